This is an optimization exercise on Yosys and OpenROAD, whose aim is small area, a short achievable clock period and few clock cycles, not a production implementation. RTL that was checked went through simulation tests only; none was proved equivalent to the original. Order is by start time. A run may have started before the one above it ended, and the first run may already hold edits. The series may have gaps, and a smaller design here may also do less where the tests do not look. Only the layout flow was run in runs 8 to 12, 19 and 33; the RTL was not checked for function there.

==> design/flow/run.sh <==
#!/bin/bash
# synth_recipe.tcl (not shown) runs the flow's synth.tcl, then flattens the netlist and writes it again
# the make line also repeats each setting of config.mk as NAME=value (left out here)
make -C /OpenROAD-flow-scripts/flow DESIGN_CONFIG=/design/flow/config.mk WORK_HOME=/design/flow/orfs CLKGATE_MAP_FILE= SYNTH_SCRIPT=/design/flow/synth_recipe.tcl finish
==> design/flow/config.mk <==
export PLATFORM = sky130hd
export DESIGN_NAME = ahb_lite_fir_filter
export DESIGN_NICKNAME = ahb_lite_fir_filter
export VERILOG_FILES = /design/flow/design.v
export SDC_FILE = /design/flow/constraint.sdc
export NUM_CORES = 4
export LEC_CHECK = 0
export CAP_MARGIN = 20
export CORE_MARGIN = 2
export CORE_UTILIZATION = 40
export SLEW_MARGIN = 20
==> design/flow/constraint.sdc <==
create_clock -name core_clock -period 11.0 [get_ports {clk}]
set_input_delay 2.2000 -clock core_clock [delete_from_list [all_inputs] [get_ports {clk}]]
set_output_delay 2.2000 -clock core_clock [all_outputs]
set_load 0.01 [all_outputs]
==> design/flow/design.v <==
module flex_counter
#(
	parameter NUM_CNT_BITS = 4
)
(
	input wire clk,
	input wire n_rst,
	input wire clear,
	input wire count_enable,
	input wire [NUM_CNT_BITS-1:0]rollover_val,
	output reg [NUM_CNT_BITS-1:0]count_out,
	output reg rollover_flag
);
	reg [NUM_CNT_BITS-1:0] next_count;
	reg flag;
 	always_comb
	begin
		next_count = count_out;
		flag = rollover_flag;
		if (clear)
		begin
			next_count = 0;
			flag = 0;
		end		
		else if (count_enable)
		begin
			if (rollover_flag == 1'b1)
			begin
				next_count = 1;
			end
			else begin
				next_count = count_out + 1'b1;
			end
			if ((count_out + 1 == rollover_val) || (count_out == 1 && rollover_val == 1))
			begin
				flag = 1'b1;
			end
			else
			begin
				flag = 1'b0;
			end
		end
	end
	always_ff @(negedge n_rst, posedge clk)
	begin
		if(n_rst == 0)
		begin
			count_out <= 0;
			rollover_flag <= 1'b0;
		end
		else
		begin
			count_out <= next_count;
			rollover_flag <= flag;
		end
	end
endmodule
module counter
(
    input wire clk,
    input wire n_rst,
    input wire cnt_up,
    input wire clear,
    output reg one_k_samples
);
    wire [9:0] o;
    flex_counter #(
    	.NUM_CNT_BITS(10)
    )
    CORE (
	.clk(clk),
	.n_rst(n_rst),
	.clear(clear),
	.count_enable(cnt_up),
	.rollover_val(10'd1000),
	.count_out(o),
	.rollover_flag(one_k_samples)
    );
endmodule
module magnitude
(
   input wire [16:0] in,
   output reg [15:0] out
);
   always_comb
   begin: SIGNED
   	if (in [16] == 1'b1)
	    out = (~in[15:0] + 1'b1);
   	else
	    out = in[15:0];
   end
endmodule
module datapath_decode
(
  input  wire [2:0] op,
  output wire       w_en,
  output wire [1:0] w_data_sel,
  output wire [1:0] alu_op
);
  assign w_en          = (op != 3'b000);
  assign w_data_sel[1] = ~(op[1] & ~op[2]);
  assign w_data_sel[0] = ~w_data_sel[1] & op[0];
  assign alu_op[0]     = op[2] & ~op[0];
  assign alu_op[1]     = op[1] ? (op[2] & ~op[0]) : (op[2] & op[0]);
endmodule
module alu
(
  input  wire [16:0] src1_data,
  input  wire [16:0] src2_data,
  input  wire [1:0]  alu_op,
  output reg  [16:0] result,
  output reg         overflow
);
  wire [17:0] large_sum;
  wire [17:0] large_dif;
  wire [31:0] full_mult;
  assign large_sum = {src1_data[16], src1_data} + {src2_data[16], src2_data};
  assign large_dif = {src1_data[16], src1_data} - {src2_data[16], src2_data};
  assign full_mult = src1_data[15:0] * src2_data[15:0];
  always_comb
  begin
    case (alu_op)
      2'b00: begin
        result   = src1_data;
        overflow = 1'b0;
      end
      2'b01: begin
        result   = large_sum[16:0];
        overflow = large_sum[17] ^ large_sum[16];
      end
      2'b10: begin
        result   = large_dif[16:0];
        overflow = large_dif[17] ^ large_dif[16];
      end
      default: begin
        result   = {1'b0, full_mult[30:15]};
        overflow = full_mult[31];
      end
    endcase
  end
endmodule
module flex_sreg
#(
  parameter NUM_BITS = 17
)
(
  input  wire                clk,
  input  wire                n_reset,
  input  wire                write_enable,
  input  wire [NUM_BITS-1:0] new_value,
  output reg  [NUM_BITS-1:0] current_value
);
  always_ff @ (posedge clk, negedge n_reset)
  begin
    if (!n_reset)
      current_value <= '0;
    else if (write_enable)
      current_value <= new_value;
  end
endmodule
module register_file
(
  input  wire        clk,
  input  wire        n_reset,
  input  wire        w_en,
  input  wire [3:0]  r1_sel,
  input  wire [3:0]  r2_sel,
  input  wire [3:0]  w_sel,
  input  wire [16:0] w_data,
  output wire [16:0] r1_data,
  output wire [16:0] r2_data,
  output wire [16:0] outreg_data
);
  wire [16:0] regs_matrix [15:0];
  genvar i;
  generate
    for (i = 0; i < 16; i = i + 1) begin : genblk1
      flex_sreg #(.NUM_BITS(17)) REGX
      (
        .clk(clk),
        .n_reset(n_reset),
        .write_enable(w_en && (w_sel == i)),
        .new_value(w_data),
        .current_value(regs_matrix[i])
      );
    end
  endgenerate
  assign r1_data     = regs_matrix[r1_sel];
  assign r2_data     = regs_matrix[r2_sel];
  assign outreg_data = regs_matrix[0];
endmodule
module datapath
(
  input  wire        clk,
  input  wire        n_reset,
  input  wire [2:0]  op,
  input  wire [3:0]  src1,
  input  wire [3:0]  src2,
  input  wire [3:0]  dest,
  input  wire [15:0] ext_data1,
  input  wire [15:0] ext_data2,
  output wire [16:0] outreg_data,
  output wire        overflow
);
  wire        w_en;
  wire [1:0]  w_data_sel;
  wire [1:0]  alu_op;
  wire [16:0] src1_data;
  wire [16:0] src2_data;
  wire [16:0] alu_result;
  reg  [16:0] dest_data;
  datapath_decode DEC
  (
    .op(op),
    .w_en(w_en),
    .w_data_sel(w_data_sel),
    .alu_op(alu_op)
  );
  alu CORE
  (
    .src1_data(src1_data),
    .src2_data(src2_data),
    .alu_op(alu_op),
    .result(alu_result),
    .overflow(overflow)
  );
  register_file RF
  (
    .clk(clk),
    .n_reset(n_reset),
    .w_en(w_en),
    .r1_sel(src1),
    .r2_sel(src2),
    .w_sel(dest),
    .w_data(dest_data),
    .r1_data(src1_data),
    .r2_data(src2_data),
    .outreg_data(outreg_data)
  );
  always_comb
  begin
    if (w_data_sel[1])
      dest_data = alu_result;
    else if (w_data_sel[0])
      dest_data = {1'b0, ext_data2};
    else
      dest_data = {1'b0, ext_data1};
  end
endmodule
module controller
(
    input wire clk,
    input wire n_rst,
    input wire dr,
    input wire lc,
    input wire overflow,
    output reg cnt_up,
    output reg clear,
    output reg modwait,
    output reg [2:0] op,
    output reg [3:0] src1,
    output reg [3:0] src2,
    output reg [3:0] dest,
    output reg err
);
    typedef enum bit[4:0] {IDLE,  LOAD1, WAIT1, LOAD2, WAIT2, LOAD3,
               WAIT3, LOAD4, STORE, ZERO, SORT1, SORT2,
               SORT3, SORT4, MUL1, ADD1, MUL2, SUB1,
               MUL3, ADD2, MUL4, SUB2, EIDLE} stateType;
    stateType state;
    stateType next_state;
    always_ff @ (posedge clk, negedge n_rst)
    begin: STATE
    	if (!n_rst)
	    state <= IDLE;
	else
	    state <= next_state;
    end
    always_comb
    begin: PROCESS
      next_state = state;
      case(state)
	IDLE:begin
	      begin
		if (dr)	next_state = STORE;
	      end 
	      begin
		if (lc)	next_state = LOAD1;
	      end
	     end
	LOAD1:	next_state = WAIT1;
	WAIT1:	if (lc)	next_state = LOAD2;
		else next_state = WAIT1;
	LOAD2:	next_state = WAIT2;
	WAIT2:	if (lc)	next_state = LOAD3;
		else next_state = WAIT2;
	LOAD3:	next_state = WAIT3;
	WAIT3:	if (lc)	next_state = LOAD4;
		else next_state = WAIT3;
	LOAD4:	next_state = IDLE;
	STORE:	if (!dr) next_state = EIDLE;
		else next_state = ZERO;
	ZERO:	next_state = SORT1;
	SORT1:	next_state = SORT2;
	SORT2:	next_state = SORT3;
	SORT3:	next_state = SORT4;
	SORT4:	next_state = MUL1;
	MUL1:	next_state = ADD1;
	ADD1:  if (overflow) next_state = EIDLE;
	       else next_state = MUL2;
	MUL2: next_state = SUB1;
	SUB1: if (overflow) next_state = EIDLE;
	      else next_state = MUL3;
	MUL3: next_state = ADD2;
	ADD2:   if (overflow) next_state = EIDLE;
	        else next_state = MUL4;
	MUL4:	next_state = SUB2;
	SUB2:	if (overflow) next_state = EIDLE;
		else	next_state = IDLE;
	EIDLE: begin
		  if (lc)	next_state = LOAD1;
		  else if (dr)	next_state = STORE;
		  else next_state = EIDLE;
	     end
      endcase
    end
    always_comb
    begin: OUTPUT
      cnt_up = 1'b0;
      clear = 1'b0;
      modwait = 1'b1;
      op = 3'b000;
      src1 = 4'b0000;
      src2 = 4'b0000;
      dest = 4'b0000;
      err = 1'b0;
      case(state)
	IDLE: begin
		cnt_up = 1'b0;
		clear = 1'b0;
		modwait = 1'b0;
		op = 3'b000;
		src1 = 4'b0000;
		src2 = 4'b0000;
		dest = 4'b0000;
		err = 1'b0;
	      end
	LOAD1: begin
		cnt_up = 1'b0;
		clear = 1'b1;
		modwait = 1'b1;
		op = 3'b011;
		src1 = 4'd0;
		src2 = 4'd0;
		dest = 4'd9;
		err = 1'b0;
	      end
	WAIT1: begin
		cnt_up = 1'b0;
		clear = 1'b1;
		modwait = 1'b0;
		op = 3'b000;
		src1 = 4'd0;
		src2 = 4'd0;
		dest = 4'd0;
		err = 1'b0;
	      end
	LOAD2: begin
		cnt_up = 1'b0;
		clear = 1'b1;
		modwait = 1'b1;
		op = 3'b011;
		src1 = 4'd0;
		src2 = 4'd0;
		dest = 4'd8;
		err = 1'b0;
	      end
	WAIT2: begin
		cnt_up = 1'b0;
		clear = 1'b1;
		modwait = 1'b0;
		op = 3'b000;
		src1 = 4'b0000;
		src2 = 4'b0000;
		dest = 4'b0000;
		err = 1'b0;
	       end
	LOAD3: begin
		cnt_up = 1'b0;
		clear = 1'b1;
		modwait = 1'b1;
		op = 3'b011;
		src1 = 4'b0000;
		src2 = 4'b0000;
		dest = 4'd7;
		err = 1'b0;
	       end
	WAIT3: begin
		cnt_up = 1'b0;
		clear = 1'b1;
		modwait = 1'b0;
		op = 3'b000;
		src1 = 4'b0000;
		src2 = 4'b0000;
		dest = 4'b0000;
		err = 1'b0;
	       end
	LOAD4: begin
		cnt_up = 1'b0;
		clear = 1'b1;
		modwait = 1'b1;
		op = 3'b011;
		src1 = 4'b0000;
		src2 = 4'b0000;
		dest = 4'd6;
		err = 1'b0;
	       end
	STORE: begin
		cnt_up = 1'b0;
		clear = 1'b0;
		modwait = 1'b1;
		op = 3'b010;
		src1 = 4'b0000;
		src2 = 4'b0000;
		dest = 4'd5;
		err = 1'b0;
	      end
	ZERO: begin
		cnt_up = 1'b1;
		clear = 1'b0;
		modwait = 1'b1;
		op = 3'b101;
		src1 = 4'd5;
		src2 = 4'd5;
		dest = 4'b0000;
		err = 1'b0;
	      end
	SORT1: begin
		cnt_up = 1'b0;
		clear = 1'b0;
		modwait = 1'b1;
		op = 3'b001;
		src1 = 4'd2;
		src2 = 4'b0000;
		dest = 4'd1;
		err = 1'b0;
	      end
	SORT2: begin
		cnt_up = 1'b0;
		clear = 1'b0;
		modwait = 1'b1;
		op = 3'b001;
		src1 = 4'd3;
		src2 = 4'b0000;
		dest = 4'd2;
		err = 1'b0;
	      end
	SORT3: begin
		cnt_up = 1'b0;
		clear = 1'b0;
		modwait = 1'b1;
		op = 3'b001;
		src1 = 4'd4;
		src2 = 4'b0000;
		dest = 4'd3;
		err = 1'b0;
	      end
	SORT4: begin
		cnt_up = 1'b0;
		clear = 1'b0;
		modwait = 1'b1;
		op = 3'b001;
		src1 = 4'd5;
		src2 = 4'b0000;
		dest = 4'd4;
		err = 1'b0;
	      end
	MUL1: begin
		cnt_up = 1'b0;
		clear = 1'b0;
		modwait = 1'b1;
		op = 3'b110;
		src1 = 4'd1;
		src2 = 4'd6;
		dest = 4'd10;
		err = 1'b0;
	      end
	ADD1: begin
		cnt_up = 1'b0;
		clear = 1'b0;
		modwait = 1'b1;
		op = 3'b100;
		src1 = 4'd0;
		src2 = 4'd10;
		dest = 4'd0;
		err = 1'b0;
	      end
	MUL2: begin
		cnt_up = 1'b0;
		clear = 1'b0;
		modwait = 1'b1;
		op = 3'b110;
		src1 = 4'd2;
		src2 = 4'd7;
		dest = 4'd10;
		err = 1'b0;
	      end
	SUB1: begin
		cnt_up = 1'b0;
		clear = 1'b0;
		modwait = 1'b1;
		op = 3'b101;
		src1 = 4'd0;
		src2 = 4'd10;
		dest = 4'd0;
		err = 1'b0;
	      end
	MUL3: begin
		cnt_up = 1'b0;
		clear = 1'b0;
		modwait = 1'b1;
		op = 3'b110;
		src1 = 4'd3;
		src2 = 4'd8;
		dest = 4'd10;
		err = 1'b0;
	      end
	ADD2: begin
		cnt_up = 1'b0;
		clear = 1'b0;
		modwait = 1'b1;
		op = 3'b100;
		src1 = 4'd0;
		src2 = 4'd10;
		dest = 4'd0;
		err = 1'b0;
	      end
	MUL4: begin
		cnt_up = 1'b0;
		clear = 1'b0;
		modwait = 1'b1;
		op = 3'b110;
		src1 = 4'd4;
		src2 = 4'd9;
		dest = 4'd10;
		err = 1'b0;
	      end
	SUB2: begin
		cnt_up = 1'b0;
		clear = 1'b0;
		modwait = 1'b1;
		op = 3'b101;
		src1 = 4'd0;
		src2 = 4'd10;
		dest = 4'd0;
		err = 1'b0;
	      end
	EIDLE: begin
		cnt_up = 1'b0;
		clear = 1'b0;
		modwait = 1'b0;
		op = 3'b000;
		src1 = 4'b0000;
		src2 = 4'b0000;
		dest = 4'b0000;
		err = 1'b1;
	      end
      endcase
    end
endmodule
module fir_filter
(
  input wire clk,
  input wire n_reset,
  input wire [15:0] sample_data,
  input wire [15:0] fir_coefficient,
  input wire load_coeff,
  input wire data_ready,
  output reg one_k_samples,
  output reg modwait,
  output reg [15:0] fir_out,
  output reg err
);
  wire clear, cnt_up, overflow;
  wire [2:0] op;
  wire [3:0] src1;
  wire [3:0] src2;
  wire [3:0] dest;
  wire [16:0] outreg_data;
  controller CTRL
    (
	.clk(clk),
	.n_rst(n_reset),
	.dr(data_ready),
	.lc(load_coeff),
	.overflow(overflow),
	.cnt_up(cnt_up),
	.clear(clear),
	.modwait(modwait),
	.op(op),
	.src1(src1),
	.src2(src2),
	.dest(dest),
	.err(err)
    );
  counter COUNTER
    (
	.clk(clk),
	.n_rst(n_reset),
	.cnt_up(cnt_up),
	.clear(clear),
	.one_k_samples(one_k_samples)
    );
  magnitude MGNTD
    (
	.in(outreg_data),
	.out(fir_out)
    );
  datapath DTPATH
    (
	.clk(clk),
	.n_reset(n_reset),
	.op(op),
	.src1(src1),
	.src2(src2),
	.dest(dest),
	.ext_data1(sample_data),
	.ext_data2(fir_coefficient),
	.outreg_data(outreg_data),
	.overflow(overflow)
    );
endmodule
module coefficient_loader
(
  input wire clk,
  input wire n_reset,
  input wire new_coefficient_set,
  input wire modwait,
  output reg load_coeff,
  output reg [1:0] coefficient_num,
  output reg load_done
);
  typedef enum bit[3:0] {IDLE, LOAD1, WAIT1, LOAD2, WAIT2, LOAD3, WAIT3, LOAD4, WAIT4} stateType;
  stateType state;
  stateType next_state;
  always_ff @ (posedge clk, negedge n_reset)
  begin: STATE
    if (!n_reset)
      state <= IDLE;
    else
      state <= next_state;
  end
  always_comb
  begin: PROCESS
    next_state = state;
    case(state)
      IDLE: 	if (!modwait && new_coefficient_set)  next_state = LOAD1;
	    	else	next_state = IDLE;
      LOAD1: 	next_state = WAIT1;
      WAIT1:	if (!modwait)	next_state = LOAD2;
		else	next_state = WAIT1;
      LOAD2:	next_state = WAIT2;
      WAIT2:	if (!modwait)	next_state = LOAD3;
		else	next_state = WAIT2;
      LOAD3:	next_state = WAIT3;
      WAIT3:	if (!modwait)	next_state = LOAD4;
		else	next_state = WAIT3;
      LOAD4:	next_state = WAIT4;
      WAIT4:    next_state = IDLE;
    endcase
  end
  always_comb
  begin: OUTPUT
    load_coeff = 1'b0;
    coefficient_num = 2'd0;
    load_done = 1'b0;
    case(state)
      LOAD1: begin
		load_coeff = 1'b1;
		coefficient_num = 2'd0;
      end
      WAIT1: begin
               coefficient_num = 2'd0;
	 end
      LOAD2: begin
		load_coeff = 1'b1;
		coefficient_num = 2'd1;
      end
      WAIT2: begin
               coefficient_num = 2'd1;
	    end
      LOAD3: begin
		load_coeff = 1'b1;
		coefficient_num = 2'd2;
      end
      WAIT3: begin
               coefficient_num = 2'd2;
	 end
      LOAD4: begin
		load_coeff = 1'b1;
		coefficient_num = 2'd3;
      end
      WAIT4: begin;
	        load_done = 1'b1;
                coefficient_num = 2'd3;
             end
    endcase
  end
endmodule
module ahb_lite_slave
(
  input wire 	    clk,
  input wire 	    n_rst,
  output reg [15:0] sample_data,
  output reg 	    data_ready,
  output reg [15:0] fir_coefficient,
  output reg 	    new_coefficient_set,
  input wire [1:0]  coefficient_num,
  input wire 	    modwait, 
  input wire [15:0] fir_out,
  input wire 	    err,
  input wire        load_done,
  input wire 	    hsel,
  input wire [3:0]  haddr,
  input wire 	    hsize,
  input wire [1:0]  htrans,
  input wire 	    hwrite,
  input wire [15:0] hwdata,
  output reg [15:0] hrdata,
  output reg 	    hresp
);
  typedef enum bit[1:0] {IDLE, WRITE, READ, ERROR} stateType;
  stateType state;
  stateType next_state;
  reg [14:0][7:0] rf;
  reg [14:0][7:0] next_rf;
  reg [3:0] prev_haddr;
  reg prev_hsize;
  reg [2:0] next_data_ready;
  always_ff @ (posedge clk, negedge n_rst)
  begin: STATE
    if (!n_rst) begin
      state <= IDLE;
      rf[0] <= '0;
      rf[1] <= '0; 
      rf[2] <= '0;
      rf[3] <= '0; 
      rf[4] <= '0;
      rf[5] <= '0; 
      rf[6] <= '0;
      rf[7] <= '0; 
      rf[8] <= '0;
      rf[9] <= '0; 
      rf[10] <= '0;
      rf[11] <= '0; 
      rf[12] <= '0;
      rf[13] <= '0; 
      rf[14] <= '0;
      sample_data <= '0;
      fir_coefficient <= '0;
      new_coefficient_set <= 0;
      prev_haddr <= '0;
      prev_hsize <= '0;
      next_data_ready <= '0;
    end
    else begin
      state <= next_state;
      rf <= next_rf;
      sample_data <= {next_rf[5],next_rf[4]};
      if (coefficient_num == 2'd0) fir_coefficient <= {next_rf[7],next_rf[6]};
      else if (coefficient_num == 2'd1) fir_coefficient <= {next_rf[9],next_rf[8]};
      else if (coefficient_num == 2'd2) fir_coefficient <= {next_rf[11],next_rf[10]};
      else if (coefficient_num == 2'd3) fir_coefficient <= {next_rf[13],next_rf[12]};
      if (load_done) begin
        new_coefficient_set <= 1'b0; 
	rf[14] <= 8'd0;
      end
      else new_coefficient_set <= next_rf[14][0]; 
      prev_haddr <= haddr;
      prev_hsize <= hsize;
      if (htrans == 2'd2 && hsel && hwrite && (haddr == 4'd4 || haddr == 4'd5)) 
	 next_data_ready <= 3'b011;
      else
	next_data_ready <= {next_data_ready[1:0],1'b0};     
    end
  end
  always_comb
  begin: LOGIC
    next_state = state;
   hresp = 1'b0;
    case(state)
      IDLE: begin 
	     if (htrans == 2'd2 && hsel && hwrite) begin
		if (haddr == 4'd4 || haddr == 4'd5 || haddr == 4'd6 || 
                    haddr == 4'd7 || haddr == 4'd8 || haddr == 4'd9 || 
                    haddr == 4'd10 || haddr == 4'd11 || haddr == 4'd12 || 
                    haddr == 4'd13 || haddr == 4'd14)
		  next_state = WRITE;
		else begin
		  hresp = 1'b1;
                  next_state = ERROR;
		end
	     end
	     else if (htrans == 2'd2 && hsel && !hwrite) begin
	        if (haddr == 4'd15) begin
		  hresp = 1'b1;
		  next_state = ERROR;
		end
		else  
		  next_state = READ;
	     end
	     else
		next_state = IDLE;
	    end
      WRITE: begin 
	     if (htrans == 2'd0)
		next_state = IDLE;
	     else if (htrans == 2'd2 && hsel && !hwrite) begin
	        if (haddr == 4'd15) begin
		  hresp = 1'b1;
                  next_state = ERROR;
		end
		else  
		  next_state = READ;
	     end
	     else if (htrans == 2'd2 && hsel && hwrite) begin
		if (haddr == 4'd4 || haddr == 4'd5 || haddr == 4'd6 || 
                    haddr == 4'd7 || haddr == 4'd8 || haddr == 4'd9 || 
                    haddr == 4'd10 || haddr == 4'd11 || haddr == 4'd12 || 
                    haddr == 4'd13 || haddr == 4'd14)
		  next_state = WRITE;
		else begin
		  hresp = 1'b1;
		  next_state = ERROR; 
		end
	     end
	     else
		next_state = IDLE;
	    end
      READ:  begin 
	     if (htrans == 2'd0)
		next_state = IDLE;
	     else if (htrans == 2'd2 && hsel && hwrite) begin
		if (haddr == 4'd4 || haddr == 4'd5 || haddr == 4'd6 || 
                    haddr == 4'd7 || haddr == 4'd8 || haddr == 4'd9 || 
                    haddr == 4'd10 || haddr == 4'd11 || haddr == 4'd12 || 
                    haddr == 4'd13 || haddr == 4'd14)
		  next_state = WRITE;
		else begin
		  hresp = 1'b1;
		  next_state = ERROR; 
		end
	     end
	     else if (htrans == 2'd2 && hsel && !hwrite) begin
	        if (haddr == 4'd15) begin
		  hresp = 1'b1;
                  next_state = ERROR;
		end
		else  
		  next_state = READ;
	     end
	     else
		next_state = IDLE;
      end  
      ERROR:  begin 
	     if (htrans == 2'd0)
		next_state = IDLE;
	     else if (htrans == 2'd2 && hsel && hwrite) begin
		if (haddr == 4'd4 || haddr == 4'd5 || haddr == 4'd6 || 
                    haddr == 4'd7 || haddr == 4'd8 || haddr == 4'd9 || 
                    haddr == 4'd10 || haddr == 4'd11 || haddr == 4'd12 || 
                    haddr == 4'd13 || haddr == 4'd14)
		  next_state = WRITE;
		else begin
		  hresp = 1'b1;
		  next_state = ERROR; 
		end
	     end
	     else if (htrans == 2'd2 && hsel && !hwrite) begin
	        if (haddr == 4'd15) begin
		  hresp = 1'b1;
                  next_state = ERROR;
		end
		else  
		  next_state = READ;
	     end
	     else
		next_state = IDLE;
	   end
    endcase 
  end
  always_comb
    begin: OUTPUT
    next_rf = rf;   
    hrdata ='0;
    data_ready = next_data_ready[2];
    if (new_coefficient_set)  next_rf[0] = 8'd1;
    else if (modwait)  next_rf[0] = 8'd1;
    else next_rf[0] = 8'd0; 
    next_rf[1] = {7'd0,err};
    next_rf[2] = fir_out[7:0];
    next_rf[3] = fir_out[15:8]; 
    next_rf[4] = sample_data[7:0];
    next_rf[5] = sample_data[15:8];
    next_rf[6] = rf[6];
    next_rf[7] = rf[7]; 
    next_rf[8] = rf[8];
    next_rf[9] = rf[9]; 
    next_rf[10] = rf[10];
    next_rf[11] = rf[11]; 
    next_rf[12] = rf[12];
    next_rf[13] = rf[13]; 
    next_rf[14] = {7'd0, new_coefficient_set};
    case(state)
      WRITE: begin
	      if (prev_hsize == 1'b0)
		if (prev_haddr % 2 == 0) 
		  next_rf [prev_haddr] = hwdata[7:0];
	        else  
		  next_rf [prev_haddr] = hwdata[15:8];
	      else begin
		 if (prev_haddr == 4'he) begin
		    next_rf [prev_haddr] = hwdata[7:0];
		 end
		 else if (prev_haddr % 2 == 0) begin  
	           next_rf [prev_haddr] = hwdata[7:0];
		   next_rf [prev_haddr+1'b1] = hwdata[15:8];
		 end
		 else begin  
		   next_rf [prev_haddr-1'b1] = hwdata[7:0];
		   next_rf [prev_haddr] = hwdata[15:8];
		 end
	      end
	     end
      READ: begin
	      if (prev_hsize == 1'b0)
		if (prev_haddr % 2 == 0) 
		  hrdata = {8'd0,next_rf[prev_haddr]};
	        else  
		  hrdata = {next_rf[prev_haddr],8'd0};
	      else begin
		 if (prev_haddr == 4'he)
		   hrdata = {8'd0, next_rf[prev_haddr]};
		 else if (prev_haddr % 2 == 0)  
	            hrdata = {next_rf[prev_haddr+1'b1],next_rf[prev_haddr]};
		 else  
		    hrdata = {next_rf[prev_haddr],next_rf[prev_haddr-1'b1]};
	      end
	     end
    endcase 
  end 
endmodule
module ahb_lite_fir_filter
(
  input wire clk,
  input wire n_rst,
  input wire hsel,
  input wire [3:0] haddr,
  input wire hsize,
  input wire [1:0] htrans,
  input wire hwrite,
  input wire [15:0] hwdata,
  output reg [15:0] hrdata,
  output reg hresp
);
  wire data_ready, new_coefficient_set, modwait, err, load_coeff, load_done;
  wire [15:0] fir_coefficient;
  wire [15:0] fir_out;
  wire [15:0] sample_data; 
  wire [1:0] coefficient_num;
  ahb_lite_slave CTRL
  (
    .clk(clk),
    .n_rst(n_rst),
    .sample_data(sample_data),
    .data_ready(data_ready),
    .fir_coefficient(fir_coefficient),
    .new_coefficient_set(new_coefficient_set),
    .coefficient_num(coefficient_num),
    .modwait(modwait), 
    .fir_out(fir_out),
    .err(err),
    .load_done(load_done),
    .hsel(hsel),
    .haddr(haddr),
    .hsize(hsize),
    .htrans(htrans),
    .hwrite(hwrite),
    .hwdata(hwdata),
    .hrdata(hrdata),
    .hresp(hresp)
  );
  coefficient_loader LOADER
  (
    .clk(clk),
    .n_reset(n_rst),
    .new_coefficient_set(new_coefficient_set),
    .modwait(modwait),
    .load_coeff(load_coeff),
    .coefficient_num(coefficient_num),
    .load_done(load_done)
  );
  fir_filter FILTER
  (
    .clk(clk),
    .n_reset(n_rst),
    .sample_data(sample_data),
    .fir_coefficient(fir_coefficient),
    .load_coeff(load_coeff),
    .data_ready(data_ready),
    .one_k_samples(),
    .modwait(modwait),
    .fir_out(fir_out),
    .err(err)
  );
endmodule
==> results.sh, run 1 <==
export IMPL_cp_end_kind="flop"
export IMPL_ys_warn_count=9
export IMPL_drc=0
export IMPL_die_width_um=301.8
export IMPL_report_final_setup_viol=0
export IMPL_synth_seq_area_share_pct=27.36
export IMPL_cap_viol_max_count=0
export IMPL_grt_ovfl_total=0
export IMPL_cp_arrival_ps=11020
export IMPL_cp_slowest_stage_delay_ps=930
export IMPL_first_pass_iters=7
export IMPL_yosysUniqueCellTypes=103
export IMPL_die_h_um=301.8
export IMPL_grt_total_usage_pct=32.54
export IMPL_wl_per_cell_um=27.33
export IMPL_hpwl_mm=109.9
export IMPL_synth_area_top_cells="dfrtp_1 (27%), fa_1 (11%), nand2_1 (7.5%)"
export IMPL_synth_cells=4320
export IMPL_clockBufferDepth=3
export IMPL_wl_mm=149.2
export IMPL_min_path_type="flop to flop"
export IMPL_synth_top_area_share_pct=27.36
export IMPL_finClkSkew_ps=26.04
export IMPL_period_share_pct=95.62
export IMPL_grtUsageMet2_pct=47.86
export IMPL_slowest_stage="a2111oi_4"
export IMPL_htree_levels=2
export IMPL_n_fill_cell=8826
export IMPL_syn_avg_cell_area_um2=8.214
export IMPL_use_met1_pct=44.99
export IMPL_fmax_mhz=95.07
export IMPL_crit_fanout=16
export IMPL_vias=34895
export IMPL_seq_area_um2=9717
export IMPL_hold_violations=0
export IMPL_gp_congestion=0.9964
export IMPL_multi_input_area_um2=23420
export IMPL_path_class="flop to flop"
export IMPL_drt_initial_drc_count=4632
export IMPL_start_util_pct=40.27
export IMPL_yosysTopAreaCell="dfrtp_1"
export IMPL_io_buffer_count=43
export IMPL_holdBufCountCts=0
export IMPL_area_growth_pct=9.778
export IMPL_rsz0062_at_grt="no"
export IMPL_drive_above_1_share_pct=9.502
export IMPL_synth_edf_count=0
export IMPL_grt_antenna_before_repair=0
export IMPL_core_area_um2=88100
export IMPL_numClockSinks=388
export IMPL_crit_family="adder cells"
export IMPL_syn_num_nets=4704
export IMPL_tightest_slew_ps=1227
export IMPL_required_ps=11500
export IMPL_cp_common_cell="fa_1"
export IMPL_grt_busiest_layer="met2"
export IMPL_yosysMostFrequentCell="nand2_1"
export IMPL_use_met3_pct=8.303
export IMPL_grt_max_degree=119
export IMPL_status="no timing/DRC/antenna violations"
export IMPL_start_kind="flop"
export IMPL_slew_headroom_pct=18.20
export IMPL_rows=109
export IMPL_fin_tns_setup_ps=0
export IMPL_synth_commonest_cells="nand2_1 (712), dfrtp_1 (388), nor2_1 (326), o21ai_0 (321), inv_1 (306)"
export IMPL_synth_area_um2=35480
export IMPL_ant_nets=0
export IMPL_worstSkewPairLatency_ps=610
export IMPL_yosys_register_bits=388
export IMPL_cts_made_buffers=45
export IMPL_dieArea_um2=91100
export IMPL_synthArstFlopShare_pct=100.0
export IMPL_tritoncts="done"
export IMPL_cp_num_buf_inv=8
export IMPL_nNetsFinal=4643
export IMPL_finalMaxSlewViolations=0
export IMPL_clk_pin_slew_worst_paths_ps=60
export IMPL_via_per_inst=6.390
export IMPL_grt_pass1_vias=33624
export IMPL_synth_main_ff_cell="dfrtp_1"
export IMPL_grt_pass1_wl_mm=223.4
export IMPL_cts_root_buf="clkbuf_16"
export IMPL_min_period_ps=10520
export IMPL_ios=44
state kept, by name, summed over array words and instances (netlist names):
name,count
CTRL.next_data_ready,3
CTRL.new_coefficient_set,1
LOADER.state,4
CTRL.state,2
CTRL.rf,65
FILTER.DTPATH.RF.genblk1.REGX.current_value,272
CTRL.fir_coefficient,16
FILTER.CTRL.state,5
CTRL.sample_data,15
CTRL.prev_haddr,4
CTRL.prev_hsize,1
path summary, 6_finish.rpt:
check                                                     to                         startpoint  cells after the start  slack (ps)
max in group asynchronous          CTRL.prev_hsize$_DFF_PN0_                              n_rst                      2        7740
hold / removal             CTRL.next_data_ready[1]$_DFF_PN0_  CTRL.next_data_ready[0]$_DFF_PN0_                      1         440
setup reg to reg                                        flop   FILTER.CTRL.state[1]$_DFFE_PN0P_                     34         480
hold reg to reg            CTRL.next_data_ready[1]$_DFF_PN0_  CTRL.next_data_ready[0]$_DFF_PN0_                      1         440
min in group asynchronous                          async pin                              n_rst                      1        1690
setup / recovery                                        flop   FILTER.CTRL.state[1]$_DFFE_PN0P_                     34         480
worst register-to-register path: cells and delay by family (launching register included):
family | cells | cell delay [ps]
flip-flops | 1 | 510
AO/OA/AOI/OAI | 9 | 3090
AND/OR/NAND/NOR | 9 | 1650
adder cells (fa/ha/maj) | 8 | 3740
buffers and inverters | 8 | 1400
layout by cell type (no fill, tap or decap), drive strengths merged, types with 31 or more instances in the layout:
cell           netlist  final
nand2              713    713
fa                 195    195
mux4                37     37
o22ai               50     50
nor3                70     70
buf                 67    168
ha                 162    162
nand3               98     98
a221oi              55     55
dfrtp              388    388
nand4               39     39
a211oi              31     31
a22o                31     31
o21ai              376    376
o31ai               40     40
a21oi              281    281
a22oi              141    141
a31oi               34     34
and2                59     59
mux2                32     32
inv                308    312
clkdlybuf4s50        0     42
nor2               327    327
clkbuf             251     55
mux2i               67     67
repair_timing:
item                                   CTS  global route
endpoints found under the hold margin    0             0
setup endpoints to repair                0            67
buffers inserted                         0             0
gates resized for setup                  0             3
through the flow:
step / worst slack [ps] / util, % / hold WS [ps] / std cells / area (um^2)
after floorplan: 1965 / - / 408.4 / 4320 / 35480
after global placement: 683.2 / 42.52 / 421.0 / 5377 / 37460
after detailed placement: 410.4 / 42.52 / 425.6 / 5377 / 37460
after CTS: 357.3 / 44.18 / 440.0 / 5459 / 38920
after global routing: 2.630 / 44.21 / 465.8 / 5459 / 38950
final: 481.7 / 44.21 / 438.3 / 5461 / 38950
layout make-up:
type	count	share of cell area, %
clock buffer	55	3.167
inverter	313	3.016
timing repair buffer	210	4.401
tap	1165	3.742
clock inverter	27	0.5910
sequential	388	24.95
antenna	2	0.01285
multi-input combinational	3301	60.12
cells by family after synthesis:
family / Yosys count / synth area share, %
flip-flops: 388 / 27.36
adder cells (fa/ha/maj): 357 / 16.71
buffers and inverters: 631 / 6.943
XOR/XNOR: 41 / 1.051
AO/OA/AOI/OAI: 1316 / 24.55
AND/OR/NAND/NOR: 1451 / 18.12
multiplexers: 136 / 5.254
routing by layer:
layer  part of all wire [%]  wire (um)
met1                     41      61550
met2                     42      63040
met3                     11      16970
met4                    5.1       7668
met5                      0          0
Testbench counts, summed over its fixed seeds: cycles 15,160.
Power of run 1 is not shown: default switching activity piles up to over one toggle a cycle in this logic, so the estimate is an artifact.
==> inputs of run 2 (changes only) <==
==> design/flow/design.v (replaced) <==
module ahb_lite_fir_filter
(
  input  wire        clk,
  input  wire        n_rst,
  input  wire        hsel,
  input  wire [3:0]  haddr,
  input  wire        hsize,
  input  wire [1:0]  htrans,
  input  wire        hwrite,
  input  wire [15:0] hwdata,
  output reg  [15:0] hrdata,
  output reg         hresp
);
  wire xfer   = hsel & (htrans == 2'd2);
  wire wr_ok  = (haddr >= 4'd4) & (haddr <= 4'd14);
  always_comb hresp = xfer & (hwrite ? ~wr_ok : (haddr == 4'd15));
  reg        wp;           
  reg [3:0]  pa;           
  reg        ps;           
  always_ff @(posedge clk, negedge n_rst)
    if (!n_rst) wp <= 1'b0;
    else        wp <= xfer & hwrite & wr_ok;
  always_ff @(posedge clk) begin
    pa <= haddr;
    ps <= hsize;
  end
  wire wlo = wp & (ps | ~pa[0]);
  wire whi = wp & (ps |  pa[0]);
  reg [15:0] smp;                  
  reg [15:0] f0, f1, f2, f3;       
  reg [15:0] c0, c1, c2, c3;       
  reg [15:0] x1, x2;               
  reg [17:0] acc;                  
  reg [15:0] res;                  
  reg        rneg;                 
  reg        err;
  reg        go;                   
  reg [1:0]  pc;                   
  wire sel_smp = pa[3:1] == 3'd2;
  wire start   = wp & sel_smp;
  wire load    = wp & (pa == 4'd14) & hwdata[0];
  wire [15:0] smp_n = {whi & sel_smp ? hwdata[15:8] : smp[15:8],
                       wlo & sel_smp ? hwdata[7:0]  : smp[7:0]};
  reg  [15:0] ma, mb;
  always_comb begin
    if (go)              begin ma = smp; mb = c0; end
    else if (pc == 2'd1) begin ma = smp; mb = c1; end
    else if (pc == 2'd2) begin ma = x1;  mb = c2; end
    else                 begin ma = x2;  mb = c3; end
  end
  wire [31:0] prod = ma * mb;
  wire [15:0] m    = prod[30:15];
  wire        sub  = go | (pc == 2'd2);
  wire [17:0] opa  = (pc == 2'd1 && !go) ? 18'd0 : acc;
  wire [17:0] sum  = sub ? opa - {2'b0, m} : opa + {2'b0, m};
  wire ovf3 = ~acc[17] & acc[16];           
  wire ovf4 = sum[17] & ~sum[16];           
  always_ff @(posedge clk, negedge n_rst) begin
    if (!n_rst) begin
      smp <= '0;
      f0 <= '0; f1 <= '0; f2 <= '0; f3 <= '0;
      c0 <= '0; c1 <= '0; c2 <= '0; c3 <= '0;
      x1 <= '0; x2 <= '0;
      acc <= '0;
      res <= '0;
      rneg <= 1'b0;
      err <= 1'b0;
      go <= 1'b0;
      pc <= 2'd0;
    end else begin
      smp <= smp_n;
      if (wlo && pa[3:1] == 3'd3) f0[7:0]  <= hwdata[7:0];
      if (whi && pa[3:1] == 3'd3) f0[15:8] <= hwdata[15:8];
      if (wlo && pa[3:1] == 3'd4) f1[7:0]  <= hwdata[7:0];
      if (whi && pa[3:1] == 3'd4) f1[15:8] <= hwdata[15:8];
      if (wlo && pa[3:1] == 3'd5) f2[7:0]  <= hwdata[7:0];
      if (whi && pa[3:1] == 3'd5) f2[15:8] <= hwdata[15:8];
      if (wlo && pa[3:1] == 3'd6) f3[7:0]  <= hwdata[7:0];
      if (whi && pa[3:1] == 3'd6) f3[15:8] <= hwdata[15:8];
      if (start) begin
        x1 <= smp;
        x2 <= x1;
      end
      go <= start;
      if (load) begin
        c0 <= f0; c1 <= f1; c2 <= f2; c3 <= f3;
        err <= 1'b0;
        pc <= 2'd1;
      end else if (go) begin
        pc <= 2'd1;
      end else if (pc != 2'd0) begin
        pc <= pc + 2'd1;
      end
      if (go) begin
        err  <= ovf3 | ovf4;
        res  <= sum[15:0];
        rneg <= sum[17];
      end else begin
        if (pc != 2'd0)
          acc <= sum;
        if (rneg) begin
          res  <= -res;
          rneg <= 1'b0;
        end
      end
    end
  end
  reg [7:0] blo, bhi;
  always_comb begin
    case (pa[3:1])
      3'd0:    begin blo = {7'b0, go}; bhi = {7'b0, err}; end
      3'd1:    begin blo = res[7:0];   bhi = res[15:8];   end
      3'd2:    begin blo = smp[7:0];   bhi = smp[15:8];   end
      3'd3:    begin blo = f0[7:0];    bhi = f0[15:8];    end
      3'd4:    begin blo = f1[7:0];    bhi = f1[15:8];    end
      3'd5:    begin blo = f2[7:0];    bhi = f2[15:8];    end
      3'd6:    begin blo = f3[7:0];    bhi = f3[15:8];    end
      default: begin blo = 8'd0;       bhi = 8'd0;        end
    endcase
    hrdata = {(ps | pa[0]) ? bhi : 8'd0, (ps | ~pa[0]) ? blo : 8'd0};
  end
endmodule
==> results.sh, run 2 <==
export IMPL_final_cell_mix="inv_1 (247), nand2_1 (230), dfrtp_1 (215)"
export IMPL_cp_end_kind="flop"
export IMPL_rsz0062_at_grt="no"
export IMPL_die_h_um=225.3
export IMPL_finalMaxSlewViolations=0
export IMPL_slowest_stage="fa_1"
export IMPL_hold_violations=0
export IMPL_synth_main_ff_cell="dfrtp_1"
export IMPL_grt_total_usage_pct=22.34
export IMPL_clk_pin_slew_worst_paths_ps=60
export IMPL_cts_root_buf="clkbuf_16"
export IMPL_ctsResizeCount=0
export IMPL_area_growth_pct=10.72
export IMPL_grt_pass1_vias=15488
export IMPL_worstSkewPairLatency_ps=550
export IMPL_ios=44
export IMPL_hold_depth=2
export IMPL_yosysUniqueCellTypes=70
export IMPL_grt_ovfl_total=0
export IMPL_cp_common_cell="fa_1"
export IMPL_fmax_mhz=97.11
export IMPL_min_to="acc[13]$_DFFE_PN0P_"
export IMPL_drive_above_1_share_pct=14.81
export IMPL_nNetsFinal=2375
export IMPL_cap_viol_max_count=0
export IMPL_min_path_type="flop to flop"
export IMPL_report_final_setup_viol=0
export IMPL_rr_worst_depth=38
export IMPL_finClkSkew_ps=30.32
export IMPL_syn_num_nets=2338
export IMPL_place_area_um2=20910
export IMPL_synth_commonest_cells="inv_1 (247), nand2_1 (230), dfrtp_1 (216), fa_1 (193), nor2_1 (190)"
export IMPL_min_period_ps=10300
export IMPL_fin_tns_setup_ps=0
export IMPL_multi_input_area_um2=12950
export IMPL_first_pass_iters=5
export IMPL_grt_pass1_wl_mm=87.41
export IMPL_drt_initial_drc_count=1104
export IMPL_dieArea_um2=50760
export IMPL_grt_antenna_before_repair=0
export IMPL_r2r_end="acc[16]$_DFFE_PN0P_"
export IMPL_synth_top_area_share_pct=27.59
export IMPL_die_width_um=225.3
export IMPL_path_class="flop to flop"
export IMPL_cts_made_buffers=23
export IMPL_finish_instance_area_um2=21690
export IMPL_diodes=0
export IMPL_largest_reg_flops=18
export IMPL_n_fill_cell=4711
export IMPL_tritoncts="done"
export IMPL_start_util_pct=40.27
export IMPL_regMostFlops="acc"
export IMPL_ant_nets=0
export IMPL_cp_arrival_ps=10690
export IMPL_start_kind="flop"
export IMPL_cp_slowest_stage_delay_ps=570
export IMPL_vias=14743
export IMPL_slew_headroom_pct=31.19
export IMPL_status="no timing/DRC/antenna violations"
export IMPL_gp_congestion=0.9447
export IMPL_synth_seq_area_share_pct=28.10
export IMPL_ys_warn_count=1
export IMPL_yosysTopAreaCell="dfrtp_1"
export IMPL_htree_levels=1
export IMPL_min_from="acc[13]$_DFFE_PN0P_"
export IMPL_hpwl_mm=41.24
export IMPL_holdBufCountCts=0
export IMPL_r2r_slack_ps=700
export IMPL_yosys_register_bits=221
export IMPL_synth_area_um2=19590
export IMPL_rows=81
export IMPL_wl_mm=54.47
export IMPL_required_ps=11390
export IMPL_grt_max_degree=84
export IMPL_synth_edf_count=0
export IMPL_period_share_pct=93.62
export IMPL_numClockSinks=221
export IMPL_wl_per_cell_um=20.36
export IMPL_synth_cells=1999
export IMPL_synth_area_top_cells="dfrtp_1 (28%), fa_1 (20%), mux2_2 (11%)"
export IMPL_crit_fanout=17
export IMPL_post_cts_setup_buffer_count=0
export IMPL_drc=0
export IMPL_io_buffer_count=43
export IMPL_clockBufferDepth=3
export IMPL_yosysMostFrequentCell="inv_1"
export IMPL_core_area_um2=48650
export IMPL_final_common_cell="inv_1"
export IMPL_syn_avg_cell_area_um2=9.799
export IMPL_via_per_inst=5.511
export IMPL_r2r_start="pc[0]$_DFFE_PN0P_"
export IMPL_seq_area_um2=5508
export IMPL_synthArstFlopShare_pct=97.74
export IMPL_tightest_slew_ps=1028
[run 2: cell type report]
type                            count  area share (%)
Tap cell                          622           3.588
Timing Repair Buffer               90           3.652
Sequential cell                   221           25.39
Inverter                          247           4.275
Multi-Input combinational cell   1453           59.73
Clock inverter                      7          0.2711
Clock buffer                       35           3.092
[run 2: through the flow]
step	worst slack [ps]	hold slack [ps]	utilization [%]	cells
6_report	702.2	471.1	44.59	2675
3_5_place_dp	564.6	460.4	42.99	2633
5_1_grt	4.783	495.4	44.59	2675
2_1_floorplan	824.7	437.5	-	1999
4_1_cts	494.2	475.8	44.49	2675
3_3_place_gp	706.0	451.7	42.99	2633
[run 2: cells by family after synthesis]
group | Yosys count | synth area share, %
simple gates | 556 | 12.37
fa+ha+maj | 312 | 27.33
buf+inv | 325 | 6.272
xor+xnor | 64 | 2.862
mux | 226 | 12.85
flops | 221 | 28.10
compound gates | 295 | 10.22
[run 2: worst max-delay path, delay by kind of cell, from the launching register on]
kind / cells / cell delay [ps]
fa+ha+maj: 10 / 4280
simple gates: 8 / 1530
compound gates: 10 / 2050
xor+xnor: 3 / 880
buf+inv: 6 / 710
mux: 1 / 300
flops: 1 / 410
[run 2: metal layers]
layer / routed length, um / GRT usage, % / share of wire (%) / vias to the layer above
met5: 0 / 0 / 0 / -
met4: 2428 / 9.378 / 4.5 / 0
met3: 3365 / 3.325 / 6.2 / 105
met2: 25280 / 36.77 / 46 / 454
met1: 23390 / 29.46 / 43 / 7476
li1: - / - / - / 6708
[run 2: how the worst max path moves through the flow]
stage / startpoint / to / slack, ps / cells past startpoint
after floorplan: pc[0]$_DFFE_PN0P_ / err$_DFFE_PN0P_ / 820 / 41
after global placement: pc[0]$_DFFE_PN0P_ / err$_DFFE_PN0P_ / 710 / 39
after detailed placement: pc[0]$_DFFE_PN0P_ / err$_DFFE_PN0P_ / 560 / 39
after CTS: pc[0]$_DFFE_PN0P_ / err$_DFFE_PN0P_ / 490 / 39
after global routing: pc[0]$_DFFE_PN0P_ / err$_DFFE_PN0P_ / 5 / 42
final: pc[0]$_DFFE_PN0P_ / acc[16]$_DFFE_PN0P_ / 700 / 38
Testbench counts for the RTL of run 2, summed over its fixed seeds: cycles 4,104.
Power of run 2 is not shown: the default activity estimate is doubtful for this run.
==> inputs of run 3 (changes only) <==
==> design/flow/design.v (replaced) <==
module ahb_lite_fir_filter
(
  input  wire        clk,
  input  wire        n_rst,
  input  wire        hsel,
  input  wire [3:0]  haddr,
  input  wire        hsize,
  input  wire [1:0]  htrans,
  input  wire        hwrite,
  input  wire [15:0] hwdata,
  output reg  [15:0] hrdata,
  output reg         hresp
);
  wire xfer   = hsel & (htrans == 2'd2);
  wire wr_ok  = (haddr >= 4'd4) & (haddr <= 4'd14);
  always_comb hresp = xfer & (hwrite ? ~wr_ok : (haddr == 4'd15));
  reg        wp;           
  reg [3:0]  pa;           
  reg        ps;           
  always_ff @(posedge clk, negedge n_rst)
    if (!n_rst) wp <= 1'b0;
    else        wp <= xfer & hwrite & wr_ok;
  always_ff @(posedge clk) begin
    pa <= haddr;
    ps <= hsize;
  end
  wire wlo = wp & (ps | ~pa[0]);
  wire whi = wp & (ps |  pa[0]);
  reg [15:0] smp;                  
  reg [15:0] f0, f1, f2, f3;       
  reg [15:0] c0, c1, c2, c3;       
  reg [15:0] x1, x2;               
  reg [17:0] acc;                  
  reg [15:0] res;                  
  reg        err;
  reg [15:0] mr;                   
  reg [15:0] ma, mb;               
  reg s_0;                         
  reg u;                           
  reg s_c1;                        
  reg s_c2;                        
  reg s_c3;                        
  reg s_a3;                        
  reg g2;                          
  wire sel_smp = pa[3:1] == 3'd2;
  wire start   = wp & sel_smp;
  wire load    = wp & (pa == 4'd14) & hwdata[0];
  wire [15:0] smp_n = {whi & sel_smp ? hwdata[15:8] : smp[15:8],
                       wlo & sel_smp ? hwdata[7:0]  : smp[7:0]};
  always_ff @(posedge clk) begin
    if (start)     begin ma <= smp_n; mb <= c0; end
    else if (s_0)  begin ma <= smp;   mb <= c1; end
    else if (s_c1) begin ma <= x1;    mb <= c2; end
    else           begin ma <= x2;    mb <= c3; end
  end
  wire [31:0] prod = ma * mb;
  wire        sub  = g2 | s_c3;
  wire [17:0] opa  = s_c2 ? 18'd0 : acc;
  wire [17:0] sum  = sub ? opa - {2'b0, mr} : opa + {2'b0, mr};
  wire err_now = (~acc[17] & acc[16]) | (acc[17] & (mr > acc[15:0]));
  always_ff @(posedge clk)
    mr <= prod[30:15];
  always_ff @(posedge clk, negedge n_rst) begin
    if (!n_rst) begin
      smp <= '0;
      f0 <= '0; f1 <= '0; f2 <= '0; f3 <= '0;
      c0 <= '0; c1 <= '0; c2 <= '0; c3 <= '0;
      x1 <= '0; x2 <= '0;
      acc <= '0;
      res <= '0;
      err <= 1'b0;
      s_0 <= 1'b0; u <= 1'b0; s_c1 <= 1'b0; s_c2 <= 1'b0; s_c3 <= 1'b0;
      s_a3 <= 1'b0; g2 <= 1'b0;
    end else begin
      smp <= smp_n;
      if (wlo && pa[3:1] == 3'd3) f0[7:0]  <= hwdata[7:0];
      if (whi && pa[3:1] == 3'd3) f0[15:8] <= hwdata[15:8];
      if (wlo && pa[3:1] == 3'd4) f1[7:0]  <= hwdata[7:0];
      if (whi && pa[3:1] == 3'd4) f1[15:8] <= hwdata[15:8];
      if (wlo && pa[3:1] == 3'd5) f2[7:0]  <= hwdata[7:0];
      if (whi && pa[3:1] == 3'd5) f2[15:8] <= hwdata[15:8];
      if (wlo && pa[3:1] == 3'd6) f3[7:0]  <= hwdata[7:0];
      if (whi && pa[3:1] == 3'd6) f3[15:8] <= hwdata[15:8];
      if (start) begin
        x1 <= smp;
        x2 <= x1;
      end
      s_0  <= start | load;
      u    <= start;
      s_c1 <= s_0;
      g2   <= s_0 & u;
      s_c2 <= s_c1;
      s_c3 <= s_c2;
      s_a3 <= s_c3;
      if (load) begin
        c0 <= f0; c1 <= f1; c2 <= f2; c3 <= f3;
      end
      if (load)
        err <= 1'b0;
      else if (g2)
        err <= err_now;
      if (g2)
        res <= sum[17] ? 16'd0 - sum[15:0] : sum[15:0];
      if (s_c2 | s_c3 | s_a3)
        acc <= sum;
    end
  end
  reg [7:0] blo, bhi;
  always_comb begin
    case (pa[3:1])
      3'd0:    begin blo = {7'b0, s_0}; bhi = {7'b0, g2 ? err_now : err}; end
      3'd1:    begin blo = res[7:0];     bhi = res[15:8];   end
      3'd2:    begin blo = smp[7:0];     bhi = smp[15:8];   end
      3'd3:    begin blo = f0[7:0];      bhi = f0[15:8];    end
      3'd4:    begin blo = f1[7:0];      bhi = f1[15:8];    end
      3'd5:    begin blo = f2[7:0];      bhi = f2[15:8];    end
      3'd6:    begin blo = f3[7:0];      bhi = f3[15:8];    end
      default: begin blo = 8'd0;         bhi = 8'd0;        end
    endcase
    hrdata = {(ps | pa[0]) ? bhi : 8'd0, (ps | ~pa[0]) ? blo : 8'd0};
  end
endmodule
==> results.sh, run 3 <==
export IMPL_fmax_mhz=149.9
export IMPL_gp_congestion=0.8614
export IMPL_numClockSinks=272
export IMPL_r2r_slack_ps=4330
export IMPL_crit_family="adder cells"
export IMPL_cts_made_buffers=29
export IMPL_synthArstFlopShare_pct=80.51
export IMPL_post_cts_setup_buffer_count=0
export IMPL_n_fill_cell=4874
export IMPL_htree_levels=1
export IMPL_r2r_end="mr[15]$_DFF_P_"
export IMPL_drive_above_1_share_pct=11.03
export IMPL_yosysTopAreaCell="dfrtp_1"
export IMPL_synth_area_um2=20580
export IMPL_final_cell_mix="nand2_1 (315), inv_1 (256), dfrtp_1 (217)"
export IMPL_largest_reg_flops=18
export IMPL_cp_end_kind="flop"
export IMPL_finalMaxSlewViolations=0
export IMPL_cp_slowest_stage_delay_ps=730
export IMPL_dieArea_um2=53280
export IMPL_report_final_setup_viol=0
export IMPL_grt_max_degree=84
export IMPL_first_pass_iters=5
export IMPL_cap_viol_max_count=0
export IMPL_synth_main_ff_cell="dfrtp_1"
export IMPL_synth_area_top_cells="dfrtp_1 (27%), fa_1 (19%), mux2_2 (8.4%)"
export IMPL_die_width_um=230.8
export IMPL_holdBufCountCts=0
export IMPL_grt_antenna_before_repair=1
export IMPL_cp_arrival_ps=7130
export IMPL_min_from="s_c3$_DFF_PN0_"
export IMPL_startpoint="ma[10]$_DFF_P_"
export IMPL_required_ps=11460
export IMPL_drc=0
export IMPL_tritoncts="done"
export IMPL_nNetsFinal=2441
export IMPL_grt_ovfl_total=0
export IMPL_worstSkewPairLatency_ps=570
export IMPL_grt_pass1_wl_mm=83.03
export IMPL_synth_commonest_cells="nand2_1 (315), inv_1 (256), dfrtp_1 (219), fa_1 (193), mux2_2 (154)"
export IMPL_tightest_slew_ps=979.2
export IMPL_critical_path_cell_chain="nand2_1 > fa_1 > fa_1 > fa_1 > inv_1 > fa_1 > fa_1 > inv_1 > fa_1 > inv_1 > ha_1 > nand2_1 > a211o_1 > a21o_1 > o21ai_0 > o31a_1 > a21oi_1 > o211ai_1 > a31o_2 > a21oi_1 > xnor2_1"
export IMPL_ios=44
export IMPL_start_util_pct=40.28
export IMPL_hold_depth=0
export IMPL_core_area_um2=51090
export IMPL_synth_seq_area_share_pct=31.78
export IMPL_fin_tns_setup_ps=0
export IMPL_min_period_ps=6670
export IMPL_die_h_um=230.8
export IMPL_syn_avg_cell_area_um2=9.847
export IMPL_ctsResizeCount=0
export IMPL_ant_nets=0
export IMPL_regMostFlops="acc"
export IMPL_yosysUniqueCellTypes=67
export IMPL_drt_initial_drc_count=1005
export IMPL_start_kind="flop"
export IMPL_rows=83
export IMPL_area_growth_pct=9.593
export IMPL_synth_cells=2090
export IMPL_crit_fanout=16
export IMPL_diodes=0
export IMPL_multi_input_area_um2=12760
export IMPL_r2r_start="ma[10]$_DFF_P_"
export IMPL_rr_worst_depth=21
export IMPL_hold_violations=0
export IMPL_clockBufferDepth=3
export IMPL_wl_mm=50.49
export IMPL_hpwl_mm=37.72
export IMPL_status="no timing/DRC/antenna violations"
export IMPL_clk_pin_slew_worst_paths_ps=70
export IMPL_cp_num_buf_inv=3
export IMPL_period_share_pct=60.64
export IMPL_vias=14478
export IMPL_cts_root_buf="clkbuf_16"
export IMPL_grt_total_usage_pct=19.57
export IMPL_finClkSkew_ps=14.26
export IMPL_io_buffer_count=43
export IMPL_seq_area_um2=6544
export IMPL_via_per_inst=5.186
export IMPL_final_common_cell="nand2_1"
export IMPL_ys_warn_count=1
export IMPL_slowest_stage="dfxtp_1"
export IMPL_synth_top_area_share_pct=26.63
export IMPL_wl_per_cell_um=18.08
export IMPL_grt_pass1_vias=14967
export IMPL_yosysMostFrequentCell="nand2_1"
export IMPL_min_to="s_a3$_DFF_PN0_"
export IMPL_min_path_type="flop to flop"
export IMPL_cp_common_cell="fa_1"
export IMPL_yosys_register_bits=272
export IMPL_syn_num_nets=2442
export IMPL_path_class="flop to flop"
export IMPL_rsz0062_at_grt="no"
export IMPL_synth_edf_count=0
export IMPL_slew_headroom_pct=34.63
## run 3: cell types whose count changed after synthesis, sizes merged, moves of 22 or more
cell	change
a22oi	+23
o21ai	+26
a211oi	-22
dfxtp	+48
mux2	-34
nand2	+86
nor2	-91
and2	+96
## run 3: how the worst max path moves through the flow
| stage | end | cells past startpoint |
|---|---|---|
| after floorplan | mr[15]$_DFF_P_ | 22 |
| after global placement | mr[15]$_DFF_P_ | 21 |
| after detailed placement | mr[15]$_DFF_P_ | 21 |
| after CTS | mr[15]$_DFF_P_ | 21 |
| after global routing | mr[15]$_DFF_P_ | 21 |
| final | mr[15]$_DFF_P_ | 21 |
## run 3: area by class of cell
| class | count | area share (%) |
|---|---|---|
| multi-input cells | 1472 | 56.57 |
| repair buffers | 57 | 2.413 |
| well taps | 680 | 3.772 |
| clock buffers | 47 | 3.694 |
| inverters | 257 | 4.277 |
| flip-flops and latches | 272 | 29.01 |
| clock inverters | 7 | 0.2607 |
## run 3: per-layer routing
metal / track usage, % / wire length, um
met1: 28.17 / 23670
met2: 31.44 / 23450
met3: 1.902 / 2152
met4: 5.423 / 1202
met5: 0 / 13
## run 3: metrics by stage
stage                     cells  worst slack, ps  area (um^2)  utilization (%)  hold slack, ps
final                      2792             4330        22560            44.14           441.7
after global routing       2792             3911        22560            44.14           443.7
after CTS                  2792             4262        22550            44.14           439.7
after detailed placement   2738             4284        21660            42.39           423.0
after global placement     2738             4377        21660            42.39           418.4
after floorplan            2090             5096        20580                -           351.9
## run 3: logic make-up after synthesis
kind of cell    synth area share, %
compound gates                8.171
xor+xnor                      2.590
fa+ha+maj                     26.80
buf+inv                       6.371
flops                         31.78
mux                           10.38
simple gates                  13.90
## run 3: worst register-to-register path: cells and delay by family (launching register included)
family	cells	cell delay, ps
AOI/OAI and AO/OA	8	1970
adders and majority gates	7	3320
DFF	1	730
and+or+nand+nor	2	290
xor gates and xnor gates	1	120
buffers and inverters	3	160
Testbench counts for the RTL of run 3, summed over its fixed seeds: cycles 4,104.
Power of run 3 is not shown: the default activity estimate is doubtful for this run.
==> inputs of run 4 (changes only) <==
--- a/design/flow/design.v
+++ b/design/flow/design.v
@@ -1,2 +1,862 @@
+module fir_mul
+(
+  input  wire [15:0] a,
+  input  wire [8:0]  one,
+  input  wire [7:0]  two,
+  input  wire [7:0]  neg,
+  output wire [15:0] m
+);
+  wire pp1;
+  wire pp2;
+  wire pp3;
+  wire pp4;
+  wire pp5;
+  wire pp6;
+  wire pp7;
+  wire pp8;
+  wire pp9;
+  wire pp10;
+  wire pp11;
+  wire pp12;
+  wire pp13;
+  wire pp14;
+  wire pp15;
+  wire pp16;
+  wire pp17;
+  wire pp18;
+  wire pp19;
+  wire pp20;
+  wire pp21;
+  wire pp22;
+  wire pp23;
+  wire pp24;
+  wire pp25;
+  wire pp26;
+  wire pp27;
+  wire pp28;
+  wire pp29;
+  wire pp30;
+  wire pp31;
+  wire pp32;
+  wire pp33;
+  wire pp34;
+  wire pp35;
+  wire pp36;
+  wire pp37;
+  wire pp38;
+  wire pp39;
+  wire pp40;
+  wire pp41;
+  wire pp42;
+  wire pp43;
+  wire pp44;
+  wire pp45;
+  wire pp46;
+  wire pp47;
+  wire pp48;
+  wire pp49;
+  wire pp50;
+  wire pp51;
+  wire pp52;
+  wire pp53;
+  wire pp54;
+  wire pp55;
+  wire pp56;
+  wire pp57;
+  wire pp58;
+  wire pp59;
+  wire pp60;
+  wire pp61;
+  wire pp62;
+  wire pp63;
+  wire pp64;
+  wire pp65;
+  wire pp66;
+  wire pp67;
+  wire pp68;
+  wire pp69;
+  wire pp70;
+  wire pp71;
+  wire pp72;
+  wire pp73;
+  wire pp74;
+  wire pp75;
+  wire pp76;
+  wire pp77;
+  wire pp78;
+  wire pp79;
+  wire pp80;
+  wire pp81;
+  wire pp82;
+  wire pp83;
+  wire pp84;
+  wire pp85;
+  wire pp86;
+  wire pp87;
+  wire pp88;
+  wire pp89;
+  wire pp90;
+  wire pp91;
+  wire pp92;
+  wire pp93;
+  wire pp94;
+  wire pp95;
+  wire pp96;
+  wire pp97;
+  wire pp98;
+  wire pp99;
+  wire pp100;
+  wire pp101;
+  wire pp102;
+  wire pp103;
+  wire pp104;
+  wire pp105;
+  wire pp106;
+  wire pp107;
+  wire pp108;
+  wire pp109;
+  wire pp110;
+  wire pp111;
+  wire pp112;
+  wire pp113;
+  wire pp114;
+  wire pp115;
+  wire pp116;
+  wire pp117;
+  wire pp118;
+  wire pp119;
+  wire pp120;
+  wire pp121;
+  wire pp122;
+  wire pp123;
+  wire pp124;
+  wire pp125;
+  wire pp126;
+  wire pp127;
+  wire pp128;
+  wire pp129;
+  wire pp130;
+  wire pp131;
+  wire pp132;
+  wire pp133;
+  wire pp134;
+  wire pp135;
+  wire pp136;
+  wire pp137;
+  wire pp138;
+  wire pp139;
+  wire pp140;
+  wire pp141;
+  wire pp142;
+  wire pp143;
+  wire pp144;
+  wire pp145;
+  wire pp146;
+  wire pp147;
+  wire pp148;
+  wire pp149;
+  wire pp150;
+  wire pp151;
+  wire pp152;
+  wire s153;
+  wire c154;
+  wire s155;
+  wire c156;
+  wire s157;
+  wire c158;
+  wire s159;
+  wire c160;
+  wire s161;
+  wire c162;
+  wire s163;
+  wire c164;
+  wire s165;
+  wire c166;
+  wire s167;
+  wire c168;
+  wire s169;
+  wire c170;
+  wire s171;
+  wire c172;
+  wire s173;
+  wire c174;
+  wire s175;
+  wire c176;
+  wire s177;
+  wire c178;
+  wire s179;
+  wire c180;
+  wire s181;
+  wire c182;
+  wire s183;
+  wire c184;
+  wire s185;
+  wire c186;
+  wire s187;
+  wire c188;
+  wire s189;
+  wire c190;
+  wire s191;
+  wire c192;
+  wire s193;
+  wire c194;
+  wire s195;
+  wire c196;
+  wire s197;
+  wire c198;
+  wire s199;
+  wire c200;
+  wire s201;
+  wire c202;
+  wire s203;
+  wire c204;
+  wire s205;
+  wire c206;
+  wire s207;
+  wire c208;
+  wire s209;
+  wire c210;
+  wire s211;
+  wire c212;
+  wire s213;
+  wire c214;
+  wire s215;
+  wire c216;
+  wire s217;
+  wire c218;
+  wire s219;
+  wire c220;
+  wire s221;
+  wire c222;
+  wire s223;
+  wire c224;
+  wire s225;
+  wire c226;
+  wire s227;
+  wire c228;
+  wire s229;
+  wire c230;
+  wire s231;
+  wire c232;
+  wire s233;
+  wire c234;
+  wire s235;
+  wire c236;
+  wire s237;
+  wire c238;
+  wire s239;
+  wire c240;
+  wire s241;
+  wire c242;
+  wire s243;
+  wire c244;
+  wire s245;
+  wire c246;
+  wire s247;
+  wire c248;
+  wire s249;
+  wire c250;
+  wire s251;
+  wire c252;
+  wire s253;
+  wire c254;
+  wire s255;
+  wire c256;
+  wire s257;
+  wire c258;
+  wire s259;
+  wire c260;
+  wire s261;
+  wire c262;
+  wire s263;
+  wire c264;
+  wire s265;
+  wire c266;
+  wire s267;
+  wire c268;
+  wire s269;
+  wire c270;
+  wire s271;
+  wire c272;
+  wire s273;
+  wire c274;
+  wire s275;
+  wire c276;
+  wire s277;
+  wire c278;
+  wire s279;
+  wire c280;
+  wire s281;
+  wire c282;
+  wire s283;
+  wire c284;
+  wire s285;
+  wire c286;
+  wire s287;
+  wire c288;
+  wire s289;
+  wire c290;
+  wire s291;
+  wire c292;
+  wire s293;
+  wire c294;
+  wire s295;
+  wire c296;
+  wire s297;
+  wire c298;
+  wire s299;
+  wire c300;
+  wire s301;
+  wire c302;
+  wire s303;
+  wire c304;
+  wire s305;
+  wire c306;
+  wire s307;
+  wire c308;
+  wire s309;
+  wire c310;
+  wire s311;
+  wire c312;
+  wire s313;
+  wire c314;
+  wire s315;
+  wire c316;
+  wire s317;
+  wire c318;
+  wire s319;
+  wire c320;
+  wire s321;
+  wire c322;
+  wire s323;
+  wire c324;
+  wire s325;
+  wire c326;
+  wire s327;
+  wire c328;
+  wire s329;
+  wire c330;
+  wire s331;
+  wire c332;
+  wire s333;
+  wire c334;
+  wire s335;
+  wire c336;
+  wire s337;
+  wire c338;
+  wire s339;
+  wire c340;
+  wire s341;
+  wire c342;
+  wire s343;
+  wire c344;
+  wire s345;
+  wire c346;
+  wire s347;
+  wire c348;
+  wire s349;
+  wire c350;
+  wire s351;
+  wire c352;
+  wire s353;
+  wire c354;
+  wire s355;
+  wire c356;
+  wire s357;
+  wire c358;
+  wire s359;
+  wire c360;
+  wire s361;
+  wire c362;
+  wire s363;
+  wire c364;
+  wire s365;
+  wire c366;
+  wire s367;
+  wire c368;
+  wire s369;
+  wire c370;
+  wire s371;
+  wire c372;
+  wire s373;
+  wire c374;
+  wire s375;
+  wire c376;
+  wire s377;
+  wire c378;
+  wire s379;
+  wire c380;
+  wire s381;
+  wire c382;
+  wire s383;
+  wire c384;
+  wire s385;
+  wire c386;
+  wire s387;
+  wire c388;
+  wire s389;
+  wire c390;
+  wire s391;
+  wire c392;
+  wire s393;
+  wire c394;
+  wire s395;
+  wire c396;
+  wire s397;
+  wire c398;
+  wire s399;
+  wire c400;
+  wire s401;
+  wire c402;
+  wire s403;
+  wire c404;
+  wire s405;
+  wire c406;
+  wire s407;
+  wire c408;
+  wire s409;
+  wire c410;
+  wire s411;
+  wire c412;
+  wire s413;
+  wire c414;
+  assign pp1 = ((one[0] & a[0])) ^ neg[0];
+  assign pp2 = ((one[0] & a[1]) | (two[0] & a[0])) ^ neg[0];
+  assign pp3 = ((one[0] & a[2]) | (two[0] & a[1])) ^ neg[0];
+  assign pp4 = ((one[0] & a[3]) | (two[0] & a[2])) ^ neg[0];
+  assign pp5 = ((one[0] & a[4]) | (two[0] & a[3])) ^ neg[0];
+  assign pp6 = ((one[0] & a[5]) | (two[0] & a[4])) ^ neg[0];
+  assign pp7 = ((one[0] & a[6]) | (two[0] & a[5])) ^ neg[0];
+  assign pp8 = ((one[0] & a[7]) | (two[0] & a[6])) ^ neg[0];
+  assign pp9 = ((one[0] & a[8]) | (two[0] & a[7])) ^ neg[0];
+  assign pp10 = ((one[0] & a[9]) | (two[0] & a[8])) ^ neg[0];
+  assign pp11 = ((one[0] & a[10]) | (two[0] & a[9])) ^ neg[0];
+  assign pp12 = ((one[0] & a[11]) | (two[0] & a[10])) ^ neg[0];
+  assign pp13 = ((one[0] & a[12]) | (two[0] & a[11])) ^ neg[0];
+  assign pp14 = ((one[0] & a[13]) | (two[0] & a[12])) ^ neg[0];
+  assign pp15 = ((one[0] & a[14]) | (two[0] & a[13])) ^ neg[0];
+  assign pp16 = ((one[0] & a[15]) | (two[0] & a[14])) ^ neg[0];
+  assign pp17 = ((two[0] & a[15])) ^ neg[0];
+  assign pp18 = ((one[1] & a[0])) ^ neg[1];
+  assign pp19 = ((one[1] & a[1]) | (two[1] & a[0])) ^ neg[1];
+  assign pp20 = ((one[1] & a[2]) | (two[1] & a[1])) ^ neg[1];
+  assign pp21 = ((one[1] & a[3]) | (two[1] & a[2])) ^ neg[1];
+  assign pp22 = ((one[1] & a[4]) | (two[1] & a[3])) ^ neg[1];
+  assign pp23 = ((one[1] & a[5]) | (two[1] & a[4])) ^ neg[1];
+  assign pp24 = ((one[1] & a[6]) | (two[1] & a[5])) ^ neg[1];
+  assign pp25 = ((one[1] & a[7]) | (two[1] & a[6])) ^ neg[1];
+  assign pp26 = ((one[1] & a[8]) | (two[1] & a[7])) ^ neg[1];
+  assign pp27 = ((one[1] & a[9]) | (two[1] & a[8])) ^ neg[1];
+  assign pp28 = ((one[1] & a[10]) | (two[1] & a[9])) ^ neg[1];
+  assign pp29 = ((one[1] & a[11]) | (two[1] & a[10])) ^ neg[1];
+  assign pp30 = ((one[1] & a[12]) | (two[1] & a[11])) ^ neg[1];
+  assign pp31 = ((one[1] & a[13]) | (two[1] & a[12])) ^ neg[1];
+  assign pp32 = ((one[1] & a[14]) | (two[1] & a[13])) ^ neg[1];
+  assign pp33 = ((one[1] & a[15]) | (two[1] & a[14])) ^ neg[1];
+  assign pp34 = ((two[1] & a[15])) ^ neg[1];
+  assign pp35 = ((one[2] & a[0])) ^ neg[2];
+  assign pp36 = ((one[2] & a[1]) | (two[2] & a[0])) ^ neg[2];
+  assign pp37 = ((one[2] & a[2]) | (two[2] & a[1])) ^ neg[2];
+  assign pp38 = ((one[2] & a[3]) | (two[2] & a[2])) ^ neg[2];
+  assign pp39 = ((one[2] & a[4]) | (two[2] & a[3])) ^ neg[2];
+  assign pp40 = ((one[2] & a[5]) | (two[2] & a[4])) ^ neg[2];
+  assign pp41 = ((one[2] & a[6]) | (two[2] & a[5])) ^ neg[2];
+  assign pp42 = ((one[2] & a[7]) | (two[2] & a[6])) ^ neg[2];
+  assign pp43 = ((one[2] & a[8]) | (two[2] & a[7])) ^ neg[2];
+  assign pp44 = ((one[2] & a[9]) | (two[2] & a[8])) ^ neg[2];
+  assign pp45 = ((one[2] & a[10]) | (two[2] & a[9])) ^ neg[2];
+  assign pp46 = ((one[2] & a[11]) | (two[2] & a[10])) ^ neg[2];
+  assign pp47 = ((one[2] & a[12]) | (two[2] & a[11])) ^ neg[2];
+  assign pp48 = ((one[2] & a[13]) | (two[2] & a[12])) ^ neg[2];
+  assign pp49 = ((one[2] & a[14]) | (two[2] & a[13])) ^ neg[2];
+  assign pp50 = ((one[2] & a[15]) | (two[2] & a[14])) ^ neg[2];
+  assign pp51 = ((two[2] & a[15])) ^ neg[2];
+  assign pp52 = ((one[3] & a[0])) ^ neg[3];
+  assign pp53 = ((one[3] & a[1]) | (two[3] & a[0])) ^ neg[3];
+  assign pp54 = ((one[3] & a[2]) | (two[3] & a[1])) ^ neg[3];
+  assign pp55 = ((one[3] & a[3]) | (two[3] & a[2])) ^ neg[3];
+  assign pp56 = ((one[3] & a[4]) | (two[3] & a[3])) ^ neg[3];
+  assign pp57 = ((one[3] & a[5]) | (two[3] & a[4])) ^ neg[3];
+  assign pp58 = ((one[3] & a[6]) | (two[3] & a[5])) ^ neg[3];
+  assign pp59 = ((one[3] & a[7]) | (two[3] & a[6])) ^ neg[3];
+  assign pp60 = ((one[3] & a[8]) | (two[3] & a[7])) ^ neg[3];
+  assign pp61 = ((one[3] & a[9]) | (two[3] & a[8])) ^ neg[3];
+  assign pp62 = ((one[3] & a[10]) | (two[3] & a[9])) ^ neg[3];
+  assign pp63 = ((one[3] & a[11]) | (two[3] & a[10])) ^ neg[3];
+  assign pp64 = ((one[3] & a[12]) | (two[3] & a[11])) ^ neg[3];
+  assign pp65 = ((one[3] & a[13]) | (two[3] & a[12])) ^ neg[3];
+  assign pp66 = ((one[3] & a[14]) | (two[3] & a[13])) ^ neg[3];
+  assign pp67 = ((one[3] & a[15]) | (two[3] & a[14])) ^ neg[3];
+  assign pp68 = ((two[3] & a[15])) ^ neg[3];
+  assign pp69 = ((one[4] & a[0])) ^ neg[4];
+  assign pp70 = ((one[4] & a[1]) | (two[4] & a[0])) ^ neg[4];
+  assign pp71 = ((one[4] & a[2]) | (two[4] & a[1])) ^ neg[4];
+  assign pp72 = ((one[4] & a[3]) | (two[4] & a[2])) ^ neg[4];
+  assign pp73 = ((one[4] & a[4]) | (two[4] & a[3])) ^ neg[4];
+  assign pp74 = ((one[4] & a[5]) | (two[4] & a[4])) ^ neg[4];
+  assign pp75 = ((one[4] & a[6]) | (two[4] & a[5])) ^ neg[4];
+  assign pp76 = ((one[4] & a[7]) | (two[4] & a[6])) ^ neg[4];
+  assign pp77 = ((one[4] & a[8]) | (two[4] & a[7])) ^ neg[4];
+  assign pp78 = ((one[4] & a[9]) | (two[4] & a[8])) ^ neg[4];
+  assign pp79 = ((one[4] & a[10]) | (two[4] & a[9])) ^ neg[4];
+  assign pp80 = ((one[4] & a[11]) | (two[4] & a[10])) ^ neg[4];
+  assign pp81 = ((one[4] & a[12]) | (two[4] & a[11])) ^ neg[4];
+  assign pp82 = ((one[4] & a[13]) | (two[4] & a[12])) ^ neg[4];
+  assign pp83 = ((one[4] & a[14]) | (two[4] & a[13])) ^ neg[4];
+  assign pp84 = ((one[4] & a[15]) | (two[4] & a[14])) ^ neg[4];
+  assign pp85 = ((two[4] & a[15])) ^ neg[4];
+  assign pp86 = ((one[5] & a[0])) ^ neg[5];
+  assign pp87 = ((one[5] & a[1]) | (two[5] & a[0])) ^ neg[5];
+  assign pp88 = ((one[5] & a[2]) | (two[5] & a[1])) ^ neg[5];
+  assign pp89 = ((one[5] & a[3]) | (two[5] & a[2])) ^ neg[5];
+  assign pp90 = ((one[5] & a[4]) | (two[5] & a[3])) ^ neg[5];
+  assign pp91 = ((one[5] & a[5]) | (two[5] & a[4])) ^ neg[5];
+  assign pp92 = ((one[5] & a[6]) | (two[5] & a[5])) ^ neg[5];
+  assign pp93 = ((one[5] & a[7]) | (two[5] & a[6])) ^ neg[5];
+  assign pp94 = ((one[5] & a[8]) | (two[5] & a[7])) ^ neg[5];
+  assign pp95 = ((one[5] & a[9]) | (two[5] & a[8])) ^ neg[5];
+  assign pp96 = ((one[5] & a[10]) | (two[5] & a[9])) ^ neg[5];
+  assign pp97 = ((one[5] & a[11]) | (two[5] & a[10])) ^ neg[5];
+  assign pp98 = ((one[5] & a[12]) | (two[5] & a[11])) ^ neg[5];
+  assign pp99 = ((one[5] & a[13]) | (two[5] & a[12])) ^ neg[5];
+  assign pp100 = ((one[5] & a[14]) | (two[5] & a[13])) ^ neg[5];
+  assign pp101 = ((one[5] & a[15]) | (two[5] & a[14])) ^ neg[5];
+  assign pp102 = ((two[5] & a[15])) ^ neg[5];
+  assign pp103 = ((one[6] & a[0])) ^ neg[6];
+  assign pp104 = ((one[6] & a[1]) | (two[6] & a[0])) ^ neg[6];
+  assign pp105 = ((one[6] & a[2]) | (two[6] & a[1])) ^ neg[6];
+  assign pp106 = ((one[6] & a[3]) | (two[6] & a[2])) ^ neg[6];
+  assign pp107 = ((one[6] & a[4]) | (two[6] & a[3])) ^ neg[6];
+  assign pp108 = ((one[6] & a[5]) | (two[6] & a[4])) ^ neg[6];
+  assign pp109 = ((one[6] & a[6]) | (two[6] & a[5])) ^ neg[6];
+  assign pp110 = ((one[6] & a[7]) | (two[6] & a[6])) ^ neg[6];
+  assign pp111 = ((one[6] & a[8]) | (two[6] & a[7])) ^ neg[6];
+  assign pp112 = ((one[6] & a[9]) | (two[6] & a[8])) ^ neg[6];
+  assign pp113 = ((one[6] & a[10]) | (two[6] & a[9])) ^ neg[6];
+  assign pp114 = ((one[6] & a[11]) | (two[6] & a[10])) ^ neg[6];
+  assign pp115 = ((one[6] & a[12]) | (two[6] & a[11])) ^ neg[6];
+  assign pp116 = ((one[6] & a[13]) | (two[6] & a[12])) ^ neg[6];
+  assign pp117 = ((one[6] & a[14]) | (two[6] & a[13])) ^ neg[6];
+  assign pp118 = ((one[6] & a[15]) | (two[6] & a[14])) ^ neg[6];
+  assign pp119 = ((two[6] & a[15])) ^ neg[6];
+  assign pp120 = ((one[7] & a[0])) ^ neg[7];
+  assign pp121 = ((one[7] & a[1]) | (two[7] & a[0])) ^ neg[7];
+  assign pp122 = ((one[7] & a[2]) | (two[7] & a[1])) ^ neg[7];
+  assign pp123 = ((one[7] & a[3]) | (two[7] & a[2])) ^ neg[7];
+  assign pp124 = ((one[7] & a[4]) | (two[7] & a[3])) ^ neg[7];
+  assign pp125 = ((one[7] & a[5]) | (two[7] & a[4])) ^ neg[7];
+  assign pp126 = ((one[7] & a[6]) | (two[7] & a[5])) ^ neg[7];
+  assign pp127 = ((one[7] & a[7]) | (two[7] & a[6])) ^ neg[7];
+  assign pp128 = ((one[7] & a[8]) | (two[7] & a[7])) ^ neg[7];
+  assign pp129 = ((one[7] & a[9]) | (two[7] & a[8])) ^ neg[7];
+  assign pp130 = ((one[7] & a[10]) | (two[7] & a[9])) ^ neg[7];
+  assign pp131 = ((one[7] & a[11]) | (two[7] & a[10])) ^ neg[7];
+  assign pp132 = ((one[7] & a[12]) | (two[7] & a[11])) ^ neg[7];
+  assign pp133 = ((one[7] & a[13]) | (two[7] & a[12])) ^ neg[7];
+  assign pp134 = ((one[7] & a[14]) | (two[7] & a[13])) ^ neg[7];
+  assign pp135 = ((one[7] & a[15]) | (two[7] & a[14])) ^ neg[7];
+  assign pp136 = ((two[7] & a[15])) ^ neg[7];
+  assign pp137 = one[8] & a[0];
+  assign pp138 = one[8] & a[1];
+  assign pp139 = one[8] & a[2];
+  assign pp140 = one[8] & a[3];
+  assign pp141 = one[8] & a[4];
+  assign pp142 = one[8] & a[5];
+  assign pp143 = one[8] & a[6];
+  assign pp144 = one[8] & a[7];
+  assign pp145 = one[8] & a[8];
+  assign pp146 = one[8] & a[9];
+  assign pp147 = one[8] & a[10];
+  assign pp148 = one[8] & a[11];
+  assign pp149 = one[8] & a[12];
+  assign pp150 = one[8] & a[13];
+  assign pp151 = one[8] & a[14];
+  assign pp152 = one[8] & a[15];
+  assign s153 = pp11 ^ pp26;
+  assign c154 = pp11 & pp26;
+  assign s155 = pp12 ^ pp27;
+  assign c156 = pp12 & pp27;
+  assign s157 = pp13 ^ pp28 ^ pp43;
+  assign c158 = (pp13 & pp28) | (pp13 & pp43) | (pp28 & pp43);
+  assign s159 = pp58 ^ pp73;
+  assign c160 = pp58 & pp73;
+  assign s161 = pp14 ^ pp29 ^ pp44;
+  assign c162 = (pp14 & pp29) | (pp14 & pp44) | (pp29 & pp44);
+  assign s163 = pp59 ^ pp74;
+  assign c164 = pp59 & pp74;
+  assign s165 = pp15 ^ pp30 ^ pp45;
+  assign c166 = (pp15 & pp30) | (pp15 & pp45) | (pp30 & pp45);
+  assign s167 = pp60 ^ pp75 ^ pp90;
+  assign c168 = (pp60 & pp75) | (pp60 & pp90) | (pp75 & pp90);
+  assign s169 = pp105 ^ pp120;
+  assign c170 = pp105 & pp120;
+  assign s171 = pp16 ^ pp31 ^ pp46;
+  assign c172 = (pp16 & pp31) | (pp16 & pp46) | (pp31 & pp46);
+  assign s173 = pp61 ^ pp76 ^ pp91;
+  assign c174 = (pp61 & pp76) | (pp61 & pp91) | (pp76 & pp91);
+  assign s175 = pp106 ^ pp121;
+  assign c176 = pp106 & pp121;
+  assign s177 = pp17 ^ pp32 ^ pp47;
+  assign c178 = (pp17 & pp32) | (pp17 & pp47) | (pp32 & pp47);
+  assign s179 = pp62 ^ pp77 ^ pp92;
+  assign c180 = (pp62 & pp77) | (pp62 & pp92) | (pp77 & pp92);
+  assign s181 = pp107 ^ pp122 ^ pp137;
+  assign c182 = (pp107 & pp122) | (pp107 & pp137) | (pp122 & pp137);
+  assign s183 = pp33 ^ pp48 ^ pp63;
+  assign c184 = (pp33 & pp48) | (pp33 & pp63) | (pp48 & pp63);
+  assign s185 = pp78 ^ pp93 ^ pp108;
+  assign c186 = (pp78 & pp93) | (pp78 & pp108) | (pp93 & pp108);
+  assign s187 = pp123 ^ pp138 ^ neg[0];
+  assign c188 = (pp123 & pp138) | (pp123 & neg[0]) | (pp138 & neg[0]);
+  assign s189 = pp34 ^ pp49 ^ pp64;
+  assign c190 = (pp34 & pp49) | (pp34 & pp64) | (pp49 & pp64);
+  assign s191 = pp79 ^ pp94 ^ pp109;
+  assign c192 = (pp79 & pp94) | (pp79 & pp109) | (pp94 & pp109);
+  assign s193 = pp124 ^ pp139 ^ neg[0];
+  assign c194 = (pp124 & pp139) | (pp124 & neg[0]) | (pp139 & neg[0]);
+  assign s195 = pp50 ^ pp65 ^ pp80;
+  assign c196 = (pp50 & pp65) | (pp50 & pp80) | (pp65 & pp80);
+  assign s197 = pp95 ^ pp110 ^ pp125;
+  assign c198 = (pp95 & pp110) | (pp95 & pp125) | (pp110 & pp125);
+  assign s199 = pp140 ^ ~neg[0] ^ ~neg[1];
+  assign c200 = (pp140 & ~neg[0]) | (pp140 & ~neg[1]) | (~neg[0] & ~neg[1]);
+  assign s201 = pp51 ^ pp66 ^ pp81;
+  assign c202 = (pp51 & pp66) | (pp51 & pp81) | (pp66 & pp81);
+  assign s203 = pp96 ^ pp111 ^ pp126;
+  assign c204 = (pp96 & pp111) | (pp96 & pp126) | (pp111 & pp126);
+  assign s205 = pp141 ^ 1'b1;
+  assign c206 = pp141 & 1'b1;
+  assign s207 = pp67 ^ pp82 ^ pp97;
+  assign c208 = (pp67 & pp82) | (pp67 & pp97) | (pp82 & pp97);
+  assign s209 = pp112 ^ pp127 ^ pp142;
+  assign c210 = (pp112 & pp127) | (pp112 & pp142) | (pp127 & pp142);
+  assign s211 = pp68 ^ pp83 ^ pp98;
+  assign c212 = (pp68 & pp83) | (pp68 & pp98) | (pp83 & pp98);
+  assign s213 = pp113 ^ pp128;
+  assign c214 = pp113 & pp128;
+  assign s215 = pp84 ^ pp99 ^ pp114;
+  assign c216 = (pp84 & pp99) | (pp84 & pp114) | (pp99 & pp114);
+  assign s217 = pp85 ^ pp100;
+  assign c218 = pp85 & pp100;
+  assign s219 = pp7 ^ pp22;
+  assign c220 = pp7 & pp22;
+  assign s221 = pp8 ^ pp23;
+  assign c222 = pp8 & pp23;
+  assign s223 = pp9 ^ pp24 ^ pp39;
+  assign c224 = (pp9 & pp24) | (pp9 & pp39) | (pp24 & pp39);
+  assign s225 = pp54 ^ pp69;
+  assign c226 = pp54 & pp69;
+  assign s227 = pp10 ^ pp25 ^ pp40;
+  assign c228 = (pp10 & pp25) | (pp10 & pp40) | (pp25 & pp40);
+  assign s229 = pp55 ^ pp70;
+  assign c230 = pp55 & pp70;
+  assign s231 = s153 ^ pp41 ^ pp56;
+  assign c232 = (s153 & pp41) | (s153 & pp56) | (pp41 & pp56);
+  assign s233 = pp71 ^ pp86 ^ neg[5];
+  assign c234 = (pp71 & pp86) | (pp71 & neg[5]) | (pp86 & neg[5]);
+  assign s235 = c154 ^ s155 ^ pp42;
+  assign c236 = (c154 & s155) | (c154 & pp42) | (s155 & pp42);
+  assign s237 = pp57 ^ pp72 ^ pp87;
+  assign c238 = (pp57 & pp72) | (pp57 & pp87) | (pp72 & pp87);
+  assign s239 = c156 ^ s157 ^ s159;
+  assign c240 = (c156 & s157) | (c156 & s159) | (s157 & s159);
+  assign s241 = pp88 ^ pp103 ^ neg[6];
+  assign c242 = (pp88 & pp103) | (pp88 & neg[6]) | (pp103 & neg[6]);
+  assign s243 = c158 ^ c160 ^ s161;
+  assign c244 = (c158 & c160) | (c158 & s161) | (c160 & s161);
+  assign s245 = s163 ^ pp89 ^ pp104;
+  assign c246 = (s163 & pp89) | (s163 & pp104) | (pp89 & pp104);
+  assign s247 = c162 ^ c164 ^ s165;
+  assign c248 = (c162 & c164) | (c162 & s165) | (c164 & s165);
+  assign s249 = s167 ^ s169 ^ neg[7];
+  assign c250 = (s167 & s169) | (s167 & neg[7]) | (s169 & neg[7]);
+  assign s251 = c166 ^ c168 ^ c170;
+  assign c252 = (c166 & c168) | (c166 & c170) | (c168 & c170);
+  assign s253 = s171 ^ s173 ^ s175;
+  assign c254 = (s171 & s173) | (s171 & s175) | (s173 & s175);
+  assign s255 = c172 ^ c174 ^ c176;
+  assign c256 = (c172 & c174) | (c172 & c176) | (c174 & c176);
+  assign s257 = s177 ^ s179 ^ s181;
+  assign c258 = (s177 & s179) | (s177 & s181) | (s179 & s181);
+  assign s259 = c178 ^ c180 ^ c182;
+  assign c260 = (c178 & c180) | (c178 & c182) | (c180 & c182);
+  assign s261 = s183 ^ s185 ^ s187;
+  assign c262 = (s183 & s185) | (s183 & s187) | (s185 & s187);
+  assign s263 = c184 ^ c186 ^ c188;
+  assign c264 = (c184 & c186) | (c184 & c188) | (c186 & c188);
+  assign s265 = s189 ^ s191 ^ s193;
+  assign c266 = (s189 & s191) | (s189 & s193) | (s191 & s193);
+  assign s267 = c190 ^ c192 ^ c194;
+  assign c268 = (c190 & c192) | (c190 & c194) | (c192 & c194);
+  assign s269 = s195 ^ s197 ^ s199;
+  assign c270 = (s195 & s197) | (s195 & s199) | (s197 & s199);
+  assign s271 = c196 ^ c198 ^ c200;
+  assign c272 = (c196 & c198) | (c196 & c200) | (c198 & c200);
+  assign s273 = s201 ^ s203 ^ s205;
+  assign c274 = (s201 & s203) | (s201 & s205) | (s203 & s205);
+  assign s275 = c202 ^ c204 ^ c206;
+  assign c276 = (c202 & c204) | (c202 & c206) | (c204 & c206);
+  assign s277 = s207 ^ s209 ^ ~neg[2];
+  assign c278 = (s207 & s209) | (s207 & ~neg[2]) | (s209 & ~neg[2]);
+  assign s279 = c208 ^ c210 ^ s211;
+  assign c280 = (c208 & c210) | (c208 & s211) | (c210 & s211);
+  assign s281 = s213 ^ pp143 ^ 1'b1;
+  assign c282 = (s213 & pp143) | (s213 & 1'b1) | (pp143 & 1'b1);
+  assign s283 = c212 ^ c214 ^ s215;
+  assign c284 = (c212 & c214) | (c212 & s215) | (c214 & s215);
+  assign s285 = pp129 ^ pp144 ^ ~neg[3];
+  assign c286 = (pp129 & pp144) | (pp129 & ~neg[3]) | (pp144 & ~neg[3]);
+  assign s287 = c216 ^ s217 ^ pp115;
+  assign c288 = (c216 & s217) | (c216 & pp115) | (s217 & pp115);
+  assign s289 = pp130 ^ pp145 ^ 1'b1;
+  assign c290 = (pp130 & pp145) | (pp130 & 1'b1) | (pp145 & 1'b1);
+  assign s291 = c218 ^ pp101 ^ pp116;
+  assign c292 = (c218 & pp101) | (c218 & pp116) | (pp101 & pp116);
+  assign s293 = pp131 ^ pp146 ^ ~neg[4];
+  assign c294 = (pp131 & pp146) | (pp131 & ~neg[4]) | (pp146 & ~neg[4]);
+  assign s295 = pp102 ^ pp117 ^ pp132;
+  assign c296 = (pp102 & pp117) | (pp102 & pp132) | (pp117 & pp132);
+  assign s297 = pp147 ^ 1'b1;
+  assign c298 = pp147 & 1'b1;
+  assign s299 = pp118 ^ pp133 ^ pp148;
+  assign c300 = (pp118 & pp133) | (pp118 & pp148) | (pp133 & pp148);
+  assign s301 = pp119 ^ pp134;
+  assign c302 = pp119 & pp134;
+  assign s303 = pp5 ^ pp20;
+  assign c304 = pp5 & pp20;
+  assign s305 = pp6 ^ pp21;
+  assign c306 = pp6 & pp21;
+  assign s307 = s219 ^ pp37 ^ pp52;
+  assign c308 = (s219 & pp37) | (s219 & pp52) | (pp37 & pp52);
+  assign s309 = c220 ^ s221 ^ pp38;
+  assign c310 = (c220 & s221) | (c220 & pp38) | (s221 & pp38);
+  assign s311 = c222 ^ s223 ^ s225;
+  assign c312 = (c222 & s223) | (c222 & s225) | (s223 & s225);
+  assign s313 = c224 ^ c226 ^ s227;
+  assign c314 = (c224 & c226) | (c224 & s227) | (c226 & s227);
+  assign s315 = c228 ^ c230 ^ s231;
+  assign c316 = (c228 & c230) | (c228 & s231) | (c230 & s231);
+  assign s317 = c232 ^ c234 ^ s235;
+  assign c318 = (c232 & c234) | (c232 & s235) | (c234 & s235);
+  assign s319 = c236 ^ c238 ^ s239;
+  assign c320 = (c236 & c238) | (c236 & s239) | (c238 & s239);
+  assign s321 = c240 ^ c242 ^ s243;
+  assign c322 = (c240 & c242) | (c240 & s243) | (c242 & s243);
+  assign s323 = c244 ^ c246 ^ s247;
+  assign c324 = (c244 & c246) | (c244 & s247) | (c246 & s247);
+  assign s325 = c248 ^ c250 ^ s251;
+  assign c326 = (c248 & c250) | (c248 & s251) | (c250 & s251);
+  assign s327 = c252 ^ c254 ^ s255;
+  assign c328 = (c252 & c254) | (c252 & s255) | (c254 & s255);
+  assign s329 = c256 ^ c258 ^ s259;
+  assign c330 = (c256 & c258) | (c256 & s259) | (c258 & s259);
+  assign s331 = c260 ^ c262 ^ s263;
+  assign c332 = (c260 & c262) | (c260 & s263) | (c262 & s263);
+  assign s333 = c264 ^ c266 ^ s267;
+  assign c334 = (c264 & c266) | (c264 & s267) | (c266 & s267);
+  assign s335 = c268 ^ c270 ^ s271;
+  assign c336 = (c268 & c270) | (c268 & s271) | (c270 & s271);
+  assign s337 = c272 ^ c274 ^ s275;
+  assign c338 = (c272 & c274) | (c272 & s275) | (c274 & s275);
+  assign s339 = c276 ^ c278 ^ s279;
+  assign c340 = (c276 & c278) | (c276 & s279) | (c278 & s279);
+  assign s341 = c280 ^ c282 ^ s283;
+  assign c342 = (c280 & c282) | (c280 & s283) | (c282 & s283);
+  assign s343 = c284 ^ c286 ^ s287;
+  assign c344 = (c284 & c286) | (c284 & s287) | (c286 & s287);
+  assign s345 = c288 ^ c290 ^ s291;
+  assign c346 = (c288 & c290) | (c288 & s291) | (c290 & s291);
+  assign s347 = c292 ^ c294 ^ s295;
+  assign c348 = (c292 & c294) | (c292 & s295) | (c294 & s295);
+  assign s349 = c296 ^ c298 ^ s299;
+  assign c350 = (c296 & c298) | (c296 & s299) | (c298 & s299);
+  assign s351 = c300 ^ s301 ^ pp149;
+  assign c352 = (c300 & s301) | (c300 & pp149) | (s301 & pp149);
+  assign s353 = c302 ^ pp135 ^ pp150;
+  assign c354 = (c302 & pp135) | (c302 & pp150) | (pp135 & pp150);
+  assign s355 = pp136 ^ pp151;
+  assign c356 = pp136 & pp151;
+  assign s357 = pp3 ^ pp18;
+  assign c358 = pp3 & pp18;
+  assign s359 = pp4 ^ pp19;
+  assign c360 = pp4 & pp19;
+  assign s361 = s303 ^ pp35 ^ neg[2];
+  assign c362 = (s303 & pp35) | (s303 & neg[2]) | (pp35 & neg[2]);
+  assign s363 = c304 ^ s305 ^ pp36;
+  assign c364 = (c304 & s305) | (c304 & pp36) | (s305 & pp36);
+  assign s365 = c306 ^ s307 ^ neg[3];
+  assign c366 = (c306 & s307) | (c306 & neg[3]) | (s307 & neg[3]);
+  assign s367 = c308 ^ s309 ^ pp53;
+  assign c368 = (c308 & s309) | (c308 & pp53) | (s309 & pp53);
+  assign s369 = c310 ^ s311 ^ neg[4];
+  assign c370 = (c310 & s311) | (c310 & neg[4]) | (s311 & neg[4]);
+  assign s371 = c312 ^ s313 ^ s229;
+  assign c372 = (c312 & s313) | (c312 & s229) | (s313 & s229);
+  assign s373 = c314 ^ s315 ^ s233;
+  assign c374 = (c314 & s315) | (c314 & s233) | (s315 & s233);
+  assign s375 = c316 ^ s317 ^ s237;
+  assign c376 = (c316 & s317) | (c316 & s237) | (s317 & s237);
+  assign s377 = c318 ^ s319 ^ s241;
+  assign c378 = (c318 & s319) | (c318 & s241) | (s319 & s241);
+  assign s379 = c320 ^ s321 ^ s245;
+  assign c380 = (c320 & s321) | (c320 & s245) | (s321 & s245);
+  assign s381 = c322 ^ s323 ^ s249;
+  assign c382 = (c322 & s323) | (c322 & s249) | (s323 & s249);
+  assign s383 = c324 ^ s325 ^ s253;
+  assign c384 = (c324 & s325) | (c324 & s253) | (s325 & s253);
+  assign s385 = c326 ^ s327 ^ s257;
+  assign c386 = (c326 & s327) | (c326 & s257) | (s327 & s257);
+  assign s387 = c328 ^ s329 ^ s261;
+  assign c388 = (c328 & s329) | (c328 & s261) | (s329 & s261);
+  assign s389 = c330 ^ s331 ^ s265;
+  assign c390 = (c330 & s331) | (c330 & s265) | (s331 & s265);
+  assign s391 = c332 ^ s333 ^ s269;
+  assign c392 = (c332 & s333) | (c332 & s269) | (s333 & s269);
+  assign s393 = c334 ^ s335 ^ s273;
+  assign c394 = (c334 & s335) | (c334 & s273) | (s335 & s273);
+  assign s395 = c336 ^ s337 ^ s277;
+  assign c396 = (c336 & s337) | (c336 & s277) | (s337 & s277);
+  assign s397 = c338 ^ s339 ^ s281;
+  assign c398 = (c338 & s339) | (c338 & s281) | (s339 & s281);
+  assign s399 = c340 ^ s341 ^ s285;
+  assign c400 = (c340 & s341) | (c340 & s285) | (s341 & s285);
+  assign s401 = c342 ^ s343 ^ s289;
+  assign c402 = (c342 & s343) | (c342 & s289) | (s343 & s289);
+  assign s403 = c344 ^ s345 ^ s293;
+  assign c404 = (c344 & s345) | (c344 & s293) | (s345 & s293);
+  assign s405 = c346 ^ s347 ^ s297;
+  assign c406 = (c346 & s347) | (c346 & s297) | (s347 & s297);
+  assign s407 = c348 ^ s349 ^ ~neg[5];
+  assign c408 = (c348 & s349) | (c348 & ~neg[5]) | (s349 & ~neg[5]);
+  assign s409 = c350 ^ s351 ^ 1'b1;
+  assign c410 = (c350 & s351) | (c350 & 1'b1) | (s351 & 1'b1);
+  assign s411 = c352 ^ s353 ^ ~neg[6];
+  assign c412 = (c352 & s353) | (c352 & ~neg[6]) | (s353 & ~neg[6]);
+  assign s413 = c354 ^ s355 ^ 1'b1;
+  assign c414 = (c354 & s355) | (c354 & 1'b1) | (s355 & 1'b1);
+  wire [30:0] r0 = {c412, c410, c408, c406, c404, c402, c400, c398, c396, c394, c392, c390, c388, c386, c384, c382, c380, c378, c376, c374, c372, c370, c368, c366, c364, c362, c360, c358, s357, pp2, pp1};
+  wire [30:0] r1 = {s413, s411, s409, s407, s405, s403, s401, s399, s397, s395, s393, s391, s389, s387, s385, s383, s381, s379, s377, s375, s373, s371, s369, s367, s365, s363, s361, s359, neg[1], 1'b0, neg[0]};
+  wire [30:0] p = r0 + r1;
+  assign m = p[30:15];
+endmodule
+module fir_booth
+(
+  input  wire [15:0] b,
+  output wire [8:0]  one,
+  output wire [7:0]  two,
+  output wire [7:0]  neg
+);
+  wire [16:0] bx = {b, 1'b0};
+  genvar i;
+  generate
+    for (i = 0; i < 8; i = i + 1) begin : dig
+      wire h = bx[2*i+2], m = bx[2*i+1], l = bx[2*i];
+      assign one[i] = m ^ l;
+      assign two[i] = (h & ~m & ~l) | (~h & m & l);
+      assign neg[i] = h & ~(m & l);
+    end
+  endgenerate
+  assign one[8] = b[15];
+endmodule
 module ahb_lite_fir_filter
 (
@@ -35,5 +895,7 @@
   reg        err;
   reg [15:0] mr;                   
-  reg [15:0] ma, mb;               
+  reg [15:0] ma;                   
+  reg [8:0]  bone;                 
+  reg [7:0]  btwo, bneg;
   reg s_0;                         
   reg u;                           
@@ -48,11 +910,25 @@
   wire [15:0] smp_n = {whi & sel_smp ? hwdata[15:8] : smp[15:8],
                        wlo & sel_smp ? hwdata[7:0]  : smp[7:0]};
+  reg  [15:0] bn;
+  wire [8:0]  bn_one;
+  wire [7:0]  bn_two, bn_neg;
+  wire [15:0] m;
+  always_comb begin
+    if (start)     bn = c0;
+    else if (s_0)  bn = c1;
+    else if (s_c1) bn = c2;
+    else           bn = c3;
+  end
+  fir_booth ENC (.b(bn), .one(bn_one), .two(bn_two), .neg(bn_neg));
   always_ff @(posedge clk) begin
-    if (start)     begin ma <= smp_n; mb <= c0; end
-    else if (s_0)  begin ma <= smp;   mb <= c1; end
-    else if (s_c1) begin ma <= x1;    mb <= c2; end
-    else           begin ma <= x2;    mb <= c3; end
+    if (start)     ma <= smp_n;
+    else if (s_0)  ma <= smp;
+    else if (s_c1) ma <= x1;
+    else           ma <= x2;
+    bone <= bn_one;
+    btwo <= bn_two;
+    bneg <= bn_neg;
   end
-  wire [31:0] prod = ma * mb;
+  fir_mul MUL (.a(ma), .one(bone), .two(btwo), .neg(bneg), .m(m));
   wire        sub  = g2 | s_c3;
   wire [17:0] opa  = s_c2 ? 18'd0 : acc;
@@ -60,5 +936,5 @@
   wire err_now = (~acc[17] & acc[16]) | (acc[17] & (mr > acc[15:0]));
   always_ff @(posedge clk)
-    mr <= prod[30:15];
+    mr <= m;
   always_ff @(posedge clk, negedge n_rst) begin
     if (!n_rst) begin
==> design/flow/flow/run.sh (new file) <==
#!/bin/bash
set -uo pipefail
export SETUP_SLACK_MARGIN=6.0
export BUFFER_PORTS_ARGS="-buffer_cell sky130_fd_sc_hd__buf_2"
bash standard.sh > standard.log 2>&1
==> design/flow/standard.sh (new file) <==
#!/bin/bash
# synth_recipe.tcl (not shown) runs the flow's synth.tcl, then flattens the netlist and writes it again
# the make line also repeats each setting of config.mk as NAME=value (left out here)
make -C /OpenROAD-flow-scripts/flow DESIGN_CONFIG=/design/flow/config.mk WORK_HOME=/design/flow/orfs CLKGATE_MAP_FILE= SYNTH_SCRIPT=/design/flow/synth_recipe.tcl "${@:-finish}"
removed: design/flow/run.sh
==> results.sh, run 4 <==
export IMPL_grt_pass1_wl_mm=85.88
export IMPL_syn_avg_cell_area_um2=9.522
export IMPL_seq_area_um2=6842
export IMPL_area_growth_pct=12.83
export IMPL_synth_top_area_share_pct=27.33
export IMPL_clk_pin_slew_worst_paths_ps=60
export IMPL_min_path_type="flop to flop"
export IMPL_fin_tns_setup_ps=0
export IMPL_status="no timing/DRC/antenna violations"
export IMPL_required_ps=8800
export IMPL_start_kind="flop"
export IMPL_drive_above_1_share_pct=19.93
export IMPL_dieArea_um2=51940
export IMPL_slew_headroom_pct=29.73
export IMPL_start_util_pct=40.22
export IMPL_cts_made_buffers=34
export IMPL_hpwl_mm=39.07
export IMPL_final_cell_mix="dfrtp_1 (217), nand2_1 (210), inv_1 (201)"
export IMPL_synth_area_um2=20050
export IMPL_grt_max_degree=98
export IMPL_htree_levels=2
export IMPL_tritoncts="done"
export IMPL_ios=44
export IMPL_hold_violations=0
export IMPL_min_period_ps=4944
export IMPL_fmax_mhz=202.3
export IMPL_via_per_inst=5.452
export IMPL_synth_commonest_cells="dfrtp_1 (219), nand2_1 (210), inv_1 (202), mux2_2 (156), xnor2_1 (134)"
export IMPL_report_final_setup_viol=0
export IMPL_nNetsFinal=2341
export IMPL_finalMaxSlewViolations=0
export IMPL_cp_end_kind="primary output"
export IMPL_first_pass_iters=5
export IMPL_worstSkewPairLatency_ps=550
export IMPL_drc=0
export IMPL_r2r_start="ma[0]$_DFF_P_"
export IMPL_yosysUniqueCellTypes=76
export IMPL_yosysMostFrequentCell="dfrtp_1"
export IMPL_grt_ovfl_total=0
export IMPL_wl_per_cell_um=19.38
export IMPL_period_share_pct=44.94
export IMPL_ant_nets=0
export IMPL_tightest_slew_ps=1027
export IMPL_post_route_util_pct=45.38
export IMPL_n_fill_cell=4795
export IMPL_diodes=0
export IMPL_vias=15341
export IMPL_crit_fanout=3
export IMPL_grt_pass1_vias=14988
export IMPL_syn_num_nets=2328
export IMPL_cp_arrival_ps=2740
export IMPL_multi_input_area_um2=12240
export IMPL_grt_total_usage_pct=20.58
export IMPL_core_area_um2=49860
export IMPL_finClkSkew_ps=27.70
export IMPL_largest_reg_flops=18
export IMPL_cap_viol_max_count=0
export IMPL_final_common_cell="dfrtp_1"
export IMPL_clockBufferDepth=3
export IMPL_gp_congestion=0.8771
export IMPL_ys_warn_count=1
export IMPL_synth_cells=2106
export IMPL_wl_mm=54.54
export IMPL_grt_antenna_before_repair=0
export IMPL_startpoint="acc[14]$_DFFE_PN0P_"
export IMPL_synth_seq_area_share_pct=33.52
export IMPL_rows=82
export IMPL_path_class="flop to primary output"
export IMPL_synth_main_ff_cell="dfrtp_1"
export IMPL_hold_ws_ps=451.9
export IMPL_numClockSinks=281
export IMPL_yosysTopAreaCell="dfrtp_1"
export IMPL_finish_instance_area_um2=22630
export IMPL_cts_root_buf="clkbuf_16"
export IMPL_drt_initial_drc_count=1056
export IMPL_synth_area_top_cells="dfrtp_1 (27%), fa_1 (10%), mux2_2 (8.8%)"
export IMPL_yosys_register_bits=281
export IMPL_synth_edf_count=0
export IMPL_synthArstFlopShare_pct=77.94
export IMPL_regMostFlops="acc"
export IMPL_io_buffer_count=43
export IMPL_place_area_um2=20730
export IMPL_die_width_um=227.9
export IMPL_min_from="s_c3$_DFF_PN0_"
export IMPL_rsz0062_at_grt="yes"
export IMPL_die_h_um=227.9
==> run 4: repair_timing <==
item                                    in CTS  in global routing
gates resized for setup                     67                 48
pin swaps                                    5                 15
hold buffers                                 0                  0
buffers inserted                             1                 55
endpoints found under the setup margin      27                 17
==> run 4: critical path: stages (launching register included) <==
cell and delay [ps]:
dfrtp_1 360, inv_1 70, ha_1 300, nand4_1 230, nor2_1 190, o31ai_2 120
a2111oi_4 440, o21ai_1 110, a21oi_1 200, buf_2 170
==> run 4: path summary, 6_finish.rpt <==
path / slack [ps] / to / cells past startpoint
max: 6060 / hrdata[8] / 9
min: 450 / s_a3$_DFF_PN0_ / 0
max reg2reg: 6140 / mr[10]$_DFF_P_ / 16
min reg2reg: 450 / s_a3$_DFF_PN0_ / 0
max in group asynchronous: 8090 / acc[5]$_DFFE_PN0P_ / 2
min in group asynchronous: 1690 / c2[3]$_DFFE_PN0P_ / 1
==> run 4: logic make-up after synthesis <==
kind of cell,after synthesis,share of synthesized area [%]
AO/OA/AOI/OAI,431,14.47
XOR/XNOR,176,7.687
adder cells (fa/ha/maj),195,16.10
buffers and inverters,347,6.638
flip-flops,281,33.52
multiplexers,200,11.02
AND/OR/NAND/NOR,476,10.58
==> run 4: cell type report <==
class                      instances  share of cell area, %
multi-input combinational       1478                  54.09
sequential                       281                  30.23
clock buffer                      48                  4.302
timing repair buffer             118                  3.771
tap                              672                  3.716
inverter                         206                  3.417
clock inverter                    11                 0.4645
==> run 4: metrics by stage <==
stage | cells | setup WS, ps
detailed placement | 2699 | 5441
global route | 2814 | 5921
global placement | 2699 | 5476
finish | 2814 | 6056
CTS | 2759 | 5957
floorplan | 2106 | 5978
==> run 4: layer usage <==
| metal | up-vias | share of wire (%) | global-route usage (%) |
|---|---|---|---|
| met5 | - | 0 | 0 |
| met1 | 7595 | 46 | 29.82 |
| met4 | 0 | 2.3 | 5.372 |
| met2 | 457 | 45 | 31.99 |
| li1 | 7199 | - | - |
| met3 | 90 | 6.0 | 3.300 |
Testbench counts for the RTL of run 4, summed over its fixed seeds: cycles 4,104.
Power of run 4 is not shown: the default activity estimate is doubtful for this run.
==> inputs of run 5 (changes only) <==
==> design/flow/run.sh (new file) <==
#!/bin/bash
# synth_recipe.tcl (not shown) runs the flow's synth.tcl, then flattens the netlist and writes it again
# the make line also repeats each setting of config.mk as NAME=value (left out here)
make -C /OpenROAD-flow-scripts/flow DESIGN_CONFIG=/design/flow/config.mk WORK_HOME=/design/flow/orfs CLKGATE_MAP_FILE= SYNTH_SCRIPT=/design/flow/synth_recipe.tcl finish
--- a/design/flow/config.mk
+++ b/design/flow/config.mk
@@ -9,3 +9,4 @@
 export CORE_MARGIN = 2
 export CORE_UTILIZATION = 40
+export SETUP_SLACK_MARGIN = 5
 export SLEW_MARGIN = 20
removed: design/flow/flow/run.sh
removed: design/flow/standard.sh
==> results.sh, run 5 <==
export IMPL_cp_end_kind="primary output"
export IMPL_ant_nets=0
export IMPL_synth_top_area_share_pct=27.33
export IMPL_dieArea_um2=51940
export IMPL_gp_congestion=0.8100
export IMPL_grt_pass1_wl_mm=84.48
export IMPL_synth_area_top_cells="dfrtp_1 (27%), fa_1 (10%), mux2_2 (8.8%)"
export IMPL_fmax_mhz=173.4
export IMPL_synth_commonest_cells="dfrtp_1 (219), nand2_1 (210), inv_1 (202), mux2_2 (156), xnor2_1 (134)"
export IMPL_ios=44
export IMPL_hpwl_mm=38.05
export IMPL_nNetsFinal=2285
export IMPL_core_area_um2=49860
export IMPL_tritoncts="done"
export IMPL_syn_num_nets=2328
export IMPL_syn_avg_cell_area_um2=9.522
export IMPL_cts_root_buf="clkbuf_16"
export IMPL_yosysUniqueCellTypes=76
export IMPL_yosysMostFrequentCell="dfrtp_1"
export IMPL_drt_initial_drc_count=1176
export IMPL_first_pass_iters=5
export IMPL_finalMaxSlewViolations=0
export IMPL_r2r_start="bneg[4]$_DFF_P_"
export IMPL_crit_fanout=3
export IMPL_synth_main_ff_cell="dfrtp_1"
export IMPL_synth_area_um2=20050
export IMPL_post_cts_setup_buffer_count=0
export IMPL_largest_reg_flops=18
export IMPL_vias=14978
export IMPL_regMostFlops="acc"
export IMPL_grt_max_degree=85
export IMPL_required_ps=8800
export IMPL_grt_total_usage_pct=20.11
export IMPL_cap_viol_max_count=0
export IMPL_clockBufferDepth=3
export IMPL_synth_cells=2106
export IMPL_tightest_slew_ps=1122
export IMPL_grt_antenna_before_repair=0
export IMPL_path_class="input port to primary output"
export IMPL_io_buffer_count=43
export IMPL_htree_levels=1
export IMPL_fin_tns_setup_ps=0
export IMPL_min_period_ps=5766
export IMPL_grt_ovfl_total=0
export IMPL_synth_edf_count=0
export IMPL_die_width_um=227.9
export IMPL_final_common_cell="dfrtp_1"
export IMPL_diodes=0
export IMPL_rsz0062_at_grt="no"
export IMPL_drc=0
export IMPL_grt_pass1_vias=14993
export IMPL_hold_violations=0
export IMPL_numClockSinks=281
export IMPL_yosysTopAreaCell="dfrtp_1"
export IMPL_worstSkewPairLatency_ps=600
export IMPL_status="no timing/DRC/antenna violations"
export IMPL_drive_above_1_share_pct=12.55
export IMPL_cp_arrival_ps=3570
export IMPL_clk_pin_slew_worst_paths_ps=60
export IMPL_final_cell_mix="dfrtp_1 (217), nand2_1 (210), inv_1 (202)"
export IMPL_synth_seq_area_share_pct=33.52
export IMPL_synthArstFlopShare_pct=77.94
export IMPL_ys_warn_count=1
export IMPL_period_share_pct=52.42
export IMPL_rows=82
export IMPL_die_h_um=227.9
export IMPL_cts_made_buffers=31
export IMPL_startpoint="haddr[2]"
export IMPL_post_route_util_pct=44.13
export IMPL_start_util_pct=40.22
export IMPL_wl_per_cell_um=19.02
export IMPL_via_per_inst=5.427
export IMPL_start_kind="input port"
export IMPL_min_path_type="flop to flop"
export IMPL_finClkSkew_ps=37.00
export IMPL_wl_mm=52.51
export IMPL_yosys_register_bits=281
export IMPL_area_growth_pct=9.720
export IMPL_slew_headroom_pct=25.11
export IMPL_min_from="u$_DFF_PN0_"
export IMPL_report_final_setup_viol=0
run 5: cell count changes in the layout (fill, tap and decap cells not counted), moves of 11 or more:
cell	before	now
dfxtp_1	28	62
clkdlybuf4s50_1	0	42
dfxtp_4	30	0
buf_4	63	21
a22oi_2	11	0
buf_2	44	0
a22oi_1	119	130
run 5: final cells by class:
type | instances | area [um^2]
clock buffers | 49 | 923.4
clock inverters | 9 | 90.09
fillers | 4898 | 27860
inverters | 206 | 773.2
multi-input cells | 1478 | 12030
flip-flops and latches | 281 | 6724
well taps | 672 | 840.8
repair buffers | 65 | 620.6
run 5: metal layers:
layer | vias to the layer above | GRT usage, % | share of wire, %
li1 | 7088 | - | -
met1 | 7377 | 28.64 | 46
met2 | 448 | 33.01 | 46
met3 | 65 | 2.513 | 5.7
met4 | 0 | 3.942 | 1.6
met5 | - | 0 | 0
run 5: cell families (layout without fill, tap and decap cells):
family                   Yosys count  in the layout  share of synthesized area [%]
AND/OR/NAND/NOR                  476            476                          10.58
AO/OA/AOI/OAI                    431            431                          14.47
buffers and inverters            347            329                          6.638
flip-flops                       281            281                          33.52
multiplexers                     200            200                          11.02
adder cells (fa/ha/maj)          195            195                          16.10
XOR/XNOR                         176            176                          7.687
run 5: worst paths after layout:
kind                                endpoint  slack (ps)  cells after the start
setup / recovery                       hresp        5230                      5
hold / removal                  g2$_DFF_PN0_         450                      1
setup reg to reg              mr[15]$_DFF_P_        5320                     17
hold reg to reg                 g2$_DFF_PN0_         450                      1
max in group asynchronous  smp[15]$_DFF_PN0_        7960                      2
min in group asynchronous  x1[2]$_DFFE_PN0P_        1600                      1
run 5: worst max-delay path: stages:
cell and delay [ps]:
clkdlybuf4s50_1 440, nor2_1 150, nand2_1 70, a21oi_1 150, clkdlybuf4s50_1 560
run 5: repair_timing:
| item | 4_1_cts | 5_1_grt |
|---|---|---|
| setup endpoints to repair | 1 | 1 |
| resized for setup | 1 | 1 |
| pin swaps | 0 | 0 |
| hold buffers | 0 | 0 |
run 5: stage by stage:
| stage | std cells | worst slack, ps | area (um^2) | hold slack, ps |
|---|---|---|---|---|
| 2_1_floorplan | 2106 | 5757 | 20050 | 351.9 |
| 3_3_place_gp | 2700 | 5217 | 20950 | 433.3 |
| 3_5_place_dp | 2700 | 5232 | 20950 | 441.4 |
| 4_1_cts | 2758 | 5118 | 21960 | 454.2 |
| 5_1_grt | 2760 | 5039 | 22000 | 466.2 |
| 6_report | 2760 | 5234 | 22000 | 454.1 |
Power of run 5 is not shown: the default activity estimate is doubtful for this run.
==> inputs of run 6 (changes only) <==
==> design/flow/flow/run.sh (new file) <==
#!/bin/bash
set -uo pipefail
export SETUP_SLACK_MARGIN=6.0
export BUFFER_PORTS_ARGS="-buffer_cell sky130_fd_sc_hd__buf_2"
bash standard.sh > standard.log 2>&1
==> design/flow/standard.sh (new file) <==
#!/bin/bash
# synth_recipe.tcl (not shown) runs the flow's synth.tcl, then flattens the netlist and writes it again
# the make line also repeats each setting of config.mk as NAME=value (left out here)
make -C /OpenROAD-flow-scripts/flow DESIGN_CONFIG=/design/flow/config.mk WORK_HOME=/design/flow/orfs CLKGATE_MAP_FILE= SYNTH_SCRIPT=/design/flow/synth_recipe.tcl "${@:-finish}"
--- a/design/flow/config.mk
+++ b/design/flow/config.mk
@@ -9,4 +9,4 @@
 export CORE_MARGIN = 2
 export CORE_UTILIZATION = 40
-export SETUP_SLACK_MARGIN = 5
+export CTS_BUF_LIST = sky130_fd_sc_hd__clkbuf_8
 export SLEW_MARGIN = 20
removed: design/flow/run.sh
==> results.sh, run 6 <==
export IMPL_synthArstFlopShare_pct=77.94
export IMPL_synth_area_um2=20050
export IMPL_ios=44
export IMPL_syn_num_nets=2328
export IMPL_synth_area_top_cells="dfrtp_1 (27%), fa_1 (10%), mux2_2 (8.8%)"
export IMPL_grt_pass1_wl_mm=86.26
export IMPL_min_period_ps=4977
export IMPL_wl_met1_mm=25.26
export IMPL_syn_avg_cell_area_um2=9.522
export IMPL_start_util_pct=40.22
export IMPL_status="no timing/DRC/antenna violations"
export IMPL_io_buffer_count=43
export IMPL_area_growth_pct=11.97
export IMPL_core_area_um2=49860
export IMPL_fmax_mhz=200.9
export IMPL_clockBufferDepth=3
export IMPL_finClkSkew_ps=37.12
export IMPL_grt_antenna_before_repair=0
export IMPL_fin_tns_setup_ps=0
export IMPL_wl_met3_mm=3.037
export IMPL_synth_edf_count=0
export IMPL_largest_reg_flops=18
export IMPL_finalMaxSlewViolations=0
export IMPL_slew_headroom_pct=33.05
export IMPL_gp_congestion=0.8771
export IMPL_grt_pass1_vias=15119
export IMPL_cp_arrival_ps=2780
export IMPL_drc=0
export IMPL_final_common_cell="inv_1"
export IMPL_wl_mm=54.30
export IMPL_grt_total_usage_pct=20.66
export IMPL_required_ps=8800
export IMPL_drive_above_1_share_pct=20.30
export IMPL_synth_main_ff_cell="dfrtp_1"
export IMPL_period_share_pct=45.25
export IMPL_regMostFlops="acc"
export IMPL_yosysMostFrequentCell="dfrtp_1"
export IMPL_synth_commonest_cells="dfrtp_1 (219), nand2_1 (210), inv_1 (202), mux2_2 (156), xnor2_1 (134)"
export IMPL_finish_instance_area_um2=22460
export IMPL_yosys_register_bits=281
export IMPL_report_final_setup_viol=0
export IMPL_rsz0062_at_grt="yes"
export IMPL_tritoncts="done"
export IMPL_top_layer="met4"
export IMPL_hpwl_mm=39.07
export IMPL_cts_root_buf="clkbuf_8"
export IMPL_cp_end_kind="primary output"
export IMPL_ys_warn_count=1
export IMPL_holdBufCountCts=0
export IMPL_final_cell_mix="inv_1 (222), dfrtp_1 (217), nand2_1 (210)"
export IMPL_hold_violations=0
export IMPL_pre_cts_ws_ps=5441
export IMPL_synth_top_area_share_pct=27.33
export IMPL_path_class="flop to primary output"
export IMPL_synth_cells=2106
export IMPL_setup_slack_ps=6023
export IMPL_yosysTopAreaCell="dfrtp_1"
export IMPL_min_path_type="flop to flop"
export IMPL_rows=82
export IMPL_die_h_um=227.9
export IMPL_start_kind="flop"
export IMPL_nNetsFinal=2346
export IMPL_tightest_slew_ps=998.2
export IMPL_numClockSinks=281
export IMPL_ant_nets=0
export IMPL_vias=15322
export IMPL_place_area_um2=20730
export IMPL_yosysUniqueCellTypes=76
export IMPL_cts_made_buffers=47
export IMPL_via_per_inst=5.405
export IMPL_clk_pin_slew_worst_paths_ps=60
export IMPL_htree_levels=2
export IMPL_synth_seq_area_share_pct=33.52
export IMPL_dieArea_um2=51940
export IMPL_dr_wl_met2_mm=24.88
export IMPL_grt_ovfl_total=0
export IMPL_diodes=0
export IMPL_drt_initial_drc_count=1055
export IMPL_die_width_um=227.9
export IMPL_wl_per_cell_um=19.15
export IMPL_worstSkewPairLatency_ps=620
export IMPL_grt_max_degree=98
export IMPL_first_pass_iters=6
export IMPL_cap_viol_max_count=0
export IMPL_crit_fanout=3
## run 6: cell counts after synthesis
No cell type changed its count.
## run 6: worst max-delay path: stages (launching register included)
cell and delay, ps:
dfrtp_1 370, inv_2 70, ha_4 260, nand4_1 240
nor2_2 210, o31ai_4 110, a2111oi_4 420, o21ai_1 100
a21oi_1 200, buf_2 170
## run 6: worst paths after layout
path	end	from	slack, ps	cells after the start
worst min-delay path	g2$_DFF_PN0_	u$_DFF_PN0_	460	1
worst max-delay path	hrdata[8]	acc[14]$_DFFE_PN0P_	6020	9
worst min register to register	g2$_DFF_PN0_	u$_DFF_PN0_	460	1
max in group asynchronous	c3[10]$_DFFE_PN0P_	n_rst	8160	2
worst max register to register	mr[10]$_DFF_P_	ma[14]$_DFF_P_	6150	17
min in group asynchronous	c2[3]$_DFFE_PN0P_	n_rst	1600	1
## run 6: timing repair
item | in CTS | in global routing
buffers inserted | 6 | 42
resized for setup | 59 | 61
hold endpoints to repair | 0 | 0
pin swaps | 6 | 12
endpoints found under the setup margin | 28 | 14
## run 6: layout make-up
type,instances,area (um^2)
clock buffer,57,784.5
clock inverter,31,168.9
fill,4827,27410
inverter,206,773.2
multi-input combinational,1478,12270
sequential,281,6844
tap,672,840.8
timing repair buffer,110,770.7
## run 6: routing by layer
layer / vias up / global-route usage (%)
li1: 7222 / -
met1: 7567 / 29.84
met2: 450 / 32.27
met3: 83 / 3.388
met4: 0 / 5.229
met5: - / 0
## run 6: metrics by stage
stage / util [%] / hold slack (ps) / std cells
after global placement: 41.57 / 422.2 / 2699
after CTS: 43.87 / 454.8 / 2793
final: 45.03 / 455.4 / 2835
after global routing: 45.03 / 476.0 / 2835
after detailed placement: 41.58 / 432.5 / 2699
after floorplan: - / 351.9 / 2106
## run 6: cell families (layout without fill, tap and decap cells)
group | after synthesis | in the layout | share of synthesized area (%)
AO/OA/AOI/OAI | 431 | 431 | 14.47
XOR/XNOR | 176 | 176 | 7.687
flip-flops | 281 | 281 | 33.52
adder cells (fa/ha/maj) | 195 | 195 | 16.10
AND/OR/NAND/NOR | 476 | 476 | 10.58
buffers and inverters | 347 | 404 | 6.638
multiplexers | 200 | 200 | 11.02
Power of run 6 is not shown: the default activity estimate is doubtful for this run.
==> inputs of run 7 (changes only) <==
--- a/design/flow/config.mk
+++ b/design/flow/config.mk
@@ -9,4 +9,5 @@
 export CORE_MARGIN = 2
 export CORE_UTILIZATION = 40
-export CTS_BUF_LIST = sky130_fd_sc_hd__clkbuf_8
+export CTS_BUF_LIST = sky130_fd_sc_hd__clkbuf_4
+export CTS_CLUSTER_SIZE = 30
 export SLEW_MARGIN = 20
==> results.sh, run 7 <==
export IMPL_startpoint="acc[14]$_DFFE_PN0P_"
export IMPL_final_common_cell="dfrtp_1"
export IMPL_r2r_start="ma[11]$_DFF_P_"
export IMPL_syn_num_nets=2328
export IMPL_largest_reg_flops=18
export IMPL_start_kind="flop"
export IMPL_clockBufferDepth=3
export IMPL_drive_above_1_share_pct=23.50
export IMPL_pre_cts_ws_ps=5441
export IMPL_die_width_um=227.9
export IMPL_drt_initial_drc_count=1037
export IMPL_cap_viol_max_count=0
export IMPL_rr_worst_depth=18
export IMPL_cp_arrival_ps=3020
export IMPL_hold_violations=0
export IMPL_period_share_pct=47.42
export IMPL_r2r_slack_ps=6170
export IMPL_cp_end_kind="primary output"
export IMPL_fmax_mhz=191.7
export IMPL_die_h_um=227.9
export IMPL_status="no timing/DRC/antenna violations"
export IMPL_dr_wl_met2_mm=25.37
export IMPL_start_util_pct=40.22
export IMPL_report_final_setup_viol=0
export IMPL_critPathCapture="hrdata[8]"
export IMPL_slew_headroom_pct=35.18
export IMPL_yosysTopAreaCell="dfrtp_1"
export IMPL_top_layer="met4"
export IMPL_grt_max_degree=98
export IMPL_wl_per_cell_um=18.92
export IMPL_muxShareOfSynthArea_pct=11.02
export IMPL_grt_pass1_wl_mm=86.58
export IMPL_synthAdderAreaFrac_pct=16.10
export IMPL_synth_top_family_by_area="adder cells"
export IMPL_tightest_slew_ps=947.8
export IMPL_hold_ws_ps=447.3
export IMPL_clk_pin_slew_worst_paths_ps=60
export IMPL_hpwl_mm=39.07
export IMPL_synth_area_top_cells="dfrtp_1 (27%), fa_1 (10%), mux2_2 (8.8%)"
export IMPL_via_per_inst=5.402
export IMPL_gp_congestion=0.8771
export IMPL_fin_tns_setup_ps=0
export IMPL_synth_commonest_cells="dfrtp_1 (219), nand2_1 (210), inv_1 (202), mux2_2 (156), xnor2_1 (134)"
export IMPL_vias=15714
export IMPL_grt_ovfl_total=0
export IMPL_min_period_ps=5216
export IMPL_tritoncts="done"
export IMPL_io_buffer_count=43
export IMPL_numClockSinks=281
export IMPL_final_cell_mix="dfrtp_1 (217), nand2_1 (210), inv_1 (200)"
export IMPL_wl_mm=55.03
export IMPL_htree_levels=3
export IMPL_ys_warn_count=1
export IMPL_ios=44
export IMPL_min_path_type="flop to flop"
export IMPL_r2r_end="mr[10]$_DFF_P_"
export IMPL_crit_fanout=3
export IMPL_drc=0
export IMPL_nNetsFinal=2399
export IMPL_finalMaxSlewViolations=0
export IMPL_synth_edf_count=0
export IMPL_yosysMostFrequentCell="dfrtp_1"
export IMPL_dieArea_um2=51940
export IMPL_path_class="flop to primary output"
export IMPL_setup_slack_ps=5784
export IMPL_cts_root_buf="clkbuf_4"
export IMPL_cts_made_buffers=76
export IMPL_required_ps=8800
export IMPL_core_area_um2=49860
export IMPL_rows=82
export IMPL_worstSkewPairLatency_ps=820
export IMPL_grt_antenna_before_repair=2
export IMPL_rsz0062_at_grt="yes"
export IMPL_synth_main_ff_cell="dfrtp_1"
export IMPL_syn_avg_cell_area_um2=9.522
export IMPL_synthSimpleGateAreaFrac_pct=10.58
export IMPL_synthArstFlopShare_pct=77.94
export IMPL_synthXorXnorAreaFrac_pct=7.687
export IMPL_finClkSkew_ps=89.21
export IMPL_area_growth_pct=13.26
export IMPL_yosysUniqueCellTypes=76
export IMPL_first_pass_iters=7
export IMPL_synth_top_area_share_pct=27.33
export IMPL_regMostFlops="acc"
export IMPL_dp_cells=2699
export IMPL_synth_compound_area_share_pct=14.47
export IMPL_wl_met3_mm=2.990
export IMPL_stdcell_count=2909
export IMPL_synth_seq_area_share_pct=33.52
export IMPL_grt_pass1_vias=15380
export IMPL_wl_met1_mm=25.60
export IMPL_grt_total_usage_pct=20.83
export IMPL_synth_cells=2106
export IMPL_synth_area_um2=20050
export IMPL_ant_nets=0
export IMPL_yosys_register_bits=281
==> run 7: changes by cell type in the layout (fill, tap and decap cells not counted), sizes merged, moves of 2 or more <==
cell      before  now
clkbuf        59  122
inv          230  206
clkinvlp       0    2
diode          0    3
buf          108  132
clkinv         6   11
==> run 7: layer usage <==
metal | GRT usage [%] | vias to the layer above
met5 | 0 | -
li1 | - | 7381
met2 | 32.37 | 472
met3 | 4.113 | 86
met1 | 29.69 | 7775
met4 | 5.474 | 0
==> run 7: repair_timing <==
item	CTS	global route
hold buffers	0	0
buffers inserted	8	64
resized for setup	56	63
endpoints found under the setup margin	29	22
pin swaps	6	19
==> run 7: worst min path at each step <==
stage                   start              to  slack (ps)  cells past startpoint
2_1_floorplan  s_c1$_DFF_PN0_  s_c2$_DFF_PN0_         350                      0
3_3_place_gp   s_c3$_DFF_PN0_  s_a3$_DFF_PN0_         420                      0
5_1_grt        s_c3$_DFF_PN0_  s_a3$_DFF_PN0_         470                      0
6_report          u$_DFF_PN0_    g2$_DFF_PN0_         450                      1
4_1_cts        s_c3$_DFF_PN0_  s_a3$_DFF_PN0_         450                      0
3_5_place_dp   s_c3$_DFF_PN0_  s_a3$_DFF_PN0_         430                      0
==> run 7: cell families (layout without fill, tap and decap cells) <==
| kind of cell | count (synthesis) | after routing |
|---|---|---|
| buf+inv | 347 | 475 |
| flops | 281 | 281 |
| simple gates | 476 | 476 |
| other cells | 0 | 3 |
| fa+ha+maj | 195 | 195 |
| xor+xnor | 176 | 176 |
| compound gates | 431 | 431 |
| mux | 200 | 200 |
==> run 7: through the flow <==
| step | util (%) | cell area, um^2 |
|---|---|---|
| final | 45.55 | 22710 |
| after detailed placement | 41.58 | 20730 |
| after floorplan | - | 20060 |
| after CTS | 44.10 | 21990 |
| after global routing | 45.55 | 22710 |
| after global placement | 41.57 | 20730 |
==> run 7: layout make-up <==
cell class / instances / area, um^2
inverter: 206 / 775.7
antenna: 3 / 7.507
sequential: 281 / 6840
tap: 672 / 840.8
clock buffer: 120 / 900.9
timing repair buffer: 134 / 973.4
clock inverter: 15 / 123.9
fill: 4838 / 27150
multi-input combinational: 1478 / 12250
==> run 7: critical path, cell delays in order (launching register included) <==
cell and delay [ps]:
dfrtp_1 360, inv_1 70, ha_1 300, nand4_1 210, nor2_1 200, o31ai_2 120
a2111oi_4 450, o21ai_1 110, a21oi_1 200, buf_2 170
Power of run 7 is not shown: the default activity estimate is doubtful for this run.
==> inputs of run 8 (changes only) <==
--- a/design/flow/design.v
+++ b/design/flow/design.v
@@ -891,4 +891,5 @@
   reg [15:0] c0, c1, c2, c3;       
   reg [15:0] x1, x2;               
+  reg        vc, vx1, vx2;         
   reg [17:0] acc;                  
   reg [15:0] res;                  
@@ -907,5 +908,6 @@
   wire sel_smp = pa[3:1] == 3'd2;
   wire start   = wp & sel_smp;
-  wire load    = wp & (pa == 4'd14) & hwdata[0];
+  wire wr14    = wp & (pa == 4'd14);
+  wire load    = wr14 & hwdata[0];
   wire [15:0] smp_n = {whi & sel_smp ? hwdata[15:8] : smp[15:8],
                        wlo & sel_smp ? hwdata[7:0]  : smp[7:0]};
@@ -914,16 +916,11 @@
   wire [7:0]  bn_two, bn_neg;
   wire [15:0] m;
-  always_comb begin
-    if (start)     bn = c0;
-    else if (s_0)  bn = c1;
-    else if (s_c1) bn = c2;
-    else           bn = c3;
-  end
+  always_comb
+    bn = ({16{start & vc}} & c0) | ({16{s_0 & vc}} & c1) |
+         ({16{s_c1 & vc}} & c2) | ({16{s_c2 & vc}} & c3);
   fir_booth ENC (.b(bn), .one(bn_one), .two(bn_two), .neg(bn_neg));
   always_ff @(posedge clk) begin
-    if (start)     ma <= smp_n;
-    else if (s_0)  ma <= smp;
-    else if (s_c1) ma <= x1;
-    else           ma <= x2;
+    ma <= ({16{start | wr14 | s_0}} & smp_n) | ({16{s_c1 & vx1}} & x1) |
+          ({16{s_c2 & vx2}} & x2);
     bone <= bn_one;
     btwo <= bn_two;
@@ -941,6 +938,5 @@
       smp <= '0;
       f0 <= '0; f1 <= '0; f2 <= '0; f3 <= '0;
-      c0 <= '0; c1 <= '0; c2 <= '0; c3 <= '0;
-      x1 <= '0; x2 <= '0;
+      vc <= 1'b0; vx1 <= 1'b0; vx2 <= 1'b0;
       acc <= '0;
       res <= '0;
@@ -959,7 +955,9 @@
       if (whi && pa[3:1] == 3'd6) f3[15:8] <= hwdata[15:8];
       if (start) begin
-        x1 <= smp;
-        x2 <= x1;
+        vx1 <= 1'b1;
+        vx2 <= vx1;
       end
+      if (load)
+        vc <= 1'b1;
       s_0  <= start | load;
       u    <= start;
@@ -969,7 +967,4 @@
       s_c3 <= s_c2;
       s_a3 <= s_c3;
-      if (load) begin
-        c0 <= f0; c1 <= f1; c2 <= f2; c3 <= f3;
-      end
       if (load)
         err <= 1'b0;
@@ -982,4 +977,13 @@
     end
   end
+  always_ff @(posedge clk) begin
+    if (start) begin
+      x1 <= smp;
+      x2 <= x1;
+    end
+    if (load) begin
+      c0 <= f0; c1 <= f1; c2 <= f2; c3 <= f3;
+    end
+  end
   reg [7:0] blo, bhi;
   always_comb begin
--- a/design/flow/config.mk
+++ b/design/flow/config.mk
@@ -9,5 +9,6 @@
 export CORE_MARGIN = 2
 export CORE_UTILIZATION = 40
-export CTS_BUF_LIST = sky130_fd_sc_hd__clkbuf_4
-export CTS_CLUSTER_SIZE = 30
+export CTS_BUF_LIST = sky130_fd_sc_hd__clkbuf_16
+export CTS_CLUSTER_DIAMETER = 80
+export CTS_CLUSTER_SIZE = 25
 export SLEW_MARGIN = 20
==> results.sh, run 8 <==
export IMPL_r2r_start="btwo[3]$_DFF_P_"
export IMPL_htree_levels=1
export IMPL_yosysMostFrequentCell="inv_1"
export IMPL_wl_mm=51.38
export IMPL_report_final_setup_viol=0
export IMPL_synth_edf_count=96
export IMPL_grt_antenna_before_repair=1
export IMPL_grtUsageMet2_pct=34.40
export IMPL_clk_pin_slew_worst_paths_ps=100
export IMPL_grt_total_usage_pct=20.98
export IMPL_vias=13957
export IMPL_fmax_mhz=194.5
export IMPL_drt_initial_drc_count=1211
export IMPL_tightest_slew_ps=1041
export IMPL_holdBufCountCts=0
export IMPL_hold_depth=0
export IMPL_grt_pass1_vias=14195
export IMPL_syn_num_nets=2068
export IMPL_synthArstFlopShare_pct=44.37
export IMPL_synth_seq_area_share_pct=38.15
export IMPL_use_met3_pct=2.327
export IMPL_drc=0
export IMPL_use_met1_pct=29.17
export IMPL_final_common_cell="inv_1"
export IMPL_synth_cells=1846
export IMPL_synth_main_ff_cell="dfrtp_1"
export IMPL_rows=80
export IMPL_synth_commonest_cells="inv_1 (209), a22oi_1 (143), xnor2_1 (134), dfrtp_1 (126), fa_1 (105)"
export IMPL_finalMaxSlewViolations=0
export IMPL_ios=44
export IMPL_die_width_um=222.4
export IMPL_clockBufferDepth=3
export IMPL_grt_pass1_wl_mm=82.03
export IMPL_synth_top_area_share_pct=16.53
export IMPL_min_path_type="flop to flop"
export IMPL_worstSkewPairLatency_ps=520
export IMPL_first_pass_iters=5
export IMPL_cp_arrival_ps=5550
export IMPL_period_share_pct=46.73
export IMPL_start_kind="flop"
export IMPL_hold_violations=0
export IMPL_io_buffer_count=43
export IMPL_area_growth_pct=13.08
export IMPL_crit_fanout=6
export IMPL_cts_made_buffers=17
export IMPL_setup_slack_ps=5859
export IMPL_rsz0062_at_grt="yes"
export IMPL_yosysTopAreaCell="dfrtp_1"
export IMPL_dieArea_um2=49460
export IMPL_startpoint="btwo[3]$_DFF_P_"
export IMPL_via_per_inst=5.552
export IMPL_rr_worst_depth=20
export IMPL_yosysUniqueCellTypes=71
export IMPL_path_class="flop to flop"
export IMPL_finClkSkew_ps=16.43
export IMPL_gp_congestion=0.8706
export IMPL_slew_headroom_pct=30.49
export IMPL_required_ps=11410
export IMPL_fin_tns_setup_ps=0
export IMPL_grt_ovfl_total=0
export IMPL_regMostFlops="acc"
export IMPL_min_period_ps=5141
export IMPL_diodes=0
export IMPL_pre_cts_ws_ps=5100
export IMPL_drive_above_1_share_pct=21.48
export IMPL_wl_per_cell_um=20.44
export IMPL_start_util_pct=40.21
export IMPL_numClockSinks=284
export IMPL_hpwl_mm=35.27
export IMPL_yosys_register_bits=284
export IMPL_ys_warn_count=1
export IMPL_cap_viol_max_count=0
export IMPL_min_from="s_c1$_DFF_PN0_"
export IMPL_cts_root_buf="clkbuf_16"
export IMPL_die_h_um=222.4
export IMPL_final_cell_mix="inv_1 (204), xnor2_1 (126), dfrtp_1 (126)"
export IMPL_largest_reg_flops=18
export IMPL_tritoncts="done"
export IMPL_synth_area_um2=19080
export IMPL_ant_nets=0
export IMPL_grt_max_degree=79
export IMPL_syn_avg_cell_area_um2=10.33
export IMPL_status="no timing/DRC/antenna violations"
export IMPL_synth_area_top_cells="dfrtp_1 (17%), edfxtp_1 (15%), fa_1 (11%)"
export IMPL_grt_busiest_layer="met2"
export IMPL_nNetsFinal=2110
export IMPL_core_area_um2=47450
export IMPL_cp_end_kind="flop"
run 8: metrics by stage:
stage | instances | utilization, % | hold WS [ps] | area (um^2)
2_1_floorplan | 1846 | - | 359.2 | 19490
3_3_place_gp | 2395 | 41.74 | 378.1 | 19800
3_5_place_dp | 2395 | 41.74 | 387.2 | 19800
4_1_cts | 2500 | 44.83 | 410.9 | 21270
5_1_grt | 2514 | 45.47 | 418.0 | 21570
6_report | 2514 | 45.47 | 408.7 | 21570
run 8: final timing paths:
kind | end | slack (ps)
worst max-delay path | mr[15]$_DFF_P_ | 5860
worst min-delay path | s_c2$_DFF_PN0_ | 410
worst max register to register | mr[15]$_DFF_P_ | 5860
worst min register to register | s_c2$_DFF_PN0_ | 410
max in group asynchronous | f0[1]$_DFFE_PN0P_ | 8120
min in group asynchronous | res[14]$_DFFE_PN0P_ | 1710
run 8: area by class of cell:
type,instances,area [um^2]
clock buffers,17,425.4
clock inverters,13,111.4
fillers,4492,25870
inverters,211,794.5
multi-input cells,1226,10990
flip-flops and latches,284,7417
well taps,615,769.5
repair buffers,148,1069
run 8: logic make-up after synthesis:
group           synth area share (%)
xor+xnor                       8.631
compound gates                 14.43
fa+ha+maj                      16.92
mux                            6.795
flops                          38.15
buf+inv                        6.690
simple gates                   8.389
run 8: layer usage:
| metal | vias up | share of wire (%) |
|---|---|---|
| li1 | 6440 | - |
| met1 | 6923 | 44 |
| met2 | 497 | 47 |
| met3 | 97 | 5.8 |
| met4 | 0 | 3.0 |
| met5 | - | 0 |
run 8: worst max-delay path: stages (launching register included):
cell	delay [ps]
dfxtp_4	390
a22oi_2	210
xnor2_1	120
fa_2	380
fa_1	500
inv_2	40
fa_1	520
inv_1	50
fa_1	510
inv_2	50
ha_4	210
a211oi_2	240
nor2_2	70
or4b_4	520
and3_4	170
a211o_4	300
a211oi_4	260
buf_6	150
a31oi_4	90
a21oi_2	160
xnor2_1	70
run 8: timing repair:
item                       4_1_cts  5_1_grt
setup buffers                   75       14
setup endpoints to repair       26       25
gates resized for setup        126       41
pin swaps                       24       31
Power of run 8 is not shown: the default activity estimate is doubtful for this run.
==> inputs of run 9 (changes only) <==
--- a/design/flow/config.mk
+++ b/design/flow/config.mk
@@ -10,5 +10,5 @@
 export CORE_UTILIZATION = 40
 export CTS_BUF_LIST = sky130_fd_sc_hd__clkbuf_16
-export CTS_CLUSTER_DIAMETER = 80
-export CTS_CLUSTER_SIZE = 25
+export CTS_CLUSTER_DIAMETER = 60
+export CTS_CLUSTER_SIZE = 35
 export SLEW_MARGIN = 20
==> results.sh, run 9 <==
export IMPL_min_period_ps=5146
export IMPL_r2r_start="btwo[0]$_DFF_P_"
export IMPL_grt_antenna_before_repair=1
export IMPL_slowest_stage="fa_1"
export IMPL_setup_slack_ps=5854
export IMPL_clockBufferDepth=3
export IMPL_grt_total_usage_pct=21.05
export IMPL_start_util_pct=40.21
export IMPL_drc=0
export IMPL_yosys_register_bits=284
export IMPL_start_kind="flop"
export IMPL_synth_seq_area_share_pct=38.15
export IMPL_core_area_um2=47450
export IMPL_r2r_end="mr[15]$_DFF_P_"
export IMPL_worstSkewPairLatency_ps=560
export IMPL_fmax_mhz=194.3
export IMPL_tightest_slew_ps=1024
export IMPL_crit_fanout=6
export IMPL_n_fill_cell=4466
export IMPL_htree_levels=1
export IMPL_synth_area_um2=19080
export IMPL_hpwl_mm=35.27
export IMPL_period_share_pct=46.78
export IMPL_cp_slowest_stage_delay_ps=540
export IMPL_yosysMostFrequentCell="inv_1"
export IMPL_ant_nets=0
export IMPL_cp_num_buf_inv=5
export IMPL_grt_ovfl_total=0
export IMPL_rows=80
export IMPL_use_met1_pct=29.18
export IMPL_synth_area_top_cells="dfrtp_1 (17%), edfxtp_1 (15%), fa_1 (11%)"
export IMPL_synth_main_ff_cell="dfrtp_1"
export IMPL_cts_root_buf="clkbuf_16"
export IMPL_final_cell_mix="inv_1 (200), xnor2_1 (126), dfrtp_1 (126)"
export IMPL_largest_reg_flops=18
export IMPL_slew_headroom_pct=31.75
export IMPL_rsz0062_at_grt="yes"
export IMPL_tritoncts="done"
export IMPL_path_class="flop to flop"
export IMPL_hold_violations=0
export IMPL_wl_per_cell_um=20.51
export IMPL_grt_busiest_layer="met2"
export IMPL_first_pass_iters=6
export IMPL_cts_made_buffers=24
export IMPL_syn_avg_cell_area_um2=10.33
export IMPL_die_h_um=222.4
export IMPL_regMostFlops="acc"
export IMPL_fin_tns_setup_ps=0
export IMPL_wl_mm=51.65
export IMPL_use_met3_pct=2.433
export IMPL_synth_commonest_cells="inv_1 (209), a22oi_1 (143), xnor2_1 (134), dfrtp_1 (126), fa_1 (105)"
export IMPL_syn_num_nets=2068
export IMPL_yosysUniqueCellTypes=71
export IMPL_drive_above_1_share_pct=21.91
export IMPL_grt_pass1_vias=14234
export IMPL_numClockSinks=284
export IMPL_final_common_cell="inv_1"
export IMPL_min_path_type="flop to flop"
export IMPL_yosysTopAreaCell="dfrtp_1"
export IMPL_required_ps=11480
export IMPL_cp_end_kind="flop"
export IMPL_finClkSkew_ps=30.43
export IMPL_crit_family="adder cells"
export IMPL_via_per_inst=5.571
export IMPL_hold_ws_ps=400.5
export IMPL_nNetsFinal=2107
export IMPL_startpoint="btwo[0]$_DFF_P_"
export IMPL_synthArstFlopShare_pct=44.37
export IMPL_area_growth_pct=14.59
export IMPL_status="no timing/DRC/antenna violations"
export IMPL_gp_congestion=0.8706
export IMPL_die_width_um=222.4
export IMPL_vias=14029
export IMPL_critical_path_cell_chain="a22oi_2 > xnor2_1 > fa_1 > inv_1 > fa_1 > inv_2 > fa_1 > inv_1 > fa_1 > inv_1 > ha_4 > o21ai_2 > nor2_2 > or4b_4 > and3_4 > a211o_4 > a211oi_4 > buf_6 > a31oi_4 > a21oi_2 > xnor2_1"
export IMPL_ys_warn_count=1
export IMPL_grt_pass1_wl_mm=82.17
export IMPL_clk_pin_slew_worst_paths_ps=100
export IMPL_io_buffer_count=43
export IMPL_synth_top_area_share_pct=16.53
export IMPL_path_depth=21
export IMPL_r2r_slack_ps=5850
export IMPL_grt_max_degree=79
export IMPL_diodes=0
export IMPL_holdBufCountCts=0
export IMPL_rr_worst_depth=21
export IMPL_synth_cells=1846
export IMPL_ios=44
export IMPL_cap_viol_max_count=0
export IMPL_dieArea_um2=49460
export IMPL_drt_initial_drc_count=1194
export IMPL_cp_arrival_ps=5630
export IMPL_grtUsageMet2_pct=34.40
export IMPL_cp_common_cell="fa_1"
export IMPL_finalMaxSlewViolations=0
export IMPL_synth_edf_count=96
export IMPL_critPathCapture="mr[15]$_DFF_P_"
export IMPL_report_final_setup_viol=0
export IMPL_pre_cts_ws_ps=5100
==> run 9: cell types whose count changed in the layout (fill, tap and decap cells not counted), moves of 3 or more <==
cell / previous run / this run
inv_2: 13 / 10
clkinv_8: 0 / 3
buf_4: 93 / 86
clkbuf_16: 17 / 25
a22oi_1: 121 / 118
a22oi_2: 22 / 25
inv_1: 204 / 200
inv_12: 1 / 5
==> run 9: metal layers <==
| layer | vias up | part of all wire [%] |
|---|---|---|
| met3 | 96 | 6.5 |
| met1 | 6943 | 44 |
| li1 | 6443 | - |
| met2 | 547 | 47 |
| met4 | 0 | 3.2 |
| met5 | - | 0 |
==> run 9: final cells by class <==
cell class,count,area (um^2),share of cell area (%)
inverters,211,794.5,3.634
clock inverters,19,302.8,1.385
well taps,615,769.5,3.520
flip-flops and latches,284,7417,33.93
multi-input cells,1226,10960,50.14
clock buffers,25,625.6,2.862
repair buffers,138,989.7,4.527
==> run 9: through the flow <==
step,instances,instance area (um^2),util (%)
5_1_grt,2518,21860,46.08
3_3_place_gp,2395,19800,41.74
4_1_cts,2510,21620,45.56
3_5_place_dp,2395,19800,41.74
2_1_floorplan,1846,19490,-
6_report,2518,21860,46.08
==> run 9: worst min-delay path by stage <==
stage / from / endpoint / slack [ps] / cells after the start
floorplan: s_c1$_DFF_PN0_ / s_c2$_DFF_PN0_ / 360 / 0
global placement: s_c1$_DFF_PN0_ / s_c2$_DFF_PN0_ / 380 / 0
detailed placement: s_c1$_DFF_PN0_ / s_c2$_DFF_PN0_ / 390 / 0
CTS: s_c1$_DFF_PN0_ / s_c2$_DFF_PN0_ / 410 / 0
global route: s_c1$_DFF_PN0_ / s_c2$_DFF_PN0_ / 410 / 0
finish: s_c1$_DFF_PN0_ / s_c2$_DFF_PN0_ / 400 / 0
==> run 9: logic make-up (layout without fill, tap and decap cells) <==
logic type	count (synthesis)	after routing	share of synthesized area [%]
adders and majority gates	195	195	16.92
xor gates and xnor gates	188	188	8.631
and+or+nand+nor	330	330	8.389
DFF	284	284	38.15
AOI/OAI and AO/OA	395	395	14.43
buffers and inverters	336	393	6.690
muxes	118	118	6.795
==> run 9: repair_timing <==
item	4_1_cts	5_1_grt
setup buffers	71	8
endpoints found under the setup margin	26	34
resized for setup	121	42
hold endpoints to repair	0	0
pin swaps	33	25
Power of run 9 is not shown: the default activity estimate is doubtful for this run.
==> inputs of run 10 (changes only) <==
--- a/design/flow/design.v
+++ b/design/flow/design.v
@@ -837,6 +837,126 @@
   wire [30:0] r0 = {c412, c410, c408, c406, c404, c402, c400, c398, c396, c394, c392, c390, c388, c386, c384, c382, c380, c378, c376, c374, c372, c370, c368, c366, c364, c362, c360, c358, s357, pp2, pp1};
   wire [30:0] r1 = {s413, s411, s409, s407, s405, s403, s401, s399, s397, s395, s393, s391, s389, s387, s385, s383, s381, s379, s377, s375, s373, s371, s369, s367, s365, s363, s361, s359, neg[1], 1'b0, neg[0]};
-  wire [30:0] p = r0 + r1;
-  assign m = p[30:15];
+  wire [30:0] g0 = r0 & r1;
+  wire [30:0] p0 = r0 ^ r1;
+  wire G1 = g0[1] | (p0[1] & g0[0]);
+  wire P1 = p0[1] & p0[0];
+  wire G2 = g0[3] | (p0[3] & g0[2]);
+  wire P2 = p0[3] & p0[2];
+  wire G3 = g0[5] | (p0[5] & g0[4]);
+  wire P3 = p0[5] & p0[4];
+  wire G4 = g0[7] | (p0[7] & g0[6]);
+  wire P4 = p0[7] & p0[6];
+  wire G5 = g0[9] | (p0[9] & g0[8]);
+  wire P5 = p0[9] & p0[8];
+  wire G6 = g0[11] | (p0[11] & g0[10]);
+  wire P6 = p0[11] & p0[10];
+  wire G7 = g0[13] | (p0[13] & g0[12]);
+  wire P7 = p0[13] & p0[12];
+  wire G8 = g0[15] | (p0[15] & g0[14]);
+  wire P8 = p0[15] & p0[14];
+  wire G9 = g0[17] | (p0[17] & g0[16]);
+  wire P9 = p0[17] & p0[16];
+  wire G10 = g0[19] | (p0[19] & g0[18]);
+  wire P10 = p0[19] & p0[18];
+  wire G11 = g0[21] | (p0[21] & g0[20]);
+  wire P11 = p0[21] & p0[20];
+  wire G12 = g0[23] | (p0[23] & g0[22]);
+  wire P12 = p0[23] & p0[22];
+  wire G13 = g0[25] | (p0[25] & g0[24]);
+  wire P13 = p0[25] & p0[24];
+  wire G14 = g0[27] | (p0[27] & g0[26]);
+  wire P14 = p0[27] & p0[26];
+  wire G15 = g0[29] | (p0[29] & g0[28]);
+  wire P15 = p0[29] & p0[28];
+  wire G16 = G2 | (P2 & G1);
+  wire P16 = P2 & P1;
+  wire G17 = G4 | (P4 & G3);
+  wire P17 = P4 & P3;
+  wire G18 = G6 | (P6 & G5);
+  wire P18 = P6 & P5;
+  wire G19 = G8 | (P8 & G7);
+  wire P19 = P8 & P7;
+  wire G20 = G10 | (P10 & G9);
+  wire P20 = P10 & P9;
+  wire G21 = G12 | (P12 & G11);
+  wire P21 = P12 & P11;
+  wire G22 = G14 | (P14 & G13);
+  wire P22 = P14 & P13;
+  wire G23 = G17 | (P17 & G16);
+  wire P23 = P17 & P16;
+  wire G24 = G19 | (P19 & G18);
+  wire P24 = P19 & P18;
+  wire G25 = G21 | (P21 & G20);
+  wire P25 = P21 & P20;
+  wire G26 = G24 | (P24 & G23);
+  wire P26 = P24 & P23;
+  wire G27 = G25 | (P25 & G26);
+  wire P27 = P25 & P26;
+  wire G28 = G18 | (P18 & G23);
+  wire P28 = P18 & P23;
+  wire G29 = G20 | (P20 & G26);
+  wire P29 = P20 & P26;
+  wire G30 = G22 | (P22 & G27);
+  wire P30 = P22 & P27;
+  wire G31 = G3 | (P3 & G16);
+  wire P31 = P3 & P16;
+  wire G32 = G5 | (P5 & G23);
+  wire P32 = P5 & P23;
+  wire G33 = G7 | (P7 & G28);
+  wire P33 = P7 & P28;
+  wire G34 = G9 | (P9 & G26);
+  wire P34 = P9 & P26;
+  wire G35 = G11 | (P11 & G29);
+  wire P35 = P11 & P29;
+  wire G36 = G13 | (P13 & G27);
+  wire P36 = P13 & P27;
+  wire G37 = G15 | (P15 & G30);
+  wire P37 = P15 & P30;
+  wire G38 = g0[2] | (p0[2] & G1);
+  wire P38 = p0[2] & P1;
+  wire G39 = g0[4] | (p0[4] & G16);
+  wire P39 = p0[4] & P16;
+  wire G40 = g0[6] | (p0[6] & G31);
+  wire P40 = p0[6] & P31;
+  wire G41 = g0[8] | (p0[8] & G23);
+  wire P41 = p0[8] & P23;
+  wire G42 = g0[10] | (p0[10] & G32);
+  wire P42 = p0[10] & P32;
+  wire G43 = g0[12] | (p0[12] & G28);
+  wire P43 = p0[12] & P28;
+  wire G44 = g0[14] | (p0[14] & G33);
+  wire P44 = p0[14] & P33;
+  wire G45 = g0[16] | (p0[16] & G26);
+  wire P45 = p0[16] & P26;
+  wire G46 = g0[18] | (p0[18] & G34);
+  wire P46 = p0[18] & P34;
+  wire G47 = g0[20] | (p0[20] & G29);
+  wire P47 = p0[20] & P29;
+  wire G48 = g0[22] | (p0[22] & G35);
+  wire P48 = p0[22] & P35;
+  wire G49 = g0[24] | (p0[24] & G27);
+  wire P49 = p0[24] & P27;
+  wire G50 = g0[26] | (p0[26] & G36);
+  wire P50 = p0[26] & P36;
+  wire G51 = g0[28] | (p0[28] & G30);
+  wire P51 = p0[28] & P30;
+  wire G52 = g0[30] | (p0[30] & G37);
+  wire P52 = p0[30] & P37;
+  assign m[0] = p0[15] ^ G44;
+  assign m[1] = p0[16] ^ G26;
+  assign m[2] = p0[17] ^ G45;
+  assign m[3] = p0[18] ^ G34;
+  assign m[4] = p0[19] ^ G46;
+  assign m[5] = p0[20] ^ G29;
+  assign m[6] = p0[21] ^ G47;
+  assign m[7] = p0[22] ^ G35;
+  assign m[8] = p0[23] ^ G48;
+  assign m[9] = p0[24] ^ G27;
+  assign m[10] = p0[25] ^ G49;
+  assign m[11] = p0[26] ^ G36;
+  assign m[12] = p0[27] ^ G50;
+  assign m[13] = p0[28] ^ G30;
+  assign m[14] = p0[29] ^ G51;
+  assign m[15] = p0[30] ^ G37;
 endmodule
 module fir_booth
--- a/design/flow/config.mk
+++ b/design/flow/config.mk
@@ -10,5 +10,5 @@
 export CORE_UTILIZATION = 40
 export CTS_BUF_LIST = sky130_fd_sc_hd__clkbuf_16
-export CTS_CLUSTER_DIAMETER = 60
-export CTS_CLUSTER_SIZE = 35
+export CTS_CLUSTER_DIAMETER = 80
+export CTS_CLUSTER_SIZE = 25
 export SLEW_MARGIN = 20
==> results.sh, run 10 <==
export IMPL_status="no timing/DRC/antenna violations"
export IMPL_slowest_stage="dfrtp_1"
export IMPL_r2r_end="mr[13]$_DFF_P_"
export IMPL_start_util_pct=40.29
export IMPL_worstSkewPairLatency_ps=530
export IMPL_post_route_util_pct=46.09
export IMPL_yosysTopAreaCell="dfrtp_1"
export IMPL_cts_root_buf="clkbuf_16"
export IMPL_ant_nets=0
export IMPL_synth_commonest_cells="a22oi_1 (183), inv_1 (181), xnor2_1 (148), dfrtp_1 (126), fa_1 (112)"
export IMPL_drt_initial_drc_count=1146
export IMPL_cp_slowest_stage_delay_ps=390
export IMPL_grt_ovfl_total=0
export IMPL_dieArea_um2=48440
export IMPL_grt_pass1_vias=13505
export IMPL_largest_reg_flops=18
export IMPL_cp_common_cell="o21a_1"
export IMPL_min_period_ps=5032
export IMPL_synth_area_top_cells="dfrtp_1 (17%), edfxtp_1 (15%), fa_1 (12%)"
export IMPL_rsz0062_at_grt="yes"
export IMPL_multi_input_area_um2=10800
export IMPL_r2r_start="ma[8]$_DFF_P_"
export IMPL_syn_num_nets=1990
export IMPL_rr_worst_depth=19
export IMPL_numClockSinks=284
export IMPL_ys_warn_count=1
export IMPL_grt_max_degree=81
export IMPL_gp_congestion=0.9012
export IMPL_clockBufferDepth=3
export IMPL_grt_pass1_wl_mm=77.51
export IMPL_fin_tns_setup_ps=0
export IMPL_synth_edf_count=96
export IMPL_synthXorXnorAreaFrac_pct=8.668
export IMPL_path_class="flop to primary output"
export IMPL_muxShareOfSynthArea_pct=5.835
export IMPL_synth_area_um2=18680
export IMPL_hpwl_mm=34.88
export IMPL_vias=13673
export IMPL_synth_cells=1761
export IMPL_htree_levels=1
export IMPL_hold_depth=0
export IMPL_r2r_slack_ps=6020
export IMPL_first_pass_iters=5
export IMPL_slew_headroom_pct=34.05
export IMPL_yosys_register_bits=284
export IMPL_via_per_inst=5.618
export IMPL_synthAdderAreaFrac_pct=18.03
export IMPL_synth_compound_area_share_pct=14.36
export IMPL_area_growth_pct=14.38
export IMPL_start_kind="flop"
export IMPL_regMostFlops="acc"
export IMPL_die_h_um=220.1
export IMPL_finalMaxSlewViolations=0
export IMPL_min_from="s_c1$_DFF_PN0_"
export IMPL_drc=0
export IMPL_finClkSkew_ps=29.78
export IMPL_yosysMostFrequentCell="a22oi_1"
export IMPL_wl_mm=50.68
export IMPL_hold_violations=0
export IMPL_report_final_setup_viol=0
export IMPL_wl_per_cell_um=20.82
export IMPL_die_width_um=220.1
export IMPL_pre_cts_ws_ps=5181
export IMPL_tritoncts="done"
export IMPL_required_ps=8800
export IMPL_fmax_mhz=198.7
export IMPL_seq_area_um2=7426
export IMPL_tightest_slew_ps=983.9
export IMPL_cp_end_kind="primary output"
export IMPL_synthArstFlopShare_pct=44.37
export IMPL_synth_seq_area_share_pct=38.96
export IMPL_cp_arrival_ps=2830
export IMPL_synthSimpleGateAreaFrac_pct=8.052
export IMPL_diodes=0
export IMPL_crit_fanout=2
export IMPL_synth_main_ff_cell="dfrtp_1"
export IMPL_critical_path_cell_chain="inv_2 > ha_4 > nor2b_1 > o21a_1 > o21a_1 > o21a_1 > o21a_1 > o211ai_1 > a21oi_1 > nor3b_2 > buf_4 > o31ai_4 > buf_2"
export IMPL_synth_top_area_share_pct=16.88
export IMPL_period_share_pct=45.74
export IMPL_min_path_type="flop to flop"
export IMPL_rows=79
export IMPL_nNetsFinal=2045
export IMPL_drive_above_1_share_pct=22.00
export IMPL_holdBufCountCts=0
export IMPL_yosysUniqueCellTypes=63
export IMPL_min_to="s_c2$_DFF_PN0_"
export IMPL_grt_total_usage_pct=20.69
export IMPL_ios=44
export IMPL_setup_slack_ps=5968
export IMPL_cap_viol_max_count=0
export IMPL_syn_avg_cell_area_um2=10.61
export IMPL_final_cell_mix="inv_1 (185), a22oi_1 (162), xnor2_1 (144)"
export IMPL_clk_pin_slew_worst_paths_ps=100
export IMPL_cts_made_buffers=18
export IMPL_n_fill_cell=4259
export IMPL_grt_antenna_before_repair=1
export IMPL_core_area_um2=46360
export IMPL_synth_top_family_by_area="adder cells"
export IMPL_final_common_cell="inv_1"
export IMPL_io_buffer_count=43
==> run 10: cell count changes after synthesis, moves of 15 or more <==
cell	previous run	this run
inv_1	209	181
a21oi_1	63	43
nor2_1	92	73
xor2_1	54	35
a22oi_1	143	183
o21ai_0	64	49
a31oi_1	8	24
==> run 10: area by class of cell <==
| type | count | area share (%) |
|---|---|---|
| Clock buffer | 19 | 2.225 |
| Clock inverter | 12 | 0.5739 |
| Inverter | 186 | 3.297 |
| Multi-Input combinational cell | 1176 | 50.54 |
| Sequential cell | 284 | 34.76 |
| Tap cell | 607 | 3.555 |
| Timing Repair Buffer | 150 | 5.054 |
==> run 10: worst max-delay path by stage <==
stage | from | to | slack [ps] | cells after the start
after global placement | bneg[0]$_DFF_P_ | mr[13]$_DFF_P_ | 5300 | 17
final | acc[1]$_DFFE_PN0P_ | hrdata[8] | 5970 | 13
after floorplan | btwo[0]$_DFF_P_ | mr[13]$_DFF_P_ | 6000 | 19
after global routing | ma[7]$_DFF_P_ | mr[13]$_DFF_P_ | 5840 | 21
after CTS | btwo[0]$_DFF_P_ | mr[13]$_DFF_P_ | 5900 | 18
after detailed placement | bneg[0]$_DFF_P_ | mr[13]$_DFF_P_ | 5180 | 17
==> run 10: metrics by stage <==
stage / std cells / hold WS, ps / instance area, um^2
floorplan: 1761 / 359.2 / 18840
global placement: 2307 / 376.5 / 19390
detailed placement: 2307 / 377.9 / 19390
CTS: 2385 / 406.3 / 20610
global route: 2434 / 432.9 / 21360
finish: 2434 / 403.3 / 21360
==> run 10: cell families (layout without fill, tap and decap cells) <==
group           count (synthesis)  after routing
mux                            98             98
xor+xnor                      184            184
simple gates                  310            310
compound gates                382            382
buf+inv                       301            367
flops                         284            284
fa+ha+maj                     202            202
==> run 10: worst max-delay path: cells and delay by family, from the launching register on <==
| kind | cells | cell delay [ps] |
|---|---|---|
| AOI/OAI and AO/OA | 7 | 1010 |
| buffers and inverters | 3 | 400 |
| DFF | 1 | 390 |
| and+or+nand+nor | 2 | 300 |
| adders and majority gates | 1 | 200 |
==> run 10: timing repair <==
action | 4_1_cts | 5_1_grt
setup buffers | 47 | 49
resized for setup | 97 | 75
setup endpoints to repair | 29 | 38
pin swaps | 9 | 36
==> run 10: per-layer routing <==
layer | track usage (%) | up-vias | wire length (um)
li1 | - | 6219 | -
met1 | 29.14 | 6872 | 22080
met2 | 33.66 | 502 | 24080
met3 | 2.319 | 80 | 3208
met4 | 5.906 | 0 | 1321
met5 | 0 | - | 0
Power of run 10 is not shown: the default activity estimate is doubtful for this run.
==> inputs of run 11 (changes only) <==
--- a/design/flow/design.v
+++ b/design/flow/design.v
@@ -869,94 +869,140 @@
   wire G15 = g0[29] | (p0[29] & g0[28]);
   wire P15 = p0[29] & p0[28];
-  wire G16 = G2 | (P2 & G1);
-  wire P16 = P2 & P1;
-  wire G17 = G4 | (P4 & G3);
-  wire P17 = P4 & P3;
-  wire G18 = G6 | (P6 & G5);
-  wire P18 = P6 & P5;
-  wire G19 = G8 | (P8 & G7);
-  wire P19 = P8 & P7;
-  wire G20 = G10 | (P10 & G9);
-  wire P20 = P10 & P9;
-  wire G21 = G12 | (P12 & G11);
-  wire P21 = P12 & P11;
-  wire G22 = G14 | (P14 & G13);
-  wire P22 = P14 & P13;
-  wire G23 = G17 | (P17 & G16);
-  wire P23 = P17 & P16;
-  wire G24 = G19 | (P19 & G18);
-  wire P24 = P19 & P18;
-  wire G25 = G21 | (P21 & G20);
-  wire P25 = P21 & P20;
-  wire G26 = G24 | (P24 & G23);
-  wire P26 = P24 & P23;
-  wire G27 = G25 | (P25 & G26);
-  wire P27 = P25 & P26;
-  wire G28 = G18 | (P18 & G23);
-  wire P28 = P18 & P23;
-  wire G29 = G20 | (P20 & G26);
-  wire P29 = P20 & P26;
-  wire G30 = G22 | (P22 & G27);
-  wire P30 = P22 & P27;
-  wire G31 = G3 | (P3 & G16);
-  wire P31 = P3 & P16;
-  wire G32 = G5 | (P5 & G23);
-  wire P32 = P5 & P23;
-  wire G33 = G7 | (P7 & G28);
-  wire P33 = P7 & P28;
-  wire G34 = G9 | (P9 & G26);
-  wire P34 = P9 & P26;
-  wire G35 = G11 | (P11 & G29);
-  wire P35 = P11 & P29;
-  wire G36 = G13 | (P13 & G27);
-  wire P36 = P13 & P27;
-  wire G37 = G15 | (P15 & G30);
-  wire P37 = P15 & P30;
-  wire G38 = g0[2] | (p0[2] & G1);
-  wire P38 = p0[2] & P1;
-  wire G39 = g0[4] | (p0[4] & G16);
-  wire P39 = p0[4] & P16;
-  wire G40 = g0[6] | (p0[6] & G31);
-  wire P40 = p0[6] & P31;
-  wire G41 = g0[8] | (p0[8] & G23);
-  wire P41 = p0[8] & P23;
-  wire G42 = g0[10] | (p0[10] & G32);
-  wire P42 = p0[10] & P32;
-  wire G43 = g0[12] | (p0[12] & G28);
-  wire P43 = p0[12] & P28;
-  wire G44 = g0[14] | (p0[14] & G33);
-  wire P44 = p0[14] & P33;
-  wire G45 = g0[16] | (p0[16] & G26);
-  wire P45 = p0[16] & P26;
-  wire G46 = g0[18] | (p0[18] & G34);
-  wire P46 = p0[18] & P34;
-  wire G47 = g0[20] | (p0[20] & G29);
-  wire P47 = p0[20] & P29;
-  wire G48 = g0[22] | (p0[22] & G35);
-  wire P48 = p0[22] & P35;
-  wire G49 = g0[24] | (p0[24] & G27);
-  wire P49 = p0[24] & P27;
-  wire G50 = g0[26] | (p0[26] & G36);
-  wire P50 = p0[26] & P36;
-  wire G51 = g0[28] | (p0[28] & G30);
-  wire P51 = p0[28] & P30;
-  wire G52 = g0[30] | (p0[30] & G37);
-  wire P52 = p0[30] & P37;
-  assign m[0] = p0[15] ^ G44;
-  assign m[1] = p0[16] ^ G26;
-  assign m[2] = p0[17] ^ G45;
-  assign m[3] = p0[18] ^ G34;
-  assign m[4] = p0[19] ^ G46;
-  assign m[5] = p0[20] ^ G29;
-  assign m[6] = p0[21] ^ G47;
-  assign m[7] = p0[22] ^ G35;
-  assign m[8] = p0[23] ^ G48;
-  assign m[9] = p0[24] ^ G27;
-  assign m[10] = p0[25] ^ G49;
-  assign m[11] = p0[26] ^ G36;
-  assign m[12] = p0[27] ^ G50;
-  assign m[13] = p0[28] ^ G30;
-  assign m[14] = p0[29] ^ G51;
-  assign m[15] = p0[30] ^ G37;
+  wire G16 = g0[2] | (p0[2] & G1);
+  wire P16 = p0[2] & P1;
+  wire G17 = G2 | (P2 & G1);
+  wire P17 = P2 & P1;
+  wire G18 = g0[6] | (p0[6] & G3);
+  wire P18 = p0[6] & P3;
+  wire G19 = G4 | (P4 & G3);
+  wire P19 = P4 & P3;
+  wire G20 = g0[10] | (p0[10] & G5);
+  wire P20 = p0[10] & P5;
+  wire G21 = G6 | (P6 & G5);
+  wire P21 = P6 & P5;
+  wire G22 = g0[14] | (p0[14] & G7);
+  wire P22 = p0[14] & P7;
+  wire G23 = G8 | (P8 & G7);
+  wire P23 = P8 & P7;
+  wire G24 = g0[18] | (p0[18] & G9);
+  wire P24 = p0[18] & P9;
+  wire G25 = G10 | (P10 & G9);
+  wire P25 = P10 & P9;
+  wire G26 = g0[22] | (p0[22] & G11);
+  wire P26 = p0[22] & P11;
+  wire G27 = G12 | (P12 & G11);
+  wire P27 = P12 & P11;
+  wire G28 = g0[26] | (p0[26] & G13);
+  wire P28 = p0[26] & P13;
+  wire G29 = G14 | (P14 & G13);
+  wire P29 = P14 & P13;
+  wire G30 = g0[30] | (p0[30] & G15);
+  wire P30 = p0[30] & P15;
+  wire G31 = g0[4] | (p0[4] & G17);
+  wire P31 = p0[4] & P17;
+  wire G32 = G3 | (P3 & G17);
+  wire P32 = P3 & P17;
+  wire G33 = G18 | (P18 & G17);
+  wire P33 = P18 & P17;
+  wire G34 = G19 | (P19 & G17);
+  wire P34 = P19 & P17;
+  wire G35 = g0[12] | (p0[12] & G21);
+  wire P35 = p0[12] & P21;
+  wire G36 = G7 | (P7 & G21);
+  wire P36 = P7 & P21;
+  wire G37 = G22 | (P22 & G21);
+  wire P37 = P22 & P21;
+  wire G38 = G23 | (P23 & G21);
+  wire P38 = P23 & P21;
+  wire G39 = g0[20] | (p0[20] & G25);
+  wire P39 = p0[20] & P25;
+  wire G40 = G11 | (P11 & G25);
+  wire P40 = P11 & P25;
+  wire G41 = G26 | (P26 & G25);
+  wire P41 = P26 & P25;
+  wire G42 = G27 | (P27 & G25);
+  wire P42 = P27 & P25;
+  wire G43 = g0[28] | (p0[28] & G29);
+  wire P43 = p0[28] & P29;
+  wire G44 = G15 | (P15 & G29);
+  wire P44 = P15 & P29;
+  wire G45 = G30 | (P30 & G29);
+  wire P45 = P30 & P29;
+  wire G46 = g0[8] | (p0[8] & G34);
+  wire P46 = p0[8] & P34;
+  wire G47 = G5 | (P5 & G34);
+  wire P47 = P5 & P34;
+  wire G48 = G20 | (P20 & G34);
+  wire P48 = P20 & P34;
+  wire G49 = G21 | (P21 & G34);
+  wire P49 = P21 & P34;
+  wire G50 = G35 | (P35 & G34);
+  wire P50 = P35 & P34;
+  wire G51 = G36 | (P36 & G34);
+  wire P51 = P36 & P34;
+  wire G52 = G37 | (P37 & G34);
+  wire P52 = P37 & P34;
+  wire G53 = G38 | (P38 & G34);
+  wire P53 = P38 & P34;
+  wire G54 = g0[24] | (p0[24] & G42);
+  wire P54 = p0[24] & P42;
+  wire G55 = G13 | (P13 & G42);
+  wire P55 = P13 & P42;
+  wire G56 = G28 | (P28 & G42);
+  wire P56 = P28 & P42;
+  wire G57 = G29 | (P29 & G42);
+  wire P57 = P29 & P42;
+  wire G58 = G43 | (P43 & G42);
+  wire P58 = P43 & P42;
+  wire G59 = G44 | (P44 & G42);
+  wire P59 = P44 & P42;
+  wire G60 = G45 | (P45 & G42);
+  wire P60 = P45 & P42;
+  wire G61 = g0[16] | (p0[16] & G53);
+  wire P61 = p0[16] & P53;
+  wire G62 = G9 | (P9 & G53);
+  wire P62 = P9 & P53;
+  wire G63 = G24 | (P24 & G53);
+  wire P63 = P24 & P53;
+  wire G64 = G25 | (P25 & G53);
+  wire P64 = P25 & P53;
+  wire G65 = G39 | (P39 & G53);
+  wire P65 = P39 & P53;
+  wire G66 = G40 | (P40 & G53);
+  wire P66 = P40 & P53;
+  wire G67 = G41 | (P41 & G53);
+  wire P67 = P41 & P53;
+  wire G68 = G42 | (P42 & G53);
+  wire P68 = P42 & P53;
+  wire G69 = G54 | (P54 & G53);
+  wire P69 = P54 & P53;
+  wire G70 = G55 | (P55 & G53);
+  wire P70 = P55 & P53;
+  wire G71 = G56 | (P56 & G53);
+  wire P71 = P56 & P53;
+  wire G72 = G57 | (P57 & G53);
+  wire P72 = P57 & P53;
+  wire G73 = G58 | (P58 & G53);
+  wire P73 = P58 & P53;
+  wire G74 = G59 | (P59 & G53);
+  wire P74 = P59 & P53;
+  wire G75 = G60 | (P60 & G53);
+  wire P75 = P60 & P53;
+  assign m[0] = p0[15] ^ G52;
+  assign m[1] = p0[16] ^ G53;
+  assign m[2] = p0[17] ^ G61;
+  assign m[3] = p0[18] ^ G62;
+  assign m[4] = p0[19] ^ G63;
+  assign m[5] = p0[20] ^ G64;
+  assign m[6] = p0[21] ^ G65;
+  assign m[7] = p0[22] ^ G66;
+  assign m[8] = p0[23] ^ G67;
+  assign m[9] = p0[24] ^ G68;
+  assign m[10] = p0[25] ^ G69;
+  assign m[11] = p0[26] ^ G70;
+  assign m[12] = p0[27] ^ G71;
+  assign m[13] = p0[28] ^ G72;
+  assign m[14] = p0[29] ^ G73;
+  assign m[15] = p0[30] ^ G74;
 endmodule
 module fir_booth
==> results.sh, run 11 <==
export IMPL_worstSkewPairLatency_ps=510
export IMPL_dieArea_um2=48960
export IMPL_nNetsFinal=2045
export IMPL_area_growth_pct=11.39
export IMPL_regMostFlops="acc"
export IMPL_drc=0
export IMPL_tritoncts="done"
export IMPL_slew_headroom_pct=28.04
export IMPL_synth_main_ff_cell="dfrtp_1"
export IMPL_final_common_cell="inv_1"
export IMPL_required_ps=8800
export IMPL_diodes=0
export IMPL_syn_num_nets=2034
export IMPL_die_h_um=221.3
export IMPL_grt_pass1_vias=13963
export IMPL_ant_nets=0
export IMPL_fin_tns_setup_ps=0
export IMPL_rsz0062_at_grt="yes"
export IMPL_cap_viol_max_count=0
export IMPL_via_per_inst=5.636
export IMPL_start_kind="flop"
export IMPL_hpwl_mm=35.21
export IMPL_cts_made_buffers=17
export IMPL_die_width_um=221.3
export IMPL_hold_ws_ps=413.8
export IMPL_setup_slack_ps=5769
export IMPL_largest_reg_flops=18
export IMPL_grt_ovfl_total=0
export IMPL_htree_levels=1
export IMPL_yosysMostFrequentCell="inv_1"
export IMPL_syn_avg_cell_area_um2=10.43
export IMPL_cp_end_kind="primary output"
export IMPL_finalMaxSlewViolations=0
export IMPL_synth_top_area_share_pct=16.70
export IMPL_wl_mm=50.36
export IMPL_vias=13752
export IMPL_path_class="flop to primary output"
export IMPL_critical_path_cell_chain="inv_2 > ha_4 > a21o_1 > a21o_1 > a21o_1 > a21oi_2 > nor2_2 > a2111oi_4 > o221ai_4 > o21ai_4 > a31oi_1 > buf_2"
export IMPL_report_final_setup_viol=0
export IMPL_grt_antenna_before_repair=0
export IMPL_tightest_slew_ps=1077
export IMPL_synth_edf_count=96
export IMPL_ys_warn_count=1
export IMPL_r2r_slack_ps=5900
export IMPL_synthArstFlopShare_pct=44.37
export IMPL_grt_max_degree=71
export IMPL_synth_area_top_cells="dfrtp_1 (17%), edfxtp_1 (15%), fa_1 (11%)"
export IMPL_status="no timing/DRC/antenna violations"
export IMPL_yosysUniqueCellTypes=70
export IMPL_period_share_pct=47.56
export IMPL_holdBufCountCts=0
export IMPL_io_buffer_count=43
export IMPL_synth_area_um2=18880
export IMPL_fmax_mhz=191.2
export IMPL_synth_commonest_cells="inv_1 (176), a22oi_1 (146), xnor2_1 (145), dfrtp_1 (126), clkbuf_1 (118)"
export IMPL_wl_per_cell_um=20.64
export IMPL_drive_above_1_share_pct=18.71
export IMPL_yosys_register_bits=284
export IMPL_cp_common_cell="a21o_1"
export IMPL_finClkSkew_ps=30.33
export IMPL_cts_root_buf="clkbuf_16"
export IMPL_min_period_ps=5231
export IMPL_numClockSinks=284
export IMPL_final_cell_mix="inv_1 (176), xnor2_1 (141), a22oi_1 (134)"
export IMPL_yosysTopAreaCell="dfrtp_1"
export IMPL_slowest_stage="dfrtp_1"
export IMPL_cp_arrival_ps=3030
export IMPL_pre_cts_ws_ps=4898
export IMPL_ios=44
export IMPL_synth_seq_area_share_pct=38.54
export IMPL_synth_cells=1811
export IMPL_gp_congestion=0.8534
export IMPL_hold_violations=0
export IMPL_place_area_um2=19530
export IMPL_clockBufferDepth=3
export IMPL_cp_slowest_stage_delay_ps=410
export IMPL_clk_pin_slew_worst_paths_ps=100
export IMPL_n_fill_cell=4283
export IMPL_min_path_type="flop to flop"
export IMPL_grt_pass1_wl_mm=79.98
export IMPL_crit_fanout=2
export IMPL_rows=79
export IMPL_first_pass_iters=6
export IMPL_grt_total_usage_pct=20.43
export IMPL_drt_initial_drc_count=1275
export IMPL_start_util_pct=40.55
export IMPL_finish_instance_area_um2=21030
export IMPL_core_area_um2=46560
==> run 11: timing repair <==
item / in CTS / in global routing
pin swaps: 40 / 32
cloned: 0 / 1
gates resized for setup: 101 / 45
endpoints found under the setup margin: 18 / 38
buffers inserted: 52 / 7
==> run 11: worst paths after layout <==
check                           cells past startpoint          startpoint             endpoint
worst max-delay path                               12  acc[9]$_DFFE_PN0P_            hrdata[8]
worst min-delay path                                0      s_c1$_DFF_PN0_       s_c2$_DFF_PN0_
worst max register to register                     19       ma[9]$_DFF_P_       mr[15]$_DFF_P_
worst min register to register                      0      s_c1$_DFF_PN0_       s_c2$_DFF_PN0_
max in group asynchronous                           2               n_rst    f1[4]$_DFFE_PN0P_
min in group asynchronous                           1               n_rst  res[15]$_DFFE_PN0P_
==> run 11: cell families after synthesis <==
kind of cell               synth area share (%)
AOI/OAI and AO/OA                         14.47
and+or+nand+nor                           9.271
buffers and inverters                     6.189
DFF                                       38.54
adders and majority gates                 17.20
xor gates and xnor gates                  8.118
muxes                                     6.209
==> run 11: routing by layer <==
layer  GRT usage, %  share of wire, %  wire length [um]
met1          28.08                44             22360
met2          33.87                47             23830
met3          1.846               5.1              2589
met4          7.015               3.2              1589
met5              0                 0                 0
==> run 11: through the flow <==
step | instances | util (%)
floorplan | 1811 | -
global placement | 2350 | 41.94
detailed placement | 2350 | 41.94
CTS | 2432 | 44.57
global route | 2440 | 45.17
finish | 2440 | 45.17
==> run 11: critical path: cells and delay by family, from the launching register on <==
family / cells / cell delay (ps)
flops: 1 / 410
buf+inv: 2 / 290
simple gates: 1 / 60
compound gates: 8 / 1560
fa+ha+maj: 1 / 210
==> run 11: layout make-up <==
| type | instances | area, um^2 | area share, % |
|---|---|---|---|
| clock buffers | 17 | 425.4 | 2.023 |
| clock inverters | 13 | 107.6 | 0.5116 |
| inverters | 180 | 681.9 | 3.242 |
| multi-input cells | 1220 | 10850 | 51.60 |
| flip-flops and latches | 284 | 7387 | 35.12 |
| well taps | 607 | 759.5 | 3.611 |
| repair buffers | 119 | 818.3 | 3.891 |
Power of run 11 is not shown: the default activity estimate is doubtful for this run.
==> inputs of run 12 (changes only) <==
--- a/design/flow/design.v
+++ b/design/flow/design.v
@@ -869,140 +869,94 @@
   wire G15 = g0[29] | (p0[29] & g0[28]);
   wire P15 = p0[29] & p0[28];
-  wire G16 = g0[2] | (p0[2] & G1);
-  wire P16 = p0[2] & P1;
-  wire G17 = G2 | (P2 & G1);
-  wire P17 = P2 & P1;
-  wire G18 = g0[6] | (p0[6] & G3);
-  wire P18 = p0[6] & P3;
-  wire G19 = G4 | (P4 & G3);
-  wire P19 = P4 & P3;
-  wire G20 = g0[10] | (p0[10] & G5);
-  wire P20 = p0[10] & P5;
-  wire G21 = G6 | (P6 & G5);
-  wire P21 = P6 & P5;
-  wire G22 = g0[14] | (p0[14] & G7);
-  wire P22 = p0[14] & P7;
-  wire G23 = G8 | (P8 & G7);
-  wire P23 = P8 & P7;
-  wire G24 = g0[18] | (p0[18] & G9);
-  wire P24 = p0[18] & P9;
-  wire G25 = G10 | (P10 & G9);
-  wire P25 = P10 & P9;
-  wire G26 = g0[22] | (p0[22] & G11);
-  wire P26 = p0[22] & P11;
-  wire G27 = G12 | (P12 & G11);
-  wire P27 = P12 & P11;
-  wire G28 = g0[26] | (p0[26] & G13);
-  wire P28 = p0[26] & P13;
-  wire G29 = G14 | (P14 & G13);
-  wire P29 = P14 & P13;
-  wire G30 = g0[30] | (p0[30] & G15);
-  wire P30 = p0[30] & P15;
-  wire G31 = g0[4] | (p0[4] & G17);
-  wire P31 = p0[4] & P17;
-  wire G32 = G3 | (P3 & G17);
-  wire P32 = P3 & P17;
-  wire G33 = G18 | (P18 & G17);
-  wire P33 = P18 & P17;
-  wire G34 = G19 | (P19 & G17);
-  wire P34 = P19 & P17;
-  wire G35 = g0[12] | (p0[12] & G21);
-  wire P35 = p0[12] & P21;
-  wire G36 = G7 | (P7 & G21);
-  wire P36 = P7 & P21;
-  wire G37 = G22 | (P22 & G21);
-  wire P37 = P22 & P21;
-  wire G38 = G23 | (P23 & G21);
-  wire P38 = P23 & P21;
-  wire G39 = g0[20] | (p0[20] & G25);
-  wire P39 = p0[20] & P25;
-  wire G40 = G11 | (P11 & G25);
-  wire P40 = P11 & P25;
-  wire G41 = G26 | (P26 & G25);
-  wire P41 = P26 & P25;
-  wire G42 = G27 | (P27 & G25);
-  wire P42 = P27 & P25;
-  wire G43 = g0[28] | (p0[28] & G29);
-  wire P43 = p0[28] & P29;
-  wire G44 = G15 | (P15 & G29);
-  wire P44 = P15 & P29;
-  wire G45 = G30 | (P30 & G29);
-  wire P45 = P30 & P29;
-  wire G46 = g0[8] | (p0[8] & G34);
-  wire P46 = p0[8] & P34;
-  wire G47 = G5 | (P5 & G34);
-  wire P47 = P5 & P34;
-  wire G48 = G20 | (P20 & G34);
-  wire P48 = P20 & P34;
-  wire G49 = G21 | (P21 & G34);
-  wire P49 = P21 & P34;
-  wire G50 = G35 | (P35 & G34);
-  wire P50 = P35 & P34;
-  wire G51 = G36 | (P36 & G34);
-  wire P51 = P36 & P34;
-  wire G52 = G37 | (P37 & G34);
-  wire P52 = P37 & P34;
-  wire G53 = G38 | (P38 & G34);
-  wire P53 = P38 & P34;
-  wire G54 = g0[24] | (p0[24] & G42);
-  wire P54 = p0[24] & P42;
-  wire G55 = G13 | (P13 & G42);
-  wire P55 = P13 & P42;
-  wire G56 = G28 | (P28 & G42);
-  wire P56 = P28 & P42;
-  wire G57 = G29 | (P29 & G42);
-  wire P57 = P29 & P42;
-  wire G58 = G43 | (P43 & G42);
-  wire P58 = P43 & P42;
-  wire G59 = G44 | (P44 & G42);
-  wire P59 = P44 & P42;
-  wire G60 = G45 | (P45 & G42);
-  wire P60 = P45 & P42;
-  wire G61 = g0[16] | (p0[16] & G53);
-  wire P61 = p0[16] & P53;
-  wire G62 = G9 | (P9 & G53);
-  wire P62 = P9 & P53;
-  wire G63 = G24 | (P24 & G53);
-  wire P63 = P24 & P53;
-  wire G64 = G25 | (P25 & G53);
-  wire P64 = P25 & P53;
-  wire G65 = G39 | (P39 & G53);
-  wire P65 = P39 & P53;
-  wire G66 = G40 | (P40 & G53);
-  wire P66 = P40 & P53;
-  wire G67 = G41 | (P41 & G53);
-  wire P67 = P41 & P53;
-  wire G68 = G42 | (P42 & G53);
-  wire P68 = P42 & P53;
-  wire G69 = G54 | (P54 & G53);
-  wire P69 = P54 & P53;
-  wire G70 = G55 | (P55 & G53);
-  wire P70 = P55 & P53;
-  wire G71 = G56 | (P56 & G53);
-  wire P71 = P56 & P53;
-  wire G72 = G57 | (P57 & G53);
-  wire P72 = P57 & P53;
-  wire G73 = G58 | (P58 & G53);
-  wire P73 = P58 & P53;
-  wire G74 = G59 | (P59 & G53);
-  wire P74 = P59 & P53;
-  wire G75 = G60 | (P60 & G53);
-  wire P75 = P60 & P53;
-  assign m[0] = p0[15] ^ G52;
-  assign m[1] = p0[16] ^ G53;
-  assign m[2] = p0[17] ^ G61;
-  assign m[3] = p0[18] ^ G62;
-  assign m[4] = p0[19] ^ G63;
-  assign m[5] = p0[20] ^ G64;
-  assign m[6] = p0[21] ^ G65;
-  assign m[7] = p0[22] ^ G66;
-  assign m[8] = p0[23] ^ G67;
-  assign m[9] = p0[24] ^ G68;
-  assign m[10] = p0[25] ^ G69;
-  assign m[11] = p0[26] ^ G70;
-  assign m[12] = p0[27] ^ G71;
-  assign m[13] = p0[28] ^ G72;
-  assign m[14] = p0[29] ^ G73;
-  assign m[15] = p0[30] ^ G74;
+  wire G16 = G2 | (P2 & G1);
+  wire P16 = P2 & P1;
+  wire G17 = G4 | (P4 & G3);
+  wire P17 = P4 & P3;
+  wire G18 = G6 | (P6 & G5);
+  wire P18 = P6 & P5;
+  wire G19 = G8 | (P8 & G7);
+  wire P19 = P8 & P7;
+  wire G20 = G10 | (P10 & G9);
+  wire P20 = P10 & P9;
+  wire G21 = G12 | (P12 & G11);
+  wire P21 = P12 & P11;
+  wire G22 = G14 | (P14 & G13);
+  wire P22 = P14 & P13;
+  wire G23 = G17 | (P17 & G16);
+  wire P23 = P17 & P16;
+  wire G24 = G19 | (P19 & G18);
+  wire P24 = P19 & P18;
+  wire G25 = G21 | (P21 & G20);
+  wire P25 = P21 & P20;
+  wire G26 = G24 | (P24 & G23);
+  wire P26 = P24 & P23;
+  wire G27 = G25 | (P25 & G26);
+  wire P27 = P25 & P26;
+  wire G28 = G18 | (P18 & G23);
+  wire P28 = P18 & P23;
+  wire G29 = G20 | (P20 & G26);
+  wire P29 = P20 & P26;
+  wire G30 = G22 | (P22 & G27);
+  wire P30 = P22 & P27;
+  wire G31 = G3 | (P3 & G16);
+  wire P31 = P3 & P16;
+  wire G32 = G5 | (P5 & G23);
+  wire P32 = P5 & P23;
+  wire G33 = G7 | (P7 & G28);
+  wire P33 = P7 & P28;
+  wire G34 = G9 | (P9 & G26);
+  wire P34 = P9 & P26;
+  wire G35 = G11 | (P11 & G29);
+  wire P35 = P11 & P29;
+  wire G36 = G13 | (P13 & G27);
+  wire P36 = P13 & P27;
+  wire G37 = G15 | (P15 & G30);
+  wire P37 = P15 & P30;
+  wire G38 = g0[2] | (p0[2] & G1);
+  wire P38 = p0[2] & P1;
+  wire G39 = g0[4] | (p0[4] & G16);
+  wire P39 = p0[4] & P16;
+  wire G40 = g0[6] | (p0[6] & G31);
+  wire P40 = p0[6] & P31;
+  wire G41 = g0[8] | (p0[8] & G23);
+  wire P41 = p0[8] & P23;
+  wire G42 = g0[10] | (p0[10] & G32);
+  wire P42 = p0[10] & P32;
+  wire G43 = g0[12] | (p0[12] & G28);
+  wire P43 = p0[12] & P28;
+  wire G44 = g0[14] | (p0[14] & G33);
+  wire P44 = p0[14] & P33;
+  wire G45 = g0[16] | (p0[16] & G26);
+  wire P45 = p0[16] & P26;
+  wire G46 = g0[18] | (p0[18] & G34);
+  wire P46 = p0[18] & P34;
+  wire G47 = g0[20] | (p0[20] & G29);
+  wire P47 = p0[20] & P29;
+  wire G48 = g0[22] | (p0[22] & G35);
+  wire P48 = p0[22] & P35;
+  wire G49 = g0[24] | (p0[24] & G27);
+  wire P49 = p0[24] & P27;
+  wire G50 = g0[26] | (p0[26] & G36);
+  wire P50 = p0[26] & P36;
+  wire G51 = g0[28] | (p0[28] & G30);
+  wire P51 = p0[28] & P30;
+  wire G52 = g0[30] | (p0[30] & G37);
+  wire P52 = p0[30] & P37;
+  assign m[0] = p0[15] ^ G44;
+  assign m[1] = p0[16] ^ G26;
+  assign m[2] = p0[17] ^ G45;
+  assign m[3] = p0[18] ^ G34;
+  assign m[4] = p0[19] ^ G46;
+  assign m[5] = p0[20] ^ G29;
+  assign m[6] = p0[21] ^ G47;
+  assign m[7] = p0[22] ^ G35;
+  assign m[8] = p0[23] ^ G48;
+  assign m[9] = p0[24] ^ G27;
+  assign m[10] = p0[25] ^ G49;
+  assign m[11] = p0[26] ^ G36;
+  assign m[12] = p0[27] ^ G50;
+  assign m[13] = p0[28] ^ G30;
+  assign m[14] = p0[29] ^ G51;
+  assign m[15] = p0[30] ^ G37;
 endmodule
 module fir_booth
@@ -1078,4 +1032,16 @@
   wire [15:0] smp_n = {whi & sel_smp ? hwdata[15:8] : smp[15:8],
                        wlo & sel_smp ? hwdata[7:0]  : smp[7:0]};
+  function automatic gt16(input [15:0] a, input [15:0] b);
+    reg [15:0] g, l;
+    integer w, i;
+    g = a & ~b;
+    l = ~a & b;
+    for (w = 1; w < 16; w = w * 2)
+      for (i = 0; i < 16; i = i + 2 * w) begin
+        g[i] = g[i + w] | (~l[i + w] & g[i]);
+        l[i] = l[i + w] | (~g[i + w] & l[i]);
+      end
+    gt16 = g[0];
+  endfunction
   reg  [15:0] bn;
   wire [8:0]  bn_one;
@@ -1097,5 +1063,5 @@
   wire [17:0] opa  = s_c2 ? 18'd0 : acc;
   wire [17:0] sum  = sub ? opa - {2'b0, mr} : opa + {2'b0, mr};
-  wire err_now = (~acc[17] & acc[16]) | (acc[17] & (mr > acc[15:0]));
+  wire err_now = (~acc[17] & acc[16]) | (acc[17] & gt16(mr, acc[15:0]));
   always_ff @(posedge clk)
     mr <= m;
@@ -1152,17 +1118,25 @@
     end
   end
-  reg [7:0] blo, bhi;
+  reg [6:0] rlo, rhi;
+  wire      rd = xfer & ~hwrite;
+  always_ff @(posedge clk) begin
+    for (int k = 0; k < 7; k++) begin
+      rlo[k] <= rd & (haddr[3:1] == k) & (hsize | ~haddr[0]);
+      rhi[k] <= rd & (haddr[3:1] == k) & (hsize |  haddr[0]);
+    end
+  end
+  wire [15:0] g0 = {7'b0, g2 ? err_now : err, 7'b0, s_0};
+  wire [15:0] r_hl [0:6];
+  assign r_hl[0] = g0;
+  assign r_hl[1] = res;
+  assign r_hl[2] = smp;
+  assign r_hl[3] = f0;
+  assign r_hl[4] = f1;
+  assign r_hl[5] = f2;
+  assign r_hl[6] = f3;
   always_comb begin
-    case (pa[3:1])
-      3'd0:    begin blo = {7'b0, s_0}; bhi = {7'b0, g2 ? err_now : err}; end
-      3'd1:    begin blo = res[7:0];     bhi = res[15:8];   end
-      3'd2:    begin blo = smp[7:0];     bhi = smp[15:8];   end
-      3'd3:    begin blo = f0[7:0];      bhi = f0[15:8];    end
-      3'd4:    begin blo = f1[7:0];      bhi = f1[15:8];    end
-      3'd5:    begin blo = f2[7:0];      bhi = f2[15:8];    end
-      3'd6:    begin blo = f3[7:0];      bhi = f3[15:8];    end
-      default: begin blo = 8'd0;         bhi = 8'd0;        end
-    endcase
-    hrdata = {(ps | pa[0]) ? bhi : 8'd0, (ps | ~pa[0]) ? blo : 8'd0};
+    hrdata = 16'd0;
+    for (int k = 0; k < 7; k++)
+      hrdata = hrdata | ({{8{rhi[k]}}, {8{rlo[k]}}} & r_hl[k]);
   end
 endmodule
==> results.sh, run 12 <==
export IMPL_status="no timing/DRC/antenna violations"
export IMPL_clk_pin_slew_worst_paths_ps=100
export IMPL_synth_commonest_cells="inv_1 (185), a22oi_1 (181), xnor2_1 (151), dfrtp_1 (126), clkbuf_1 (115)"
export IMPL_required_ps=8800
export IMPL_grt_total_usage_pct=19.73
export IMPL_hpwl_mm=34.49
export IMPL_yosysTopAreaCell="dfrtp_1"
export IMPL_synth_area_top_cells="dfrtp_1 (17%), edfxtp_1 (15%), fa_1 (12%)"
export IMPL_synth_area_um2=19020
export IMPL_dieArea_um2=49310
export IMPL_cp_end_kind="primary output"
export IMPL_rows=79
export IMPL_area_growth_pct=11.93
export IMPL_path_class="flop to primary output"
export IMPL_finalMaxSlewViolations=0
export IMPL_synth_cells=1805
export IMPL_htree_levels=1
export IMPL_yosysUniqueCellTypes=78
export IMPL_drt_initial_drc_count=1104
export IMPL_yosys_register_bits=298
export IMPL_tritoncts="done"
export IMPL_grt_pass1_wl_mm=77.51
export IMPL_drive_above_1_share_pct=19.68
export IMPL_start_util_pct=40.68
export IMPL_clockBufferDepth=3
export IMPL_report_final_setup_viol=0
export IMPL_final_cell_mix="inv_1 (183), a22oi_1 (156), xnor2_1 (143)"
export IMPL_min_path_type="flop to flop"
export IMPL_fin_tns_setup_ps=0
export IMPL_ant_nets=0
export IMPL_nNetsFinal=2020
export IMPL_largest_reg_flops=18
export IMPL_min_period_ps=5219
export IMPL_grt_pass1_vias=13702
export IMPL_cts_root_buf="clkbuf_16"
export IMPL_die_width_um=222.1
export IMPL_slew_headroom_pct=28.45
export IMPL_cap_viol_max_count=0
export IMPL_finClkSkew_ps=21.67
export IMPL_crit_fanout=2
export IMPL_rsz0062_at_grt="yes"
export IMPL_synth_edf_count=96
export IMPL_wl_per_cell_um=20.25
export IMPL_syn_avg_cell_area_um2=10.54
export IMPL_grt_antenna_before_repair=0
export IMPL_grt_ovfl_total=0
export IMPL_die_h_um=222.1
export IMPL_synthArstFlopShare_pct=42.28
export IMPL_gp_congestion=0.8675
export IMPL_ys_warn_count=1
export IMPL_syn_num_nets=2018
export IMPL_diodes=0
export IMPL_core_area_um2=46750
export IMPL_tightest_slew_ps=1067
export IMPL_start_kind="flop"
export IMPL_holdBufCountCts=0
export IMPL_synth_seq_area_share_pct=39.74
export IMPL_grt_max_degree=70
export IMPL_period_share_pct=47.44
export IMPL_wl_mm=49.12
export IMPL_ios=44
export IMPL_regMostFlops="acc"
export IMPL_via_per_inst=5.592
export IMPL_hold_violations=0
export IMPL_first_pass_iters=5
export IMPL_final_common_cell="inv_1"
export IMPL_cp_arrival_ps=3020
export IMPL_synth_main_ff_cell="dfrtp_1"
export IMPL_vias=13566
export IMPL_worstSkewPairLatency_ps=530
export IMPL_fmax_mhz=191.6
export IMPL_numClockSinks=298
export IMPL_io_buffer_count=43
export IMPL_synth_top_area_share_pct=16.58
export IMPL_yosysMostFrequentCell="inv_1"
export IMPL_drc=0
export IMPL_cts_made_buffers=18
[run 12: layout make-up]
class                      count  area (um^2)
fill                        4321        25470
multi-input combinational   1191        10710
sequential                   298         7690
timing repair buffer         108        773.2
tap                          607        759.5
inverter                     190        718.2
clock buffer                  18        450.4
clock inverter                14        188.9
[run 12: per-layer routing]
| metal | vias to the layer above | GRT usage, % | part of all wire (%) |
|---|---|---|---|
| met2 | 458 | 33.05 | 48 |
| met4 | 0 | 5.776 | 2.7 |
| met1 | 6789 | 27.26 | 45 |
| li1 | 6237 | - | - |
| met5 | - | 0 | 0 |
| met3 | 82 | 1.776 | 5.2 |
[run 12: kinds of logic after synthesis]
| logic type | after synthesis | synth area share, % |
|---|---|---|
| AOI/OAI and AO/OA | 381 | 14.22 |
| xor gates and xnor gates | 183 | 8.507 |
| and+or+nand+nor | 346 | 8.961 |
| buffers and inverters | 316 | 6.474 |
| adders and majority gates | 195 | 17.13 |
| muxes | 86 | 4.974 |
| DFF | 298 | 39.74 |
[run 12: repair_timing]
item	CTS	global route
gates resized for setup	106	84
endpoints found under the hold margin	0	0
pin swaps	15	42
buffers inserted	12	41
setup endpoints to repair	19	12
[run 12: path summary, 6_finish.rpt]
kind	start	endpoint	slack, ps	cells past startpoint
max reg2reg	bone[3]$_DFF_P_	mr[14]$_DFF_P_	6030	20
min reg2reg	s_c1$_DFF_PN0_	s_c2$_DFF_PN0_	430	0
max in group asynchronous	n_rst	f2[1]$_DFFE_PN0P_	8050	2
min	s_c1$_DFF_PN0_	s_c2$_DFF_PN0_	430	0
min in group asynchronous	n_rst	res[15]$_DFFE_PN0P_	1680	1
max	mr[0]$_DFF_P_	hrdata[8]	5780	10
[run 12: stage by stage]
stage                     instance area, um^2  setup slack [ps]  instances  hold WS [ps]  util (%)
final                                   21290              5781       2426         428.2     45.53
after global routing                    21290              5739       2426         455.8     45.53
after CTS                               20620              5742       2385         426.0     44.11
after detailed placement                19600              5163       2341         395.4     41.93
after global placement                  19600              5253       2341         380.1     41.93
after floorplan                         19110              5994       1805         359.2         -
[run 12: worst max-delay path, stage by stage, from the launching register on]
cell and delay [ps]:
dfxtp_4 360, nor2b_4 120, maj3_2 300, maj3_2 310
maj3_2 330, a21oi_2 140, maj3_2 230, o221ai_4 120
a31oi_4 240, o211ai_1 170, buf_2 180
Power of run 12 is not shown: the default activity estimate is doubtful for this run.
==> inputs of run 13 (changes only) <==
--- a/design/flow/design.v
+++ b/design/flow/design.v
@@ -869,94 +869,140 @@
   wire G15 = g0[29] | (p0[29] & g0[28]);
   wire P15 = p0[29] & p0[28];
-  wire G16 = G2 | (P2 & G1);
-  wire P16 = P2 & P1;
-  wire G17 = G4 | (P4 & G3);
-  wire P17 = P4 & P3;
-  wire G18 = G6 | (P6 & G5);
-  wire P18 = P6 & P5;
-  wire G19 = G8 | (P8 & G7);
-  wire P19 = P8 & P7;
-  wire G20 = G10 | (P10 & G9);
-  wire P20 = P10 & P9;
-  wire G21 = G12 | (P12 & G11);
-  wire P21 = P12 & P11;
-  wire G22 = G14 | (P14 & G13);
-  wire P22 = P14 & P13;
-  wire G23 = G17 | (P17 & G16);
-  wire P23 = P17 & P16;
-  wire G24 = G19 | (P19 & G18);
-  wire P24 = P19 & P18;
-  wire G25 = G21 | (P21 & G20);
-  wire P25 = P21 & P20;
-  wire G26 = G24 | (P24 & G23);
-  wire P26 = P24 & P23;
-  wire G27 = G25 | (P25 & G26);
-  wire P27 = P25 & P26;
-  wire G28 = G18 | (P18 & G23);
-  wire P28 = P18 & P23;
-  wire G29 = G20 | (P20 & G26);
-  wire P29 = P20 & P26;
-  wire G30 = G22 | (P22 & G27);
-  wire P30 = P22 & P27;
-  wire G31 = G3 | (P3 & G16);
-  wire P31 = P3 & P16;
-  wire G32 = G5 | (P5 & G23);
-  wire P32 = P5 & P23;
-  wire G33 = G7 | (P7 & G28);
-  wire P33 = P7 & P28;
-  wire G34 = G9 | (P9 & G26);
-  wire P34 = P9 & P26;
-  wire G35 = G11 | (P11 & G29);
-  wire P35 = P11 & P29;
-  wire G36 = G13 | (P13 & G27);
-  wire P36 = P13 & P27;
-  wire G37 = G15 | (P15 & G30);
-  wire P37 = P15 & P30;
-  wire G38 = g0[2] | (p0[2] & G1);
-  wire P38 = p0[2] & P1;
-  wire G39 = g0[4] | (p0[4] & G16);
-  wire P39 = p0[4] & P16;
-  wire G40 = g0[6] | (p0[6] & G31);
-  wire P40 = p0[6] & P31;
-  wire G41 = g0[8] | (p0[8] & G23);
-  wire P41 = p0[8] & P23;
-  wire G42 = g0[10] | (p0[10] & G32);
-  wire P42 = p0[10] & P32;
-  wire G43 = g0[12] | (p0[12] & G28);
-  wire P43 = p0[12] & P28;
-  wire G44 = g0[14] | (p0[14] & G33);
-  wire P44 = p0[14] & P33;
-  wire G45 = g0[16] | (p0[16] & G26);
-  wire P45 = p0[16] & P26;
-  wire G46 = g0[18] | (p0[18] & G34);
-  wire P46 = p0[18] & P34;
-  wire G47 = g0[20] | (p0[20] & G29);
-  wire P47 = p0[20] & P29;
-  wire G48 = g0[22] | (p0[22] & G35);
-  wire P48 = p0[22] & P35;
-  wire G49 = g0[24] | (p0[24] & G27);
-  wire P49 = p0[24] & P27;
-  wire G50 = g0[26] | (p0[26] & G36);
-  wire P50 = p0[26] & P36;
-  wire G51 = g0[28] | (p0[28] & G30);
-  wire P51 = p0[28] & P30;
-  wire G52 = g0[30] | (p0[30] & G37);
-  wire P52 = p0[30] & P37;
-  assign m[0] = p0[15] ^ G44;
-  assign m[1] = p0[16] ^ G26;
-  assign m[2] = p0[17] ^ G45;
-  assign m[3] = p0[18] ^ G34;
-  assign m[4] = p0[19] ^ G46;
-  assign m[5] = p0[20] ^ G29;
-  assign m[6] = p0[21] ^ G47;
-  assign m[7] = p0[22] ^ G35;
-  assign m[8] = p0[23] ^ G48;
-  assign m[9] = p0[24] ^ G27;
-  assign m[10] = p0[25] ^ G49;
-  assign m[11] = p0[26] ^ G36;
-  assign m[12] = p0[27] ^ G50;
-  assign m[13] = p0[28] ^ G30;
-  assign m[14] = p0[29] ^ G51;
-  assign m[15] = p0[30] ^ G37;
+  wire G16 = g0[2] | (p0[2] & G1);
+  wire P16 = p0[2] & P1;
+  wire G17 = G2 | (P2 & G1);
+  wire P17 = P2 & P1;
+  wire G18 = g0[6] | (p0[6] & G3);
+  wire P18 = p0[6] & P3;
+  wire G19 = G4 | (P4 & G3);
+  wire P19 = P4 & P3;
+  wire G20 = g0[10] | (p0[10] & G5);
+  wire P20 = p0[10] & P5;
+  wire G21 = G6 | (P6 & G5);
+  wire P21 = P6 & P5;
+  wire G22 = g0[14] | (p0[14] & G7);
+  wire P22 = p0[14] & P7;
+  wire G23 = G8 | (P8 & G7);
+  wire P23 = P8 & P7;
+  wire G24 = g0[18] | (p0[18] & G9);
+  wire P24 = p0[18] & P9;
+  wire G25 = G10 | (P10 & G9);
+  wire P25 = P10 & P9;
+  wire G26 = g0[22] | (p0[22] & G11);
+  wire P26 = p0[22] & P11;
+  wire G27 = G12 | (P12 & G11);
+  wire P27 = P12 & P11;
+  wire G28 = g0[26] | (p0[26] & G13);
+  wire P28 = p0[26] & P13;
+  wire G29 = G14 | (P14 & G13);
+  wire P29 = P14 & P13;
+  wire G30 = g0[30] | (p0[30] & G15);
+  wire P30 = p0[30] & P15;
+  wire G31 = g0[4] | (p0[4] & G17);
+  wire P31 = p0[4] & P17;
+  wire G32 = G3 | (P3 & G17);
+  wire P32 = P3 & P17;
+  wire G33 = G18 | (P18 & G17);
+  wire P33 = P18 & P17;
+  wire G34 = G19 | (P19 & G17);
+  wire P34 = P19 & P17;
+  wire G35 = g0[12] | (p0[12] & G21);
+  wire P35 = p0[12] & P21;
+  wire G36 = G7 | (P7 & G21);
+  wire P36 = P7 & P21;
+  wire G37 = G22 | (P22 & G21);
+  wire P37 = P22 & P21;
+  wire G38 = G23 | (P23 & G21);
+  wire P38 = P23 & P21;
+  wire G39 = g0[20] | (p0[20] & G25);
+  wire P39 = p0[20] & P25;
+  wire G40 = G11 | (P11 & G25);
+  wire P40 = P11 & P25;
+  wire G41 = G26 | (P26 & G25);
+  wire P41 = P26 & P25;
+  wire G42 = G27 | (P27 & G25);
+  wire P42 = P27 & P25;
+  wire G43 = g0[28] | (p0[28] & G29);
+  wire P43 = p0[28] & P29;
+  wire G44 = G15 | (P15 & G29);
+  wire P44 = P15 & P29;
+  wire G45 = G30 | (P30 & G29);
+  wire P45 = P30 & P29;
+  wire G46 = g0[8] | (p0[8] & G34);
+  wire P46 = p0[8] & P34;
+  wire G47 = G5 | (P5 & G34);
+  wire P47 = P5 & P34;
+  wire G48 = G20 | (P20 & G34);
+  wire P48 = P20 & P34;
+  wire G49 = G21 | (P21 & G34);
+  wire P49 = P21 & P34;
+  wire G50 = G35 | (P35 & G34);
+  wire P50 = P35 & P34;
+  wire G51 = G36 | (P36 & G34);
+  wire P51 = P36 & P34;
+  wire G52 = G37 | (P37 & G34);
+  wire P52 = P37 & P34;
+  wire G53 = G38 | (P38 & G34);
+  wire P53 = P38 & P34;
+  wire G54 = g0[24] | (p0[24] & G42);
+  wire P54 = p0[24] & P42;
+  wire G55 = G13 | (P13 & G42);
+  wire P55 = P13 & P42;
+  wire G56 = G28 | (P28 & G42);
+  wire P56 = P28 & P42;
+  wire G57 = G29 | (P29 & G42);
+  wire P57 = P29 & P42;
+  wire G58 = G43 | (P43 & G42);
+  wire P58 = P43 & P42;
+  wire G59 = G44 | (P44 & G42);
+  wire P59 = P44 & P42;
+  wire G60 = G45 | (P45 & G42);
+  wire P60 = P45 & P42;
+  wire G61 = g0[16] | (p0[16] & G53);
+  wire P61 = p0[16] & P53;
+  wire G62 = G9 | (P9 & G53);
+  wire P62 = P9 & P53;
+  wire G63 = G24 | (P24 & G53);
+  wire P63 = P24 & P53;
+  wire G64 = G25 | (P25 & G53);
+  wire P64 = P25 & P53;
+  wire G65 = G39 | (P39 & G53);
+  wire P65 = P39 & P53;
+  wire G66 = G40 | (P40 & G53);
+  wire P66 = P40 & P53;
+  wire G67 = G41 | (P41 & G53);
+  wire P67 = P41 & P53;
+  wire G68 = G42 | (P42 & G53);
+  wire P68 = P42 & P53;
+  wire G69 = G54 | (P54 & G53);
+  wire P69 = P54 & P53;
+  wire G70 = G55 | (P55 & G53);
+  wire P70 = P55 & P53;
+  wire G71 = G56 | (P56 & G53);
+  wire P71 = P56 & P53;
+  wire G72 = G57 | (P57 & G53);
+  wire P72 = P57 & P53;
+  wire G73 = G58 | (P58 & G53);
+  wire P73 = P58 & P53;
+  wire G74 = G59 | (P59 & G53);
+  wire P74 = P59 & P53;
+  wire G75 = G60 | (P60 & G53);
+  wire P75 = P60 & P53;
+  assign m[0] = p0[15] ^ G52;
+  assign m[1] = p0[16] ^ G53;
+  assign m[2] = p0[17] ^ G61;
+  assign m[3] = p0[18] ^ G62;
+  assign m[4] = p0[19] ^ G63;
+  assign m[5] = p0[20] ^ G64;
+  assign m[6] = p0[21] ^ G65;
+  assign m[7] = p0[22] ^ G66;
+  assign m[8] = p0[23] ^ G67;
+  assign m[9] = p0[24] ^ G68;
+  assign m[10] = p0[25] ^ G69;
+  assign m[11] = p0[26] ^ G70;
+  assign m[12] = p0[27] ^ G71;
+  assign m[13] = p0[28] ^ G72;
+  assign m[14] = p0[29] ^ G73;
+  assign m[15] = p0[30] ^ G74;
 endmodule
 module fir_booth
==> results.sh, run 13 <==
export IMPL_status="no timing/DRC/antenna violations"
export IMPL_worstSkewPairLatency_ps=550
export IMPL_tightest_slew_ps=1035
export IMPL_largest_reg_flops=18
export IMPL_report_final_setup_viol=0
export IMPL_final_common_cell="inv_1"
export IMPL_htree_levels=1
export IMPL_grt_pass1_vias=13598
export IMPL_seq_area_um2=7692
export IMPL_fin_tns_setup_ps=0
export IMPL_finClkSkew_ps=26.30
export IMPL_area_growth_pct=12.74
export IMPL_drc=0
export IMPL_path_class="input port to primary output"
export IMPL_tritoncts="done"
export IMPL_synthArstFlopShare_pct=42.28
export IMPL_hold_violations=0
export IMPL_grt_antenna_before_repair=0
export IMPL_start_util_pct=40.64
export IMPL_synth_edf_count=96
export IMPL_synth_area_top_cells="dfrtp_1 (17%), edfxtp_1 (15%), fa_1 (11%)"
export IMPL_grt_ovfl_total=0
export IMPL_synth_cells=1834
export IMPL_clk_pin_slew_worst_paths_ps=90
export IMPL_r2r_end="mr[1]$_DFF_P_"
export IMPL_yosys_register_bits=298
export IMPL_cts_root_buf="clkbuf_16"
export IMPL_synth_top_area_share_pct=16.59
export IMPL_first_pass_iters=7
export IMPL_n_fill_cell=4339
export IMPL_vias=13822
export IMPL_slew_headroom_pct=30.75
export IMPL_clockBufferDepth=3
export IMPL_grt_max_degree=66
export IMPL_yosysTopAreaCell="dfrtp_1"
export IMPL_nNetsFinal=2056
export IMPL_regMostFlops="acc"
export IMPL_gp_congestion=0.8712
export IMPL_synth_area_um2=19000
export IMPL_yosysUniqueCellTypes=80
export IMPL_min_path_type="flop to flop"
export IMPL_drt_initial_drc_count=1313
export IMPL_syn_avg_cell_area_um2=10.36
export IMPL_drive_above_1_share_pct=19.12
export IMPL_die_h_um=222.0
export IMPL_final_cell_mix="inv_1 (188), a22oi_1 (157), xnor2_1 (138)"
export IMPL_crit_fanout=7
export IMPL_start_kind="input port"
export IMPL_syn_num_nets=2041
export IMPL_finalMaxSlewViolations=0
export IMPL_ys_warn_count=1
export IMPL_cp_arrival_ps=2800
export IMPL_grt_total_usage_pct=19.95
export IMPL_period_share_pct=45.42
export IMPL_via_per_inst=5.598
export IMPL_numClockSinks=298
export IMPL_wl_mm=49.81
export IMPL_die_width_um=222.0
export IMPL_ios=44
export IMPL_min_from="s_c1$_DFF_PN0_"
export IMPL_grt_pass1_wl_mm=78.24
export IMPL_rows=79
export IMPL_cts_made_buffers=19
export IMPL_hold_depth=0
export IMPL_fmax_mhz=200.1
export IMPL_r2r_slack_ps=6020
export IMPL_wl_per_cell_um=20.17
export IMPL_ant_nets=0
export IMPL_yosysMostFrequentCell="a22oi_1"
export IMPL_diodes=0
export IMPL_synth_main_ff_cell="dfrtp_1"
export IMPL_io_buffer_count=43
export IMPL_rsz0062_at_grt="yes"
export IMPL_rr_worst_depth=15
export IMPL_required_ps=8800
export IMPL_dieArea_um2=49260
export IMPL_cp_end_kind="primary output"
export IMPL_cap_viol_max_count=0
export IMPL_synth_commonest_cells="a22oi_1 (183), inv_1 (182), xnor2_1 (144), dfrtp_1 (126), nand2_1 (122)"
export IMPL_min_period_ps=4997
export IMPL_hold_ws_ps=400.5
export IMPL_min_to="s_c2$_DFF_PN0_"
export IMPL_core_area_um2=46750
export IMPL_multi_input_area_um2=10780
export IMPL_hpwl_mm=35.13
export IMPL_r2r_start="ma[11]$_DFF_P_"
export IMPL_synth_seq_area_share_pct=39.77
run 13: cell count changes in the layout (fill, tap and decap cells not counted), sizes merged, moves of 5 or more:
cell and delta:
nand3 +9, a21oi -6, fa -6, nor2 +5
o31ai +5, xnor2 -7, nand2 +8, o21bai -7
nor2b +6, a21o -5, nor3 +7, o21ai +8
maj3 -7, buf +12
run 13: worst max-delay path by stage:
stage,from,cells past startpoint,end,slack (ps)
3_5_place_dp,bneg[4]$_DFF_P_,18,mr[14]$_DFF_P_,5160
6_report,haddr[3],5,hresp,6000
5_1_grt,bone[3]$_DFF_P_,17,mr[1]$_DFF_P_,5870
2_1_floorplan,bneg[0]$_DFF_P_,18,mr[14]$_DFF_P_,6000
4_1_cts,ma[1]$_DFF_P_,17,mr[14]$_DFF_P_,5920
3_3_place_gp,bneg[4]$_DFF_P_,16,mr[14]$_DFF_P_,5270
run 13: cells by family (layout without fill, tap and decap cells):
kind of cell / count (synthesis) / after routing / share of synthesized area, %
AND/OR/NAND/NOR: 380 / 380 / 9.719
adder cells (fa/ha/maj): 182 / 182 / 16.15
AO/OA/AOI/OAI: 400 / 400 / 14.99
multiplexers: 85 / 85 / 4.912
flip-flops: 298 / 298 / 39.77
XOR/XNOR: 177 / 177 / 8.198
buffers and inverters: 312 / 340 / 6.262
run 13: final cells by class:
class	count	share of cell area, %
sequential	298	35.91
tap	607	3.545
multi-input combinational	1224	50.30
clock buffer	19	2.219
timing repair buffer	120	3.995
inverter	186	3.259
clock inverter	15	0.7768
run 13: timing repair:
item                       CTS  global route
gates cloned                 0             0
pin swaps                    3            42
buffers inserted            24            38
hold buffers                 0             0
gates resized for setup     83            98
setup endpoints to repair   18            30
run 13: worst max-delay path, stage by stage:
cell and delay [ps]:
clkbuf_4 150, nor2_2 110, nand2_1 80, a21oi_2 120, buf_2 140
run 13: per-stage QoR:
| step | instances | setup slack (ps) | cell area (um^2) | utilization, % |
|---|---|---|---|---|
| floorplan | 1834 | 6003 | 19100 | - |
| global placement | 2373 | 5268 | 19620 | 41.97 |
| detailed placement | 2373 | 5159 | 19620 | 41.97 |
| CTS | 2431 | 5916 | 20650 | 44.17 |
| global route | 2469 | 5872 | 21420 | 45.82 |
| finish | 2469 | 6003 | 21420 | 45.82 |
run 13: metal layers:
metal | global-route usage (%) | part of all wire (%)
met1 | 28.47 | 45
met2 | 31.96 | 47
met3 | 2.385 | 5.5
met4 | 5.776 | 2.6
met5 | 0 | 0
Testbench counts for the RTL of run 13, summed over its fixed seeds: cycles 4,104.
Power of run 13 is not shown: the default activity estimate is doubtful for this run.
==> inputs of run 14 (changes only) <==
==> design/flow/flow/run.sh (replaced) <==
#!/bin/bash
set -uo pipefail
export SETUP_SLACK_MARGIN=6.0
export BUFFER_PORTS_ARGS="-buffer_cell sky130_fd_sc_hd__buf_2"
export CTS_ARGS="-sink_clustering_enable -repair_clock_nets -sink_clustering_size 25 -sink_clustering_max_diameter 80 -buf_list sky130_fd_sc_hd__clkbuf_16 -dont_use_dummy_load"
bash standard.sh > standard.log 2>&1
--- a/design/flow/config.mk
+++ b/design/flow/config.mk
@@ -9,6 +9,3 @@
 export CORE_MARGIN = 2
 export CORE_UTILIZATION = 40
-export CTS_BUF_LIST = sky130_fd_sc_hd__clkbuf_16
-export CTS_CLUSTER_DIAMETER = 80
-export CTS_CLUSTER_SIZE = 25
 export SLEW_MARGIN = 20
==> results.sh, run 14 <==
export IMPL_drt_initial_drc_count=1183
export IMPL_slowest_stage="fa_2"
export IMPL_syn_avg_cell_area_um2=10.36
export IMPL_yosysMostFrequentCell="a22oi_1"
export IMPL_r2r_end="mr[1]$_DFF_P_"
export IMPL_grt_antenna_before_repair=0
export IMPL_diodes=0
export IMPL_hpwl_mm=35.13
export IMPL_status="no timing/DRC/antenna violations"
export IMPL_fin_tns_setup_ps=0
export IMPL_grt_max_degree=66
export IMPL_clockBufferDepth=3
export IMPL_synth_commonest_cells="a22oi_1 (183), inv_1 (182), xnor2_1 (144), dfrtp_1 (126), nand2_1 (122)"
export IMPL_hold_depth=0
export IMPL_cap_viol_max_count=0
export IMPL_r2r_slack_ps=5970
export IMPL_min_period_ps=5034
export IMPL_numClockSinks=298
export IMPL_finClkSkew_ps=68.06
export IMPL_io_buffer_count=43
export IMPL_drive_above_1_share_pct=20.33
export IMPL_grt_pass1_wl_mm=77.76
export IMPL_htree_levels=1
export IMPL_synth_seq_area_share_pct=39.77
export IMPL_synth_edf_count=96
export IMPL_cp_end_kind="flop"
export IMPL_period_share_pct=45.76
export IMPL_grt_ovfl_total=0
export IMPL_dieArea_um2=49260
export IMPL_cp_slowest_stage_delay_ps=550
export IMPL_worstSkewPairLatency_ps=530
export IMPL_report_final_setup_viol=0
export IMPL_die_width_um=222.0
export IMPL_slew_headroom_pct=29.86
export IMPL_start_kind="flop"
export IMPL_first_pass_iters=6
export IMPL_die_h_um=222.0
export IMPL_rr_worst_depth=15
export IMPL_yosys_register_bits=298
export IMPL_tritoncts="done"
export IMPL_cp_num_buf_inv=2
export IMPL_min_path_type="flop to flop"
export IMPL_nNetsFinal=2073
export IMPL_holdBufCountCts=0
export IMPL_ys_warn_count=1
export IMPL_wl_mm=50.08
export IMPL_gp_congestion=0.8712
export IMPL_cp_common_cell="fa_1"
export IMPL_n_fill_cell=4359
export IMPL_vias=13926
export IMPL_grt_pass1_vias=13526
export IMPL_ios=44
export IMPL_crit_family="adder cells"
export IMPL_via_per_inst=5.636
export IMPL_required_ps=11390
export IMPL_r2r_start="ma[11]$_DFF_P_"
export IMPL_fmax_mhz=198.6
export IMPL_synth_cells=1834
export IMPL_min_to="s_c2$_DFF_PN0_"
export IMPL_min_from="s_c1$_DFF_PN0_"
export IMPL_tightest_slew_ps=1046
export IMPL_start_util_pct=40.64
export IMPL_syn_num_nets=2041
export IMPL_largest_reg_flops=18
export IMPL_synth_top_area_share_pct=16.59
export IMPL_ant_nets=0
export IMPL_crit_fanout=8
export IMPL_synth_area_um2=19000
export IMPL_critical_path_cell_chain="a22oi_2 > xor2_2 > fa_1 > fa_2 > fa_1 > inv_1 > fa_1 > ha_1 > o2111ai_4 > or4_4 > a21oi_4 > o21ai_2 > and2_4 > fa_2 > inv_1"
export IMPL_drc=0
export IMPL_rsz0062_at_grt="yes"
export IMPL_rows=79
export IMPL_synth_main_ff_cell="dfrtp_1"
export IMPL_post_route_util_pct=45.89
export IMPL_final_common_cell="inv_1"
export IMPL_cts_root_buf="clkbuf_16"
export IMPL_wl_per_cell_um=20.27
export IMPL_hold_violations=0
export IMPL_yosysTopAreaCell="dfrtp_1"
export IMPL_path_class="flop to flop"
export IMPL_final_cell_mix="inv_1 (180), a22oi_1 (154), xnor2_1 (135)"
export IMPL_core_area_um2=46750
export IMPL_cp_arrival_ps=5420
export IMPL_synthArstFlopShare_pct=42.28
export IMPL_regMostFlops="acc"
export IMPL_synth_area_top_cells="dfrtp_1 (17%), edfxtp_1 (15%), fa_1 (11%)"
export IMPL_area_growth_pct=12.91
export IMPL_yosysUniqueCellTypes=80
export IMPL_finalMaxSlewViolations=0
export IMPL_cts_made_buffers=19
export IMPL_clk_pin_slew_worst_paths_ps=90
export IMPL_grt_total_usage_pct=19.81
[run 14: cell count changes in the layout (fill, tap and decap cells not counted), moves of 7 or more]
cell   change
fa_2       +7
inv_1      -8
fa_1       -7
buf_4     +13
[run 14: cell families after synthesis]
family                     count (synthesis)  synth area share [%]
and+or+nand+nor                          380                 9.719
xor gates and xnor gates                 177                 8.198
AOI/OAI and AO/OA                        400                 14.99
DFF                                      298                 39.77
buffers and inverters                    312                 6.262
adders and majority gates                182                 16.15
muxes                                     85                 4.912
[run 14: repair_timing]
| action | in CTS | in global routing |
|---|---|---|
| resized for setup | 83 | 111 |
| buffers inserted | 14 | 65 |
| endpoints found under the setup margin | 18 | 31 |
| pin swaps | 3 | 46 |
[run 14: metrics by stage]
| step | setup WS [ps] | hold WS [ps] | cells | instance area (um^2) |
|---|---|---|---|---|
| after floorplan | 6003 | 359.2 | 1834 | 19100 |
| after global placement | 5268 | 373.0 | 2373 | 19620 |
| after detailed placement | 5159 | 379.1 | 2373 | 19620 |
| after CTS | 5911 | 400.5 | 2406 | 20400 |
| after global routing | 5808 | 421.6 | 2471 | 21460 |
| final | 5966 | 400.1 | 2471 | 21460 |
[run 14: how the worst max path moves through the flow]
stage,slack [ps],end,startpoint,cells past startpoint
4_1_cts,5910,mr[14]$_DFF_P_,ma[1]$_DFF_P_,17
3_5_place_dp,5160,mr[14]$_DFF_P_,bneg[4]$_DFF_P_,18
2_1_floorplan,6000,mr[14]$_DFF_P_,bneg[0]$_DFF_P_,18
3_3_place_gp,5270,mr[14]$_DFF_P_,bneg[4]$_DFF_P_,16
5_1_grt,5810,mr[14]$_DFF_P_,ma[7]$_DFF_P_,18
6_report,5970,mr[1]$_DFF_P_,ma[11]$_DFF_P_,15
[run 14: metal layers]
metal / up-vias / track usage [%] / routed length, um
met4: 0 / 5.645 / 1263
li1: 6422 / - / -
met5: - / 0 / 0
met1: 6990 / 28.39 / 22780
met3: 65 / 2.332 / 2661
met2: 449 / 31.68 / 23370
[run 14: cell type report]
class | instances | area [um^2] | area share, %
clock buffer | 19 | 475.5 | 2.216
inverter | 186 | 700.7 | 3.266
multi-input combinational | 1224 | 10840 | 50.50
sequential | 298 | 7690 | 35.84
tap | 607 | 759.5 | 3.540
timing repair buffer | 137 | 994.7 | 4.636
Power of run 14 is not shown: the default activity estimate is doubtful for this run.
==> inputs of run 15 (changes only) <==
--- a/design/flow/design.v
+++ b/design/flow/design.v
@@ -1106,8 +1106,12 @@
   end
   fir_mul MUL (.a(ma), .one(bone), .two(btwo), .neg(bneg), .m(m));
+  wire        mgt  = gt16(mr, acc[15:0]);
+  wire        dneg = acc[17] | mgt;
   wire        sub  = g2 | s_c3;
   wire [17:0] opa  = s_c2 ? 18'd0 : acc;
-  wire [17:0] sum  = sub ? opa - {2'b0, mr} : opa + {2'b0, mr};
-  wire err_now = (~acc[17] & acc[16]) | (acc[17] & gt16(mr, acc[15:0]));
+  wire [17:0] opb  = sub ? ~{2'b0, mr} : {2'b0, mr};
+  wire        cin  = s_c3 | (g2 & ~dneg);
+  wire [17:0] sum  = opa + opb + {17'd0, cin};
+  wire err_now = (~acc[17] & acc[16]) | (acc[17] & mgt);
   always_ff @(posedge clk)
     mr <= m;
@@ -1150,5 +1154,5 @@
         err <= err_now;
       if (g2)
-        res <= sum[17] ? 16'd0 - sum[15:0] : sum[15:0];
+        res <= sum[15:0] ^ {16{dneg}};
       if (s_c2 | s_c3 | s_a3)
         acc <= sum;
==> design/flow/flow/run.sh (replaced) <==
#!/bin/bash
set -uo pipefail
export SETUP_SLACK_MARGIN=6.0
export BUFFER_PORTS_ARGS="-buffer_cell sky130_fd_sc_hd__buf_2"
bash standard.sh > standard.log 2>&1
--- a/design/flow/config.mk
+++ b/design/flow/config.mk
@@ -9,3 +9,6 @@
 export CORE_MARGIN = 2
 export CORE_UTILIZATION = 40
+export CTS_BUF_LIST = sky130_fd_sc_hd__clkbuf_16
+export CTS_CLUSTER_DIAMETER = 80
+export CTS_CLUSTER_SIZE = 25
 export SLEW_MARGIN = 20
==> results.sh, run 15 <==
export IMPL_min_period_ps=4975
export IMPL_die_width_um=219.0
export IMPL_slew_headroom_pct=27.41
export IMPL_ios=44
export IMPL_tritoncts="done"
export IMPL_hold_depth=0
export IMPL_start_util_pct=40.66
export IMPL_worstSkewPairLatency_ps=520
export IMPL_fmax_mhz=201.0
export IMPL_finalMaxSlewViolations=0
export IMPL_tightest_slew_ps=1085
export IMPL_period_share_pct=45.23
export IMPL_min_from="s_c1$_DFF_PN0_"
export IMPL_synth_area_top_cells="dfrtp_1 (17%), edfxtp_1 (16%), fa_1 (12%)"
export IMPL_first_pass_iters=6
export IMPL_clk_pin_slew_worst_paths_ps=100
export IMPL_multi_input_area_um2=10030
export IMPL_yosys_register_bits=298
export IMPL_cts_made_buffers=18
export IMPL_grt_pass1_wl_mm=72.88
export IMPL_cp_num_buf_inv=2
export IMPL_cap_viol_max_count=0
export IMPL_seq_area_um2=7654
export IMPL_hold_violations=0
export IMPL_r2r_start="btwo[1]$_DFF_P_"
export IMPL_grt_pass1_vias=12621
export IMPL_drive_above_1_share_pct=17.95
export IMPL_slowest_stage="a21oi_2"
export IMPL_synth_main_ff_cell="dfrtp_1"
export IMPL_drt_initial_drc_count=814
export IMPL_cp_arrival_ps=2770
export IMPL_yosysMostFrequentCell="a22oi_1"
export IMPL_required_ps=8800
export IMPL_syn_num_nets=1918
export IMPL_synth_edf_count=96
export IMPL_synth_cells=1713
export IMPL_die_h_um=219.0
export IMPL_min_path_type="flop to flop"
export IMPL_via_per_inst=5.477
export IMPL_hpwl_mm=34.05
export IMPL_grt_total_usage_pct=19.50
export IMPL_crit_family="buffers and inverters"
export IMPL_yosysUniqueCellTypes=75
export IMPL_final_common_cell="inv_1"
export IMPL_finClkSkew_ps=25.09
export IMPL_final_cell_mix="inv_1 (183), a22oi_1 (171), xnor2_1 (159)"
export IMPL_core_area_um2=45480
export IMPL_use_met1_pct=27.17
export IMPL_report_final_setup_viol=0
export IMPL_cp_end_kind="primary output"
export IMPL_cts_root_buf="clkbuf_16"
export IMPL_ant_nets=0
export IMPL_grtUsageMet2_pct=31.56
export IMPL_n_fill_cell=4296
export IMPL_rr_worst_depth=17
export IMPL_r2r_end="mr[15]$_DFF_P_"
export IMPL_wl_mm=47.48
export IMPL_cp_slowest_stage_delay_ps=150
export IMPL_start_kind="input port"
export IMPL_r2r_slack_ps=6140
export IMPL_grt_max_degree=75
export IMPL_synthArstFlopShare_pct=42.28
export IMPL_status="no timing/DRC/antenna violations"
export IMPL_synth_seq_area_share_pct=40.87
export IMPL_synth_top_area_share_pct=17.05
export IMPL_regMostFlops="acc"
export IMPL_vias=12746
export IMPL_min_to="s_c2$_DFF_PN0_"
export IMPL_use_met3_pct=2.758
export IMPL_ys_warn_count=1
export IMPL_fin_tns_setup_ps=0
export IMPL_nNetsFinal=1920
export IMPL_diodes=0
export IMPL_synth_area_um2=18490
export IMPL_rows=78
export IMPL_io_buffer_count=43
export IMPL_area_growth_pct=10.53
export IMPL_numClockSinks=298
export IMPL_clockBufferDepth=3
export IMPL_synth_commonest_cells="a22oi_1 (182), inv_1 (177), xnor2_1 (161), dfrtp_1 (126), clkbuf_1 (113)"
export IMPL_yosysTopAreaCell="dfrtp_1"
export IMPL_rsz0062_at_grt="yes"
export IMPL_grt_busiest_layer="met2"
export IMPL_wl_per_cell_um=20.40
export IMPL_path_class="input port to primary output"
export IMPL_largest_reg_flops=18
export IMPL_crit_fanout=9
export IMPL_grt_antenna_before_repair=0
export IMPL_dieArea_um2=47970
export IMPL_htree_levels=1
export IMPL_drc=0
export IMPL_gp_congestion=0.8569
export IMPL_grt_ovfl_total=0
export IMPL_syn_avg_cell_area_um2=10.80
export IMPL_critical_path_cell_chain="buf_4 > nand4_1 > a21oi_2 > buf_2"
## run 15: cell count changes in the layout (fill, tap and decap cells not counted), sizes merged, moves of 11 or more
| cell | change |
|---|---|
| nor3 | -11 |
| xnor2 | +16 |
| nor2 | -25 |
| mux2 | +12 |
| nand2 | -22 |
| o21ai | -29 |
| nand3 | -13 |
| buf | -31 |
## run 15: area by class of cell
cell class                 instances  area share (%)
multi-input combinational       1111           49.08
sequential                       298           37.44
tap                              600           3.673
timing repair buffer             105           3.557
inverter                         181           3.324
clock buffer                      19           2.326
clock inverter                    13          0.5999
## run 15: metal layers
layer	routed length [um]	vias to the layer above
met5	0	-
met4	1441	0
met3	2684	65
met2	22310	331
met1	21050	6465
li1	-	5885
## run 15: worst max path at each step
stage / slack, ps / cells past startpoint / end / startpoint
final: 6030 / 4 / hresp / haddr[1]
after global routing: 5930 / 17 / mr[15]$_DFF_P_ / ma[11]$_DFF_P_
after CTS: 6000 / 17 / mr[15]$_DFF_P_ / ma[9]$_DFF_P_
after detailed placement: 5180 / 17 / mr[15]$_DFF_P_ / bneg[0]$_DFF_P_
after global placement: 5330 / 17 / mr[15]$_DFF_P_ / bneg[0]$_DFF_P_
after floorplan: 6010 / 19 / mr[15]$_DFF_P_ / bneg[0]$_DFF_P_
## run 15: kinds of logic (layout without fill, tap and decap cells)
group | count (synthesis) | count (layout) | share of synthesized area, %
adders and majority gates | 180 | 180 | 16.50
DFF | 298 | 298 | 40.87
buffers and inverters | 304 | 318 | 6.279
xor gates and xnor gates | 192 | 192 | 9.093
and+or+nand+nor | 306 | 306 | 8.268
muxes | 96 | 96 | 5.724
AOI/OAI and AO/OA | 337 | 337 | 13.27
## run 15: repair_timing
item | in CTS | in global routing
buffers inserted | 2 | 47
pin swaps | 4 | 17
gates cloned | 0 | 0
hold buffers | 0 | 0
setup endpoints to repair | 19 | 17
gates resized for setup | 66 | 49
## run 15: metrics by stage
step	hold slack (ps)	setup WS, ps	std cells	cell area, um^2	utilization (%)
floorplan	359.2	6005	1713	18500	-
global placement	369.6	5330	2245	19110	42.02
detailed placement	372.4	5181	2245	19110	42.02
CTS	396.7	6000	2279	19880	43.71
global route	420.8	5925	2327	20440	44.94
finish	403.8	6025	2327	20440	44.94
Testbench counts for the RTL of run 15, summed over its fixed seeds: cycles 4,104.
Power of run 15 is not shown: the default activity estimate is doubtful for this run.
==> inputs of run 16 (changes only) <==
==> design/flow/flow/run.sh (replaced) <==
#!/bin/bash
set -uo pipefail
export SETUP_SLACK_MARGIN=6.25
export BUFFER_PORTS_ARGS="-buffer_cell sky130_fd_sc_hd__buf_2"
bash standard.sh > standard.log 2>&1
--- a/design/flow/config.mk
+++ b/design/flow/config.mk
@@ -8,5 +8,5 @@
 export CAP_MARGIN = 20
 export CORE_MARGIN = 2
-export CORE_UTILIZATION = 40
+export CORE_UTILIZATION = 60
 export CTS_BUF_LIST = sky130_fd_sc_hd__clkbuf_16
 export CTS_CLUSTER_DIAMETER = 80
==> results.sh, run 16 <==
export IMPL_vias=12893
export IMPL_dieArea_um2=32240
export IMPL_status="no timing/DRC/antenna violations"
export IMPL_start_kind="input port"
export IMPL_cp_arrival_ps=2720
export IMPL_start_util_pct=60.61
export IMPL_largest_reg_flops=18
export IMPL_yosys_register_bits=298
export IMPL_ant_nets=0
export IMPL_area_growth_pct=10.70
export IMPL_drive_above_1_share_pct=20.19
export IMPL_report_final_setup_viol=0
export IMPL_htree_levels=1
export IMPL_die_width_um=179.6
export IMPL_grt_max_degree=73
export IMPL_synth_main_ff_cell="dfrtp_1"
export IMPL_io_buffer_count=43
export IMPL_synth_area_um2=18490
export IMPL_rsz0062_at_grt="yes"
export IMPL_rows=64
export IMPL_grt_ovfl_total=0
export IMPL_crit_fanout=4
export IMPL_cts_root_buf="clkbuf_16"
export IMPL_cp_end_kind="primary output"
export IMPL_finClkSkew_ps=20.65
export IMPL_cts_made_buffers=16
export IMPL_syn_num_nets=1918
export IMPL_tightest_slew_ps=1014
export IMPL_path_class="input port to primary output"
export IMPL_hpwl_mm=32.22
export IMPL_synth_area_top_cells="dfrtp_1 (17%), edfxtp_1 (16%), fa_1 (12%)"
export IMPL_cap_viol_max_count=0
export IMPL_fin_tns_setup_ps=0
export IMPL_synthArstFlopShare_pct=42.28
export IMPL_yosysUniqueCellTypes=75
export IMPL_ys_warn_count=1
export IMPL_hold_violations=0
export IMPL_synth_commonest_cells="a22oi_1 (182), inv_1 (177), xnor2_1 (161), dfrtp_1 (126), clkbuf_1 (113)"
export IMPL_ios=44
export IMPL_worstSkewPairLatency_ps=510
export IMPL_grt_pass1_wl_mm=72.17
export IMPL_min_path_type="flop to flop"
export IMPL_period_share_pct=44.71
export IMPL_die_h_um=179.6
export IMPL_numClockSinks=298
export IMPL_synth_seq_area_share_pct=40.87
export IMPL_diodes=0
export IMPL_synth_edf_count=96
export IMPL_nNetsFinal=1943
export IMPL_grt_pass1_vias=12762
export IMPL_grt_antenna_before_repair=0
export IMPL_first_pass_iters=6
export IMPL_hold_depth=0
export IMPL_seq_area_um2=7667
export IMPL_slew_headroom_pct=32.22
export IMPL_syn_avg_cell_area_um2=10.80
export IMPL_wl_mm=47.08
export IMPL_final_cell_mix="inv_1 (184), a22oi_1 (169), xnor2_1 (154)"
export IMPL_regMostFlops="acc"
export IMPL_n_fill_cell=2383
export IMPL_drt_initial_drc_count=1077
export IMPL_tritoncts="done"
export IMPL_clockBufferDepth=3
export IMPL_synth_cells=1713
export IMPL_yosysTopAreaCell="dfrtp_1"
export IMPL_grt_total_usage_pct=28.53
export IMPL_rr_worst_depth=18
export IMPL_yosysMostFrequentCell="a22oi_1"
export IMPL_wl_per_cell_um=21.96
export IMPL_multi_input_area_um2=10200
export IMPL_finalMaxSlewViolations=0
export IMPL_core_area_um2=30510
export IMPL_fmax_mhz=203.3
export IMPL_via_per_inst=6.014
export IMPL_synth_top_area_share_pct=17.05
export IMPL_clk_pin_slew_worst_paths_ps=100
export IMPL_min_period_ps=4918
export IMPL_gp_congestion=0.8537
export IMPL_final_common_cell="inv_1"
export IMPL_required_ps=8800
export IMPL_drc=0
-- run 16: cell counts after synthesis --
Identical to the previous run, type by type.
-- run 16: area by class of cell --
class	count	area share [%]
Tap cell	396	2.420
Inverter	181	3.331
Sequential cell	298	37.45
Clock inverter	11	0.3301
Clock buffer	17	2.078
Multi-Input combinational cell	1111	49.85
Timing Repair Buffer	130	4.535
-- run 16: path summary, 6_finish.rpt --
check | endpoint | start | slack, ps
max | hresp | haddr[2] | 6080
min | s_c2$_DFF_PN0_ | s_c1$_DFF_PN0_ | 400
max reg2reg | mr[15]$_DFF_P_ | bone[2]$_DFF_P_ | 6160
min reg2reg | s_c2$_DFF_PN0_ | s_c1$_DFF_PN0_ | 400
max in group asynchronous | res[11]$_DFFE_PN0P_ | n_rst | 8020
min in group asynchronous | f2[2]$_DFFE_PN0P_ | n_rst | 1660
-- run 16: timing repair --
item                       in CTS  in global routing
pin swaps                      10                 31
hold buffers                    0                  0
setup endpoints to repair      19                 19
setup buffers                  14                 61
gates resized for setup        85                 62
-- run 16: worst max-delay path, cell delays in order --
cell and delay (ps):
buf_12 110, nor2_4 110, nand2_2 50, a21oi_2 120
buf_2 130
-- run 16: per-layer routing --
| layer | wire [um] | GRT usage [%] |
|---|---|---|
| met1 | 21330 | 40.84 |
| met2 | 22050 | 46.61 |
| met3 | 2134 | 2.755 |
| met4 | 1556 | 8.488 |
| met5 | 0 | 0 |
-- run 16: per-stage QoR --
| stage | worst slack, ps | instances | utilization, % | hold slack (ps) | area (um^2) |
|---|---|---|---|---|---|
| after floorplan | 6175 | 1713 | - | 359.2 | 18620 |
| after global placement | 5492 | 2041 | 61.92 | 385.2 | 18890 |
| after detailed placement | 5408 | 2041 | 61.92 | 392.2 | 18890 |
| after CTS | 6077 | 2083 | 64.55 | 403.2 | 19690 |
| after global routing | 5991 | 2144 | 67.10 | 421.2 | 20470 |
| final | 6082 | 2144 | 67.10 | 400.6 | 20470 |
-- run 16: cell families after synthesis --
logic type / count (synthesis) / synth area share [%]
DFF: 298 / 40.87
adders and majority gates: 180 / 16.50
buffers and inverters: 304 / 6.279
AOI/OAI and AO/OA: 337 / 13.27
and+or+nand+nor: 306 / 8.268
muxes: 96 / 5.724
xor gates and xnor gates: 192 / 9.093
Power of run 16 is not shown: the default activity estimate is doubtful for this run.
==> inputs of run 17 (changes only) <==
==> design/flow/flow/run.sh (replaced) <==
#!/bin/bash
set -uo pipefail
export SETUP_SLACK_MARGIN=6.0
export BUFFER_PORTS_ARGS="-buffer_cell sky130_fd_sc_hd__buf_2"
bash standard.sh > standard.log 2>&1
--- a/design/flow/config.mk
+++ b/design/flow/config.mk
@@ -8,5 +8,5 @@
 export CAP_MARGIN = 20
 export CORE_MARGIN = 2
-export CORE_UTILIZATION = 60
+export CORE_UTILIZATION = 70
 export CTS_BUF_LIST = sky130_fd_sc_hd__clkbuf_16
 export CTS_CLUSTER_DIAMETER = 80
==> results.sh, run 17 <==
export IMPL_grt_pass1_vias=13088
export IMPL_regMostFlops="acc"
export IMPL_gp_congestion=0.8981
export IMPL_final_common_cell="inv_1"
export IMPL_slowest_stage="nand3b_1"
export IMPL_ys_warn_count=1
export IMPL_path_class="input port to primary output"
export IMPL_tritoncts="done"
export IMPL_fin_tns_setup_ps=0
export IMPL_cp_slowest_stage_delay_ps=210
export IMPL_synth_edf_count=96
export IMPL_numClockSinks=298
export IMPL_die_width_um=166.5
export IMPL_start_util_pct=71.17
export IMPL_core_area_um2=25980
export IMPL_cap_viol_max_count=0
export IMPL_cp_end_kind="primary output"
export IMPL_min_period_ps=4961
export IMPL_diodes=0
export IMPL_cts_made_buffers=16
export IMPL_yosys_register_bits=298
export IMPL_drt_initial_drc_count=1308
export IMPL_tightest_slew_ps=1059
export IMPL_drc=0
export IMPL_grt_ovfl_total=0
export IMPL_drive_above_1_share_pct=16.45
export IMPL_syn_avg_cell_area_um2=10.80
export IMPL_wl_per_cell_um=22.57
export IMPL_fmax_mhz=201.6
export IMPL_worstSkewPairLatency_ps=510
export IMPL_post_route_util_pct=76.48
export IMPL_largest_reg_flops=18
export IMPL_hpwl_mm=31.90
export IMPL_holdBufCountCts=0
export IMPL_hold_depth=0
export IMPL_hold_violations=0
export IMPL_cts_root_buf="clkbuf_16"
export IMPL_via_per_inst=6.431
export IMPL_synthArstFlopShare_pct=42.28
export IMPL_finClkSkew_ps=27.58
export IMPL_synth_area_um2=18490
export IMPL_rows=59
export IMPL_period_share_pct=45.10
export IMPL_setup_slack_ps=6039
export IMPL_required_ps=8800
export IMPL_vias=13177
export IMPL_area_growth_pct=7.463
export IMPL_rr_worst_depth=17
export IMPL_die_h_um=166.5
export IMPL_synth_commonest_cells="a22oi_1 (182), inv_1 (177), xnor2_1 (161), dfrtp_1 (126), clkbuf_1 (113)"
export IMPL_crit_fanout=4
export IMPL_grt_antenna_before_repair=0
export IMPL_clk_pin_slew_worst_paths_ps=110
export IMPL_synth_top_area_share_pct=17.05
export IMPL_synth_main_ff_cell="dfrtp_1"
export IMPL_nNetsFinal=1909
export IMPL_syn_num_nets=1918
export IMPL_final_cell_mix="inv_1 (185), a22oi_1 (175), xnor2_1 (161)"
export IMPL_clockBufferDepth=3
export IMPL_io_buffer_count=43
export IMPL_grt_total_usage_pct=32.93
export IMPL_wl_mm=46.24
export IMPL_pre_cts_ws_ps=5442
export IMPL_report_final_setup_viol=0
export IMPL_grt_pass1_wl_mm=72.16
export IMPL_synth_cells=1713
export IMPL_min_path_type="flop to flop"
export IMPL_ant_nets=0
export IMPL_first_pass_iters=8
export IMPL_yosysMostFrequentCell="a22oi_1"
export IMPL_start_kind="input port"
export IMPL_synth_seq_area_share_pct=40.87
export IMPL_slew_headroom_pct=29.31
export IMPL_critical_path_cell_chain="buf_6 > nand3b_1 > a21oi_2 > buf_2"
export IMPL_htree_levels=1
export IMPL_yosysTopAreaCell="dfrtp_1"
export IMPL_grt_max_degree=79
export IMPL_yosysUniqueCellTypes=75
export IMPL_finalMaxSlewViolations=0
export IMPL_status="no timing/DRC/antenna violations"
export IMPL_rsz0062_at_grt="yes"
export IMPL_dieArea_um2=27730
export IMPL_ios=44
export IMPL_cp_arrival_ps=2760
export IMPL_synth_area_top_cells="dfrtp_1 (17%), edfxtp_1 (16%), fa_1 (12%)"
[run 17: final timing paths]
path	end	from	slack (ps)
min in group asynchronous	f0[2]$_DFFE_PN0P_	n_rst	1710
max in group asynchronous	acc[13]$_DFFE_PN0P_	n_rst	8150
worst min register to register	s_c2$_DFF_PN0_	s_c1$_DFF_PN0_	430
worst max-delay path	hresp	htrans[0]	6040
worst max register to register	mr[15]$_DFF_P_	bneg[0]$_DFF_P_	6070
worst min-delay path	s_c2$_DFF_PN0_	s_c1$_DFF_PN0_	430
[run 17: area by class of cell]
class / instances / area [um^2]
multi-input cells: 1111 / 9966
flip-flops and latches: 298 / 7661
fillers: 1800 / 6112
inverters: 181 / 679.4
repair buffers: 96 / 658.1
clock buffers: 17 / 425.4
well taps: 335 / 419.2
clock inverters: 11 / 63.81
[run 17: timing repair]
item	4_1_cts	5_1_grt
endpoints found under the setup margin	17	15
gates resized for setup	59	49
setup buffers	1	36
pin swaps	2	20
[run 17: layer usage]
metal / vias to the layer above / track usage [%] / routed length (um)
met5: - / 0 / 0
met4: 0 / 9.933 / 1596
met3: 128 / 2.852 / 3325
met2: 625 / 55.10 / 22440
met1: 6564 / 46.52 / 18880
li1: 5860 / - / -
[run 17: kinds of logic after synthesis]
| group | share of synthesized area, % |
|---|---|
| flops | 40.87 |
| mux | 5.724 |
| compound gates | 13.27 |
| xor+xnor | 9.093 |
| buf+inv | 6.279 |
| fa+ha+maj | 16.50 |
| simple gates | 8.268 |
[run 17: critical path, delay by kind of cell]
kind,cells,cell delay (ps)
buffers and inverters,2,230
and+or+nand+nor,1,210
AOI/OAI and AO/OA,1,130
[run 17: through the flow]
| step | instance area, um^2 | hold slack [ps] | instances |
|---|---|---|---|
| finish | 19870 | 428.2 | 2049 |
| CTS | 19420 | 428.6 | 2013 |
| global placement | 18800 | 401.7 | 1984 |
| detailed placement | 18800 | 402.8 | 1984 |
| global route | 19870 | 438.2 | 2049 |
| floorplan | 18500 | 359.2 | 1713 |
Power of run 17 is not shown: the default activity estimate is doubtful for this run.
==> inputs of run 18 (changes only) <==
--- a/design/flow/config.mk
+++ b/design/flow/config.mk
@@ -8,7 +8,8 @@
 export CAP_MARGIN = 20
 export CORE_MARGIN = 2
-export CORE_UTILIZATION = 70
+export CORE_UTILIZATION = 60
 export CTS_BUF_LIST = sky130_fd_sc_hd__clkbuf_16
 export CTS_CLUSTER_DIAMETER = 80
 export CTS_CLUSTER_SIZE = 25
+export PLACE_DENSITY = 0.75
 export SLEW_MARGIN = 20
==> results.sh, run 18 <==
export IMPL_status="no timing/DRC/antenna violations"
export IMPL_drive_above_1_share_pct=16.42
export IMPL_final_common_cell="inv_1"
export IMPL_drc=0
export IMPL_regMostFlops="acc"
export IMPL_via_per_inst=6.159
export IMPL_cp_arrival_ps=2810
export IMPL_area_growth_pct=7.781
export IMPL_synth_area_top_cells="dfrtp_1 (17%), edfxtp_1 (16%), fa_1 (12%)"
export IMPL_clk_pin_slew_worst_paths_ps=100
export IMPL_path_class="flop to primary output"
export IMPL_grt_total_usage_pct=27.51
export IMPL_cap_viol_max_count=0
export IMPL_dieArea_um2=32240
export IMPL_yosysUniqueCellTypes=75
export IMPL_grt_max_degree=54
export IMPL_gp_congestion=0.9089
export IMPL_ios=44
export IMPL_grt_pass1_vias=12540
export IMPL_min_period_ps=5012
export IMPL_crit_fanout=4
export IMPL_synth_area_um2=18490
export IMPL_yosysTopAreaCell="dfrtp_1"
export IMPL_start_kind="flop"
export IMPL_final_cell_mix="inv_1 (184), a22oi_1 (175), xnor2_1 (161)"
export IMPL_hpwl_mm=32.49
export IMPL_grt_ovfl_total=0
export IMPL_clockBufferDepth=3
export IMPL_grt_pass1_wl_mm=70.44
export IMPL_tightest_slew_ps=1021
export IMPL_worstSkewPairLatency_ps=520
export IMPL_finClkSkew_ps=38.38
export IMPL_wl_per_cell_um=21.55
export IMPL_yosys_register_bits=298
export IMPL_grt_antenna_before_repair=0
export IMPL_synth_main_ff_cell="dfrtp_1"
export IMPL_tritoncts="done"
export IMPL_die_width_um=179.6
export IMPL_synth_commonest_cells="a22oi_1 (182), inv_1 (177), xnor2_1 (161), dfrtp_1 (126), clkbuf_1 (113)"
export IMPL_synth_edf_count=96
export IMPL_synthArstFlopShare_pct=42.28
export IMPL_rsz0062_at_grt="yes"
export IMPL_required_ps=8800
export IMPL_cts_made_buffers=17
export IMPL_ant_nets=0
export IMPL_syn_avg_cell_area_um2=10.80
export IMPL_wl_mm=45.40
export IMPL_slew_headroom_pct=31.90
export IMPL_syn_num_nets=1918
export IMPL_min_path_type="flop to flop"
export IMPL_synth_top_area_share_pct=17.05
export IMPL_synth_cells=1713
export IMPL_finalMaxSlewViolations=0
export IMPL_numClockSinks=298
export IMPL_cts_root_buf="clkbuf_16"
export IMPL_fin_tns_setup_ps=0
export IMPL_yosysMostFrequentCell="a22oi_1"
export IMPL_die_h_um=179.6
export IMPL_vias=12978
export IMPL_diodes=0
export IMPL_cp_end_kind="primary output"
export IMPL_drt_initial_drc_count=1312
export IMPL_first_pass_iters=7
export IMPL_rows=64
export IMPL_start_util_pct=60.61
export IMPL_period_share_pct=45.56
export IMPL_htree_levels=1
export IMPL_nNetsFinal=1906
export IMPL_hold_violations=0
export IMPL_largest_reg_flops=18
export IMPL_ys_warn_count=1
export IMPL_core_area_um2=30510
export IMPL_synth_seq_area_share_pct=40.87
export IMPL_fmax_mhz=199.5
export IMPL_report_final_setup_viol=0
export IMPL_io_buffer_count=43
==> run 18: cell counts after synthesis <==
No cell type changed its count.
==> run 18: worst paths after layout <==
check	slack, ps	cells after the start	start	to
max	5990	10	acc[1]$_DFFE_PN0P_	hrdata[8]
min	400	0	s_c1$_DFF_PN0_	s_c2$_DFF_PN0_
max reg2reg	6200	18	btwo[1]$_DFF_P_	mr[15]$_DFF_P_
min reg2reg	400	0	s_c1$_DFF_PN0_	s_c2$_DFF_PN0_
max in group asynchronous	7740	3	n_rst	acc[4]$_DFFE_PN0P_
min in group asynchronous	1630	1	n_rst	f3[10]$_DFFE_PN0P_
==> run 18: cells by family (layout without fill, tap and decap cells) <==
| family | Yosys count | in the layout | synth area share [%] |
|---|---|---|---|
| AOI/OAI and AO/OA | 337 | 337 | 13.27 |
| xor gates and xnor gates | 192 | 192 | 9.093 |
| adders and majority gates | 180 | 180 | 16.50 |
| buffers and inverters | 304 | 302 | 6.279 |
| DFF | 298 | 298 | 40.87 |
| muxes | 96 | 96 | 5.724 |
| and+or+nand+nor | 306 | 306 | 8.268 |
==> run 18: per-layer routing <==
layer,part of all wire (%),vias up,track usage (%)
met3,7.1,97,4.032
met2,47,540,43.16
met5,0,-,0
met1,42,6480,38.78
met4,4.1,0,11.22
li1,-,5861,-
==> run 18: area by class of cell <==
cell class | instances | area [um^2]
Fill cell | 2342 | 10580
Multi-Input combinational cell | 1111 | 9941
Sequential cell | 298 | 7687
Inverter | 181 | 681.9
Timing Repair Buffer | 92 | 610.6
Tap cell | 396 | 495.5
Clock buffer | 17 | 425.4
Clock inverter | 12 | 90.09
==> run 18: timing repair <==
item | 4_1_cts | 5_1_grt
hold buffers | 0 | 0
gates resized for setup | 52 | 61
endpoints found under the hold margin | 0 | 0
pin swaps | 5 | 13
setup buffers | 0 | 36
endpoints found under the setup margin | 21 | 22
==> run 18: per-stage QoR <==
step           setup slack (ps)  area (um^2)  utilization [%]  hold WS (ps)  instances
6_report                   5988        19930            65.33         395.9       2107
5_1_grt                    5877        19930            65.33         411.3       2107
4_1_cts                    5947        19470            63.82         397.6       2071
3_5_place_dp               5305        18850            61.79         374.3       2042
3_3_place_gp               5470        18850            61.79         385.8       2042
2_1_floorplan              6005        18500                -         359.2       1713
==> run 18: critical path, stage by stage (launching register included) <==
cell and delay [ps]:
dfrtp_1 390, nor2b_2 150, o221ai_1 130, a22oi_1 160, o21ai_1 100, a21o_1 200, a221o_1 390, o211a_1 280
o22ai_4 230, o21ai_2 100, buf_2 150
Power of run 18 is not shown: the default activity estimate is doubtful for this run.
==> inputs of run 19 (changes only) <==
--- a/design/flow/design.v
+++ b/design/flow/design.v
@@ -869,140 +869,94 @@
   wire G15 = g0[29] | (p0[29] & g0[28]);
   wire P15 = p0[29] & p0[28];
-  wire G16 = g0[2] | (p0[2] & G1);
-  wire P16 = p0[2] & P1;
-  wire G17 = G2 | (P2 & G1);
-  wire P17 = P2 & P1;
-  wire G18 = g0[6] | (p0[6] & G3);
-  wire P18 = p0[6] & P3;
-  wire G19 = G4 | (P4 & G3);
-  wire P19 = P4 & P3;
-  wire G20 = g0[10] | (p0[10] & G5);
-  wire P20 = p0[10] & P5;
-  wire G21 = G6 | (P6 & G5);
-  wire P21 = P6 & P5;
-  wire G22 = g0[14] | (p0[14] & G7);
-  wire P22 = p0[14] & P7;
-  wire G23 = G8 | (P8 & G7);
-  wire P23 = P8 & P7;
-  wire G24 = g0[18] | (p0[18] & G9);
-  wire P24 = p0[18] & P9;
-  wire G25 = G10 | (P10 & G9);
-  wire P25 = P10 & P9;
-  wire G26 = g0[22] | (p0[22] & G11);
-  wire P26 = p0[22] & P11;
-  wire G27 = G12 | (P12 & G11);
-  wire P27 = P12 & P11;
-  wire G28 = g0[26] | (p0[26] & G13);
-  wire P28 = p0[26] & P13;
-  wire G29 = G14 | (P14 & G13);
-  wire P29 = P14 & P13;
-  wire G30 = g0[30] | (p0[30] & G15);
-  wire P30 = p0[30] & P15;
-  wire G31 = g0[4] | (p0[4] & G17);
-  wire P31 = p0[4] & P17;
-  wire G32 = G3 | (P3 & G17);
-  wire P32 = P3 & P17;
-  wire G33 = G18 | (P18 & G17);
-  wire P33 = P18 & P17;
-  wire G34 = G19 | (P19 & G17);
-  wire P34 = P19 & P17;
-  wire G35 = g0[12] | (p0[12] & G21);
-  wire P35 = p0[12] & P21;
-  wire G36 = G7 | (P7 & G21);
-  wire P36 = P7 & P21;
-  wire G37 = G22 | (P22 & G21);
-  wire P37 = P22 & P21;
-  wire G38 = G23 | (P23 & G21);
-  wire P38 = P23 & P21;
-  wire G39 = g0[20] | (p0[20] & G25);
-  wire P39 = p0[20] & P25;
-  wire G40 = G11 | (P11 & G25);
-  wire P40 = P11 & P25;
-  wire G41 = G26 | (P26 & G25);
-  wire P41 = P26 & P25;
-  wire G42 = G27 | (P27 & G25);
-  wire P42 = P27 & P25;
-  wire G43 = g0[28] | (p0[28] & G29);
-  wire P43 = p0[28] & P29;
-  wire G44 = G15 | (P15 & G29);
-  wire P44 = P15 & P29;
-  wire G45 = G30 | (P30 & G29);
-  wire P45 = P30 & P29;
-  wire G46 = g0[8] | (p0[8] & G34);
-  wire P46 = p0[8] & P34;
-  wire G47 = G5 | (P5 & G34);
-  wire P47 = P5 & P34;
-  wire G48 = G20 | (P20 & G34);
-  wire P48 = P20 & P34;
-  wire G49 = G21 | (P21 & G34);
-  wire P49 = P21 & P34;
-  wire G50 = G35 | (P35 & G34);
-  wire P50 = P35 & P34;
-  wire G51 = G36 | (P36 & G34);
-  wire P51 = P36 & P34;
-  wire G52 = G37 | (P37 & G34);
-  wire P52 = P37 & P34;
-  wire G53 = G38 | (P38 & G34);
-  wire P53 = P38 & P34;
-  wire G54 = g0[24] | (p0[24] & G42);
-  wire P54 = p0[24] & P42;
-  wire G55 = G13 | (P13 & G42);
-  wire P55 = P13 & P42;
-  wire G56 = G28 | (P28 & G42);
-  wire P56 = P28 & P42;
-  wire G57 = G29 | (P29 & G42);
-  wire P57 = P29 & P42;
-  wire G58 = G43 | (P43 & G42);
-  wire P58 = P43 & P42;
-  wire G59 = G44 | (P44 & G42);
-  wire P59 = P44 & P42;
-  wire G60 = G45 | (P45 & G42);
-  wire P60 = P45 & P42;
-  wire G61 = g0[16] | (p0[16] & G53);
-  wire P61 = p0[16] & P53;
-  wire G62 = G9 | (P9 & G53);
-  wire P62 = P9 & P53;
-  wire G63 = G24 | (P24 & G53);
-  wire P63 = P24 & P53;
-  wire G64 = G25 | (P25 & G53);
-  wire P64 = P25 & P53;
-  wire G65 = G39 | (P39 & G53);
-  wire P65 = P39 & P53;
-  wire G66 = G40 | (P40 & G53);
-  wire P66 = P40 & P53;
-  wire G67 = G41 | (P41 & G53);
-  wire P67 = P41 & P53;
-  wire G68 = G42 | (P42 & G53);
-  wire P68 = P42 & P53;
-  wire G69 = G54 | (P54 & G53);
-  wire P69 = P54 & P53;
-  wire G70 = G55 | (P55 & G53);
-  wire P70 = P55 & P53;
-  wire G71 = G56 | (P56 & G53);
-  wire P71 = P56 & P53;
-  wire G72 = G57 | (P57 & G53);
-  wire P72 = P57 & P53;
-  wire G73 = G58 | (P58 & G53);
-  wire P73 = P58 & P53;
-  wire G74 = G59 | (P59 & G53);
-  wire P74 = P59 & P53;
-  wire G75 = G60 | (P60 & G53);
-  wire P75 = P60 & P53;
-  assign m[0] = p0[15] ^ G52;
-  assign m[1] = p0[16] ^ G53;
-  assign m[2] = p0[17] ^ G61;
-  assign m[3] = p0[18] ^ G62;
-  assign m[4] = p0[19] ^ G63;
-  assign m[5] = p0[20] ^ G64;
-  assign m[6] = p0[21] ^ G65;
-  assign m[7] = p0[22] ^ G66;
-  assign m[8] = p0[23] ^ G67;
-  assign m[9] = p0[24] ^ G68;
-  assign m[10] = p0[25] ^ G69;
-  assign m[11] = p0[26] ^ G70;
-  assign m[12] = p0[27] ^ G71;
-  assign m[13] = p0[28] ^ G72;
-  assign m[14] = p0[29] ^ G73;
-  assign m[15] = p0[30] ^ G74;
+  wire G16 = G2 | (P2 & G1);
+  wire P16 = P2 & P1;
+  wire G17 = G4 | (P4 & G3);
+  wire P17 = P4 & P3;
+  wire G18 = G6 | (P6 & G5);
+  wire P18 = P6 & P5;
+  wire G19 = G8 | (P8 & G7);
+  wire P19 = P8 & P7;
+  wire G20 = G10 | (P10 & G9);
+  wire P20 = P10 & P9;
+  wire G21 = G12 | (P12 & G11);
+  wire P21 = P12 & P11;
+  wire G22 = G14 | (P14 & G13);
+  wire P22 = P14 & P13;
+  wire G23 = G17 | (P17 & G16);
+  wire P23 = P17 & P16;
+  wire G24 = G19 | (P19 & G18);
+  wire P24 = P19 & P18;
+  wire G25 = G21 | (P21 & G20);
+  wire P25 = P21 & P20;
+  wire G26 = G24 | (P24 & G23);
+  wire P26 = P24 & P23;
+  wire G27 = G25 | (P25 & G26);
+  wire P27 = P25 & P26;
+  wire G28 = G18 | (P18 & G23);
+  wire P28 = P18 & P23;
+  wire G29 = G20 | (P20 & G26);
+  wire P29 = P20 & P26;
+  wire G30 = G22 | (P22 & G27);
+  wire P30 = P22 & P27;
+  wire G31 = G3 | (P3 & G16);
+  wire P31 = P3 & P16;
+  wire G32 = G5 | (P5 & G23);
+  wire P32 = P5 & P23;
+  wire G33 = G7 | (P7 & G28);
+  wire P33 = P7 & P28;
+  wire G34 = G9 | (P9 & G26);
+  wire P34 = P9 & P26;
+  wire G35 = G11 | (P11 & G29);
+  wire P35 = P11 & P29;
+  wire G36 = G13 | (P13 & G27);
+  wire P36 = P13 & P27;
+  wire G37 = G15 | (P15 & G30);
+  wire P37 = P15 & P30;
+  wire G38 = g0[2] | (p0[2] & G1);
+  wire P38 = p0[2] & P1;
+  wire G39 = g0[4] | (p0[4] & G16);
+  wire P39 = p0[4] & P16;
+  wire G40 = g0[6] | (p0[6] & G31);
+  wire P40 = p0[6] & P31;
+  wire G41 = g0[8] | (p0[8] & G23);
+  wire P41 = p0[8] & P23;
+  wire G42 = g0[10] | (p0[10] & G32);
+  wire P42 = p0[10] & P32;
+  wire G43 = g0[12] | (p0[12] & G28);
+  wire P43 = p0[12] & P28;
+  wire G44 = g0[14] | (p0[14] & G33);
+  wire P44 = p0[14] & P33;
+  wire G45 = g0[16] | (p0[16] & G26);
+  wire P45 = p0[16] & P26;
+  wire G46 = g0[18] | (p0[18] & G34);
+  wire P46 = p0[18] & P34;
+  wire G47 = g0[20] | (p0[20] & G29);
+  wire P47 = p0[20] & P29;
+  wire G48 = g0[22] | (p0[22] & G35);
+  wire P48 = p0[22] & P35;
+  wire G49 = g0[24] | (p0[24] & G27);
+  wire P49 = p0[24] & P27;
+  wire G50 = g0[26] | (p0[26] & G36);
+  wire P50 = p0[26] & P36;
+  wire G51 = g0[28] | (p0[28] & G30);
+  wire P51 = p0[28] & P30;
+  wire G52 = g0[30] | (p0[30] & G37);
+  wire P52 = p0[30] & P37;
+  assign m[0] = p0[15] ^ G44;
+  assign m[1] = p0[16] ^ G26;
+  assign m[2] = p0[17] ^ G45;
+  assign m[3] = p0[18] ^ G34;
+  assign m[4] = p0[19] ^ G46;
+  assign m[5] = p0[20] ^ G29;
+  assign m[6] = p0[21] ^ G47;
+  assign m[7] = p0[22] ^ G35;
+  assign m[8] = p0[23] ^ G48;
+  assign m[9] = p0[24] ^ G27;
+  assign m[10] = p0[25] ^ G49;
+  assign m[11] = p0[26] ^ G36;
+  assign m[12] = p0[27] ^ G50;
+  assign m[13] = p0[28] ^ G30;
+  assign m[14] = p0[29] ^ G51;
+  assign m[15] = p0[30] ^ G37;
 endmodule
 module fir_booth
--- a/design/flow/config.mk
+++ b/design/flow/config.mk
@@ -12,4 +12,3 @@
 export CTS_CLUSTER_DIAMETER = 80
 export CTS_CLUSTER_SIZE = 25
-export PLACE_DENSITY = 0.75
 export SLEW_MARGIN = 20
==> results.sh, run 19 <==
export IMPL_final_cell_mix="inv_1 (181), a22oi_1 (165), xnor2_1 (148)"
export IMPL_grt_pass1_wl_mm=71.48
export IMPL_cts_root_buf="clkbuf_16"
export IMPL_yosys_register_bits=298
export IMPL_start_util_pct=60.55
export IMPL_synth_area_top_cells="dfrtp_1 (17%), edfxtp_1 (16%), fa_1 (12%)"
export IMPL_area_growth_pct=10.63
export IMPL_vias=12623
export IMPL_min_period_ps=5015
export IMPL_crit_fanout=9
export IMPL_gp_congestion=0.8714
export IMPL_grt_max_degree=76
export IMPL_grt_antenna_before_repair=1
export IMPL_die_h_um=179
export IMPL_final_common_cell="inv_1"
export IMPL_numClockSinks=298
export IMPL_wl_per_cell_um=22.05
export IMPL_startpoint="ma[13]$_DFF_P_"
export IMPL_synth_top_area_share_pct=17.16
export IMPL_via_per_inst=5.963
export IMPL_finalMaxSlewViolations=0
export IMPL_drt_initial_drc_count=1107
export IMPL_synth_commonest_cells="a22oi_1 (182), inv_1 (178), xnor2_1 (150), dfrtp_1 (126), fa_1 (113)"
export IMPL_rows=64
export IMPL_post_route_util_pct=66.98
export IMPL_cp_end_kind="flop"
export IMPL_synth_seq_area_share_pct=41.13
export IMPL_tritoncts="done"
export IMPL_slew_headroom_pct=35.36
export IMPL_path_class="flop to flop"
export IMPL_nNetsFinal=1921
export IMPL_r2r_start="ma[13]$_DFF_P_"
export IMPL_hpwl_mm=32.61
export IMPL_required_ps=11400
export IMPL_rr_worst_depth=19
export IMPL_grt_total_usage_pct=29.59
export IMPL_synthArstFlopShare_pct=42.28
export IMPL_min_path_type="flop to flop"
export IMPL_fmax_mhz=199.4
export IMPL_r2r_slack_ps=5980
export IMPL_finClkSkew_ps=17.65
export IMPL_syn_num_nets=1899
export IMPL_hold_ws_ps=426.7
export IMPL_critPathCapture="mr[12]$_DFF_P_"
export IMPL_tightest_slew_ps=966.5
export IMPL_synth_edf_count=96
export IMPL_grt_ovfl_total=0
export IMPL_cp_arrival_ps=5420
export IMPL_synth_cells=1688
export IMPL_r2r_end="mr[12]$_DFF_P_"
export IMPL_largest_reg_flops=18
export IMPL_finish_instance_area_um2=20330
export IMPL_htree_levels=1
export IMPL_fin_tns_setup_ps=0
export IMPL_yosysMostFrequentCell="a22oi_1"
export IMPL_die_width_um=179
export IMPL_dieArea_um2=32040
export IMPL_worstSkewPairLatency_ps=520
export IMPL_ios=44
export IMPL_period_share_pct=45.59
export IMPL_start_kind="flop"
export IMPL_regMostFlops="acc"
export IMPL_drive_above_1_share_pct=19.93
export IMPL_report_final_setup_viol=0
export IMPL_yosysUniqueCellTypes=62
export IMPL_drc=0
export IMPL_wl_mm=46.67
export IMPL_synth_area_um2=18380
export IMPL_diodes=0
export IMPL_core_area_um2=30350
export IMPL_rsz0062_at_grt="yes"
export IMPL_cap_viol_max_count=0
export IMPL_first_pass_iters=6
export IMPL_place_area_um2=18830
export IMPL_status="no timing/DRC/antenna violations"
export IMPL_ys_warn_count=1
export IMPL_synth_main_ff_cell="dfrtp_1"
export IMPL_grt_pass1_vias=12384
export IMPL_cts_made_buffers=17
export IMPL_clk_pin_slew_worst_paths_ps=100
export IMPL_min_from="s_c1$_DFF_PN0_"
export IMPL_n_fill_cell=2372
export IMPL_ant_nets=0
export IMPL_clockBufferDepth=3
export IMPL_hold_violations=0
export IMPL_yosysTopAreaCell="dfrtp_1"
export IMPL_syn_avg_cell_area_um2=10.89
export IMPL_io_buffer_count=43
==> run 19: routing by layer <==
| layer | share of wire (%) | track usage [%] | up-vias |
|---|---|---|---|
| li1 | - | - | 5815 |
| met1 | 45 | 43.54 | 6257 |
| met2 | 46 | 47.12 | 484 |
| met3 | 6.9 | 3.859 | 65 |
| met4 | 2.2 | 6.504 | 2 |
| met5 | 0.028 | 0 | - |
==> run 19: worst min-delay path by stage <==
stage,end,slack [ps],cells after the start
2_1_floorplan,s_c2$_DFF_PN0_,360,0
3_3_place_gp,s_c2$_DFF_PN0_,400,0
3_5_place_dp,s_c2$_DFF_PN0_,400,0
4_1_cts,s_c2$_DFF_PN0_,420,0
5_1_grt,s_c2$_DFF_PN0_,440,0
6_report,s_c2$_DFF_PN0_,430,0
==> run 19: timing repair <==
action	CTS	global route
setup buffers	62	3
resized for setup	109	35
hold buffers	0	0
pin swaps	31	20
setup endpoints to repair	22	14
==> run 19: cells by family (layout without fill, tap and decap cells) <==
group	count (synthesis)	count (layout)	share of synthesized area [%]
AND/OR/NAND/NOR	280	280	7.415
buffers and inverters	303	336	6.285
XOR/XNOR	193	193	9.199
flip-flops	298	298	41.13
multiplexers	98	98	5.897
adder cells (fa/ha/maj)	192	192	17.62
AO/OA/AOI/OAI	324	324	12.45
==> run 19: area by class of cell <==
cell class              instances  area [um^2]  share of cell area, %
multi-input cells            1087        10040                  49.38
inverters                     184        698.2                  3.434
flip-flops and latches        298         7687                  37.82
repair buffers                122        889.6                  4.376
well taps                     396        495.5                  2.437
clock inverters                13        95.09                 0.4678
clock buffers                  17        425.4                  2.093
==> run 19: critical path: stages (launching register included) <==
cell	delay, ps
dfxtp_4	390
buf_4	180
buf_4	180
a22oi_1	220
xnor2_1	120
fa_1	510
inv_1	50
fa_1	490
inv_1	50
fa_1	500
fa_1	440
ha_1	310
nor2b_1	130
o21ai_0	180
nand2b_1	110
o21bai_4	200
a21o_1	180
a21o_1	180
fa_2	330
xor2_1	150
==> run 19: stage by stage <==
step	cells	worst slack (ps)
2_1_floorplan	1688	5922
3_3_place_gp	2022	5287
3_5_place_dp	2022	5185
6_report	2117	5985
5_1_grt	2117	5796
4_1_cts	2114	5888
Power of run 19 is not shown: the default activity estimate is doubtful for this run.
==> inputs of run 20 (changes only) <==
==> design/flow/design.v: back to that of run 15 <==
--- a/design/flow/config.mk
+++ b/design/flow/config.mk
@@ -10,5 +10,5 @@
 export CORE_UTILIZATION = 60
 export CTS_BUF_LIST = sky130_fd_sc_hd__clkbuf_16
-export CTS_CLUSTER_DIAMETER = 80
-export CTS_CLUSTER_SIZE = 25
+export CTS_CLUSTER_DIAMETER = 70
+export CTS_CLUSTER_SIZE = 35
 export SLEW_MARGIN = 20
==> results.sh, run 20 <==
export IMPL_required_ps=8800
export IMPL_numClockSinks=298
export IMPL_core_area_um2=30510
export IMPL_cp_num_buf_inv=2
export IMPL_wl_per_cell_um=22.11
export IMPL_crit_family="buffers and inverters"
export IMPL_yosys_register_bits=298
export IMPL_tightest_slew_ps=1040
export IMPL_ios=44
export IMPL_ys_warn_count=1
export IMPL_via_per_inst=6.090
export IMPL_grt_total_usage_pct=29.05
export IMPL_cap_viol_max_count=0
export IMPL_top_layer="met4"
export IMPL_clk_pin_slew_worst_paths_ps=120
export IMPL_synth_commonest_cells="a22oi_1 (182), inv_1 (177), xnor2_1 (161), dfrtp_1 (126), clkbuf_1 (113)"
export IMPL_synth_cells=1713
export IMPL_vias=12874
export IMPL_htree_levels=1
export IMPL_drive_above_1_share_pct=17.64
export IMPL_final_cell_mix="inv_1 (177), a22oi_1 (175), xnor2_1 (157)"
export IMPL_die_h_um=179.6
export IMPL_grt_pass1_wl_mm=73.67
export IMPL_synth_area_um2=18490
export IMPL_slew_headroom_pct=30.42
export IMPL_nNetsFinal=1911
export IMPL_multi_input_area_um2=10030
export IMPL_clockBufferDepth=3
export IMPL_syn_avg_cell_area_um2=10.80
export IMPL_drc=0
export IMPL_min_period_ps=4971
export IMPL_hpwl_mm=32.34
export IMPL_hold_violations=0
export IMPL_cts_made_buffers=18
export IMPL_rows=64
export IMPL_synth_main_ff_cell="dfrtp_1"
export IMPL_synth_seq_area_share_pct=40.87
export IMPL_status="no timing/DRC/antenna violations"
export IMPL_synth_edf_count=96
export IMPL_cp_end_kind="primary output"
export IMPL_gp_congestion=0.8763
export IMPL_yosysTopAreaCell="dfrtp_1"
export IMPL_slowest_stage="clkbuf_4"
export IMPL_wl_met3_mm=2.534
export IMPL_worstSkewPairLatency_ps=530
export IMPL_min_path_type="flop to flop"
export IMPL_yosysUniqueCellTypes=75
export IMPL_cp_slowest_stage_delay_ps=150
export IMPL_finalMaxSlewViolations=0
export IMPL_drt_initial_drc_count=1166
export IMPL_seq_area_um2=7656
export IMPL_synthArstFlopShare_pct=42.28
export IMPL_grt_max_degree=68
export IMPL_cts_root_buf="clkbuf_16"
export IMPL_regMostFlops="acc"
export IMPL_tritoncts="done"
export IMPL_fin_tns_setup_ps=0
export IMPL_ant_nets=0
export IMPL_synth_area_top_cells="dfrtp_1 (17%), edfxtp_1 (16%), fa_1 (12%)"
export IMPL_dieArea_um2=32240
export IMPL_start_kind="input port"
export IMPL_wl_met1_mm=20.79
export IMPL_grt_ovfl_total=0
export IMPL_finClkSkew_ps=28.54
export IMPL_crit_fanout=7
export IMPL_die_width_um=179.6
export IMPL_critical_path_cell_chain="clkbuf_4 > nor2_4 > nand2_1 > a21oi_2 > buf_2"
export IMPL_report_final_setup_viol=0
export IMPL_syn_num_nets=1918
export IMPL_final_common_cell="inv_1"
export IMPL_diodes=0
export IMPL_path_class="input port to primary output"
export IMPL_grt_antenna_before_repair=0
export IMPL_rsz0062_at_grt="no"
export IMPL_largest_reg_flops=18
export IMPL_area_growth_pct=9.330
export IMPL_r2r_slack_ps=6190
export IMPL_start_util_pct=60.61
export IMPL_wl_mm=46.74
export IMPL_synth_top_area_share_pct=17.05
export IMPL_period_share_pct=45.19
export IMPL_fmax_mhz=201.2
export IMPL_yosysMostFrequentCell="a22oi_1"
export IMPL_first_pass_iters=9
export IMPL_io_buffer_count=43
export IMPL_cp_arrival_ps=2770
export IMPL_dr_wl_met2_mm=22.02
export IMPL_grt_pass1_vias=12762
export IMPL_n_fill_cell=2427
run 20: final cells by class:
class | instances | area share [%]
clock buffer | 19 | 2.352
clock inverter | 13 | 1.108
inverter | 181 | 3.373
multi-input combinational | 1111 | 49.61
sequential | 298 | 37.87
tap | 396 | 2.451
timing repair buffer | 96 | 3.243
run 20: path summary, 6_finish.rpt:
check                               start                  end  cells after the start
max                              haddr[3]                hresp                      5
min                        s_c1$_DFF_PN0_       s_c2$_DFF_PN0_                      0
max reg2reg                 ma[4]$_DFF_P_       mr[15]$_DFF_P_                     16
min reg2reg                s_c1$_DFF_PN0_       s_c2$_DFF_PN0_                      0
max in group asynchronous           n_rst  acc[14]$_DFFE_PN0P_                      2
min in group asynchronous           n_rst    f1[2]$_DFFE_PN0P_                      1
run 20: worst register-to-register path, delay by kind of cell, from the launching register on:
family | cells | cell delay, ps
flip-flops | 1 | 610
adder cells (fa/ha/maj) | 4 | 1710
buffers and inverters | 1 | 80
AO/OA/AOI/OAI | 7 | 1700
AND/OR/NAND/NOR | 3 | 410
XOR/XNOR | 1 | 220
run 20: per-layer routing:
layer  global-route usage, %  vias to the layer above
met3                   2.066                       99
met5                       0                        -
met2                   47.02                      430
met4                   8.715                        0
li1                        -                     5862
met1                   42.48                     6483
run 20: kinds of logic after synthesis:
| kind of cell | share of synthesized area (%) |
|---|---|
| AOI/OAI and AO/OA | 13.27 |
| and+or+nand+nor | 8.268 |
| buffers and inverters | 6.279 |
| DFF | 40.87 |
| xor gates and xnor gates | 9.093 |
| adders and majority gates | 16.50 |
| muxes | 5.724 |
run 20: what timing repair did:
action	CTS	global route
cloned	0	0
pin swaps	4	19
setup endpoints to repair	17	14
setup buffers	5	34
hold buffers	0	0
resized for setup	61	50
run 20: stage by stage:
stage	std cells	hold WS, ps	setup slack (ps)	util [%]	instance area, um^2
floorplan	1713	359.2	6005	-	18500
global placement	2043	393.8	5472	61.93	18890
detailed placement	2043	396.6	5355	61.93	18890
CTS	2080	409.6	6000	64.78	19770
global route	2114	417.0	5968	66.27	20220
finish	2114	404.6	6029	66.27	20220
Testbench counts for the RTL of run 20, summed over its fixed seeds: cycles 4,104.
Power of run 20 is not shown: the default activity estimate is doubtful for this run.
==> inputs of run 21 (changes only) <==
--- a/design/flow/config.mk
+++ b/design/flow/config.mk
@@ -10,5 +10,5 @@
 export CORE_UTILIZATION = 60
 export CTS_BUF_LIST = sky130_fd_sc_hd__clkbuf_16
-export CTS_CLUSTER_DIAMETER = 70
-export CTS_CLUSTER_SIZE = 35
+export CTS_CLUSTER_DIAMETER = 80
+export CTS_CLUSTER_SIZE = 25
 export SLEW_MARGIN = 20
==> results.sh, run 21 <==
export IMPL_status="no timing/DRC/antenna violations"
export IMPL_synth_seq_area_share_pct=40.87
export IMPL_grt_max_degree=68
export IMPL_pre_cts_ws_ps=5355
export IMPL_nNetsFinal=1912
export IMPL_hold_violations=0
export IMPL_min_period_ps=4968
export IMPL_synth_edf_count=96
export IMPL_yosysTopAreaCell="dfrtp_1"
export IMPL_ios=44
export IMPL_worstSkewPairLatency_ps=510
export IMPL_core_area_um2=30510
export IMPL_drive_above_1_share_pct=17.24
export IMPL_cap_viol_max_count=0
export IMPL_area_growth_pct=8.410
export IMPL_path_class="input port to primary output"
export IMPL_grt_total_usage_pct=28.95
export IMPL_post_route_util_pct=65.71
export IMPL_cp_end_kind="primary output"
export IMPL_final_cell_mix="inv_1 (185), a22oi_1 (171), xnor2_1 (158)"
export IMPL_r2r_start="btwo[1]$_DFF_P_"
export IMPL_rr_worst_depth=20
export IMPL_crit_fanout=7
export IMPL_drc=0
export IMPL_hpwl_mm=32.34
export IMPL_r2r_slack_ps=6160
export IMPL_tightest_slew_ps=1007
export IMPL_synth_commonest_cells="a22oi_1 (182), inv_1 (177), xnor2_1 (161), dfrtp_1 (126), clkbuf_1 (113)"
export IMPL_htree_levels=1
export IMPL_ant_nets=0
export IMPL_largest_reg_flops=18
export IMPL_holdBufCountCts=0
export IMPL_yosysMostFrequentCell="a22oi_1"
export IMPL_die_h_um=179.6
export IMPL_die_width_um=179.6
export IMPL_cts_root_buf="clkbuf_16"
export IMPL_cts_made_buffers=16
export IMPL_start_kind="input port"
export IMPL_regMostFlops="acc"
export IMPL_min_path_type="flop to flop"
export IMPL_grt_antenna_before_repair=0
export IMPL_fmax_mhz=201.3
export IMPL_clockBufferDepth=3
export IMPL_synth_top_area_share_pct=17.05
export IMPL_critPathCapture="hresp"
export IMPL_required_ps=8800
export IMPL_synth_cells=1713
export IMPL_cp_arrival_ps=2770
export IMPL_startpoint="haddr[3]"
export IMPL_synth_area_top_cells="dfrtp_1 (17%), edfxtp_1 (16%), fa_1 (12%)"
export IMPL_drt_initial_drc_count=1179
export IMPL_gp_congestion=0.8763
export IMPL_syn_num_nets=1918
export IMPL_synth_area_um2=18490
export IMPL_yosysUniqueCellTypes=75
export IMPL_syn_avg_cell_area_um2=10.80
export IMPL_n_fill_cell=2456
export IMPL_io_buffer_count=43
export IMPL_finClkSkew_ps=30.24
export IMPL_synth_main_ff_cell="dfrtp_1"
export IMPL_diodes=0
export IMPL_final_common_cell="inv_1"
export IMPL_rsz0062_at_grt="no"
export IMPL_grt_ovfl_total=0
export IMPL_yosys_register_bits=298
export IMPL_report_final_setup_viol=0
export IMPL_r2r_end="mr[12]$_DFF_P_"
export IMPL_period_share_pct=45.16
export IMPL_first_pass_iters=5
export IMPL_synthArstFlopShare_pct=42.28
export IMPL_dieArea_um2=32240
export IMPL_finalMaxSlewViolations=0
export IMPL_tritoncts="done"
export IMPL_wl_per_cell_um=22.22
export IMPL_grt_pass1_wl_mm=73.46
export IMPL_numClockSinks=298
export IMPL_grt_pass1_vias=12778
export IMPL_clk_pin_slew_worst_paths_ps=110
export IMPL_ys_warn_count=1
export IMPL_start_util_pct=60.61
export IMPL_vias=12870
export IMPL_fin_tns_setup_ps=0
export IMPL_via_per_inst=6.091
export IMPL_rows=64
export IMPL_slew_headroom_pct=32.66
export IMPL_wl_mm=46.95
export IMPL_setup_slack_ps=6032
==> run 21: cell counts after synthesis <==
No cell type changed its count.
==> run 21: what timing repair did <==
item                       CTS  global route
setup buffers                2            40
pin swaps                    3            18
setup endpoints to repair   19            14
gates cloned                 0             0
resized for setup           59            56
==> run 21: logic make-up (layout without fill, tap and decap cells) <==
| group | Yosys count | count (layout) | synth area share (%) |
|---|---|---|---|
| muxes | 96 | 96 | 5.724 |
| DFF | 298 | 298 | 40.87 |
| adders and majority gates | 180 | 180 | 16.50 |
| and+or+nand+nor | 306 | 306 | 8.268 |
| xor gates and xnor gates | 192 | 192 | 9.093 |
| AOI/OAI and AO/OA | 337 | 337 | 13.27 |
| buffers and inverters | 304 | 308 | 6.279 |
==> run 21: worst min path at each step <==
stage	startpoint	cells after the start	endpoint
after floorplan	s_c1$_DFF_PN0_	0	s_c2$_DFF_PN0_
after global placement	s_c1$_DFF_PN0_	0	s_c2$_DFF_PN0_
after detailed placement	s_c1$_DFF_PN0_	0	s_c2$_DFF_PN0_
after CTS	s_c1$_DFF_PN0_	0	s_c2$_DFF_PN0_
after global routing	s_c1$_DFF_PN0_	0	s_c2$_DFF_PN0_
final	s_c1$_DFF_PN0_	0	s_c2$_DFF_PN0_
==> run 21: stage by stage <==
step	hold slack, ps	instances	instance area [um^2]
after floorplan	359.2	1713	18500
after global placement	393.8	2043	18890
after detailed placement	396.6	2043	18890
after CTS	411.3	2073	19520
after global routing	423.9	2113	20050
final	402.6	2113	20050
==> run 21: cell type report <==
type	count	area, um^2	share of cell area, %
clock buffers	17	425.4	2.122
inverters	181	681.9	3.401
repair buffers	99	690.7	3.445
well taps	396	495.5	2.471
flip-flops and latches	298	7652	38.17
clock inverters	11	62.56	0.3121
multi-input cells	1111	10040	50.08
==> run 21: critical path: stages <==
cell	delay [ps]
clkbuf_4	150
nor2_4	90
nand2_1	70
a21oi_2	120
buf_2	130
==> run 21: layer usage <==
metal	routed length (um)	GRT usage, %	vias up
met5	0	0	-
li1	-	-	5866
met2	22320	47.00	452
met4	1293	8.846	0
met3	2361	2.147	76
met1	20980	42.07	6476
Power of run 21 is not shown: the default activity estimate is doubtful for this run.
==> inputs of run 22 (changes only) <==
--- a/design/flow/config.mk
+++ b/design/flow/config.mk
@@ -6,4 +6,5 @@
 export NUM_CORES = 4
 export LEC_CHECK = 0
+export ABC_AREA = 1
 export CAP_MARGIN = 20
 export CORE_MARGIN = 2
==> results.sh, run 22 <==
export IMPL_tritoncts="done"
export IMPL_seq_area_um2=7585
export IMPL_cap_viol_max_count=0
export IMPL_drt_initial_drc_count=1534
export IMPL_synth_area_um2=19090
export IMPL_die_h_um=182.4
export IMPL_via_per_inst=5.698
export IMPL_n_fill_cell=2650
export IMPL_period_share_pct=45.00
export IMPL_r2r_start="ma[12]$_DFF_P_"
export IMPL_wl_mm=52.74
export IMPL_grt_pass1_vias=14765
export IMPL_use_met1_pct=44.68
export IMPL_tightest_slew_ps=937.7
export IMPL_drive_above_1_share_pct=10.38
export IMPL_cp_end_kind="primary output"
export IMPL_synth_area_top_cells="dfrtp_1 (17%), edfxtp_1 (15%), nand2_1 (11%)"
export IMPL_multi_input_area_um2=9975
export IMPL_hold_depth=0
export IMPL_min_to="s_c2$_DFF_PN0_"
export IMPL_fmax_mhz=202.0
export IMPL_r2r_end="mr[15]$_DFF_P_"
export IMPL_path_class="input port to primary output"
export IMPL_r2r_slack_ps=6210
export IMPL_clk_pin_slew_worst_paths_ps=100
export IMPL_holdBufCountCts=0
export IMPL_worstSkewPairLatency_ps=550
export IMPL_crit_family="simple AND/OR/NAND/NOR gates"
export IMPL_regMostFlops="acc"
export IMPL_syn_avg_cell_area_um2=8.496
export IMPL_grt_max_degree=75
export IMPL_final_common_cell="nand2_1"
export IMPL_clockBufferDepth=3
export IMPL_synth_commonest_cells="nand2_1 (579), inv_1 (343), xor2_1 (152), dfrtp_1 (126), o22ai_1 (120)"
export IMPL_drc=0
export IMPL_wl_per_cell_um=19.36
export IMPL_min_period_ps=4950
export IMPL_nNetsFinal=2515
export IMPL_grtUsageMet2_pct=51.80
export IMPL_area_growth_pct=10.68
export IMPL_grt_antenna_before_repair=0
export IMPL_fin_tns_setup_ps=0
export IMPL_dp_cells=2612
export IMPL_synth_top_area_share_pct=16.52
export IMPL_crit_fanout=8
export IMPL_ant_nets=0
export IMPL_gp_congestion=0.9114
export IMPL_core_area_um2=31470
export IMPL_cp_slowest_stage_delay_ps=130
export IMPL_synth_edf_count=96
export IMPL_diodes=0
export IMPL_stdcell_count=2724
export IMPL_yosysMostFrequentCell="nand2_1"
export IMPL_grt_total_usage_pct=31.35
export IMPL_finalMaxSlewViolations=0
export IMPL_htree_levels=1
export IMPL_rsz0062_at_grt="no"
export IMPL_hold_violations=0
export IMPL_slowest_stage="buf_2"
export IMPL_synth_cells=2247
export IMPL_numClockSinks=298
export IMPL_cp_num_buf_inv=2
export IMPL_synthArstFlopShare_pct=42.28
export IMPL_synth_main_ff_cell="dfrtp_1"
export IMPL_yosys_register_bits=298
export IMPL_min_path_type="flop to flop"
export IMPL_rr_worst_depth=20
export IMPL_cts_made_buffers=18
export IMPL_cp_arrival_ps=2750
export IMPL_post_route_util_pct=67.13
export IMPL_final_cell_mix="nand2_1 (578), inv_1 (323), xor2_1 (149)"
export IMPL_yosysTopAreaCell="dfrtp_1"
export IMPL_grt_pass1_wl_mm=81.59
export IMPL_io_buffer_count=43
export IMPL_syn_num_nets=2452
export IMPL_synth_seq_area_share_pct=39.59
export IMPL_required_ps=8800
export IMPL_min_from="s_c1$_DFF_PN0_"
export IMPL_ios=44
export IMPL_rows=65
export IMPL_start_util_pct=60.65
export IMPL_cts_root_buf="clkbuf_16"
export IMPL_largest_reg_flops=18
export IMPL_yosysUniqueCellTypes=44
export IMPL_start_kind="input port"
export IMPL_first_pass_iters=8
export IMPL_slew_headroom_pct=37.28
export IMPL_report_final_setup_viol=0
export IMPL_ys_warn_count=1
export IMPL_use_met3_pct=3.552
export IMPL_status="no timing/DRC/antenna violations"
export IMPL_die_width_um=182.4
export IMPL_grt_busiest_layer="met2"
export IMPL_vias=15520
export IMPL_grt_ovfl_total=0
export IMPL_finClkSkew_ps=54.31
export IMPL_hpwl_mm=37.18
export IMPL_critical_path_cell_chain="buf_8 > nand3_4 > nor2_4 > a21oi_2 > nor2_1 > buf_2"
export IMPL_dieArea_um2=33260
-- run 22: per-stage QoR --
stage | setup slack [ps] | hold WS [ps] | area, um^2
floorplan | 6219 | 374.0 | 19090
global placement | 5635 | 413.2 | 19520
detailed placement | 5461 | 427.4 | 19520
CTS | 5971 | 448.4 | 20310
global route | 5980 | 451.4 | 21130
finish | 6050 | 456.5 | 21130
-- run 22: area by class of cell --
class | count | share of cell area, %
repair buffers | 127 | 4.696
flip-flops and latches | 298 | 35.90
well taps | 402 | 2.381
inverters | 354 | 6.781
clock buffers | 19 | 2.250
clock inverters | 13 | 0.6751
multi-input cells | 1507 | 47.21
repair inverters | 4 | 0.1066
-- run 22: worst max path at each step --
stage	from	endpoint	slack, ps	cells past startpoint
after floorplan	haddr[2]	hresp	6220	4
after global placement	bneg[0]$_DFF_P_	mr[1]$_DFF_P_	5640	16
after detailed placement	bneg[1]$_DFF_P_	mr[1]$_DFF_P_	5460	16
after CTS	ma[8]$_DFF_P_	mr[1]$_DFF_P_	5970	17
after global routing	ma[1]$_DFF_P_	mr[13]$_DFF_P_	5980	20
final	haddr[2]	hresp	6050	6
-- run 22: logic make-up (layout without fill, tap and decap cells) --
family / after synthesis / in the layout / share of synthesized area (%)
compound gates: 324 / 324 / 10.12
simple gates: 843 / 843 / 18.11
buf+inv: 442 / 517 / 8.875
xor+xnor: 162 / 162 / 7.433
flops: 298 / 298 / 39.59
fa+ha+maj: 178 / 178 / 15.87
-- run 22: per-layer routing --
metal	wire (um)	vias to the layer above
li1	-	7341
met1	22760	7363
met2	24430	692
met3	4042	124
met4	1502	0
met5	0	-
-- run 22: worst register-to-register path, cell delays in order, from the launching register on --
cell and delay [ps]:
dfxtp_2 380, clkinvlp_4 170, buf_6 210, o22ai_1 200
xor2_1 270, fa_1 480, fa_1 420, fa_1 540
inv_1 50, fa_1 500, inv_1 40, ha_1 360
nand2_1 110, nor2_1 180, inv_1 90, nor2_2 150
inv_1 90, nor3_1 200, nand2_1 90, nand3_1 80
nand2_1 50
-- run 22: repair_timing --
item,CTS,global route
pin swaps,2,5
gates resized for setup,32,56
setup buffers,10,66
setup endpoints to repair,17,17
cloned,0,4
Power of run 22 is not shown: the default activity estimate is doubtful for this run.
==> inputs of run 23 (changes only) <==
==> design/flow/flow/run.sh (replaced) <==
#!/bin/bash
set -uo pipefail
export SETUP_SLACK_MARGIN=6.0
export BUFFER_PORTS_ARGS="-buffer_cell sky130_fd_sc_hd__buf_2"
export SYNTH_ARGS="-noabc"
bash standard.sh > standard.log 2>&1
--- a/design/flow/config.mk
+++ b/design/flow/config.mk
@@ -6,5 +6,4 @@
 export NUM_CORES = 4
 export LEC_CHECK = 0
-export ABC_AREA = 1
 export CAP_MARGIN = 20
 export CORE_MARGIN = 2
==> results.sh, run 23 <==
export IMPL_status="no timing/DRC/antenna violations"
export IMPL_tritoncts="done"
export IMPL_synth_compound_area_share_pct=14.68
export IMPL_gp_congestion=0.8919
export IMPL_report_final_setup_viol=0
export IMPL_min_period_ps=5211
export IMPL_top_layer="met4"
export IMPL_worstSkewPairLatency_ps=550
export IMPL_cp_arrival_ps=3010
export IMPL_wl_mm=49.97
export IMPL_cp_end_kind="primary output"
export IMPL_hold_ws_ps=452.7
export IMPL_clk_pin_slew_worst_paths_ps=90
export IMPL_synth_edf_count=96
export IMPL_largest_reg_flops=18
export IMPL_hold_depth=0
export IMPL_critical_path_cell_chain="nand2b_4 > maj3_2 > maj3_2 > a211oi_2 > o211ai_1 > o2111a_2 > a2111oi_4 > buf_6 > o21ai_4 > o21ai_1 > buf_2"
export IMPL_start_util_pct=60.59
export IMPL_fmax_mhz=191.9
export IMPL_dr_wl_met2_mm=23.66
export IMPL_startpoint="acc[4]$_DFFE_PN0P_"
export IMPL_wl_met1_mm=21.33
export IMPL_slowest_stage="dfrtp_1"
export IMPL_grt_antenna_before_repair=1
export IMPL_period_share_pct=47.37
export IMPL_stdcell_count=2135
export IMPL_synth_top_area_share_pct=17.10
export IMPL_via_per_inst=6.342
export IMPL_core_area_um2=30430
export IMPL_synth_area_um2=18440
export IMPL_drive_above_1_share_pct=20.94
export IMPL_yosys_register_bits=298
export IMPL_grt_pass1_wl_mm=75.53
export IMPL_rr_worst_depth=22
export IMPL_cts_root_buf="clkbuf_16"
export IMPL_grt_max_degree=72
export IMPL_cp_common_cell="maj3_2"
export IMPL_muxShareOfSynthArea_pct=4.940
export IMPL_crit_fanout=3
export IMPL_synth_cells=1692
export IMPL_start_kind="flop"
export IMPL_first_pass_iters=8
export IMPL_rows=64
export IMPL_io_buffer_count=43
export IMPL_hold_violations=0
export IMPL_grt_total_usage_pct=31.08
export IMPL_min_path_type="flop to flop"
export IMPL_critPathCapture="hrdata[8]"
export IMPL_required_ps=8800
export IMPL_clockBufferDepth=3
export IMPL_dp_cells=2014
export IMPL_synthSimpleGateAreaFrac_pct=9.114
export IMPL_cp_slowest_stage_delay_ps=390
export IMPL_wl_per_cell_um=23.41
export IMPL_r2r_end="res[14]$_DFFE_PN0P_"
export IMPL_path_class="flop to primary output"
export IMPL_final_cell_mix="xnor2_1 (160), a22oi_1 (158), nand2_1 (132)"
export IMPL_slew_headroom_pct=31.54
export IMPL_synth_commonest_cells="a22oi_1 (183), xnor2_1 (165), nand2_1 (132), clkbuf_1 (127), dfrtp_1 (126)"
export IMPL_fin_tns_setup_ps=0
export IMPL_drc=0
export IMPL_hpwl_mm=34.48
export IMPL_numClockSinks=298
export IMPL_cap_viol_max_count=0
export IMPL_post_route_util_pct=68.05
export IMPL_r2r_start="acc[4]$_DFFE_PN0P_"
export IMPL_area_growth_pct=12.31
export IMPL_synthXorXnorAreaFrac_pct=8.408
export IMPL_synthAdderAreaFrac_pct=17.21
export IMPL_dieArea_um2=32150
export IMPL_r2r_slack_ps=5860
export IMPL_wl_met3_mm=3.130
export IMPL_syn_num_nets=1904
export IMPL_grt_ovfl_total=0
export IMPL_synth_main_ff_cell="dfrtp_1"
export IMPL_vias=13541
export IMPL_yosysTopAreaCell="dfrtp_1"
export IMPL_synth_seq_area_share_pct=40.99
export IMPL_synth_top_family_by_area="adder cells"
export IMPL_finalMaxSlewViolations=0
export IMPL_die_h_um=179.3
export IMPL_ant_nets=0
export IMPL_tightest_slew_ps=1023
export IMPL_htree_levels=1
export IMPL_nNetsFinal=1938
export IMPL_drt_initial_drc_count=1450
export IMPL_yosysMostFrequentCell="a22oi_1"
export IMPL_cts_made_buffers=18
export IMPL_syn_avg_cell_area_um2=10.90
export IMPL_synthArstFlopShare_pct=42.28
export IMPL_synth_area_top_cells="dfrtp_1 (17%), edfxtp_1 (16%), fa_1 (12%)"
export IMPL_die_width_um=179.3
export IMPL_yosysUniqueCellTypes=69
export IMPL_final_common_cell="xnor2_1"
export IMPL_finClkSkew_ps=54.21
export IMPL_grt_pass1_vias=13106
export IMPL_regMostFlops="acc"
export IMPL_ys_warn_count=1
export IMPL_rsz0062_at_grt="yes"
export IMPL_ios=44
-- run 23: layer usage --
layer	up-vias	global-route usage (%)
met5	-	0
met3	121	3.181
met2	560	50.56
met4	0	8.770
li1	6037	-
met1	6823	44.60
-- run 23: worst min path at each step --
stage	start	to	slack (ps)
floorplan	s_c3$_DFF_PN0_	s_a3$_DFF_PN0_	350
global placement	s_c1$_DFF_PN0_	s_c2$_DFF_PN0_	410
detailed placement	s_c1$_DFF_PN0_	s_c2$_DFF_PN0_	430
CTS	s_c1$_DFF_PN0_	s_c2$_DFF_PN0_	450
global route	s_c1$_DFF_PN0_	s_c2$_DFF_PN0_	460
finish	s_c1$_DFF_PN0_	s_c2$_DFF_PN0_	450
-- run 23: kinds of logic after synthesis --
| logic type | Yosys count |
|---|---|
| xor+xnor | 177 |
| flops | 298 |
| buf+inv | 226 |
| mux | 83 |
| compound gates | 373 |
| simple gates | 347 |
| fa+ha+maj | 188 |
-- run 23: what timing repair did --
| action | CTS | global route |
|---|---|---|
| setup buffers | 34 | 54 |
| resized for setup | 85 | 95 |
| endpoints found under the hold margin | 0 | 0 |
| setup endpoints to repair | 32 | 31 |
| pin swaps | 19 | 48 |
| hold buffers | 0 | 0 |
-- run 23: critical path, delay by kind of cell (launching register included) --
kind / cells / cell delay (ps)
compound gates: 6 / 1030
simple gates: 1 / 140
fa+ha+maj: 2 / 610
buf+inv: 2 / 320
flops: 1 / 390
-- run 23: layout make-up --
cell class,instances,area (um^2)
Fill cell,2286,9722
Tap cell,396,495.5
Antenna cell,1,2.502
Multi-Input combinational cell,1168,10480
Timing Repair Buffer,147,1109
Clock buffer,18,450.4
Sequential cell,298,7681
Inverter,93,349.1
Clock inverter,14,143.9
-- run 23: stage by stage --
stage               worst slack (ps)  area, um^2
floorplan                       5908       18450
global placement                5199       18790
detailed placement              5087       18790
CTS                             5702       19860
global route                    5681       20710
finish                          5789       20710
Power of run 23 is not shown: the default activity estimate is doubtful for this run.
==> inputs of run 24 (changes only) <==
==> design/flow/flow/run.sh (replaced) <==
#!/bin/bash
set -uo pipefail
export SETUP_SLACK_MARGIN=6.0
export BUFFER_PORTS_ARGS="-buffer_cell sky130_fd_sc_hd__buf_2"
R=orfs/results/sky130hd/ahb_lite_fir_filter/base
bash standard.sh synth > synth.log 2>&1 || exit 1
cp $R/1_2_yosys.v synth_netlist.v
python3 flow/polfa.py synth_netlist.v $R/1_2_yosys.v > polfa.log 2>&1 || exit 1
rm -f $R/1_synth.odb $R/1_synth.sdc
bash standard.sh > standard.log 2>&1
==> design/flow/flow/polfa.py (new file) <==
#!/usr/bin/env python3
"""Remove inverters around full adders in a Yosys gate netlist.

A full adder on complemented inputs gives complemented outputs:
FA(~a, ~b, ~c) = (~s, ~co). So each sky130 fa cell may be "flipped": it then
carries the complement of its original logical values, with no change to the
cell. This script picks flips that minimise the inverters needed between full
adders (and between full adders and other cells), removes the inverters next
to full adders and re-inserts only the ones still needed. An xor2/xnor2 whose
every consumer wants its complement is swapped to the other type instead.
The netlist's function is unchanged; no flip-flop is touched.

usage: polfa.py in.v out.v
"""
import re
import sys
import random
from collections import defaultdict

OUTS = {"X", "Y", "Q", "Q_N", "SUM", "COUT", "HI", "LO"}
P = "sky130_fd_sc_hd__"

src = open(sys.argv[1]).read()
inst_re = re.compile(r"^(\s*)(" + P + r"\w+)\s+(\S+)\s*\((.*?)\);\n", re.S | re.M)
pin_re = re.compile(r"\.(\w+)\(([^()]*)\)")

insts = {}      # name -> [type, {pin: raw net}]
order = []
spans = {}
for m in inst_re.finditer(src):
    typ, name, body = m.group(2), m.group(3), m.group(4)
    pins = {p: n for p, n in pin_re.findall(body)}
    insts[name] = [typ, pins]
    order.append(name)
    spans[name] = (m.start(), m.end())


def key(raw):
    return raw.strip()


drv = {}
loads = defaultdict(list)   # net -> [(inst, pin)]
for name, (typ, pins) in insts.items():
    for p, n in pins.items():
        k = key(n)
        if p in OUTS:
            drv[k] = (name, p)
        else:
            loads[k].append((name, p))

# nets that are module ports must not lose their driver: find port names
ports = set()
for m in re.finditer(r"^\s*(?:input|output)\s+(?:\[[^\]]*\]\s*)?(\S+);", src, re.M):
    ports.add(m.group(1))


def is_port(k):
    base = k.split("[")[0].lstrip("\\")
    return base in ports or k in ports


def ctype(name):
    return insts[name][0][len(P):]


fas = [n for n in order if ctype(n).startswith("fa_")]
faset = set(fas)


def is_inv(name):
    t = ctype(name)
    return t.startswith("inv_") or t.startswith("clkinv_")


# scope inverters: input driven by a full adder, or every load a full adder input
scope = set()
for name in order:
    if not is_inv(name):
        continue
    a = key(insts[name][1]["A"])
    y = key(insts[name][1]["Y"])
    if is_port(y) or is_port(a):
        continue
    d = drv.get(a)
    ls = loads[y]
    if (d and d[0] in faset) or (ls and all(l[0] in faset for l in ls)):
        scope.add(name)

# follow scope inverters back to a source: net -> (source net, parity)
def source(k):
    p = 0
    seen = 0
    while True:
        d = drv.get(k)
        if d and d[0] in scope:
            k = key(insts[d[0]][1]["A"])
            p ^= 1
            seen += 1
            if seen > 10:
                raise SystemExit("inverter loop")
        else:
            return k, p


# consumers: (consumer inst, pin, needed logical = source ^ parity)
# collect demands for every source net of interest
demands = defaultdict(list)   # src net -> [(inst, pin, parity)]
for name in order:
    if name in scope:
        continue
    for p, n in insts[name][1].items():
        if p in OUTS:
            continue
        k = key(n)
        s, par = source(k)
        d = drv.get(k)
        if (d and d[0] in scope) or (name in faset) or (drv.get(s) and drv[s][0] in faset):
            demands[s].append((name, p, par))
# port nets / loads outside instances: a scope inverter driving a port is excluded above

srcs = list(demands)


def src_flip(s, f):
    d = drv.get(s)
    if d and d[0] in faset:
        return f[d[0]]
    return 0


def swappable(s):
    d = drv.get(s)
    if d is None or ctype(d[0]).split("_")[0] not in ("xor2", "xnor2") or is_port(s):
        return False
    # every load of s must be a demand (or a removed inverter)
    dem = set((i, p) for i, p, _ in demands[s])
    return all(l in dem or l[0] in scope for l in loads[s])


def cost(f):
    c = 0
    for s in srcs:
        fs = src_flip(s, f)
        need = [par ^ fs ^ (f[i] if i in faset else 0) for i, _, par in demands[s]]
        if any(need):
            if all(need) and swappable(s):
                continue
            c += 1
    return c


f = {n: 0 for n in fas}
best = cost(f)
start_cost = best
touch = defaultdict(set)
for s in srcs:
    d = drv.get(s)
    if d and d[0] in faset:
        touch[d[0]].add(s)
    for i, _, _ in demands[s]:
        if i in faset:
            touch[i].add(s)


def local(s, f):
    fs = src_flip(s, f)
    need = [par ^ fs ^ (f[i] if i in faset else 0) for i, _, par in demands[s]]
    if any(need):
        if all(need) and swappable(s):
            return 0
        return 1
    return 0


rng = random.Random(1)
cur = dict(f)
curc = best
for rnd in range(40):
    improved = True
    while improved:
        improved = False
        for n in fas:
            before = sum(local(s, cur) for s in touch[n])
            cur[n] ^= 1
            after = sum(local(s, cur) for s in touch[n])
            if after < before:
                curc += after - before
                improved = True
            else:
                cur[n] ^= 1
    if curc < best:
        best, f = curc, dict(cur)
    # perturb
    cur = dict(f)
    curc = best
    for n in rng.sample(fas, max(1, len(fas) // 10)):
        before = sum(local(s, cur) for s in touch[n])
        cur[n] ^= 1
        curc += sum(local(s, cur) for s in touch[n]) - before

sys.stderr.write(f"polfa: {len(fas)} full adders, {len(scope)} inverters in scope, "
                 f"cost {start_cost} -> {best}, flipped {sum(f.values())}\n")

# ---- rebuild ----
newwires = []
newinst = []
rename = {}   # (inst, pin) -> raw net
swap = set()
cnt = 0
for s in srcs:
    fs = src_flip(s, f)
    need = [(i, p, par ^ fs ^ (f[i] if i in faset else 0)) for i, p, par in demands[s]]
    raw_s = s + (" " if s.startswith("\\") else "")
    if any(n for _, _, n in need) and all(n for _, _, n in need) and swappable(s):
        swap.add(drv[s][0])
        for i, p, _ in need:
            rename[(i, p)] = raw_s
        continue
    inv_net = None
    for i, p, n in need:
        if n:
            if inv_net is None:
                cnt += 1
                inv_net = f"_polinv{cnt}_"
                newwires.append(f"  wire {inv_net};\n")
                newinst.append(f"  {P}inv_1 _polinvc{cnt}_ (\n    .A({raw_s}),\n    .Y({inv_net})\n  );\n")
            rename[(i, p)] = inv_net
        else:
            rename[(i, p)] = raw_s

out = []
pos = 0
for name in order:
    a, b = spans[name]
    out.append(src[pos:a])
    pos = b
    if name in scope:
        continue
    typ, pins = insts[name]
    if name in swap:
        t = ctype(name)
        if t.startswith("xnor2"):
            typ = P + t.replace("xnor2", "xor2")
            pins = {("X" if p == "Y" else p): n for p, n in pins.items()}
        else:
            typ = P + t.replace("xor2", "xnor2")
            pins = {("Y" if p == "X" else p): n for p, n in pins.items()}
    body = ",\n".join(f"    .{p}({rename.get((name, p), n)})" for p, n in pins.items())
    out.append(f"  {typ} {name} (\n{body}\n  );\n")
rest = src[pos:]
text = "".join(out)
# declare new wires after the last existing wire declaration
idx = text.rfind("  wire ")
idx = text.index("\n", idx) + 1
text = text[:idx] + "".join(newwires) + text[idx:]
rest = "".join(newinst) + rest
open(sys.argv[2], "w").write(text + rest)
==> results.sh, run 24 <==
export IMPL_nNetsFinal=1796
export IMPL_min_from="s_c1$_DFF_PN0_"
export IMPL_synth_cells=1608
export IMPL_regMostFlops="acc"
export IMPL_rsz0062_at_grt="yes"
export IMPL_hpwl_mm=33.44
export IMPL_syn_avg_cell_area_um2=11.26
export IMPL_period_share_pct=45.06
export IMPL_wl_mm=46.04
export IMPL_wl_per_cell_um=23.12
export IMPL_first_pass_iters=6
export IMPL_grt_max_degree=65
export IMPL_hold_ws_ps=414.7
export IMPL_slew_headroom_pct=31.52
export IMPL_grt_total_usage_pct=29.65
export IMPL_die_width_um=177.7
export IMPL_numClockSinks=298
export IMPL_syn_num_nets=1813
export IMPL_cts_made_buffers=16
export IMPL_fmax_mhz=201.7
export IMPL_status="no timing/DRC/antenna violations"
export IMPL_r2r_start="btwo[0]$_DFF_P_"
export IMPL_clk_pin_slew_worst_paths_ps=100
export IMPL_rows=63
export IMPL_synth_area_um2=18100
export IMPL_required_ps=8800
export IMPL_tritoncts="done"
export IMPL_start_kind="flop"
export IMPL_cap_viol_max_count=0
export IMPL_min_period_ps=4957
export IMPL_cts_root_buf="clkbuf_16"
export IMPL_dieArea_um2=31570
export IMPL_path_class="flop to primary output"
export IMPL_die_h_um=177.7
export IMPL_tightest_slew_ps=1023
export IMPL_grt_ovfl_total=0
export IMPL_cp_arrival_ps=2760
export IMPL_ios=44
export IMPL_finClkSkew_ps=18.12
export IMPL_core_area_um2=29640
export IMPL_vias=12493
export IMPL_drc=0
export IMPL_startpoint="acc[4]$_DFFE_PN0P_"
export IMPL_min_path_type="flop to flop"
export IMPL_finalMaxSlewViolations=0
export IMPL_grt_antenna_before_repair=1
export IMPL_report_final_setup_viol=0
export IMPL_largest_reg_flops=18
export IMPL_gp_congestion=0.8545
export IMPL_drt_initial_drc_count=1445
export IMPL_final_cell_mix="a22oi_1 (178), xnor2_1 (138), dfrtp_1 (126)"
export IMPL_hold_violations=0
export IMPL_grt_pass1_wl_mm=70.88
export IMPL_ys_warn_count=1
export IMPL_cp_end_kind="primary output"
export IMPL_grt_pass1_vias=12137
export IMPL_htree_levels=1
export IMPL_worstSkewPairLatency_ps=500
export IMPL_diodes=0
export IMPL_start_util_pct=61.06
export IMPL_via_per_inst=6.275
export IMPL_fin_tns_setup_ps=0
export IMPL_holdBufCountCts=0
export IMPL_ant_nets=0
export IMPL_final_common_cell="a22oi_1"
export IMPL_area_growth_pct=7.639
export IMPL_drive_above_1_share_pct=16.74
export IMPL_crit_fanout=3
export IMPL_clockBufferDepth=3
export IMPL_io_buffer_count=43
-- run 24: what timing repair did --
item	CTS	global route
gates cloned	0	0
resized for setup	54	46
endpoints found under the setup margin	17	14
pin swaps	2	15
buffers inserted	0	30
-- run 24: worst paths after layout --
kind / to / slack (ps) / cells after the start
setup / recovery: hrdata[8] / 6040 / 10
hold / removal: s_c2$_DFF_PN0_ / 410 / 0
setup reg to reg: mr[15]$_DFF_P_ / 6090 / 16
hold reg to reg: s_c2$_DFF_PN0_ / 410 / 0
max in group asynchronous: f1[15]$_DFFE_PN0P_ / 8010 / 2
min in group asynchronous: acc[1]$_DFFE_PN0P_ / 1660 / 1
-- run 24: per-layer routing --
metal	GRT usage [%]	up-vias	wire length [um]
li1	-	5636	-
met1	42.34	6267	20050
met2	47.85	485	21720
met3	3.042	105	2633
met4	9.631	0	1635
met5	0	-	0
-- run 24: area by class of cell --
class | count | area, um^2
Clock inverter | 11 | 85.08
Multi-Input combinational cell | 1111 | 9937
Inverter | 76 | 287.8
Timing Repair Buffer | 88 | 585.6
Clock buffer | 17 | 425.4
Tap cell | 390 | 488.0
Fill cell | 2374 | 10160
Sequential cell | 298 | 7672
-- run 24: critical path, cell delays in order (launching register included) --
cell      delay, ps
dfrtp_1         430
nand2b_4         60
maj3_2          300
nor2_2          130
a211oi_2         40
a21o_1          210
a221o_1         400
o211a_1         280
o22ai_4         160
o21ai_2          90
buf_2           150
-- run 24: stage by stage --
| step | utilization [%] | worst slack, ps | instances | instance area [um^2] |
|---|---|---|---|---|
| final | 65.73 | 6043 | 1991 | 19480 |
| after global routing | 65.73 | 5945 | 1991 | 19480 |
| after CTS | 64.47 | 5962 | 1961 | 19110 |
| after detailed placement | 62.37 | 5473 | 1933 | 18490 |
| after global placement | 62.37 | 5491 | 1933 | 18490 |
| after floorplan | - | 6014 | 1608 | 18100 |
Power of run 24 is not shown: the default activity estimate is doubtful for this run.
==> inputs of run 25 (changes only) <==
--- a/design/flow/flow/run.sh
+++ b/design/flow/flow/run.sh
@@ -1,5 +1,5 @@
 #!/bin/bash
 set -uo pipefail
-export SETUP_SLACK_MARGIN=6.0
+export SETUP_SLACK_MARGIN=6.1
 export BUFFER_PORTS_ARGS="-buffer_cell sky130_fd_sc_hd__buf_2"
 R=orfs/results/sky130hd/ahb_lite_fir_filter/base
==> results.sh, run 25 <==
export IMPL_status="no timing/DRC/antenna violations"
export IMPL_core_area_um2=29640
export IMPL_vias=12476
export IMPL_drt_initial_drc_count=1234
export IMPL_tightest_slew_ps=973.6
export IMPL_ios=44
export IMPL_grt_pass1_vias=12369
export IMPL_rows=63
export IMPL_required_ps=8800
export IMPL_worstSkewPairLatency_ps=500
export IMPL_tritoncts="done"
export IMPL_clk_pin_slew_worst_paths_ps=100
export IMPL_regMostFlops="acc"
export IMPL_final_cell_mix="a22oi_1 (173), xnor2_1 (137), dfrtp_1 (126)"
export IMPL_hold_violations=0
export IMPL_path_class="input port to primary output"
export IMPL_grt_ovfl_total=0
export IMPL_cp_arrival_ps=2730
export IMPL_syn_avg_cell_area_um2=11.26
export IMPL_ys_warn_count=1
export IMPL_first_pass_iters=5
export IMPL_clockBufferDepth=3
export IMPL_cap_viol_max_count=0
export IMPL_cp_end_kind="primary output"
export IMPL_fmax_mhz=202.9
export IMPL_numClockSinks=298
export IMPL_area_growth_pct=8.876
export IMPL_report_final_setup_viol=0
export IMPL_critical_path_cell_chain="buf_2 > nand3b_1 > a21oi_2 > buf_2"
export IMPL_slew_headroom_pct=34.85
export IMPL_period_share_pct=44.81
export IMPL_syn_num_nets=1813
export IMPL_dieArea_um2=31570
export IMPL_largest_reg_flops=18
export IMPL_die_width_um=177.7
export IMPL_min_period_ps=4930
export IMPL_final_common_cell="a22oi_1"
export IMPL_grt_total_usage_pct=29.94
export IMPL_cp_slowest_stage_delay_ps=180
export IMPL_nNetsFinal=1812
export IMPL_drive_above_1_share_pct=18.49
export IMPL_cp_common_cell="buf_2"
export IMPL_htree_levels=1
export IMPL_crit_fanout=2
export IMPL_fin_tns_setup_ps=0
export IMPL_start_kind="input port"
export IMPL_start_util_pct=61.06
export IMPL_via_per_inst=6.213
export IMPL_drc=0
export IMPL_gp_congestion=0.9128
export IMPL_synth_cells=1608
export IMPL_slowest_stage="nand3b_1"
export IMPL_min_path_type="flop to flop"
export IMPL_cts_made_buffers=16
export IMPL_die_h_um=177.7
export IMPL_wl_mm=46.36
export IMPL_hpwl_mm=33.13
export IMPL_grt_antenna_before_repair=1
export IMPL_ant_nets=0
export IMPL_wl_per_cell_um=23.09
export IMPL_io_buffer_count=43
export IMPL_grt_max_degree=66
export IMPL_finClkSkew_ps=17.21
export IMPL_rsz0062_at_grt="yes"
export IMPL_synth_area_um2=18100
export IMPL_finalMaxSlewViolations=0
export IMPL_cts_root_buf="clkbuf_16"
export IMPL_grt_pass1_wl_mm=71.97
run 25: changes by cell type in the layout (fill, tap and decap cells not counted), sizes merged:
cell,change
diode,+1
buf,+13
clkbuf,+3
bufinv,-1
clkinv,+1
run 25: worst paths after layout:
path | from | endpoint | slack [ps] | depth (start not counted)
max | htrans[0] | hresp | 6070 | 4
min | s_c1$_DFF_PN0_ | s_c2$_DFF_PN0_ | 430 | 0
min in group asynchronous | n_rst | acc[1]$_DFFE_PN0P_ | 1670 | 1
max in group asynchronous | n_rst | f3[7]$_DFFE_PN0P_ | 8010 | 2
min reg2reg | s_c1$_DFF_PN0_ | s_c2$_DFF_PN0_ | 430 | 0
max reg2reg | ma[7]$_DFF_P_ | mr[15]$_DFF_P_ | 6160 | 17
run 25: layer usage:
| layer | global-route usage [%] | vias to the layer above | routed length [um] |
|---|---|---|---|
| li1 | - | 5672 | - |
| met3 | 3.213 | 98 | 2561 |
| met1 | 42.02 | 6272 | 20170 |
| met4 | 9.153 | 0 | 1547 |
| met5 | 0 | - | 0 |
| met2 | 49.29 | 434 | 22090 |
run 25: final cells by class:
| class | instances | area (um^2) |
|---|---|---|
| clock inverter | 11 | 62.56 |
| tap | 390 | 488.0 |
| inverter | 76 | 287.8 |
| sequential | 298 | 7665 |
| multi-input combinational | 1111 | 10030 |
| antenna | 1 | 2.502 |
| timing repair buffer | 104 | 747.0 |
| fill | 2363 | 9933 |
| clock buffer | 17 | 425.4 |
run 25: metrics by stage:
stage	std cells	setup WS [ps]	hold WS, ps	utilization [%]	instance area [um^2]
floorplan	1608	6110	359.2	-	18110
global placement	1934	5478	385.6	62.38	18490
detailed placement	1934	5308	391.8	62.38	18490
CTS	1966	6059	415.4	64.69	19170
global route	2007	6001	424.4	66.48	19700
finish	2008	6070	430.2	66.49	19710
run 25: critical path, delay by kind of cell:
kind,cells,cell delay (ps)
buffers and inverters,2,230
AND/OR/NAND/NOR,1,180
AO/OA/AOI/OAI,1,120
run 25: what timing repair did:
action | in CTS | in global routing
setup endpoints to repair | 19 | 17
resized for setup | 74 | 49
hold buffers | 0 | 0
buffers inserted | 4 | 41
pin swaps | 10 | 15
Power of run 25 is not shown: the default activity estimate is doubtful for this run.
==> inputs of run 26 (changes only) <==
--- a/design/flow/flow/run.sh
+++ b/design/flow/flow/run.sh
@@ -1,5 +1,5 @@
 #!/bin/bash
 set -uo pipefail
-export SETUP_SLACK_MARGIN=6.1
+export SETUP_SLACK_MARGIN=6.0
 export BUFFER_PORTS_ARGS="-buffer_cell sky130_fd_sc_hd__buf_2"
 R=orfs/results/sky130hd/ahb_lite_fir_filter/base
--- a/design/flow/config.mk
+++ b/design/flow/config.mk
@@ -8,5 +8,5 @@
 export CAP_MARGIN = 20
 export CORE_MARGIN = 2
-export CORE_UTILIZATION = 60
+export CORE_UTILIZATION = 70
 export CTS_BUF_LIST = sky130_fd_sc_hd__clkbuf_16
 export CTS_CLUSTER_DIAMETER = 80
==> results.sh, run 26 <==
export IMPL_ant_nets=0
export IMPL_min_period_ps=4981
export IMPL_grt_pass1_wl_mm=69.72
export IMPL_finClkSkew_ps=24.66
export IMPL_ys_warn_count=1
export IMPL_htree_levels=1
export IMPL_min_path_type="flop to flop"
export IMPL_final_cell_mix="a22oi_1 (177), xnor2_1 (138), dfrtp_1 (126)"
export IMPL_via_per_inst=6.571
export IMPL_holdBufCountCts=0
export IMPL_grt_ovfl_total=0
export IMPL_tightest_slew_ps=1052
export IMPL_grt_max_degree=72
export IMPL_grt_antenna_before_repair=1
export IMPL_final_common_cell="a22oi_1"
export IMPL_slew_headroom_pct=29.78
export IMPL_wl_per_cell_um=23.27
export IMPL_clk_pin_slew_worst_paths_ps=100
export IMPL_fin_tns_setup_ps=0
export IMPL_required_ps=8800
export IMPL_cp_arrival_ps=2780
export IMPL_synth_cells=1608
export IMPL_r2r_slack_ps=6140
export IMPL_io_buffer_count=43
export IMPL_grt_total_usage_pct=33.69
export IMPL_critical_path_cell_chain="buf_6 > nand3b_1 > a21oi_2 > buf_2"
export IMPL_cts_made_buffers=16
export IMPL_fmax_mhz=200.8
export IMPL_worstSkewPairLatency_ps=510
export IMPL_drt_initial_drc_count=1168
export IMPL_hold_violations=0
export IMPL_diodes=0
export IMPL_core_area_um2=25250
export IMPL_crit_fanout=4
export IMPL_rows=58
export IMPL_finalMaxSlewViolations=0
export IMPL_syn_num_nets=1813
export IMPL_gp_congestion=0.8938
export IMPL_numClockSinks=298
export IMPL_synth_area_um2=18100
export IMPL_drive_above_1_share_pct=16.45
export IMPL_die_width_um=164.8
export IMPL_cp_end_kind="primary output"
export IMPL_area_growth_pct=6.595
export IMPL_first_pass_iters=6
export IMPL_vias=12596
export IMPL_wl_mm=44.62
export IMPL_period_share_pct=45.28
export IMPL_status="no timing/DRC/antenna violations"
export IMPL_drc=0
export IMPL_start_kind="input port"
export IMPL_ios=44
export IMPL_start_util_pct=71.67
export IMPL_clockBufferDepth=3
export IMPL_dieArea_um2=27160
export IMPL_slowest_stage="nand3b_1"
export IMPL_largest_reg_flops=18
export IMPL_nNetsFinal=1782
export IMPL_n_fill_cell=1729
export IMPL_tritoncts="done"
export IMPL_grt_pass1_vias=12456
export IMPL_rsz0062_at_grt="yes"
export IMPL_hpwl_mm=32.02
export IMPL_die_h_um=164.8
export IMPL_syn_avg_cell_area_um2=11.26
export IMPL_cts_root_buf="clkbuf_16"
export IMPL_cap_viol_max_count=0
export IMPL_cp_slowest_stage_delay_ps=220
export IMPL_regMostFlops="acc"
export IMPL_path_class="input port to primary output"
export IMPL_report_final_setup_viol=0
run 26: area by class of cell:
class / instances / area [um^2] / share of cell area [%]
Clock inverter: 11 / 65.06 / 0.3372
Clock buffer: 17 / 425.4 / 2.205
Timing Repair Buffer: 74 / 484.2 / 2.510
Multi-Input combinational cell: 1111 / 9956 / 51.61
Sequential cell: 298 / 7661 / 39.71
Tap cell: 330 / 412.9 / 2.140
Inverter: 76 / 287.8 / 1.492
run 26: worst max-delay path: cells and delay by family:
kind,cells,cell delay [ps]
compound gates,1,140
simple gates,1,220
buf+inv,2,230
run 26: per-stage QoR:
stage / cells / instance area [um^2] / util [%] / hold WS (ps) / setup WS, ps
final: 1917 / 19290 / 76.39 / 411.3 / 6019
after global routing: 1917 / 19290 / 76.39 / 409.0 / 5944
after CTS: 1899 / 19000 / 75.22 / 410.2 / 5977
after detailed placement: 1871 / 18380 / 72.76 / 390.6 / 5398
after global placement: 1871 / 18380 / 72.76 / 390.4 / 5468
after floorplan: 1608 / 18100 / - / 359.2 / 6014
run 26: repair_timing:
item	4_1_cts	5_1_grt
setup buffers	0	18
resized for setup	63	40
pin swaps	2	16
setup endpoints to repair	18	11
run 26: final timing paths:
path	start	end	cells after the start
worst max-delay path	htrans[0]	hresp	4
worst min-delay path	s_c1$_DFF_PN0_	s_c2$_DFF_PN0_	0
min in group asynchronous	n_rst	f1[1]$_DFFE_PN0P_	1
max in group asynchronous	n_rst	smp[14]$_DFF_PN0_	2
worst max register to register	ma[0]$_DFF_P_	mr[15]$_DFF_P_	15
worst min register to register	s_c1$_DFF_PN0_	s_c2$_DFF_PN0_	0
run 26: routing by layer:
metal | wire, um | global-route usage [%] | part of all wire (%)
met1 | 18500 | 46.68 | 41
met3 | 3162 | 4.294 | 7.1
met2 | 21450 | 55.29 | 48
met4 | 1485 | 12.13 | 3.3
met5 | 13 | 0 | 0.029
Power of run 26 is not shown: the default activity estimate is doubtful for this run.
==> inputs of run 27 (changes only) <==
--- a/design/flow/flow/run.sh
+++ b/design/flow/flow/run.sh
@@ -3,4 +3,5 @@
 export SETUP_SLACK_MARGIN=6.0
 export BUFFER_PORTS_ARGS="-buffer_cell sky130_fd_sc_hd__buf_2"
+export CTS_ARGS="-sink_clustering_enable -repair_clock_nets -sink_clustering_size 25 -sink_clustering_max_diameter 80 -buf_list sky130_fd_sc_hd__clkbuf_16 -dont_use_dummy_load"
 R=orfs/results/sky130hd/ahb_lite_fir_filter/base
 bash standard.sh synth > synth.log 2>&1 || exit 1
--- a/design/flow/config.mk
+++ b/design/flow/config.mk
@@ -8,5 +8,5 @@
 export CAP_MARGIN = 20
 export CORE_MARGIN = 2
-export CORE_UTILIZATION = 70
+export CORE_UTILIZATION = 60
 export CTS_BUF_LIST = sky130_fd_sc_hd__clkbuf_16
 export CTS_CLUSTER_DIAMETER = 80
==> results.sh, run 27 <==
export IMPL_status="no timing/DRC/antenna violations"
export IMPL_cp_end_kind="primary output"
export IMPL_ant_nets=0
export IMPL_drc=0
export IMPL_cp_num_buf_inv=1
export IMPL_path_class="flop to primary output"
export IMPL_dp_cells=1933
export IMPL_synth_cells=1608
export IMPL_synth_area_um2=18100
export IMPL_cts_made_buffers=16
export IMPL_final_cell_mix="a22oi_1 (180), xnor2_1 (138), dfrtp_1 (126)"
export IMPL_vias=12424
export IMPL_required_ps=8800
export IMPL_via_per_inst=6.294
export IMPL_slowest_stage="dfrtp_1"
export IMPL_die_h_um=177.7
export IMPL_area_growth_pct=6.623
export IMPL_gp_congestion=0.8545
export IMPL_wl_per_cell_um=23.29
export IMPL_numClockSinks=298
export IMPL_syn_avg_cell_area_um2=11.26
export IMPL_critical_path_cell_chain="nand2b_4 > maj3_2 > nor2_2 > a211oi_2 > a21o_1 > a221o_1 > o211a_1 > o22ai_4 > o21ai_2 > buf_2"
export IMPL_ios=44
export IMPL_finClkSkew_ps=40.71
export IMPL_diodes=0
export IMPL_grt_antenna_before_repair=1
export IMPL_start_util_pct=61.06
export IMPL_crit_family="compound AO/OA/AOI/OAI gates"
export IMPL_clk_pin_slew_worst_paths_ps=110
export IMPL_cap_viol_max_count=0
export IMPL_holdBufCountCts=0
export IMPL_largest_reg_flops=18
export IMPL_grt_max_degree=65
export IMPL_clockBufferDepth=3
export IMPL_die_width_um=177.7
export IMPL_drt_initial_drc_count=1361
export IMPL_report_final_setup_viol=0
export IMPL_ys_warn_count=1
export IMPL_cts_root_buf="clkbuf_16"
export IMPL_fmax_mhz=202.3
export IMPL_crit_fanout=3
export IMPL_setup_slack_ps=6056
export IMPL_tritoncts="done"
export IMPL_finalMaxSlewViolations=0
export IMPL_slew_headroom_pct=34.22
export IMPL_syn_num_nets=1813
export IMPL_rows=63
export IMPL_wl_mm=45.97
export IMPL_drive_above_1_share_pct=16.22
export IMPL_grt_total_usage_pct=29.66
export IMPL_grt_pass1_vias=12124
export IMPL_tightest_slew_ps=983.0
export IMPL_period_share_pct=44.94
export IMPL_rsz0062_at_grt="yes"
export IMPL_hpwl_mm=33.44
export IMPL_stdcell_count=1974
export IMPL_hold_violations=0
export IMPL_min_period_ps=4944
export IMPL_core_area_um2=29640
export IMPL_cp_arrival_ps=2740
export IMPL_min_path_type="flop to flop"
export IMPL_dieArea_um2=31570
export IMPL_cp_slowest_stage_delay_ps=430
export IMPL_io_buffer_count=43
export IMPL_htree_levels=1
export IMPL_first_pass_iters=6
export IMPL_regMostFlops="acc"
export IMPL_pre_cts_ws_ps=5473
export IMPL_grt_ovfl_total=0
export IMPL_grt_pass1_wl_mm=70.88
export IMPL_final_common_cell="a22oi_1"
export IMPL_worstSkewPairLatency_ps=510
export IMPL_start_kind="flop"
export IMPL_nNetsFinal=1791
export IMPL_fin_tns_setup_ps=0
-- run 27: changes by cell type in the layout (fill, tap and decap cells not counted), sizes merged --
| cell | before | now |
|---|---|---|
| buf | 72 | 82 |
| clkbuf | 19 | 17 |
| inv | 87 | 76 |
-- run 27: cell type report --
cell class	instances	area, um^2
multi-input cells	1111	9927
clock buffers	16	400.4
repair buffers	83	544.3
well taps	390	488.0
fillers	2398	10340
flip-flops and latches	298	7650
inverters	76	287.8
-- run 27: routing by layer --
layer	part of all wire, %	global-route usage [%]	up-vias
met2	48	47.85	467
met3	6.2	3.278	107
li1	-	-	5608
met1	43	42.08	6242
met5	0	0	-
met4	3.4	9.904	0
-- run 27: final timing paths --
| kind | to | from | slack (ps) | cells past startpoint |
|---|---|---|---|---|
| hold / removal | s_c2$_DFF_PN0_ | s_c1$_DFF_PN0_ | 410 | 0 |
| setup / recovery | hrdata[8] | acc[4]$_DFFE_PN0P_ | 6060 | 10 |
| min in group asynchronous | acc[1]$_DFFE_PN0P_ | n_rst | 1660 | 1 |
| hold reg to reg | s_c2$_DFF_PN0_ | s_c1$_DFF_PN0_ | 410 | 0 |
| setup reg to reg | mr[15]$_DFF_P_ | ma[7]$_DFF_P_ | 6070 | 16 |
| max in group asynchronous | f3[9]$_DFFE_PN0P_ | n_rst | 8020 | 2 |
-- run 27: what timing repair did --
item | 4_1_cts | 5_1_grt
endpoints found under the setup margin | 17 | 15
endpoints found under the hold margin | 0 | 0
pin swaps | 3 | 14
setup buffers | 3 | 22
gates resized for setup | 54 | 35
-- run 27: worst register-to-register path, stage by stage, from the launching register on --
cell      delay [ps]
dfxtp_4          420
a22oi_2          230
xor2_1           210
fa_1             480
fa_1             440
fa_1             580
fa_1             430
ha_1             310
a21o_1           180
a211o_1          340
a21oi_2          200
or2_2            170
a211oi_2          70
o21ai_2          220
nand3_2          120
and3_1           200
a311oi_1         270
-- run 27: stage by stage --
step	hold slack (ps)	util [%]	instance area, um^2
after CTS	409.9	64.18	19020
after detailed placement	396.0	62.37	18490
after global routing	435.4	65.11	19300
after floorplan	359.2	-	18100
after global placement	393.2	62.37	18490
final	410.8	65.11	19300
Power of run 27 is not shown: the default activity estimate is doubtful for this run.
==> inputs of run 28 (changes only) <==
--- a/design/flow/config.mk
+++ b/design/flow/config.mk
@@ -8,5 +8,5 @@
 export CAP_MARGIN = 20
 export CORE_MARGIN = 2
-export CORE_UTILIZATION = 60
+export CORE_UTILIZATION = 70
 export CTS_BUF_LIST = sky130_fd_sc_hd__clkbuf_16
 export CTS_CLUSTER_DIAMETER = 80
==> results.sh, run 28 <==
export IMPL_grt_pass1_vias=12429
export IMPL_vias=12493
export IMPL_grt_pass1_wl_mm=69.43
export IMPL_grt_ovfl_total=0
export IMPL_ios=44
export IMPL_clockBufferDepth=3
export IMPL_start_util_pct=71.67
export IMPL_hpwl_mm=32.02
export IMPL_dieArea_um2=27160
export IMPL_cts_root_buf="clkbuf_16"
export IMPL_wl_mm=44.16
export IMPL_area_growth_pct=5.787
export IMPL_report_final_setup_viol=0
export IMPL_rr_worst_depth=15
export IMPL_final_cell_mix="a22oi_1 (177), xnor2_1 (138), dfrtp_1 (126)"
export IMPL_via_per_inst=6.572
export IMPL_gp_congestion=0.8938
export IMPL_holdBufCountCts=0
export IMPL_r2r_slack_ps=6130
export IMPL_start_kind="input port"
export IMPL_die_h_um=164.8
export IMPL_fin_tns_setup_ps=0
export IMPL_htree_levels=1
export IMPL_required_ps=8800
export IMPL_hold_depth=0
export IMPL_drive_above_1_share_pct=15.85
export IMPL_period_share_pct=45.23
export IMPL_grt_antenna_before_repair=1
export IMPL_worstSkewPairLatency_ps=500
export IMPL_min_period_ps=4975
export IMPL_finalMaxSlewViolations=0
export IMPL_syn_num_nets=1813
export IMPL_tritoncts="done"
export IMPL_fmax_mhz=201.0
export IMPL_first_pass_iters=6
export IMPL_ys_warn_count=1
export IMPL_clk_pin_slew_worst_paths_ps=90
export IMPL_min_path_type="flop to flop"
export IMPL_status="no timing/DRC/antenna violations"
export IMPL_slew_headroom_pct=30.59
export IMPL_nNetsFinal=1778
export IMPL_final_common_cell="a22oi_1"
export IMPL_path_class="input port to primary output"
export IMPL_n_fill_cell=1734
export IMPL_diodes=0
export IMPL_die_width_um=164.8
export IMPL_crit_fanout=4
export IMPL_r2r_start="ma[0]$_DFF_P_"
export IMPL_io_buffer_count=43
export IMPL_cp_arrival_ps=2780
export IMPL_ant_nets=0
export IMPL_drc=0
export IMPL_largest_reg_flops=18
export IMPL_rows=58
export IMPL_rsz0062_at_grt="yes"
export IMPL_core_area_um2=25250
export IMPL_finClkSkew_ps=44.18
export IMPL_syn_avg_cell_area_um2=11.26
export IMPL_wl_per_cell_um=23.23
export IMPL_r2r_end="mr[15]$_DFF_P_"
export IMPL_cts_made_buffers=16
export IMPL_cap_viol_max_count=0
export IMPL_synth_cells=1608
export IMPL_min_from="s_c1$_DFF_PN0_"
export IMPL_tightest_slew_ps=1040
export IMPL_drt_initial_drc_count=1041
export IMPL_cp_end_kind="primary output"
export IMPL_hold_violations=0
export IMPL_numClockSinks=298
export IMPL_grt_total_usage_pct=33.56
export IMPL_regMostFlops="acc"
export IMPL_grt_max_degree=72
export IMPL_min_to="s_c2$_DFF_PN0_"
export IMPL_synth_area_um2=18100
==> run 28: what timing repair did <==
item                       CTS  global route
setup endpoints to repair   18            13
setup buffers                0            14
gates resized for setup     60            37
pin swaps                    1            14
==> run 28: cell type report <==
type	count	area, um^2	area share [%]
Inverter	76	287.8	1.503
Tap cell	330	412.9	2.157
Sequential cell	298	7662	40.02
Clock buffer	16	400.4	2.091
Timing Repair Buffer	70	454.2	2.372
Multi-Input combinational cell	1111	9928	51.86
==> run 28: critical path, stage by stage <==
cell	delay, ps
buf_6	90
nand3b_1	220
a21oi_2	140
buf_2	140
==> run 28: worst max path at each step <==
stage | start | slack (ps) | to
4_1_cts | bneg[2]$_DFF_P_ | 5930 | mr[15]$_DFF_P_
3_5_place_dp | bneg[0]$_DFF_P_ | 5400 | mr[15]$_DFF_P_
5_1_grt | acc[1]$_DFFE_PN0P_ | 5970 | hrdata[8]
2_1_floorplan | haddr[2] | 6010 | hresp
6_report | htrans[0] | 6020 | hresp
3_3_place_gp | bneg[1]$_DFF_P_ | 5470 | mr[15]$_DFF_P_
==> run 28: through the flow <==
stage | utilization [%] | cell area (um^2) | setup WS (ps) | cells | hold slack [ps]
3_5_place_dp | 72.76 | 18380 | 5398 | 1871 | 390.6
6_report | 75.81 | 19150 | 6025 | 1901 | 405.4
2_1_floorplan | - | 18100 | 6014 | 1608 | 359.2
4_1_cts | 74.84 | 18900 | 5931 | 1887 | 409.4
3_3_place_gp | 72.76 | 18380 | 5468 | 1871 | 390.4
5_1_grt | 75.81 | 19150 | 5975 | 1901 | 406.7
==> run 28: metal layers <==
metal  track usage (%)  share of wire [%]
met1             46.54                 42
met2             55.10                 48
met3             4.294                7.0
met4             11.98                3.5
met5                 0              0.029
Power of run 28 is not shown: the default activity estimate is doubtful for this run.
==> inputs of run 29 (changes only) <==
--- a/design/flow/config.mk
+++ b/design/flow/config.mk
@@ -12,3 +12,4 @@
 export CTS_CLUSTER_DIAMETER = 80
 export CTS_CLUSTER_SIZE = 25
+export GPL_ROUTABILITY_DRIVEN = 0
 export SLEW_MARGIN = 20
==> results.sh, run 29 <==
export IMPL_status="no timing/DRC/antenna violations"
export IMPL_final_common_cell="a22oi_1"
export IMPL_clockBufferDepth=3
export IMPL_finalMaxSlewViolations=0
export IMPL_period_share_pct=45.47
export IMPL_grt_pass1_vias=12400
export IMPL_hpwl_mm=31.78
export IMPL_crit_fanout=4
export IMPL_grt_max_degree=70
export IMPL_cp_arrival_ps=2800
export IMPL_ios=44
export IMPL_n_fill_cell=1757
export IMPL_cp_end_kind="primary output"
export IMPL_start_kind="input port"
export IMPL_cap_viol_max_count=0
export IMPL_worstSkewPairLatency_ps=510
export IMPL_min_period_ps=5002
export IMPL_holdBufCountCts=0
export IMPL_min_path_type="flop to flop"
export IMPL_ys_warn_count=1
export IMPL_report_final_setup_viol=0
export IMPL_cts_made_buffers=16
export IMPL_syn_num_nets=1813
export IMPL_core_area_um2=25250
export IMPL_synth_cells=1608
export IMPL_tritoncts="done"
export IMPL_startpoint="htrans[0]"
export IMPL_multi_input_area_um2=9903
export IMPL_die_width_um=164.8
export IMPL_min_from="s_c1$_DFF_PN0_"
export IMPL_grt_total_usage_pct=33.24
export IMPL_seq_area_um2=7681
export IMPL_path_class="input port to primary output"
export IMPL_grt_pass1_wl_mm=69.01
export IMPL_r2r_start="ma[8]$_DFF_P_"
export IMPL_drc=0
export IMPL_stdcell_count=1896
export IMPL_vias=12435
export IMPL_tightest_slew_ps=955.8
export IMPL_fin_tns_setup_ps=0
export IMPL_start_util_pct=71.67
export IMPL_numClockSinks=298
export IMPL_pre_cts_ws_ps=5454
export IMPL_ant_nets=0
export IMPL_dp_cells=1873
export IMPL_dieArea_um2=27160
export IMPL_critPathCapture="hresp"
export IMPL_required_ps=8800
export IMPL_first_pass_iters=8
export IMPL_rsz0062_at_grt="yes"
export IMPL_rows=58
export IMPL_via_per_inst=6.559
export IMPL_wl_per_cell_um=23.23
export IMPL_die_h_um=164.8
export IMPL_io_buffer_count=43
export IMPL_grt_ovfl_total=0
export IMPL_drt_initial_drc_count=1373
export IMPL_final_cell_mix="a22oi_1 (181), xnor2_1 (138), dfrtp_1 (126)"
export IMPL_diodes=0
export IMPL_r2r_end="mr[15]$_DFF_P_"
export IMPL_nNetsFinal=1773
export IMPL_syn_avg_cell_area_um2=11.26
export IMPL_largest_reg_flops=18
export IMPL_grt_antenna_before_repair=0
export IMPL_slew_headroom_pct=36.28
export IMPL_hold_violations=0
export IMPL_drive_above_1_share_pct=15.33
export IMPL_setup_slack_ps=5999
export IMPL_htree_levels=1
export IMPL_fmax_mhz=199.9
export IMPL_r2r_slack_ps=6060
export IMPL_rr_worst_depth=16
export IMPL_regMostFlops="acc"
export IMPL_area_growth_pct=5.586
export IMPL_synth_area_um2=18100
export IMPL_finClkSkew_ps=40.78
export IMPL_wl_mm=44.05
export IMPL_clk_pin_slew_worst_paths_ps=90
export IMPL_cts_root_buf="clkbuf_16"
run 29: routing by layer:
| layer | routed length (um) | part of all wire [%] | global-route usage [%] | vias up |
|---|---|---|---|---|
| met5 | 0 | 0 | 0 | - |
| met4 | 1434 | 3.3 | 10.67 | 0 |
| met3 | 3178 | 7.2 | 5.349 | 112 |
| met2 | 21060 | 48 | 54.70 | 543 |
| met1 | 18380 | 42 | 45.72 | 6193 |
| li1 | - | - | - | 5587 |
run 29: worst min-delay path by stage:
stage	to	depth (start not counted)
3_5_place_dp	s_c2$_DFF_PN0_	0
4_1_cts	s_c2$_DFF_PN0_	0
3_3_place_gp	s_c2$_DFF_PN0_	0
2_1_floorplan	s_c2$_DFF_PN0_	0
5_1_grt	g2$_DFF_PN0_	1
6_report	s_c2$_DFF_PN0_	0
run 29: stage by stage:
step	util [%]	hold WS, ps	instance area (um^2)
finish	75.67	437.5	19110
global route	75.67	457.7	19110
CTS	74.81	441.1	18890
detailed placement	72.82	408.9	18390
global placement	72.82	404.0	18390
floorplan	-	359.2	18100
run 29: worst max-delay path, stage by stage:
cell and delay [ps]:
buf_6 90, nand3b_1 220, a21oi_2 150, buf_2 140
run 29: cell type report:
class                   count  area share (%)
repair buffers             65           2.220
flip-flops and latches    298           40.20
inverters                  76           1.506
multi-input cells        1111           51.82
clock buffers              16           2.095
well taps                 330           2.161
run 29: repair_timing:
| action | 4_1_cts | 5_1_grt |
|---|---|---|
| pin swaps | 1 | 8 |
| endpoints found under the hold margin | 0 | 0 |
| setup buffers | 0 | 7 |
| endpoints found under the setup margin | 17 | 15 |
| gates resized for setup | 49 | 56 |
Power of run 29 is not shown: the default activity estimate is doubtful for this run.
==> inputs of run 30 (changes only) <==
--- a/design/flow/config.mk
+++ b/design/flow/config.mk
@@ -12,4 +12,4 @@
 export CTS_CLUSTER_DIAMETER = 80
 export CTS_CLUSTER_SIZE = 25
-export GPL_ROUTABILITY_DRIVEN = 0
+export GPL_TIMING_DRIVEN = 0
 export SLEW_MARGIN = 20
==> results.sh, run 30 <==
export IMPL_status="no timing/DRC/antenna violations"
export IMPL_die_width_um=164.8
export IMPL_io_buffer_count=43
export IMPL_worstSkewPairLatency_ps=520
export IMPL_ys_warn_count=1
export IMPL_vias=13360
export IMPL_required_ps=11380
export IMPL_via_per_inst=6.588
export IMPL_critical_path_cell_chain="buf_8 > buf_6 > a22oi_2 > xor2_1 > fa_2 > fa_1 > fa_1 > fa_1 > ha_4 > a21o_1 > a211o_1 > a21oi_4 > or2_4 > a211oi_4 > o21ai_2 > nand3_4 > and3_4 > a311oi_2"
export IMPL_n_fill_cell=1565
export IMPL_synth_area_um2=18100
export IMPL_drc=0
export IMPL_cp_slowest_stage_delay_ps=540
export IMPL_cp_end_kind="flop"
export IMPL_cp_arrival_ps=5420
export IMPL_slowest_stage="fa_1"
export IMPL_cts_made_buffers=16
export IMPL_diodes=0
export IMPL_wl_mm=49.51
export IMPL_min_path_type="flop to flop"
export IMPL_slew_headroom_pct=37.22
export IMPL_path_class="flop to flop"
export IMPL_fin_tns_setup_ps=0
export IMPL_crit_family="adder cells"
export IMPL_hold_violations=0
export IMPL_final_cell_mix="a22oi_1 (171), xnor2_1 (137), dfrtp_1 (126)"
export IMPL_final_common_cell="a22oi_1"
export IMPL_grt_ovfl_total=0
export IMPL_syn_num_nets=1813
export IMPL_fmax_mhz=198.2
export IMPL_tightest_slew_ps=938.2
export IMPL_cp_num_buf_inv=2
export IMPL_cap_viol_max_count=0
export IMPL_ios=44
export IMPL_numClockSinks=298
export IMPL_synth_cells=1608
export IMPL_syn_avg_cell_area_um2=11.26
export IMPL_crit_fanout=4
export IMPL_grt_max_degree=71
export IMPL_finClkSkew_ps=59.21
export IMPL_drive_above_1_share_pct=19.79
export IMPL_wl_per_cell_um=24.42
export IMPL_seq_area_um2=7571
export IMPL_largest_reg_flops=18
export IMPL_dieArea_um2=27160
export IMPL_area_growth_pct=12.03
export IMPL_first_pass_iters=7
export IMPL_start_kind="flop"
export IMPL_multi_input_area_um2=10180
export IMPL_tritoncts="done"
export IMPL_cts_root_buf="clkbuf_16"
export IMPL_grt_pass1_vias=13369
export IMPL_clockBufferDepth=3
export IMPL_hpwl_mm=36.08
export IMPL_nNetsFinal=1905
export IMPL_drt_initial_drc_count=1348
export IMPL_finalMaxSlewViolations=0
export IMPL_cp_common_cell="fa_1"
export IMPL_regMostFlops="acc"
export IMPL_rsz0062_at_grt="yes"
export IMPL_grt_antenna_before_repair=0
export IMPL_grt_pass1_wl_mm=75.02
export IMPL_rows=58
export IMPL_clk_pin_slew_worst_paths_ps=100
export IMPL_core_area_um2=25250
export IMPL_htree_levels=1
export IMPL_ant_nets=0
export IMPL_period_share_pct=45.86
export IMPL_start_util_pct=71.67
export IMPL_report_final_setup_viol=0
export IMPL_grt_total_usage_pct=36.97
export IMPL_die_h_um=164.8
export IMPL_min_period_ps=5045
export IMPL_gp_congestion=0.9779
run 30: layout make-up:
cell class / instances / share of cell area (%)
Multi-Input combinational cell: 1111 / 50.21
Clock buffer: 16 / 1.975
Tap cell: 330 / 2.036
Buffer: 123 / 4.437
Timing Repair Buffer: 74 / 2.586
Inverter: 76 / 1.419
Sequential cell: 298 / 37.34
run 30: routing by layer:
layer	wire length, um	share of wire (%)	track usage [%]
met4	2711	5.5	18.38
met2	23390	47	59.74
met3	4126	8.3	6.153
met5	0	0	0
met1	19290	39	48.92
run 30: final timing paths:
path,endpoint,startpoint,slack [ps],cells after the start
max,mr[15]$_DFF_P_,ma[8]$_DFF_P_,5960,18
min,s_c2$_DFF_PN0_,s_c1$_DFF_PN0_,380,0
max reg2reg,mr[15]$_DFF_P_,ma[8]$_DFF_P_,5960,18
min reg2reg,s_c2$_DFF_PN0_,s_c1$_DFF_PN0_,380,0
max in group asynchronous,smp[15]$_DFF_PN0_,n_rst,8660,2
min in group asynchronous,f0[1]$_DFFE_PN0P_,n_rst,1610,1
run 30: repair_timing:
| action | in CTS | in global routing |
|---|---|---|
| pin swaps | 21 | 33 |
| hold buffers | 0 | 0 |
| buffers inserted | 12 | 10 |
| endpoints found under the hold margin | 0 | 0 |
| setup endpoints to repair | 19 | 21 |
| gates resized for setup | 154 | 133 |
run 30: stage by stage:
| stage | area [um^2] | setup slack (ps) | util, % | hold WS [ps] | cells |
|---|---|---|---|---|---|
| final | 20280 | 5955 | 80.29 | 384.5 | 2028 |
| after global routing | 20280 | 5815 | 80.29 | 402.5 | 2028 |
| after CTS | 19870 | 5963 | 78.67 | 386.0 | 2018 |
| after detailed placement | 18900 | 4797 | 74.84 | 377.7 | 1990 |
| after global placement | 18730 | 4659 | 74.17 | 367.1 | 1981 |
| after floorplan | 18100 | 6014 | - | 359.2 | 1608 |
Power of run 30 is not shown: the default activity estimate is doubtful for this run.
==> inputs of run 31 (changes only) <==
--- a/design/flow/config.mk
+++ b/design/flow/config.mk
@@ -12,4 +12,4 @@
 export CTS_CLUSTER_DIAMETER = 80
 export CTS_CLUSTER_SIZE = 25
-export GPL_TIMING_DRIVEN = 0
 export SLEW_MARGIN = 20
+export TNS_END_PERCENT = 20
==> results.sh, run 31 <==
export IMPL_status="no timing/DRC/antenna violations"
export IMPL_syn_avg_cell_area_um2=11.26
export IMPL_min_period_ps=5003
export IMPL_wl_met3_mm=3.009
export IMPL_vias=12440
export IMPL_cp_slowest_stage_delay_ps=170
export IMPL_synth_area_um2=18100
export IMPL_seq_area_um2=7676
export IMPL_final_cell_mix="a22oi_1 (178), xnor2_1 (138), dfrtp_1 (126)"
export IMPL_first_pass_iters=6
export IMPL_start_util_pct=71.67
export IMPL_holdBufCountCts=0
export IMPL_die_width_um=164.8
export IMPL_min_path_type="flop to flop"
export IMPL_finClkSkew_ps=46.88
export IMPL_htree_levels=1
export IMPL_cap_viol_max_count=0
export IMPL_path_class="input port to primary output"
export IMPL_cp_arrival_ps=2800
export IMPL_hpwl_mm=31.64
export IMPL_fmax_mhz=199.9
export IMPL_slew_headroom_pct=39.56
export IMPL_post_route_util_pct=75.91
export IMPL_gp_congestion=0.9086
export IMPL_cts_root_buf="clkbuf_16"
export IMPL_final_common_cell="a22oi_1"
export IMPL_drt_initial_drc_count=1204
export IMPL_period_share_pct=45.48
export IMPL_rsz0062_at_grt="yes"
export IMPL_regMostFlops="acc"
export IMPL_largest_reg_flops=18
export IMPL_core_area_um2=25250
export IMPL_cp_end_kind="primary output"
export IMPL_dr_wl_met2_mm=20.74
export IMPL_drive_above_1_share_pct=16.14
export IMPL_crit_fanout=10
export IMPL_startpoint="haddr[2]"
export IMPL_critical_path_cell_chain="clkbuf_4 > nor2_4 > nand2_1 > a21oi_2 > buf_2"
export IMPL_rr_worst_depth=16
export IMPL_r2r_slack_ps=6160
export IMPL_path_depth=5
export IMPL_finalMaxSlewViolations=0
export IMPL_grt_max_degree=51
export IMPL_grt_antenna_before_repair=0
export IMPL_syn_num_nets=1813
export IMPL_ant_nets=0
export IMPL_required_ps=8800
export IMPL_setup_slack_ps=5997
export IMPL_drc=0
export IMPL_grt_pass1_vias=12447
export IMPL_dieArea_um2=27160
export IMPL_report_final_setup_viol=0
export IMPL_numClockSinks=298
export IMPL_top_layer="met4"
export IMPL_slowest_stage="clkbuf_4"
export IMPL_clockBufferDepth=3
export IMPL_clk_pin_slew_worst_paths_ps=100
export IMPL_multi_input_area_um2=9942
export IMPL_hold_violations=0
export IMPL_wl_per_cell_um=22.79
export IMPL_cp_num_buf_inv=2
export IMPL_diodes=0
export IMPL_die_h_um=164.8
export IMPL_crit_family="buffers and inverters"
export IMPL_r2r_end="mr[15]$_DFF_P_"
export IMPL_tritoncts="done"
export IMPL_io_buffer_count=43
export IMPL_critPathCapture="hresp"
export IMPL_area_growth_pct=5.925
export IMPL_wl_met1_mm=18.31
export IMPL_grt_pass1_wl_mm=68.87
export IMPL_wl_mm=43.39
export IMPL_grt_ovfl_total=0
export IMPL_rows=58
export IMPL_tightest_slew_ps=903.3
export IMPL_synth_cells=1608
export IMPL_cts_made_buffers=16
export IMPL_pre_cts_ws_ps=5385
export IMPL_start_kind="input port"
export IMPL_ios=44
export IMPL_ys_warn_count=1
export IMPL_n_fill_cell=1778
export IMPL_hold_depth=0
export IMPL_fin_tns_setup_ps=0
export IMPL_nNetsFinal=1781
export IMPL_r2r_start="btwo[1]$_DFF_P_"
export IMPL_via_per_inst=6.534
export IMPL_grt_total_usage_pct=33.13
export IMPL_worstSkewPairLatency_ps=510
-- run 31: layout make-up --
cell class                      instances  share of cell area (%)
Sequential cell                       298                   40.04
Timing Repair Buffer                   73                   2.343
Clock buffer                           16                   2.088
Tap cell                              330                   2.154
Inverter                               76                   1.514
Multi-Input combinational cell       1111                   51.86
-- run 31: how the worst min path moves through the flow --
stage,start,endpoint,slack (ps)
CTS,s_c1$_DFF_PN0_,s_c2$_DFF_PN0_,390
detailed placement,s_c1$_DFF_PN0_,s_c2$_DFF_PN0_,400
floorplan,s_c1$_DFF_PN0_,s_c2$_DFF_PN0_,360
global route,s_c1$_DFF_PN0_,s_c2$_DFF_PN0_,420
global placement,s_c1$_DFF_PN0_,s_c2$_DFF_PN0_,400
finish,s_c1$_DFF_PN0_,s_c2$_DFF_PN0_,400
-- run 31: stage by stage --
stage / area (um^2) / hold slack [ps] / std cells
floorplan: 18100 / 359.2 / 1608
global route: 19170 / 418.6 / 1904
CTS: 18900 / 386.9 / 1889
finish: 19170 / 396.4 / 1904
global placement: 18390 / 399.7 / 1873
detailed placement: 18390 / 398.1 / 1873
-- run 31: repair_timing --
| action | CTS | global route |
|---|---|---|
| hold endpoints to repair | 0 | 0 |
| setup buffers | 0 | 15 |
| endpoints found under the setup margin | 17 | 16 |
| gates resized for setup | 56 | 47 |
| pin swaps | 1 | 17 |
-- run 31: layer usage --
layer / vias to the layer above / GRT usage (%)
met3: 110 / 4.169
met2: 538 / 54.09
met1: 6194 / 46.97
met4: 0 / 10.20
li1: 5598 / -
met5: - / 0
-- run 31: worst reg2reg max path, cell delays in order (launching register included) --
cell and delay, ps:
dfxtp_4 420, a22oi_1 260, xnor2_1 190, fa_1 470, fa_1 510, fa_1 430, fa_1 470, ha_1 330
a21o_1 190, a211o_1 330, a21oi_2 180, or2_2 150, a211oi_2 70, o21ai_2 210, nand3_2 120, and3_1 210
a311oi_1 200
Power of run 31 is not shown: the default activity estimate is doubtful for this run.
==> inputs of run 32 (changes only) <==
--- a/design/flow/config.mk
+++ b/design/flow/config.mk
@@ -6,5 +6,5 @@
 export NUM_CORES = 4
 export LEC_CHECK = 0
-export CAP_MARGIN = 20
+export CAP_MARGIN = 0
 export CORE_MARGIN = 2
 export CORE_UTILIZATION = 70
@@ -12,4 +12,3 @@
 export CTS_CLUSTER_DIAMETER = 80
 export CTS_CLUSTER_SIZE = 25
-export SLEW_MARGIN = 20
-export TNS_END_PERCENT = 20
+export SLEW_MARGIN = 0
==> results.sh, run 32 <==
export IMPL_status="no timing/DRC/antenna violations"
export IMPL_rsz0062_at_grt="yes"
export IMPL_hold_depth=0
export IMPL_grt_max_degree=72
export IMPL_gp_congestion=0.8938
export IMPL_crit_family="buffers and inverters"
export IMPL_htree_levels=1
export IMPL_period_share_pct=45.23
export IMPL_r2r_start="ma[0]$_DFF_P_"
export IMPL_syn_num_nets=1813
export IMPL_r2r_slack_ps=6130
export IMPL_grt_ovfl_total=0
export IMPL_drive_above_1_share_pct=15.85
export IMPL_first_pass_iters=6
export IMPL_grt_pass1_wl_mm=69.43
export IMPL_regMostFlops="acc"
export IMPL_report_final_setup_viol=0
export IMPL_grt_antenna_before_repair=1
export IMPL_wl_per_cell_um=23.23
export IMPL_die_h_um=164.8
export IMPL_largest_reg_flops=18
export IMPL_ys_warn_count=1
export IMPL_cp_end_kind="primary output"
export IMPL_finalMaxSlewViolations=0
export IMPL_post_route_util_pct=75.81
export IMPL_die_width_um=164.8
export IMPL_ant_nets=0
export IMPL_core_area_um2=25250
export IMPL_fmax_mhz=201.0
export IMPL_via_per_inst=6.572
export IMPL_final_cell_mix="a22oi_1 (177), xnor2_1 (138), dfrtp_1 (126)"
export IMPL_diodes=0
export IMPL_slowest_stage="nand3b_1"
export IMPL_crit_fanout=4
export IMPL_dieArea_um2=27160
export IMPL_drt_initial_drc_count=1041
export IMPL_r2r_end="mr[15]$_DFF_P_"
export IMPL_min_to="s_c2$_DFF_PN0_"
export IMPL_syn_avg_cell_area_um2=11.26
export IMPL_min_path_type="flop to flop"
export IMPL_final_common_cell="a22oi_1"
export IMPL_cap_viol_max_count=0
export IMPL_numClockSinks=298
export IMPL_min_from="s_c1$_DFF_PN0_"
export IMPL_clockBufferDepth=3
export IMPL_synth_cells=1608
export IMPL_wl_mm=44.16
export IMPL_min_period_ps=4975
export IMPL_drc=0
export IMPL_rows=58
export IMPL_io_buffer_count=43
export IMPL_slew_headroom_pct=30.59
export IMPL_cp_slowest_stage_delay_ps=220
export IMPL_cts_made_buffers=16
export IMPL_synth_area_um2=18100
export IMPL_cts_root_buf="clkbuf_16"
export IMPL_nNetsFinal=1778
export IMPL_vias=12493
export IMPL_grt_total_usage_pct=33.56
export IMPL_cp_num_buf_inv=2
export IMPL_worstSkewPairLatency_ps=500
export IMPL_hold_violations=0
export IMPL_rr_worst_depth=15
export IMPL_start_util_pct=71.67
export IMPL_finClkSkew_ps=44.18
export IMPL_tightest_slew_ps=1040
export IMPL_required_ps=8800
export IMPL_hpwl_mm=32.02
export IMPL_critical_path_cell_chain="buf_6 > nand3b_1 > a21oi_2 > buf_2"
export IMPL_ios=44
export IMPL_cp_arrival_ps=2780
export IMPL_grt_pass1_vias=12429
export IMPL_area_growth_pct=5.787
export IMPL_tritoncts="done"
export IMPL_fin_tns_setup_ps=0
export IMPL_clk_pin_slew_worst_paths_ps=90
export IMPL_start_kind="input port"
export IMPL_path_class="input port to primary output"
[run 32: worst max-delay path by stage]
stage	from	to	slack, ps	cells past startpoint
4_1_cts	bneg[2]$_DFF_P_	mr[15]$_DFF_P_	5930	16
3_5_place_dp	bneg[0]$_DFF_P_	mr[15]$_DFF_P_	5400	15
3_3_place_gp	bneg[1]$_DFF_P_	mr[15]$_DFF_P_	5470	15
5_1_grt	acc[1]$_DFFE_PN0P_	hrdata[8]	5970	10
6_report	htrans[0]	hresp	6020	4
2_1_floorplan	haddr[2]	hresp	6010	3
[run 32: per-layer routing]
metal / track usage (%) / vias to the layer above / part of all wire, %
met5: 0 / - / 0.029
met4: 11.98 / 2 / 3.5
met3: 4.294 / 114 / 7.0
met2: 55.10 / 555 / 48
met1: 46.54 / 6243 / 42
li1: - / 5579 / -
[run 32: final cells by class]
class	count	area, um^2
Clock buffer	16	400.4
Sequential cell	298	7662
Timing Repair Buffer	70	454.2
Fill cell	1734	6108
Inverter	76	287.8
Tap cell	330	412.9
Multi-Input combinational cell	1111	9928
[run 32: through the flow]
stage | setup slack [ps] | hold slack, ps | instances | cell area, um^2
2_1_floorplan | 6014 | 359.2 | 1608 | 18100
3_3_place_gp | 5468 | 390.4 | 1871 | 18380
3_5_place_dp | 5398 | 390.6 | 1871 | 18380
4_1_cts | 5931 | 409.4 | 1887 | 18900
5_1_grt | 5975 | 406.7 | 1901 | 19150
6_report | 6025 | 405.4 | 1901 | 19150
[run 32: worst reg2reg max path, cell delays in order (launching register included)]
cell and delay [ps]:
dfxtp_1 820, nand2_1 180, xnor2_1 300, ha_1 310, fa_1 510, fa_1 460, ha_1 330, a21o_1 160
a21oi_1 130, nor2b_1 80, a2111oi_4 530, a211oi_2 210, o21ai_2 200, nand3_2 120, and3_1 210, a311oi_2 240
[run 32: what timing repair did]
item,CTS,global route
setup buffers,0,14
resized for setup,60,37
setup endpoints to repair,18,13
pin swaps,1,14
hold buffers,0,0
Power of run 32 is not shown: the default activity estimate is doubtful for this run.
==> inputs of run 33 (changes only) <==
--- a/design/flow/design.v
+++ b/design/flow/design.v
@@ -839,20 +839,21 @@
   wire [30:0] g0 = r0 & r1;
   wire [30:0] p0 = r0 ^ r1;
-  wire G1 = g0[1] | (p0[1] & g0[0]);
-  wire P1 = p0[1] & p0[0];
-  wire G2 = g0[3] | (p0[3] & g0[2]);
-  wire P2 = p0[3] & p0[2];
-  wire G3 = g0[5] | (p0[5] & g0[4]);
-  wire P3 = p0[5] & p0[4];
-  wire G4 = g0[7] | (p0[7] & g0[6]);
-  wire P4 = p0[7] & p0[6];
-  wire G5 = g0[9] | (p0[9] & g0[8]);
-  wire P5 = p0[9] & p0[8];
-  wire G6 = g0[11] | (p0[11] & g0[10]);
-  wire P6 = p0[11] & p0[10];
-  wire G7 = g0[13] | (p0[13] & g0[12]);
-  wire P7 = p0[13] & p0[12];
+  wire [14:0] q0 = r0[14:0] | r1[14:0];
+  wire G1 = g0[1] | (q0[1] & g0[0]);
+  wire P1 = q0[1] & q0[0];
+  wire G2 = g0[3] | (q0[3] & g0[2]);
+  wire P2 = q0[3] & q0[2];
+  wire G3 = g0[5] | (q0[5] & g0[4]);
+  wire P3 = q0[5] & q0[4];
+  wire G4 = g0[7] | (q0[7] & g0[6]);
+  wire P4 = q0[7] & q0[6];
+  wire G5 = g0[9] | (q0[9] & g0[8]);
+  wire P5 = q0[9] & q0[8];
+  wire G6 = g0[11] | (q0[11] & g0[10]);
+  wire P6 = q0[11] & q0[10];
+  wire G7 = g0[13] | (q0[13] & g0[12]);
+  wire P7 = q0[13] & q0[12];
   wire G8 = g0[15] | (p0[15] & g0[14]);
-  wire P8 = p0[15] & p0[14];
+  wire P8 = p0[15] & q0[14];
   wire G9 = g0[17] | (p0[17] & g0[16]);
   wire P9 = p0[17] & p0[16];
@@ -869,18 +870,18 @@
   wire G15 = g0[29] | (p0[29] & g0[28]);
   wire P15 = p0[29] & p0[28];
-  wire G16 = g0[2] | (p0[2] & G1);
-  wire P16 = p0[2] & P1;
+  wire G16 = g0[2] | (q0[2] & G1);
+  wire P16 = q0[2] & P1;
   wire G17 = G2 | (P2 & G1);
   wire P17 = P2 & P1;
-  wire G18 = g0[6] | (p0[6] & G3);
-  wire P18 = p0[6] & P3;
+  wire G18 = g0[6] | (q0[6] & G3);
+  wire P18 = q0[6] & P3;
   wire G19 = G4 | (P4 & G3);
   wire P19 = P4 & P3;
-  wire G20 = g0[10] | (p0[10] & G5);
-  wire P20 = p0[10] & P5;
+  wire G20 = g0[10] | (q0[10] & G5);
+  wire P20 = q0[10] & P5;
   wire G21 = G6 | (P6 & G5);
   wire P21 = P6 & P5;
-  wire G22 = g0[14] | (p0[14] & G7);
-  wire P22 = p0[14] & P7;
+  wire G22 = g0[14] | (q0[14] & G7);
+  wire P22 = q0[14] & P7;
   wire G23 = G8 | (P8 & G7);
   wire P23 = P8 & P7;
@@ -899,6 +900,6 @@
   wire G30 = g0[30] | (p0[30] & G15);
   wire P30 = p0[30] & P15;
-  wire G31 = g0[4] | (p0[4] & G17);
-  wire P31 = p0[4] & P17;
+  wire G31 = g0[4] | (q0[4] & G17);
+  wire P31 = q0[4] & P17;
   wire G32 = G3 | (P3 & G17);
   wire P32 = P3 & P17;
@@ -907,6 +908,6 @@
   wire G34 = G19 | (P19 & G17);
   wire P34 = P19 & P17;
-  wire G35 = g0[12] | (p0[12] & G21);
-  wire P35 = p0[12] & P21;
+  wire G35 = g0[12] | (q0[12] & G21);
+  wire P35 = q0[12] & P21;
   wire G36 = G7 | (P7 & G21);
   wire P36 = P7 & P21;
@@ -929,6 +930,6 @@
   wire G45 = G30 | (P30 & G29);
   wire P45 = P30 & P29;
-  wire G46 = g0[8] | (p0[8] & G34);
-  wire P46 = p0[8] & P34;
+  wire G46 = g0[8] | (q0[8] & G34);
+  wire P46 = q0[8] & P34;
   wire G47 = G5 | (P5 & G34);
   wire P47 = P5 & P34;
@@ -1060,4 +1061,5 @@
   reg [17:0] acc;                  
   reg [15:0] res;                  
+  reg        rv;                   
   reg        err;
   reg [15:0] mr;                   
@@ -1122,5 +1124,5 @@
       vc <= 1'b0; vx1 <= 1'b0; vx2 <= 1'b0;
       acc <= '0;
-      res <= '0;
+      rv <= 1'b0;
       err <= 1'b0;
       s_0 <= 1'b0; u <= 1'b0; s_c1 <= 1'b0; s_c2 <= 1'b0; s_c3 <= 1'b0;
@@ -1154,5 +1156,5 @@
         err <= err_now;
       if (g2)
-        res <= sum[15:0] ^ {16{dneg}};
+        rv <= 1'b1;
       if (s_c2 | s_c3 | s_a3)
         acc <= sum;
@@ -1160,4 +1162,6 @@
   end
   always_ff @(posedge clk) begin
+    if (g2)
+      res <= sum[15:0] ^ {16{dneg}};
     if (start) begin
       x1 <= smp;
@@ -1188,5 +1192,5 @@
     hrdata = 16'd0;
     for (int k = 0; k < 7; k++)
-      hrdata = hrdata | ({{8{rhi[k]}}, {8{rlo[k]}}} & r_hl[k]);
+      hrdata = hrdata | ({{8{rhi[k] & (rv | k != 1)}}, {8{rlo[k] & (rv | k != 1)}}} & r_hl[k]);
   end
 endmodule
--- a/design/flow/config.mk
+++ b/design/flow/config.mk
@@ -6,5 +6,5 @@
 export NUM_CORES = 4
 export LEC_CHECK = 0
-export CAP_MARGIN = 0
+export CAP_MARGIN = 20
 export CORE_MARGIN = 2
 export CORE_UTILIZATION = 70
@@ -12,3 +12,3 @@
 export CTS_CLUSTER_DIAMETER = 80
 export CTS_CLUSTER_SIZE = 25
-export SLEW_MARGIN = 0
+export SLEW_MARGIN = 20
==> results.sh, run 33 <==
export IMPL_status="no timing/DRC/antenna violations"
export IMPL_diodes=0
export IMPL_rr_worst_depth=15
export IMPL_grtUsageMet2_pct=55.97
export IMPL_hold_depth=0
export IMPL_hpwl_mm=31.25
export IMPL_cp_slowest_stage_delay_ps=130
export IMPL_drc=0
export IMPL_htree_levels=1
export IMPL_cts_root_buf="clkbuf_16"
export IMPL_cp_arrival_ps=2720
export IMPL_core_area_um2=25180
export IMPL_largest_reg_flops=18
export IMPL_tritoncts="done"
export IMPL_ios=44
export IMPL_period_share_pct=44.75
export IMPL_numClockSinks=299
export IMPL_io_buffer_count=43
export IMPL_die_h_um=164.3
export IMPL_slowest_stage="buf_2"
export IMPL_r2r_end="mr[14]$_DFF_P_"
export IMPL_cp_num_buf_inv=2
export IMPL_min_path_type="flop to flop"
export IMPL_use_met1_pct=45.59
export IMPL_grt_antenna_before_repair=1
export IMPL_synth_area_um2=17980
export IMPL_die_width_um=164.3
export IMPL_path_class="input port to primary output"
export IMPL_start_kind="input port"
export IMPL_r2r_start="ma[10]$_DFF_P_"
export IMPL_via_per_inst=6.552
export IMPL_hold_violations=0
export IMPL_cts_made_buffers=17
export IMPL_crit_family="buffers and inverters"
export IMPL_rows=58
export IMPL_clk_pin_slew_worst_paths_ps=90
export IMPL_first_pass_iters=8
export IMPL_synth_cells=1605
export IMPL_finClkSkew_ps=73.03
export IMPL_gp_congestion=0.8831
export IMPL_syn_num_nets=1797
export IMPL_grt_pass1_wl_mm=69.51
export IMPL_tightest_slew_ps=1096
export IMPL_report_final_setup_viol=0
export IMPL_ys_warn_count=1
export IMPL_finalMaxSlewViolations=0
export IMPL_grt_ovfl_total=0
export IMPL_final_common_cell="xnor2_1"
export IMPL_slew_headroom_pct=26.66
export IMPL_syn_avg_cell_area_um2=11.20
export IMPL_use_met3_pct=4.874
export IMPL_clockBufferDepth=3
export IMPL_rsz0062_at_grt="no"
export IMPL_final_cell_mix="xnor2_1 (135), nand2_1 (128), a22oi_1 (121)"
export IMPL_grt_pass1_vias=12635
export IMPL_fmax_mhz=203.2
export IMPL_nNetsFinal=1845
export IMPL_wl_per_cell_um=23.67
export IMPL_regMostFlops="acc"
export IMPL_crit_fanout=10
export IMPL_min_from="s_c1$_DFF_PN0_"
export IMPL_dieArea_um2=26990
export IMPL_grt_total_usage_pct=33.71
export IMPL_drive_above_1_share_pct=21.14
export IMPL_fin_tns_setup_ps=0
export IMPL_vias=12979
export IMPL_min_period_ps=4922
export IMPL_cp_end_kind="primary output"
export IMPL_drt_initial_drc_count=1622
export IMPL_min_to="s_c2$_DFF_PN0_"
export IMPL_area_growth_pct=11.15
export IMPL_cap_viol_max_count=0
export IMPL_grt_max_degree=74
export IMPL_r2r_slack_ps=6110
export IMPL_wl_mm=46.90
export IMPL_grt_busiest_layer="met2"
export IMPL_worstSkewPairLatency_ps=520
export IMPL_start_util_pct=71.41
export IMPL_critical_path_cell_chain="buf_12 > nor2_4 > nand2_1 > a21oi_2 > buf_2"
export IMPL_required_ps=8800
export IMPL_ant_nets=0
run 33: final cells by class:
cell class	count	area [um^2]
repair buffers	153	1167
fillers	1517	5195
inverters	96	367.9
clock buffers	17	425.4
multi-input cells	1086	9817
flip-flops and latches	299	7796
well taps	330	412.9
run 33: layer usage:
metal / vias to the layer above / routed length [um]
met5: - / 10
met4: 2 / 2125
met3: 169 / 3647
met2: 667 / 22560
met1: 6420 / 18550
li1: 5721 / -
run 33: through the flow:
stage / worst slack (ps) / hold slack, ps / utilization [%] / area, um^2 / std cells
floorplan: 6007 / 351.9 / - / 17980 / 1605
detailed placement: 5464 / 369.9 / 72.41 / 18230 / 1868
global route: 5928 / 384.8 / 79.37 / 19990 / 1981
global placement: 5623 / 368.3 / 72.41 / 18230 / 1868
finish: 6078 / 359.7 / 79.37 / 19990 / 1981
CTS: 5917 / 356.4 / 74.43 / 18740 / 1885
run 33: repair_timing:
action	in CTS	in global routing
cloned	0	1
endpoints found under the setup margin	27	25
resized for setup	49	110
hold buffers	0	0
buffers inserted	0	95
pin swaps	1	37
run 33: how the worst max path moves through the flow:
stage                     endpoint  depth (start not counted)            start
floorplan           mr[14]$_DFF_P_                         18  bneg[3]$_DFF_P_
global placement    mr[14]$_DFF_P_                         17  bneg[3]$_DFF_P_
detailed placement  mr[14]$_DFF_P_                         17  bneg[3]$_DFF_P_
CTS                 mr[14]$_DFF_P_                         17    ma[7]$_DFF_P_
global route        mr[14]$_DFF_P_                         15   ma[10]$_DFF_P_
finish                       hresp                          5         haddr[2]
Power of run 33 is not shown: the default activity estimate is doubtful for this run.

[port drivers added, routing unchanged]
In the flow no input, the clock included, has a driving cell. The finished layouts below were timed again as built, in two steps. Step 1 assumes that a clkbuf_16 drives the clock port and a buf_2 every other input. Step 2 times the ports against the registers' clock, not the clock port: input delays grow and output delays shrink by t, the midpoint of the rising clock arrivals with the driver on. a / b / c = ideal ports / drivers / drivers and shift; a / b = the first two.
run	t, ns	slack for setup (ns)	worst hold slack (ns)
run 1	0.674	0.482 / 0.482 / 0.482	0.438 / 0.438 / 0.438
run 2	0.584	0.702 / 0.702 / 0.702	0.471 / 0.471 / 0.471
run 3	0.619	4.330 / 4.330 / 4.330	0.442 / 0.442 / 0.442
run 4	0.595	6.056 / 5.998 / 6.037	0.452 / 0.452 / 0.452
run 5	0.639	5.234 / 5.212 / 5.212	0.454 / 0.454 / 0.454
run 6	0.657	6.023 / 5.969 / 6.037	0.455 / 0.455 / 0.455
run 7	0.827	5.784 / 5.732 / 6.037	0.447 / 0.447 / 0.447
run 8	0.572	5.859 / 5.859 / 5.859	0.409 / 0.409 / 0.409
run 9	0.599	5.854 / 5.854 / 5.854	0.400 / 0.400 / 0.400
run 10	0.567	5.968 / 5.917 / 6.019	0.403 / 0.403 / 0.403
run 11	0.553	5.769 / 5.716 / 5.902	0.414 / 0.414 / 0.414
run 12	0.568	5.781 / 5.731 / 6.011	0.428 / 0.428 / 0.428
run 13	0.586	6.003 / 5.982 / 5.982	0.400 / 0.400 / 0.400
run 14	0.558	5.966 / 5.966 / 5.966	0.400 / 0.400 / 0.400
run 15	0.554	6.025 / 5.975 / 5.975	0.404 / 0.404 / 0.404
run 16	0.546	6.082 / 6.030 / 6.030	0.401 / 0.401 / 0.401
run 17	0.546	6.039 / 6.009 / 6.009	0.428 / 0.428 / 0.428
run 18	0.553	5.988 / 5.938 / 5.991	0.396 / 0.396 / 0.396
run 19	0.565	5.985 / 5.969 / 5.985	0.427 / 0.427 / 0.427
run 20	0.567	6.029 / 6.007 / 6.007	0.405 / 0.405 / 0.405
run 21	0.553	6.032 / 6.010 / 6.010	0.403 / 0.403 / 0.403
run 22	0.583	6.050 / 6.000 / 6.000	0.456 / 0.456 / 0.456
run 23	0.580	5.789 / 5.734 / 5.859	0.453 / 0.453 / 0.453
run 24	0.546	6.043 / 5.992 / 6.039	0.415 / 0.415 / 0.415
run 25	0.547	6.070 / 6.026 / 6.026	0.430 / 0.430 / 0.430
run 26	0.545	6.019 / 5.988 / 5.988	0.411 / 0.411 / 0.411
run 27	0.538	6.056 / 6.006 / 6.040	0.411 / 0.411 / 0.411
run 28	0.527	6.025 / 5.993 / 5.993	0.405 / 0.405 / 0.405
run 29	0.542	5.999 / 5.967 / 5.967	0.437 / 0.437 / 0.437
run 30	0.543	5.955 / 5.930 / 5.930	0.384 / 0.384 / 0.384
run 31	0.538	5.997 / 5.977 / 5.977	0.396 / 0.396 / 0.396
run 32	0.527	6.025 / 5.993 / 5.993	0.405 / 0.405 / 0.405
run 33	0.532	6.078 / 6.009 / 6.009	0.360 / 0.360 / 0.360
After both steps every run listed still meets setup and hold. The setup slack of run 33, which loses most, moves by -0.069 ns with the drivers and by -0.069 ns with both steps.
